What follows belongs to an exercise in optimizing a design on an open flow for small area and a short achievable clock period; a production flow would make more cautious choices. Where RTL was checked, it was by simulation tests only, not by an equivalence proof against the original. Order is by start time. A run may have started before the one above it ended, and the first run may already hold edits. Not every run is shown, and edits may drop behaviour that the tests do not exercise. Function not checked in runs 2 to 16, 22, 23, 34 and 35: the RTL went through the layout flow alone. The flow treats the clock pin as an ideal source, which a real chip does not have. No activity file was given, so power comes from the tool's default toggle rates.

[design.v]
`timescale 1ns / 1ps
module adder(
    input [31:0] a,
    input [31:0] b,
    output [31:0] result
);
    assign result = a + b;
endmodule
`timescale 1ns / 1ps
module mux_32(
    input [31:0] a,
    input [31:0] b,
    input sel,
    output [31:0] y
);
    assign y = sel ? a : b;
endmodule
`timescale 1ns / 1ps
module mux_5(
    input [4:0] a,
    input [4:0] b,
    input sel,
    output [4:0] y
);
    assign y = sel ? a : b;
endmodule
`timescale 1ns / 1ps
module alu_control(
    input [1:0] alu_op,
    input [5:0] funct,
    output reg [2:0] select
);
    always @(*) begin
        case(alu_op)
            2'b00: select = 3'b010;  
            2'b01: select = 3'b110;  
            2'b10: begin
                case(funct)
                    6'b100000: select = 3'b010;  
                    6'b100010: select = 3'b110;  
                    6'b100100: select = 3'b000;  
                    6'b100101: select = 3'b001;  
                    6'b101010: select = 3'b111;  
                    default:   select = 3'b011;
                endcase
            end
            default: select = 3'b011;
        endcase
    end
endmodule
`timescale 1ns / 1ps
module alu(
    input [31:0] a,
    input [31:0] b,
    input [2:0] control,
    output reg [31:0] result,
    output zero
);
    always @(*) begin
        case(control)
            3'b000: result = a & b;         
            3'b001: result = a | b;         
            3'b010: result = a + b;         
            3'b110: result = a - b;         
            3'b111: result = (a < b) ? 1 : 0;  
            default: result = 32'b0;        
        endcase
    end
    assign zero = (result == 0);
endmodule
`timescale 1ns / 1ps
module ex_mem_latch(
    input clk,
    input [1:0] ctlwb_in,
    input [1:0] ctlm_in,
    input [31:0] adder_in,
    input [31:0] alu_result_in,
    input [31:0] rdata2_in,
    input [4:0] muxout_in,
    input alu_zero_in,
    output reg [1:0] ctlwb_out,
    output reg [1:0] ctlm_out,
    output reg [31:0] adder_out,
    output reg [31:0] alu_result_out,
    output reg [31:0] rdata2_out,
    output reg [4:0] muxout_out,
    output reg alu_zero_out
);
    always @(posedge clk) begin
        ctlwb_out <= ctlwb_in;
        ctlm_out <= ctlm_in;
        adder_out <= adder_in;
        alu_result_out <= alu_result_in;
        rdata2_out <= rdata2_in;
        muxout_out <= muxout_in;
        alu_zero_out <= alu_zero_in;
    end
endmodule
`timescale 1ns / 1ps
module execute(
    input clk,
    input [1:0] ctlwb_in, ctlm_in,
    input [31:0] npc, rdata1, rdata2, s_extend,
    input [4:0] instr_2016, instr_1511,
    input [1:0] alu_op,
    input [5:0] funct,
    input alusrc, regdst,
    output [1:0] ctlwb_out, ctlm_out,
    output [31:0] adder_out, alu_result_out, rdata2_out,
    output [4:0] muxout_out
);
    wire [31:0] adder_result;
    wire [31:0] alu_in2;
    wire [2:0] alu_control_out;
    wire [31:0] alu_result;
    wire alu_zero;
    wire [4:0] regdst_muxout;
    adder adder_inst(
        .a(npc), 
        .b(s_extend), 
        .result(adder_result)
    );
    mux_32 alusrc_mux(
        .a(s_extend), 
        .b(rdata2), 
        .sel(alusrc), 
        .y(alu_in2)
    );
    alu_control alu_ctrl_inst(
        .alu_op(alu_op), 
        .funct(funct), 
        .select(alu_control_out)
    );
    alu alu_inst(
        .a(rdata1), 
        .b(alu_in2), 
        .control(alu_control_out), 
        .result(alu_result), 
        .zero(alu_zero)
    );
    mux_5 regdst_mux(
        .a(instr_1511), 
        .b(instr_2016), 
        .sel(regdst), 
        .y(regdst_muxout)
    );
    ex_mem_latch ex_mem_reg(
        .clk(clk),
        .ctlwb_in(ctlwb_in),
        .ctlm_in(ctlm_in),
        .adder_in(adder_result),
        .alu_result_in(alu_result),
        .rdata2_in(rdata2),
        .muxout_in(regdst_muxout),
        .alu_zero_in(alu_zero),
        .ctlwb_out(ctlwb_out),
        .ctlm_out(ctlm_out),
        .adder_out(adder_out),
        .alu_result_out(alu_result_out),
        .rdata2_out(rdata2_out),
        .muxout_out(muxout_out),
        .alu_zero_out()  
    );
endmodule
[config.mk]
export PLATFORM = sky130hd
export DESIGN_NAME = execute
export DESIGN_NICKNAME = execute
export VERILOG_FILES = /design/flow/design.v
export SDC_FILE = /design/flow/constraint.sdc
export NUM_CORES = 4
export LEC_CHECK = 0
export CAP_MARGIN = 20
export CORE_MARGIN = 2
export CORE_UTILIZATION = 40
export SLEW_MARGIN = 20
[constraint.sdc]
create_clock -name core_clock -period 3.6 [get_ports {clk}]
set_input_delay 0.7200 -clock core_clock [delete_from_list [all_inputs] [get_ports {clk}]]
set_output_delay 0.7200 -clock core_clock [all_outputs]
set_load 0.01 [all_outputs]
[run.sh]
#!/bin/bash
# synth_recipe.tcl (not shown) runs the flow's synth.tcl, then flattens the netlist and writes it again
# the make line also repeats each setting of config.mk as NAME=value (left out here)
make -C /OpenROAD-flow-scripts/flow DESIGN_CONFIG=/design/flow/config.mk WORK_HOME=/design/flow/orfs CLKGATE_MAP_FILE= SYNTH_SCRIPT=/design/flow/synth_recipe.tcl finish
==> key figures, run 1 <==
Synthesis
  – Mapped Cells: around 1100
  – Cell taking the most area after synthesis: dfxtp_1
  – Most used DFF post-synth: dfxtp_1
  – Async set-or-reset flop fraction in the synthesized netlist: 0
  – Simple-Gate Fraction of Synth Area: 0.153
  – Synth Area in Compound Gates: 0.261
  – Mux cell area share after synthesis: 0.0486
  – Ys Warns: 3
  – Syn Area/Cell: around 8 um^2
  – Mapped cell area: ~9000 um^2
  – Top cells by count, synth: ha_1, a21oi_1, inv_1
  – Adder-Cell Fraction of Synth Area: 0.185
  – EDFF count, synth: 0
  – Cell variety after synth: 84
  – Xor/xnor share of the synthesized area: 0.0488
  – Post-synth top area share: 0.234
  – Top post-synthesis cells by area: dfxtp_1, ha_1, a21oi_1, inv_1, mux2i_1
  – Count leader, synth: ha_1
  – Post-Syn Nets: 1405
  – Largest family of logic cells by synthesized area: compound AO/OA/AOI/OAI gates
  – Post-synthesis sequential area ratio: 0.234
  – Flops & latches, synth: 105

CTS
  – Root buffer cell: clkbuf_16
  – CTS tree: built
  – Clock sink total: roughly 110
  – H-tree levels: 3
  – Hold_buf cts: 0
  – Clk buf depth: 2
  – Clock Pin Slew Worst Setup and Hold Paths: ~0.080 ns
  – CTS buffer count: 9

STA
  – Setup WS post-layout: about 0.10 ns
  – Period utilization: 0.971
  – Slew headroom: 0.477
  – Least-Margin Pin Slew: between 0.7 and 0.8 ns
  – Fin. max-slew vios: 0
  – Final Critical Period: roughly 3.5 ns
  – RSZ-0062 raised after global routing: true
  – Final Setup Violations: 0
  – Final hold vios: 0
  – Fmax: 286 MHz

Floorplanning
  – Core Rows: 54
  – # IOs: roughly 260
  – Die X: between 150 and 200 um
  – Die height: 154 um
  – Initial Util: 0.409
  – Die area: 23700 um^2
  – Core Area: 22000 um^2

Placed design
  – Post-DP HPWL: between 20000 and 30000 um
  – Port Buf Inserts: 257
  – Placer Congestion: between 0.9 and 1
  – Pre-CTS WS: -0.446 ns
  – Post-DP Area: approximately 14000 um^2

GRT
  – Antenna violations before repair: 0
  – Vias in the first global route: about 9500
  – First-pass GRT wire length: 49200 um
  – GRT Total Usage: 0.257
  – GR Overflow Total: 0
  – Pin count of the biggest net entering global routing: between 50 and 60

Critical path
  – Crit start category: input port
  – Critical Path Sink Type: flip-flop
  – Worst endpoint data arrival time: 3.77 ns
  – Required time of the critical path: a little under 4 ns
  – Worst setup path class: input port to flip-flop
  – Maximum fanout along the worst path: 9

Power and ir drop
  – Cell Pwr Density: between 300 and 400 nW/um^2
  – VDD IR max: about 0.00023 V
  – P_leak: between 0.006 and 0.007 uW

Routing
  – DR pass1 iterations: 6
  – Antenna-violating nets left: 0
  – WL/cell: 16.7 um
  – DR vias: 9827
  – Final WL: about 31000 um
  – # DRC: 0
  – Vias per inst: ~5.3
  – Drt first-iter violations: 627

Cells and area
  – Final-layout fill cell count: 1970
  – P&R area growth vs syn: 56.7%
  – Layout Cell Area excl Fill: 14100 um^2
  – Area occupied by registers: 2100 um^2
  – Share of cells above drive strength 1: 0.205
  – Final net count: between 1500 and 2000
  – Multi-input combinational cell area: 6490 um^2
  – # diodes: 0

Outcome
  – Outcome: no timing/DRC/antenna violations

Flow run
  – Max-cap violation count: 0

Min path
  – HP Class: input port to flip-flop
[repair_timing]
action | 4_1_cts | 5_1_grt
setup buffers | 0 | 1
gates resized for setup | 4 | 45
endpoints found under the setup margin | 8 | 23
endpoints found under the hold margin | 0 | 0
cloned | 0 | 0
pin swaps | 0 | 11
[report_power, final]
group | switching [uW] | total [uW] | internal (uW)
combinational | 1080 | 2290 | 1210
clock | 534 | 1100 | 563
sequential | 49.1 | 1380 | 1330
[registers in the layout (all words and copies together), names as in the netlist]
signal                     flops
ex_mem_reg.adder_out          32
ex_mem_reg.alu_result_out     32
ex_mem_reg.rdata2_out         32
ex_mem_reg.muxout_out          5
ex_mem_reg.ctlm_out            2
ex_mem_reg.ctlwb_out           2
[critical path, stage by stage]
cell	delay, ns
buf_2	0.11
buf_4	0.22
buf_4	0.18
mux2i_2	0.29
ha_1	0.33
a21o_1	0.20
a21o_1	0.18
a21oi_1	0.19
o211ai_1	0.15
a2111o_1	0.49
a31oi_4	0.21
a21oi_1	0.09
o211a_1	0.23
o221ai_1	0.16
[per-stage QoR]
stage	power [uW]	instances	util	hold slack, ns	TNS, ns
finish	4770	1860	0.641	0.795	0
global route	5060	1860	0.641	0.783	-0.00665
floorplan	2490	1121	-	0.748	-0.0654
global placement	3620	1843	0.615	1.17	-6.43
detailed placement	3630	1843	0.615	1.17	-7.46
CTS	4770	1859	0.631	0.779	0
[metal layers]
layer / global-route usage / vias up / wire length [um]
li1: - / 4909 / -
met5: 0 / - / 0
met1: 0.350 / 4575 / 14500
met4: 0.0565 / 0 / 521
met2: 0.430 / 303 / 14400
met3: 0.0397 / 40 / 1580
[path summary, 6_finish.rpt]
kind / start / end / slack (ns) / cells past startpoint
max: alusrc / ex_mem_reg.alu_result_out[27]$_DFF_P_ / 0.10 / 14
min: ctlwb_in[1] / ex_mem_reg.ctlwb_out[1]$_DFF_P_ / 0.80 / 1
[logic make-up after synthesis]
logic type,after synthesis
fa+ha+maj,131
simple gates,279
xor+xnor,50
compound gates,353
flops,105
buf+inv,160
mux,43
[cells in the final DEF, fill, tap and decap left out, types with 4 or more instances in the layout]
cell type / count
a21oi_2: 4
o21ai_0: 47
inv_1: 107
nor2_1: 94
a21o_1: 28
a31oi_1: 8
nand2b_1: 12
clkbuf_16: 9
o21ai_2: 4
mux2i_1: 32
nor4_1: 7
dfxtp_1: 105
nand4_1: 11
nand3_1: 25
o211ai_1: 14
xnor2_1: 38
o21a_1: 6
clkdlybuf4s50_1: 256
o21bai_1: 17
mux2i_2: 6
nor2b_1: 14
and3_1: 9
a211oi_1: 6
o32ai_1: 4
mux2_2: 5
xor2_1: 12
a211o_1: 4
o31ai_1: 15
buf_4: 235
a21oi_1: 110
nand2_1: 47
ha_2: 4
ha_1: 122
a211oi_2: 4
nor3_1: 29
o22ai_1: 23
[area by class of cell]
| cell class | instances | area share |
|---|---|---|
| tap | 280 | 0.0249 |
| timing repair buffer | 495 | 0.312 |
| inverter | 108 | 0.0288 |
| sequential | 105 | 0.149 |
| clock buffer | 9 | 0.0160 |
| multi-input combinational | 856 | 0.462 |
| clock inverter | 7 | 0.00712 |
==> run 2, diff against run 1 <==
==> design.v (replaced) <==
`timescale 1ns / 1ps
module execute(
    input clk,
    input [1:0] ctlwb_in, ctlm_in,
    input [31:0] npc, rdata1, rdata2, s_extend,
    input [4:0] instr_2016, instr_1511,
    input [1:0] alu_op,
    input [5:0] funct,
    input alusrc, regdst,
    output reg [1:0] ctlwb_out, ctlm_out,
    output reg [31:0] adder_out, alu_result_out, rdata2_out,
    output reg [4:0] muxout_out
);
    wire rtype   = (alu_op == 2'b10);
    wire f_add   = rtype & (funct == 6'b100000);
    wire f_sub   = rtype & (funct == 6'b100010);
    wire op_and  = rtype & (funct == 6'b100100);
    wire op_or   = rtype & (funct == 6'b100101);
    wire op_slt  = rtype & (funct == 6'b101010);
    wire op_arith = (alu_op == 2'b00) | (alu_op == 2'b01) | f_add | f_sub;
    wire sub     = (alu_op == 2'b01) | f_sub | op_slt;
    wire [31:0] a = rdata1;
    wire [31:0] b = alusrc ? s_extend : rdata2;
    wire [31:0] bx = b ^ {32{sub}};
    wire [33:0] s = {1'b0, a, 1'b1} + {1'b0, bx, sub};
    wire [31:0] sum = s[32:1];
    wire lt = ~s[33];
    wire [31:0] alu_result = ({32{op_arith}} & sum)
                           | ({32{op_and}} & (a & b))
                           | ({32{op_or}} & (a | b))
                           | {31'b0, op_slt & lt};
    always @(posedge clk) begin
        ctlwb_out      <= ctlwb_in;
        ctlm_out       <= ctlm_in;
        adder_out      <= npc + s_extend;
        alu_result_out <= alu_result;
        rdata2_out     <= rdata2;
        muxout_out     <= regdst ? instr_1511 : instr_2016;
    end
endmodule
==> key figures, run 2 <==
Outcome
  – Outcome: no timing/DRC/antenna violations (unchanged)

Floorplanning
  – Core Rows: 49 (was 54)
  – Die X: 139 um (was 154 um)
  – Core Area: 17900 um^2 (was 22000 um^2)
  – Die area: 19300 um^2 (was 23700 um^2)
  – Initial Util: 0.407 (was 0.409)
  – Die height: 139 um (was 154 um)
  – # IOs: 258 (unchanged)

Routing
  – Vias per inst: 5.14 (was 5.28)
  – Drt first-iter violations: 333 (was 627)
  – # DRC: 0 (unchanged)
  – WL/cell: 16.1 um (was 16.7 um)
  – DR pass1 iterations: 5 (was 6)
  – Antenna-violating nets left: 0 (unchanged)
  – Final WL: 24300 um (was 31000 um)
  – DR vias: 7735 (was 9827)

CTS
  – Clk buf depth: 2 (unchanged)
  – Clock sink total: 105 (unchanged)
  – Root buffer cell: clkbuf_16 (unchanged)
  – CTS tree: built (unchanged)
  – H-tree levels: 3 (unchanged)
  – Clock Pin Slew Worst Setup and Hold Paths: 0.08 ns (about the same)
  – CTS buffer count: 9 (unchanged)
  – Hold_buf cts: 0 (unchanged)

Cells and area
  – Top flop regs: adder_out x32, alu_result_out x32, rdata2_out x32 (was ex_mem_reg.adder_out x32, ex_mem_reg.alu_result_out x32, ex_mem_reg.rdata2_out x32)
  – # diodes: 0 (unchanged)
  – Final Instance Count excl. Fillers: 1505 (was 1860)
  – Commonest cells after routing, fill and taps aside: clkdlybuf4s50_1, buf_4, dfxtp_1, a21oi_1, o21ai_0 (was clkdlybuf4s50_1, buf_4, ha_1, a21oi_1, inv_1)
  – Layout Cell Area excl Fill: 12000 um^2 (was 14100 um^2)
  – Most common cell after layout, fill and taps aside: clkdlybuf4s50_1 (unchanged)
  – Share of cells above drive strength 1: 0.194 (was 0.205)
  – Final net count: 1497 (was 1859)
  – P&R area growth vs syn: 64.2% (was 56.7%)

STA
  – Final Critical Period: 3.47 ns (was 3.50 ns)
  – Least-Margin Pin Slew: 0.626 ns (was 0.785 ns)
  – Period utilization: 0.963 (was 0.971)
  – Fmax: 288 MHz (was 286 MHz)
  – Worst Hold Slack: 0.796 ns (was 0.795 ns)
  – Slew headroom: 0.582 (was 0.477)
  – Final Setup Violations: 0 (unchanged)
  – Final setup TNS: 0 ns (unchanged)
  – Final hold vios: 0 (unchanged)
  – Fin. max-slew vios: 0 (unchanged)

Power and ir drop
  – Switch Pwr: 1570 uW (was 1660 uW)
  – Clock Power Share: 0.223 (was 0.230)
  – P_leak: 0.00534 uW (was 0.00649 uW)
  – VDD IR max: 0.000253 V (was 0.000230 V)
  – Cell Pwr Density: 395 nW/um^2 (was 339 nW/um^2)
  – Comb power frac: 0.480 (about the same)
  – Sequential share of power: 0.297 (was 0.290)
  – P_int: 3150 uW (was 3110 uW)
  – Sw frac: 0.333 (was 0.348)

Critical path
  – Critical Path Sink Type: flip-flop (unchanged)
  – Maximum fanout along the worst path: 6 (was 9)
  – Crit start category: input port (unchanged)
  – Required time of the critical path: 3.84 ns (was 3.88 ns)
  – Worst endpoint data arrival time: 3.71 ns (was 3.77 ns)
  – Worst setup path class: input port to flip-flop (unchanged)

GRT
  – GR Overflow Total: 0 (unchanged)
  – First-pass GRT wire length: 38400 um (was 49200 um)
  – Vias in the first global route: 7566 (was 9523)
  – GRT Total Usage: 0.243 (was 0.257)
  – Pin count of the biggest net entering global routing: 33 (was 54)
  – Antenna violations before repair: 0 (unchanged)

Placed design
  – Post-DP HPWL: 19200 um (was 25300 um)
  – Placed Cells incl. Taps: 1468 (was 1843)
  – Port Buf Inserts: 257 (unchanged)
  – Post-DP Area: 11100 um^2 (was 13500 um^2)
  – Placer Congestion: 0.916 (was 0.919)

Synthesis
  – Syn Area/Cell: 8.39 um^2 (was 8.01 um^2)
  – Cell variety after synth: 76 (was 84)
  – EDFF count, synth: 0 (unchanged)
  – Mapped cell area: 7280 um^2 (was 8980 um^2)
  – Adder-Cell Fraction of Synth Area: 0.129 (was 0.185)
  – Ys Warns: 1 (was 3)
  – Xor/xnor share of the synthesized area: 0.102 (was 0.0488)
  – Largest family of logic cells by synthesized area: compound AO/OA/AOI/OAI gates (unchanged)
  – Post-synthesis sequential area ratio: 0.289 (was 0.234)
  – Count leader, synth: dfxtp_1 (was ha_1)
  – Post-synth top area share: 0.289 (was 0.234)
  – Simple-Gate Fraction of Synth Area: 0.125 (was 0.153)
  – Top cells by count, synth: dfxtp_1, a21oi_1, o21ai_0 (was ha_1, a21oi_1, inv_1)
  – Mapped Cells: 867 (was 1121)
  – Mux cell area share after synthesis: 0.0555 (was 0.0486)
  – Synth Area in Compound Gates: 0.259 (was 0.261)
  – Most used DFF post-synth: dfxtp_1 (unchanged)
  – Top post-synthesis cells by area: dfxtp_1, ha_1, xor2_1, a21oi_1, o21ai_0 (was dfxtp_1, ha_1, a21oi_1, inv_1, mux2i_1)
  – Cell taking the most area after synthesis: dfxtp_1 (unchanged)
  – Post-Syn Nets: 1093 (was 1405)
  – Async set-or-reset flop fraction in the synthesized netlist: 0 (unchanged)
  – Flops & latches, synth: 105 (unchanged)

Min path
  – HP Class: input port to flip-flop (unchanged)

Flow run
  – Max-cap violation count: 0 (unchanged)
[run 2: changes by cell type in the layout (fill, tap and decap cells not counted), moves of 23 or more]
cell / change
xor2_1: +35
o21ai_0: +29
buf_4: -83
a21oi_1: -27
nor2_1: -40
inv_1: -56
ha_1: -52
nor3_1: -23
[run 2: layer usage]
| metal | vias to the layer above | share of wire | track usage | routed length, um |
|---|---|---|---|---|
| li1 | 3930 | - | - | - |
| met1 | 3586 | 0.47 | 0.334 | 11500 |
| met2 | 196 | 0.47 | 0.407 | 11500 |
| met3 | 23 | 0.037 | 0.0345 | 902 |
| met4 | 0 | 0.015 | 0.0505 | 367 |
| met5 | - | 0 | 0 | 0 |
[run 2: power by group through the flow]
stage / logic [uW] / registers (uW) / clock network (uW)
after CTS: 2180 / 1400 / 1070
after global routing: 2450 / 1420 / 1130
final: 2270 / 1400 / 1050
after global placement: 2100 / 1420 / 0
after detailed placement: 2110 / 1430 / 0
after floorplan: 913 / 1530 / 0
[run 2: final cells by class]
| type | count | area [um^2] |
|---|---|---|
| fill | 1538 | 5950 |
| inverter | 51 | 191 |
| tap | 229 | 287 |
| clock buffer | 10 | 239 |
| sequential | 105 | 2100 |
| clock inverter | 6 | 72.6 |
| multi-input combinational | 685 | 5180 |
| timing repair buffer | 419 | 3880 |
[run 2: stage by stage]
step | power, uW | util | setup WS [ns]
3_3_place_gp | 3530 | 0.622 | -0.411
3_5_place_dp | 3530 | 0.622 | -0.493
4_1_cts | 4650 | 0.652 | 0.00000844
6_report | 4720 | 0.668 | 0.132
2_1_floorplan | 2440 | - | 0.0239
5_1_grt | 5000 | 0.668 | -0.0200
[run 2: kinds of logic after synthesis]
group,Yosys count
compound gates,301
simple gates,185
flops,105
xor+xnor,85
buf+inv,77
fa+ha+maj,75
mux,39
[run 2: repair_timing]
action | 4_1_cts | 5_1_grt
pin swaps | 14 | 42
gates resized for setup | 29 | 55
cloned | 2 | 0
hold endpoints to repair | 0 | 0
setup buffers | 5 | 17
setup endpoints to repair | 7 | 26
[run 2: path summary, 6_finish.rpt]
path	startpoint	to	slack (ns)	cells after the start
setup / recovery	funct[0]	alu_result_out[0]$_DFF_P_	0.13	17
hold / removal	ctlwb_in[0]	ctlwb_out[0]$_DFF_P_	0.80	1
[run 2: worst max-delay path: stages]
cell and delay (ns):
dlygate4sd2_1 0.24, and4bb_2 0.34, a21oi_4 0.08, buf_6 0.14, buf_12 0.14, buf_8 0.14
buf_4 0.14, xor2_2 0.17, ha_1 0.33, nor2_1 0.07, o21a_1 0.20, o32a_1 0.42
nand2_2 0.12, a211oi_4 0.07, buf_4 0.14, nor3_1 0.14, o21ai_0 0.09
==> run 3, diff against run 2 <==
--- a/config.mk
+++ b/config.mk
@@ -5,7 +5,10 @@
 export SDC_FILE = /design/flow/constraint.sdc
 export NUM_CORES = 4
 export LEC_CHECK = 0
+export ABC_CLOCK_PERIOD_IN_PS = 1500
 export CAP_MARGIN = 20
 export CORE_MARGIN = 2
 export CORE_UTILIZATION = 40
+export GPL_TIMING_DRIVEN = 0
+export SETUP_SLACK_MARGIN = 1.5
 export SLEW_MARGIN = 20
==> key figures, run 3 <==
Power and ir drop
  – Final Power: 5010 uW (was 4720 uW)
  – VDD IR max: 0.000278 V (was 0.000253 V)
  – P_leak: 0.00534 uW (about the same)
  – Cell Pwr Density: 389 nW/um^2 (was 395 nW/um^2)

Placed design
  – Pre-CTS WS: -0.934 ns (was -0.493 ns)
  – Post-DP HPWL: 18900 um (was 19200 um)
  – Placed Cells incl. Taps: 1352 (was 1468)
  – Port Buf Inserts: 256 (was 257)
  – Placer Congestion: 0.895 (was 0.916)

Min path
  – Worst hold stages: 2 (was 1)
  – Hold path startpoint: npc[0] (was ctlwb_in[0])
  – HP Class: input port to flip-flop (unchanged)
  – Hold Path Sink: adder_out[0]$_DFF_P_ (was ctlwb_out[0]$_DFF_P_)

GRT
  – Pin count of the biggest net entering global routing: 17 (was 33)
  – Vias in the first global route: 7802 (was 7566)
  – Antenna violations before repair: 0 (unchanged)
  – First-pass GRT wire length: 40800 um (was 38400 um)
  – GRT Total Usage: 0.262 (was 0.243)
  – GR Overflow Total: 0 (unchanged)

Synthesis
  – Ys Warns: 1 (unchanged)
  – Mux cell area share after synthesis: 0.0555 (unchanged)
  – Largest family of logic cells by synthesized area: compound AO/OA/AOI/OAI gates (unchanged)
  – Syn Area/Cell: 8.39 um^2 (unchanged)
  – Async set-or-reset flop fraction in the synthesized netlist: 0 (unchanged)
  – Post-synth top area share: 0.289 (unchanged)
  – Post-synthesis sequential area ratio: 0.289 (unchanged)
  – Cell taking the most area after synthesis: dfxtp_1 (unchanged)
  – Post-Syn Nets: 1093 (unchanged)
  – Mapped cell area: 7280 um^2 (unchanged)
  – Simple-Gate Fraction of Synth Area: 0.125 (unchanged)
  – Flops & latches, synth: 105 (unchanged)
  – Most used DFF post-synth: dfxtp_1 (unchanged)
  – Count leader, synth: dfxtp_1 (unchanged)
  – Mapped Cells: 867 (unchanged)
  – Synth Area in Compound Gates: 0.259 (unchanged)
  – Top post-synthesis cells by area: dfxtp_1, ha_1, xor2_1, a21oi_1, o21ai_0 (unchanged)
  – Adder-Cell Fraction of Synth Area: 0.129 (unchanged)
  – Cell variety after synth: 76 (unchanged)
  – Xor/xnor share of the synthesized area: 0.102 (unchanged)
  – Top cells by count, synth: dfxtp_1, a21oi_1, o21ai_0 (unchanged)
  – EDFF count, synth: 0 (unchanged)

Critical path
  – Maximum fanout along the worst path: 7 (was 6)
  – Critical Path Sink Type: flip-flop (unchanged)
  – Worst Setup SP: funct[2] (was funct[0])
  – Worst setup path class: input port to flip-flop (unchanged)
  – Worst endpoint data arrival time: 3.53 ns (was 3.71 ns)
  – Required time of the critical path: 3.83 ns (was 3.84 ns)
  – Crit start category: input port (unchanged)

Floorplanning
  – Die X: 139 um (unchanged)
  – Initial Util: 0.407 (unchanged)
  – Core Rows: 49 (unchanged)
  – Die area: 19300 um^2 (unchanged)
  – Core Area: 17900 um^2 (unchanged)
  – Die height: 139 um (unchanged)
  – # IOs: 258 (unchanged)

Cells and area
  – Final net count: 1468 (was 1497)
  – Final Instance Count excl. Fillers: 1475 (was 1505)
  – P&R area growth vs syn: 76.9% (was 64.2%)
  – Most common cell after layout, fill and taps aside: clkdlybuf4s50_1 (unchanged)
  – Share of cells above drive strength 1: 0.274 (was 0.194)
  – Commonest cells after routing, fill and taps aside: clkdlybuf4s50_1, dfxtp_1, buf_4, a21oi_1, o21ai_0 (was clkdlybuf4s50_1, buf_4, dfxtp_1, a21oi_1, o21ai_0)
  – # diodes: 0 (unchanged)
  – Top flop regs: adder_out x32, alu_result_out x32, rdata2_out x32 (unchanged)

Outcome
  – Outcome: no timing/DRC/antenna violations (unchanged)

STA
  – Final Setup Violations: 0 (unchanged)
  – Final hold vios: 0 (unchanged)
  – Slew headroom: 0.502 (was 0.582)
  – Setup WS post-layout: 0.299 ns (was 0.132 ns)
  – Worst Hold Slack: 0.566 ns (was 0.796 ns)
  – Period utilization: 0.917 (was 0.963)
  – Final Critical Period: 3.30 ns (was 3.47 ns)
  – RSZ-0062 raised after global routing: true
  – Fin. max-slew vios: 0 (unchanged)
  – Least-Margin Pin Slew: 0.739 ns (was 0.626 ns)
  – Fmax: 303 MHz (was 288 MHz)

CTS
  – Clock Pin Slew Worst Setup and Hold Paths: 0.07 ns (was 0.08 ns)
  – Clk buf depth: 2 (unchanged)
  – Hold_buf cts: 0 (unchanged)
  – Clock sink total: 105 (unchanged)
  – H-tree levels: 3 (unchanged)
  – Root buffer cell: clkbuf_16 (unchanged)
  – CTS buffer count: 9 (unchanged)
  – CTS tree: built (unchanged)

Routing
  – Antenna-violating nets left: 0 (unchanged)
  – DR vias: 8032 (was 7735)
  – DR pass1 iterations: 6 (was 5)
  – Vias per inst: 5.45 (was 5.14)
  – Drt first-iter violations: 381 (was 333)
  – Final WL: 26800 um (was 24300 um)
  – WL/cell: 18.2 um (was 16.1 um)
  – # DRC: 0 (unchanged)

Flow run
  – Max-cap violation count: 0 (unchanged)
-- run 3: final cells by class --
class | instances | area [um^2]
Inverter | 51 | 191
Sequential cell | 105 | 2100
Tap cell | 229 | 287
Fill cell | 1329 | 5030
Multi-Input combinational cell | 685 | 6240
Clock inverter | 5 | 56.3
Clock buffer | 10 | 229
Buffer | 26 | 228
Timing Repair Buffer | 364 | 3540
-- run 3: worst max-delay path: stages --
cell       delay (ns)
buf_8            0.09
and4bb_2         0.33
a21oi_4          0.07
buf_12           0.15
buf_12           0.15
xor2_1           0.16
ha_1             0.36
nand3_1          0.09
a21o_1           0.19
o21ai_4          0.27
o2111ai_4        0.18
o21ba_4          0.26
nor3b_4          0.23
mux2i_1          0.22
o21ai_1          0.07
-- run 3: report_power, final --
group          internal [uW]  switching, uW  leakage (uW)  total (uW)
sequential              1350           47.2      0.000883        1400
clock                    537            469      0.000139        1010
combinational           1380           1230       0.00432        2600
-- run 3: worst max path at each step --
stage / end / slack (ns)
detailed placement: alu_result_out[27]$_DFF_P_ / -0.93
global route: alu_result_out[29]$_DFF_P_ / 0.18
floorplan: alu_result_out[31]$_DFF_P_ / 0.36
CTS: alu_result_out[31]$_DFF_P_ / 0.29
global placement: alu_result_out[27]$_DFF_P_ / -0.92
finish: alu_result_out[31]$_DFF_P_ / 0.30
-- run 3: kinds of logic after synthesis --
logic type	after synthesis
xor gates and xnor gates	85
DFF	105
AOI/OAI and AO/OA	301
adders and majority gates	75
muxes	39
and+or+nand+nor	185
buffers and inverters	77
-- run 3: timing repair --
action / in CTS / in global routing
setup buffers: 78 / 28
cloned: 2 / 0
gates resized for setup: 277 / 98
endpoints found under the setup margin: 58 / 57
pin swaps: 111 / 80
-- run 3: through the flow --
| step | instance area (um^2) | TNS (ns) | util |
|---|---|---|---|
| 6_report | 12900 | 0 | 0.719 |
| 5_1_grt | 12900 | 0 | 0.719 |
| 4_1_cts | 12200 | 0 | 0.680 |
| 3_5_place_dp | 10400 | -18.65 | 0.581 |
| 3_3_place_gp | 10400 | -17.99 | 0.581 |
| 2_1_floorplan | 7540 | 0 | - |
-- run 3: per-layer routing --
layer | global-route usage | wire (um) | vias up
li1 | - | - | 3867
met1 | 0.341 | 11600 | 3796
met2 | 0.445 | 12800 | 311
met3 | 0.0466 | 1650 | 58
met4 | 0.0776 | 802 | 0
met5 | 0 | 0 | -
==> run 4, diff against run 3 <==
--- a/config.mk
+++ b/config.mk
@@ -10,5 +10,4 @@
 export CORE_MARGIN = 2
 export CORE_UTILIZATION = 40
 export GPL_TIMING_DRIVEN = 0
-export SETUP_SLACK_MARGIN = 1.5
 export SLEW_MARGIN = 20
==> key figures, run 4 <==
Outcome
  – Outcome: no timing/DRC/antenna violations (unchanged)

Synthesis
  – EDFF count, synth: 0 (unchanged)
  – Async set-or-reset flop fraction in the synthesized netlist: 0 (unchanged)
  – Count leader, synth: dfxtp_1 (unchanged)
  – Post-Syn Nets: 1093 (unchanged)
  – Most used DFF post-synth: dfxtp_1 (unchanged)
  – Flops & latches, synth: 105 (unchanged)
  – Top cells by count, synth: dfxtp_1, a21oi_1, o21ai_0 (unchanged)
  – Syn Area/Cell: 8.39 um^2 (unchanged)
  – Mapped Cells: 867 (unchanged)
  – Mapped cell area: 7280 um^2 (unchanged)
  – Post-synth top area share: 0.289 (unchanged)
  – Ys Warns: 1 (unchanged)
  – Post-synthesis sequential area ratio: 0.289 (unchanged)
  – Cell variety after synth: 76 (unchanged)
  – Cell taking the most area after synthesis: dfxtp_1 (unchanged)
  – Top post-synthesis cells by area: dfxtp_1, ha_1, xor2_1, a21oi_1, o21ai_0 (unchanged)

STA
  – Slew headroom: 0.464 (was 0.502)
  – Final hold vios: 0 (unchanged)
  – Final Setup Violations: 0 (unchanged)
  – Least-Margin Pin Slew: 0.795 ns (was 0.739 ns)
  – Fin. max-slew vios: 0 (unchanged)
  – Period utilization: 0.969 (was 0.917)
  – Worst Hold Slack: 0.797 ns (was 0.566 ns)
  – Setup WS post-layout: 0.112 ns (was 0.299 ns)
  – RSZ-0062 raised after global routing: true (unchanged)
  – Final Critical Period: 3.49 ns (was 3.30 ns)
  – Fmax: 287 MHz (was 303 MHz)

Critical path
  – Worst setup path class: input port to flip-flop (unchanged)
  – Worst path cell trace: dlygate4sd2_1 -> nor3b_4 -> a21oi_4 -> buf_12 -> buf_8 -> xor2_2 -> ha_1 -> a21oi_2 -> o21ai_2 -> a221oi_2 -> o32a_1 -> nand2_2 -> a211oi_4 -> xor2_1 -> o21ai_0 (was buf_8 -> and4bb_2 -> a21oi_4 -> buf_12 -> buf_12 -> xor2_1 -> ha_1 -> nand3_1 -> a21o_1 -> o21ai_4 -> o2111ai_4 -> o21ba_4 -> nor3b_4 -> mux2i_1 -> o21ai_1)
  – Maximum fanout along the worst path: 10 (was 7)
  – Worst endpoint data arrival time: 3.71 ns (was 3.53 ns)
  – CP max stage cell: ha_1 (unchanged)
  – Required time of the critical path: 3.82 ns (was 3.83 ns)
  – Crit start category: input port (unchanged)
  – Critical Path Sink Type: flip-flop (unchanged)
  – Worst path max stage delay: 0.36 ns (about the same)

Power and ir drop
  – VDD IR max: 0.000242 V (was 0.000278 V)
  – Cell Pwr Density: 402 nW/um^2 (was 389 nW/um^2)
  – P_leak: 0.00465 uW (was 0.00534 uW)

Placed design
  – Post-DP HPWL: 18600 um (was 18900 um)
  – Port Buf Inserts: 256 (unchanged)
  – Placed Cells incl. Taps: 1352 (unchanged)
  – Placer Congestion: 0.876 (was 0.895)
  – Pre-CTS WS: -1.56 ns (was -0.934 ns)

Routing
  – # DRC: 0 (unchanged)
  – Final WL: 23700 um (was 26800 um)
  – Drt first-iter violations: 396 (was 381)
  – Antenna-violating nets left: 0 (unchanged)
  – DR vias: 7404 (was 8032)
  – WL/cell: 17.0 um (was 18.2 um)
  – DR pass1 iterations: 5 (was 6)
  – Vias per inst: 5.31 (was 5.45)

Cells and area
  – Final net count: 1386 (was 1468)
  – P&R area growth vs syn: 50.2% (was 76.9%)
  – Final Instance Count excl. Fillers: 1394 (was 1475)
  – Share of cells above drive strength 1: 0.0936 (was 0.274)
  – Top flop regs: adder_out x32, alu_result_out x32, rdata2_out x32 (unchanged)
  – # diodes: 0 (unchanged)
  – Layout Utilization: 0.610 (was 0.719)
  – Commonest cells after routing, fill and taps aside: clkdlybuf4s50_1, dfxtp_1, a21oi_1, o21ai_0, ha_1 (was clkdlybuf4s50_1, dfxtp_1, buf_4, a21oi_1, o21ai_0)
  – Most common cell after layout, fill and taps aside: clkdlybuf4s50_1 (unchanged)

Floorplanning
  – # IOs: 258 (unchanged)
  – Die X: 139 um (unchanged)
  – Die area: 19300 um^2 (unchanged)
  – Core Rows: 49 (unchanged)
  – Core Area: 17900 um^2 (unchanged)
  – Die height: 139 um (unchanged)
  – Initial Util: 0.407 (unchanged)

Min path
  – HP Class: input port to flip-flop (unchanged)

GRT
  – Vias in the first global route: 7126 (was 7802)
  – GR Overflow Total: 0 (unchanged)
  – Pin count of the biggest net entering global routing: 19 (was 17)
  – First-pass GRT wire length: 37400 um (was 40800 um)
  – Antenna violations before repair: 0 (unchanged)
  – GRT Total Usage: 0.239 (was 0.262)

CTS
  – CTS tree: built (unchanged)
  – CTS buffer count: 9 (unchanged)
  – Root buffer cell: clkbuf_16 (unchanged)
  – Hold_buf cts: 0 (unchanged)
  – Clock Pin Slew Worst Setup and Hold Paths: 0.08 ns (was 0.07 ns)
  – H-tree levels: 3 (unchanged)
  – Clock sink total: 105 (unchanged)
  – Clk buf depth: 2 (unchanged)

Flow run
  – Max-cap violation count: 0 (unchanged)
[run 4: what timing repair did]
item / CTS / global route
gates resized for setup: 54 / 30
pin swaps: 27 / 23
setup endpoints to repair: 34 / 27
buffers inserted: 22 / 5
[run 4: final timing paths]
kind,slack [ns],end,from,cells after the start
min,0.80,ctlwb_out[0]$_DFF_P_,ctlwb_in[0],1
max,0.11,alu_result_out[28]$_DFF_P_,alu_op[0],15
[run 4: power by group]
part,internal [uW],switching [uW]
registers,1350,46.9
clock network,504,498
logic,1020,980
[run 4: final cells by class]
cell class	instances	area (um^2)
buffer	25	149
clock buffer	11	243
clock inverter	5	47.5
fill	1608	6970
inverter	51	191
multi-input combinational	685	5130
sequential	105	2100
tap	229	287
timing repair buffer	283	2780
[run 4: metrics by stage]
step	setup TNS [ns]	instance area (um^2)	total power [uW]
2_1_floorplan	0	7280	2440
3_3_place_gp	-39.95	10100	3250
3_5_place_dp	-38.10	10100	3250
4_1_cts	0	10800	4370
5_1_grt	-0.0680	10900	4660
6_report	0	10900	4400
[run 4: critical path, delay by kind of cell]
family	cells	cell delay, ns
simple gates	2	0.37
xor+xnor	2	0.39
compound gates	7	1.25
fa+ha+maj	1	0.36
buf+inv	3	0.58
[run 4: routing by layer]
layer,track usage,part of all wire
met5,0,0
met4,0.0532,0.012
met3,0.0363,0.048
met2,0.408,0.48
met1,0.320,0.46
[run 4: logic make-up after synthesis]
family                     after synthesis  synth area share
AOI/OAI and AO/OA                      301             0.259
and+or+nand+nor                        185             0.125
DFF                                    105             0.289
xor gates and xnor gates                85             0.102
buffers and inverters                   77            0.0399
adders and majority gates               75             0.129
muxes                                   39            0.0555
==> run 5, diff against run 4 <==
==> flow/run.sh (new file) <==
#!/bin/bash
set -euo pipefail
cd "$(dirname "$0")/.."
bash standard.sh BUFFER_PORTS_ARGS="-buffer_cell sky130_fd_sc_hd__buf_1" finish > standard.log 2>&1
==> standard.sh (new file) <==
#!/bin/bash
# synth_recipe.tcl (not shown) runs the flow's synth.tcl, then flattens the netlist and writes it again
# the make line also repeats each setting of config.mk as NAME=value (left out here)
make -C /OpenROAD-flow-scripts/flow DESIGN_CONFIG=/design/flow/config.mk WORK_HOME=/design/flow/orfs CLKGATE_MAP_FILE= SYNTH_SCRIPT=/design/flow/synth_recipe.tcl "${@:-finish}"
--- a/config.mk
+++ b/config.mk
@@ -5,7 +5,6 @@
 export SDC_FILE = /design/flow/constraint.sdc
 export NUM_CORES = 4
 export LEC_CHECK = 0
-export ABC_CLOCK_PERIOD_IN_PS = 1500
 export CAP_MARGIN = 20
 export CORE_MARGIN = 2
 export CORE_UTILIZATION = 40
removed: run.sh
==> key figures, run 5 <==
Cells and area
  – Most common cell after layout, fill and taps aside: buf_1 (was clkdlybuf4s50_1)
  – Final net count: 1371 (was 1386)
  – Commonest cells after routing, fill and taps aside: buf_1, dfxtp_1, a21oi_1, o21ai_0, ha_1 (was clkdlybuf4s50_1, dfxtp_1, a21oi_1, o21ai_0, ha_1)
  – Final Instance Count excl. Fillers: 1380 (was 1394)
  – Share of cells above drive strength 1: 0.0722 (was 0.0936)
  – P&R area growth vs syn: 25.5% (was 50.2%)
  – Layout Utilization: 0.510 (was 0.610)
  – Top flop regs: adder_out x32, alu_result_out x32, rdata2_out x32 (unchanged)

GRT
  – Pin count of the biggest net entering global routing: 19 (unchanged)
  – Antenna violations before repair: 0 (unchanged)
  – GRT Total Usage: 0.218 (was 0.239)
  – First-pass GRT wire length: 34100 um (was 37400 um)
  – Vias in the first global route: 6697 (was 7126)
  – GR Overflow Total: 0 (unchanged)

STA
  – Final setup TNS: 0 ns (unchanged)
  – Fmax: 287 MHz (about the same)
  – Setup WS post-layout: 0.118 ns (was 0.112 ns)
  – Slew headroom: 0.446 (was 0.464)
  – Fin. max-slew vios: 0 (unchanged)
  – Least-Margin Pin Slew: 0.822 ns (was 0.795 ns)
  – Final hold vios: 0 (unchanged)
  – Final Critical Period: 3.48 ns (was 3.49 ns)
  – Period utilization: 0.967 (was 0.969)
  – Final Setup Violations: 0 (unchanged)

Synthesis
  – EDFF count, synth: 0 (unchanged)
  – Top cells by count, synth: dfxtp_1, a21oi_1, o21ai_0 (unchanged)
  – Count leader, synth: dfxtp_1 (unchanged)
  – Post-synthesis sequential area ratio: 0.289 (unchanged)
  – Mapped cell area: 7280 um^2 (unchanged)
  – Post-Syn Nets: 1093 (unchanged)
  – Top post-synthesis cells by area: dfxtp_1, ha_1, xor2_1, a21oi_1, o21ai_0 (unchanged)
  – Syn Area/Cell: 8.39 um^2 (unchanged)
  – Most used DFF post-synth: dfxtp_1 (unchanged)
  – Cell variety after synth: 76 (unchanged)
  – Post-synth top area share: 0.289 (unchanged)
  – Flops & latches, synth: 105 (unchanged)
  – Cell taking the most area after synthesis: dfxtp_1 (unchanged)
  – Ys Warns: 1 (unchanged)
  – Async set-or-reset flop fraction in the synthesized netlist: 0 (unchanged)
  – Mapped Cells: 867 (unchanged)

Critical path
  – Crit start category: input port (unchanged)
  – Critical Path Sink Type: flip-flop (unchanged)
  – Required time of the critical path: 3.82 ns (about the same)
  – Maximum fanout along the worst path: 10 (unchanged)
  – Worst endpoint data arrival time: 3.70 ns (was 3.71 ns)
  – Worst Setup SP: funct[0] (was alu_op[0])
  – Worst setup path class: input port to flip-flop (unchanged)

Floorplanning
  – Core Area: 17900 um^2 (unchanged)
  – Die height: 139 um (unchanged)
  – Die area: 19300 um^2 (unchanged)
  – Die X: 139 um (unchanged)
  – # IOs: 258 (unchanged)
  – Core Rows: 49 (unchanged)
  – Initial Util: 0.407 (unchanged)

Min path
  – HP Class: input port to flip-flop (unchanged)
  – Hold path startpoint: ctlm_in[0] (was ctlwb_in[0])

CTS
  – Clock sink total: 105 (unchanged)
  – Clk buf depth: 2 (unchanged)
  – Hold_buf cts: 0 (unchanged)
  – CTS buffer count: 9 (unchanged)
  – Clock Pin Slew Worst Setup and Hold Paths: 0.08 ns (about the same)
  – H-tree levels: 3 (unchanged)
  – CTS tree: built (unchanged)
  – Root buffer cell: clkbuf_16 (unchanged)

Outcome
  – Outcome: no timing/DRC/antenna violations (unchanged)

Power and ir drop
  – P_leak: 0.00386 uW (was 0.00465 uW)
  – Final Power: 3950 uW (was 4400 uW)
  – VDD IR max: 0.000238 V (was 0.000242 V)
  – Cell Pwr Density: 432 nW/um^2 (was 402 nW/um^2)

Routing
  – Drt first-iter violations: 386 (was 396)
  – Final WL: 21800 um (was 23700 um)
  – # DRC: 0 (unchanged)
  – DR pass1 iterations: 5 (unchanged)
  – Antenna-violating nets left: 0 (unchanged)
  – DR vias: 7107 (was 7404)
  – WL/cell: 15.8 um (was 17.0 um)
  – Vias per inst: 5.15 (was 5.31)

Placed design
  – Placed Cells incl. Taps: 1352 (unchanged)
  – Placer Congestion: 0.897 (was 0.876)
  – Post-DP HPWL: 17400 um (was 18600 um)
  – Port Buf Inserts: 256 (unchanged)
  – Pre-CTS WS: -1.23 ns (was -1.56 ns)

Flow run
  – Max-cap violation count: 0 (unchanged)
## run 5: cell count changes in the layout (fill, tap and decap cells not counted), moves of 3 or more
| cell | delta |
|---|---|
| a21oi_1 | +6 |
| mux2i_1 | -3 |
| clkdlybuf4s50_1 | -249 |
| mux2i_2 | +4 |
| buf_1 | +253 |
| a21oi_2 | -7 |
| dlygate4sd2_1 | -3 |
| buf_4 | -15 |
## run 5: layer usage
| metal | global-route usage | wire [um] |
|---|---|---|
| met5 | 0 | 0 |
| met1 | 0.295 | 10200 |
| met3 | 0.0325 | 1070 |
| met2 | 0.357 | 10100 |
| met4 | 0.0718 | 399 |
## run 5: timing repair
| item | in CTS | in global routing |
|---|---|---|
| resized for setup | 20 | 39 |
| buffers inserted | 4 | 7 |
| pin swaps | 2 | 14 |
| setup endpoints to repair | 29 | 19 |
## run 5: path summary, 6_finish.rpt
path,endpoint,depth (start not counted)
worst max-delay path,alu_result_out[31]$_DFF_P_,16
worst min-delay path,ctlm_out[0]$_DFF_P_,1
## run 5: where the power goes
group	internal, uW	leakage [uW]	switching, uW
Sequential	1350	0.000883	45.4
Clock	499	0.000145	488
Combinational	632	0.00284	931
## run 5: cell type report
cell class                      instances  area [um^2]
Fill cell                            1835         8760
Multi-Input combinational cell        685         5030
Sequential cell                       105         2100
Timing Repair Buffer                  267         1070
Tap cell                              229          287
Clock buffer                           10          239
Inverter                               51          191
Buffer                                 26          173
Clock inverter                          6         51.3
Antenna cell                            1         2.50
## run 5: kinds of logic (layout without fill, tap and decap cells)
family                     Yosys count  after routing  share of synthesized area
AOI/OAI and AO/OA                  301            301                      0.259
xor gates and xnor gates            85             85                      0.102
adders and majority gates           75             75                      0.129
buffers and inverters               77            360                     0.0399
DFF                                105            105                      0.289
muxes                               39             39                     0.0555
other                                0              1                          0
and+or+nand+nor                    185            185                      0.125
## run 5: critical path, cell delays in order
cell	delay, ns
buf_4	0.15
and4bb_2	0.35
a21oi_4	0.08
buf_12	0.15
buf_6	0.12
buf_12	0.14
xnor2_2	0.14
ha_1	0.33
nand3_1	0.09
a21o_1	0.18
o21ai_4	0.27
o2111ai_4	0.17
o21ba_4	0.25
nor3b_4	0.22
mux2i_1	0.21
o21ai_0	0.11
## run 5: through the flow
step | hold WS, ns | instance area (um^2)
6_report | 0.439 | 9140
5_1_grt | 0.435 | 9140
4_1_cts | 0.430 | 8910
3_5_place_dp | 0.813 | 8540
3_3_place_gp | 0.812 | 8530
2_1_floorplan | 0.748 | 7280
==> run 6, diff against run 5 <==
==> flow/run.sh (replaced) <==
#!/bin/bash
set -euo pipefail
cd "$(dirname "$0")/.."
bash standard.sh BUFFER_PORTS_ARGS="-buffer_cell sky130_fd_sc_hd__buf_1"  finish > standard.log 2>&1
--- a/config.mk
+++ b/config.mk
@@ -9,4 +9,5 @@
 export CORE_MARGIN = 2
 export CORE_UTILIZATION = 40
 export GPL_TIMING_DRIVEN = 0
+export SETUP_SLACK_MARGIN = 1.2
 export SLEW_MARGIN = 20
==> key figures, run 6 <==
Synthesis
  – Count leader, synth: dfxtp_1 (unchanged)
  – Mapped cell area: 7280 um^2 (unchanged)
  – Ys Warns: 1 (unchanged)
  – Top post-synthesis cells by area: dfxtp_1, ha_1, xor2_1, a21oi_1, o21ai_0 (unchanged)
  – Flops & latches, synth: 105 (unchanged)
  – Post-synthesis sequential area ratio: 0.289 (unchanged)
  – Post-Syn Nets: 1093 (unchanged)
  – Cell variety after synth: 76 (unchanged)
  – Most used DFF post-synth: dfxtp_1 (unchanged)
  – Mapped Cells: 867 (unchanged)
  – Async set-or-reset flop fraction in the synthesized netlist: 0 (unchanged)
  – Cell taking the most area after synthesis: dfxtp_1 (unchanged)
  – EDFF count, synth: 0 (unchanged)
  – Post-synth top area share: 0.289 (unchanged)
  – Top cells by count, synth: dfxtp_1, a21oi_1, o21ai_0 (unchanged)
  – Syn Area/Cell: 8.39 um^2 (unchanged)

STA
  – Slew headroom: 0.461 (was 0.446)
  – Fmax: 304 MHz (was 287 MHz)
  – RSZ-0062 raised after global routing: true
  – Final hold vios: 0 (unchanged)
  – Fin. max-slew vios: 0 (unchanged)
  – Final Setup Violations: 0 (unchanged)
  – Period utilization: 0.914 (was 0.967)
  – Least-Margin Pin Slew: 0.800 ns (was 0.822 ns)
  – Final Critical Period: 3.29 ns (was 3.48 ns)

Cells and area
  – # diodes: 0 (was 1)
  – Commonest cells after routing, fill and taps aside: buf_1, dfxtp_1, a21oi_1, buf_4, o21ai_0 (was buf_1, dfxtp_1, a21oi_1, o21ai_0, ha_1)
  – Share of cells above drive strength 1: 0.261 (was 0.0722)
  – Multi-input combinational cell area: 6220 um^2 (was 5030 um^2)
  – Most common cell after layout, fill and taps aside: buf_1 (unchanged)
  – Final-layout fill cell count: 1545 (was 1835)
  – Area occupied by registers: 2100 um^2 (unchanged)
  – Final net count: 1448 (was 1371)
  – Layout Utilization: 0.622 (was 0.510)
  – Top flop regs: adder_out x32, alu_result_out x32, rdata2_out x32 (unchanged)
  – P&R area growth vs syn: 53.0% (was 25.5%)

GRT
  – Global Route met1 Usage: 0.307 (was 0.295)
  – Met2 Use GR: 0.410 (was 0.357)
  – Met3 Track Usage GR: 0.0466 (was 0.0325)
  – Antenna violations before repair: 0 (unchanged)
  – GRT Total Usage: 0.240 (was 0.218)
  – GRT busiest layer: met2 (unchanged)
  – First-pass GRT wire length: 37600 um (was 34100 um)
  – Vias in the first global route: 7348 (was 6697)
  – Pin count of the biggest net entering global routing: 19 (unchanged)
  – GR Overflow Total: 0 (unchanged)

Placed design
  – Placer Congestion: 0.862 (was 0.897)
  – Post-DP HPWL: 17800 um (was 17400 um)
  – Port Buf Inserts: 256 (unchanged)

Routing
  – WL/cell: 17.4 um (was 15.8 um)
  – # DRC: 0 (unchanged)
  – Antenna-violating nets left: 0 (unchanged)
  – Drt first-iter violations: 486 (was 386)
  – Vias per inst: 5.35 (was 5.15)
  – Final WL: 25300 um (was 21800 um)
  – DR vias: 7784 (was 7107)
  – DR pass1 iterations: 5 (unchanged)

Critical path
  – Worst endpoint data arrival time: 3.52 ns (was 3.70 ns)
  – Worst path max stage delay: 0.33 ns (was 0.35 ns)
  – Critical Path Sink Type: flip-flop (unchanged)
  – Crit-path most repeated cell: buf_12 (unchanged)
  – Maximum fanout along the worst path: 5 (was 10)
  – Crit start category: input port (unchanged)
  – CP max stage cell: and4bb_2 (unchanged)
  – Required time of the critical path: 3.83 ns (was 3.82 ns)
  – Worst path cell trace: buf_12 -> and4bb_2 -> a21oi_4 -> buf_6 -> buf_12 -> xor2_4 -> ha_4 -> nand3_2 -> a21o_1 -> o21ai_4 -> o2111ai_4 -> o21ba_4 -> nor3b_4 -> mux2i_1 -> o21ai_1 (was buf_4 -> and4bb_2 -> a21oi_4 -> buf_12 -> buf_6 -> buf_12 -> xnor2_2 -> ha_1 -> nand3_1 -> a21o_1 -> o21ai_4 -> o2111ai_4 -> o21ba_4 -> nor3b_4 -> mux2i_1 -> o21ai_0)
  – Worst setup path class: input port to flip-flop (unchanged)

CTS
  – CTS tree: built (unchanged)
  – Root buffer cell: clkbuf_16 (unchanged)
  – H-tree levels: 3 (unchanged)
  – CTS buffer count: 9 (unchanged)
  – Clock sink total: 105 (unchanged)
  – Clk buf depth: 2 (unchanged)
  – Clock Pin Slew Worst Setup and Hold Paths: 0.08 ns (about the same)

Outcome
  – Outcome: no timing/DRC/antenna violations (unchanged)

Power and ir drop
  – Final Power: 4560 uW (was 3950 uW)
  – P_leak: 0.00453 uW (was 0.00386 uW)
  – Cell Pwr Density: 409 nW/um^2 (was 432 nW/um^2)
  – VDD IR max: 0.000256 V (was 0.000238 V)

Min path
  – HP Class: input port to flip-flop (unchanged)

Floorplanning
  – Die height: 139 um (unchanged)
  – Core Area: 17900 um^2 (unchanged)
  – Die area: 19300 um^2 (unchanged)
  – Core Rows: 49 (unchanged)
  – Initial Util: 0.407 (unchanged)
  – # IOs: 258 (unchanged)
  – Die X: 139 um (unchanged)

Flow run
  – Max-cap violation count: 0 (unchanged)
-- run 6: cell type report --
type	instances	area share
inverter	51	0.0172
tap	229	0.0257
clock inverter	6	0.00449
buffer	26	0.0177
timing repair buffer	344	0.167
sequential	105	0.189
multi-input combinational	685	0.558
clock buffer	10	0.0206
-- run 6: critical path: cells and delay by family --
family / cells / cell delay [ns]
XOR/XNOR: 1 / 0.19
multiplexers: 1 / 0.22
AND/OR/NAND/NOR: 3 / 0.62
buffers and inverters: 3 / 0.39
AO/OA/AOI/OAI: 6 / 1.03
adder cells (fa/ha/maj): 1 / 0.33
-- run 6: final timing paths --
path                                     end        from  cells past startpoint  slack (ns)
setup / recovery  alu_result_out[31]$_DFF_P_    funct[0]                     15        0.31
hold / removal           ctlm_out[1]$_DFF_P_  ctlm_in[1]                      1        0.45
-- run 6: kinds of logic after synthesis --
logic type,synth area share
compound gates,0.259
simple gates,0.125
flops,0.289
xor+xnor,0.102
buf+inv,0.0399
fa+ha+maj,0.129
mux,0.0555
-- run 6: layer usage --
layer | vias to the layer above | routed length, um
met4 | 0 | 536
met2 | 254 | 12600
met5 | - | 0
met3 | 42 | 1490
li1 | 3824 | -
met1 | 3664 | 10700
-- run 6: through the flow --
step	instances	hold WS, ns	setup TNS [ns]	cell area (um^2)	setup slack (ns)
4_1_cts	1432	0.434	0	10300	0.390
3_5_place_dp	1352	0.813	-9.38	8790	-0.594
6_report	1456	0.446	0	11100	0.311
3_3_place_gp	1352	0.812	-8.62	8780	-0.574
5_1_grt	1456	0.438	0	11100	0.203
2_1_floorplan	867	0.748	0	7530	0.362
-- run 6: where the power goes --
part | internal [uW] | total [uW] | switching (uW)
clock network | 481 | 970 | 489
registers | 1350 | 1400 | 44.4
logic | 1000 | 2190 | 1190
total | 2830 | 4560 | 1720
-- run 6: timing repair --
action                     CTS  global route
buffers inserted            62            24
setup endpoints to repair   49            50
gates cloned                 2             0
pin swaps                   85            82
hold buffers                 0             0
resized for setup          158           130
==> run 7, diff against run 6 <==
--- a/design.v
+++ b/design.v
@@ -21,14 +21,29 @@
     wire sub     = (alu_op == 2'b01) | f_sub | op_slt;
     wire [31:0] a = rdata1;
     wire [31:0] b = alusrc ? s_extend : rdata2;
-    wire [31:0] bx = b ^ {32{sub}};
-    wire [33:0] s = {1'b0, a, 1'b1} + {1'b0, bx, sub};
-    wire [31:0] sum = s[32:1];
-    wire lt = ~s[33];
-    wire [31:0] alu_result = ({32{op_arith}} & sum)
-                           | ({32{op_and}} & (a & b))
-                           | ({32{op_or}} & (a | b))
-                           | {31'b0, op_slt & lt};
+    wire [31:0] bx = alusrc ? (s_extend ^ {32{sub}}) : (rdata2 ^ {32{sub}});
+    wire [31:0] g0 = a & bx;
+    wire [31:0] t0 = a | bx;
+    wire [31:0] h  = t0 & ~g0;           
+    reg  [31:0] g, t;
+    integer i, j;
+    always @(*) begin
+        g = g0;
+        t = t0;
+        g[0] = g0[0] | (t0[0] & sub);
+        for (i = 0; i < 5; i = i + 1)
+            for (j = 0; j < 32; j = j + 1)
+                if (j[i]) begin
+                    g[j] = g[j] | (t[j] & g[((j >> i) << i) - 1]);
+                    t[j] = t[j] & t[((j >> i) << i) - 1];
+                end
+    end
+    wire [31:0] c = {g[30:0], sub};
+    wire lt = ~g[31];
+    wire [31:0] logic_r = ({32{op_and}} & (a & b)) | ({32{op_or}} & (a | b));
+    wire [31:0] r0 = ({32{op_arith}} & h) | logic_r;
+    wire [31:0] r1 = ({32{op_arith}} & ~h) | logic_r;
+    wire [31:0] alu_result = ((c & r1) | (~c & r0)) | {31'b0, op_slt & lt};
     always @(posedge clk) begin
         ctlwb_out      <= ctlwb_in;
         ctlm_out       <= ctlm_in;
==> flow/run.sh (replaced) <==
#!/bin/bash
set -euo pipefail
cd "$(dirname "$0")/.."
bash standard.sh BUFFER_PORTS_ARGS="-buffer_cell sky130_fd_sc_hd__buf_1" ADDER_MAP_FILE= finish > standard.log 2>&1
==> key figures, run 7 <==
Outcome
  – Outcome: failed layout checks (was no timing/DRC/antenna violations)
  – Violated Checks: setup timing

CTS
  – Clk buf depth: 2 (unchanged)
  – Clock sink total: 105 (unchanged)
  – H-tree levels: 3 (unchanged)
  – Root buffer cell: clkbuf_16 (unchanged)
  – Clock Pin Slew Worst Setup and Hold Paths: 0.08 ns (about the same)
  – CTS tree: built (unchanged)
  – CTS buffer count: 9 (unchanged)
  – Hold_buf cts: 0 (unchanged)

Cells and area
  – Final net count: 1329 (was 1448)
  – Commonest cells after routing, fill and taps aside: buf_1, dfxtp_1, xnor2_1, buf_4, nor2_1 (was buf_1, dfxtp_1, a21oi_1, buf_4, o21ai_0)
  – # diodes: 0 (unchanged)
  – Share of cells above drive strength 1: 0.279 (was 0.261)
  – Top flop regs: adder_out x32, alu_result_out x32, rdata2_out x32 (unchanged)
  – Final-layout fill cell count: 1492 (was 1545)
  – Most common cell after layout, fill and taps aside: buf_1 (unchanged)
  – P&R area growth vs syn: 53.9% (was 53.0%)
  – Layout Utilization: 0.633 (was 0.622)
  – Layout Cell Area excl Fill: 11000 um^2 (was 11100 um^2)

Synthesis
  – Largest family of logic cells by synthesized area: compound AO/OA/AOI/OAI gates (unchanged)
  – Post-Syn Nets: 975 (was 1093)
  – Post-synthesis sequential area ratio: 0.295 (was 0.289)
  – Ys Warns: 1 (unchanged)
  – Most used DFF post-synth: dfxtp_1 (unchanged)
  – Post-synth top area share: 0.295 (was 0.289)
  – Mux cell area share after synthesis: 0.0889 (was 0.0555)
  – Count leader, synth: xnor2_1 (was dfxtp_1)
  – Xor/xnor share of the synthesized area: 0.179 (was 0.102)
  – Simple-Gate Fraction of Synth Area: 0.136 (was 0.125)
  – Flops & latches, synth: 105 (unchanged)
  – Mapped Cells: 822 (was 867)
  – Async set-or-reset flop fraction in the synthesized netlist: 0 (unchanged)
  – Adder-Cell Fraction of Synth Area: 0.0686 (was 0.129)
  – Cell variety after synth: 85 (was 76)
  – Mapped cell area: 7140 um^2 (was 7280 um^2)
  – Syn Area/Cell: 8.68 um^2 (was 8.39 um^2)
  – Cell taking the most area after synthesis: dfxtp_1 (unchanged)
  – Synth Area in Compound Gates: 0.195 (was 0.259)
  – EDFF count, synth: 0 (unchanged)
  – Top post-synthesis cells by area: dfxtp_1, xnor2_1, maj3_1, mux2i_1, a21oi_1 (was dfxtp_1, ha_1, xor2_1, a21oi_1, o21ai_0)
  – Top cells by count, synth: xnor2_1, dfxtp_1, nor2_1 (was dfxtp_1, a21oi_1, o21ai_0)

Floorplanning
  – Die height: 138 um (was 139 um)
  – Die X: 138 um (was 139 um)
  – Initial Util: 0.411 (was 0.407)
  – Core Area: 17400 um^2 (was 17900 um^2)
  – Die area: 18900 um^2 (was 19300 um^2)
  – Core Rows: 48 (was 49)
  – # IOs: 258 (unchanged)

Placed design
  – Post-DP HPWL: 16200 um (was 17800 um)
  – Pre-CTS WS: -1.09 ns (was -0.594 ns)
  – Placer Congestion: 0.870 (was 0.862)
  – Post-DP Area: 8590 um^2 (was 8790 um^2)
  – Port Buf Inserts: 244 (was 256)

STA
  – Final Setup Violations: 11 (was 0)
  – Final Critical Period: 3.75 ns (was 3.29 ns)
  – Fmax: 266 MHz (was 304 MHz)
  – Period utilization: 1.04 (was 0.914)
  – RSZ-0062 raised after global routing: true (unchanged)
  – Least-Margin Pin Slew: 0.801 ns (was 0.800 ns)
  – Final hold vios: 0 (unchanged)
  – Fin. max-slew vios: 0 (unchanged)
  – Slew headroom: 0.466 (was 0.461)
  – Setup WS post-layout: -0.155 ns (was 0.311 ns)

Routing
  – # DRC: 0 (unchanged)
  – Antenna-violating nets left: 0 (unchanged)
  – Final WL: 24300 um (was 25300 um)
  – WL/cell: 17.3 um (was 17.4 um)
  – DR pass1 iterations: 5 (unchanged)
  – Vias per inst: 5.32 (was 5.35)
  – Drt first-iter violations: 373 (was 486)
  – DR vias: 7478 (was 7784)

Power and ir drop
  – Sw frac: 0.342 (was 0.378)
  – Comb power frac: 0.435 (was 0.481)
  – Cell Pwr Density: 401 nW/um^2 (was 409 nW/um^2)
  – Sequential share of power: 0.315 (was 0.306)
  – Clock Power Share: 0.250 (was 0.213)
  – P_leak: 0.00411 uW (was 0.00453 uW)
  – Switch Pwr: 1510 uW (was 1720 uW)
  – P_int: 2890 uW (was 2830 uW)
  – VDD IR max: 0.000264 V (was 0.000256 V)
  – Final Power: 4400 uW (was 4560 uW)

Critical path
  – Critical Path Sink Type: flip-flop (unchanged)
  – Worst path cell trace: buf_8 -> and4bb_4 -> a32o_1 -> buf_6 -> mux2_4 -> a211oi_4 -> o221ai_2 -> a21o_1 -> a21o_1 -> nand2_2 -> o211ai_4 -> maj3_4 -> a21oi_4 -> mux2i_1 -> or4_1 -> o2111ai_1 (was buf_12 -> and4bb_2 -> a21oi_4 -> buf_6 -> buf_12 -> xor2_4 -> ha_4 -> nand3_2 -> a21o_1 -> o21ai_4 -> o2111ai_4 -> o21ba_4 -> nor3b_4 -> mux2i_1 -> o21ai_1)
  – CP top delay family: compound AO/OA/AOI/OAI gates (unchanged)
  – Crit start category: input port (unchanged)
  – Worst setup path class: input port to flip-flop (unchanged)
  – Required time of the critical path: 3.88 ns (was 3.83 ns)
  – CP max stage cell: or4_1 (was and4bb_2)
  – Worst path max stage delay: 0.43 ns (was 0.33 ns)
  – CP bufs+invs: 2 (was 3)
  – Crit path depth: 16 (was 15)
  – Worst endpoint data arrival time: 4.03 ns (was 3.52 ns)
  – Maximum fanout along the worst path: 6 (was 5)
  – Crit-path most repeated cell: a21o_1 (was buf_12)

GRT
  – Antenna violations before repair: 0 (unchanged)
  – Vias in the first global route: 6779 (was 7348)
  – GRT Total Usage: 0.237 (was 0.240)
  – First-pass GRT wire length: 34700 um (was 37600 um)
  – GR Overflow Total: 0 (unchanged)
  – Pin count of the biggest net entering global routing: 18 (was 19)

Min path
  – HP Class: input port to flip-flop (unchanged)
  – Worst hold stages: 1 (unchanged)

Flow run
  – Max-cap violation count: 0 (unchanged)
## run 7: path summary, 6_finish.rpt
check	slack (ns)	endpoint	from
setup / recovery	-0.15	alu_result_out[27]$_DFF_P_	alu_op[0]
hold / removal	0.45	ctlwb_out[0]$_DFF_P_	ctlwb_in[0]
## run 7: cell families after synthesis
| family | after synthesis |
|---|---|
| flops | 105 |
| fa+ha+maj | 48 |
| mux | 60 |
| simple gates | 197 |
| xor+xnor | 146 |
| compound gates | 202 |
| buf+inv | 64 |
## run 7: stage by stage
step,setup TNS [ns],std cells,hold slack [ns]
6_report,-0.954,1406,0.447
5_1_grt,-2.07,1406,0.442
4_1_cts,-1.49,1368,0.441
3_5_place_dp,-19.82,1291,0.816
3_3_place_gp,-19.23,1291,0.813
2_1_floorplan,-2.45,822,0.748
## run 7: cell type report
| cell class | count | area (um^2) | area share |
|---|---|---|---|
| clock inverter | 6 | 91.3 | 0.00832 |
| clock buffer | 10 | 229 | 0.0209 |
| sequential | 105 | 2100 | 0.191 |
| inverter | 24 | 90.1 | 0.00821 |
| timing repair buffer | 343 | 2020 | 0.184 |
| buffer | 40 | 369 | 0.0336 |
| multi-input combinational | 653 | 5800 | 0.528 |
| tap | 225 | 282 | 0.0256 |
## run 7: power by group through the flow
stage,logic (uW),clock network [uW],registers [uW]
global placement,1370,0,1410
floorplan,877,0,1510
global route,2060,1180,1410
detailed placement,1380,0,1410
finish,1910,1100,1390
CTS,1650,1120,1390
## run 7: repair_timing
item	CTS	global route
setup endpoints to repair	49	54
resized for setup	170	112
setup buffers	60	35
pin swaps	65	57
gates cloned	1	3
## run 7: layer usage
| metal | up-vias | wire, um | GRT usage |
|---|---|---|---|
| met4 | 0 | 450 | 0.0584 |
| met2 | 250 | 12200 | 0.410 |
| met3 | 30 | 1500 | 0.0522 |
| li1 | 3688 | - | - |
| met1 | 3510 | 10100 | 0.297 |
| met5 | - | 0 | 0 |
==> run 8, diff against run 7 <==
==> flow/run.sh (replaced) <==
#!/bin/bash
# The standard layout (standard.sh) with: synthesis through flow/synth.tcl
# (ABC mapping script flow/abc.script, no full/half-adder cell extraction),
# and plain buf_1 cells as the port buffers.
set -euo pipefail
cd "$(dirname "$0")/.."
export MY_ABC_SCRIPT=$PWD/flow/abc.script
bash standard.sh SYNTH_SCRIPT=$PWD/flow/synth.tcl ADDER_MAP_FILE= BUFFER_PORTS_ARGS="-buffer_cell sky130_fd_sc_hd__buf_1"  finish > standard.log 2>&1
==> flow/abc.script (new file) <==
strash
dch -f
map -D 1200
topo
buffer -c
upsize -c
dnsize -c
==> flow/synth.tcl (new file) <==
# The standard synthesis (synth_recipe.tcl), with ABC's mapping script
# replaced by flow/abc.script (delay-driven mapping).
proc synth {args} { yosys synth -nofsm -noshare {*}$args }
proc abc {args} {
  set i [lsearch $args -script]
  if {$i >= 0} { lset args [expr {$i+1}] $::env(MY_ABC_SCRIPT) }
  yosys abc {*}$args
}
source $::env(SCRIPTS_DIR)/synth.tcl
# left out here: clear keep_hierarchy, flatten, clean up, hide names made inside functions, write 1_2_yosys.v
--- a/config.mk
+++ b/config.mk
@@ -9,5 +9,4 @@
 export CORE_MARGIN = 2
 export CORE_UTILIZATION = 40
 export GPL_TIMING_DRIVEN = 0
-export SETUP_SLACK_MARGIN = 1.2
 export SLEW_MARGIN = 20
==> key figures, run 8 <==
GRT
  – First-pass GRT wire length: 47600 um (was 34700 um)
  – GR Overflow Total: 0 (unchanged)
  – GRT Total Usage: 0.277 (was 0.237)
  – Antenna violations before repair: 3 (was 0)
  – Vias in the first global route: 9109 (was 6779)
  – Pin count of the biggest net entering global routing: 21 (was 18)

CTS
  – Clk buf depth: 2 (unchanged)
  – H-tree levels: 3 (unchanged)
  – CTS buffer count: 9 (unchanged)
  – CTS tree: built (unchanged)
  – Post-CTS Setup Repair Bufs: 0 (was 60)
  – Hold_buf cts: 0 (unchanged)
  – Post-cts resize count: 0 (was 170)
  – Root buffer cell: clkbuf_16 (unchanged)
  – Clock Pin Slew Worst Setup and Hold Paths: 0.08 ns (about the same)
  – Clock sink total: 105 (unchanged)

Power and ir drop
  – Comb power frac: 0.365 (was 0.435)
  – P_int: 2250 uW (was 2890 uW)
  – P_leak: 0.00464 uW (was 0.00411 uW)
  – Clock Power Share: 0.273 (was 0.250)
  – Sequential share of power: 0.361 (was 0.315)
  – Cell Pwr Density: 380 nW/um^2 (was 401 nW/um^2)
  – VDD IR max: 0.000210 V (was 0.000264 V)
  – Final Power: 3750 uW (was 4400 uW)
  – Switch Pwr: 1500 uW (was 1510 uW)
  – Sw frac: 0.399 (was 0.342)

STA
  – RSZ-0062 raised after global routing: false (was true)
  – Final hold vios: 0 (unchanged)
  – Final Setup Violations: 0 (was 11)
  – Final Critical Period: 3.09 ns (was 3.75 ns)
  – Setup WS post-layout: 0.515 ns (was -0.155 ns)
  – Least-Margin Pin Slew: 0.824 ns (was 0.801 ns)
  – Fmax: 324 MHz (was 266 MHz)
  – Slew headroom: 0.446 (was 0.466)
  – Period utilization: 0.857 (was 1.04)
  – Final setup TNS: 0 ns (was -0.954 ns)
  – Fin. max-slew vios: 0 (unchanged)

Synthesis
  – Cell taking the most area after synthesis: dfxtp_1 (unchanged)
  – Post-synth top area share: 0.254 (was 0.295)
  – Top cells by count, synth: nand2_1, inv_1, nor2_1 (was xnor2_1, dfxtp_1, nor2_1)
  – Ys Warns: 1 (unchanged)
  – Syn Area/Cell: 6.23 um^2 (was 8.68 um^2)
  – Async set-or-reset flop fraction in the synthesized netlist: 0 (unchanged)
  – Flops & latches, synth: 105 (unchanged)
  – Count leader, synth: nand2_1 (was xnor2_1)
  – EDFF count, synth: 0 (unchanged)
  – Post-Syn Nets: 1481 (was 975)
  – Mapped Cells: 1328 (was 822)
  – Top post-synthesis cells by area: dfxtp_1, nand2_1, inv_1, nor2_1, nand3_1 (was dfxtp_1, xnor2_1, maj3_1, mux2i_1, a21oi_1)
  – Most used DFF post-synth: dfxtp_1 (unchanged)
  – Post-synthesis sequential area ratio: 0.254 (was 0.295)
  – Cell variety after synth: 61 (was 85)
  – Mapped cell area: 8270 um^2 (was 7140 um^2)

Floorplanning
  – Die height: 148 um (was 138 um)
  – Die X: 148 um (was 138 um)
  – Die area: 21900 um^2 (was 18900 um^2)
  – Core Area: 20300 um^2 (was 17400 um^2)
  – Core Rows: 52 (was 48)
  – Initial Util: 0.408 (was 0.411)
  – # IOs: 258 (unchanged)

Critical path
  – CP top delay family: buffers and inverters (was compound AO/OA/AOI/OAI gates)
  – Worst path cell trace: buf_1 -> inv_2 -> nand3_1 -> o22ai_2 -> nor2_2 -> buf_2 -> nand2_1 -> a32oi_2 -> nand4_2 -> a21oi_2 -> buf_4 -> o21bai_1 -> nand3_1 -> nand2_1 (was buf_8 -> and4bb_4 -> a32o_1 -> buf_6 -> mux2_4 -> a211oi_4 -> o221ai_2 -> a21o_1 -> a21o_1 -> nand2_2 -> o211ai_4 -> maj3_4 -> a21oi_4 -> mux2i_1 -> or4_1 -> o2111ai_1)
  – CP bufs+invs: 4 (was 2)
  – Worst endpoint data arrival time: 3.33 ns (was 4.03 ns)
  – Worst setup path class: input port to flip-flop (unchanged)
  – Required time of the critical path: 3.84 ns (was 3.88 ns)
  – Critical Path Sink Type: flip-flop (unchanged)
  – CP max stage cell: a21oi_2 (was or4_1)
  – Worst path max stage delay: 0.35 ns (was 0.43 ns)
  – Crit start category: input port (unchanged)
  – Maximum fanout along the worst path: 10 (was 6)

Routing
  – WL/cell: 16.6 um (was 17.3 um)
  – Antenna-violating nets left: 0 (unchanged)
  – Final WL: 31100 um (was 24300 um)
  – DR vias: 9974 (was 7478)
  – DR pass1 iterations: 5 (unchanged)
  – Drt first-iter violations: 568 (was 373)
  – Vias per inst: 5.33 (was 5.32)
  – # DRC: 0 (unchanged)

Cells and area
  – P&R area growth vs syn: 19.4% (was 53.9%)
  – Commonest cells after routing, fill and taps aside: nand2_1, buf_1, inv_1, nor2_1, dfxtp_1 (was buf_1, dfxtp_1, xnor2_1, buf_4, nor2_1)
  – Most common cell after layout, fill and taps aside: nand2_1 (was buf_1)
  – Final Instance Count excl. Fillers: 1871 (was 1406)
  – Top flop regs: adder_out x32, alu_result_out x32, rdata2_out x32 (unchanged)
  – Share of cells above drive strength 1: 0.0688 (was 0.279)
  – Layout Cell Area excl Fill: 9880 um^2 (was 11000 um^2)
  – Final-layout fill cell count: 2244 (was 1492)
  – Final net count: 1748 (was 1329)

Flow run
  – Max-cap violation count: 0 (unchanged)

Placed design
  – Placed Cells incl. Taps: 1854 (was 1291)
  – Post-DP Area: 9580 um^2 (was 8590 um^2)
  – Post-DP HPWL: 24800 um (was 16200 um)
  – Pre-CTS WS: 0.182 ns (was -1.09 ns)
  – Port Buf Inserts: 256 (was 244)
  – Placer Congestion: 0.908 (was 0.870)

Min path
  – Hold path startpoint: ctlm_in[0] (was ctlwb_in[0])
  – HP Class: input port to flip-flop (unchanged)
  – Hold Path Sink: ctlm_out[0]$_DFF_P_ (was ctlwb_out[0]$_DFF_P_)
  – Worst hold stages: 1 (unchanged)

Outcome
  – Outcome: no timing/DRC/antenna violations (was failed layout checks)
## run 8: cell types whose count changed after synthesis, sizes merged, moves of 14 or more
cell    delta
mux2i     -38
nand4     +48
nand3     +94
clkbuf    -14
a21oi     +63
o21bai    +25
maj3      -48
nand2    +282
mux2      -16
o21ai     +46
nor2      +93
inv      +129
xnor2    -109
## run 8: per-stage QoR
step | util | hold WS (ns)
after floorplan | - | 0.748
after global placement | 0.472 | 0.812
after detailed placement | 0.472 | 0.816
after CTS | 0.486 | 0.430
after global routing | 0.487 | 0.431
final | 0.487 | 0.440
## run 8: logic make-up after synthesis
logic type	count (synthesis)	share of synthesized area
buffers and inverters	189	0.0959
AOI/OAI and AO/OA	319	0.243
and+or+nand+nor	682	0.370
DFF	105	0.254
muxes	6	0.00801
xor gates and xnor gates	27	0.0286
## run 8: worst max path at each step
stage	cells after the start	slack, ns	end	startpoint
2_1_floorplan	14	1.00	alu_result_out[24]$_DFF_P_	alusrc
3_3_place_gp	14	0.19	alu_result_out[29]$_DFF_P_	alu_op[0]
3_5_place_dp	14	0.18	alu_result_out[30]$_DFF_P_	alu_op[0]
4_1_cts	14	0.56	alu_result_out[30]$_DFF_P_	alu_op[0]
5_1_grt	14	0.37	alu_result_out[25]$_DFF_P_	funct[3]
6_report	14	0.51	alu_result_out[30]$_DFF_P_	alu_op[0]
## run 8: layout make-up
| cell class | count | area (um^2) | share of cell area |
|---|---|---|---|
| Inverter | 154 | 578 | 0.0585 |
| Clock inverter | 7 | 70.1 | 0.00709 |
| Tap cell | 270 | 338 | 0.0342 |
| Multi-Input combinational cell | 1034 | 5390 | 0.545 |
| Antenna cell | 1 | 2.50 | 0.000253 |
| Buffer | 35 | 215 | 0.0218 |
| Timing Repair Buffer | 256 | 961 | 0.0973 |
| Clock buffer | 9 | 225 | 0.0228 |
| Sequential cell | 105 | 2100 | 0.213 |
## run 8: metal layers
| metal | part of all wire | global-route usage | vias up |
|---|---|---|---|
| met5 | 0.00097 | 0 | - |
| met4 | 0.019 | 0.0695 | 4 |
| met3 | 0.070 | 0.0463 | 41 |
| met2 | 0.46 | 0.464 | 353 |
| met1 | 0.45 | 0.371 | 4538 |
| li1 | - | - | 5038 |
## run 8: power by group through the flow
stage	sequential, uW	clock, uW	combinational [uW]
after detailed placement	1380	0	1350
after global routing	1370	1090	1520
final	1360	1030	1370
after CTS	1360	1060	1360
after global placement	1380	0	1350
after floorplan	1460	0	813
==> run 9, diff against run 8 <==
==> flow/abc.script (replaced) <==
strash
dch -f
map -D 1600
topo
buffer -c
upsize -c
dnsize -c
==> key figures, run 9 <==
Routing
  – DR pass1 iterations: 5 (unchanged)
  – DR vias: 8076 (was 9974)
  – Final WL: 24300 um (was 31100 um)
  – WL/cell: 14.9 um (was 16.6 um)
  – # DRC: 0 (unchanged)
  – Antenna-violating nets left: 0 (unchanged)
  – Vias per inst: 4.94 (was 5.33)
  – Drt first-iter violations: 499 (was 568)

Cells and area
  – Share of cells above drive strength 1: 0.0676 (was 0.0688)
  – Multi-input combinational cell area: 4480 um^2 (was 5390 um^2)
  – Area occupied by registers: 2100 um^2 (unchanged)
  – Final Instance Count excl. Fillers: 1634 (was 1871)
  – Top flop regs: adder_out x32, alu_result_out x32, rdata2_out x32 (unchanged)
  – Most common cell after layout, fill and taps aside: buf_1 (was nand2_1)
  – P&R area growth vs syn: 20.9% (was 19.4%)
  – Final net count: 1553 (was 1748)
  – Final-layout fill cell count: 1981 (was 2244)
  – Commonest cells after routing, fill and taps aside: buf_1, nand2_1, nor2_1, inv_1, dfxtp_1 (was nand2_1, buf_1, inv_1, nor2_1, dfxtp_1)
  – Layout Utilization: 0.494 (was 0.487)
  – # diodes: 0 (was 1)

Critical path
  – Worst endpoint data arrival time: 3.52 ns (was 3.33 ns)
  – Crit-path most repeated cell: nand2_1
  – Critical Path Sink Type: flip-flop (unchanged)
  – Crit start category: input port (unchanged)
  – Required time of the critical path: 3.83 ns (was 3.84 ns)
  – CP max stage cell: buf_2 (was a21oi_2)
  – Worst path cell trace: buf_1 -> inv_2 -> nor2_4 -> nand2_1 -> or2_4 -> nand3_4 -> buf_6 -> xnor2_1 -> nand2_1 -> a21oi_1 -> a21oi_2 -> o211ai_4 -> buf_2 -> a21oi_1 -> o22ai_1 -> nand2_1 (was buf_1 -> inv_2 -> nand3_1 -> o22ai_2 -> nor2_2 -> buf_2 -> nand2_1 -> a32oi_2 -> nand4_2 -> a21oi_2 -> buf_4 -> o21bai_1 -> nand3_1 -> nand2_1)
  – CP top delay family: compound AO/OA/AOI/OAI gates (was buffers and inverters)
  – Worst path max stage delay: 0.33 ns (was 0.35 ns)
  – Worst setup path class: input port to flip-flop (unchanged)
  – Maximum fanout along the worst path: 10 (unchanged)
  – CP bufs+invs: 4 (unchanged)

Synthesis
  – Ys Warns: 1 (unchanged)
  – Cell variety after synth: 57 (was 61)
  – Flops & latches, synth: 105 (unchanged)
  – Async set-or-reset flop fraction in the synthesized netlist: 0 (unchanged)
  – Post-synthesis sequential area ratio: 0.285 (was 0.254)
  – Most used DFF post-synth: dfxtp_1 (unchanged)
  – Cell taking the most area after synthesis: dfxtp_1 (unchanged)
  – Syn Area/Cell: 6.51 um^2 (was 6.23 um^2)
  – Mapped Cells: 1133 (was 1328)
  – Count leader, synth: nand2_1 (unchanged)
  – EDFF count, synth: 0 (unchanged)
  – Top post-synthesis cells by area: dfxtp_1, nand2_1, nor2_1, inv_1, a21oi_1 (was dfxtp_1, nand2_1, inv_1, nor2_1, nand3_1)
  – Mapped cell area: 7370 um^2 (was 8270 um^2)
  – Post-synth top area share: 0.285 (was 0.254)
  – Top cells by count, synth: nand2_1, nor2_1, inv_1 (was nand2_1, inv_1, nor2_1)
  – Post-Syn Nets: 1286 (was 1481)

STA
  – RSZ-0062 raised after global routing: false (unchanged)
  – Final setup TNS: 0 ns (unchanged)
  – Least-Margin Pin Slew: 0.935 ns (was 0.824 ns)
  – Slew headroom: 0.371 (was 0.446)
  – Final hold vios: 0 (unchanged)
  – Fin. max-slew vios: 0 (unchanged)
  – Worst Hold Slack: 0.447 ns (was 0.440 ns)
  – Period utilization: 0.913 (was 0.857)
  – Setup WS post-layout: 0.312 ns (was 0.515 ns)
  – Fmax: 304 MHz (was 324 MHz)
  – Final Critical Period: 3.29 ns (was 3.09 ns)
  – Final Setup Violations: 0 (unchanged)

CTS
  – Post-CTS Setup Repair Bufs: 0 (unchanged)
  – Root buffer cell: clkbuf_16 (unchanged)
  – Hold_buf cts: 0 (unchanged)
  – Clock Pin Slew Worst Setup and Hold Paths: 0.07 ns (was 0.08 ns)
  – H-tree levels: 3 (unchanged)
  – Post-cts resize count: 0 (unchanged)
  – Clock sink total: 105 (unchanged)
  – Clk buf depth: 2 (unchanged)
  – CTS buffer count: 9 (unchanged)
  – CTS tree: built (unchanged)

GRT
  – GRT Total Usage: 0.241 (was 0.277)
  – Pin count of the biggest net entering global routing: 19 (was 21)
  – First-pass GRT wire length: 37500 um (was 47600 um)
  – GR Overflow Total: 0 (unchanged)
  – Vias in the first global route: 7259 (was 9109)
  – Antenna violations before repair: 0 (was 3)

Floorplanning
  – # IOs: 258 (unchanged)
  – Die height: 140 um (was 148 um)
  – Die area: 19500 um^2 (was 21900 um^2)
  – Core Rows: 49 (was 52)
  – Die X: 140 um (was 148 um)
  – Core Area: 18000 um^2 (was 20300 um^2)
  – Initial Util: 0.409 (was 0.408)

Power and ir drop
  – P_leak: 0.00415 uW (was 0.00464 uW)
  – Cell Pwr Density: 411 nW/um^2 (was 380 nW/um^2)
  – VDD IR max: 0.000227 V (was 0.000210 V)

Placed design
  – Port Buf Inserts: 256 (unchanged)
  – Post-DP HPWL: 19600 um (was 24800 um)
  – Pre-CTS WS: 0.00221 ns (was 0.182 ns)
  – Placer Congestion: 0.880 (was 0.908)
  – Placed Cells incl. Taps: 1618 (was 1854)

Min path
  – HP Class: input port to flip-flop (unchanged)

Outcome
  – Outcome: no timing/DRC/antenna violations (unchanged)

Flow run
  – Max-cap violation count: 0 (unchanged)
## run 9: cell count changes after synthesis, sizes merged, moves of 10 or more
cell    change
o21ai      +14
o21bai     -23
xor2       +41
nand4      -48
nand3      -61
nand2     -139
buf        -12
inv        +19
nor2       +30
mux2       +10
## run 9: final timing paths
kind | from | end | slack [ns] | depth (start not counted)
max | alu_op[1] | alu_result_out[20]$_DFF_P_ | 0.31 | 16
min | ctlwb_in[0] | ctlwb_out[0]$_DFF_P_ | 0.45 | 1
## run 9: area by class of cell
class	instances	share of cell area
Buffer	22	0.0161
Clock buffer	10	0.0268
Clock inverter	6	0.00562
Inverter	174	0.0733
Multi-Input combinational cell	832	0.502
Sequential cell	105	0.236
Tap cell	229	0.0321
Timing Repair Buffer	256	0.108
## run 9: cells by family after synthesis
family          count (synthesis)  share of synthesized area
mux                            15                     0.0229
xor+xnor                       67                     0.0852
simple gates                  455                      0.260
buf+inv                       196                      0.108
flops                         105                      0.285
compound gates                295                      0.239
## run 9: layer usage
layer,vias to the layer above,part of all wire,global-route usage
met1,3523,0.44,0.307
met5,-,0,0
met4,0,0.020,0.0726
li1,4235,-,-
met3,24,0.070,0.0399
met2,294,0.47,0.420
## run 9: power by group
| part | total [uW] | internal, uW | switching, uW |
|---|---|---|---|
| sequential | 1370 | 1330 | 43.3 |
| combinational | 1310 | 451 | 855 |
| clock | 984 | 498 | 487 |
## run 9: metrics by stage
| step | instance area [um^2] | total power, uW |
|---|---|---|
| 2_1_floorplan | 7370 | 2280 |
| 3_3_place_gp | 8620 | 2690 |
| 3_5_place_dp | 8620 | 2700 |
| 4_1_cts | 8910 | 3680 |
| 5_1_grt | 8910 | 3890 |
| 6_report | 8910 | 3660 |
==> run 10, diff against run 9 <==
==> flow/abc.script (replaced) <==
strash
dch -f
map -D 1200
topo
buffer -c
upsize -c
dnsize -c
--- a/config.mk
+++ b/config.mk
@@ -9,4 +9,5 @@
 export CORE_MARGIN = 2
 export CORE_UTILIZATION = 40
 export GPL_TIMING_DRIVEN = 0
+export SETUP_SLACK_MARGIN = 1.2
 export SLEW_MARGIN = 20
==> key figures, run 10 <==
Synthesis
  – Mapped Cells: 1328 (was 1133)
  – Post-synthesis sequential area ratio: 0.254 (was 0.285)
  – Flops & latches, synth: 105 (unchanged)
  – Syn Area/Cell: 6.23 um^2 (was 6.51 um^2)
  – Count leader, synth: nand2_1 (unchanged)
  – Post-Syn Nets: 1481 (was 1286)
  – Async set-or-reset flop fraction in the synthesized netlist: 0 (unchanged)
  – Cell taking the most area after synthesis: dfxtp_1 (unchanged)
  – EDFF count, synth: 0 (unchanged)
  – Cell variety after synth: 61 (was 57)
  – Post-synth top area share: 0.254 (was 0.285)
  – Top post-synthesis cells by area: dfxtp_1, nand2_1, inv_1, nor2_1, nand3_1 (was dfxtp_1, nand2_1, nor2_1, inv_1, a21oi_1)
  – Top cells by count, synth: nand2_1, inv_1, nor2_1 (was nand2_1, nor2_1, inv_1)
  – Ys Warns: 1 (unchanged)
  – Most used DFF post-synth: dfxtp_1 (unchanged)
  – Mapped cell area: 8270 um^2 (was 7370 um^2)

Routing
  – WL/cell: 16.9 um (was 14.9 um)
  – Antenna-violating nets left: 0 (unchanged)
  – DR pass1 iterations: 5 (unchanged)
  – Drt first-iter violations: 579 (was 499)
  – DR vias: 10400 (was 8076)
  – # DRC: 0 (unchanged)
  – Vias per inst: 5.41 (was 4.94)
  – Final WL: 32500 um (was 24300 um)

GRT
  – Antenna violations before repair: 2 (was 0)
  – GRT Total Usage: 0.282 (was 0.241)
  – Vias in the first global route: 9409 (was 7259)
  – Pin count of the biggest net entering global routing: 21 (was 19)
  – GR Overflow Total: 0 (unchanged)
  – First-pass GRT wire length: 48700 um (was 37500 um)

Critical path
  – Required time of the critical path: 3.84 ns (was 3.83 ns)
  – Crit start category: input port (unchanged)
  – Worst setup path class: input port to flip-flop (unchanged)
  – Critical Path Sink Type: flip-flop (unchanged)
  – Maximum fanout along the worst path: 4 (was 10)
  – Worst endpoint data arrival time: 2.79 ns (was 3.52 ns)

Cells and area
  – Final net count: 1802 (was 1553)
  – P&R area growth vs syn: 36.6% (was 20.9%)
  – Top flop regs: adder_out x32, alu_result_out x32, rdata2_out x32 (unchanged)
  – Most common cell after layout, fill and taps aside: nand2_1 (was buf_1)
  – Share of cells above drive strength 1: 0.176 (was 0.0676)
  – Commonest cells after routing, fill and taps aside: nand2_1, buf_1, inv_1, nor2_1, dfxtp_1 (was buf_1, nand2_1, nor2_1, inv_1, dfxtp_1)
  – Final Instance Count excl. Fillers: 1927 (was 1634)

CTS
  – CTS buffer count: 9 (unchanged)
  – H-tree levels: 3 (unchanged)
  – CTS tree: built (unchanged)
  – Hold_buf cts: 0 (unchanged)
  – Clk buf depth: 2 (unchanged)
  – Clock sink total: 105 (unchanged)
  – Clock Pin Slew Worst Setup and Hold Paths: 0.08 ns (was 0.07 ns)
  – Root buffer cell: clkbuf_16 (unchanged)

STA
  – Final Critical Period: 2.55 ns (was 3.29 ns)
  – Final Setup Violations: 0 (unchanged)
  – Fmax: 392 MHz (was 304 MHz)
  – RSZ-0062 raised after global routing: true (was false)
  – Final hold vios: 0 (unchanged)
  – Period utilization: 0.709 (was 0.913)
  – Fin. max-slew vios: 0 (unchanged)
  – Final setup TNS: 0 ns (unchanged)
  – Least-Margin Pin Slew: 0.627 ns (was 0.935 ns)
  – Slew headroom: 0.582 (was 0.371)
  – Worst Hold Slack: 0.440 ns (was 0.447 ns)

Floorplanning
  – Core Area: 20300 um^2 (was 18000 um^2)
  – Core Rows: 52 (was 49)
  – Die height: 148 um (was 140 um)
  – Initial Util: 0.408 (was 0.409)
  – Die X: 148 um (was 140 um)
  – Die area: 21900 um^2 (was 19500 um^2)
  – # IOs: 258 (unchanged)

Placed design
  – Post-DP HPWL: 24800 um (was 19600 um)
  – Placed Cells incl. Taps: 1855 (was 1618)
  – Placer Congestion: 0.923 (was 0.880)
  – Port Buf Inserts: 256 (unchanged)

Power and ir drop
  – P_leak: 0.00520 uW (was 0.00415 uW)
  – Final Power: 4170 uW (was 3660 uW)
  – Cell Pwr Density: 369 nW/um^2 (was 411 nW/um^2)
  – VDD IR max: 0.000204 V (was 0.000227 V)

Flow run
  – Max-cap violation count: 0 (unchanged)

Min path
  – HP Class: input port to flip-flop (unchanged)

Outcome
  – Outcome: no timing/DRC/antenna violations (unchanged)
## run 10: cell types whose count changed in the layout (fill, tap and decap cells not counted), moves of 16 or more
cell and delta:
xor2_1 -38, nor2_1 -38, nand3_2 +25, nand2_2 +28
nand2_1 +109, buf_4 +46, o21bai_1 +18, a21oi_2 +20
nand4_1 +41, nand3_1 +33, o21ai_0 -16, inv_1 -27
a21oi_1 -17
## run 10: final cells by class
| cell class | instances | area (um^2) |
|---|---|---|
| fill | 2110 | 9000 |
| tap | 270 | 338 |
| sequential | 105 | 2100 |
| multi-input combinational | 1035 | 6010 |
| antenna | 3 | 7.51 |
| clock inverter | 7 | 124 |
| clock buffer | 9 | 225 |
| buffer | 35 | 325 |
| inverter | 154 | 594 |
| timing repair buffer | 309 | 1570 |
## run 10: layer usage
metal,track usage,up-vias,share of wire
met5,0,-,0.00040
met4,0.0862,2,0.026
met3,0.0531,52,0.078
met2,0.476,435,0.47
met1,0.367,4773,0.43
li1,-,5158,-
## run 10: through the flow
step           cell area [um^2]  worst slack, ns  utilization
6_report                  11300             1.05        0.557
5_1_grt                   11300            0.952        0.556
4_1_cts                   10800             1.10        0.534
3_5_place_dp               9740            0.190        0.480
3_3_place_gp               9730            0.206        0.479
2_1_floorplan              8430             1.12            -
## run 10: worst paths after layout
check | from | to | slack [ns] | depth (start not counted)
hold / removal | ctlwb_in[0] | ctlwb_out[0]$_DFF_P_ | 0.44 | 1
setup / recovery | funct[0] | alu_result_out[31]$_DFF_P_ | 1.05 | 15
## run 10: report_power, final
part	leakage, uW	switching (uW)	internal (uW)
Combinational	0.00415	1040	610
Clock	0.000169	534	634
Sequential	0.000883	38.9	1320
## run 10: timing repair
item,4_1_cts,5_1_grt
endpoints found under the hold margin,0,0
gates resized for setup,114,76
buffers inserted,28,20
pin swaps,32,56
gates cloned,4,1
setup endpoints to repair,45,41
## run 10: worst max-delay path, stage by stage
cell      delay, ns
buf_8          0.10
inv_2          0.05
nand4_1        0.21
o22ai_4        0.29
buf_6          0.17
o22ai_4        0.07
nand3_2        0.10
nand4_1        0.18
nand2_1        0.16
nand2_2        0.09
a21oi_4        0.26
buf_6          0.17
o21bai_1       0.06
nand3_1        0.08
nand2_2        0.07
## run 10: logic make-up (layout without fill, tap and decap cells)
group | count (synthesis) | count (layout) | synth area share
other cells | 0 | 3 | 0
mux | 6 | 6 | 0.00801
compound gates | 319 | 319 | 0.243
flops | 105 | 105 | 0.254
buf+inv | 189 | 514 | 0.0959
xor+xnor | 27 | 27 | 0.0286
simple gates | 682 | 683 | 0.370
==> run 11, diff against run 10 <==
==> flow/abc.script (replaced) <==
strash
dch -f
map -D 1600
topo
buffer -c
upsize -c
dnsize -c
--- a/config.mk
+++ b/config.mk
@@ -9,5 +9,5 @@
 export CORE_MARGIN = 2
 export CORE_UTILIZATION = 40
 export GPL_TIMING_DRIVEN = 0
-export SETUP_SLACK_MARGIN = 1.2
+export SETUP_SLACK_MARGIN = 0.9
 export SLEW_MARGIN = 20
==> key figures, run 11 <==
GRT
  – Global Route met1 Usage: 0.313 (was 0.367)
  – Met3 Track Usage GR: 0.0451 (was 0.0531)
  – GRT busiest layer: met2 (unchanged)
  – Met2 Use GR: 0.449 (was 0.476)
  – Antenna violations before repair: 1 (was 2)
  – GR Overflow Total: 0 (unchanged)
  – First-pass GRT wire length: 39400 um (was 48700 um)
  – Vias in the first global route: 7875 (was 9409)
  – GRT Total Usage: 0.252 (was 0.282)
  – Pin count of the biggest net entering global routing: 20 (was 21)

Power and ir drop
  – Cell Pwr Density: 403 nW/um^2 (was 369 nW/um^2)
  – P_leak: 0.00459 uW (was 0.00520 uW)
  – VDD IR max: 0.000287 V (was 0.000204 V)

Placed design
  – Placer Congestion: 0.916 (was 0.923)
  – Port Buf Inserts: 256 (unchanged)
  – Post-DP Area: 8700 um^2 (was 9740 um^2)
  – Placed Cells incl. Taps: 1618 (was 1855)
  – Post-DP HPWL: 19800 um (was 24800 um)
  – Pre-CTS WS: 0.107 ns (was 0.190 ns)

CTS
  – Clock sink total: 105 (unchanged)
  – Clk buf depth: 2 (unchanged)
  – Root buffer cell: clkbuf_16 (unchanged)
  – H-tree levels: 3 (unchanged)
  – CTS tree: built (unchanged)
  – CTS buffer count: 9 (unchanged)
  – Hold_buf cts: 0 (unchanged)
  – Clock Pin Slew Worst Setup and Hold Paths: 0.08 ns (about the same)

Synthesis
  – Cell variety after synth: 57 (was 61)
  – Top post-synthesis cells by area: dfxtp_1, nand2_1, nor2_1, inv_1, a21oi_1 (was dfxtp_1, nand2_1, inv_1, nor2_1, nand3_1)
  – Syn Area/Cell: 6.51 um^2 (was 6.23 um^2)
  – Post-Syn Nets: 1286 (was 1481)
  – Top cells by count, synth: nand2_1, nor2_1, inv_1 (was nand2_1, inv_1, nor2_1)
  – Async set-or-reset flop fraction in the synthesized netlist: 0 (unchanged)
  – Cell taking the most area after synthesis: dfxtp_1 (unchanged)
  – Flops & latches, synth: 105 (unchanged)
  – Post-synth top area share: 0.285 (was 0.254)
  – Ys Warns: 1 (unchanged)
  – Mapped cell area: 7370 um^2 (was 8270 um^2)
  – Most used DFF post-synth: dfxtp_1 (unchanged)
  – Count leader, synth: nand2_1 (unchanged)
  – EDFF count, synth: 0 (unchanged)
  – Mapped Cells: 1133 (was 1328)
  – Post-synthesis sequential area ratio: 0.285 (was 0.254)

Routing
  – Drt first-iter violations: 572 (was 579)
  – Vias per inst: 5.05 (was 5.41)
  – DR pass1 iterations: 5 (unchanged)
  – WL/cell: 15.3 um (was 16.9 um)
  – Final WL: 25800 um (was 32500 um)
  – DR vias: 8488 (was 10400)
  – # DRC: 0 (unchanged)
  – Antenna-violating nets left: 0 (unchanged)

Floorplanning
  – Die height: 140 um (was 148 um)
  – Core Rows: 49 (was 52)
  – Die X: 140 um (was 148 um)
  – # IOs: 258 (unchanged)
  – Die area: 19500 um^2 (was 21900 um^2)
  – Initial Util: 0.409 (was 0.408)
  – Core Area: 18000 um^2 (was 20300 um^2)

STA
  – Period utilization: 0.802 (was 0.709)
  – Final hold vios: 0 (unchanged)
  – RSZ-0062 raised after global routing: true (unchanged)
  – Fmax: 346 MHz (was 392 MHz)
  – Setup WS post-layout: 0.712 ns (was 1.05 ns)
  – Slew headroom: 0.320 (was 0.582)
  – Final setup TNS: 0 ns (unchanged)
  – Least-Margin Pin Slew: 1.01 ns (was 0.627 ns)
  – Fin. max-slew vios: 0 (unchanged)
  – Final Setup Violations: 0 (unchanged)
  – Final Critical Period: 2.89 ns (was 2.55 ns)

Critical path
  – Worst path max stage delay: 0.25 ns (was 0.29 ns)
  – CP top delay family: simple AND/OR/NAND/NOR gates (unchanged)
  – Worst path cell trace: buf_1 -> nor2_4 -> nand3_2 -> nand3b_1 -> nand3_4 -> buf_12 -> buf_16 -> xor2_4 -> nor2_4 -> nor2_2 -> nor2_1 -> nand2_2 -> o211ai_4 -> buf_12 -> buf_6 -> a21boi_1 -> o22ai_1 -> nand2_1 (was buf_8 -> inv_2 -> nand4_1 -> o22ai_4 -> buf_6 -> o22ai_4 -> nand3_2 -> nand4_1 -> nand2_1 -> nand2_2 -> a21oi_4 -> buf_6 -> o21bai_1 -> nand3_1 -> nand2_2)
  – Critical Path Sink Type: flip-flop (unchanged)
  – Crit start category: input port (unchanged)
  – CP bufs+invs: 5 (was 4)
  – Maximum fanout along the worst path: 6 (was 4)
  – CP max stage cell: nand3b_1 (was o22ai_4)
  – Worst setup path class: input port to flip-flop (unchanged)
  – Worst endpoint data arrival time: 3.13 ns (was 2.79 ns)
  – Required time of the critical path: 3.84 ns (about the same)

Flow run
  – Max-cap violation count: 0 (unchanged)

Cells and area
  – Final-layout fill cell count: 1819 (was 2110)
  – Most common cell after layout, fill and taps aside: buf_1 (was nand2_1)
  – Commonest cells after routing, fill and taps aside: buf_1, inv_1, nand2_1, nor2_1, dfxtp_1 (was nand2_1, buf_1, inv_1, nor2_1, dfxtp_1)
  – Final net count: 1599 (was 1802)
  – Final Instance Count excl. Fillers: 1682 (was 1927)
  – Multi-input combinational cell area: 5070 um^2 (was 6010 um^2)
  – Layout Utilization: 0.558 (was 0.557)
  – Area occupied by registers: 2100 um^2 (unchanged)
  – Layout Cell Area excl Fill: 10100 um^2 (was 11300 um^2)
  – Top flop regs: adder_out x32, alu_result_out x32, rdata2_out x32 (unchanged)
  – P&R area growth vs syn: 36.4% (was 36.6%)
  – Share of cells above drive strength 1: 0.167 (was 0.176)

Min path
  – HP Class: input port to flip-flop (unchanged)

Outcome
  – Outcome: no timing/DRC/antenna violations (unchanged)
## run 11: kinds of logic (layout without fill, tap and decap cells)
family                 Yosys count  after routing  synth area share
AND/OR/NAND/NOR                455            455             0.260
AO/OA/AOI/OAI                  295            295             0.239
buffers and inverters          196            514             0.108
flip-flops                     105            105             0.285
XOR/XNOR                        67             67            0.0852
multiplexers                    15             15            0.0229
other                            0              2                 0
## run 11: path summary, 6_finish.rpt
| check | endpoint | from | slack, ns | cells past startpoint |
|---|---|---|---|---|
| worst max-delay path | alu_result_out[21]$_DFF_P_ | funct[4] | 0.71 | 18 |
| worst min-delay path | ctlm_out[1]$_DFF_P_ | ctlm_in[1] | 0.45 | 1 |
## run 11: layout make-up
class                           instances  share of cell area
Multi-Input combinational cell        832               0.504
Sequential cell                       105               0.209
Timing Repair Buffer                  302               0.142
Inverter                              174              0.0661
Tap cell                              229              0.0285
Clock buffer                            9              0.0224
Buffer                                 22              0.0194
Clock inverter                          7             0.00858
Antenna cell                            2            0.000498
## run 11: timing repair
action | in CTS | in global routing
gates cloned | 3 | 2
setup buffers | 19 | 22
pin swaps | 16 | 45
setup endpoints to repair | 39 | 39
gates resized for setup | 52 | 111
## run 11: metal layers
layer / vias to the layer above / wire length [um]
met4: 0 / 648
met2: 320 / 12500
li1: 4333 / -
met3: 36 / 1730
met5: - / 0
met1: 3799 / 10900
## run 11: where the power goes
group | switching [uW] | total (uW) | internal [uW] | leakage, uW
Combinational | 997 | 1630 | 634 | 0.00355
Sequential | 42.2 | 1370 | 1330 | 0.000883
Clock | 496 | 1050 | 555 | 0.000154
Total | 1530 | 4050 | 2520 | 0.00459
## run 11: per-stage QoR
step | power [uW] | hold WS (ns)
after floorplan | 2300 | 0.748
after global placement | 2710 | 0.810
after detailed placement | 2720 | 0.813
after CTS | 3890 | 0.427
after global routing | 4300 | 0.432
final | 4050 | 0.447
==> run 12, diff against run 11 <==
==> design.v (replaced) <==
`timescale 1ns / 1ps
module execute(
    input clk,
    input [1:0] ctlwb_in, ctlm_in,
    input [31:0] npc, rdata1, rdata2, s_extend,
    input [4:0] instr_2016, instr_1511,
    input [1:0] alu_op,
    input [5:0] funct,
    input alusrc, regdst,
    output reg [1:0] ctlwb_out, ctlm_out,
    output reg [31:0] adder_out, alu_result_out, rdata2_out,
    output reg [4:0] muxout_out
);
    wire rtype    = (alu_op == 2'b10);
    wire f_add    = rtype & (funct == 6'b100000);
    wire f_sub    = rtype & (funct == 6'b100010);
    wire op_and   = rtype & (funct == 6'b100100);
    wire op_or    = rtype & (funct == 6'b100101);
    wire op_slt   = rtype & (funct == 6'b101010);
    wire op_arith = (alu_op == 2'b00) | (alu_op == 2'b01) | f_add | f_sub;
    wire sub      = (alu_op == 2'b01) | f_sub | op_slt;
    wire [31:0] ax = rdata1 ^ {32{sub}};
    wire [31:0] b  = alusrc ? s_extend : rdata2;
    wire [31:0] ag = ax & b;
    wire [31:0] at = ax | b;
    wire [31:0] ah = ax ^ b;
    reg [31:0] g, t;
    integer i, j;
    always @(*) begin
        g = ag;
        t = at;
        for (i = 0; i < 5; i = i + 1)
            for (j = 31; j >= (1 << i); j = j - 1) begin
                g[j] = g[j] | (t[j] & g[j - (1 << i)]);
                t[j] = t[j] & t[j - (1 << i)];
            end
    end
    wire [31:0] c  = {g[30:0], 1'b0};
    wire        lt = g[31];
    wire [31:0] hs  = ah ^ {32{sub}};
    wire [31:0] lg  = ({32{op_and}} & ag) | ({32{op_or}} & at);
    wire [31:0] r0  = ({32{op_arith}} & hs) | lg;
    wire [31:0] r1  = ({32{op_arith}} & ~hs) | lg;
    wire [31:0] alu_result = (c & r1) | (~c & r0) | {31'b0, op_slt & lt};
    wire [31:0] bg0 = npc & s_extend;
    wire [31:0] bp0 = npc ^ s_extend;
    reg  [31:0] bg, bp;
    integer l, k;
    always @(*) begin
        bg = bg0;
        bp = bp0;
        for (l = 0; l < 5; l = l + 1)
            for (k = (2 << l) - 1; k < 32; k = k + (2 << l)) begin
                bg[k] = bg[k] | (bp[k] & bg[k - (1 << l)]);
                bp[k] = bp[k] & bp[k - (1 << l)];
            end
        for (l = 3; l >= 0; l = l - 1)
            for (k = (3 << l) - 1; k < 32; k = k + (2 << l)) begin
                bg[k] = bg[k] | (bp[k] & bg[k - (1 << l)]);
                bp[k] = bp[k] & bp[k - (1 << l)];
            end
    end
    wire [31:0] branch = bp0 ^ {bg[30:0], 1'b0};
    always @(posedge clk) begin
        ctlwb_out      <= ctlwb_in;
        ctlm_out       <= ctlm_in;
        adder_out      <= branch;
        alu_result_out <= alu_result;
        rdata2_out     <= rdata2;
        muxout_out     <= regdst ? instr_1511 : instr_2016;
    end
endmodule
==> flow/abc.script (replaced) <==
strash
map -D 2000
topo
buffer -c
upsize -c
dnsize -c
--- a/config.mk
+++ b/config.mk
@@ -9,5 +9,5 @@
 export CORE_MARGIN = 2
 export CORE_UTILIZATION = 40
 export GPL_TIMING_DRIVEN = 0
-export SETUP_SLACK_MARGIN = 0.9
+export SETUP_SLACK_MARGIN = 1.2
 export SLEW_MARGIN = 20
==> key figures, run 12 <==
Outcome
  – Outcome: no timing/DRC/antenna violations (unchanged)

Synthesis
  – Count leader, synth: nand2_1 (unchanged)
  – EDFF count, synth: 0 (unchanged)
  – Mapped Cells: 1092 (was 1133)
  – Most used DFF post-synth: dfxtp_1 (unchanged)
  – Post-synthesis sequential area ratio: 0.280 (was 0.285)
  – Top post-synthesis cells by area: dfxtp_1, nand2_1, nor2_1, xor2_1, inv_1 (was dfxtp_1, nand2_1, nor2_1, inv_1, a21oi_1)
  – Ys Warns: 1 (unchanged)
  – Post-Syn Nets: 1245 (was 1286)
  – Post-synth top area share: 0.280 (was 0.285)
  – Top cells by count, synth: nand2_1, nor2_1, inv_1 (unchanged)
  – Syn Area/Cell: 6.87 um^2 (was 6.51 um^2)
  – Cell taking the most area after synthesis: dfxtp_1 (unchanged)
  – Flops & latches, synth: 105 (unchanged)
  – Cell variety after synth: 58 (was 57)
  – Async set-or-reset flop fraction in the synthesized netlist: 0 (unchanged)
  – Mapped cell area: 7500 um^2 (was 7370 um^2)

Cells and area
  – Share of cells above drive strength 1: 0.311 (was 0.167)
  – Final net count: 1618 (was 1599)
  – Layout Utilization: 0.618 (was 0.558)
  – P&R area growth vs syn: 52.6% (was 36.4%)
  – Top flop regs: adder_out x32, alu_result_out x32, rdata2_out x32 (unchanged)
  – Most common cell after layout, fill and taps aside: buf_1 (unchanged)
  – Layout Cell Area excl Fill: 11400 um^2 (was 10100 um^2)
  – Commonest cells after routing, fill and taps aside: buf_1, nand2_1, inv_1, dfxtp_1, nor2_1 (was buf_1, inv_1, nand2_1, nor2_1, dfxtp_1)
  – # diodes: 0 (was 2)

Routing
  – Vias per inst: 5.09 (was 5.05)
  – DR vias: 8681 (was 8488)
  – WL/cell: 16.2 um (was 15.3 um)
  – Drt first-iter violations: 434 (was 572)
  – # DRC: 0 (unchanged)
  – Final WL: 27600 um (was 25800 um)
  – DR pass1 iterations: 7 (was 5)
  – Antenna-violating nets left: 0 (unchanged)

Critical path
  – Crit-path most repeated cell: buf_4
  – Worst endpoint data arrival time: 3.15 ns (was 3.13 ns)
  – Worst path cell trace: clkbuf_2 -> nor2_4 -> nand4_1 -> buf_4 -> buf_4 -> buf_4 -> buf_4 -> buf_4 -> buf_4 -> buf_4 -> buf_4 -> buf_4 -> buf_4 -> buf_4 -> buf_4 -> buf_4 -> buf_4 -> buf_4 -> o221ai_2 (was buf_1 -> nor2_4 -> nand3_2 -> nand3b_1 -> nand3_4 -> buf_12 -> buf_16 -> xor2_4 -> nor2_4 -> nor2_2 -> nor2_1 -> nand2_2 -> o211ai_4 -> buf_12 -> buf_6 -> a21boi_1 -> o22ai_1 -> nand2_1)
  – Worst setup path class: input port to flip-flop (unchanged)
  – Required time of the critical path: 3.89 ns (was 3.84 ns)
  – Critical Path Sink Type: flip-flop (unchanged)
  – CP max stage cell: nand4_1 (was nand3b_1)
  – Worst path max stage delay: 0.20 ns (was 0.25 ns)
  – Crit start category: input port (unchanged)
  – Maximum fanout along the worst path: 3 (was 6)

Power and ir drop
  – Comb power frac: 0.467 (was 0.402)
  – Sequential share of power: 0.307 (was 0.338)
  – P_int: 2660 uW (was 2520 uW)
  – Final Power: 4490 uW (was 4050 uW)
  – Cell Pwr Density: 392 nW/um^2 (was 403 nW/um^2)
  – VDD IR max: 0.000265 V (was 0.000287 V)
  – Sw frac: 0.407 (was 0.379)
  – P_leak: 0.00499 uW (was 0.00459 uW)
  – Clock Power Share: 0.226 (was 0.259)
  – Switch Pwr: 1830 uW (was 1530 uW)

Floorplanning
  – Die height: 141 um (was 140 um)
  – Die X: 141 um (was 140 um)
  – Die area: 19900 um^2 (was 19500 um^2)
  – # IOs: 258 (unchanged)
  – Initial Util: 0.405 (was 0.409)
  – Core Rows: 50 (was 49)
  – Core Area: 18500 um^2 (was 18000 um^2)

Flow run
  – Max-cap violation count: 0 (unchanged)

STA
  – RSZ-0062 raised after global routing: true (unchanged)
  – Period utilization: 0.792 (was 0.802)
  – Fin. max-slew vios: 0 (unchanged)
  – Final Setup Violations: 0 (unchanged)
  – Final hold vios: 0 (unchanged)
  – Fmax: 351 MHz (was 346 MHz)
  – Slew headroom: 0.446 (was 0.320)
  – Final Critical Period: 2.85 ns (was 2.89 ns)
  – Least-Margin Pin Slew: 0.807 ns (was 1.01 ns)

Placed design
  – Post-DP Area: 8970 um^2 (was 8700 um^2)
  – Port Buf Inserts: 256 (unchanged)
  – Placer Congestion: 0.936 (was 0.916)
  – Post-DP HPWL: 20300 um (was 19800 um)

CTS
  – Hold_buf cts: 0 (unchanged)
  – Clock sink total: 105 (unchanged)
  – CTS buffer count: 9 (unchanged)
  – Clk buf depth: 2 (unchanged)
  – H-tree levels: 3 (unchanged)
  – Clock Pin Slew Worst Setup and Hold Paths: 0.08 ns (about the same)
  – CTS tree: built (unchanged)
  – Root buffer cell: clkbuf_16 (unchanged)

GRT
  – GRT Total Usage: 0.263 (was 0.252)
  – Vias in the first global route: 7984 (was 7875)
  – Pin count of the biggest net entering global routing: 21 (was 20)
  – First-pass GRT wire length: 40800 um (was 39400 um)
  – Antenna violations before repair: 0 (was 1)
  – GR Overflow Total: 0 (unchanged)

Min path
  – HP Class: input port to flip-flop (unchanged)
[run 12: changes by cell type in the layout (fill, tap and decap cells not counted), moves of 20 or more]
cell and delta:
nor2_2 +29, nor2_1 -58, buf_4 +54, a22oi_1 +20, inv_1 -55, nand2_1 -26, inv_2 +34, nand3_1 -30
mux2i_1 +25, a21oi_1 -57, o21ai_0 -26
[run 12: path summary, 6_finish.rpt]
kind              cells past startpoint  slack [ns]  startpoint                   endpoint
hold / removal                        1        0.44  ctlm_in[1]        ctlm_out[1]$_DFF_P_
setup / recovery                     19        0.75    funct[4]  alu_result_out[0]$_DFF_P_
[run 12: cell families after synthesis]
family	share of synthesized area
muxes	0.0436
adders and majority gates	0.00134
xor gates and xnor gates	0.125
DFF	0.280
and+or+nand+nor	0.226
AOI/OAI and AO/OA	0.227
buffers and inverters	0.0958
[run 12: metal layers]
layer  up-vias  track usage  wire (um)
met5         -            0          0
met4         0        0.118        936
met3        58       0.0506       1740
met2       349        0.442      13200
met1      3974        0.327      11700
li1       4300            -          -
[run 12: worst max-delay path: cells and delay by family]
kind	cells	cell delay, ns
AOI/OAI and AO/OA	1	0.12
and+or+nand+nor	2	0.33
buffers and inverters	16	1.99
[run 12: layout make-up]
class | count | area [um^2]
sequential | 105 | 2100
inverter | 155 | 611
fill | 1736 | 7080
clock buffer | 9 | 225
tap | 234 | 293
timing repair buffer | 362 | 1960
multi-input combinational | 810 | 5990
buffer | 22 | 184
clock inverter | 7 | 73.8
[run 12: power by group through the flow]
stage                     sequential (uW)  clock (uW)  combinational (uW)
final                                1380        1020                2090
after global routing                 1390        1080                2250
after CTS                            1380        1040                1860
after detailed placement             1410           0                1490
after global placement               1400           0                1480
after floorplan                      1500           0                 910
[run 12: repair_timing]
action,CTS,global route
pin swaps,86,91
resized for setup,228,152
gates cloned,2,0
buffers inserted,82,22
endpoints found under the setup margin,42,44
[run 12: through the flow]
stage	setup slack, ns	cells	hold slack, ns	TNS (ns)
after floorplan	0.960	1092	0.748	0
after global placement	-0.260	1582	0.811	-0.633
after global routing	0.669	1704	0.436	0
after detailed placement	-0.261	1582	0.813	-0.636
after CTS	0.809	1682	0.429	0
final	0.747	1704	0.438	0
==> run 13, diff against run 12 <==
==> flow/abc.script (replaced) <==
strash
dch -f
map -D 1600
topo
buffer -c
upsize -c
dnsize -c
==> key figures, run 13 <==
STA
  – Least-Margin Pin Slew: 0.790 ns (was 0.807 ns)
  – Final Setup Violations: 0 (unchanged)
  – Final hold vios: 0 (unchanged)
  – Setup WS post-layout: 0.696 ns (was 0.747 ns)
  – Fmax: 344 MHz (was 351 MHz)
  – Fin. max-slew vios: 0 (unchanged)
  – Slew headroom: 0.474 (was 0.446)
  – Period utilization: 0.807 (was 0.792)
  – Final Critical Period: 2.90 ns (was 2.85 ns)
  – Final setup TNS: 0 ns (unchanged)
  – RSZ-0062 raised after global routing: true (unchanged)

CTS
  – Root buffer cell: clkbuf_16 (unchanged)
  – Clk buf depth: 2 (unchanged)
  – H-tree levels: 3 (unchanged)
  – CTS tree: built (unchanged)
  – Clock sink total: 105 (unchanged)
  – CTS buffer count: 9 (unchanged)
  – Clock Pin Slew Worst Setup and Hold Paths: 0.08 ns (about the same)

Synthesis
  – Cell variety after synth: 62 (was 58)
  – Post-synthesis sequential area ratio: 0.271 (was 0.280)
  – Flops & latches, synth: 105 (unchanged)
  – Ys Warns: 1 (unchanged)
  – EDFF count, synth: 0 (unchanged)
  – Count leader, synth: nand2_1 (unchanged)
  – Syn Area/Cell: 6.51 um^2 (was 6.87 um^2)
  – Most used DFF post-synth: dfxtp_1 (unchanged)
  – Async set-or-reset flop fraction in the synthesized netlist: 0 (unchanged)
  – Mapped Cells: 1190 (was 1092)
  – Top cells by count, synth: nand2_1, inv_1, nor2_1 (was nand2_1, nor2_1, inv_1)
  – Top post-synthesis cells by area: dfxtp_1, nand2_1, xor2_1, inv_1, nor2_1 (was dfxtp_1, nand2_1, nor2_1, xor2_1, inv_1)
  – Post-synth top area share: 0.271 (was 0.280)
  – Cell taking the most area after synthesis: dfxtp_1 (unchanged)
  – Post-Syn Nets: 1343 (was 1245)
  – Mapped cell area: 7750 um^2 (was 7500 um^2)

Placed design
  – Placer Congestion: 0.974 (was 0.936)
  – Post-DP HPWL: 22900 um (was 20300 um)
  – Port Buf Inserts: 256 (unchanged)
  – Post-DP Area: 9320 um^2 (was 8970 um^2)
  – Pre-CTS WS: -0.0804 ns (was -0.261 ns)

Critical path
  – Maximum fanout along the worst path: 8 (was 3)
  – Crit start category: input port (unchanged)
  – CP endpoint: alu_result_out[12]$_DFF_P_ (was alu_result_out[0]$_DFF_P_)
  – Required time of the critical path: 3.85 ns (was 3.89 ns)
  – Worst Setup SP: funct[5] (was funct[4])
  – Critical Path Sink Type: flip-flop (unchanged)
  – Worst setup path class: input port to flip-flop (unchanged)
  – Worst endpoint data arrival time: 3.16 ns (was 3.15 ns)

Power and ir drop
  – Clock Power Share: 0.233 (was 0.226)
  – Switch Pwr: 1940 uW (was 1830 uW)
  – P_leak: 0.00548 uW (was 0.00499 uW)
  – Sequential share of power: 0.292 (was 0.307)
  – P_int: 2760 uW (was 2660 uW)
  – Comb power frac: 0.475 (was 0.467)
  – Cell Pwr Density: 373 nW/um^2 (was 392 nW/um^2)
  – Final Power: 4700 uW (was 4490 uW)
  – Sw frac: 0.412 (was 0.407)
  – VDD IR max: 0.000247 V (was 0.000265 V)

Floorplanning
  – Die height: 143 um (was 141 um)
  – Core Rows: 50 (unchanged)
  – Die area: 20500 um^2 (was 19900 um^2)
  – Core Area: 18800 um^2 (was 18500 um^2)
  – Initial Util: 0.411 (was 0.405)
  – Die X: 143 um (was 141 um)
  – # IOs: 258 (unchanged)

GRT
  – GRT Total Usage: 0.293 (was 0.263)
  – Pin count of the biggest net entering global routing: 21 (unchanged)
  – First-pass GRT wire length: 46100 um (was 40800 um)
  – GR Overflow Total: 0 (unchanged)
  – Vias in the first global route: 9058 (was 7984)
  – Antenna violations before repair: 0 (unchanged)

Cells and area
  – # diodes: 0 (unchanged)
  – Layout Cell Area excl Fill: 12600 um^2 (was 11400 um^2)
  – Top flop regs: adder_out x32, alu_result_out x32, rdata2_out x32 (unchanged)
  – P&R area growth vs syn: 62.5% (was 52.6%)
  – Final-layout fill cell count: 1658 (was 1736)
  – Share of cells above drive strength 1: 0.347 (was 0.311)
  – Most common cell after layout, fill and taps aside: buf_1 (unchanged)
  – Final net count: 1711 (was 1618)
  – Commonest cells after routing, fill and taps aside: buf_1, nand2_1, inv_1, dfxtp_1, nor2_1 (unchanged)

Routing
  – WL/cell: 17.8 um (was 16.2 um)
  – Final WL: 32400 um (was 27600 um)
  – DR vias: 9656 (was 8681)
  – Antenna-violating nets left: 0 (unchanged)
  – Drt first-iter violations: 685 (was 434)
  – Vias per inst: 5.30 (was 5.09)
  – # DRC: 0 (unchanged)
  – DR pass1 iterations: 5 (was 7)

Min path
  – HP Class: input port to flip-flop (unchanged)

Outcome
  – Outcome: no timing/DRC/antenna violations (unchanged)

Flow run
  – Max-cap violation count: 0 (unchanged)
-- run 13: changes by cell type after synthesis, sizes merged, moves of 15 or more --
| cell | delta |
|---|---|
| nand3 | +39 |
| nand2 | +118 |
| xnor2 | -15 |
| nor2 | -41 |
| mux2i | -27 |
| o21ai | +16 |
-- run 13: kinds of logic (layout without fill, tap and decap cells) --
family	after synthesis	in the layout	share of synthesized area
AND/OR/NAND/NOR	553	554	0.315
flip-flops	105	105	0.271
AO/OA/AOI/OAI	281	281	0.226
multiplexers	7	7	0.0102
XOR/XNOR	78	78	0.0901
buffers and inverters	166	538	0.0880
-- run 13: cell type report --
class / count / area, um^2 / share of cell area
clock inverter: 7 / 97.6 / 0.00775
clock buffer: 9 / 225 / 0.0179
sequential: 105 / 2100 / 0.167
inverter: 142 / 556 / 0.0441
multi-input combinational: 920 / 7030 / 0.558
timing repair buffer: 356 / 2030 / 0.161
tap: 260 / 325 / 0.0258
buffer: 24 / 229 / 0.0182
-- run 13: routing by layer --
metal / vias to the layer above / track usage / share of wire
met5: - / 0 / 0
met4: 0 / 0.121 / 0.036
met1: 4446 / 0.363 / 0.41
met2: 466 / 0.493 / 0.47
li1: 4657 / - / -
met3: 87 / 0.0614 / 0.083
-- run 13: metrics by stage --
stage               hold WS, ns  instances  utilization
finish                    0.438       1823        0.669
global route              0.427       1823        0.669
CTS                       0.428       1795        0.618
detailed placement        0.813       1706        0.495
global placement          0.811       1706        0.495
floorplan                 0.748       1190            -
-- run 13: timing repair --
item                                    4_1_cts  5_1_grt
hold buffers                                  0        0
endpoints found under the setup margin       37       44
gates resized for setup                     326      180
pin swaps                                   104      128
gates cloned                                  5        0
buffers inserted                             68       28
-- run 13: power groups by stage --
stage / clock network (uW) / logic [uW] / registers [uW]
final: 1090 / 2230 / 1370
after global routing: 1140 / 2380 / 1390
after CTS: 1110 / 1940 / 1380
after detailed placement: 0 / 1480 / 1400
after global placement: 0 / 1480 / 1400
after floorplan: 0 / 925 / 1490
-- run 13: worst min path at each step --
stage,cells past startpoint,slack (ns),endpoint,start
after floorplan,0,0.75,ctlm_out[0]$_DFF_P_,ctlm_in[0]
after detailed placement,1,0.81,ctlwb_out[0]$_DFF_P_,ctlwb_in[0]
after global placement,1,0.81,ctlm_out[1]$_DFF_P_,ctlm_in[1]
final,1,0.44,ctlm_out[1]$_DFF_P_,ctlm_in[1]
after global routing,1,0.43,ctlwb_out[0]$_DFF_P_,ctlwb_in[0]
after CTS,1,0.43,ctlwb_out[0]$_DFF_P_,ctlwb_in[0]
-- run 13: critical path: stages --
cell	delay, ns
buf_8	0.08
inv_6	0.03
nor2_4	0.10
nand3_2	0.07
or3b_4	0.41
nand3_4	0.09
buf_12	0.18
buf_16	0.14
buf_6	0.10
nand2_4	0.06
nand3_4	0.15
nand2_4	0.10
nor4_4	0.32
nand2_2	0.13
a31o_1	0.24
a31o_1	0.24
==> run 14, diff against run 13 <==
--- a/design.v
+++ b/design.v
@@ -30,10 +30,11 @@
         g = ag;
         t = at;
         for (i = 0; i < 5; i = i + 1)
-            for (j = 31; j >= (1 << i); j = j - 1) begin
-                g[j] = g[j] | (t[j] & g[j - (1 << i)]);
-                t[j] = t[j] & t[j - (1 << i)];
-            end
+            for (j = 0; j < 32; j = j + 1)
+                if (j[i]) begin
+                    g[j] = g[j] | (t[j] & g[((j >> i) << i) - 1]);
+                    t[j] = t[j] & t[((j >> i) << i) - 1];
+                end
     end
     wire [31:0] c  = {g[30:0], 1'b0};
     wire        lt = g[31];
--- a/config.mk
+++ b/config.mk
@@ -11,3 +11,4 @@
 export GPL_TIMING_DRIVEN = 0
 export SETUP_SLACK_MARGIN = 1.2
 export SLEW_MARGIN = 20
+export TNS_END_PERCENT = 0
==> key figures, run 14 <==
Synthesis
  – Post-Syn Nets: 1137 (was 1343)
  – Syn Area/Cell: 6.89 um^2 (was 6.51 um^2)
  – Mux cell area share after synthesis: 0.0183 (was 0.0102)
  – Top post-synthesis cells by area: dfxtp_1, nand2_1, xor2_1, inv_1, nor2_1 (unchanged)
  – Cell variety after synth: 54 (was 62)
  – Top cells by count, synth: nand2_1, inv_1, nor2_1 (unchanged)
  – Post-synth top area share: 0.310 (was 0.271)
  – Mapped cell area: 6780 um^2 (was 7750 um^2)
  – EDFF count, synth: 0 (unchanged)
  – Simple-Gate Fraction of Synth Area: 0.249 (was 0.315)
  – Largest family of logic cells by synthesized area: simple AND/OR/NAND/NOR gates (unchanged)
  – Adder-Cell Fraction of Synth Area: 0 (unchanged)
  – Most used DFF post-synth: dfxtp_1 (unchanged)
  – Cell taking the most area after synthesis: dfxtp_1 (unchanged)
  – Xor/xnor share of the synthesized area: 0.121 (was 0.0901)
  – Synth Area in Compound Gates: 0.215 (was 0.226)
  – Flops & latches, synth: 105 (unchanged)
  – Ys Warns: 1 (unchanged)
  – Count leader, synth: nand2_1 (unchanged)
  – Post-synthesis sequential area ratio: 0.310 (was 0.271)
  – Mapped Cells: 984 (was 1190)
  – Async set-or-reset flop fraction in the synthesized netlist: 0 (unchanged)

CTS
  – Clock sink total: 105 (unchanged)
  – Clock Pin Slew Worst Setup and Hold Paths: 0.08 ns (about the same)
  – Clk buf depth: 2 (unchanged)
  – CTS tree: built (unchanged)
  – CTS buffer count: 9 (unchanged)
  – H-tree levels: 3 (unchanged)
  – Root buffer cell: clkbuf_16 (unchanged)

Critical path
  – Worst Setup SP: funct[4] (was funct[5])
  – Worst path max stage delay: 0.24 ns (was 0.41 ns)
  – CP bufs+invs: 7 (was 5)
  – Required time of the critical path: 3.88 ns (was 3.85 ns)
  – Worst endpoint data arrival time: 3.20 ns (was 3.16 ns)
  – Crit start category: input port (unchanged)
  – CP top delay family: simple AND/OR/NAND/NOR gates (unchanged)
  – Worst path cell trace: buf_1 -> inv_1 -> nand2_2 -> nor3_4 -> nand4_1 -> nand3_4 -> buf_12 -> inv_2 -> buf_8 -> nand2_2 -> nand2_1 -> nand2_1 -> inv_1 -> nand2_1 -> nand3_4 -> o21ai_4 -> buf_6 -> nand2_8 -> a21boi_4 -> o21ai_2 -> o21ai_2 (was buf_8 -> inv_6 -> nor2_4 -> nand3_2 -> or3b_4 -> nand3_4 -> buf_12 -> buf_16 -> buf_6 -> nand2_4 -> nand3_4 -> nand2_4 -> nor4_4 -> nand2_2 -> a31o_1 -> a31o_1)
  – Crit-path most repeated cell: nand2_1
  – CP max stage cell: o21ai_4 (was or3b_4)
  – Critical Path Sink Type: flip-flop (unchanged)
  – Maximum fanout along the worst path: 10 (was 8)
  – Worst setup path class: input port to flip-flop (unchanged)

Routing
  – DR pass1 iterations: 5 (unchanged)
  – WL/cell: 14.4 um (was 17.8 um)
  – Top layer in use: met4 (unchanged)
  – Length of routed met2 wiring: 10200 um (was 15200 um)
  – Final WL: 21600 um (was 32400 um)
  – Antenna-violating nets left: 0 (unchanged)
  – Drt first-iter violations: 358 (was 685)
  – Metal1 wirelength: 9900 um (was 13300 um)
  – Vias per inst: 4.87 (was 5.30)
  – Met3 routed WL: 1040 um (was 2670 um)
  – # DRC: 0 (unchanged)
  – DR vias: 7326 (was 9656)

GRT
  – GR Overflow Total: 0 (unchanged)
  – Antenna violations before repair: 0 (unchanged)
  – GRT Total Usage: 0.228 (was 0.293)
  – First-pass GRT wire length: 32500 um (was 46100 um)
  – Vias in the first global route: 6569 (was 9058)
  – Pin count of the biggest net entering global routing: 20 (was 21)

Floorplanning
  – Die area: 18000 um^2 (was 20500 um^2)
  – Core Rows: 47 (was 50)
  – # IOs: 258 (unchanged)
  – Die height: 134 um (was 143 um)
  – Core Area: 16600 um^2 (was 18800 um^2)
  – Initial Util: 0.409 (was 0.411)
  – Die X: 134 um (was 143 um)

STA
  – Final setup TNS: 0 ns (unchanged)
  – Slew headroom: 0.450 (was 0.474)
  – Final Critical Period: 2.92 ns (was 2.90 ns)
  – Final Setup Violations: 0 (unchanged)
  – RSZ-0062 raised after global routing: true (unchanged)
  – Least-Margin Pin Slew: 0.822 ns (was 0.790 ns)
  – Final hold vios: 0 (unchanged)
  – Fin. max-slew vios: 0 (unchanged)
  – Period utilization: 0.812 (was 0.807)
  – Fmax: 342 MHz (was 344 MHz)

Cells and area
  – P&R area growth vs syn: 32.1% (was 62.5%)
  – # diodes: 0 (unchanged)
  – Layout Utilization: 0.540 (was 0.669)
  – Final net count: 1432 (was 1711)
  – Top flop regs: adder_out x32, alu_result_out x32, rdata2_out x32 (unchanged)
  – Area occupied by registers: 2100 um^2 (unchanged)
  – Multi-input combinational cell area: 4480 um^2 (was 7030 um^2)
  – Final-layout fill cell count: 1665 (was 1658)
  – Most common cell after layout, fill and taps aside: buf_1 (unchanged)
  – Commonest cells after routing, fill and taps aside: buf_1, nand2_1, inv_1, nor2_1, dfxtp_1 (was buf_1, nand2_1, inv_1, dfxtp_1, nor2_1)
  – Share of cells above drive strength 1: 0.143 (was 0.347)

Placed design
  – Post-DP HPWL: 16200 um (was 22900 um)
  – Port Buf Inserts: 257 (was 256)
  – Placer Congestion: 0.897 (was 0.974)

Outcome
  – Outcome: no timing/DRC/antenna violations (unchanged)

Power and ir drop
  – P_int: 2330 uW (was 2760 uW)
  – Comb power frac: 0.363 (was 0.475)
  – P_leak: 0.00395 uW (was 0.00548 uW)
  – Sw frac: 0.372 (was 0.412)
  – Switch Pwr: 1380 uW (was 1940 uW)
  – Clock Power Share: 0.267 (was 0.233)
  – VDD IR max: 0.000254 V (was 0.000247 V)
  – Sequential share of power: 0.370 (was 0.292)
  – Cell Pwr Density: 414 nW/um^2 (was 373 nW/um^2)

Min path
  – Worst hold stages: 1 (unchanged)
  – HP Class: input port to flip-flop (unchanged)
  – Hold path startpoint: ctlwb_in[0] (was ctlm_in[1])
  – Hold Path Sink: ctlwb_out[0]$_DFF_P_ (was ctlm_out[1]$_DFF_P_)

Flow run
  – Max-cap violation count: 0 (unchanged)
## run 14: kinds of logic after synthesis
| logic type | count (synthesis) |
|---|---|
| flops | 105 |
| mux | 11 |
| xor+xnor | 93 |
| simple gates | 388 |
| compound gates | 244 |
| buf+inv | 143 |
## run 14: final cells by class
| type | instances | share of cell area |
|---|---|---|
| Multi-Input combinational cell | 737 | 0.500 |
| Buffer | 24 | 0.0207 |
| Timing Repair Buffer | 283 | 0.132 |
| Sequential cell | 105 | 0.235 |
| Clock inverter | 6 | 0.00629 |
| Inverter | 119 | 0.0499 |
| Tap cell | 220 | 0.0307 |
| Clock buffer | 10 | 0.0256 |
## run 14: routing by layer
metal / vias up / track usage
met1: 3290 / 0.310
li1: 3794 / -
met3: 28 / 0.0302
met4: 0 / 0.0731
met5: - / 0
met2: 214 / 0.376
## run 14: repair_timing
action / 4_1_cts / 5_1_grt
pin swaps: 6 / 30
setup buffers: 6 / 19
resized for setup: 24 / 89
gates cloned: 0 / 2
hold buffers: 0 / 0
endpoints found under the setup margin: 46 / 46
## run 14: how the worst max path moves through the flow
stage / end / slack [ns] / cells past startpoint
6_report: alu_result_out[22]$_DFF_P_ / 0.68 / 21
5_1_grt: alu_result_out[0]$_DFF_P_ / 0.54 / 18
4_1_cts: alu_result_out[13]$_DFF_P_ / 0.74 / 18
3_5_place_dp: adder_out[31]$_DFF_P_ / 0.14 / 15
3_3_place_gp: adder_out[31]$_DFF_P_ / 0.17 / 15
2_1_floorplan: alu_result_out[27]$_DFF_P_ / 0.88 / 16
## run 14: metrics by stage
step	power [uW]	hold slack [ns]	cell area (um^2)	worst slack, ns	instances
floorplan	2190	0.748	6780	0.884	984
global placement	2550	0.812	8020	0.169	1461
detailed placement	2560	0.813	8020	0.140	1461
CTS	3600	0.430	8450	0.741	1483
global route	3940	0.442	8950	0.539	1504
finish	3710	0.446	8950	0.678	1504
## run 14: power groups by stage
stage | Clock (uW) | Sequential [uW] | Combinational [uW]
6_report | 989 | 1370 | 1350
5_1_grt | 1060 | 1390 | 1490
4_1_cts | 1030 | 1370 | 1200
3_5_place_dp | 0 | 1400 | 1160
3_3_place_gp | 0 | 1400 | 1160
2_1_floorplan | 0 | 1490 | 694
==> run 15, diff against run 14 <==
==> design.v (replaced) <==
`timescale 1ns / 1ps
module execute(
    input clk,
    input [1:0] ctlwb_in, ctlm_in,
    input [31:0] npc, rdata1, rdata2, s_extend,
    input [4:0] instr_2016, instr_1511,
    input [1:0] alu_op,
    input [5:0] funct,
    input alusrc, regdst,
    output reg [1:0] ctlwb_out, ctlm_out,
    output reg [31:0] adder_out, alu_result_out, rdata2_out,
    output reg [4:0] muxout_out
);
    wire rtype   = (alu_op == 2'b10);
    wire f_add   = rtype & (funct == 6'b100000);
    wire f_sub   = rtype & (funct == 6'b100010);
    wire op_and  = rtype & (funct == 6'b100100);
    wire op_or   = rtype & (funct == 6'b100101);
    wire op_slt  = rtype & (funct == 6'b101010);
    wire op_arith = (alu_op == 2'b00) | (alu_op == 2'b01) | f_add | f_sub;
    wire sub     = (alu_op == 2'b01) | f_sub | op_slt;
    wire [31:0] a = rdata1;
    wire [31:0] b = alusrc ? s_extend : rdata2;
    wire [31:0] bx = alusrc ? (s_extend ^ {32{sub}}) : (rdata2 ^ {32{sub}});
    wire [31:0] g0 = a & bx;
    wire [31:0] t0 = a | bx;
    wire [31:0] h  = t0 & ~g0;           
    reg  [31:0] g, t;
    integer i, j;
    always @(*) begin
        g = g0;
        t = t0;
        g[0] = g0[0] | (t0[0] & sub);
        for (i = 0; i < 5; i = i + 1)
            for (j = 0; j < 32; j = j + 1)
                if (j[i]) begin
                    g[j] = g[j] | (t[j] & g[((j >> i) << i) - 1]);
                    t[j] = t[j] & t[((j >> i) << i) - 1];
                end
    end
    wire [31:0] c = {g[30:0], sub};
    wire lt = ~g[31];
    wire [31:0] logic_r = ({32{op_and}} & (a & b)) | ({32{op_or}} & (a | b));
    wire [31:0] r0 = ({32{op_arith}} & h) | logic_r;
    wire [31:0] r1 = ({32{op_arith}} & ~h) | logic_r;
    wire [31:0] alu_result = ((c & r1) | (~c & r0)) | {31'b0, op_slt & lt};
    always @(posedge clk) begin
        ctlwb_out      <= ctlwb_in;
        ctlm_out       <= ctlm_in;
        adder_out      <= npc + s_extend;
        alu_result_out <= alu_result;
        rdata2_out     <= rdata2;
        muxout_out     <= regdst ? instr_1511 : instr_2016;
    end
endmodule
--- a/config.mk
+++ b/config.mk
@@ -9,6 +9,6 @@
 export CORE_MARGIN = 2
 export CORE_UTILIZATION = 40
 export GPL_TIMING_DRIVEN = 0
-export SETUP_SLACK_MARGIN = 1.2
+export SETUP_SLACK_MARGIN = 0.9
 export SLEW_MARGIN = 20
 export TNS_END_PERCENT = 0
==> key figures, run 15 <==
Critical path
  – Critical Path Sink Type: flip-flop (unchanged)
  – Required time of the critical path: 3.90 ns (was 3.88 ns)
  – CP top delay family: simple AND/OR/NAND/NOR gates (unchanged)
  – Crit start category: input port (unchanged)
  – CP max stage cell: nand3b_1 (was o21ai_4)
  – Worst path cell trace: buf_1 -> inv_2 -> nor2_4 -> nand3_2 -> nand3b_1 -> nand3_4 -> buf_12 -> buf_16 -> xor2_4 -> a22oi_2 -> inv_1 -> nor2_4 -> nand2_4 -> nor3_2 -> a21boi_1 -> o22ai_1 -> nand2_1 (was buf_1 -> inv_1 -> nand2_2 -> nor3_4 -> nand4_1 -> nand3_4 -> buf_12 -> inv_2 -> buf_8 -> nand2_2 -> nand2_1 -> nand2_1 -> inv_1 -> nand2_1 -> nand3_4 -> o21ai_4 -> buf_6 -> nand2_8 -> a21boi_4 -> o21ai_2 -> o21ai_2)
  – Worst path max stage delay: 0.26 ns (was 0.24 ns)
  – Worst endpoint data arrival time: 3.20 ns (about the same)
  – Worst setup path class: input port to flip-flop (unchanged)
  – CP bufs+invs: 5 (was 7)
  – Crit-path most repeated cell: nor2_4 (was nand2_1)
  – Maximum fanout along the worst path: 9 (was 10)

Placed design
  – Post-DP HPWL: 19800 um (was 16200 um)
  – Post-DP Area: 8660 um^2 (was 8020 um^2)
  – Placer Congestion: 0.895 (was 0.897)
  – Port Buf Inserts: 256 (was 257)

STA
  – Final hold vios: 0 (unchanged)
  – Least-Margin Pin Slew: 0.791 ns (was 0.822 ns)
  – Slew headroom: 0.470 (was 0.450)
  – Final Setup Violations: 0 (unchanged)
  – RSZ-0062 raised after global routing: true (unchanged)
  – Final Critical Period: 2.90 ns (was 2.92 ns)
  – Period utilization: 0.806 (was 0.812)
  – Fmax: 345 MHz (was 342 MHz)
  – Fin. max-slew vios: 0 (unchanged)
  – Worst Hold Slack: 0.449 ns (was 0.446 ns)

Synthesis
  – Async set-or-reset flop fraction in the synthesized netlist: 0 (unchanged)
  – EDFF count, synth: 0 (unchanged)
  – Flops & latches, synth: 105 (unchanged)
  – Syn Area/Cell: 6.51 um^2 (was 6.89 um^2)
  – Cell variety after synth: 57 (was 54)
  – Mapped Cells: 1133 (was 984)
  – Top cells by count, synth: nand2_1, nor2_1, inv_1 (was nand2_1, inv_1, nor2_1)
  – Post-synth top area share: 0.285 (was 0.310)
  – Post-synthesis sequential area ratio: 0.285 (was 0.310)
  – Mapped cell area: 7370 um^2 (was 6780 um^2)
  – Top post-synthesis cells by area: dfxtp_1, nand2_1, nor2_1, inv_1, a21oi_1 (was dfxtp_1, nand2_1, xor2_1, inv_1, nor2_1)
  – Ys Warns: 1 (unchanged)
  – Count leader, synth: nand2_1 (unchanged)
  – Post-Syn Nets: 1286 (was 1137)
  – Most used DFF post-synth: dfxtp_1 (unchanged)
  – Cell taking the most area after synthesis: dfxtp_1 (unchanged)

CTS
  – Clock Pin Slew Worst Setup and Hold Paths: 0.07 ns (was 0.08 ns)
  – Root buffer cell: clkbuf_16 (unchanged)
  – Clock sink total: 105 (unchanged)
  – CTS tree: built (unchanged)
  – H-tree levels: 3 (unchanged)
  – Clk buf depth: 2 (unchanged)
  – CTS buffer count: 9 (unchanged)

Cells and area
  – Top flop regs: adder_out x32, alu_result_out x32, rdata2_out x32 (unchanged)
  – Final net count: 1574 (was 1432)
  – Layout Cell Area excl Fill: 9650 um^2 (was 8950 um^2)
  – Most common cell after layout, fill and taps aside: buf_1 (unchanged)
  – P&R area growth vs syn: 30.9% (was 32.1%)
  – Final-layout fill cell count: 1884 (was 1665)
  – Multi-input combinational cell area: 4920 um^2 (was 4480 um^2)
  – Commonest cells after routing, fill and taps aside: buf_1, nand2_1, inv_1, nor2_1, dfxtp_1 (unchanged)
  – Share of cells above drive strength 1: 0.128 (was 0.143)
  – Area occupied by registers: 2100 um^2 (unchanged)

Routing
  – WL/cell: 15.2 um (was 14.4 um)
  – DR pass1 iterations: 5 (unchanged)
  – DR vias: 8321 (was 7326)
  – Vias per inst: 5.03 (was 4.87)
  – Drt first-iter violations: 548 (was 358)
  – Antenna-violating nets left: 0 (unchanged)
  – # DRC: 0 (unchanged)
  – Final WL: 25200 um (was 21600 um)

GRT
  – Pin count of the biggest net entering global routing: 17 (was 20)
  – GR Overflow Total: 0 (unchanged)
  – Antenna violations before repair: 2 (was 0)
  – First-pass GRT wire length: 37900 um (was 32500 um)
  – GRT Total Usage: 0.244 (was 0.228)
  – Vias in the first global route: 7447 (was 6569)

Power and ir drop
  – VDD IR max: 0.000242 V (was 0.000254 V)
  – Cell Pwr Density: 412 nW/um^2 (was 414 nW/um^2)
  – P_leak: 0.00440 uW (was 0.00395 uW)

Floorplanning
  – Core Rows: 49 (was 47)
  – Die area: 19500 um^2 (was 18000 um^2)
  – Die X: 140 um (was 134 um)
  – Initial Util: 0.409 (about the same)
  – # IOs: 258 (unchanged)
  – Die height: 140 um (was 134 um)
  – Core Area: 18000 um^2 (was 16600 um^2)

Min path
  – HP Class: input port to flip-flop (unchanged)

Flow run
  – Max-cap violation count: 0 (unchanged)

Outcome
  – Outcome: no timing/DRC/antenna violations (unchanged)
## run 15: path summary, 6_finish.rpt
check	end	start	cells after the start	slack, ns
worst max-delay path	alu_result_out[31]$_DFF_P_	funct[5]	17	0.70
worst min-delay path	ctlm_out[0]$_DFF_P_	ctlm_in[0]	1	0.45
## run 15: area by class of cell
class | instances | share of cell area
Multi-Input combinational cell | 832 | 0.510
Tap cell | 229 | 0.0297
Clock inverter | 5 | 0.0108
Sequential cell | 105 | 0.218
Buffer | 22 | 0.0189
Clock buffer | 9 | 0.0233
Inverter | 174 | 0.0677
Timing Repair Buffer | 277 | 0.122
Antenna cell | 1 | 0.000259
## run 15: repair_timing
item | in CTS | in global routing
gates cloned | 0 | 4
buffers inserted | 6 | 11
resized for setup | 33 | 78
pin swaps | 7 | 31
hold endpoints to repair | 0 | 0
setup endpoints to repair | 40 | 41
hold buffers | 0 | 0
## run 15: metrics by stage
step / cells / setup slack (ns) / TNS [ns] / util / power, uW
after CTS: 1638 / 0.741 / 0 / 0.508 / 3900
after detailed placement: 1618 / 0.139 / 0 / 0.480 / 2700
after global placement: 1618 / -0.177 / -1.27 / 0.480 / 2690
after global routing: 1653 / 0.552 / 0 / 0.535 / 4220
after floorplan: 1133 / 0.844 / 0 / - / 2290
final: 1654 / 0.698 / 0 / 0.535 / 3980
## run 15: cell families (layout without fill, tap and decap cells)
family / count (synthesis) / after routing / share of synthesized area
simple gates: 455 / 455 / 0.260
compound gates: 295 / 295 / 0.239
buf+inv: 196 / 487 / 0.108
flops: 105 / 105 / 0.285
xor+xnor: 67 / 67 / 0.0852
mux: 15 / 15 / 0.0229
other cells: 0 / 1 / 0
## run 15: routing by layer
metal,routed length (um),share of wire,global-route usage,vias up
met3,2130,0.084,0.0557,29
li1,-,-,-,4269
met2,12100,0.48,0.427,295
met5,0,0,0,-
met4,427,0.017,0.0674,0
met1,10600,0.42,0.300,3728
## run 15: report_power, final
group / switching, uW / internal [uW] / total [uW]
clock network: 456 / 674 / 1130
logic: 933 / 546 / 1480
registers: 43.0 / 1330 / 1370
total: 1430 / 2550 / 3980
==> run 16, diff against run 15 <==
==> design.v (replaced) <==
`timescale 1ns / 1ps
module execute(
    input clk,
    input [1:0] ctlwb_in, ctlm_in,
    input [31:0] npc, rdata1, rdata2, s_extend,
    input [4:0] instr_2016, instr_1511,
    input [1:0] alu_op,
    input [5:0] funct,
    input alusrc, regdst,
    output reg [1:0] ctlwb_out, ctlm_out,
    output reg [31:0] adder_out, alu_result_out, rdata2_out,
    output reg [4:0] muxout_out
);
    wire rtype    = (alu_op == 2'b10);
    wire f_add    = rtype & (funct == 6'b100000);
    wire f_sub    = rtype & (funct == 6'b100010);
    wire op_and   = rtype & (funct == 6'b100100);
    wire op_or    = rtype & (funct == 6'b100101);
    wire op_slt   = rtype & (funct == 6'b101010);
    wire op_arith = (alu_op == 2'b00) | (alu_op == 2'b01) | f_add | f_sub;
    wire sub      = alu_op[0] | (alu_op[1] & funct[1]);
    wire [31:0] ax = rdata1 ^ {32{sub}};
    wire [31:0] b  = alusrc ? s_extend : rdata2;
    wire [31:0] ag = ax & b;
    wire [31:0] at = ax | b;
    wire [31:0] ah = ax ^ b;
    reg [31:0] g, t;
    integer i, j;
    always @(*) begin
        g = ag;
        t = at;
        for (i = 0; i < 5; i = i + 1)
            for (j = 0; j < 32; j = j + 1)
                if (j[i]) begin
                    g[j] = g[j] | (t[j] & g[((j >> i) << i) - 1]);
                    t[j] = t[j] & t[((j >> i) << i) - 1];
                end
    end
    wire [31:0] c  = {g[30:0], 1'b0};
    wire        lt = g[31];
    wire [31:0] hs  = ah ^ {32{sub}};
    wire [31:0] lg  = ({32{op_and}} & ag) | ({32{op_or}} & at);
    wire [31:0] r0  = ({32{op_arith}} & hs) | lg;
    wire [31:0] r1  = ({32{op_arith}} & ~hs) | lg;
    wire [31:0] alu_result = (c & r1) | (~c & r0) | {31'b0, op_slt & lt};
    wire [31:0] bg0 = npc & s_extend;
    wire [31:0] bp0 = npc ^ s_extend;
    reg  [31:0] bg, bp;
    integer l, k;
    always @(*) begin
        bg = bg0;
        bp = bp0;
        for (l = 0; l < 5; l = l + 1)
            for (k = (2 << l) - 1; k < 32; k = k + (2 << l)) begin
                bg[k] = bg[k] | (bp[k] & bg[k - (1 << l)]);
                bp[k] = bp[k] & bp[k - (1 << l)];
            end
        for (l = 3; l >= 0; l = l - 1)
            for (k = (3 << l) - 1; k < 32; k = k + (2 << l)) begin
                bg[k] = bg[k] | (bp[k] & bg[k - (1 << l)]);
                bp[k] = bp[k] & bp[k - (1 << l)];
            end
    end
    wire [31:0] branch = bp0 ^ {bg[30:0], 1'b0};
    always @(posedge clk) begin
        ctlwb_out      <= ctlwb_in;
        ctlm_out       <= ctlm_in;
        adder_out      <= branch;
        alu_result_out <= alu_result;
        rdata2_out     <= rdata2;
        muxout_out     <= regdst ? instr_1511 : instr_2016;
    end
endmodule
--- a/config.mk
+++ b/config.mk
@@ -9,6 +9,6 @@
 export CORE_MARGIN = 2
 export CORE_UTILIZATION = 40
 export GPL_TIMING_DRIVEN = 0
-export SETUP_SLACK_MARGIN = 0.9
+export SETUP_SLACK_MARGIN = 1.2
 export SLEW_MARGIN = 20
 export TNS_END_PERCENT = 0
==> key figures, run 16 <==
STA
  – Final setup TNS: 0 ns (unchanged)
  – Least-Margin Pin Slew: 0.622 ns (was 0.791 ns)
  – Fin. max-slew vios: 0 (unchanged)
  – Slew headroom: 0.585 (was 0.470)
  – Setup WS post-layout: 1.02 ns (was 0.698 ns)
  – Final hold vios: 0 (unchanged)
  – Final Setup Violations: 0 (unchanged)
  – Final Critical Period: 2.58 ns (was 2.90 ns)
  – Fmax: 388 MHz (was 345 MHz)
  – RSZ-0062 raised after global routing: true (unchanged)
  – Period utilization: 0.716 (was 0.806)

Routing
  – WL/cell: 14.2 um (was 15.2 um)
  – Drt first-iter violations: 365 (was 548)
  – # DRC: 0 (unchanged)
  – Vias per inst: 4.78 (was 5.03)
  – Final WL: 20600 um (was 25200 um)
  – Antenna-violating nets left: 0 (unchanged)
  – DR vias: 6911 (was 8321)
  – DR pass1 iterations: 5 (unchanged)

Placed design
  – Pre-CTS WS: 0.0315 ns (was 0.139 ns)
  – Placed Cells incl. Taps: 1410 (was 1618)
  – Placer Congestion: 0.882 (was 0.895)
  – Port Buf Inserts: 256 (unchanged)
  – Post-DP HPWL: 16100 um (was 19800 um)
  – Post-DP Area: 7930 um^2 (was 8660 um^2)

Cells and area
  – Final net count: 1378 (was 1574)
  – Share of cells above drive strength 1: 0.113 (was 0.128)
  – Final-layout fill cell count: 1679 (was 1884)
  – P&R area growth vs syn: 30.3% (was 30.9%)
  – Layout Cell Area excl Fill: 8610 um^2 (was 9650 um^2)
  – Commonest cells after routing, fill and taps aside: buf_1, nand2_1, nor2_1, dfxtp_1, inv_1 (was buf_1, nand2_1, inv_1, nor2_1, dfxtp_1)
  – Top flop regs: adder_out x32, alu_result_out x32, rdata2_out x32 (unchanged)
  – Final Instance Count excl. Fillers: 1446 (was 1654)
  – # diodes: 0 (was 1)
  – Most common cell after layout, fill and taps aside: buf_1 (unchanged)

CTS
  – Root buffer cell: clkbuf_16 (unchanged)
  – H-tree levels: 3 (unchanged)
  – CTS tree: built (unchanged)
  – CTS buffer count: 9 (unchanged)
  – Clock sink total: 105 (unchanged)
  – Clk buf depth: 2 (unchanged)
  – Clock Pin Slew Worst Setup and Hold Paths: 0.08 ns (was 0.07 ns)
  – Hold_buf cts: 0 (unchanged)

Critical path
  – Worst setup path class: input port to flip-flop (unchanged)
  – Required time of the critical path: 3.89 ns (was 3.90 ns)
  – Maximum fanout along the worst path: 7 (was 9)
  – Worst endpoint data arrival time: 2.86 ns (was 3.20 ns)
  – Critical Path Sink Type: flip-flop (unchanged)
  – Crit start category: input port (unchanged)

Min path
  – Hold Path Sink: ctlwb_out[1]$_DFF_P_ (was ctlm_out[0]$_DFF_P_)
  – Worst hold stages: 1 (unchanged)
  – Hold path startpoint: ctlwb_in[1] (was ctlm_in[0])
  – HP Class: input port to flip-flop (unchanged)

Flow run
  – Max-cap violation count: 0 (unchanged)

GRT
  – GRT Total Usage: 0.228 (was 0.244)
  – First-pass GRT wire length: 31700 um (was 37900 um)
  – GR Overflow Total: 0 (unchanged)
  – Pin count of the biggest net entering global routing: 21 (was 17)
  – Antenna violations before repair: 0 (was 2)
  – Vias in the first global route: 6314 (was 7447)

Floorplanning
  – Core Rows: 46 (was 49)
  – Die area: 17600 um^2 (was 19500 um^2)
  – Die height: 133 um (was 140 um)
  – Core Area: 16000 um^2 (was 18000 um^2)
  – Die X: 133 um (was 140 um)
  – # IOs: 258 (unchanged)
  – Initial Util: 0.413 (was 0.409)

Synthesis
  – Flops & latches, synth: 105 (unchanged)
  – Mapped cell area: 6610 um^2 (was 7370 um^2)
  – Ys Warns: 1 (unchanged)
  – Cell taking the most area after synthesis: dfxtp_1 (unchanged)
  – Post-synth top area share: 0.318 (was 0.285)
  – Most used DFF post-synth: dfxtp_1 (unchanged)
  – Top cells by count, synth: nand2_1, nor2_1, dfxtp_1 (was nand2_1, nor2_1, inv_1)
  – Cell variety after synth: 65 (was 57)
  – Top post-synthesis cells by area: dfxtp_1, nand2_1, xor2_1, nor2_1, inv_1 (was dfxtp_1, nand2_1, nor2_1, inv_1, a21oi_1)
  – Async set-or-reset flop fraction in the synthesized netlist: 0 (unchanged)
  – Syn Area/Cell: 7.05 um^2 (was 6.51 um^2)
  – Count leader, synth: nand2_1 (unchanged)
  – Post-synthesis sequential area ratio: 0.318 (was 0.285)
  – Mapped Cells: 938 (was 1133)
  – EDFF count, synth: 0 (unchanged)
  – Post-Syn Nets: 1091 (was 1286)

Power and ir drop
  – VDD IR max: 0.000268 V (was 0.000242 V)
  – Final Power: 3770 uW (was 3980 uW)
  – P_leak: 0.00390 uW (was 0.00440 uW)
  – Cell Pwr Density: 438 nW/um^2 (was 412 nW/um^2)

Outcome
  – Outcome: no timing/DRC/antenna violations (unchanged)
run 16: cell count changes in the layout (fill, tap and decap cells not counted), sizes merged, moves of 15 or more:
cell / delta
nand3: -36
nor2: -32
o21ai: -23
a21oi: -65
inv: -63
xor2: +15
run 16: worst max-delay path: stages:
cell and delay (ns):
buf_8 0.11, nand2_8 0.07, nand2_8 0.08, bufbuf_16 0.28
xor2_2 0.14, nor2_1 0.18, inv_1 0.11, nand3_1 0.12
nor2_2 0.06, or2_4 0.24, nand4_2 0.10, nand2_4 0.08
buf_4 0.16, a31oi_1 0.21, nand2_1 0.09, o21ai_1 0.09
run 16: cell families after synthesis:
logic type,share of synthesized area
flops,0.318
compound gates,0.200
mux,0.0235
buf+inv,0.0822
xor+xnor,0.127
simple gates,0.250
run 16: area by class of cell:
cell class | count | area, um^2 | share of cell area
clock buffers | 9 | 225 | 0.0262
plain buffers | 21 | 189 | 0.0219
multi-input cells | 703 | 4130 | 0.480
well taps | 216 | 270 | 0.0314
inverters | 109 | 415 | 0.0483
clock inverters | 7 | 97.6 | 0.0113
flip-flops and latches | 105 | 2100 | 0.244
repair buffers | 276 | 1180 | 0.137
run 16: worst max path at each step:
stage | cells after the start | to | from | slack, ns
after detailed placement | 8 | alu_result_out[11]$_DFF_P_ | alu_op[1] | 0.03
after CTS | 16 | alu_result_out[0]$_DFF_P_ | funct[1] | 1.06
after global routing | 19 | alu_result_out[21]$_DFF_P_ | funct[1] | 0.88
after global placement | 8 | alu_result_out[19]$_DFF_P_ | alu_op[1] | 0.04
final | 16 | alu_result_out[25]$_DFF_P_ | funct[1] | 1.02
after floorplan | 15 | alu_result_out[0]$_DFF_P_ | alu_op[1] | 1.03
run 16: power breakdown:
part | internal (uW) | leakage, uW | switching (uW)
Sequential | 1340 | 0.000883 | 45.1
Combinational | 517 | 0.00286 | 806
Clock | 561 | 0.000157 | 504
Total | 2410 | 0.00390 | 1360
run 16: per-layer routing:
metal  global-route usage  vias up  part of all wire
met1                0.289     3030              0.45
met3               0.0517       25             0.073
li1                     -     3622                 -
met2                0.384      234              0.46
met5                    0        -                 0
met4               0.0723        0             0.020
run 16: timing repair:
action / in CTS / in global routing
setup endpoints to repair: 45 / 40
setup buffers: 15 / 4
cloned: 1 / 0
pin swaps: 12 / 7
gates resized for setup: 44 / 18
run 16: through the flow:
stage	util	hold slack [ns]
final	0.538	0.445
after global routing	0.538	0.427
after CTS	0.532	0.432
after detailed placement	0.495	0.813
after global placement	0.495	0.813
after floorplan	-	0.748
==> run 17, diff against run 16 <==
--- a/design.v
+++ b/design.v
@@ -30,11 +30,15 @@
         g = ag;
         t = at;
         for (i = 0; i < 5; i = i + 1)
-            for (j = 0; j < 32; j = j + 1)
-                if (j[i]) begin
-                    g[j] = g[j] | (t[j] & g[((j >> i) << i) - 1]);
-                    t[j] = t[j] & t[((j >> i) << i) - 1];
-                end
+            for (j = (2 << i) - 1; j < 32; j = j + (2 << i)) begin
+                g[j] = g[j] | (t[j] & g[j - (1 << i)]);
+                t[j] = t[j] & t[j - (1 << i)];
+            end
+        for (i = 3; i >= 0; i = i - 1)
+            for (j = (3 << i) - 1; j < 32; j = j + (2 << i)) begin
+                g[j] = g[j] | (t[j] & g[j - (1 << i)]);
+                t[j] = t[j] & t[j - (1 << i)];
+            end
     end
     wire [31:0] c  = {g[30:0], 1'b0};
     wire        lt = g[31];
==> key figures, run 17 <==
Cells and area
  – Most common cell after layout, fill and taps aside: buf_1 (unchanged)
  – P&R area growth vs syn: 30.5% (was 30.3%)
  – Final net count: 1304 (was 1378)
  – Final Instance Count excl. Fillers: 1373 (was 1446)
  – Layout Utilization: 0.529 (was 0.538)
  – Share of cells above drive strength 1: 0.117 (was 0.113)
  – Top flop regs: adder_out x32, alu_result_out x32, rdata2_out x32 (unchanged)
  – Final-layout fill cell count: 1622 (was 1679)
  – Commonest cells after routing, fill and taps aside: buf_1, nand2_1, dfxtp_1, inv_1, nor2_1 (was buf_1, nand2_1, nor2_1, dfxtp_1, inv_1)

Routing
  – DR vias: 6489 (was 6911)
  – Final WL: 18800 um (was 20600 um)
  – WL/cell: 13.7 um (was 14.2 um)
  – Vias per inst: 4.73 (was 4.78)
  – DR pass1 iterations: 5 (unchanged)
  – Drt first-iter violations: 270 (was 365)
  – # DRC: 0 (unchanged)
  – Antenna-violating nets left: 0 (unchanged)

Synthesis
  – Top cells by count, synth: nand2_1, nor2_1, dfxtp_1 (unchanged)
  – Async set-or-reset flop fraction in the synthesized netlist: 0 (unchanged)
  – Syn Area/Cell: 7.34 um^2 (was 7.05 um^2)
  – Flops & latches, synth: 105 (unchanged)
  – Post-synthesis sequential area ratio: 0.329 (was 0.318)
  – Top post-synthesis cells by area: dfxtp_1, xor2_1, nand2_1, nor2_1, inv_1 (was dfxtp_1, nand2_1, xor2_1, nor2_1, inv_1)
  – Mapped cell area: 6390 um^2 (was 6610 um^2)
  – Mapped Cells: 870 (was 938)
  – Count leader, synth: nand2_1 (unchanged)
  – EDFF count, synth: 0 (unchanged)
  – Most used DFF post-synth: dfxtp_1 (unchanged)
  – Cell variety after synth: 59 (was 65)
  – Post-synth top area share: 0.329 (was 0.318)
  – Cell taking the most area after synthesis: dfxtp_1 (unchanged)
  – Post-Syn Nets: 1023 (was 1091)
  – Ys Warns: 1 (unchanged)

Floorplanning
  – Core Rows: 46 (unchanged)
  – Core Area: 15800 um^2 (was 16000 um^2)
  – Die height: 130 um (was 133 um)
  – Die area: 17000 um^2 (was 17600 um^2)
  – Die X: 130 um (was 133 um)
  – Initial Util: 0.405 (was 0.413)
  – # IOs: 258 (unchanged)

Critical path
  – Crit start category: input port (unchanged)
  – Worst path cell trace: buf_8 -> a21oi_4 -> buf_12 -> buf_12 -> xor2_2 -> or2_1 -> o21ai_2 -> nand3_1 -> nand3_2 -> o21bai_4 -> a21boi_4 -> o21bai_4 -> nand2_2 -> a21oi_2 -> o21ai_1 -> o221ai_1 (was buf_8 -> nand2_8 -> nand2_8 -> bufbuf_16 -> xor2_2 -> nor2_1 -> inv_1 -> nand3_1 -> nor2_2 -> or2_4 -> nand4_2 -> nand2_4 -> buf_4 -> a31oi_1 -> nand2_1 -> o21ai_1)
  – Worst setup path class: input port to flip-flop (unchanged)
  – Critical Path Sink Type: flip-flop (unchanged)
  – CP max stage cell: or2_1 (was bufbuf_16)
  – Maximum fanout along the worst path: 6 (was 7)
  – CP bufs+invs: 3 (was 4)
  – Required time of the critical path: 3.79 ns (was 3.89 ns)
  – CP top delay family: compound AO/OA/AOI/OAI gates (was simple AND/OR/NAND/NOR gates)
  – Worst endpoint data arrival time: 2.82 ns (was 2.86 ns)
  – Worst path max stage delay: 0.27 ns (was 0.28 ns)

STA
  – Fin. max-slew vios: 0 (unchanged)
  – RSZ-0062 raised after global routing: true (unchanged)
  – Least-Margin Pin Slew: 0.741 ns (was 0.622 ns)
  – Worst Hold Slack: 0.450 ns (was 0.445 ns)
  – Final setup TNS: 0 ns (unchanged)
  – Period utilization: 0.731 (was 0.716)
  – Final Critical Period: 2.63 ns (was 2.58 ns)
  – Fmax: 380 MHz (was 388 MHz)
  – Final Setup Violations: 0 (unchanged)
  – Final hold vios: 0 (unchanged)
  – Slew headroom: 0.506 (was 0.585)

Power and ir drop
  – Sw frac: 0.357 (was 0.360)
  – Clock Power Share: 0.270 (was 0.283)
  – P_leak: 0.00371 uW (was 0.00390 uW)
  – Final Power: 3620 uW (was 3770 uW)
  – Comb power frac: 0.348 (was 0.351)
  – Sequential share of power: 0.382 (was 0.366)
  – Switch Pwr: 1290 uW (was 1360 uW)
  – P_int: 2330 uW (was 2410 uW)
  – Cell Pwr Density: 434 nW/um^2 (was 438 nW/um^2)
  – VDD IR max: 0.000237 V (was 0.000268 V)

Placed design
  – Placed Cells incl. Taps: 1342 (was 1410)
  – Placer Congestion: 0.845 (was 0.882)
  – Post-DP HPWL: 14500 um (was 16100 um)
  – Port Buf Inserts: 256 (unchanged)

CTS
  – Clk buf depth: 2 (unchanged)
  – CTS tree: built (unchanged)
  – CTS buffer count: 9 (unchanged)
  – Clock Pin Slew Worst Setup and Hold Paths: 0.07 ns (was 0.08 ns)
  – Root buffer cell: clkbuf_16 (unchanged)
  – Hold_buf cts: 0 (unchanged)
  – H-tree levels: 3 (unchanged)
  – Clock sink total: 105 (unchanged)

Flow run
  – Max-cap violation count: 0 (unchanged)

GRT
  – Antenna violations before repair: 0 (unchanged)
  – Pin count of the biggest net entering global routing: 19 (was 21)
  – First-pass GRT wire length: 28800 um (was 31700 um)
  – Vias in the first global route: 5994 (was 6314)
  – GRT Total Usage: 0.218 (was 0.228)
  – GR Overflow Total: 0 (unchanged)

Min path
  – HP Class: input port to flip-flop (unchanged)

Outcome
  – Outcome: no timing/DRC/antenna violations (unchanged)
[run 17: cells by family after synthesis]
kind of cell	share of synthesized area
buffers and inverters	0.0797
DFF	0.329
muxes	0.0370
AOI/OAI and AO/OA	0.182
xor gates and xnor gates	0.158
and+or+nand+nor	0.214
[run 17: repair_timing]
action | 4_1_cts | 5_1_grt
endpoints found under the setup margin | 40 | 42
gates resized for setup | 35 | 35
setup buffers | 9 | 4
gates cloned | 1 | 0
pin swaps | 16 | 18
[run 17: final cells by class]
type,instances,area [um^2],area share
Antenna cell,1,2.50,0.000300
Buffer,17,136,0.0164
Clock buffer,11,243,0.0291
Clock inverter,5,43.8,0.00525
Inverter,104,390,0.0468
Multi-Input combinational cell,644,4020,0.482
Sequential cell,105,2100,0.252
Tap cell,216,270,0.0324
Timing Repair Buffer,270,1130,0.135
[run 17: final timing paths]
kind / from / end / slack [ns] / cells after the start
worst min-delay path: ctlm_in[1] / ctlm_out[1]$_DFF_P_ / 0.45 / 1
worst max-delay path: funct[1] / alu_result_out[28]$_DFF_P_ / 0.97 / 16
[run 17: power groups by stage]
stage,registers (uW),clock network (uW),logic [uW]
2_1_floorplan,1500,0,696
3_5_place_dp,1410,0,1150
3_3_place_gp,1410,0,1140
6_report,1380,978,1260
4_1_cts,1380,1010,1220
5_1_grt,1400,1060,1410
[run 17: routing by layer]
layer	global-route usage	up-vias	part of all wire
met5	0	-	0
met4	0.0701	0	0.012
met3	0.0443	15	0.074
met2	0.391	221	0.49
met1	0.260	2864	0.43
li1	-	3389	-
[run 17: per-stage QoR]
stage	area (um^2)	setup WS, ns
global route	8330	0.816
CTS	8170	0.986
detailed placement	7620	0.349
global placement	7620	0.368
finish	8340	0.969
floorplan	6390	1.02
==> run 18, diff against run 17 <==
--- a/config.mk
+++ b/config.mk
@@ -9,6 +9,6 @@
 export CORE_MARGIN = 2
 export CORE_UTILIZATION = 40
 export GPL_TIMING_DRIVEN = 0
-export SETUP_SLACK_MARGIN = 1.2
+export SETUP_SLACK_MARGIN = 1.6
 export SLEW_MARGIN = 20
 export TNS_END_PERCENT = 0
==> key figures, run 18 <==
Outcome
  – Outcome: no timing/DRC/antenna violations (unchanged)

Routing
  – WL/cell: 13.7 um (unchanged)
  – # DRC: 0 (unchanged)
  – DR pass1 iterations: 5 (unchanged)
  – Drt first-iter violations: 270 (unchanged)
  – DR vias: 6489 (unchanged)
  – Vias per inst: 4.73 (unchanged)
  – Antenna-violating nets left: 0 (unchanged)
  – Final WL: 18800 um (unchanged)

Floorplanning
  – Die X: 130 um (unchanged)
  – Core Area: 15800 um^2 (unchanged)
  – Initial Util: 0.405 (unchanged)
  – Die area: 17000 um^2 (unchanged)
  – Core Rows: 46 (unchanged)
  – # IOs: 258 (unchanged)
  – Die height: 130 um (unchanged)

Synthesis
  – EDFF count, synth: 0 (unchanged)
  – Syn Area/Cell: 7.34 um^2 (unchanged)
  – Ys Warns: 1 (unchanged)
  – Cell variety after synth: 59 (unchanged)
  – Post-synth top area share: 0.329 (unchanged)
  – Post-synthesis sequential area ratio: 0.329 (unchanged)
  – Most used DFF post-synth: dfxtp_1 (unchanged)
  – Count leader, synth: nand2_1 (unchanged)
  – Top cells by count, synth: nand2_1, nor2_1, dfxtp_1 (unchanged)
  – Cell taking the most area after synthesis: dfxtp_1 (unchanged)
  – Mapped cell area: 6390 um^2 (unchanged)
  – Post-Syn Nets: 1023 (unchanged)
  – Mapped Cells: 870 (unchanged)
  – Flops & latches, synth: 105 (unchanged)
  – Top post-synthesis cells by area: dfxtp_1, xor2_1, nand2_1, nor2_1, inv_1 (unchanged)
  – Async set-or-reset flop fraction in the synthesized netlist: 0 (unchanged)

Cells and area
  – Top flop regs: adder_out x32, alu_result_out x32, rdata2_out x32 (unchanged)
  – Share of cells above drive strength 1: 0.117 (unchanged)
  – Final net count: 1304 (unchanged)
  – P&R area growth vs syn: 30.5% (unchanged)
  – Most common cell after layout, fill and taps aside: buf_1 (unchanged)
  – Final Instance Count excl. Fillers: 1373 (unchanged)
  – Commonest cells after routing, fill and taps aside: buf_1, nand2_1, dfxtp_1, inv_1, nor2_1 (unchanged)

STA
  – Final Setup Violations: 0 (unchanged)
  – Final hold vios: 0 (unchanged)
  – Fin. max-slew vios: 0 (unchanged)
  – Setup WS post-layout: 0.969 ns (unchanged)
  – Final Critical Period: 2.63 ns (unchanged)
  – RSZ-0062 raised after global routing: true (unchanged)
  – Least-Margin Pin Slew: 0.741 ns (unchanged)
  – Final setup TNS: 0 ns (unchanged)
  – Slew headroom: 0.506 (unchanged)
  – Period utilization: 0.731 (unchanged)
  – Fmax: 380 MHz (unchanged)

Placed design
  – Port Buf Inserts: 256 (unchanged)
  – Post-DP HPWL: 14500 um (unchanged)
  – Placer Congestion: 0.845 (unchanged)
  – Placed Cells incl. Taps: 1342 (unchanged)
  – Pre-CTS WS: 0.349 ns (unchanged)

GRT
  – First-pass GRT wire length: 28800 um (unchanged)
  – Met3 Track Usage GR: 0.0443 (unchanged)
  – Vias in the first global route: 5994 (unchanged)
  – Met2 Use GR: 0.391 (unchanged)
  – GRT Total Usage: 0.218 (unchanged)
  – Global Route met1 Usage: 0.260 (unchanged)
  – GR Overflow Total: 0 (unchanged)
  – Pin count of the biggest net entering global routing: 19 (unchanged)
  – Antenna violations before repair: 0 (unchanged)
  – GRT busiest layer: met2 (unchanged)

Power and ir drop
  – VDD IR max: 0.000237 V (unchanged)
  – Cell Pwr Density: 434 nW/um^2 (unchanged)
  – P_leak: 0.00371 uW (unchanged)

CTS
  – Clock Pin Slew Worst Setup and Hold Paths: 0.07 ns (about the same)
  – Root buffer cell: clkbuf_16 (unchanged)
  – CTS tree: built (unchanged)
  – Clk buf depth: 2 (unchanged)
  – Clock sink total: 105 (unchanged)
  – H-tree levels: 3 (unchanged)
  – CTS buffer count: 9 (unchanged)

Critical path
  – CP max stage cell: or2_1 (unchanged)
  – Worst endpoint data arrival time: 2.82 ns (about the same)
  – Worst path max stage delay: 0.27 ns (about the same)
  – Crit start category: input port (unchanged)
  – Required time of the critical path: 3.79 ns (about the same)
  – Worst path cell trace: buf_8 -> a21oi_4 -> buf_12 -> buf_12 -> xor2_2 -> or2_1 -> o21ai_2 -> nand3_1 -> nand3_2 -> o21bai_4 -> a21boi_4 -> o21bai_4 -> nand2_2 -> a21oi_2 -> o21ai_1 -> o221ai_1 (unchanged)
  – Critical Path Sink Type: flip-flop (unchanged)
  – Worst setup path class: input port to flip-flop (unchanged)
  – Maximum fanout along the worst path: 6 (unchanged)

Min path
  – Hold Path Sink: ctlm_out[1]$_DFF_P_ (unchanged)
  – HP Class: input port to flip-flop (unchanged)
  – Hold path startpoint: ctlm_in[1] (unchanged)
  – Worst hold stages: 1 (unchanged)

Flow run
  – Max-cap violation count: 0 (unchanged)
run 18: cell counts after synthesis:
Identical to the previous run, type by type.
run 18: area by class of cell:
type	count	area, um^2
clock buffer	11	243
buffer	17	136
sequential	105	2100
multi-input combinational	644	4020
tap	216	270
clock inverter	5	43.8
inverter	104	390
fill	1622	7430
timing repair buffer	270	1130
antenna	1	2.50
run 18: cells by family (layout without fill, tap and decap cells):
kind of cell              after synthesis  after routing  share of synthesized area
DFF                                   105            105                      0.329
xor gates and xnor gates              113            113                      0.158
muxes                                  22             22                     0.0370
buffers and inverters                 121            407                     0.0797
other                                   0              1                          0
AOI/OAI and AO/OA                     183            183                      0.182
and+or+nand+nor                       326            326                      0.214
run 18: timing repair:
action                                  in CTS  in global routing
pin swaps                                   16                 18
endpoints found under the setup margin      51                 54
gates cloned                                 1                  0
hold buffers                                 0                  0
resized for setup                           35                 35
setup buffers                                9                  4
run 18: how the worst max path moves through the flow:
| stage | start | endpoint | cells after the start |
|---|---|---|---|
| 6_report | funct[1] | alu_result_out[28]$_DFF_P_ | 16 |
| 5_1_grt | funct[1] | alu_result_out[28]$_DFF_P_ | 14 |
| 3_5_place_dp | s_extend[0] | adder_out[31]$_DFF_P_ | 16 |
| 2_1_floorplan | funct[1] | alu_result_out[20]$_DFF_P_ | 13 |
| 3_3_place_gp | s_extend[0] | adder_out[31]$_DFF_P_ | 16 |
| 4_1_cts | alu_op[1] | alu_result_out[28]$_DFF_P_ | 17 |
run 18: per-stage QoR:
stage                      util  instance area, um^2  total power (uW)  hold slack, ns
final                     0.529                 8340              3620           0.450
after global routing      0.528                 8330              3870           0.437
after CTS                 0.518                 8170              3620           0.438
after detailed placement  0.483                 7620              2560           0.816
after global placement    0.483                 7620              2550           0.811
after floorplan               -                 6390              2200           0.748
run 18: per-layer routing:
| layer | vias up | routed length [um] |
|---|---|---|
| li1 | 3389 | - |
| met1 | 2864 | 8020 |
| met2 | 221 | 9210 |
| met3 | 15 | 1390 |
| met4 | 0 | 218 |
| met5 | - | 0 |
run 18: power by group:
part / internal, uW / total (uW) / leakage, uW / switching [uW]
clock network: 500 / 978 / 0.000141 / 479
logic: 492 / 1260 / 0.00268 / 769
registers: 1340 / 1380 / 0.000883 / 46.1
total: 2330 / 3620 / 0.00371 / 1290
run 18: critical path: cells and delay by family:
kind / cells / cell delay (ns)
compound gates: 8 / 1.02
buf+inv: 3 / 0.39
simple gates: 4 / 0.62
xor+xnor: 1 / 0.06
==> run 19, diff against run 18 <==
--- a/config.mk
+++ b/config.mk
@@ -7,8 +7,9 @@
 export LEC_CHECK = 0
 export CAP_MARGIN = 20
 export CORE_MARGIN = 2
-export CORE_UTILIZATION = 40
+export CORE_UTILIZATION = 60
 export GPL_TIMING_DRIVEN = 0
-export SETUP_SLACK_MARGIN = 1.6
+export PLACE_DENSITY = 0.8
+export SETUP_SLACK_MARGIN = 1.2
 export SLEW_MARGIN = 20
 export TNS_END_PERCENT = 0
==> key figures, run 19 <==
Outcome
  – Outcome: no timing/DRC/antenna violations (unchanged)

Routing
  – Length of routed met2 wiring: 9280 um (was 9210 um)
  – DR pass1 iterations: 5 (unchanged)
  – Antenna-violating nets left: 0 (unchanged)
  – Drt first-iter violations: 397 (was 270)
  – Met3 routed WL: 1720 um (was 1390 um)
  – Vias per inst: 5.28 (was 4.73)
  – DR vias: 6870 (was 6489)
  – Metal1 wirelength: 7310 um (was 8020 um)
  – WL/cell: 14.8 um (was 13.7 um)
  – Top layer in use: met4 (unchanged)
  – Final WL: 19200 um (was 18800 um)
  – # DRC: 0 (unchanged)

Power and ir drop
  – Cell Pwr Density: 434 nW/um^2 (about the same)
  – VDD IR max: 0.000236 V (was 0.000237 V)
  – P_leak: 0.00371 uW (about the same)

GRT
  – GRT Total Usage: 0.325 (was 0.218)
  – Antenna violations before repair: 2 (was 0)
  – Vias in the first global route: 6510 (was 5994)
  – GR Overflow Total: 0 (unchanged)
  – First-pass GRT wire length: 29400 um (was 28800 um)
  – Pin count of the biggest net entering global routing: 16 (was 19)

Critical path
  – Critical Path Sink Type: flip-flop (unchanged)
  – Worst path cell trace: buf_2 -> a21oi_4 -> buf_12 -> buf_12 -> xor2_1 -> nand2_1 -> nand2_1 -> nor2_2 -> buf_4 -> a21oi_2 -> o21a_1 -> nor2_2 -> nor2_2 -> a21oi_1 -> o21ai_1 -> o221ai_1 (was buf_8 -> a21oi_4 -> buf_12 -> buf_12 -> xor2_2 -> or2_1 -> o21ai_2 -> nand3_1 -> nand3_2 -> o21bai_4 -> a21boi_4 -> o21bai_4 -> nand2_2 -> a21oi_2 -> o21ai_1 -> o221ai_1)
  – Worst endpoint data arrival time: 2.94 ns (was 2.82 ns)
  – CP max stage cell: o21a_1 (was or2_1)
  – Maximum fanout along the worst path: 10 (was 6)
  – Worst path max stage delay: 0.21 ns (was 0.27 ns)
  – Crit start category: input port (unchanged)
  – CP top delay family: compound AO/OA/AOI/OAI gates (unchanged)
  – CP bufs+invs: 4 (was 3)
  – Required time of the critical path: 3.82 ns (was 3.79 ns)
  – Crit-path most repeated cell: nor2_2
  – Worst setup path class: input port to flip-flop (unchanged)

Floorplanning
  – Die X: 107 um (was 130 um)
  – Core Area: 10300 um^2 (was 15800 um^2)
  – Core Rows: 37 (was 46)
  – Initial Util: 0.619 (was 0.405)
  – Die area: 11500 um^2 (was 17000 um^2)
  – # IOs: 258 (unchanged)
  – Die height: 107 um (was 130 um)

Synthesis
  – Flops & latches, synth: 105 (unchanged)
  – Ys Warns: 1 (unchanged)
  – Syn Area/Cell: 7.34 um^2 (unchanged)
  – Most used DFF post-synth: dfxtp_1 (unchanged)
  – Async set-or-reset flop fraction in the synthesized netlist: 0 (unchanged)
  – Count leader, synth: nand2_1 (unchanged)
  – Post-Syn Nets: 1023 (unchanged)
  – Mapped cell area: 6390 um^2 (unchanged)
  – Cell taking the most area after synthesis: dfxtp_1 (unchanged)
  – Top post-synthesis cells by area: dfxtp_1, xor2_1, nand2_1, nor2_1, inv_1 (unchanged)
  – Mapped Cells: 870 (unchanged)
  – Post-synth top area share: 0.329 (unchanged)
  – EDFF count, synth: 0 (unchanged)
  – Top cells by count, synth: nand2_1, nor2_1, dfxtp_1 (unchanged)
  – Cell variety after synth: 59 (unchanged)
  – Post-synthesis sequential area ratio: 0.329 (unchanged)

STA
  – Fmax: 368 MHz (was 380 MHz)
  – RSZ-0062 raised after global routing: true (unchanged)
  – Final setup TNS: 0 ns (unchanged)
  – Slew headroom: 0.554 (was 0.506)
  – Least-Margin Pin Slew: 0.669 ns (was 0.741 ns)
  – Final Setup Violations: 0 (unchanged)
  – Final Critical Period: 2.72 ns (was 2.63 ns)
  – Final hold vios: 0 (unchanged)
  – Fin. max-slew vios: 0 (unchanged)
  – Period utilization: 0.756 (was 0.731)

CTS
  – CTS buffer count: 9 (unchanged)
  – Clock Pin Slew Worst Setup and Hold Paths: 0.10 ns (was 0.07 ns)
  – Clock sink total: 105 (unchanged)
  – CTS tree: built (unchanged)
  – H-tree levels: 3 (unchanged)
  – Clk buf depth: 2 (unchanged)
  – Hold_buf cts: 0 (unchanged)
  – Root buffer cell: clkbuf_8 (was clkbuf_16)

Placed design
  – Placer Congestion: 0.921 (was 0.845)
  – Placed Cells incl. Taps: 1262 (was 1342)
  – Post-DP HPWL: 13800 um (was 14500 um)
  – Port Buf Inserts: 256 (unchanged)

Min path
  – Hold Path Sink: ctlwb_out[1]$_DFF_P_ (was ctlm_out[1]$_DFF_P_)
  – Hold path startpoint: ctlwb_in[1] (was ctlm_in[1])
  – Worst hold stages: 1 (unchanged)
  – HP Class: input port to flip-flop (unchanged)

Cells and area
  – P&R area growth vs syn: 28.6% (was 30.5%)
  – Final Instance Count excl. Fillers: 1300 (was 1373)
  – Most common cell after layout, fill and taps aside: buf_1 (unchanged)
  – Final net count: 1312 (was 1304)
  – Commonest cells after routing, fill and taps aside: buf_1, nand2_1, dfxtp_1, inv_1, nor2_1 (unchanged)
  – Share of cells above drive strength 1: 0.120 (was 0.117)
  – Top flop regs: adder_out x32, alu_result_out x32, rdata2_out x32 (unchanged)

Flow run
  – Max-cap violation count: 0 (unchanged)
-- run 19: cell counts after synthesis --
Identical to the previous run, type by type.
-- run 19: final cells by class --
class,count,area (um^2)
antenna,2,5.00
buffer,17,136
clock buffer,11,141
clock inverter,3,90.1
fill,798,2110
inverter,104,390
multi-input combinational,644,4020
sequential,105,2100
tap,136,170
timing repair buffer,278,1160
-- run 19: stage by stage --
step	total power (uW)	hold slack [ns]	setup slack [ns]	utilization	cell area (um^2)
6_report	3560	0.433	0.879	0.796	8220
5_1_grt	3750	0.429	0.816	0.796	8210
4_1_cts	3510	0.427	1.02	0.788	8140
3_5_place_dp	2550	0.815	0.431	0.729	7520
3_3_place_gp	2530	0.810	0.477	0.729	7520
2_1_floorplan	2200	0.748	1.02	-	6390
-- run 19: worst max-delay path by stage --
stage | startpoint | to | slack, ns | depth (start not counted)
after global routing | alu_op[1] | alu_result_out[25]$_DFF_P_ | 0.82 | 17
after detailed placement | s_extend[0] | adder_out[31]$_DFF_P_ | 0.43 | 16
after global placement | s_extend[18] | adder_out[31]$_DFF_P_ | 0.48 | 12
after floorplan | funct[1] | alu_result_out[20]$_DFF_P_ | 1.02 | 13
after CTS | alu_op[1] | alu_result_out[20]$_DFF_P_ | 1.02 | 16
final | alu_op[1] | alu_result_out[20]$_DFF_P_ | 0.88 | 16
-- run 19: cells by family after synthesis --
group | synth area share
simple gates | 0.214
compound gates | 0.182
flops | 0.329
xor+xnor | 0.158
buf+inv | 0.0797
mux | 0.0370
-- run 19: what timing repair did --
item                                    in CTS  in global routing
endpoints found under the setup margin      39                 43
cloned                                       1                  0
buffers inserted                            15                  6
pin swaps                                   20                  5
gates resized for setup                     53                  8
-- run 19: per-layer routing --
metal	GRT usage	vias to the layer above
met5	0	-
met4	0.170	0
met3	0.0742	87
met2	0.578	346
met1	0.360	3035
li1	-	3402
-- run 19: where the power goes --
group / internal [uW] / switching, uW
combinational: 506 / 794
clock: 474 / 410
sequential: 1340 / 45.3
total: 2320 / 1250
==> run 20, diff against run 19 <==
--- a/config.mk
+++ b/config.mk
@@ -7,9 +7,9 @@
 export LEC_CHECK = 0
 export CAP_MARGIN = 20
 export CORE_MARGIN = 2
-export CORE_UTILIZATION = 60
+export CORE_UTILIZATION = 40
+export CTS_BUF_LIST = sky130_fd_sc_hd__clkbuf_4 sky130_fd_sc_hd__clkbuf_8
 export GPL_TIMING_DRIVEN = 0
-export PLACE_DENSITY = 0.8
 export SETUP_SLACK_MARGIN = 1.2
 export SLEW_MARGIN = 20
 export TNS_END_PERCENT = 0
==> key figures, run 20 <==
Outcome
  – Outcome: no timing/DRC/antenna violations (unchanged)

CTS
  – Clock Pin Slew Worst Setup and Hold Paths: 0.10 ns (about the same)
  – Root buffer cell: clkbuf_8 (unchanged)
  – H-tree levels: 3 (unchanged)
  – CTS tree: built (unchanged)
  – Clock sink total: 105 (unchanged)
  – Clk buf depth: 2 (unchanged)
  – CTS buffer count: 9 (unchanged)

Cells and area
  – Share of cells above drive strength 1: 0.122 (was 0.120)
  – P&R area growth vs syn: 29.5% (was 28.6%)
  – Top flop regs: adder_out x32, alu_result_out x32, rdata2_out x32 (unchanged)
  – # diodes: 0 (was 2)
  – Final net count: 1308 (was 1312)
  – Most common cell after layout, fill and taps aside: buf_1 (unchanged)
  – Final Instance Count excl. Fillers: 1376 (was 1300)
  – Commonest cells after routing, fill and taps aside: buf_1, nand2_1, dfxtp_1, inv_1, nor2_1 (unchanged)

Routing
  – Antenna-violating nets left: 0 (unchanged)
  – Vias per inst: 4.73 (was 5.28)
  – DR pass1 iterations: 5 (unchanged)
  – Drt first-iter violations: 286 (was 397)
  – # DRC: 0 (unchanged)
  – Final WL: 18800 um (was 19200 um)
  – DR vias: 6506 (was 6870)
  – WL/cell: 13.6 um (was 14.8 um)

Critical path
  – Maximum fanout along the worst path: 6 (was 10)
  – Worst path max stage delay: 0.28 ns (was 0.21 ns)
  – CP max stage cell: or2_1 (was o21a_1)
  – CP top delay family: buffers and inverters (was compound AO/OA/AOI/OAI gates)
  – Worst setup path class: input port to flip-flop (unchanged)
  – Worst path cell trace: buf_2 -> a21oi_4 -> buf_12 -> buf_16 -> xnor2_2 -> or2_1 -> nand4_1 -> a21oi_4 -> buf_4 -> nor2_4 -> buf_4 -> inv_2 -> a21o_1 -> a21oi_2 -> xor2_1 -> o21ai_1 (was buf_2 -> a21oi_4 -> buf_12 -> buf_12 -> xor2_1 -> nand2_1 -> nand2_1 -> nor2_2 -> buf_4 -> a21oi_2 -> o21a_1 -> nor2_2 -> nor2_2 -> a21oi_1 -> o21ai_1 -> o221ai_1)
  – Crit start category: input port (unchanged)
  – CP bufs+invs: 6 (was 4)
  – Worst endpoint data arrival time: 2.88 ns (was 2.94 ns)
  – Required time of the critical path: 3.85 ns (was 3.82 ns)
  – Critical Path Sink Type: flip-flop (unchanged)

Synthesis
  – Most used DFF post-synth: dfxtp_1 (unchanged)
  – Ys Warns: 1 (unchanged)
  – Cell variety after synth: 59 (unchanged)
  – Top cells by count, synth: nand2_1, nor2_1, dfxtp_1 (unchanged)
  – Count leader, synth: nand2_1 (unchanged)
  – Cell taking the most area after synthesis: dfxtp_1 (unchanged)
  – EDFF count, synth: 0 (unchanged)
  – Top post-synthesis cells by area: dfxtp_1, xor2_1, nand2_1, nor2_1, inv_1 (unchanged)
  – Async set-or-reset flop fraction in the synthesized netlist: 0 (unchanged)
  – Post-synth top area share: 0.329 (unchanged)
  – Post-synthesis sequential area ratio: 0.329 (unchanged)
  – Post-Syn Nets: 1023 (unchanged)
  – Flops & latches, synth: 105 (unchanged)
  – Mapped cell area: 6390 um^2 (unchanged)
  – Mapped Cells: 870 (unchanged)
  – Syn Area/Cell: 7.34 um^2 (unchanged)

Floorplanning
  – Die area: 17000 um^2 (was 11500 um^2)
  – Initial Util: 0.405 (was 0.619)
  – Core Area: 15800 um^2 (was 10300 um^2)
  – Die X: 130 um (was 107 um)
  – # IOs: 258 (unchanged)
  – Core Rows: 46 (was 37)
  – Die height: 130 um (was 107 um)

GRT
  – Antenna violations before repair: 0 (was 2)
  – First-pass GRT wire length: 29000 um (was 29400 um)
  – Pin count of the biggest net entering global routing: 19 (was 16)
  – GRT Total Usage: 0.219 (was 0.325)
  – Vias in the first global route: 6047 (was 6510)
  – GR Overflow Total: 0 (unchanged)

STA
  – Final Critical Period: 2.62 ns (was 2.72 ns)
  – RSZ-0062 raised after global routing: true (unchanged)
  – Fmax: 381 MHz (was 368 MHz)
  – Setup WS post-layout: 0.976 ns (was 0.879 ns)
  – Period utilization: 0.729 (was 0.756)
  – Final setup TNS: 0 ns (unchanged)
  – Final hold vios: 0 (unchanged)
  – Least-Margin Pin Slew: 0.700 ns (was 0.669 ns)
  – Final Setup Violations: 0 (unchanged)
  – Worst Hold Slack: 0.413 ns (was 0.433 ns)
  – Slew headroom: 0.534 (was 0.554)
  – Fin. max-slew vios: 0 (unchanged)

Placed design
  – Pre-CTS WS: 0.349 ns (was 0.431 ns)
  – Placer Congestion: 0.845 (was 0.921)
  – Port Buf Inserts: 256 (unchanged)
  – Post-DP HPWL: 14500 um (was 13800 um)
  – Placed Cells incl. Taps: 1342 (was 1262)

Flow run
  – Max-cap violation count: 0 (unchanged)

Power and ir drop
  – Cell Pwr Density: 410 nW/um^2 (was 434 nW/um^2)
  – P_leak: 0.00368 uW (was 0.00371 uW)
  – VDD IR max: 0.000226 V (was 0.000236 V)

Min path
  – HP Class: input port to flip-flop (unchanged)
## run 20: changes by cell type in the layout (fill, tap and decap cells not counted), moves of 2 or more
cell	change
inv_6	+3
a21oi_2	-2
xor2_2	+2
mux2i_2	+2
diode_2	-2
bufinv_16	-3
clkinv_4	+2
xor2_1	-3
buf_4	-5
## run 20: cell families after synthesis
| family | count (synthesis) | share of synthesized area |
|---|---|---|
| XOR/XNOR | 113 | 0.158 |
| AND/OR/NAND/NOR | 326 | 0.214 |
| buffers and inverters | 121 | 0.0797 |
| AO/OA/AOI/OAI | 183 | 0.182 |
| flip-flops | 105 | 0.329 |
| multiplexers | 22 | 0.0370 |
## run 20: worst paths after layout
check             startpoint  slack [ns]                          to  cells after the start
hold / removal    ctlm_in[1]        0.41         ctlm_out[1]$_DFF_P_                      1
setup / recovery   alu_op[1]        0.98  alu_result_out[14]$_DFF_P_                     16
## run 20: cell type report
class                   count  area (um^2)
plain buffers              17          136
flip-flops and latches    105         2100
multi-input cells         644         4050
repair buffers            274         1140
clock buffers              11          145
clock inverters             5         43.8
inverters                 104          390
fillers                  1634         7500
well taps                 216          270
## run 20: layer usage
metal / part of all wire / routed length (um) / up-vias / global-route usage
met5: 0 / 0 / - / 0
met4: 0.017 / 324 / 0 / 0.0682
met3: 0.068 / 1270 / 21 / 0.0443
met2: 0.48 / 9030 / 212 / 0.394
met1: 0.43 / 8150 / 2888 / 0.263
li1: - / - / 3385 / -
## run 20: per-stage QoR
| stage | utilization | instance area [um^2] | total power, uW |
|---|---|---|---|
| 2_1_floorplan | - | 6390 | 2200 |
| 3_3_place_gp | 0.483 | 7620 | 2550 |
| 3_5_place_dp | 0.483 | 7620 | 2560 |
| 4_1_cts | 0.520 | 8200 | 3400 |
| 5_1_grt | 0.525 | 8270 | 3630 |
| 6_report | 0.525 | 8270 | 3390 |
## run 20: where the power goes
part	switching, uW	leakage (uW)	total [uW]	internal, uW
Sequential	45.8	0.000883	1380	1340
Clock	451	0.0000983	740	289
Combinational	772	0.00269	1270	498
## run 20: repair_timing
action                                  4_1_cts  5_1_grt
gates resized for setup                      52       14
endpoints found under the setup margin       40       42
gates cloned                                  1        0
setup buffers                                15        2
hold buffers                                  0        0
pin swaps                                    21        9
endpoints found under the hold margin         0        0
==> run 21, diff against run 20 <==
--- a/flow/run.sh
+++ b/flow/run.sh
@@ -5,4 +5,4 @@
 set -euo pipefail
 cd "$(dirname "$0")/.."
 export MY_ABC_SCRIPT=$PWD/flow/abc.script
-bash standard.sh SYNTH_SCRIPT=$PWD/flow/synth.tcl ADDER_MAP_FILE= BUFFER_PORTS_ARGS="-buffer_cell sky130_fd_sc_hd__buf_1"  finish > standard.log 2>&1
+bash standard.sh SYNTH_SCRIPT=$PWD/flow/synth.tcl ADDER_MAP_FILE= BUFFER_PORTS_ARGS="-buffer_cell sky130_fd_sc_hd__buf_1" POST_CTS_TCL=$PWD/flow/post_cts.tcl finish > standard.log 2>&1
==> flow/post_cts.tcl (new file) <==
# Extra setup repair after CTS, without the footprint restriction, aimed at
# the worst path only.
estimate_parasitics -placement
repair_timing -setup -setup_margin 1.6 -repair_tns 0 -max_passes 200 -verbose
detailed_placement
check_placement -verbose
--- a/config.mk
+++ b/config.mk
@@ -8,7 +8,6 @@
 export CAP_MARGIN = 20
 export CORE_MARGIN = 2
 export CORE_UTILIZATION = 40
-export CTS_BUF_LIST = sky130_fd_sc_hd__clkbuf_4 sky130_fd_sc_hd__clkbuf_8
 export GPL_TIMING_DRIVEN = 0
 export SETUP_SLACK_MARGIN = 1.2
 export SLEW_MARGIN = 20
==> key figures, run 21 <==
GRT
  – Met2 Use GR: 0.395 (was 0.394)
  – GRT Total Usage: 0.220 (was 0.219)
  – Global Route met1 Usage: 0.263 (about the same)
  – First-pass GRT wire length: 29100 um (was 29000 um)
  – Met3 Track Usage GR: 0.0463 (was 0.0443)
  – GRT busiest layer: met2 (unchanged)
  – Pin count of the biggest net entering global routing: 19 (unchanged)
  – GR Overflow Total: 0 (unchanged)
  – Antenna violations before repair: 0 (unchanged)
  – Vias in the first global route: 6038 (was 6047)

Synthesis
  – Count leader, synth: nand2_1 (unchanged)
  – Async set-or-reset flop fraction in the synthesized netlist: 0 (unchanged)
  – Flops & latches, synth: 105 (unchanged)
  – Mapped cell area: 6390 um^2 (unchanged)
  – Ys Warns: 1 (unchanged)
  – Top cells by count, synth: nand2_1, nor2_1, dfxtp_1 (unchanged)
  – Post-synthesis sequential area ratio: 0.329 (unchanged)
  – Post-synth top area share: 0.329 (unchanged)
  – Most used DFF post-synth: dfxtp_1 (unchanged)
  – Syn Area/Cell: 7.34 um^2 (unchanged)
  – Top post-synthesis cells by area: dfxtp_1, xor2_1, nand2_1, nor2_1, inv_1 (unchanged)
  – EDFF count, synth: 0 (unchanged)
  – Cell variety after synth: 59 (unchanged)
  – Cell taking the most area after synthesis: dfxtp_1 (unchanged)
  – Post-Syn Nets: 1023 (unchanged)
  – Mapped Cells: 870 (unchanged)

Cells and area
  – Most common cell after layout, fill and taps aside: buf_1 (unchanged)
  – Multi-input combinational cell area: 4060 um^2 (was 4050 um^2)
  – Top flop regs: adder_out x32, alu_result_out x32, rdata2_out x32 (unchanged)
  – P&R area growth vs syn: 31.4% (was 29.5%)
  – Share of cells above drive strength 1: 0.121 (was 0.122)
  – Final net count: 1306 (was 1308)
  – Area occupied by registers: 2100 um^2 (unchanged)
  – Final-layout fill cell count: 1615 (was 1634)
  – Layout Utilization: 0.532 (was 0.525)
  – Commonest cells after routing, fill and taps aside: buf_1, nand2_1, dfxtp_1, inv_1, nor2_1 (unchanged)

Routing
  – DR vias: 6497 (was 6506)
  – WL/cell: 13.7 um (was 13.6 um)
  – # DRC: 0 (unchanged)
  – DR pass1 iterations: 5 (unchanged)
  – Drt first-iter violations: 292 (was 286)
  – Vias per inst: 4.73 (about the same)
  – Final WL: 18800 um (about the same)
  – Antenna-violating nets left: 0 (unchanged)

STA
  – Slew headroom: 0.524 (was 0.534)
  – Final Setup Violations: 0 (unchanged)
  – Fin. max-slew vios: 0 (unchanged)
  – Fmax: 383 MHz (was 381 MHz)
  – Period utilization: 0.725 (was 0.729)
  – Final Critical Period: 2.61 ns (was 2.62 ns)
  – Least-Margin Pin Slew: 0.714 ns (was 0.700 ns)
  – Final hold vios: 0 (unchanged)
  – RSZ-0062 raised after global routing: true (unchanged)
  – Final setup TNS: 0 ns (unchanged)

Flow run
  – Max-cap violation count: 0 (unchanged)

Critical path
  – CP max stage cell: a2111oi_4 (was or2_1)
  – Required time of the critical path: 3.85 ns (about the same)
  – Maximum fanout along the worst path: 3 (was 6)
  – Crit start category: input port (unchanged)
  – CP top delay family: compound AO/OA/AOI/OAI gates (was buffers and inverters)
  – Critical Path Sink Type: flip-flop (unchanged)
  – Crit path depth: 15 (was 16)
  – Worst path max stage delay: 0.27 ns (was 0.28 ns)
  – Worst endpoint data arrival time: 2.86 ns (was 2.88 ns)
  – Crit-path most repeated cell: nor2_1
  – Worst path cell trace: buf_1 -> and2_1 -> a21oi_1 -> nor2_1 -> a31oi_2 -> nor2_1 -> a2111oi_4 -> o31ai_4 -> nand2_2 -> a21oi_2 -> nor2_2 -> nor2_1 -> o21a_1 -> o21ai_0 -> nand2_1 (was buf_2 -> a21oi_4 -> buf_12 -> buf_16 -> xnor2_2 -> or2_1 -> nand4_1 -> a21oi_4 -> buf_4 -> nor2_4 -> buf_4 -> inv_2 -> a21o_1 -> a21oi_2 -> xor2_1 -> o21ai_1)
  – CP bufs+invs: 1 (was 6)
  – Worst setup path class: input port to flip-flop (unchanged)

Min path
  – HP Class: input port to flip-flop (unchanged)
  – Worst hold stages: 1 (unchanged)

Power and ir drop
  – Final Power: 3630 uW (was 3390 uW)
  – VDD IR max: 0.000234 V (was 0.000226 V)
  – P_leak: 0.00373 uW (was 0.00368 uW)
  – Cell Pwr Density: 432 nW/um^2 (was 410 nW/um^2)

Placed design
  – Placer Congestion: 0.845 (unchanged)
  – Post-DP HPWL: 14500 um (unchanged)
  – Port Buf Inserts: 256 (unchanged)

Floorplanning
  – Die X: 130 um (unchanged)
  – Core Area: 15800 um^2 (unchanged)
  – Die area: 17000 um^2 (unchanged)
  – Core Rows: 46 (unchanged)
  – Initial Util: 0.405 (unchanged)
  – Die height: 130 um (unchanged)
  – # IOs: 258 (unchanged)

CTS
  – Clock sink total: 105 (unchanged)
  – Clock Pin Slew Worst Setup and Hold Paths: 0.07 ns (was 0.10 ns)
  – CTS tree: built (unchanged)

Outcome
  – Outcome: no timing/DRC/antenna violations (unchanged)
-- run 21: changes by cell type in the layout (fill, tap and decap cells not counted), moves of 2 or more --
cell | before | now
clkbuf_16 | 0 | 9
clkbuf_8 | 10 | 1
buf_2 | 6 | 3
nor2_2 | 9 | 12
buf_4 | 18 | 16
buf_8 | 0 | 2
mux2i_2 | 5 | 3
nor2_4 | 4 | 2
xor2_1 | 74 | 76
-- run 21: per-stage QoR --
step	cell area, um^2	hold WS [ns]	std cells	worst slack [ns]
after floorplan	6390	0.748	870	1.02
after global placement	7620	0.811	1342	0.368
after detailed placement	7620	0.816	1342	0.349
after global routing	8390	0.437	1374	0.838
final	8390	0.452	1375	0.991
-- run 21: path summary, 6_finish.rpt --
check / from / slack, ns / endpoint
worst max-delay path: s_extend[9] / 0.99 / adder_out[31]$_DFF_P_
worst min-delay path: ctlm_in[1] / 0.45 / ctlm_out[1]$_DFF_P_
-- run 21: kinds of logic after synthesis --
logic type / after synthesis / share of synthesized area
simple gates: 326 / 0.214
compound gates: 183 / 0.182
buf+inv: 121 / 0.0797
xor+xnor: 113 / 0.158
flops: 105 / 0.329
mux: 22 / 0.0370
-- run 21: metal layers --
metal / part of all wire / up-vias
li1: - / 3393
met1: 0.43 / 2865
met2: 0.48 / 220
met3: 0.074 / 19
met4: 0.016 / 0
met5: 0 / -
-- run 21: cell type report --
type,instances,area share
Inverter,104,0.0465
Buffer,17,0.0167
Timing Repair Buffer,272,0.136
Clock inverter,5,0.00522
Multi-Input combinational cell,644,0.483
Tap cell,216,0.0322
Clock buffer,11,0.0289
Sequential cell,105,0.250
Antenna cell,1,0.000298
-- run 21: power breakdown --
part,total [uW],internal (uW),switching (uW)
sequential,1380,1340,46.3
combinational,1270,496,769
clock,979,500,479
==> run 22, diff against run 21 <==
--- a/design.v
+++ b/design.v
@@ -18,12 +18,15 @@
     wire op_or    = rtype & (funct == 6'b100101);
     wire op_slt   = rtype & (funct == 6'b101010);
     wire op_arith = (alu_op == 2'b00) | (alu_op == 2'b01) | f_add | f_sub;
-    wire sub      = alu_op[0] | (alu_op[1] & funct[1]);
-    wire [31:0] ax = rdata1 ^ {32{sub}};
+    wire sub0     = alu_op[0] | (alu_op[1] & funct[1]);
+    wire sub1     = (alu_op[0] & ~alu_op[1]) | (alu_op[1] & funct[1]);
+    wire sub2     = alu_op[0] ^ (alu_op[1] & funct[1]);
+    wire sub3     = alu_op[0] ? ~alu_op[1] : (alu_op[1] & funct[1]);
+    wire [31:0] subv = {{8{sub3}}, {8{sub2}}, {8{sub1}}, {8{sub0}}};
+    wire [31:0] ax = rdata1 ^ subv;
     wire [31:0] b  = alusrc ? s_extend : rdata2;
     wire [31:0] ag = ax & b;
     wire [31:0] at = ax | b;
-    wire [31:0] ah = ax ^ b;
     reg [31:0] g, t;
     integer i, j;
     always @(*) begin
@@ -42,7 +45,7 @@
     end
     wire [31:0] c  = {g[30:0], 1'b0};
     wire        lt = g[31];
-    wire [31:0] hs  = ah ^ {32{sub}};
+    wire [31:0] hs  = rdata1 ^ b;
     wire [31:0] lg  = ({32{op_and}} & ag) | ({32{op_or}} & at);
     wire [31:0] r0  = ({32{op_arith}} & hs) | lg;
     wire [31:0] r1  = ({32{op_arith}} & ~hs) | lg;
==> flow/run.sh (replaced) <==
#!/bin/bash
# The standard layout (standard.sh) with: synthesis through flow/synth.tcl
# (ABC mapping script flow/abc.script, no full/half-adder cell extraction),
# and plain buf_1 cells as the port buffers.
set -euo pipefail
cd "$(dirname "$0")/.."
export MY_ABC_SCRIPT=$PWD/flow/abc.script
bash standard.sh SYNTH_SCRIPT=$PWD/flow/synth.tcl ADDER_MAP_FILE= BUFFER_PORTS_ARGS="-buffer_cell sky130_fd_sc_hd__buf_1" MATCH_CELL_FOOTPRINT=0 finish > standard.log 2>&1
removed: flow/post_cts.tcl
==> key figures, run 22 <==
Outcome
  – Outcome: no timing/DRC/antenna violations (unchanged)

STA
  – RSZ-0062 raised after global routing: true (unchanged)
  – Fmax: 373 MHz (was 383 MHz)
  – Final Critical Period: 2.68 ns (was 2.61 ns)
  – Period utilization: 0.745 (was 0.725)
  – Final setup TNS: 0 ns (unchanged)
  – Fin. max-slew vios: 0 (unchanged)
  – Final Setup Violations: 0 (unchanged)
  – Slew headroom: 0.421 (was 0.524)
  – Final hold vios: 0 (unchanged)
  – Least-Margin Pin Slew: 0.864 ns (was 0.714 ns)
  – Setup WS post-layout: 0.918 ns (was 0.991 ns)

Routing
  – DR vias: 6548 (was 6497)
  – Top layer in use: met4 (unchanged)
  – # DRC: 0 (unchanged)
  – Antenna-violating nets left: 0 (unchanged)
  – Final WL: 18900 um (was 18800 um)
  – Drt first-iter violations: 256 (was 292)
  – Metal1 wirelength: 8230 um (was 8040 um)
  – DR pass1 iterations: 5 (unchanged)
  – Length of routed met2 wiring: 9280 um (was 9080 um)
  – WL/cell: 13.8 um (was 13.7 um)
  – Vias per inst: 4.79 (was 4.73)
  – Met3 routed WL: 1100 um (was 1400 um)

Critical path
  – Crit-path most repeated cell: buf_6 (was nor2_1)
  – Worst path cell trace: buf_6 -> a21oi_4 -> buf_6 -> buf_6 -> xor2_4 -> nand2_2 -> buf_4 -> nand3_1 -> o211ai_1 -> a21o_4 -> nand3_4 -> a21oi_4 -> o21ai_2 -> a21boi_2 -> buf_4 -> o31ai_2 (was buf_1 -> and2_1 -> a21oi_1 -> nor2_1 -> a31oi_2 -> nor2_1 -> a2111oi_4 -> o31ai_4 -> nand2_2 -> a21oi_2 -> nor2_2 -> nor2_1 -> o21a_1 -> o21ai_0 -> nand2_1)
  – Required time of the critical path: 3.87 ns (was 3.85 ns)
  – Critical Path Sink Type: flip-flop (unchanged)
  – CP max stage cell: a21o_4 (was a2111oi_4)
  – Worst path max stage delay: 0.23 ns (was 0.27 ns)
  – Worst setup path class: input port to flip-flop (unchanged)
  – Worst endpoint data arrival time: 2.95 ns (was 2.86 ns)
  – CP bufs+invs: 5 (was 1)
  – CP top delay family: compound AO/OA/AOI/OAI gates (unchanged)
  – Crit start category: input port (unchanged)
  – Maximum fanout along the worst path: 5 (was 3)

Synthesis
  – Top post-synthesis cells by area: dfxtp_1, xor2_1, nand2_1, inv_1, nor2_1 (was dfxtp_1, xor2_1, nand2_1, nor2_1, inv_1)
  – Post-synth top area share: 0.334 (was 0.329)
  – Mapped Cells: 862 (was 870)
  – Mapped cell area: 6300 um^2 (was 6390 um^2)
  – Async set-or-reset flop fraction in the synthesized netlist: 0 (unchanged)
  – Cell variety after synth: 57 (was 59)
  – EDFF count, synth: 0 (unchanged)
  – Flops & latches, synth: 105 (unchanged)
  – Top cells by count, synth: nand2_1, inv_1, nor2_1 (was nand2_1, nor2_1, dfxtp_1)
  – Post-synthesis sequential area ratio: 0.334 (was 0.329)
  – Post-Syn Nets: 1015 (was 1023)
  – Most used DFF post-synth: dfxtp_1 (unchanged)
  – Count leader, synth: nand2_1 (unchanged)
  – Syn Area/Cell: 7.31 um^2 (was 7.34 um^2)
  – Ys Warns: 1 (unchanged)
  – Cell taking the most area after synthesis: dfxtp_1 (unchanged)

Min path
  – Worst hold stages: 1 (unchanged)
  – HP Class: input port to flip-flop (unchanged)
  – Hold path startpoint: ctlwb_in[0] (was ctlm_in[1])
  – Hold Path Sink: ctlwb_out[0]$_DFF_P_ (was ctlm_out[1]$_DFF_P_)

Cells and area
  – Commonest cells after routing, fill and taps aside: buf_1, nand2_1, inv_1, nor2_1, dfxtp_1 (was buf_1, nand2_1, dfxtp_1, inv_1, nor2_1)
  – Top flop regs: adder_out x32, alu_result_out x32, rdata2_out x32 (unchanged)
  – # diodes: 0 (was 1)
  – Layout Cell Area excl Fill: 8420 um^2 (was 8390 um^2)
  – Final net count: 1304 (was 1306)
  – Most common cell after layout, fill and taps aside: buf_1 (unchanged)
  – P&R area growth vs syn: 33.6% (was 31.4%)
  – Share of cells above drive strength 1: 0.122 (was 0.121)

Floorplanning
  – Die height: 129 um (was 130 um)
  – Die area: 16800 um^2 (was 17000 um^2)
  – Core Area: 15300 um^2 (was 15800 um^2)
  – Core Rows: 45 (was 46)
  – Initial Util: 0.411 (was 0.405)
  – # IOs: 258 (unchanged)
  – Die X: 129 um (was 130 um)

GRT
  – First-pass GRT wire length: 28600 um (was 29100 um)
  – Vias in the first global route: 6031 (was 6038)
  – GRT Total Usage: 0.217 (was 0.220)
  – Pin count of the biggest net entering global routing: 20 (was 19)
  – GR Overflow Total: 0 (unchanged)
  – Antenna violations before repair: 0 (unchanged)

Placed design
  – Post-DP HPWL: 14600 um (was 14500 um)
  – Pre-CTS WS: 0.0499 ns (was 0.349 ns)
  – Port Buf Inserts: 256 (unchanged)
  – Post-DP Area: 7600 um^2 (was 7620 um^2)
  – Placer Congestion: 0.844 (was 0.845)

CTS
  – Clk buf depth: 2
  – Clock Pin Slew Worst Setup and Hold Paths: 0.07 ns (about the same)
  – CTS tree: built (unchanged)
  – H-tree levels: 3
  – Root buffer cell: clkbuf_16
  – Hold_buf cts: 0
  – CTS buffer count: 9
  – Clock sink total: 105 (unchanged)

Power and ir drop
  – P_int: 2380 uW (was 2330 uW)
  – Sequential share of power: 0.375 (was 0.381)
  – Comb power frac: 0.343 (was 0.349)
  – VDD IR max: 0.000326 V (was 0.000234 V)
  – Clock Power Share: 0.283 (was 0.270)
  – Cell Pwr Density: 436 nW/um^2 (was 432 nW/um^2)
  – Switch Pwr: 1290 uW (about the same)
  – P_leak: 0.00364 uW (was 0.00373 uW)
  – Sw frac: 0.352 (was 0.357)

Flow run
  – Max-cap violation count: 0 (unchanged)
run 22: repair_timing:
action,4_1_cts,5_1_grt
pin swaps,24,8
cloned,1,0
endpoints found under the setup margin,45,42
buffers inserted,19,2
resized for setup,70,23
run 22: kinds of logic after synthesis:
group | synth area share
flip-flops | 0.334
XOR/XNOR | 0.160
buffers and inverters | 0.0818
multiplexers | 0.0246
AO/OA/AOI/OAI | 0.195
AND/OR/NAND/NOR | 0.205
run 22: how the worst max path moves through the flow:
stage / cells past startpoint / start / slack [ns] / to
floorplan: 15 / alu_op[1] / 0.95 / alu_result_out[25]$_DFF_P_
global placement: 16 / s_extend[0] / 0.06 / adder_out[31]$_DFF_P_
detailed placement: 16 / s_extend[0] / 0.05 / adder_out[31]$_DFF_P_
CTS: 16 / funct[1] / 1.03 / alu_result_out[25]$_DFF_P_
global route: 18 / alu_op[1] / 0.77 / alu_result_out[29]$_DFF_P_
finish: 16 / alu_op[1] / 0.92 / alu_result_out[30]$_DFF_P_
run 22: stage by stage:
step	total power, uW	cells	utilization	hold slack (ns)
finish	3670	1367	0.550	0.447
global route	3910	1367	0.550	0.445
CTS	3670	1365	0.542	0.437
detailed placement	2530	1329	0.496	0.816
global placement	2510	1329	0.496	0.813
floorplan	2160	862	-	0.748
run 22: final cells by class:
class                   count  area [um^2]
fillers                  1580         6900
multi-input cells         624         4010
flip-flops and latches    105         2100
repair buffers            278         1180
inverters                 121          460
well taps                 211          264
clock buffers               9          225
plain buffers              12         91.3
clock inverters             7         85.1
run 22: power groups by stage:
stage | combinational [uW] | sequential [uW] | clock (uW)
final | 1260 | 1370 | 1040
after global routing | 1400 | 1390 | 1120
after CTS | 1230 | 1380 | 1070
after detailed placement | 1120 | 1400 | 0
after global placement | 1110 | 1400 | 0
after floorplan | 673 | 1490 | 0
run 22: per-layer routing:
| metal | track usage | vias to the layer above |
|---|---|---|
| met2 | 0.389 | 197 |
| met5 | 0 | - |
| met4 | 0.0651 | 0 |
| met3 | 0.0359 | 16 |
| met1 | 0.268 | 2945 |
| li1 | - | 3390 |
==> run 23, diff against run 22 <==
--- a/design.v
+++ b/design.v
@@ -33,12 +33,7 @@
         g = ag;
         t = at;
         for (i = 0; i < 5; i = i + 1)
-            for (j = (2 << i) - 1; j < 32; j = j + (2 << i)) begin
-                g[j] = g[j] | (t[j] & g[j - (1 << i)]);
-                t[j] = t[j] & t[j - (1 << i)];
-            end
-        for (i = 3; i >= 0; i = i - 1)
-            for (j = (3 << i) - 1; j < 32; j = j + (2 << i)) begin
+            for (j = 31; j >= (1 << i); j = j - 1) begin
                 g[j] = g[j] | (t[j] & g[j - (1 << i)]);
                 t[j] = t[j] & t[j - (1 << i)];
             end
==> key figures, run 23 <==
CTS
  – Root buffer cell: clkbuf_16 (unchanged)
  – CTS tree: built (unchanged)
  – Clock Pin Slew Worst Setup and Hold Paths: 0.08 ns (was 0.07 ns)
  – Clk buf depth: 2 (unchanged)
  – CTS buffer count: 9 (unchanged)
  – H-tree levels: 3 (unchanged)
  – Hold_buf cts: 0 (unchanged)
  – Clock sink total: 105 (unchanged)

Routing
  – WL/cell: 14.7 um (was 13.8 um)
  – DR pass1 iterations: 5 (unchanged)
  – # DRC: 0 (unchanged)
  – Vias per inst: 4.89 (was 4.79)
  – Final WL: 22800 um (was 18900 um)
  – Antenna-violating nets left: 0 (unchanged)
  – Drt first-iter violations: 373 (was 256)
  – DR vias: 7588 (was 6548)

GRT
  – GRT Total Usage: 0.232 (was 0.217)
  – First-pass GRT wire length: 33900 um (was 28600 um)
  – GR Overflow Total: 0 (unchanged)
  – Antenna violations before repair: 0 (unchanged)
  – Vias in the first global route: 6992 (was 6031)
  – Pin count of the biggest net entering global routing: 19 (was 20)

Cells and area
  – Final net count: 1474 (was 1304)
  – Final-layout fill cell count: 1737 (was 1580)
  – Top flop regs: adder_out x32, alu_result_out x32, rdata2_out x32 (unchanged)
  – Area occupied by registers: 2100 um^2 (unchanged)
  – Final Instance Count excl. Fillers: 1551 (was 1367)
  – # diodes: 0 (unchanged)
  – Commonest cells after routing, fill and taps aside: buf_1, nand2_1, inv_1, dfxtp_1, nor2_1 (was buf_1, nand2_1, inv_1, nor2_1, dfxtp_1)
  – Share of cells above drive strength 1: 0.220 (was 0.122)
  – Most common cell after layout, fill and taps aside: buf_1 (unchanged)
  – P&R area growth vs syn: 38.3% (was 33.6%)
  – Multi-input combinational cell area: 5130 um^2 (was 4010 um^2)

Power and ir drop
  – P_int: 2560 uW (was 2380 uW)
  – Clock Power Share: 0.247 (was 0.283)
  – VDD IR max: 0.000236 V (was 0.000326 V)
  – Switch Pwr: 1590 uW (was 1290 uW)
  – Sw frac: 0.383 (was 0.352)
  – Final Power: 4150 uW (was 3670 uW)
  – Cell Pwr Density: 422 nW/um^2 (was 436 nW/um^2)
  – P_leak: 0.00428 uW (was 0.00364 uW)
  – Sequential share of power: 0.330 (was 0.375)
  – Comb power frac: 0.422 (was 0.343)

Floorplanning
  – Die X: 137 um (was 129 um)
  – Core Rows: 48 (was 45)
  – Die height: 137 um (was 129 um)
  – Core Area: 17400 um^2 (was 15300 um^2)
  – # IOs: 258 (unchanged)
  – Die area: 18900 um^2 (was 16800 um^2)
  – Initial Util: 0.410 (was 0.411)

Synthesis
  – EDFF count, synth: 0 (unchanged)
  – Post-Syn Nets: 1167 (was 1015)
  – Mapped Cells: 1014 (was 862)
  – Flops & latches, synth: 105 (unchanged)
  – Syn Area/Cell: 7.01 um^2 (was 7.31 um^2)
  – Top post-synthesis cells by area: dfxtp_1, nand2_1, xor2_1, inv_1, nor2_1 (was dfxtp_1, xor2_1, nand2_1, inv_1, nor2_1)
  – Mapped cell area: 7110 um^2 (was 6300 um^2)
  – Cell variety after synth: 69 (was 57)
  – Async set-or-reset flop fraction in the synthesized netlist: 0 (unchanged)
  – Cell taking the most area after synthesis: dfxtp_1 (unchanged)
  – Post-synthesis sequential area ratio: 0.296 (was 0.334)
  – Ys Warns: 1 (unchanged)
  – Post-synth top area share: 0.296 (was 0.334)
  – Count leader, synth: nand2_1 (unchanged)
  – Top cells by count, synth: nand2_1, inv_1, nor2_1 (unchanged)
  – Most used DFF post-synth: dfxtp_1 (unchanged)

STA
  – Final Critical Period: 2.62 ns (was 2.68 ns)
  – Fmax: 381 MHz (was 373 MHz)
  – Final hold vios: 0 (unchanged)
  – Final setup TNS: 0 ns (unchanged)
  – Slew headroom: 0.440 (was 0.421)
  – Worst Hold Slack: 0.445 ns (was 0.447 ns)
  – Fin. max-slew vios: 0 (unchanged)
  – Period utilization: 0.729 (was 0.745)
  – RSZ-0062 raised after global routing: true (unchanged)
  – Final Setup Violations: 0 (unchanged)
  – Setup WS post-layout: 0.976 ns (was 0.918 ns)
  – Least-Margin Pin Slew: 0.840 ns (was 0.864 ns)

Critical path
  – Crit start category: input port (unchanged)
  – Worst endpoint data arrival time: 2.92 ns (was 2.95 ns)
  – Worst setup path class: input port to flip-flop (unchanged)
  – Maximum fanout along the worst path: 5 (unchanged)
  – Critical Path Sink Type: flip-flop (unchanged)
  – Required time of the critical path: 3.89 ns (was 3.87 ns)

Min path
  – HP Class: input port to flip-flop (unchanged)
  – Worst hold stages: 1 (unchanged)
  – Hold Path Sink: ctlm_out[0]$_DFF_P_ (was ctlwb_out[0]$_DFF_P_)
  – Hold path startpoint: ctlm_in[0] (was ctlwb_in[0])

Outcome
  – Outcome: no timing/DRC/antenna violations (unchanged)

Flow run
  – Max-cap violation count: 0 (unchanged)

Placed design
  – Post-DP HPWL: 17700 um (was 14600 um)
  – Placed Cells incl. Taps: 1494 (was 1329)
  – Pre-CTS WS: 0.337 ns (was 0.0499 ns)
  – Port Buf Inserts: 255 (was 256)
  – Placer Congestion: 0.929 (was 0.844)
-- run 23: cell count changes in the layout (fill, tap and decap cells not counted), moves of 12 or more --
cell / change
a21oi_2: +16
buf_4: +23
nand2_1: +34
nand2_2: +28
nor2_2: +15
nor2_4: +15
o21ai_0: -26
o21ai_1: +14
o21ai_2: +12
-- run 23: through the flow --
stage                     area, um^2   util
after floorplan                 7110      -
after global placement          8350  0.481
after detailed placement        8350  0.481
after CTS                       9150  0.527
after global routing            9840  0.567
final                           9840  0.567
-- run 23: per-layer routing --
metal	track usage	vias up	routed length, um
li1	-	3909	-
met1	0.289	3403	9790
met2	0.398	243	10800
met3	0.0456	33	1730
met4	0.0813	0	523
met5	0	-	0
-- run 23: timing repair --
action | CTS | global route
gates cloned | 1 | 0
pin swaps | 31 | 45
setup endpoints to repair | 41 | 45
resized for setup | 97 | 158
buffers inserted | 23 | 17
-- run 23: logic make-up after synthesis --
logic type	after synthesis	synth area share
multiplexers	8	0.0127
flip-flops	105	0.296
buffers and inverters	157	0.0892
AO/OA/AOI/OAI	214	0.199
XOR/XNOR	105	0.140
AND/OR/NAND/NOR	425	0.264
-- run 23: cell type report --
class                      instances  area share
clock buffer                       9      0.0229
buffer                            17      0.0153
inverter                         140      0.0534
timing repair buffer             296       0.136
sequential                       105       0.214
clock inverter                     7     0.00763
tap                              225      0.0286
multi-input combinational        752       0.522
-- run 23: worst max path at each step --
stage / endpoint / startpoint / slack, ns / cells past startpoint
final: alu_result_out[30]$_DFF_P_ / alu_op[1] / 0.98 / 16
after global routing: alu_result_out[18]$_DFF_P_ / alu_op[1] / 0.89 / 17
after CTS: adder_out[31]$_DFF_P_ / s_extend[2] / 0.98 / 16
after detailed placement: alu_result_out[23]$_DFF_P_ / alusrc / 0.34 / 12
after global placement: alu_result_out[23]$_DFF_P_ / alusrc / 0.32 / 12
after floorplan: alu_result_out[27]$_DFF_P_ / alu_op[0] / 1.0 / 18
-- run 23: critical path, stage by stage --
cell and delay [ns]:
clkbuf_4 0.15, nand2_8 0.12, nand2_8 0.08, buf_12 0.15, xor2_4 0.16, nor2_4 0.13, inv_2 0.08, nand2_2 0.06
o211ai_1 0.10, o21ai_2 0.26, o21bai_4 0.10, nand4_4 0.11, o211ai_4 0.13, a311oi_2 0.36, o21ai_1 0.11, o21ai_1 0.09
-- run 23: power by group through the flow --
stage	sequential (uW)	combinational, uW	clock, uW
floorplan	1490	865	0
global route	1390	1920	1090
detailed placement	1400	1390	0
global placement	1400	1380	0
finish	1370	1750	1030
CTS	1380	1560	1050
==> run 24, diff against run 23 <==
--- a/design.v
+++ b/design.v
@@ -18,29 +18,31 @@
     wire op_or    = rtype & (funct == 6'b100101);
     wire op_slt   = rtype & (funct == 6'b101010);
     wire op_arith = (alu_op == 2'b00) | (alu_op == 2'b01) | f_add | f_sub;
-    wire sub0     = alu_op[0] | (alu_op[1] & funct[1]);
-    wire sub1     = (alu_op[0] & ~alu_op[1]) | (alu_op[1] & funct[1]);
-    wire sub2     = alu_op[0] ^ (alu_op[1] & funct[1]);
-    wire sub3     = alu_op[0] ? ~alu_op[1] : (alu_op[1] & funct[1]);
-    wire [31:0] subv = {{8{sub3}}, {8{sub2}}, {8{sub1}}, {8{sub0}}};
-    wire [31:0] ax = rdata1 ^ subv;
+    wire sub      = alu_op[0] | (alu_op[1] & funct[1]);
+    wire [31:0] ax = rdata1 ^ {32{sub}};
     wire [31:0] b  = alusrc ? s_extend : rdata2;
     wire [31:0] ag = ax & b;
     wire [31:0] at = ax | b;
+    wire [31:0] ah = ax ^ b;
     reg [31:0] g, t;
     integer i, j;
     always @(*) begin
         g = ag;
         t = at;
         for (i = 0; i < 5; i = i + 1)
-            for (j = 31; j >= (1 << i); j = j - 1) begin
+            for (j = (2 << i) - 1; j < 32; j = j + (2 << i)) begin
+                g[j] = g[j] | (t[j] & g[j - (1 << i)]);
+                t[j] = t[j] & t[j - (1 << i)];
+            end
+        for (i = 3; i >= 0; i = i - 1)
+            for (j = (3 << i) - 1; j < 32; j = j + (2 << i)) begin
                 g[j] = g[j] | (t[j] & g[j - (1 << i)]);
                 t[j] = t[j] & t[j - (1 << i)];
             end
     end
     wire [31:0] c  = {g[30:0], 1'b0};
     wire        lt = g[31];
-    wire [31:0] hs  = rdata1 ^ b;
+    wire [31:0] hs  = ah ^ {32{sub}};
     wire [31:0] lg  = ({32{op_and}} & ag) | ({32{op_or}} & at);
     wire [31:0] r0  = ({32{op_arith}} & hs) | lg;
     wire [31:0] r1  = ({32{op_arith}} & ~hs) | lg;
==> flow/abc.script (replaced) <==
strash
dch -f
map -D 1600
==> key figures, run 24 <==
Outcome
  – Outcome: no timing/DRC/antenna violations (unchanged)

Cells and area
  – Share of cells above drive strength 1: 0.169 (was 0.220)
  – Final net count: 1329 (was 1474)
  – Top flop regs: adder_out x32, alu_result_out x32, rdata2_out x32 (unchanged)
  – Most common cell after layout, fill and taps aside: buf_1 (unchanged)
  – P&R area growth vs syn: 42.4% (was 38.3%)
  – Layout Utilization: 0.580 (was 0.567)
  – # diodes: 0 (unchanged)
  – Commonest cells after routing, fill and taps aside: buf_1, nand2_1, dfxtp_1, clkinv_1, nor2_1 (was buf_1, nand2_1, inv_1, dfxtp_1, nor2_1)
  – Final Instance Count excl. Fillers: 1369 (was 1551)

Routing
  – WL/cell: 12.8 um (was 14.7 um)
  – DR vias: 6503 (was 7588)
  – # DRC: 0 (unchanged)
  – Vias per inst: 4.75 (was 4.89)
  – DR pass1 iterations: 4 (was 5)
  – Drt first-iter violations: 204 (was 373)
  – Antenna-violating nets left: 0 (unchanged)
  – Final WL: 17500 um (was 22800 um)

Synthesis
  – Post-Syn Nets: 1006 (was 1167)
  – Post-synthesis sequential area ratio: 0.342 (was 0.296)
  – Top cells by count, synth: nand2_1, nor2_1, dfxtp_1 (was nand2_1, inv_1, nor2_1)
  – Top post-synthesis cells by area: dfxtp_1, xor2_1, nand2_1, nor2_1, o21ai_0 (was dfxtp_1, nand2_1, xor2_1, inv_1, nor2_1)
  – Mapped Cells: 853 (was 1014)
  – Syn Area/Cell: 7.20 um^2 (was 7.01 um^2)
  – Mapped cell area: 6140 um^2 (was 7110 um^2)
  – Async set-or-reset flop fraction in the synthesized netlist: 0 (unchanged)
  – Count leader, synth: nand2_1 (unchanged)
  – Most used DFF post-synth: dfxtp_1 (unchanged)
  – Cell taking the most area after synthesis: dfxtp_1 (unchanged)
  – Ys Warns: 1 (unchanged)
  – EDFF count, synth: 0 (unchanged)
  – Post-synth top area share: 0.342 (was 0.296)
  – Cell variety after synth: 33 (was 69)
  – Flops & latches, synth: 105 (unchanged)

STA
  – Final hold vios: 0 (unchanged)
  – Final Setup Violations: 0 (unchanged)
  – RSZ-0062 raised after global routing: true (unchanged)
  – Fin. max-slew vios: 0 (unchanged)
  – Fmax: 374 MHz (was 381 MHz)
  – Least-Margin Pin Slew: 0.556 ns (was 0.840 ns)
  – Final Critical Period: 2.67 ns (was 2.62 ns)
  – Slew headroom: 0.630 (was 0.440)
  – Period utilization: 0.742 (was 0.729)

CTS
  – Hold_buf cts: 0 (unchanged)
  – Clk buf depth: 2 (unchanged)
  – CTS tree: built (unchanged)
  – CTS buffer count: 9 (unchanged)
  – H-tree levels: 3 (unchanged)
  – Clock sink total: 105 (unchanged)
  – Clock Pin Slew Worst Setup and Hold Paths: 0.07 ns (was 0.08 ns)
  – Root buffer cell: clkbuf_16 (unchanged)

Placed design
  – Post-DP HPWL: 13400 um (was 17700 um)
  – Placed Cells incl. Taps: 1306 (was 1494)
  – Placer Congestion: 0.786 (was 0.929)
  – Port Buf Inserts: 257 (was 255)

Floorplanning
  – # IOs: 258 (unchanged)
  – Core Rows: 45 (was 48)
  – Initial Util: 0.407 (was 0.410)
  – Core Area: 15100 um^2 (was 17400 um^2)
  – Die height: 128 um (was 137 um)
  – Die X: 128 um (was 137 um)
  – Die area: 16400 um^2 (was 18900 um^2)

GRT
  – Pin count of the biggest net entering global routing: 25 (was 19)
  – Vias in the first global route: 6054 (was 6992)
  – Antenna violations before repair: 0 (unchanged)
  – GR Overflow Total: 0 (unchanged)
  – First-pass GRT wire length: 27600 um (was 33900 um)
  – GRT Total Usage: 0.211 (was 0.232)

Critical path
  – Worst setup path class: input port to flip-flop (unchanged)
  – Required time of the critical path: 3.83 ns (was 3.89 ns)
  – Maximum fanout along the worst path: 8 (was 5)
  – Worst endpoint data arrival time: 2.90 ns (was 2.92 ns)
  – Crit start category: input port (unchanged)
  – Critical Path Sink Type: flip-flop (unchanged)

Power and ir drop
  – Cell Pwr Density: 418 nW/um^2 (was 422 nW/um^2)
  – P_leak: 0.00352 uW (was 0.00428 uW)
  – VDD IR max: 0.000340 V (was 0.000236 V)

Flow run
  – Max-cap violation count: 0 (unchanged)

Min path
  – HP Class: input port to flip-flop (unchanged)
==> run 24: cell families (layout without fill, tap and decap cells) <==
family | Yosys count | after routing | share of synthesized area
muxes | 22 | 22 | 0.0385
xor gates and xnor gates | 113 | 113 | 0.161
AOI/OAI and AO/OA | 183 | 183 | 0.176
buffers and inverters | 104 | 432 | 0.0635
and+or+nand+nor | 326 | 326 | 0.219
DFF | 105 | 105 | 0.342
==> run 24: through the flow <==
stage          worst slack [ns]  setup TNS, ns  power, uW  instance area, um^2  hold WS [ns]
2_1_floorplan           -0.0305        -0.0459       2140                 6170         0.748
3_3_place_gp              -1.93         -47.34       2490                 7370         0.813
3_5_place_dp             -0.632          -5.52       2520                 7550         0.817
4_1_cts                   0.943              0       3620                 8420         0.438
5_1_grt                   0.800              0       3920                 8750         0.441
6_report                  0.928              0       3660                 8750         0.455
==> run 24: what timing repair did <==
action / 4_1_cts / 5_1_grt
gates cloned: 3 / 0
pin swaps: 28 / 30
setup endpoints to repair: 51 / 42
hold endpoints to repair: 0 / 0
setup buffers: 36 / 8
gates resized for setup: 83 / 61
==> run 24: final timing paths <==
| path | start | endpoint | cells past startpoint |
|---|---|---|---|
| max | funct[1] | alu_result_out[0]$_DFF_P_ | 17 |
| min | ctlwb_in[1] | ctlwb_out[1]$_DFF_P_ | 1 |
==> run 24: per-layer routing <==
metal  track usage  share of wire  vias up
met5             0              0        -
met1         0.243           0.42     2865
met2         0.385           0.50      189
met4        0.0582          0.011        0
met3        0.0576          0.076       13
li1              -              -     3436
==> run 24: layout make-up <==
type,count,area [um^2]
fillers,1509,6340
well taps,188,235
repair buffers,312,1570
multi-input cells,644,4160
clock inverters,7,55.1
clock buffers,9,225
inverters,104,394
flip-flops and latches,105,2100
==> run 24: worst max-delay path: stages <==
cell       delay, ns
buf_6           0.10
a21oi_4         0.17
clkbuf_16       0.20
buf_16          0.14
clkbuf_16       0.14
buf_4           0.11
xor2_2          0.16
nand2_2         0.10
nand2_2         0.11
nor3_4          0.05
buf_4           0.12
buf_4           0.12
buf_4           0.12
buf_4           0.12
buf_4           0.13
a31oi_2         0.19
o21ai_0         0.09
==> run 24: power breakdown <==
group	switching [uW]	total [uW]	leakage [uW]	internal (uW)
clock	469	945	0.000132	476
sequential	42.9	1380	0.000883	1340
combinational	777	1340	0.00251	560
==> run 25, diff against run 24 <==
==> flow/abc.script (replaced) <==
strash
dch -f
map -D 1600
topo
upsize -c
dnsize -c
==> key figures, run 25 <==
Synthesis
  – Most used DFF post-synth: dfxtp_1 (unchanged)
  – Syn Area/Cell: 7.26 um^2 (was 7.20 um^2)
  – Flops & latches, synth: 105 (unchanged)
  – Post-synthesis sequential area ratio: 0.339 (was 0.342)
  – Ys Warns: 1 (unchanged)
  – Mapped Cells: 853 (unchanged)
  – Post-synth top area share: 0.339 (was 0.342)
  – Post-Syn Nets: 1006 (unchanged)
  – Mapped cell area: 6190 um^2 (was 6140 um^2)
  – EDFF count, synth: 0 (unchanged)
  – Cell variety after synth: 46 (was 33)
  – Top cells by count, synth: nand2_1, nor2_1, dfxtp_1 (unchanged)
  – Cell taking the most area after synthesis: dfxtp_1 (unchanged)
  – Async set-or-reset flop fraction in the synthesized netlist: 0 (unchanged)
  – Top post-synthesis cells by area: dfxtp_1, xor2_1, nand2_1, nor2_1, clkinv_1 (was dfxtp_1, xor2_1, nand2_1, nor2_1, o21ai_0)
  – Count leader, synth: nand2_1 (unchanged)

CTS
  – H-tree levels: 3 (unchanged)
  – Root buffer cell: clkbuf_16 (unchanged)
  – CTS tree: built (unchanged)
  – Clk buf depth: 2 (unchanged)
  – Clock Pin Slew Worst Setup and Hold Paths: 0.07 ns (about the same)
  – CTS buffer count: 9 (unchanged)
  – Clock sink total: 105 (unchanged)

Cells and area
  – Top flop regs: adder_out x32, alu_result_out x32, rdata2_out x32 (unchanged)
  – Most common cell after layout, fill and taps aside: buf_1 (unchanged)
  – Share of cells above drive strength 1: 0.152 (was 0.169)
  – Final net count: 1316 (was 1329)
  – # diodes: 0 (unchanged)
  – Final Instance Count excl. Fillers: 1356 (was 1369)
  – Commonest cells after routing, fill and taps aside: buf_1, nand2_1, dfxtp_1, clkinv_1, nor2_1 (unchanged)
  – Final-layout fill cell count: 1509 (unchanged)
  – Layout Utilization: 0.570 (was 0.580)
  – Layout Cell Area excl Fill: 8630 um^2 (was 8750 um^2)
  – P&R area growth vs syn: 39.3% (was 42.4%)

Placed design
  – Post-DP HPWL: 13400 um (about the same)
  – Placer Congestion: 0.812 (was 0.786)
  – Placed Cells incl. Taps: 1306 (unchanged)
  – Port Buf Inserts: 257 (unchanged)
  – Post-DP Area: 7550 um^2 (unchanged)

STA
  – RSZ-0062 raised after global routing: true (unchanged)
  – Fin. max-slew vios: 0 (unchanged)
  – Final Setup Violations: 0 (unchanged)
  – Final hold vios: 0 (unchanged)
  – Slew headroom: 0.581 (was 0.630)
  – Final setup TNS: 0 ns (unchanged)
  – Final Critical Period: 2.68 ns (was 2.67 ns)
  – Fmax: 373 MHz (was 374 MHz)
  – Least-Margin Pin Slew: 0.625 ns (was 0.556 ns)
  – Period utilization: 0.745 (was 0.742)

Min path
  – HP Class: input port to flip-flop (unchanged)
  – Hold path startpoint: ctlm_in[1] (was ctlwb_in[1])

Critical path
  – Worst endpoint data arrival time: 2.93 ns (was 2.90 ns)
  – Required time of the critical path: 3.85 ns (was 3.83 ns)
  – Critical Path Sink Type: flip-flop (unchanged)
  – Crit start category: input port (unchanged)
  – Worst Setup SP: alu_op[1] (was funct[1])
  – Worst setup path class: input port to flip-flop (unchanged)
  – Maximum fanout along the worst path: 8 (unchanged)

GRT
  – Vias in the first global route: 5800 (was 6054)
  – Pin count of the biggest net entering global routing: 25 (unchanged)
  – Antenna violations before repair: 0 (unchanged)
  – First-pass GRT wire length: 27200 um (was 27600 um)
  – GRT Total Usage: 0.205 (was 0.211)
  – GR Overflow Total: 0 (unchanged)

Power and ir drop
  – VDD IR max: 0.000312 V (was 0.000340 V)
  – P_leak: 0.00346 uW (was 0.00352 uW)
  – Cell Pwr Density: 424 nW/um^2 (was 418 nW/um^2)

Outcome
  – Outcome: no timing/DRC/antenna violations (unchanged)

Routing
  – # DRC: 0 (unchanged)
  – Antenna-violating nets left: 0 (unchanged)
  – WL/cell: 13.3 um (was 12.8 um)
  – DR vias: 6473 (was 6503)
  – DR pass1 iterations: 4 (unchanged)
  – Drt first-iter violations: 280 (was 204)
  – Final WL: 18000 um (was 17500 um)
  – Vias per inst: 4.77 (was 4.75)

Floorplanning
  – Die height: 128 um (about the same)
  – # IOs: 258 (unchanged)
  – Initial Util: 0.409 (was 0.407)
  – Die area: 16500 um^2 (was 16400 um^2)
  – Core Rows: 45 (unchanged)
  – Core Area: 15100 um^2 (about the same)
  – Die X: 128 um (about the same)

Flow run
  – Max-cap violation count: 0 (unchanged)
run 25: cell count changes after synthesis, sizes merged:
cell    change
clkinv      -2
inv         +2
nand2b      +1
or2b        -1
run 25: repair_timing:
item                                    4_1_cts  5_1_grt
gates cloned                                  1        1
setup buffers                                21       11
endpoints found under the setup margin       49       44
pin swaps                                    20       24
resized for setup                            54       76
hold buffers                                  0        0
run 25: per-stage QoR:
step           total power [uW]  hold WS [ns]  setup slack, ns
2_1_floorplan              2160         0.748         -0.00645
3_3_place_gp               2510         0.815            -2.04
3_5_place_dp               2540         0.819           -0.495
4_1_cts                    3590         0.452            0.902
5_1_grt                    3880         0.463            0.790
6_report                   3660         0.458            0.918
run 25: final cells by class:
| type | instances | area, um^2 | share of cell area |
|---|---|---|---|
| multi-input combinational | 644 | 4170 | 0.484 |
| sequential | 105 | 2100 | 0.244 |
| timing repair buffer | 299 | 1450 | 0.168 |
| inverter | 104 | 390 | 0.0452 |
| clock buffer | 12 | 246 | 0.0286 |
| tap | 188 | 235 | 0.0273 |
| clock inverter | 4 | 28.8 | 0.00333 |
run 25: final timing paths:
kind / end / slack, ns / cells after the start
min: ctlm_out[1]$_DFF_P_ / 0.46 / 1
max: alu_result_out[30]$_DFF_P_ / 0.92 / 17
run 25: worst max-delay path, stage by stage:
cell and delay (ns):
buf_8 0.10, a21oi_4 0.19, buf_8 0.18, buf_16 0.17
buf_6 0.11, xor2_2 0.18, nor2_2 0.09, o21ai_2 0.14
o21ai_2 0.09, a21oi_4 0.22, a21boi_4 0.11, o21bai_1 0.21
nand2_2 0.12, nand2_2 0.09, nand2_2 0.07, o21ai_2 0.07
o21ai_2 0.07
run 25: logic make-up (layout without fill, tap and decap cells):
logic type / after synthesis / in the layout / synth area share
compound gates: 183 / 183 / 0.181
flops: 105 / 105 / 0.339
mux: 22 / 22 / 0.0382
buf+inv: 104 / 419 / 0.0630
simple gates: 326 / 326 / 0.218
xor+xnor: 113 / 113 / 0.161
run 25: routing by layer:
layer / up-vias / wire [um] / GRT usage
met4: 0 / 318 / 0.0679
met5: - / 0 / 0
met3: 20 / 884 / 0.0295
met1: 2881 / 8250 / 0.274
met2: 174 / 8520 / 0.342
li1: 3398 / - / -
run 25: power by group:
| part | total, uW | internal [uW] | switching (uW) |
|---|---|---|---|
| Sequential | 1380 | 1340 | 43.4 |
| Combinational | 1320 | 531 | 793 |
| Clock | 953 | 490 | 463 |
==> run 26, diff against run 25 <==
==> flow/abc.script (replaced) <==
strash
dch -f
map -D 1600
topo
buffer -c
upsize -c
dnsize -c
--- a/config.mk
+++ b/config.mk
@@ -5,10 +5,11 @@
 export SDC_FILE = /design/flow/constraint.sdc
 export NUM_CORES = 4
 export LEC_CHECK = 0
-export CAP_MARGIN = 20
+export CAP_MARGIN = 0
 export CORE_MARGIN = 2
 export CORE_UTILIZATION = 40
+export CTS_BUF_LIST = sky130_fd_sc_hd__clkbuf_8
 export GPL_TIMING_DRIVEN = 0
 export SETUP_SLACK_MARGIN = 1.2
-export SLEW_MARGIN = 20
+export SLEW_MARGIN = 0
 export TNS_END_PERCENT = 0
==> key figures, run 26 <==
GRT
  – Antenna violations before repair: 0 (unchanged)
  – GR Overflow Total: 0 (unchanged)
  – GRT Total Usage: 0.219 (was 0.205)
  – First-pass GRT wire length: 29000 um (was 27200 um)
  – Pin count of the biggest net entering global routing: 19 (was 25)
  – Vias in the first global route: 6023 (was 5800)

Routing
  – # DRC: 0 (unchanged)
  – DR pass1 iterations: 6 (was 4)
  – DR vias: 6511 (was 6473)
  – WL/cell: 13.7 um (was 13.3 um)
  – Vias per inst: 4.72 (was 4.77)
  – Drt first-iter violations: 267 (was 280)
  – Final WL: 18800 um (was 18000 um)
  – Antenna-violating nets left: 0 (unchanged)

Synthesis
  – Syn Area/Cell: 7.34 um^2 (was 7.26 um^2)
  – Cell taking the most area after synthesis: dfxtp_1 (unchanged)
  – Top post-synthesis cells by area: dfxtp_1, xor2_1, nand2_1, nor2_1, inv_1 (was dfxtp_1, xor2_1, nand2_1, nor2_1, clkinv_1)
  – Count leader, synth: nand2_1 (unchanged)
  – Mapped cell area: 6390 um^2 (was 6190 um^2)
  – Cell variety after synth: 59 (was 46)
  – Flops & latches, synth: 105 (unchanged)
  – Top cells by count, synth: nand2_1, nor2_1, dfxtp_1 (unchanged)
  – Most used DFF post-synth: dfxtp_1 (unchanged)
  – Async set-or-reset flop fraction in the synthesized netlist: 0 (unchanged)
  – Post-Syn Nets: 1023 (was 1006)
  – Post-synthesis sequential area ratio: 0.329 (was 0.339)
  – EDFF count, synth: 0 (unchanged)
  – Ys Warns: 1 (unchanged)
  – Mapped Cells: 870 (was 853)
  – Post-synth top area share: 0.329 (was 0.339)

Floorplanning
  – Die area: 17000 um^2 (was 16500 um^2)
  – Initial Util: 0.405 (was 0.409)
  – Die X: 130 um (was 128 um)
  – Core Area: 15800 um^2 (was 15100 um^2)
  – Core Rows: 46 (was 45)
  – Die height: 130 um (was 128 um)
  – # IOs: 258 (unchanged)

Min path
  – Hold Path Sink: ctlm_out[1]$_DFF_P_ (unchanged)
  – HP Class: input port to flip-flop (unchanged)
  – Worst hold stages: 1 (unchanged)
  – Hold path startpoint: ctlm_in[1] (unchanged)

Power and ir drop
  – Final Power: 3400 uW (was 3660 uW)
  – P_leak: 0.00370 uW (was 0.00346 uW)
  – VDD IR max: 0.000227 V (was 0.000312 V)
  – Cell Pwr Density: 407 nW/um^2 (was 424 nW/um^2)

STA
  – Worst Hold Slack: 0.415 ns (was 0.458 ns)
  – Fin. max-slew vios: 0 (unchanged)
  – Final Critical Period: 2.62 ns (was 2.68 ns)
  – Fmax: 382 MHz (was 373 MHz)
  – RSZ-0062 raised after global routing: true (unchanged)
  – Period utilization: 0.727 (was 0.745)
  – Final setup TNS: 0 ns (unchanged)
  – Final Setup Violations: 0 (unchanged)
  – Slew headroom: 0.511 (was 0.581)
  – Least-Margin Pin Slew: 0.733 ns (was 0.625 ns)
  – Final hold vios: 0 (unchanged)

Critical path
  – Maximum fanout along the worst path: 6 (was 8)
  – Worst setup path class: input port to flip-flop (unchanged)
  – Worst endpoint data arrival time: 2.86 ns (was 2.93 ns)
  – Required time of the critical path: 3.85 ns (about the same)
  – Critical Path Sink Type: flip-flop (unchanged)
  – Crit start category: input port (unchanged)

Cells and area
  – Most common cell after layout, fill and taps aside: buf_1 (unchanged)
  – Multi-input combinational cell area: 4090 um^2 (was 4170 um^2)
  – P&R area growth vs syn: 30.9% (was 39.3%)
  – Area occupied by registers: 2100 um^2 (unchanged)
  – Final-layout fill cell count: 1625 (was 1509)
  – Final net count: 1310 (was 1316)
  – Final Instance Count excl. Fillers: 1379 (was 1356)
  – Share of cells above drive strength 1: 0.132 (was 0.152)
  – Commonest cells after routing, fill and taps aside: buf_1, nand2_1, dfxtp_1, inv_1, nor2_1 (was buf_1, nand2_1, dfxtp_1, clkinv_1, nor2_1)
  – Top flop regs: adder_out x32, alu_result_out x32, rdata2_out x32 (unchanged)

Flow run
  – Max-cap violation count: 0 (unchanged)

Placed design
  – Post-DP HPWL: 14500 um (was 13400 um)
  – Placer Congestion: 0.845 (was 0.812)
  – Placed Cells incl. Taps: 1342 (was 1306)
  – Port Buf Inserts: 256 (was 257)

CTS
  – H-tree levels: 3 (unchanged)
  – CTS buffer count: 9 (unchanged)
  – Clk buf depth: 2 (unchanged)
  – Clock Pin Slew Worst Setup and Hold Paths: 0.12 ns (was 0.07 ns)
  – CTS tree: built (unchanged)
  – Hold_buf cts: 0 (unchanged)
  – Clock sink total: 105 (unchanged)
  – Root buffer cell: clkbuf_8 (was clkbuf_16)

Outcome
  – Outcome: no timing/DRC/antenna violations (unchanged)
==> run 26: cell types whose count changed in the layout (fill, tap and decap cells not counted), moves of 5 or more <==
cell | before | now
buf_4 | 32 | 19
clkbuf_16 | 11 | 1
clkbuf_8 | 1 | 10
clkinv_1 | 100 | 0
inv_1 | 0 | 102
mux2i_1 | 9 | 3
mux2i_2 | 0 | 5
nand2_1 | 136 | 148
nand2_2 | 22 | 11
==> run 26: what timing repair did <==
| item | in CTS | in global routing |
|---|---|---|
| setup buffers | 14 | 5 |
| gates cloned | 1 | 0 |
| setup endpoints to repair | 40 | 42 |
| resized for setup | 44 | 47 |
| pin swaps | 18 | 21 |
==> run 26: area by class of cell <==
class / count / share of cell area
antenna: 1 / 0.000299
buffer: 17 / 0.0168
clock buffer: 10 / 0.0165
clock inverter: 6 / 0.00569
inverter: 104 / 0.0467
multi-input combinational: 644 / 0.490
sequential: 105 / 0.251
tap: 216 / 0.0323
timing repair buffer: 276 / 0.141
==> run 26: kinds of logic (layout without fill, tap and decap cells) <==
kind of cell / count (synthesis) / count (layout) / synth area share
other: 0 / 1 / 0
DFF: 105 / 105 / 0.329
and+or+nand+nor: 326 / 326 / 0.214
buffers and inverters: 121 / 413 / 0.0797
AOI/OAI and AO/OA: 183 / 183 / 0.182
xor gates and xnor gates: 113 / 113 / 0.158
muxes: 22 / 22 / 0.0370
==> run 26: per-stage QoR <==
| step | cell area, um^2 | util | worst slack [ns] |
|---|---|---|---|
| after global routing | 8360 | 0.530 | 0.861 |
| after detailed placement | 7620 | 0.483 | 0.349 |
| after global placement | 7620 | 0.483 | 0.368 |
| after floorplan | 6390 | - | 1.02 |
| final | 8360 | 0.530 | 0.982 |
| after CTS | 8150 | 0.517 | 1.05 |
==> run 26: metal layers <==
layer / share of wire / vias up / wire [um] / track usage
met1: 0.43 / 2879 / 8180 / 0.264
met3: 0.068 / 17 / 1280 / 0.0431
met5: 0 / - / 0 / 0
met2: 0.48 / 218 / 9110 / 0.393
met4: 0.014 / 0 / 263 / 0.0670
li1: - / 3397 / - / -
==> run 26: power breakdown <==
part,switching [uW],internal [uW]
registers,46.3,1340
logic,780,510
clock network,449,279
==> run 26: worst max path at each step <==
stage	end	from	depth (start not counted)	slack (ns)
after global routing	alu_result_out[28]$_DFF_P_	funct[1]	16	0.86
after global placement	adder_out[31]$_DFF_P_	s_extend[0]	16	0.37
final	alu_result_out[17]$_DFF_P_	funct[1]	16	0.98
after CTS	alu_result_out[28]$_DFF_P_	alu_op[1]	17	1.05
after floorplan	alu_result_out[20]$_DFF_P_	funct[1]	13	1.02
after detailed placement	adder_out[31]$_DFF_P_	s_extend[0]	16	0.35
==> run 26: worst max-delay path: stages <==
cell and delay [ns]:
buf_8 0.10, a21oi_4 0.15, buf_12 0.15, buf_12 0.14, xor2_2 0.07, or2_1 0.27, o21ai_2 0.17, nand3_1 0.11
nand3_2 0.13, nor2_4 0.06, o21a_1 0.23, buf_4 0.15, o21ai_2 0.12, a21oi_1 0.08, o21ai_1 0.11, o221ai_1 0.12
==> run 27, diff against run 26 <==
==> flow/abc.script (replaced) <==
strash
dch -f
map -D 1300
topo
buffer -c
upsize -c
dnsize -c
==> config.mk (replaced) <==
export PLATFORM = sky130hd
export DESIGN_NAME = execute
export DESIGN_NICKNAME = execute
export VERILOG_FILES = /design/flow/design.v
export SDC_FILE = /design/flow/constraint.sdc
export NUM_CORES = 4
export LEC_CHECK = 0
export CAP_MARGIN = 20
export CORE_MARGIN = 2
export CORE_UTILIZATION = 40
export GPL_TIMING_DRIVEN = 0
export SETUP_SLACK_MARGIN = 1.2
export SLEW_MARGIN = 20
export TNS_END_PERCENT = 0
==> key figures, run 27 <==
Critical path
  – CP max stage cell: o21ai_1 (was or2_1)
  – Crit start category: input port (unchanged)
  – Crit-path most repeated cell: nand3_2
  – CP top delay family: compound AO/OA/AOI/OAI gates (unchanged)
  – Worst setup path class: input port to flip-flop (unchanged)
  – Maximum fanout along the worst path: 9 (was 6)
  – CP bufs+invs: 1 (was 4)
  – Critical Path Sink Type: flip-flop (unchanged)
  – Worst endpoint data arrival time: 2.77 ns (was 2.86 ns)
  – Required time of the critical path: 3.83 ns (was 3.85 ns)
  – Worst path cell trace: buf_6 -> o21ai_1 -> nand3_2 -> nand2_1 -> nand4_2 -> a21oi_4 -> or2_1 -> nand3_2 -> a21oi_1 -> nor2_1 -> o21ai_0 -> o221ai_1 (was buf_8 -> a21oi_4 -> buf_12 -> buf_12 -> xor2_2 -> or2_1 -> o21ai_2 -> nand3_1 -> nand3_2 -> nor2_4 -> o21a_1 -> buf_4 -> o21ai_2 -> a21oi_1 -> o21ai_1 -> o221ai_1)
  – Worst path max stage delay: 0.42 ns (was 0.27 ns)

Synthesis
  – Post-synthesis sequential area ratio: 0.312 (was 0.329)
  – Post-Syn Nets: 1125 (was 1023)
  – Post-synth top area share: 0.312 (was 0.329)
  – Cell variety after synth: 58 (was 59)
  – Mapped Cells: 972 (was 870)
  – Top post-synthesis cells by area: dfxtp_1, nand2_1, xor2_1, inv_1, nor2_1 (was dfxtp_1, xor2_1, nand2_1, nor2_1, inv_1)
  – Mapped cell area: 6730 um^2 (was 6390 um^2)
  – Flops & latches, synth: 105 (unchanged)
  – Syn Area/Cell: 6.92 um^2 (was 7.34 um^2)
  – Async set-or-reset flop fraction in the synthesized netlist: 0 (unchanged)
  – Count leader, synth: nand2_1 (unchanged)
  – Most used DFF post-synth: dfxtp_1 (unchanged)
  – EDFF count, synth: 0 (unchanged)
  – Cell taking the most area after synthesis: dfxtp_1 (unchanged)
  – Ys Warns: 1 (unchanged)
  – Top cells by count, synth: nand2_1, inv_1, dfxtp_1, nor2_1, xor2_1 (was nand2_1, nor2_1, dfxtp_1)

Placed design
  – Placer Congestion: 0.831 (was 0.845)
  – Pre-CTS WS: 0.307 ns (was 0.349 ns)
  – Post-DP HPWL: 16300 um (was 14500 um)
  – Port Buf Inserts: 256 (unchanged)

STA
  – Fin. max-slew vios: 0 (unchanged)
  – Final setup TNS: 0 ns (unchanged)
  – Slew headroom: 0.511 (about the same)
  – RSZ-0062 raised after global routing: true (unchanged)
  – Final hold vios: 0 (unchanged)
  – Final Critical Period: 2.53 ns (was 2.62 ns)
  – Final Setup Violations: 0 (unchanged)
  – Least-Margin Pin Slew: 0.730 ns (was 0.733 ns)
  – Fmax: 395 MHz (was 382 MHz)
  – Setup WS post-layout: 1.07 ns (was 0.982 ns)
  – Period utilization: 0.704 (was 0.727)

Routing
  – Drt first-iter violations: 375 (was 267)
  – DR pass1 iterations: 5 (was 6)
  – Antenna-violating nets left: 0 (unchanged)
  – Final WL: 20300 um (was 18800 um)
  – # DRC: 0 (unchanged)
  – DR vias: 6994 (was 6511)
  – WL/cell: 13.8 um (was 13.7 um)
  – Vias per inst: 4.75 (was 4.72)

GRT
  – First-pass GRT wire length: 31800 um (was 29000 um)
  – Antenna violations before repair: 0 (unchanged)
  – Pin count of the biggest net entering global routing: 19 (unchanged)
  – GR Overflow Total: 0 (unchanged)
  – Vias in the first global route: 6481 (was 6023)
  – GRT Total Usage: 0.225 (was 0.219)

Floorplanning
  – Core Rows: 47 (was 46)
  – Die area: 17900 um^2 (was 17000 um^2)
  – Die height: 134 um (was 130 um)
  – Initial Util: 0.407 (was 0.405)
  – Die X: 134 um (was 130 um)
  – Core Area: 16500 um^2 (was 15800 um^2)
  – # IOs: 258 (unchanged)

Flow run
  – Max-cap violation count: 0 (unchanged)

Outcome
  – Outcome: no timing/DRC/antenna violations (unchanged)

CTS
  – Clock Pin Slew Worst Setup and Hold Paths: 0.09 ns (was 0.12 ns)
  – H-tree levels: 3 (unchanged)
  – CTS buffer count: 9 (unchanged)
  – CTS tree: built (unchanged)
  – Clock sink total: 105 (unchanged)
  – Clk buf depth: 2 (unchanged)
  – Root buffer cell: clkbuf_16 (was clkbuf_8)

Cells and area
  – # diodes: 0 (was 1)
  – P&R area growth vs syn: 26.7% (was 30.9%)
  – Commonest cells after routing, fill and taps aside: buf_1, nand2_1, inv_1, dfxtp_1, nor2_1 (was buf_1, nand2_1, dfxtp_1, inv_1, nor2_1)
  – Final net count: 1399 (was 1310)
  – Most common cell after layout, fill and taps aside: buf_1 (unchanged)
  – Share of cells above drive strength 1: 0.104 (was 0.132)
  – Top flop regs: adder_out x32, alu_result_out x32, rdata2_out x32 (unchanged)

Power and ir drop
  – P_leak: 0.00390 uW (was 0.00370 uW)
  – Cell Pwr Density: 416 nW/um^2 (was 407 nW/um^2)
  – VDD IR max: 0.000287 V (was 0.000227 V)

Min path
  – Worst hold stages: 1 (unchanged)
  – HP Class: input port to flip-flop (unchanged)
  – Hold path startpoint: ctlm_in[0] (was ctlm_in[1])
  – Hold Path Sink: ctlm_out[0]$_DFF_P_ (was ctlm_out[1]$_DFF_P_)
run 27: cell types whose count changed after synthesis, moves of 13 or more:
cell,change
xor2_1,-21
nand3_1,+15
nand2_1,+92
inv_1,+13
run 27: worst max path at each step:
stage	start	end	cells after the start
2_1_floorplan	alusrc	alu_result_out[13]$_DFF_P_	12
3_3_place_gp	s_extend[14]	adder_out[31]$_DFF_P_	12
3_5_place_dp	s_extend[14]	adder_out[31]$_DFF_P_	12
4_1_cts	funct[1]	alu_result_out[28]$_DFF_P_	14
5_1_grt	funct[1]	alu_result_out[30]$_DFF_P_	15
6_report	alusrc	alu_result_out[14]$_DFF_P_	12
run 27: layout make-up:
cell class / instances / area (um^2)
plain buffers: 21 / 185
flip-flops and latches: 105 / 2100
repair buffers: 263 / 1020
multi-input cells: 731 / 4240
clock inverters: 6 / 48.8
fillers: 1727 / 8000
inverters: 115 / 432
well taps: 220 / 275
clock buffers: 10 / 229
run 27: layer usage:
metal	up-vias	part of all wire	GRT usage	routed length [um]
met4	0	0.011	0.0621	229
met5	-	0	0	0
met1	3075	0.45	0.287	9220
met2	192	0.47	0.381	9480
met3	16	0.069	0.0506	1400
li1	3711	-	-	-
run 27: timing repair:
item	in CTS	in global routing
cloned	0	0
setup buffers	2	5
hold buffers	0	0
pin swaps	1	9
gates resized for setup	7	46
setup endpoints to repair	43	46
run 27: logic make-up after synthesis:
| logic type | after synthesis | synth area share |
|---|---|---|
| DFF | 105 | 0.312 |
| and+or+nand+nor | 438 | 0.274 |
| buffers and inverters | 136 | 0.0876 |
| xor gates and xnor gates | 82 | 0.108 |
| AOI/OAI and AO/OA | 200 | 0.200 |
| muxes | 11 | 0.0173 |
run 27: power breakdown:
part	switching [uW]	internal (uW)	total [uW]
Sequential	38.0	1330	1360
Clock	483	479	962
Combinational	760	460	1220
run 27: stage by stage:
step,util,hold slack (ns),total power (uW),instances,cell area [um^2]
floorplan,-,0.748,2190,972,6770
global placement,0.484,0.811,2550,1448,8000
detailed placement,0.484,0.815,2560,1448,8000
CTS,0.503,0.439,3520,1466,8310
global route,0.516,0.433,3770,1471,8530
finish,0.516,0.446,3550,1471,8530
==> run 28, diff against run 27 <==
==> flow/abc.script (replaced) <==
strash
dch -f
map -D 1600
topo
buffer -c
upsize -c
dnsize -c
==> key figures, run 28 <==
CTS
  – H-tree levels: 3 (unchanged)
  – CTS tree: built (unchanged)
  – Hold_buf cts: 0 (unchanged)
  – CTS buffer count: 9 (unchanged)
  – Clock Pin Slew Worst Setup and Hold Paths: 0.07 ns (was 0.09 ns)
  – Clock sink total: 105 (unchanged)
  – Clk buf depth: 2 (unchanged)
  – Root buffer cell: clkbuf_16 (unchanged)

Synthesis
  – Async set-or-reset flop fraction in the synthesized netlist: 0 (unchanged)
  – Cell taking the most area after synthesis: dfxtp_1 (unchanged)
  – Count leader, synth: nand2_1 (unchanged)
  – Post-Syn Nets: 1023 (was 1125)
  – Top cells by count, synth: nand2_1, nor2_1, dfxtp_1 (was nand2_1, inv_1, dfxtp_1, nor2_1, xor2_1)
  – Ys Warns: 1 (unchanged)
  – Cell variety after synth: 59 (was 58)
  – Mapped Cells: 870 (was 972)
  – Flops & latches, synth: 105 (unchanged)
  – Most used DFF post-synth: dfxtp_1 (unchanged)
  – Post-synthesis sequential area ratio: 0.329 (was 0.312)
  – Post-synth top area share: 0.329 (was 0.312)
  – Top post-synthesis cells by area: dfxtp_1, xor2_1, nand2_1, nor2_1, inv_1 (was dfxtp_1, nand2_1, xor2_1, inv_1, nor2_1)
  – EDFF count, synth: 0 (unchanged)
  – Syn Area/Cell: 7.34 um^2 (was 6.92 um^2)
  – Mapped cell area: 6390 um^2 (was 6730 um^2)

Floorplanning
  – Core Rows: 46 (was 47)
  – Die height: 130 um (was 134 um)
  – Initial Util: 0.405 (was 0.407)
  – Core Area: 15800 um^2 (was 16500 um^2)
  – Die area: 17000 um^2 (was 17900 um^2)
  – # IOs: 258 (unchanged)
  – Die X: 130 um (was 134 um)

Placed design
  – Post-DP HPWL: 14500 um (was 16300 um)
  – Placed Cells incl. Taps: 1342 (was 1448)
  – Placer Congestion: 0.845 (was 0.831)
  – Pre-CTS WS: 0.349 ns (was 0.307 ns)
  – Post-DP Area: 7620 um^2 (was 8000 um^2)
  – Port Buf Inserts: 256 (unchanged)

Critical path
  – Required time of the critical path: 3.90 ns (was 3.83 ns)
  – CP endpoint: alu_result_out[19]$_DFF_P_ (was alu_result_out[14]$_DFF_P_)
  – Crit start category: input port (unchanged)
  – Worst setup path class: input port to flip-flop (unchanged)
  – Critical Path Sink Type: flip-flop (unchanged)
  – Worst endpoint data arrival time: 2.94 ns (was 2.77 ns)
  – Worst Setup SP: alu_op[1] (was alusrc)
  – Maximum fanout along the worst path: 10 (was 9)

STA
  – Final Critical Period: 2.65 ns (was 2.53 ns)
  – Fmax: 378 MHz (was 395 MHz)
  – Period utilization: 0.735 (was 0.704)
  – RSZ-0062 raised after global routing: true (unchanged)
  – Setup WS post-layout: 0.955 ns (was 1.07 ns)
  – Fin. max-slew vios: 0 (unchanged)
  – Slew headroom: 0.515 (was 0.511)
  – Least-Margin Pin Slew: 0.728 ns (was 0.730 ns)
  – Final Setup Violations: 0 (unchanged)
  – Final hold vios: 0 (unchanged)
  – Final setup TNS: 0 ns (unchanged)

Cells and area
  – Final Instance Count excl. Fillers: 1367 (was 1471)
  – Final net count: 1298 (was 1399)
  – Commonest cells after routing, fill and taps aside: buf_1, nand2_1, dfxtp_1, nor2_1, inv_1 (was buf_1, nand2_1, inv_1, dfxtp_1, nor2_1)
  – Most common cell after layout, fill and taps aside: buf_1 (unchanged)
  – Layout Cell Area excl Fill: 8140 um^2 (was 8530 um^2)
  – Final-layout fill cell count: 1640 (was 1727)
  – Share of cells above drive strength 1: 0.0948 (was 0.104)
  – Top flop regs: adder_out x32, alu_result_out x32, rdata2_out x32 (unchanged)
  – P&R area growth vs syn: 27.4% (was 26.7%)

Routing
  – DR pass1 iterations: 5 (unchanged)
  – Drt first-iter violations: 311 (was 375)
  – DR vias: 6428 (was 6994)
  – Antenna-violating nets left: 0 (unchanged)
  – Vias per inst: 4.70 (was 4.75)
  – Final WL: 18400 um (was 20300 um)
  – WL/cell: 13.5 um (was 13.8 um)
  – # DRC: 0 (unchanged)

Min path
  – HP Class: input port to flip-flop (unchanged)

GRT
  – Global Route met1 Usage: 0.260 (was 0.287)
  – First-pass GRT wire length: 28700 um (was 31800 um)
  – GR Overflow Total: 0 (unchanged)
  – Antenna violations before repair: 0 (unchanged)
  – Vias in the first global route: 5972 (was 6481)
  – GRT Total Usage: 0.217 (was 0.225)
  – Met2 Use GR: 0.390 (was 0.381)
  – Pin count of the biggest net entering global routing: 19 (unchanged)
  – Met3 Track Usage GR: 0.0443 (was 0.0506)
  – GRT busiest layer: met2 (unchanged)

Outcome
  – Outcome: no timing/DRC/antenna violations (unchanged)

Flow run
  – Max-cap violation count: 0 (unchanged)

Power and ir drop
  – Cell Pwr Density: 439 nW/um^2 (was 416 nW/um^2)
  – P_leak: 0.00364 uW (was 0.00390 uW)
  – VDD IR max: 0.000234 V (was 0.000287 V)
run 28: metrics by stage:
stage / utilization / hold slack (ns) / power [uW]
2_1_floorplan: - / 0.748 / 2200
3_3_place_gp: 0.483 / 0.811 / 2550
3_5_place_dp: 0.483 / 0.816 / 2560
4_1_cts: 0.516 / 0.438 / 3610
5_1_grt: 0.516 / 0.437 / 3820
6_report: 0.516 / 0.450 / 3570
run 28: worst min-delay path by stage:
stage / slack, ns / cells past startpoint / to / start
after floorplan: 0.75 / 0 / ctlm_out[0]$_DFF_P_ / ctlm_in[0]
after global placement: 0.81 / 1 / ctlm_out[0]$_DFF_P_ / ctlm_in[0]
after detailed placement: 0.82 / 1 / ctlm_out[0]$_DFF_P_ / ctlm_in[0]
after CTS: 0.44 / 1 / ctlm_out[1]$_DFF_P_ / ctlm_in[1]
after global routing: 0.44 / 1 / ctlm_out[1]$_DFF_P_ / ctlm_in[1]
final: 0.45 / 1 / ctlm_out[1]$_DFF_P_ / ctlm_in[1]
run 28: worst max-delay path, stage by stage:
cell	delay, ns
clkbuf_2	0.12
inv_1	0.07
nor2_1	0.15
nand2_1	0.07
nor2_1	0.08
inv_1	0.08
nor3_1	0.22
clkbuf_1	0.51
buf_1	0.61
a22oi_1	0.21
nand2_1	0.10
run 28: cells by family (layout without fill, tap and decap cells):
group	Yosys count	count (layout)	synth area share
xor+xnor	113	113	0.158
flops	105	105	0.329
mux	22	22	0.0370
compound gates	183	183	0.182
other cells	0	1	0
simple gates	326	326	0.214
buf+inv	121	401	0.0797
run 28: what timing repair did:
| action | CTS | global route |
|---|---|---|
| pin swaps | 12 | 3 |
| gates cloned | 1 | 0 |
| buffers inserted | 7 | 0 |
| gates resized for setup | 35 | 1 |
| endpoints found under the setup margin | 40 | 42 |
run 28: area by class of cell:
cell class	instances	area, um^2	area share
Buffer	17	130	0.0160
Clock inverter	5	43.8	0.00538
Timing Repair Buffer	264	1050	0.130
Inverter	104	390	0.0480
Antenna cell	1	2.50	0.000308
Clock buffer	11	243	0.0298
Tap cell	216	270	0.0332
Multi-Input combinational cell	644	3900	0.479
Sequential cell	105	2100	0.258
run 28: per-layer routing:
metal | share of wire | vias up
li1 | - | 3381
met1 | 0.43 | 2810
met2 | 0.48 | 223
met3 | 0.072 | 14
met4 | 0.014 | 0
met5 | 0 | -
run 28: power breakdown:
part | internal [uW] | total, uW | switching [uW]
Sequential | 1340 | 1380 | 46.1
Combinational | 466 | 1210 | 746
Clock | 500 | 978 | 478
==> run 29, diff against run 28 <==
==> flow/abc.script (replaced) <==
strash
dch -f
map -D 1300
topo
buffer -c
upsize -c
dnsize -c
--- a/config.mk
+++ b/config.mk
@@ -11,4 +11,4 @@
 export GPL_TIMING_DRIVEN = 0
 export SETUP_SLACK_MARGIN = 1.2
 export SLEW_MARGIN = 20
-export TNS_END_PERCENT = 0
+export TNS_END_PERCENT = 20
==> key figures, run 29 <==
STA
  – Worst Hold Slack: 0.435 ns (was 0.450 ns)
  – Final Setup Violations: 0 (unchanged)
  – Slew headroom: 0.498 (was 0.515)
  – Fin. max-slew vios: 0 (unchanged)
  – Fmax: 396 MHz (was 378 MHz)
  – Least-Margin Pin Slew: 0.750 ns (was 0.728 ns)
  – Period utilization: 0.702 (was 0.735)
  – RSZ-0062 raised after global routing: true (unchanged)
  – Final hold vios: 0 (unchanged)
  – Final Critical Period: 2.53 ns (was 2.65 ns)
  – Final setup TNS: 0 ns (unchanged)
  – Setup WS post-layout: 1.07 ns (was 0.955 ns)

Cells and area
  – Area occupied by registers: 2100 um^2 (unchanged)
  – Layout Utilization: 0.558 (was 0.516)
  – Top flop regs: adder_out x32, alu_result_out x32, rdata2_out x32 (unchanged)
  – Most common cell after layout, fill and taps aside: buf_1 (unchanged)
  – Share of cells above drive strength 1: 0.179 (was 0.0948)
  – Final net count: 1425 (was 1298)
  – Commonest cells after routing, fill and taps aside: buf_1, nand2_1, inv_1, dfxtp_1, nor2_1 (was buf_1, nand2_1, dfxtp_1, nor2_1, inv_1)
  – # diodes: 0 (was 1)
  – P&R area growth vs syn: 37.1% (was 27.4%)
  – Multi-input combinational cell area: 4580 um^2 (was 3900 um^2)
  – Final-layout fill cell count: 1672 (was 1640)

Routing
  – # DRC: 0 (unchanged)
  – Drt first-iter violations: 377 (was 311)
  – Antenna-violating nets left: 0 (unchanged)
  – Final WL: 21600 um (was 18400 um)
  – DR vias: 7297 (was 6428)
  – WL/cell: 14.4 um (was 13.5 um)
  – DR pass1 iterations: 5 (unchanged)
  – Vias per inst: 4.87 (was 4.70)

Min path
  – Worst hold stages: 1 (unchanged)
  – Hold path startpoint: ctlm_in[1] (unchanged)
  – HP Class: input port to flip-flop (unchanged)
  – Hold Path Sink: ctlm_out[1]$_DFF_P_ (unchanged)

Placed design
  – Post-DP HPWL: 16400 um (was 14500 um)
  – Port Buf Inserts: 256 (unchanged)
  – Placer Congestion: 0.868 (was 0.845)
  – Pre-CTS WS: 0.289 ns (was 0.349 ns)

Synthesis
  – Cell variety after synth: 58 (was 59)
  – Top cells by count, synth: nand2_1, inv_1, dfxtp_1, nor2_1, xor2_1 (was nand2_1, nor2_1, dfxtp_1)
  – Flops & latches, synth: 105 (unchanged)
  – Ys Warns: 1 (unchanged)
  – Post-synth top area share: 0.312 (was 0.329)
  – Post-synthesis sequential area ratio: 0.312 (was 0.329)
  – Synth Area in Compound Gates: 0.200 (was 0.182)
  – Syn Area/Cell: 6.92 um^2 (was 7.34 um^2)
  – Async set-or-reset flop fraction in the synthesized netlist: 0 (unchanged)
  – Count leader, synth: nand2_1 (unchanged)
  – Simple-Gate Fraction of Synth Area: 0.274 (was 0.214)
  – Most used DFF post-synth: dfxtp_1 (unchanged)
  – Mapped cell area: 6730 um^2 (was 6390 um^2)
  – Largest family of logic cells by synthesized area: simple AND/OR/NAND/NOR gates (unchanged)
  – Mapped Cells: 972 (was 870)
  – Adder-Cell Fraction of Synth Area: 0 (unchanged)
  – Post-Syn Nets: 1125 (was 1023)
  – Top post-synthesis cells by area: dfxtp_1, nand2_1, xor2_1, inv_1, nor2_1 (was dfxtp_1, xor2_1, nand2_1, nor2_1, inv_1)
  – Mux cell area share after synthesis: 0.0173 (was 0.0370)
  – EDFF count, synth: 0 (unchanged)
  – Xor/xnor share of the synthesized area: 0.108 (was 0.158)
  – Cell taking the most area after synthesis: dfxtp_1 (unchanged)

CTS
  – H-tree levels: 3 (unchanged)
  – Clock sink total: 105 (unchanged)
  – CTS buffer count: 9 (unchanged)
  – Clock Pin Slew Worst Setup and Hold Paths: 0.08 ns (was 0.07 ns)
  – Root buffer cell: clkbuf_16 (unchanged)
  – Clk buf depth: 2 (unchanged)
  – Hold_buf cts: 0 (unchanged)
  – CTS tree: built (unchanged)

Critical path
  – Critical Path Sink Type: flip-flop (unchanged)
  – Required time of the critical path: 3.78 ns (was 3.90 ns)
  – Worst endpoint data arrival time: 2.71 ns (was 2.94 ns)
  – Worst setup path class: input port to flip-flop (unchanged)
  – Crit start category: input port (unchanged)
  – Maximum fanout along the worst path: 5 (was 10)

Floorplanning
  – Die X: 134 um (was 130 um)
  – Core Rows: 47 (was 46)
  – # IOs: 258 (unchanged)
  – Die area: 17900 um^2 (was 17000 um^2)
  – Die height: 134 um (was 130 um)
  – Core Area: 16500 um^2 (was 15800 um^2)
  – Initial Util: 0.407 (was 0.405)

GRT
  – GR Overflow Total: 0 (unchanged)
  – Antenna violations before repair: 0 (unchanged)
  – Vias in the first global route: 6577 (was 5972)
  – GRT Total Usage: 0.233 (was 0.217)
  – First-pass GRT wire length: 32700 um (was 28700 um)
  – Pin count of the biggest net entering global routing: 20 (was 19)

Power and ir drop
  – P_leak: 0.00418 uW (was 0.00364 uW)
  – Cell Pwr Density: 410 nW/um^2 (was 439 nW/um^2)
  – VDD IR max: 0.000300 V (was 0.000234 V)

Outcome
  – Outcome: no timing/DRC/antenna violations (unchanged)

Flow run
  – Max-cap violation count: 0 (unchanged)
## run 29: cell count changes in the layout (fill, tap and decap cells not counted), sizes merged, moves of 8 or more
cell and delta:
nand2 +96, buf +25, xor2 -23, nand3 +20, inv +12, o21ai -9
mux2 -8, o221ai +8, xnor2 -8
## run 29: metrics by stage
stage	std cells	power (uW)	area [um^2]
floorplan	972	2190	6780
global placement	1448	2550	8020
detailed placement	1448	2560	8020
CTS	1487	3720	8800
global route	1497	4000	9230
finish	1497	3780	9230
## run 29: power by group
group / total, uW / switching [uW] / internal (uW)
logic: 1360 / 824 / 536
registers: 1370 / 39.2 / 1330
clock network: 1060 / 498 / 559
## run 29: repair_timing
item                                    in CTS  in global routing
setup buffers                               19                  9
resized for setup                           78                 85
cloned                                       4                  1
pin swaps                                   29                 35
endpoints found under the setup margin      43                 43
## run 29: metal layers
metal,GRT usage,wire (um),vias up
met5,0,0,-
met4,0.0751,372,0
met3,0.0479,1540,22
met2,0.395,10200,234
met1,0.296,9400,3274
li1,-,-,3767
## run 29: area by class of cell
| cell class | count | share of cell area |
|---|---|---|
| Multi-Input combinational cell | 731 | 0.497 |
| Buffer | 21 | 0.0217 |
| Tap cell | 220 | 0.0298 |
| Clock buffer | 10 | 0.0248 |
| Sequential cell | 105 | 0.228 |
| Inverter | 115 | 0.0468 |
| Timing Repair Buffer | 289 | 0.143 |
| Clock inverter | 6 | 0.00908 |
## run 29: worst max-delay path by stage
stage | from | end | slack [ns] | cells past startpoint
after detailed placement | s_extend[14] | adder_out[31]$_DFF_P_ | 0.29 | 12
final | alu_op[1] | alu_result_out[16]$_DFF_P_ | 1.07 | 13
after floorplan | alu_op[1] | alu_result_out[28]$_DFF_P_ | 1.13 | 13
after global placement | s_extend[14] | adder_out[31]$_DFF_P_ | 0.32 | 12
after global routing | alu_op[1] | alu_result_out[22]$_DFF_P_ | 0.99 | 14
after CTS | funct[1] | alu_result_out[0]$_DFF_P_ | 1.06 | 12
## run 29: critical path: stages
cell      delay [ns]
buf_6           0.11
a21oi_4         0.27
buf_6           0.19
nand2_2         0.06
nand3_2         0.08
a21boi_2        0.15
nand4_1         0.19
o21bai_4        0.25
buf_4           0.15
nand2_4         0.08
buf_4           0.13
xor2_1          0.15
o221ai_1        0.17
## run 29: cell families (layout without fill, tap and decap cells)
family / count (synthesis) / after routing
muxes: 11 / 11
DFF: 105 / 105
buffers and inverters: 136 / 441
AOI/OAI and AO/OA: 200 / 200
xor gates and xnor gates: 82 / 82
and+or+nand+nor: 438 / 438
==> run 30, diff against run 29 <==
==> flow/abc.script (replaced) <==
strash
&get -n
&st
&dch -f
&nf -p
&put
topo
buffer -c
upsize -c
dnsize -c
--- a/config.mk
+++ b/config.mk
@@ -11,4 +11,4 @@
 export GPL_TIMING_DRIVEN = 0
 export SETUP_SLACK_MARGIN = 1.2
 export SLEW_MARGIN = 20
-export TNS_END_PERCENT = 20
+export TNS_END_PERCENT = 0
==> key figures, run 30 <==
Power and ir drop
  – Final Power: 3830 uW (was 3780 uW)
  – Cell Pwr Density: 476 nW/um^2 (was 410 nW/um^2)
  – VDD IR max: 0.000262 V (was 0.000300 V)
  – P_leak: 0.00285 uW (was 0.00418 uW)

Routing
  – DR pass1 iterations: 5 (unchanged)
  – # DRC: 0 (unchanged)
  – WL/cell: 14.4 um (about the same)
  – Drt first-iter violations: 260 (was 377)
  – Final WL: 16800 um (was 21600 um)
  – Vias per inst: 4.92 (was 4.87)
  – DR vias: 5708 (was 7297)
  – Antenna-violating nets left: 0 (unchanged)

Critical path
  – Worst setup path class: input port to flip-flop (unchanged)
  – Required time of the critical path: 3.83 ns (was 3.78 ns)
  – Maximum fanout along the worst path: 10 (was 5)
  – Critical Path Sink Type: flip-flop (unchanged)
  – Crit start category: input port (unchanged)
  – CP max stage cell: a2111oi_4 (was a21oi_4)
  – Worst path cell trace: buf_8 -> a21oi_4 -> buf_12 -> buf_12 -> buf_12 -> xnor2_1 -> nor2_2 -> nor4_4 -> a2111oi_4 -> o21ai_4 -> a21oi_2 -> o31ai_4 -> maj3_2 -> xnor2_1 -> o21ai_1 (was buf_6 -> a21oi_4 -> buf_6 -> nand2_2 -> nand3_2 -> a21boi_2 -> nand4_1 -> o21bai_4 -> buf_4 -> nand2_4 -> buf_4 -> xor2_1 -> o221ai_1)
  – Worst endpoint data arrival time: 3.34 ns (was 2.71 ns)
  – Crit-path most repeated cell: buf_12
  – Worst path max stage delay: 0.40 ns (was 0.27 ns)

Floorplanning
  – Die area: 15900 um^2 (was 17900 um^2)
  – Initial Util: 0.410 (was 0.407)
  – Core Area: 14500 um^2 (was 16500 um^2)
  – Die X: 126 um (was 134 um)
  – Die height: 126 um (was 134 um)
  – # IOs: 258 (unchanged)
  – Core Rows: 44 (was 47)

CTS
  – CTS tree: built (unchanged)
  – Clock sink total: 105 (unchanged)
  – Hold_buf cts: 0 (unchanged)
  – Root buffer cell: clkbuf_16 (unchanged)
  – Clock Pin Slew Worst Setup and Hold Paths: 0.07 ns (was 0.08 ns)
  – CTS buffer count: 9 (unchanged)
  – Clk buf depth: 2 (unchanged)
  – H-tree levels: 3 (unchanged)

Synthesis
  – Count leader, synth: xnor2_1 (was nand2_1)
  – Mapped cell area: 5960 um^2 (was 6730 um^2)
  – Post-Syn Nets: 836 (was 1125)
  – Cell taking the most area after synthesis: dfxtp_1 (unchanged)
  – Cell variety after synth: 58 (unchanged)
  – Flops & latches, synth: 105 (unchanged)
  – Mapped Cells: 683 (was 972)
  – Post-synthesis sequential area ratio: 0.352 (was 0.312)
  – Most used DFF post-synth: dfxtp_1 (unchanged)
  – Post-synth top area share: 0.352 (was 0.312)
  – Syn Area/Cell: 8.73 um^2 (was 6.92 um^2)
  – EDFF count, synth: 0 (unchanged)
  – Top cells by count, synth: xnor2_1, dfxtp_1, nand2_1 (was nand2_1, inv_1, dfxtp_1, nor2_1, xor2_1)
  – Async set-or-reset flop fraction in the synthesized netlist: 0 (unchanged)
  – Top post-synthesis cells by area: dfxtp_1, xnor2_1, mux2_2, nand2_1, o21ai_0 (was dfxtp_1, nand2_1, xor2_1, inv_1, nor2_1)
  – Ys Warns: 1 (unchanged)

GRT
  – First-pass GRT wire length: 25900 um (was 32700 um)
  – GR Overflow Total: 0 (unchanged)
  – GRT Total Usage: 0.202 (was 0.233)
  – Antenna violations before repair: 0 (unchanged)
  – Pin count of the biggest net entering global routing: 18 (was 20)
  – Vias in the first global route: 5420 (was 6577)

STA
  – Fmax: 322 MHz (was 396 MHz)
  – Period utilization: 0.864 (was 0.702)
  – Slew headroom: 0.351 (was 0.498)
  – Least-Margin Pin Slew: 0.967 ns (was 0.750 ns)
  – Fin. max-slew vios: 0 (unchanged)
  – Final Critical Period: 3.11 ns (was 2.53 ns)
  – Final Setup Violations: 0 (unchanged)
  – RSZ-0062 raised after global routing: true (unchanged)
  – Final hold vios: 0 (unchanged)
  – Worst Hold Slack: 0.448 ns (was 0.435 ns)

Cells and area
  – Top flop regs: adder_out x32, alu_result_out x32, rdata2_out x32 (unchanged)
  – Share of cells above drive strength 1: 0.129 (was 0.179)
  – Final net count: 1124 (was 1425)
  – P&R area growth vs syn: 35.0% (was 37.1%)
  – Final-layout fill cell count: 1386 (was 1672)
  – Commonest cells after routing, fill and taps aside: buf_1, xnor2_1, dfxtp_1, nand2_1, nor2_1 (was buf_1, nand2_1, inv_1, dfxtp_1, nor2_1)
  – # diodes: 0 (unchanged)
  – Most common cell after layout, fill and taps aside: buf_1 (unchanged)

Placed design
  – Port Buf Inserts: 256 (unchanged)
  – Post-DP HPWL: 12600 um (was 16400 um)
  – Placer Congestion: 0.811 (was 0.868)

Min path
  – HP Class: input port to flip-flop (unchanged)

Flow run
  – Max-cap violation count: 0 (unchanged)

Outcome
  – Outcome: no timing/DRC/antenna violations (unchanged)
-- run 30: cell count changes in the layout (fill, tap and decap cells not counted), sizes merged, moves of 12 or more --
| cell | change |
|---|---|
| nand2 | -185 |
| inv | -112 |
| xnor2 | +99 |
| xor2 | -42 |
| nor2 | -39 |
| nand3 | -32 |
| nor2b | +30 |
| mux2 | +23 |
| buf | -14 |
| a21boi | -12 |
-- run 30: final timing paths --
check                      start                         end  cells past startpoint
worst max-delay path    funct[1]  alu_result_out[23]$_DFF_P_                     15
worst min-delay path  ctlm_in[1]         ctlm_out[1]$_DFF_P_                      1
-- run 30: critical path: cells and delay by family --
family | cells | cell delay (ns)
XOR/XNOR | 2 | 0.22
AND/OR/NAND/NOR | 2 | 0.39
AO/OA/AOI/OAI | 6 | 1.16
adder cells (fa/ha/maj) | 1 | 0.32
buffers and inverters | 4 | 0.49
-- run 30: layer usage --
metal / part of all wire / up-vias / track usage
met1: 0.44 / 2565 / 0.252
met5: 0 / - / 0
met2: 0.48 / 179 / 0.345
li1: - / 2950 / -
met3: 0.066 / 14 / 0.0493
met4: 0.010 / 0 / 0.0588
-- run 30: report_power, final --
part	internal, uW	switching (uW)
Combinational	582	744
Sequential	1340	46.0
Clock	653	466
-- run 30: cells by family after synthesis --
| group | synth area share |
|---|---|
| compound gates | 0.188 |
| xor+xnor | 0.205 |
| fa+ha+maj | 0.00860 |
| buf+inv | 0.0206 |
| flops | 0.352 |
| mux | 0.0613 |
| simple gates | 0.164 |
-- run 30: final cells by class --
| type | count | area, um^2 | share of cell area |
|---|---|---|---|
| multi-input cells | 554 | 4040 | 0.502 |
| plain buffers | 18 | 138 | 0.0171 |
| inverters | 6 | 22.5 | 0.00280 |
| repair buffers | 277 | 1180 | 0.147 |
| well taps | 184 | 230 | 0.0286 |
| clock buffers | 11 | 253 | 0.0314 |
| clock inverters | 5 | 86.3 | 0.0107 |
| flip-flops and latches | 105 | 2100 | 0.261 |
-- run 30: metrics by stage --
| stage | setup TNS, ns | setup WS [ns] | util | area (um^2) | cells |
|---|---|---|---|---|---|
| 6_report | 0 | 0.490 | 0.554 | 8050 | 1160 |
| 5_1_grt | 0 | 0.351 | 0.554 | 8050 | 1160 |
| 4_1_cts | 0 | 0.459 | 0.540 | 7850 | 1152 |
| 3_5_place_dp | -2.84 | -0.461 | 0.498 | 7240 | 1124 |
| 3_3_place_gp | -2.73 | -0.439 | 0.497 | 7220 | 1123 |
| 2_1_floorplan | 0 | 0.461 | - | 6030 | 683 |
-- run 30: repair_timing --
| item | 4_1_cts | 5_1_grt |
|---|---|---|
| pin swaps | 19 | 13 |
| resized for setup | 38 | 22 |
| gates cloned | 1 | 0 |
| setup buffers | 11 | 8 |
| endpoints found under the setup margin | 49 | 49 |
==> run 31, diff against run 30 <==
==> flow/abc.script (replaced) <==
strash
dch -f
amap
topo
buffer -c
upsize -c
dnsize -c
--- a/config.mk
+++ b/config.mk
@@ -9,6 +9,4 @@
 export CORE_MARGIN = 2
 export CORE_UTILIZATION = 40
 export GPL_TIMING_DRIVEN = 0
-export SETUP_SLACK_MARGIN = 1.2
 export SLEW_MARGIN = 20
-export TNS_END_PERCENT = 0
==> key figures, run 31 <==
Synthesis
  – Post-synth top area share: 0.367 (was 0.352)
  – Post-synthesis sequential area ratio: 0.367 (was 0.352)
  – Post-Syn Nets: 947 (was 836)
  – Async set-or-reset flop fraction in the synthesized netlist: 0 (unchanged)
  – Count leader, synth: nor2_1 (was xnor2_1)
  – Cell taking the most area after synthesis: dfxtp_1 (unchanged)
  – EDFF count, synth: 0 (unchanged)
  – Top cells by count, synth: nor2_1, dfxtp_1, o21ai_0 (was xnor2_1, dfxtp_1, nand2_1)
  – Cell variety after synth: 50 (was 58)
  – Syn Area/Cell: 7.22 um^2 (was 8.73 um^2)
  – Top post-synthesis cells by area: dfxtp_1, o21ai_0, nor2_1, a21oi_1, o22ai_1 (was dfxtp_1, xnor2_1, mux2_2, nand2_1, o21ai_0)
  – Ys Warns: 1 (unchanged)
  – Most used DFF post-synth: dfxtp_1 (unchanged)
  – Mapped Cells: 794 (was 683)
  – Flops & latches, synth: 105 (unchanged)
  – Mapped cell area: 5730 um^2 (was 5960 um^2)

CTS
  – Root buffer cell: clkbuf_16 (unchanged)
  – Clock sink total: 105 (unchanged)
  – Hold_buf cts: 0 (unchanged)
  – CTS buffer count: 9 (unchanged)
  – CTS tree: built (unchanged)
  – Clk buf depth: 2 (unchanged)
  – H-tree levels: 3 (unchanged)
  – Clock Pin Slew Worst Setup and Hold Paths: 0.08 ns (was 0.07 ns)

Routing
  – WL/cell: 14.2 um (was 14.4 um)
  – DR pass1 iterations: 5 (unchanged)
  – Antenna-violating nets left: 0 (unchanged)
  – Final WL: 18100 um (was 16800 um)
  – Drt first-iter violations: 315 (was 260)
  – # DRC: 0 (unchanged)
  – Vias per inst: 5.16 (was 4.92)
  – DR vias: 6554 (was 5708)

Placed design
  – Port Buf Inserts: 257 (was 256)
  – Post-DP Area: 6920 um^2 (was 7240 um^2)
  – Placer Congestion: 0.842 (was 0.811)
  – Placed Cells incl. Taps: 1231 (was 1124)
  – Post-DP HPWL: 13700 um (was 12600 um)

Outcome
  – Outcome: no timing/DRC/antenna violations (unchanged)

Power and ir drop
  – Cell Pwr Density: 438 nW/um^2 (was 476 nW/um^2)
  – VDD IR max: 0.000270 V (was 0.000262 V)
  – P_leak: 0.00299 uW (was 0.00285 uW)

Floorplanning
  – # IOs: 258 (unchanged)
  – Core Area: 13900 um^2 (was 14500 um^2)
  – Die area: 15300 um^2 (was 15900 um^2)
  – Die height: 124 um (was 126 um)
  – Die X: 124 um (was 126 um)
  – Initial Util: 0.411 (was 0.410)
  – Core Rows: 43 (was 44)

STA
  – Least-Margin Pin Slew: 1.00 ns (was 0.967 ns)
  – Final Critical Period: 3.51 ns (was 3.11 ns)
  – RSZ-0062 raised after global routing: true (unchanged)
  – Final hold vios: 0 (unchanged)
  – Worst Hold Slack: 0.450 ns (was 0.448 ns)
  – Fmax: 285 MHz (was 322 MHz)
  – Final Setup Violations: 0 (unchanged)
  – Period utilization: 0.976 (was 0.864)
  – Final setup TNS: 0 ns (unchanged)
  – Fin. max-slew vios: 0 (unchanged)
  – Slew headroom: 0.333 (was 0.351)

Flow run
  – Max-cap violation count: 0 (unchanged)

GRT
  – Pin count of the biggest net entering global routing: 19 (was 18)
  – First-pass GRT wire length: 27000 um (was 25900 um)
  – GRT Total Usage: 0.225 (was 0.202)
  – Vias in the first global route: 5754 (was 5420)
  – Antenna violations before repair: 0 (unchanged)
  – GR Overflow Total: 0 (unchanged)

Critical path
  – Maximum fanout along the worst path: 5 (was 10)
  – Critical Path Sink Type: flip-flop (unchanged)
  – Worst endpoint data arrival time: 3.73 ns (was 3.34 ns)
  – Required time of the critical path: 3.82 ns (was 3.83 ns)
  – Worst setup path class: input port to flip-flop (unchanged)
  – Crit start category: input port (unchanged)

Cells and area
  – Commonest cells after routing, fill and taps aside: buf_1, nor2_1, dfxtp_1, o21ai_0, a21oi_1 (was buf_1, xnor2_1, dfxtp_1, nand2_1, nor2_1)
  – # diodes: 0 (unchanged)
  – Share of cells above drive strength 1: 0.126 (was 0.129)
  – Final net count: 1239 (was 1124)
  – Final Instance Count excl. Fillers: 1271 (was 1160)
  – Layout Utilization: 0.554 (about the same)
  – Layout Cell Area excl Fill: 7720 um^2 (was 8050 um^2)
  – Top flop regs: adder_out x32, alu_result_out x32, rdata2_out x32 (unchanged)
  – Most common cell after layout, fill and taps aside: buf_1 (unchanged)
  – P&R area growth vs syn: 34.7% (was 35.0%)

Min path
  – HP Class: input port to flip-flop (unchanged)
## run 31: cell types whose count changed after synthesis, moves of 5 or more
cell and change:
a21oi_1 +44, inv_2 +7, nand2b_1 -8, o221ai_1 +11
xor2_1 -14, o21ai_0 +53, nor2b_1 -14, xnor2_1 -119
or2_2 +8, mux2i_1 -5, mux2_2 -28, o22ai_1 +50
nor2_1 +62, inv_1 +54
## run 31: timing repair
| action | CTS | global route |
|---|---|---|
| gates resized for setup | 21 | 61 |
| pin swaps | 4 | 11 |
| buffers inserted | 13 | 10 |
| gates cloned | 1 | 0 |
| setup endpoints to repair | 8 | 15 |
## run 31: kinds of logic after synthesis
family,share of synthesized area
compound gates,0.351
xor+xnor,0.00764
buf+inv,0.0646
flops,0.367
simple gates,0.210
## run 31: path summary, 6_finish.rpt
path,from,end,slack (ns),cells after the start
worst min-delay path,ctlwb_in[1],ctlwb_out[1]$_DFF_P_,0.45,1
worst max-delay path,alu_op[1],alu_result_out[30]$_DFF_P_,0.09,22
## run 31: where the power goes
part,total [uW],internal [uW],switching (uW)
combinational,1060,411,647
clock,990,498,492
sequential,1340,1300,39.0
total,3380,2210,1180
## run 31: critical path, stage by stage
cell      delay, ns
clkbuf_2       0.11
a21oi_4        0.24
inv_4          0.08
buf_8          0.15
o21ai_4        0.14
nor2_2         0.06
inv_1          0.09
o21ai_2        0.08
a31oi_4        0.16
inv_2          0.07
a31oi_4        0.22
inv_2          0.08
a31oi_4        0.29
nor4_4         0.07
nor4_4         0.26
nor4_4         0.07
nor4_4         0.20
nor3_2         0.07
nor3_2         0.22
inv_1          0.09
o21ai_1        0.13
o221ai_1       0.12
## run 31: layout make-up
class | count | area, um^2
timing repair buffer | 281 | 1200
multi-input combinational | 595 | 3500
sequential | 105 | 2100
tap | 180 | 225
clock buffer | 10 | 239
clock inverter | 6 | 51.3
inverter | 68 | 258
buffer | 26 | 141
fill | 1354 | 6220
## run 31: per-stage QoR
stage                     power (uW)  setup slack (ns)
final                           3380            0.0881
after global routing            3600           -0.0745
after CTS                       3350           -0.0355
after detailed placement        2310            -0.603
after global placement          2300            -0.567
after floorplan                 1990             0.179
## run 31: per-layer routing
layer	GRT usage	wire length, um
met1	0.294	8040
met2	0.359	8130
met3	0.0554	1550
met4	0.0845	384
met5	0	0
==> run 32, diff against run 31 <==
==> flow/abc.script (replaced) <==
strash
dch -f
map -D 1600
topo
buffer -c
upsize -c
dnsize -c
--- a/config.mk
+++ b/config.mk
@@ -8,5 +8,8 @@
 export CAP_MARGIN = 20
 export CORE_MARGIN = 2
 export CORE_UTILIZATION = 40
+export CTS_BUF_LIST = sky130_fd_sc_hd__clkbuf_8
 export GPL_TIMING_DRIVEN = 0
+export SETUP_SLACK_MARGIN = 1.2
 export SLEW_MARGIN = 20
+export TNS_END_PERCENT = 0
==> key figures, run 32 <==
Synthesis
  – EDFF count, synth: 0 (unchanged)
  – Post-Syn Nets: 1023 (was 947)
  – Ys Warns: 1 (unchanged)
  – Cell taking the most area after synthesis: dfxtp_1 (unchanged)
  – Flops & latches, synth: 105 (unchanged)
  – Top post-synthesis cells by area: dfxtp_1, xor2_1, nand2_1, nor2_1, inv_1 (was dfxtp_1, o21ai_0, nor2_1, a21oi_1, o22ai_1)
  – Count leader, synth: nand2_1 (was nor2_1)
  – Post-synth top area share: 0.329 (was 0.367)
  – Mapped Cells: 870 (was 794)
  – Async set-or-reset flop fraction in the synthesized netlist: 0 (unchanged)
  – Top cells by count, synth: nand2_1, nor2_1, dfxtp_1 (was nor2_1, dfxtp_1, o21ai_0)
  – Cell variety after synth: 59 (was 50)
  – Most used DFF post-synth: dfxtp_1 (unchanged)
  – Post-synthesis sequential area ratio: 0.329 (was 0.367)
  – Mapped cell area: 6390 um^2 (was 5730 um^2)
  – Syn Area/Cell: 7.34 um^2 (was 7.22 um^2)

Critical path
  – Required time of the critical path: 3.85 ns (was 3.82 ns)
  – Worst setup path class: input port to flip-flop (unchanged)
  – Worst Setup SP: funct[1] (was alu_op[1])
  – Worst endpoint data arrival time: 2.86 ns (was 3.73 ns)
  – Maximum fanout along the worst path: 6 (was 5)
  – Critical Path Sink Type: flip-flop (unchanged)
  – Crit start category: input port (unchanged)

GRT
  – GRT Total Usage: 0.219 (was 0.225)
  – GR Overflow Total: 0 (unchanged)
  – Pin count of the biggest net entering global routing: 19 (unchanged)
  – Vias in the first global route: 6023 (was 5754)
  – First-pass GRT wire length: 29000 um (was 27000 um)
  – Antenna violations before repair: 0 (unchanged)

Floorplanning
  – Die area: 17000 um^2 (was 15300 um^2)
  – Die X: 130 um (was 124 um)
  – # IOs: 258 (unchanged)
  – Core Area: 15800 um^2 (was 13900 um^2)
  – Die height: 130 um (was 124 um)
  – Core Rows: 46 (was 43)
  – Initial Util: 0.405 (was 0.411)

STA
  – Final hold vios: 0 (unchanged)
  – Final Critical Period: 2.62 ns (was 3.51 ns)
  – Fin. max-slew vios: 0 (unchanged)
  – Least-Margin Pin Slew: 0.733 ns (was 1.00 ns)
  – Slew headroom: 0.511 (was 0.333)
  – Period utilization: 0.727 (was 0.976)
  – RSZ-0062 raised after global routing: true (unchanged)
  – Fmax: 382 MHz (was 285 MHz)
  – Final Setup Violations: 0 (unchanged)
  – Final setup TNS: 0 ns (unchanged)

CTS
  – Clock sink total: 105 (unchanged)
  – H-tree levels: 3 (unchanged)
  – CTS buffer count: 9 (unchanged)
  – Root buffer cell: clkbuf_8 (was clkbuf_16)
  – Clk buf depth: 2 (unchanged)
  – CTS tree: built (unchanged)
  – Clock Pin Slew Worst Setup and Hold Paths: 0.12 ns (was 0.08 ns)

Placed design
  – Placer Congestion: 0.845 (was 0.842)
  – Port Buf Inserts: 256 (was 257)
  – Post-DP HPWL: 14500 um (was 13700 um)
  – Post-DP Area: 7620 um^2 (was 6920 um^2)

Routing
  – WL/cell: 13.7 um (was 14.2 um)
  – Antenna-violating nets left: 0 (unchanged)
  – DR vias: 6511 (was 6554)
  – Drt first-iter violations: 267 (was 315)
  – DR pass1 iterations: 6 (was 5)
  – Vias per inst: 4.72 (was 5.16)
  – # DRC: 0 (unchanged)
  – Final WL: 18800 um (was 18100 um)

Power and ir drop
  – Switch Pwr: 1280 uW (was 1180 uW)
  – Clock Power Share: 0.214 (was 0.293)
  – P_leak: 0.00370 uW (was 0.00299 uW)
  – Comb power frac: 0.379 (was 0.313)
  – P_int: 2120 uW (was 2210 uW)
  – Sequential share of power: 0.406 (was 0.395)
  – Sw frac: 0.375 (was 0.348)
  – Cell Pwr Density: 407 nW/um^2 (was 438 nW/um^2)
  – VDD IR max: 0.000227 V (was 0.000270 V)

Cells and area
  – Top flop regs: adder_out x32, alu_result_out x32, rdata2_out x32 (unchanged)
  – Final net count: 1310 (was 1239)
  – Most common cell after layout, fill and taps aside: buf_1 (unchanged)
  – Share of cells above drive strength 1: 0.132 (was 0.126)
  – Final-layout fill cell count: 1625 (was 1354)
  – P&R area growth vs syn: 30.9% (was 34.7%)
  – Layout Cell Area excl Fill: 8360 um^2 (was 7720 um^2)
  – Commonest cells after routing, fill and taps aside: buf_1, nand2_1, dfxtp_1, inv_1, nor2_1 (was buf_1, nor2_1, dfxtp_1, o21ai_0, a21oi_1)

Flow run
  – Max-cap violation count: 0 (unchanged)

Min path
  – HP Class: input port to flip-flop (unchanged)
  – Hold path startpoint: ctlm_in[1] (was ctlwb_in[1])

Outcome
  – Outcome: no timing/DRC/antenna violations (unchanged)
-- run 32: cell count changes after synthesis, moves of 16 or more --
cell	previous run	this run
nand2_1	72	157
o21ai_1	10	26
nor2_1	125	108
xnor2_1	1	30
a21oi_1	91	35
xor2_1	4	80
o221ai_1	32	7
o21ai_0	103	49
inv_1	60	101
o22ai_1	54	3
-- run 32: routing by layer --
metal / track usage / share of wire / vias up
met4: 0.0670 / 0.014 / 0
li1: - / - / 3397
met3: 0.0431 / 0.068 / 17
met2: 0.393 / 0.48 / 218
met1: 0.264 / 0.43 / 2879
met5: 0 / 0 / -
-- run 32: power groups by stage --
stage | logic [uW] | clock network [uW] | registers, uW
after floorplan | 696 | 0 | 1500
after global placement | 1140 | 0 | 1410
after detailed placement | 1150 | 0 | 1410
after CTS | 1240 | 755 | 1380
after global routing | 1440 | 800 | 1400
final | 1290 | 728 | 1380
-- run 32: through the flow --
step | utilization | setup WS (ns) | hold slack (ns) | total power (uW) | instances
after floorplan | - | 1.02 | 0.748 | 2200 | 870
after global placement | 0.483 | 0.368 | 0.811 | 2550 | 1342
after detailed placement | 0.483 | 0.349 | 0.816 | 2560 | 1342
after CTS | 0.517 | 1.05 | 0.397 | 3380 | 1373
after global routing | 0.530 | 0.861 | 0.393 | 3640 | 1378
final | 0.530 | 0.982 | 0.415 | 3400 | 1379
-- run 32: critical path, stage by stage --
cell and delay, ns:
buf_8 0.10, a21oi_4 0.15, buf_12 0.15, buf_12 0.14, xor2_2 0.07, or2_1 0.27
o21ai_2 0.17, nand3_1 0.11, nand3_2 0.13, nor2_4 0.06, o21a_1 0.23, buf_4 0.15
o21ai_2 0.12, a21oi_1 0.08, o21ai_1 0.11, o221ai_1 0.12
-- run 32: what timing repair did --
item / CTS / global route
endpoints found under the setup margin: 40 / 42
setup buffers: 14 / 5
hold buffers: 0 / 0
pin swaps: 18 / 21
gates resized for setup: 44 / 47
gates cloned: 1 / 0
-- run 32: final timing paths --
check / endpoint / depth (start not counted)
hold / removal: ctlm_out[1]$_DFF_P_ / 1
setup / recovery: alu_result_out[17]$_DFF_P_ / 16
-- run 32: cells by family (layout without fill, tap and decap cells) --
family | Yosys count | count (layout) | synth area share
AND/OR/NAND/NOR | 326 | 326 | 0.214
AO/OA/AOI/OAI | 183 | 183 | 0.182
buffers and inverters | 121 | 413 | 0.0797
XOR/XNOR | 113 | 113 | 0.158
flip-flops | 105 | 105 | 0.329
multiplexers | 22 | 22 | 0.0370
other | 0 | 1 | 0
-- run 32: area by class of cell --
type                       instances  area, um^2  share of cell area
tap                              216         270              0.0323
inverter                         104         390              0.0467
clock buffer                      10         138              0.0165
multi-input combinational        644        4090               0.490
buffer                            17         140              0.0168
sequential                       105        2100               0.251
clock inverter                     6        47.5             0.00569
timing repair buffer             276        1170               0.141
antenna                            1        2.50            0.000299
==> run 33, diff against run 32 <==
--- a/config.mk
+++ b/config.mk
@@ -9,6 +9,7 @@
 export CORE_MARGIN = 2
 export CORE_UTILIZATION = 40
 export CTS_BUF_LIST = sky130_fd_sc_hd__clkbuf_8
+export CTS_CLUSTER_SIZE = 12
 export GPL_TIMING_DRIVEN = 0
 export SETUP_SLACK_MARGIN = 1.2
 export SLEW_MARGIN = 20
==> key figures, run 33 <==
Outcome
  – Outcome: no timing/DRC/antenna violations (unchanged)

Critical path
  – Critical Path Sink Type: flip-flop (unchanged)
  – Crit start category: input port (unchanged)
  – Required time of the critical path: 3.85 ns (about the same)
  – Maximum fanout along the worst path: 6 (unchanged)
  – Worst setup path class: input port to flip-flop (unchanged)
  – Worst endpoint data arrival time: 2.86 ns (about the same)

Cells and area
  – Final Instance Count excl. Fillers: 1379 (unchanged)
  – Final-layout fill cell count: 1625 (unchanged)
  – P&R area growth vs syn: 30.9% (unchanged)
  – Commonest cells after routing, fill and taps aside: buf_1, nand2_1, dfxtp_1, inv_1, nor2_1 (unchanged)
  – Most common cell after layout, fill and taps aside: buf_1 (unchanged)
  – Final net count: 1310 (unchanged)
  – Top flop regs: adder_out x32, alu_result_out x32, rdata2_out x32 (unchanged)
  – Share of cells above drive strength 1: 0.132 (unchanged)

Synthesis
  – Cell variety after synth: 59 (unchanged)
  – Ys Warns: 1 (unchanged)
  – Flops & latches, synth: 105 (unchanged)
  – Cell taking the most area after synthesis: dfxtp_1 (unchanged)
  – Syn Area/Cell: 7.34 um^2 (unchanged)
  – Count leader, synth: nand2_1 (unchanged)
  – EDFF count, synth: 0 (unchanged)
  – Post-synth top area share: 0.329 (unchanged)
  – Post-Syn Nets: 1023 (unchanged)
  – Top post-synthesis cells by area: dfxtp_1, xor2_1, nand2_1, nor2_1, inv_1 (unchanged)
  – Async set-or-reset flop fraction in the synthesized netlist: 0 (unchanged)
  – Top cells by count, synth: nand2_1, nor2_1, dfxtp_1 (unchanged)
  – Mapped cell area: 6390 um^2 (unchanged)
  – Post-synthesis sequential area ratio: 0.329 (unchanged)
  – Mapped Cells: 870 (unchanged)
  – Most used DFF post-synth: dfxtp_1 (unchanged)

Flow run
  – Max-cap violation count: 0 (unchanged)

Min path
  – Worst hold stages: 1 (unchanged)
  – Hold path startpoint: ctlm_in[1] (unchanged)
  – HP Class: input port to flip-flop (unchanged)
  – Hold Path Sink: ctlm_out[1]$_DFF_P_ (unchanged)

STA
  – Final hold vios: 0 (unchanged)
  – Worst Hold Slack: 0.415 ns (unchanged)
  – Final setup TNS: 0 ns (unchanged)
  – Final Critical Period: 2.62 ns (unchanged)
  – RSZ-0062 raised after global routing: true (unchanged)
  – Least-Margin Pin Slew: 0.733 ns (unchanged)
  – Fmax: 382 MHz (unchanged)
  – Fin. max-slew vios: 0 (unchanged)
  – Slew headroom: 0.511 (unchanged)
  – Period utilization: 0.727 (unchanged)
  – Final Setup Violations: 0 (unchanged)

CTS
  – Hold_buf cts: 0 (unchanged)
  – Root buffer cell: clkbuf_8 (unchanged)
  – Clock Pin Slew Worst Setup and Hold Paths: 0.12 ns (about the same)
  – H-tree levels: 3 (unchanged)
  – CTS buffer count: 9 (unchanged)
  – Clk buf depth: 2 (unchanged)
  – Clock sink total: 105 (unchanged)
  – CTS tree: built (unchanged)

Routing
  – DR pass1 iterations: 6 (unchanged)
  – Antenna-violating nets left: 0 (unchanged)
  – # DRC: 0 (unchanged)
  – Final WL: 18800 um (unchanged)
  – DR vias: 6511 (unchanged)
  – Vias per inst: 4.72 (unchanged)
  – Drt first-iter violations: 267 (unchanged)
  – WL/cell: 13.7 um (unchanged)

Placed design
  – Port Buf Inserts: 256 (unchanged)
  – Placer Congestion: 0.845 (unchanged)
  – Placed Cells incl. Taps: 1342 (unchanged)
  – Post-DP HPWL: 14500 um (unchanged)

Floorplanning
  – Die height: 130 um (unchanged)
  – Core Rows: 46 (unchanged)
  – Die X: 130 um (unchanged)
  – # IOs: 258 (unchanged)
  – Die area: 17000 um^2 (unchanged)
  – Initial Util: 0.405 (unchanged)
  – Core Area: 15800 um^2 (unchanged)

GRT
  – Vias in the first global route: 6023 (unchanged)
  – Pin count of the biggest net entering global routing: 19 (unchanged)
  – First-pass GRT wire length: 29000 um (unchanged)
  – GRT Total Usage: 0.219 (unchanged)
  – Antenna violations before repair: 0 (unchanged)
  – GR Overflow Total: 0 (unchanged)

Power and ir drop
  – Final Power: 3400 uW (unchanged)
  – VDD IR max: 0.000227 V (unchanged)
  – P_leak: 0.00370 uW (unchanged)
  – Cell Pwr Density: 407 nW/um^2 (unchanged)
run 33: repair_timing:
item | CTS | global route
gates cloned | 1 | 0
pin swaps | 18 | 21
resized for setup | 44 | 47
endpoints found under the setup margin | 40 | 42
setup buffers | 14 | 5
run 33: cell type report:
type                            count  area, um^2  share of cell area
Inverter                          104         390              0.0467
Multi-Input combinational cell    644        4090               0.490
Buffer                             17         140              0.0168
Antenna cell                        1        2.50            0.000299
Tap cell                          216         270              0.0323
Clock inverter                      6        47.5             0.00569
Sequential cell                   105        2100               0.251
Clock buffer                       10         138              0.0165
Timing Repair Buffer              276        1170               0.141
run 33: cell families (layout without fill, tap and decap cells):
kind of cell	after synthesis	in the layout	share of synthesized area
buffers and inverters	121	413	0.0797
AOI/OAI and AO/OA	183	183	0.182
muxes	22	22	0.0370
and+or+nand+nor	326	326	0.214
other	0	1	0
DFF	105	105	0.329
xor gates and xnor gates	113	113	0.158
run 33: metal layers:
| metal | part of all wire | up-vias | wire length (um) | GRT usage |
|---|---|---|---|---|
| li1 | - | 3397 | - | - |
| met1 | 0.43 | 2879 | 8180 | 0.264 |
| met2 | 0.48 | 218 | 9110 | 0.393 |
| met3 | 0.068 | 17 | 1280 | 0.0431 |
| met4 | 0.014 | 0 | 263 | 0.0670 |
| met5 | 0 | - | 0 | 0 |
run 33: worst max path at each step:
stage	start	end	slack [ns]	cells past startpoint
floorplan	funct[1]	alu_result_out[20]$_DFF_P_	1.02	13
global placement	s_extend[0]	adder_out[31]$_DFF_P_	0.37	16
detailed placement	s_extend[0]	adder_out[31]$_DFF_P_	0.35	16
CTS	alu_op[1]	alu_result_out[28]$_DFF_P_	1.05	17
global route	funct[1]	alu_result_out[28]$_DFF_P_	0.86	16
finish	funct[1]	alu_result_out[17]$_DFF_P_	0.98	16
run 33: power by group:
group / internal, uW / switching [uW]
registers: 1340 / 46.3
clock network: 279 / 449
logic: 510 / 780
total: 2120 / 1280
run 33: critical path, cell delays in order:
cell      delay [ns]
buf_8           0.10
a21oi_4         0.15
buf_12          0.15
buf_12          0.14
xor2_2          0.07
or2_1           0.27
o21ai_2         0.17
nand3_1         0.11
nand3_2         0.13
nor2_4          0.06
o21a_1          0.23
buf_4           0.15
o21ai_2         0.12
a21oi_1         0.08
o21ai_1         0.11
o221ai_1        0.12
run 33: metrics by stage:
stage	util	setup slack, ns	cell area [um^2]
finish	0.530	0.982	8360
floorplan	-	1.02	6390
detailed placement	0.483	0.349	7620
global placement	0.483	0.368	7620
CTS	0.517	1.05	8150
global route	0.530	0.861	8360
==> run 34, diff against run 33 <==
--- a/design.v
+++ b/design.v
@@ -55,15 +55,11 @@
         bg = bg0;
         bp = bp0;
         for (l = 0; l < 5; l = l + 1)
-            for (k = (2 << l) - 1; k < 32; k = k + (2 << l)) begin
-                bg[k] = bg[k] | (bp[k] & bg[k - (1 << l)]);
-                bp[k] = bp[k] & bp[k - (1 << l)];
-            end
-        for (l = 3; l >= 0; l = l - 1)
-            for (k = (3 << l) - 1; k < 32; k = k + (2 << l)) begin
-                bg[k] = bg[k] | (bp[k] & bg[k - (1 << l)]);
-                bp[k] = bp[k] & bp[k - (1 << l)];
-            end
+            for (k = 0; k < 32; k = k + 1)
+                if (k[l]) begin
+                    bg[k] = bg[k] | (bp[k] & bg[((k >> l) << l) - 1]);
+                    bp[k] = bp[k] & bp[((k >> l) << l) - 1];
+                end
     end
     wire [31:0] branch = bp0 ^ {bg[30:0], 1'b0};
     always @(posedge clk) begin
==> flow/abc.script (replaced) <==
strash
dch -f
map -D 1400
topo
buffer -c
upsize -c
dnsize -c
--- a/config.mk
+++ b/config.mk
@@ -8,8 +8,6 @@
 export CAP_MARGIN = 20
 export CORE_MARGIN = 2
 export CORE_UTILIZATION = 40
-export CTS_BUF_LIST = sky130_fd_sc_hd__clkbuf_8
-export CTS_CLUSTER_SIZE = 12
 export GPL_TIMING_DRIVEN = 0
 export SETUP_SLACK_MARGIN = 1.2
 export SLEW_MARGIN = 20
==> key figures, run 34 <==
Cells and area
  – Commonest cells after routing, fill and taps aside: buf_1, nand2_1, inv_1, dfxtp_1, nor2_1 (was buf_1, nand2_1, dfxtp_1, inv_1, nor2_1)
  – Final net count: 1390 (was 1310)
  – Final-layout fill cell count: 1610 (was 1625)
  – # diodes: 0 (was 1)
  – Most common cell after layout, fill and taps aside: buf_1 (unchanged)
  – P&R area growth vs syn: 35.9% (was 30.9%)
  – Share of cells above drive strength 1: 0.148 (was 0.132)
  – Top flop regs: adder_out x32, alu_result_out x32, rdata2_out x32 (unchanged)

STA
  – Worst Hold Slack: 0.445 ns (was 0.415 ns)
  – Slew headroom: 0.520 (was 0.511)
  – Final Critical Period: 2.57 ns (was 2.62 ns)
  – Final hold vios: 0 (unchanged)
  – RSZ-0062 raised after global routing: true (unchanged)
  – Final setup TNS: 0 ns (unchanged)
  – Final Setup Violations: 0 (unchanged)
  – Fmax: 390 MHz (was 382 MHz)
  – Period utilization: 0.713 (was 0.727)
  – Least-Margin Pin Slew: 0.720 ns (was 0.733 ns)
  – Fin. max-slew vios: 0 (unchanged)

Synthesis
  – Ys Warns: 1 (unchanged)
  – Cell variety after synth: 57 (was 59)
  – Mapped Cells: 940 (was 870)
  – Flops & latches, synth: 105 (unchanged)
  – Post-synthesis sequential area ratio: 0.320 (was 0.329)
  – EDFF count, synth: 0 (unchanged)
  – Syn Area/Cell: 6.99 um^2 (was 7.34 um^2)
  – Top cells by count, synth: nand2_1, inv_1, dfxtp_1 (was nand2_1, nor2_1, dfxtp_1)
  – Cell taking the most area after synthesis: dfxtp_1 (unchanged)
  – Async set-or-reset flop fraction in the synthesized netlist: 0 (unchanged)
  – Top post-synthesis cells by area: dfxtp_1, nand2_1, xor2_1, inv_1, nor2_1 (was dfxtp_1, xor2_1, nand2_1, nor2_1, inv_1)
  – Most used DFF post-synth: dfxtp_1 (unchanged)
  – Post-synth top area share: 0.320 (was 0.329)
  – Post-Syn Nets: 1093 (was 1023)
  – Count leader, synth: nand2_1 (unchanged)
  – Mapped cell area: 6570 um^2 (was 6390 um^2)

GRT
  – GRT Total Usage: 0.220 (was 0.219)
  – Antenna violations before repair: 0 (unchanged)
  – Met3 Track Usage GR: 0.0469 (was 0.0431)
  – Global Route met1 Usage: 0.266 (was 0.264)
  – Met2 Use GR: 0.385 (was 0.393)
  – GR Overflow Total: 0 (unchanged)
  – First-pass GRT wire length: 30700 um (was 29000 um)
  – Pin count of the biggest net entering global routing: 19 (unchanged)
  – Vias in the first global route: 6343 (was 6023)
  – GRT busiest layer: met2 (unchanged)

Outcome
  – Outcome: no timing/DRC/antenna violations (unchanged)

Power and ir drop
  – Cell Pwr Density: 415 nW/um^2 (was 407 nW/um^2)
  – Final Power: 3710 uW (was 3400 uW)
  – VDD IR max: 0.000234 V (was 0.000227 V)
  – P_leak: 0.00406 uW (was 0.00370 uW)

Critical path
  – Worst path max stage delay: 0.26 ns (was 0.27 ns)
  – Maximum fanout along the worst path: 7 (was 6)
  – Critical Path Sink Type: flip-flop (unchanged)
  – Worst endpoint data arrival time: 2.79 ns (was 2.86 ns)
  – Worst path cell trace: buf_12 -> a21oi_4 -> buf_12 -> buf_4 -> nand2_1 -> a21o_1 -> o221ai_4 -> a21oi_4 -> a21oi_4 -> buf_6 -> nor2_2 -> o21ai_2 -> nand2_1 -> nand2_1 -> o221ai_2 (was buf_8 -> a21oi_4 -> buf_12 -> buf_12 -> xor2_2 -> or2_1 -> o21ai_2 -> nand3_1 -> nand3_2 -> nor2_4 -> o21a_1 -> buf_4 -> o21ai_2 -> a21oi_1 -> o21ai_1 -> o221ai_1)
  – Worst setup path class: input port to flip-flop (unchanged)
  – CP max stage cell: a21o_1 (was or2_1)
  – Required time of the critical path: 3.82 ns (was 3.85 ns)
  – Crit start category: input port (unchanged)

CTS
  – Hold_buf cts: 0 (unchanged)
  – Root buffer cell: clkbuf_16 (was clkbuf_8)
  – Clock Pin Slew Worst Setup and Hold Paths: 0.08 ns (was 0.12 ns)
  – Clk buf depth: 2 (unchanged)
  – CTS tree: built (unchanged)
  – H-tree levels: 3 (unchanged)
  – CTS buffer count: 9 (unchanged)
  – Clock sink total: 105 (unchanged)

Routing
  – WL/cell: 14.0 um (was 13.7 um)
  – DR pass1 iterations: 5 (was 6)
  – DR vias: 6987 (was 6511)
  – Final WL: 20400 um (was 18800 um)
  – # DRC: 0 (unchanged)
  – Antenna-violating nets left: 0 (unchanged)
  – Drt first-iter violations: 327 (was 267)
  – Vias per inst: 4.79 (was 4.72)

Placed design
  – Post-DP HPWL: 15200 um (was 14500 um)
  – Port Buf Inserts: 257 (was 256)
  – Placer Congestion: 0.867 (was 0.845)

Flow run
  – Max-cap violation count: 0 (unchanged)

Floorplanning
  – # IOs: 258 (unchanged)
  – Die height: 132 um (was 130 um)
  – Core Rows: 46 (unchanged)
  – Initial Util: 0.412 (was 0.405)
  – Die X: 132 um (was 130 um)
  – Core Area: 15900 um^2 (was 15800 um^2)
  – Die area: 17500 um^2 (was 17000 um^2)

Min path
  – Worst hold stages: 1 (unchanged)
  – Hold Path Sink: ctlm_out[1]$_DFF_P_ (unchanged)
  – HP Class: input port to flip-flop (unchanged)
  – Hold path startpoint: ctlm_in[1] (unchanged)
run 34: cell types whose count changed after synthesis, moves of 8 or more:
cell / change
o21ai_1: -8
a21oi_1: +10
o221ai_1: +8
o21ai_0: +11
nand2_1: +57
inv_1: +17
nor2_1: -13
xor2_1: -13
nand3_1: +20
xnor2_1: -11
run 34: per-stage QoR:
step	utilization	worst slack, ns	instance area, um^2	cells
3_5_place_dp	0.490	0.387	7810	1413
2_1_floorplan	-	1.15	6580	940
4_1_cts	0.527	1.04	8410	1442
3_3_place_gp	0.490	0.380	7810	1413
6_report	0.560	1.03	8930	1458
5_1_grt	0.560	0.888	8930	1458
run 34: logic make-up after synthesis:
family / Yosys count / share of synthesized area
DFF: 105 / 0.320
xor gates and xnor gates: 88 / 0.120
and+or+nand+nor: 401 / 0.259
muxes: 11 / 0.0181
AOI/OAI and AO/OA: 193 / 0.191
buffers and inverters: 141 / 0.0899
adders and majority gates: 1 / 0.00171
run 34: power by group:
part | internal [uW] | switching (uW)
combinational | 517 | 801
clock | 521 | 499
sequential | 1330 | 39.8
run 34: what timing repair did:
action,4_1_cts,5_1_grt
endpoints found under the setup margin,41,45
resized for setup,64,94
gates cloned,3,2
pin swaps,16,30
setup buffers,10,14
run 34: how the worst max path moves through the flow:
stage	from	endpoint	slack, ns
6_report	funct[1]	alu_result_out[25]$_DFF_P_	1.03
5_1_grt	s_extend[0]	adder_out[30]$_DFF_P_	0.89
4_1_cts	funct[1]	alu_result_out[28]$_DFF_P_	1.04
3_5_place_dp	funct[1]	alu_result_out[31]$_DFF_P_	0.39
3_3_place_gp	funct[1]	alu_result_out[31]$_DFF_P_	0.38
2_1_floorplan	alusrc	alu_result_out[31]$_DFF_P_	1.15
run 34: area by class of cell:
class,instances,area (um^2),share of cell area
Buffer,21,200,0.0224
Multi-Input combinational cell,694,4290,0.481
Sequential cell,105,2100,0.235
Clock inverter,5,46.3,0.00518
Inverter,120,450,0.0504
Tap cell,216,270,0.0303
Clock buffer,11,253,0.0283
Timing Repair Buffer,286,1310,0.147
run 34: per-layer routing:
layer,share of wire,wire (um)
met1,0.43,8810
met4,0.016,325
met3,0.062,1250
met2,0.49,9980
met5,0,0
run 34: critical path: cells and delay by family:
kind,cells,cell delay [ns]
buffers and inverters,4,0.52
AOI/OAI and AO/OA,7,1.27
and+or+nand+nor,4,0.27
==> run 35, diff against run 34 <==
==> flow/abc.script (replaced) <==
strash
dch -f
map -D 1300
topo
buffer -c
upsize -c
dnsize -c
==> key figures, run 35 <==
Outcome
  – Outcome: no timing/DRC/antenna violations (unchanged)

STA
  – Least-Margin Pin Slew: 0.730 ns (was 0.720 ns)
  – Final hold vios: 0 (unchanged)
  – Final Setup Violations: 0 (unchanged)
  – Final setup TNS: 0 ns (unchanged)
  – Setup WS post-layout: 1.04 ns (was 1.03 ns)
  – Final Critical Period: 2.56 ns (was 2.57 ns)
  – Slew headroom: 0.513 (was 0.520)
  – Fmax: 390 MHz (about the same)
  – Period utilization: 0.712 (was 0.713)
  – Fin. max-slew vios: 0 (unchanged)
  – RSZ-0062 raised after global routing: true (unchanged)

Placed design
  – Pre-CTS WS: 0.489 ns (was 0.387 ns)
  – Post-DP HPWL: 15300 um (was 15200 um)
  – Post-DP Area: 7870 um^2 (was 7810 um^2)
  – Placer Congestion: 0.829 (was 0.867)
  – Port Buf Inserts: 256 (was 257)

Synthesis
  – Ys Warns: 1 (unchanged)
  – Cell variety after synth: 54 (was 57)
  – Flops & latches, synth: 105 (unchanged)
  – Most used DFF post-synth: dfxtp_1 (unchanged)
  – Post-synthesis sequential area ratio: 0.319 (was 0.320)
  – Top post-synthesis cells by area: dfxtp_1, nand2_1, xor2_1, inv_1, nor2_1 (unchanged)
  – Mapped Cells: 955 (was 940)
  – Count leader, synth: nand2_1 (unchanged)
  – EDFF count, synth: 0 (unchanged)
  – Post-synth top area share: 0.319 (was 0.320)
  – Async set-or-reset flop fraction in the synthesized netlist: 0 (unchanged)
  – Cell taking the most area after synthesis: dfxtp_1 (unchanged)
  – Post-Syn Nets: 1108 (was 1093)
  – Mapped cell area: 6590 um^2 (was 6570 um^2)
  – Top cells by count, synth: nand2_1, inv_1, dfxtp_1 (unchanged)
  – Syn Area/Cell: 6.90 um^2 (was 6.99 um^2)

GRT
  – GR Overflow Total: 0 (unchanged)
  – First-pass GRT wire length: 31900 um (was 30700 um)
  – GRT Total Usage: 0.227 (was 0.220)
  – Pin count of the biggest net entering global routing: 17 (was 19)
  – Antenna violations before repair: 0 (unchanged)
  – Vias in the first global route: 6475 (was 6343)

CTS
  – Clk buf depth: 2 (unchanged)
  – H-tree levels: 3 (unchanged)
  – Root buffer cell: clkbuf_16 (unchanged)
  – CTS tree: built (unchanged)
  – Clock sink total: 105 (unchanged)
  – Clock Pin Slew Worst Setup and Hold Paths: 0.07 ns (was 0.08 ns)
  – CTS buffer count: 9 (unchanged)

Routing
  – # DRC: 0 (unchanged)
  – WL/cell: 13.8 um (was 14.0 um)
  – DR pass1 iterations: 6 (was 5)
  – Final WL: 20200 um (was 20400 um)
  – Vias per inst: 4.78 (was 4.79)
  – Drt first-iter violations: 435 (was 327)
  – DR vias: 7010 (was 6987)
  – Antenna-violating nets left: 0 (unchanged)

Critical path
  – CP top delay family: compound AO/OA/AOI/OAI gates (unchanged)
  – Crit start category: input port (unchanged)
  – Worst Setup SP: funct[1] (unchanged)
  – Critical Path Sink Type: flip-flop (unchanged)
  – CP bufs+invs: 3 (was 4)
  – Worst setup path class: input port to flip-flop (unchanged)
  – Worst path cell trace: buf_6 -> a21oi_4 -> buf_12 -> buf_8 -> nand2_4 -> nand3_4 -> nand4_1 -> a21oi_4 -> o21bai_4 -> a21oi_4 -> o21bai_4 -> nand2_2 -> a21oi_1 -> o21ai_1 -> o221ai_2 (was buf_12 -> a21oi_4 -> buf_12 -> buf_4 -> nand2_1 -> a21o_1 -> o221ai_4 -> a21oi_4 -> a21oi_4 -> buf_6 -> nor2_2 -> o21ai_2 -> nand2_1 -> nand2_1 -> o221ai_2)
  – Maximum fanout along the worst path: 6 (was 7)
  – Worst endpoint data arrival time: 2.77 ns (was 2.79 ns)
  – Worst path max stage delay: 0.30 ns (was 0.26 ns)
  – Crit-path most repeated cell: a21oi_4
  – CP max stage cell: a21oi_4 (was a21o_1)
  – Required time of the critical path: 3.81 ns (was 3.82 ns)

Cells and area
  – Top flop regs: adder_out x32, alu_result_out x32, rdata2_out x32 (unchanged)
  – Share of cells above drive strength 1: 0.115 (was 0.148)
  – Final-layout fill cell count: 1663 (was 1610)
  – Layout Cell Area excl Fill: 8690 um^2 (was 8930 um^2)
  – Commonest cells after routing, fill and taps aside: buf_1, nand2_1, inv_1, dfxtp_1, nor2_1 (unchanged)
  – Most common cell after layout, fill and taps aside: buf_1 (unchanged)
  – # diodes: 0 (unchanged)
  – Final net count: 1397 (was 1390)
  – P&R area growth vs syn: 31.9% (was 35.9%)
  – Multi-input combinational cell area: 4200 um^2 (was 4290 um^2)
  – Layout Utilization: 0.543 (was 0.560)
  – Area occupied by registers: 2100 um^2 (unchanged)

Floorplanning
  – # IOs: 258 (unchanged)
  – Die height: 132 um (about the same)
  – Die area: 17500 um^2 (about the same)
  – Die X: 132 um (about the same)
  – Core Area: 16000 um^2 (was 15900 um^2)
  – Core Rows: 46 (unchanged)
  – Initial Util: 0.412 (about the same)

Power and ir drop
  – Cell Pwr Density: 420 nW/um^2 (was 415 nW/um^2)
  – P_leak: 0.00400 uW (was 0.00406 uW)
  – Final Power: 3650 uW (was 3710 uW)
  – VDD IR max: 0.000220 V (was 0.000234 V)

Min path
  – HP Class: input port to flip-flop (unchanged)
  – Hold path startpoint: ctlwb_in[0] (was ctlm_in[1])

Flow run
  – Max-cap violation count: 0 (unchanged)
-- run 35: cell types whose count changed in the layout (fill, tap and decap cells not counted), moves of 5 or more --
cell and delta:
o21a_1 +5, nor2_1 +11, nand2_1 +21, clkbuf_1 +6, xnor2_1 +5, inv_2 -5, nor2_2 -5
-- run 35: logic make-up (layout without fill, tap and decap cells) --
kind of cell | after synthesis | after routing | share of synthesized area
buf+inv | 139 | 433 | 0.0882
compound gates | 197 | 197 | 0.192
simple gates | 412 | 412 | 0.259
xor+xnor | 87 | 87 | 0.117
flops | 105 | 105 | 0.319
mux | 15 | 15 | 0.0241
-- run 35: where the power goes --
group | switching (uW) | internal [uW]
Sequential | 40.4 | 1330
Combinational | 779 | 494
Clock | 461 | 543
Total | 1280 | 2370
-- run 35: what timing repair did --
| action | CTS | global route |
|---|---|---|
| hold buffers | 0 | 0 |
| setup buffers | 18 | 2 |
| setup endpoints to repair | 38 | 43 |
| pin swaps | 27 | 16 |
| gates resized for setup | 69 | 20 |
| endpoints found under the hold margin | 0 | 0 |
| gates cloned | 2 | 0 |
-- run 35: area by class of cell --
cell class	instances	share of cell area
well taps	216	0.0311
plain buffers	22	0.0199
clock inverters	4	0.00619
repair buffers	278	0.139
inverters	117	0.0510
multi-input cells	711	0.484
clock buffers	12	0.0272
flip-flops and latches	105	0.242
-- run 35: stage by stage --
stage / instances / hold slack (ns)
final: 1465 / 0.451
after CTS: 1463 / 0.444
after global placement: 1427 / 0.815
after detailed placement: 1427 / 0.819
after global routing: 1465 / 0.458
after floorplan: 955 / 0.748
-- run 35: final timing paths --
check	slack [ns]	cells after the start	end
min	0.45	1	ctlwb_out[0]$_DFF_P_
max	1.04	15	alu_result_out[28]$_DFF_P_
-- run 35: per-layer routing --
metal	global-route usage	share of wire
met2	0.384	0.47
met5	0	0
met3	0.0315	0.056
met4	0.0705	0.015
met1	0.300	0.46
==> run 36, diff against run 35 <==
--- a/design.v
+++ b/design.v
@@ -55,11 +55,15 @@
         bg = bg0;
         bp = bp0;
         for (l = 0; l < 5; l = l + 1)
-            for (k = 0; k < 32; k = k + 1)
-                if (k[l]) begin
-                    bg[k] = bg[k] | (bp[k] & bg[((k >> l) << l) - 1]);
-                    bp[k] = bp[k] & bp[((k >> l) << l) - 1];
-                end
+            for (k = (2 << l) - 1; k < 32; k = k + (2 << l)) begin
+                bg[k] = bg[k] | (bp[k] & bg[k - (1 << l)]);
+                bp[k] = bp[k] & bp[k - (1 << l)];
+            end
+        for (l = 3; l >= 0; l = l - 1)
+            for (k = (3 << l) - 1; k < 32; k = k + (2 << l)) begin
+                bg[k] = bg[k] | (bp[k] & bg[k - (1 << l)]);
+                bp[k] = bp[k] & bp[k - (1 << l)];
+            end
     end
     wire [31:0] branch = bp0 ^ {bg[30:0], 1'b0};
     always @(posedge clk) begin
==> flow/abc.script (replaced) <==
strash
dch -f
map -D 1600
topo
buffer -c
upsize -c
dnsize -c
--- a/config.mk
+++ b/config.mk
@@ -9,6 +9,6 @@
 export CORE_MARGIN = 2
 export CORE_UTILIZATION = 40
 export GPL_TIMING_DRIVEN = 0
-export SETUP_SLACK_MARGIN = 1.2
+export SETUP_SLACK_MARGIN = 0.9
 export SLEW_MARGIN = 20
 export TNS_END_PERCENT = 0
==> key figures, run 36 <==
Outcome
  – Outcome: no timing/DRC/antenna violations (unchanged)

Synthesis
  – Mapped Cells: 870 (was 955)
  – Adder-Cell Fraction of Synth Area: 0 (unchanged)
  – Syn Area/Cell: 7.34 um^2 (was 6.90 um^2)
  – Mapped cell area: 6390 um^2 (was 6590 um^2)
  – Cell variety after synth: 59 (was 54)
  – Post-Syn Nets: 1023 (was 1108)
  – Async set-or-reset flop fraction in the synthesized netlist: 0 (unchanged)
  – Post-synthesis sequential area ratio: 0.329 (was 0.319)
  – EDFF count, synth: 0 (unchanged)
  – Simple-Gate Fraction of Synth Area: 0.214 (was 0.259)
  – Cell taking the most area after synthesis: dfxtp_1 (unchanged)
  – Mux cell area share after synthesis: 0.0370 (was 0.0241)
  – Xor/xnor share of the synthesized area: 0.158 (was 0.117)
  – Flops & latches, synth: 105 (unchanged)
  – Synth Area in Compound Gates: 0.182 (was 0.192)
  – Largest family of logic cells by synthesized area: simple AND/OR/NAND/NOR gates (unchanged)
  – Ys Warns: 1 (unchanged)
  – Count leader, synth: nand2_1 (unchanged)
  – Top post-synthesis cells by area: dfxtp_1, xor2_1, nand2_1, nor2_1, inv_1 (was dfxtp_1, nand2_1, xor2_1, inv_1, nor2_1)
  – Top cells by count, synth: nand2_1, nor2_1, dfxtp_1 (was nand2_1, inv_1, dfxtp_1)
  – Most used DFF post-synth: dfxtp_1 (unchanged)
  – Post-synth top area share: 0.329 (was 0.319)

CTS
  – Root buffer cell: clkbuf_16 (unchanged)
  – Clock Pin Slew Worst Setup and Hold Paths: 0.08 ns (was 0.07 ns)
  – H-tree levels: 3 (unchanged)
  – CTS tree: built (unchanged)
  – Clock sink total: 105 (unchanged)
  – CTS buffer count: 9 (unchanged)
  – Clk buf depth: 2 (unchanged)

Routing
  – Drt first-iter violations: 248 (was 435)
  – Final WL: 18700 um (was 20200 um)
  – Antenna-violating nets left: 0 (unchanged)
  – WL/cell: 13.6 um (was 13.8 um)
  – # DRC: 0 (unchanged)
  – DR pass1 iterations: 4 (was 6)
  – Vias per inst: 4.67 (was 4.78)
  – DR vias: 6438 (was 7010)

Power and ir drop
  – VDD IR max: 0.000226 V (was 0.000220 V)
  – P_leak: 0.00376 uW (was 0.00400 uW)
  – Cell Pwr Density: 432 nW/um^2 (was 420 nW/um^2)

GRT
  – First-pass GRT wire length: 28400 um (was 31900 um)
  – GRT Total Usage: 0.213 (was 0.227)
  – Vias in the first global route: 5951 (was 6475)
  – GR Overflow Total: 0 (unchanged)
  – Pin count of the biggest net entering global routing: 19 (was 17)
  – Antenna violations before repair: 0 (unchanged)

STA
  – Final Critical Period: 2.61 ns (was 2.56 ns)
  – Slew headroom: 0.522 (was 0.513)
  – Final hold vios: 0 (unchanged)
  – Period utilization: 0.724 (was 0.712)
  – Final setup TNS: 0 ns (unchanged)
  – RSZ-0062 raised after global routing: true (unchanged)
  – Least-Margin Pin Slew: 0.716 ns (was 0.730 ns)
  – Final Setup Violations: 0 (unchanged)
  – Fmax: 384 MHz (was 390 MHz)
  – Fin. max-slew vios: 0 (unchanged)
  – Setup WS post-layout: 0.992 ns (was 1.04 ns)

Min path
  – Hold Path Sink: ctlm_out[0]$_DFF_P_ (was ctlwb_out[0]$_DFF_P_)
  – HP Class: input port to flip-flop (unchanged)
  – Hold path startpoint: ctlm_in[0] (was ctlwb_in[0])
  – Worst hold stages: 1 (unchanged)

Cells and area
  – Final Instance Count excl. Fillers: 1380 (was 1465)
  – P&R area growth vs syn: 32.0% (was 31.9%)
  – Share of cells above drive strength 1: 0.127 (was 0.115)
  – Layout Cell Area excl Fill: 8430 um^2 (was 8690 um^2)
  – Commonest cells after routing, fill and taps aside: buf_1, nand2_1, dfxtp_1, inv_1, nor2_1 (was buf_1, nand2_1, inv_1, dfxtp_1, nor2_1)
  – Layout Utilization: 0.535 (was 0.543)
  – Final-layout fill cell count: 1551 (was 1663)
  – Most common cell after layout, fill and taps aside: buf_1 (unchanged)
  – # diodes: 0 (unchanged)
  – Final net count: 1312 (was 1397)
  – Top flop regs: adder_out x32, alu_result_out x32, rdata2_out x32 (unchanged)

Placed design
  – Placer Congestion: 0.834 (was 0.829)
  – Post-DP HPWL: 14400 um (was 15300 um)
  – Placed Cells incl. Taps: 1342 (was 1427)
  – Port Buf Inserts: 256 (unchanged)
  – Pre-CTS WS: 0.403 ns (was 0.489 ns)
  – Post-DP Area: 7620 um^2 (was 7870 um^2)

Critical path
  – Crit start category: input port (unchanged)
  – Worst setup path class: input port to flip-flop (unchanged)
  – Critical Path Sink Type: flip-flop (unchanged)
  – Required time of the critical path: 3.79 ns (was 3.81 ns)
  – Worst endpoint data arrival time: 2.80 ns (was 2.77 ns)
  – Maximum fanout along the worst path: 6 (unchanged)

Floorplanning
  – Die area: 17000 um^2 (was 17500 um^2)
  – Die height: 130 um (was 132 um)
  – # IOs: 258 (unchanged)
  – Core Rows: 46 (unchanged)
  – Die X: 130 um (was 132 um)
  – Initial Util: 0.405 (was 0.412)
  – Core Area: 15800 um^2 (was 16000 um^2)

Flow run
  – Max-cap violation count: 0 (unchanged)
==> run 36: worst max-delay path: stages <==
cell,delay [ns]
buf_8,0.10
a21oi_4,0.15
buf_12,0.14
buf_12,0.13
xor2_2,0.06
or2_1,0.27
o21ai_2,0.16
nand3_1,0.09
nand3_2,0.13
o21bai_4,0.10
a21boi_4,0.22
o21bai_2,0.11
nand2_2,0.11
a21oi_2,0.06
o21ai_1,0.10
o221ai_1,0.12
==> run 36: what timing repair did <==
| action | 4_1_cts | 5_1_grt |
|---|---|---|
| gates resized for setup | 3 | 78 |
| hold buffers | 0 | 0 |
| buffers inserted | 1 | 20 |
| gates cloned | 0 | 1 |
| pin swaps | 1 | 24 |
| setup endpoints to repair | 15 | 34 |
==> run 36: layout make-up <==
class / count / area, um^2 / area share
Inverter: 104 / 390 / 0.0463
Tap cell: 216 / 270 / 0.0321
Sequential cell: 105 / 2100 / 0.249
Buffer: 17 / 144 / 0.0171
Clock inverter: 5 / 43.8 / 0.00520
Clock buffer: 11 / 243 / 0.0288
Multi-Input combinational cell: 644 / 4050 / 0.481
Timing Repair Buffer: 278 / 1180 / 0.140
==> run 36: how the worst max path moves through the flow <==
stage,cells past startpoint,end,startpoint,slack (ns)
3_3_place_gp,14,alu_result_out[25]$_DFF_P_,funct[1],0.42
2_1_floorplan,15,alu_result_out[25]$_DFF_P_,alu_op[1],1.01
5_1_grt,15,alu_result_out[28]$_DFF_P_,alu_op[1],0.83
6_report,16,alu_result_out[28]$_DFF_P_,alu_op[1],0.99
4_1_cts,17,alu_result_out[29]$_DFF_P_,funct[1],0.82
3_5_place_dp,16,adder_out[31]$_DFF_P_,s_extend[0],0.40
==> run 36: layer usage <==
layer / GRT usage / routed length, um / vias up
met4: 0.0620 / 405 / 0
met1: 0.267 / 8290 / 2809
li1: - / - / 3390
met2: 0.374 / 8810 / 215
met5: 0 / 0 / -
met3: 0.0406 / 1210 / 24
==> run 36: per-stage QoR <==
step | hold WS (ns) | total power (uW)
4_1_cts | 0.439 | 3560
2_1_floorplan | 0.748 | 2190
3_5_place_dp | 0.813 | 2560
3_3_place_gp | 0.812 | 2550
5_1_grt | 0.436 | 3890
6_report | 0.449 | 3640
==> run 36: kinds of logic after synthesis <==
| family | after synthesis |
|---|---|
| simple gates | 326 |
| buf+inv | 121 |
| compound gates | 183 |
| xor+xnor | 113 |
| flops | 105 |
| mux | 22 |
==> run 36: power by group <==
part | switching (uW) | internal [uW]
Sequential | 44.2 | 1340
Clock | 481 | 500
Combinational | 773 | 505
Total | 1300 | 2340
==> run 37, diff against run 36 <==
--- a/config.mk
+++ b/config.mk
@@ -9,6 +9,6 @@
 export CORE_MARGIN = 2
 export CORE_UTILIZATION = 40
 export GPL_TIMING_DRIVEN = 0
-export SETUP_SLACK_MARGIN = 0.9
+export SETUP_SLACK_MARGIN = 0.6
 export SLEW_MARGIN = 20
 export TNS_END_PERCENT = 0
==> key figures, run 37 <==
Critical path
  – Required time of the critical path: 3.86 ns (was 3.79 ns)
  – Critical Path Sink Type: flip-flop (unchanged)
  – Crit-path most repeated cell: inv_1 (was buf_12)
  – Worst path cell trace: buf_1 -> inv_1 -> nor2_1 -> nand2_1 -> nor2_1 -> inv_1 -> nor3_2 -> inv_1 -> clkbuf_1 -> o211ai_1 (was buf_8 -> a21oi_4 -> buf_12 -> buf_12 -> xor2_2 -> or2_1 -> o21ai_2 -> nand3_1 -> nand3_2 -> o21bai_4 -> a21boi_4 -> o21bai_2 -> nand2_2 -> a21oi_2 -> o21ai_1 -> o221ai_1)
  – Worst path max stage delay: 0.69 ns (was 0.27 ns)
  – CP max stage cell: nor3_2 (was or2_1)
  – Crit start category: input port (unchanged)
  – Worst endpoint data arrival time: 3.05 ns (was 2.80 ns)
  – Worst setup path class: input port to flip-flop (unchanged)
  – Maximum fanout along the worst path: 10 (was 6)

Synthesis
  – Cell taking the most area after synthesis: dfxtp_1 (unchanged)
  – Mux cell area share after synthesis: 0.0370 (unchanged)
  – Cell variety after synth: 59 (unchanged)
  – Synth Area in Compound Gates: 0.182 (unchanged)
  – Count leader, synth: nand2_1 (unchanged)
  – Post-synth top area share: 0.329 (unchanged)
  – Syn Area/Cell: 7.34 um^2 (unchanged)
  – Simple-Gate Fraction of Synth Area: 0.214 (unchanged)
  – Flops & latches, synth: 105 (unchanged)
  – Xor/xnor share of the synthesized area: 0.158 (unchanged)
  – Post-synthesis sequential area ratio: 0.329 (unchanged)
  – Mapped Cells: 870 (unchanged)
  – Adder-Cell Fraction of Synth Area: 0 (unchanged)
  – Ys Warns: 1 (unchanged)
  – Post-Syn Nets: 1023 (unchanged)
  – Top cells by count, synth: nand2_1, nor2_1, dfxtp_1 (unchanged)
  – Largest family of logic cells by synthesized area: simple AND/OR/NAND/NOR gates (unchanged)
  – Async set-or-reset flop fraction in the synthesized netlist: 0 (unchanged)
  – Top post-synthesis cells by area: dfxtp_1, xor2_1, nand2_1, nor2_1, inv_1 (unchanged)
  – Most used DFF post-synth: dfxtp_1 (unchanged)
  – Mapped cell area: 6390 um^2 (unchanged)
  – EDFF count, synth: 0 (unchanged)

Floorplanning
  – Core Area: 15800 um^2 (unchanged)
  – Initial Util: 0.405 (unchanged)
  – Core Rows: 46 (unchanged)
  – Die area: 17000 um^2 (unchanged)
  – # IOs: 258 (unchanged)
  – Die X: 130 um (unchanged)
  – Die height: 130 um (unchanged)

Routing
  – DR vias: 6308 (was 6438)
  – Drt first-iter violations: 326 (was 248)
  – WL/cell: 13.4 um (was 13.6 um)
  – Antenna-violating nets left: 0 (unchanged)
  – Vias per inst: 4.65 (was 4.67)
  – # DRC: 0 (unchanged)
  – Final WL: 18100 um (was 18700 um)
  – DR pass1 iterations: 5 (was 4)

CTS
  – Clock sink total: 105 (unchanged)
  – Root buffer cell: clkbuf_16 (unchanged)
  – Post-CTS Setup Repair Bufs: 0 (was 1)
  – CTS tree: built (unchanged)
  – H-tree levels: 3 (unchanged)
  – CTS buffer count: 9 (unchanged)
  – Clock Pin Slew Worst Setup and Hold Paths: 0.08 ns (about the same)
  – Clk buf depth: 2 (unchanged)

Power and ir drop
  – P_leak: 0.00354 uW (was 0.00376 uW)
  – Sw frac: 0.355 (was 0.357)
  – Cell Pwr Density: 445 nW/um^2 (was 432 nW/um^2)
  – Sequential share of power: 0.392 (was 0.379)
  – Comb power frac: 0.329 (was 0.351)
  – VDD IR max: 0.000222 V (was 0.000226 V)
  – P_int: 2270 uW (was 2340 uW)
  – Clock Power Share: 0.279 (was 0.270)
  – Switch Pwr: 1250 uW (was 1300 uW)

GRT
  – First-pass GRT wire length: 28300 um (was 28400 um)
  – Pin count of the biggest net entering global routing: 19 (unchanged)
  – GRT busiest layer: met2 (unchanged)
  – Met3 Track Usage GR: 0.0406 (unchanged)
  – GR Overflow Total: 0 (unchanged)
  – GRT Total Usage: 0.213 (about the same)
  – Global Route met1 Usage: 0.267 (unchanged)
  – Vias in the first global route: 5934 (was 5951)
  – Antenna violations before repair: 0 (unchanged)
  – Met2 Use GR: 0.373 (was 0.374)

Min path
  – HP Class: input port to flip-flop (unchanged)

STA
  – Least-Margin Pin Slew: 0.921 ns (was 0.716 ns)
  – Period utilization: 0.776 (was 0.724)
  – Fin. max-slew vios: 0 (unchanged)
  – Final hold vios: 0 (unchanged)
  – Final Critical Period: 2.79 ns (was 2.61 ns)
  – Slew headroom: 0.383 (was 0.522)
  – Fmax: 358 MHz (was 384 MHz)
  – Final Setup Violations: 0 (unchanged)
  – Final setup TNS: 0 ns (unchanged)
  – RSZ-0062 raised after global routing: true (unchanged)

Cells and area
  – Share of cells above drive strength 1: 0.0692 (was 0.127)
  – Commonest cells after routing, fill and taps aside: buf_1, nand2_1, nor2_1, dfxtp_1, inv_1 (was buf_1, nand2_1, dfxtp_1, inv_1, nor2_1)
  – Final-layout fill cell count: 1602 (was 1551)
  – Layout Utilization: 0.502 (was 0.535)
  – Top flop regs: adder_out x32, alu_result_out x32, rdata2_out x32 (unchanged)
  – P&R area growth vs syn: 23.9% (was 32.0%)
  – # diodes: 0 (unchanged)
  – Final net count: 1290 (was 1312)
  – Most common cell after layout, fill and taps aside: buf_1 (unchanged)

Flow run
  – Max-cap violation count: 0 (unchanged)

Placed design
  – Post-DP HPWL: 14400 um (unchanged)
  – Port Buf Inserts: 256 (unchanged)
  – Placer Congestion: 0.834 (unchanged)

Outcome
  – Outcome: no timing/DRC/antenna violations (unchanged)
[run 37: cell counts after synthesis]
Identical to the previous run, type by type.
[run 37: path summary, 6_finish.rpt]
| check | from | end | slack [ns] | depth (start not counted) |
|---|---|---|---|---|
| setup / recovery | alu_op[1] | alu_result_out[7]$_DFF_P_ | 0.81 | 10 |
| hold / removal | ctlm_in[0] | ctlm_out[0]$_DFF_P_ | 0.45 | 1 |
[run 37: per-layer routing]
metal  up-vias  wire length, um  share of wire
met4         0              211          0.012
met2       214             8500           0.47
met5         -                0              0
li1       3351                -              -
met1      2731             8220           0.45
met3        12             1200          0.066
[run 37: logic make-up after synthesis]
family                 count (synthesis)
flip-flops                           105
buffers and inverters                121
XOR/XNOR                             113
AND/OR/NAND/NOR                      326
AO/OA/AOI/OAI                        183
multiplexers                          22
[run 37: metrics by stage]
step                      setup WS (ns)  std cells  hold slack [ns]  cell area, um^2  power, uW
final                             0.808       1358            0.450             7910       3520
after global routing              0.530       1358            0.436             7910       3760
after floorplan                    1.01        870            0.748             6390       2190
after detailed placement          0.403       1342            0.813             7620       2560
after global placement            0.424       1342            0.812             7620       2550
after CTS                         0.774       1358            0.439             7910       3560
[run 37: layout make-up]
cell class                      instances  area, um^2  area share
Tap cell                              216         270      0.0342
Buffer                                 17         119      0.0150
Sequential cell                       105        2100       0.266
Inverter                              104         390      0.0493
Clock buffer                           11         243      0.0307
Multi-Input combinational cell        644        3780       0.478
Clock inverter                          5        43.8     0.00553
Timing Repair Buffer                  256         961       0.121
[run 37: critical path, delay by kind of cell]
kind	cells	cell delay (ns)
AOI/OAI and AO/OA	1	0.32
buffers and inverters	5	0.99
and+or+nand+nor	4	1.02
[run 37: power by group through the flow]
stage	Combinational (uW)	Sequential (uW)	Clock, uW
detailed placement	1150	1410	0
global route	1310	1400	1050
floorplan	694	1500	0
global placement	1150	1400	0
CTS	1160	1380	1010
finish	1160	1380	982
[run 37: what timing repair did]
action	4_1_cts	5_1_grt
hold buffers	0	0
resized for setup	0	1
setup endpoints to repair	0	5
endpoints found under the hold margin	0	0
==> run 38, diff against run 37 <==
--- a/config.mk
+++ b/config.mk
@@ -8,7 +8,9 @@
 export CAP_MARGIN = 20
 export CORE_MARGIN = 2
 export CORE_UTILIZATION = 40
+export CTS_CLUSTER_DIAMETER = 100
+export CTS_CLUSTER_SIZE = 30
 export GPL_TIMING_DRIVEN = 0
-export SETUP_SLACK_MARGIN = 0.6
+export SETUP_SLACK_MARGIN = 1.2
 export SLEW_MARGIN = 20
 export TNS_END_PERCENT = 0
==> key figures, run 38 <==
Cells and area
  – Final-layout fill cell count: 1640 (was 1602)
  – Layout Cell Area excl Fill: 8140 um^2 (was 7910 um^2)
  – P&R area growth vs syn: 27.4% (was 23.9%)
  – Top flop regs: adder_out x32, alu_result_out x32, rdata2_out x32 (unchanged)
  – Share of cells above drive strength 1: 0.0948 (was 0.0692)
  – Commonest cells after routing, fill and taps aside: buf_1, nand2_1, dfxtp_1, nor2_1, inv_1 (was buf_1, nand2_1, nor2_1, dfxtp_1, inv_1)
  – Final net count: 1298 (was 1290)
  – Most common cell after layout, fill and taps aside: buf_1 (unchanged)

Power and ir drop
  – Cell Pwr Density: 439 nW/um^2 (was 445 nW/um^2)
  – P_leak: 0.00364 uW (was 0.00354 uW)
  – VDD IR max: 0.000234 V (was 0.000222 V)
  – Final Power: 3570 uW (was 3520 uW)

Placed design
  – Post-DP Area: 7620 um^2 (about the same)
  – Post-DP HPWL: 14500 um (was 14400 um)
  – Port Buf Inserts: 256 (unchanged)
  – Placer Congestion: 0.845 (was 0.834)

CTS
  – Clock sink total: 105 (unchanged)
  – Root buffer cell: clkbuf_16 (unchanged)
  – Hold_buf cts: 0 (unchanged)
  – CTS tree: built (unchanged)
  – Clock Pin Slew Worst Setup and Hold Paths: 0.07 ns (was 0.08 ns)
  – H-tree levels: 3 (unchanged)
  – CTS buffer count: 9 (unchanged)
  – Clk buf depth: 2 (unchanged)

STA
  – RSZ-0062 raised after global routing: true (unchanged)
  – Least-Margin Pin Slew: 0.728 ns (was 0.921 ns)
  – Fmax: 378 MHz (was 358 MHz)
  – Worst Hold Slack: 0.450 ns (about the same)
  – Period utilization: 0.735 (was 0.776)
  – Slew headroom: 0.515 (was 0.383)
  – Final hold vios: 0 (unchanged)
  – Final Critical Period: 2.65 ns (was 2.79 ns)
  – Final setup TNS: 0 ns (unchanged)
  – Fin. max-slew vios: 0 (unchanged)
  – Final Setup Violations: 0 (unchanged)

Floorplanning
  – Die X: 130 um (unchanged)
  – Core Rows: 46 (unchanged)
  – Die height: 130 um (unchanged)
  – Core Area: 15800 um^2 (unchanged)
  – # IOs: 258 (unchanged)
  – Die area: 17000 um^2 (unchanged)
  – Initial Util: 0.405 (unchanged)

Critical path
  – Required time of the critical path: 3.90 ns (was 3.86 ns)
  – CP max stage cell: buf_1 (was nor3_2)
  – Worst Setup SP: alu_op[1] (unchanged)
  – Worst path max stage delay: 0.61 ns (was 0.69 ns)
  – Worst setup path class: input port to flip-flop (unchanged)
  – Maximum fanout along the worst path: 10 (unchanged)
  – Critical Path Sink Type: flip-flop (unchanged)
  – Crit start category: input port (unchanged)
  – Worst path cell trace: clkbuf_2 -> inv_1 -> nor2_1 -> nand2_1 -> nor2_1 -> inv_1 -> nor3_1 -> clkbuf_1 -> buf_1 -> a22oi_1 -> nand2_1 (was buf_1 -> inv_1 -> nor2_1 -> nand2_1 -> nor2_1 -> inv_1 -> nor3_2 -> inv_1 -> clkbuf_1 -> o211ai_1)
  – Worst endpoint data arrival time: 2.94 ns (was 3.05 ns)

Synthesis
  – EDFF count, synth: 0 (unchanged)
  – Most used DFF post-synth: dfxtp_1 (unchanged)
  – Post-synth top area share: 0.329 (unchanged)
  – Count leader, synth: nand2_1 (unchanged)
  – Top cells by count, synth: nand2_1, nor2_1, dfxtp_1 (unchanged)
  – Mapped Cells: 870 (unchanged)
  – Syn Area/Cell: 7.34 um^2 (unchanged)
  – Post-Syn Nets: 1023 (unchanged)
  – Mapped cell area: 6390 um^2 (unchanged)
  – Flops & latches, synth: 105 (unchanged)
  – Cell taking the most area after synthesis: dfxtp_1 (unchanged)
  – Ys Warns: 1 (unchanged)
  – Cell variety after synth: 59 (unchanged)
  – Async set-or-reset flop fraction in the synthesized netlist: 0 (unchanged)
  – Top post-synthesis cells by area: dfxtp_1, xor2_1, nand2_1, nor2_1, inv_1 (unchanged)
  – Post-synthesis sequential area ratio: 0.329 (unchanged)

Min path
  – Hold path startpoint: ctlm_in[1] (was ctlm_in[0])
  – HP Class: input port to flip-flop (unchanged)

GRT
  – Vias in the first global route: 5972 (was 5934)
  – GRT Total Usage: 0.217 (was 0.213)
  – Antenna violations before repair: 0 (unchanged)
  – GR Overflow Total: 0 (unchanged)
  – Pin count of the biggest net entering global routing: 19 (unchanged)
  – First-pass GRT wire length: 28700 um (was 28300 um)

Routing
  – Antenna-violating nets left: 0 (unchanged)
  – WL/cell: 13.5 um (was 13.4 um)
  – # DRC: 0 (unchanged)
  – Final WL: 18400 um (was 18100 um)
  – DR pass1 iterations: 5 (unchanged)
  – Vias per inst: 4.70 (was 4.65)
  – Drt first-iter violations: 311 (was 326)
  – DR vias: 6428 (was 6308)

Outcome
  – Outcome: no timing/DRC/antenna violations (unchanged)

Flow run
  – Max-cap violation count: 0 (unchanged)
-- run 38: cell count changes in the layout (fill, tap and decap cells not counted), sizes merged --
cell / previous run / this run
buf: 267 / 273
clkbuf: 17 / 19
diode: 0 / 1
-- run 38: stage by stage --
stage	util	worst slack, ns	cells
global route	0.516	0.769	1366
finish	0.516	0.955	1367
detailed placement	0.483	0.349	1342
floorplan	-	1.02	870
global placement	0.483	0.368	1342
CTS	0.516	0.975	1366
-- run 38: final cells by class --
cell class | instances | area (um^2) | share of cell area
clock inverter | 5 | 43.8 | 0.00538
clock buffer | 11 | 243 | 0.0298
multi-input combinational | 644 | 3900 | 0.479
inverter | 104 | 390 | 0.0480
tap | 216 | 270 | 0.0332
timing repair buffer | 264 | 1050 | 0.130
antenna | 1 | 2.50 | 0.000308
sequential | 105 | 2100 | 0.258
buffer | 17 | 130 | 0.0160
-- run 38: final timing paths --
path / to / slack, ns / depth (start not counted)
hold / removal: ctlm_out[1]$_DFF_P_ / 0.45 / 1
setup / recovery: alu_result_out[19]$_DFF_P_ / 0.95 / 11
-- run 38: critical path: cells and delay by family --
family                 cells  cell delay (ns)
and+or+nand+nor            5             0.62
AOI/OAI and AO/OA          1             0.21
buffers and inverters      5             1.39
-- run 38: cells by family after synthesis --
kind of cell           Yosys count  synth area share
buffers and inverters          121            0.0797
flip-flops                     105             0.329
multiplexers                    22            0.0370
XOR/XNOR                       113             0.158
AO/OA/AOI/OAI                  183             0.182
AND/OR/NAND/NOR                326             0.214
-- run 38: repair_timing --
item / in CTS / in global routing
pin swaps: 12 / 3
gates resized for setup: 35 / 1
endpoints found under the setup margin: 40 / 42
cloned: 1 / 0
setup buffers: 7 / 0
-- run 38: layer usage --
layer  GRT usage  routed length [um]  vias up
met1       0.260                8000     2810
met3      0.0443                1330       14
met5           0                   0        -
met4      0.0695                 251        0
met2       0.390                8870      223
li1            -                   -     3381
-- run 38: report_power, final --
part           internal [uW]  switching (uW)  total, uW
clock network            500             478        978
logic                    466             746       1210
registers               1340            46.1       1380
total                   2300            1270       3570
==> run 39, diff against run 38 <==
--- a/config.mk
+++ b/config.mk
@@ -8,8 +8,8 @@
 export CAP_MARGIN = 20
 export CORE_MARGIN = 2
 export CORE_UTILIZATION = 40
-export CTS_CLUSTER_DIAMETER = 100
-export CTS_CLUSTER_SIZE = 30
+export CTS_CLUSTER_DIAMETER = 200
+export CTS_CLUSTER_SIZE = 50
 export GPL_TIMING_DRIVEN = 0
 export SETUP_SLACK_MARGIN = 1.2
 export SLEW_MARGIN = 20
==> key figures, run 39 <==
Outcome
  – Outcome: no timing/DRC/antenna violations (unchanged)

Critical path
  – Worst path cell trace: clkbuf_2 -> inv_1 -> nor2_1 -> nand2_1 -> nor2_1 -> inv_1 -> nor3_1 -> clkbuf_1 -> buf_1 -> a22oi_1 -> nand2_1 (unchanged)
  – Worst path max stage delay: 0.61 ns (about the same)
  – Worst setup path class: input port to flip-flop (unchanged)
  – Crit start category: input port (unchanged)
  – Worst endpoint data arrival time: 2.94 ns (about the same)
  – Critical Path Sink Type: flip-flop (unchanged)
  – Required time of the critical path: 3.90 ns (about the same)
  – CP max stage cell: buf_1 (unchanged)
  – Maximum fanout along the worst path: 10 (unchanged)
  – CP bufs+invs: 5 (unchanged)
  – CP top delay family: buffers and inverters (unchanged)

GRT
  – GRT Total Usage: 0.217 (unchanged)
  – First-pass GRT wire length: 28700 um (unchanged)
  – Vias in the first global route: 5972 (unchanged)
  – Antenna violations before repair: 0 (unchanged)
  – Pin count of the biggest net entering global routing: 19 (unchanged)
  – GR Overflow Total: 0 (unchanged)

Routing
  – Antenna-violating nets left: 0 (unchanged)
  – Vias per inst: 4.70 (unchanged)
  – WL/cell: 13.5 um (unchanged)
  – Final WL: 18400 um (unchanged)
  – Drt first-iter violations: 311 (unchanged)
  – # DRC: 0 (unchanged)
  – DR vias: 6428 (unchanged)
  – DR pass1 iterations: 5 (unchanged)

STA
  – Fin. max-slew vios: 0 (unchanged)
  – Final Setup Violations: 0 (unchanged)
  – Fmax: 378 MHz (unchanged)
  – Final Critical Period: 2.65 ns (unchanged)
  – Final hold vios: 0 (unchanged)
  – Least-Margin Pin Slew: 0.728 ns (unchanged)
  – Setup WS post-layout: 0.955 ns (unchanged)
  – RSZ-0062 raised after global routing: true (unchanged)
  – Period utilization: 0.735 (unchanged)
  – Final setup TNS: 0 ns (unchanged)
  – Slew headroom: 0.515 (unchanged)

Placed design
  – Placed Cells incl. Taps: 1342 (unchanged)
  – Placer Congestion: 0.845 (unchanged)
  – Post-DP HPWL: 14500 um (unchanged)
  – Port Buf Inserts: 256 (unchanged)
  – Pre-CTS WS: 0.349 ns (unchanged)

Synthesis
  – Flops & latches, synth: 105 (unchanged)
  – Mapped Cells: 870 (unchanged)
  – Ys Warns: 1 (unchanged)
  – Top cells by count, synth: nand2_1, nor2_1, dfxtp_1 (unchanged)
  – Async set-or-reset flop fraction in the synthesized netlist: 0 (unchanged)
  – Cell taking the most area after synthesis: dfxtp_1 (unchanged)
  – Syn Area/Cell: 7.34 um^2 (unchanged)
  – Cell variety after synth: 59 (unchanged)
  – Mapped cell area: 6390 um^2 (unchanged)
  – Count leader, synth: nand2_1 (unchanged)
  – Post-synthesis sequential area ratio: 0.329 (unchanged)
  – Post-Syn Nets: 1023 (unchanged)
  – EDFF count, synth: 0 (unchanged)
  – Post-synth top area share: 0.329 (unchanged)
  – Top post-synthesis cells by area: dfxtp_1, xor2_1, nand2_1, nor2_1, inv_1 (unchanged)
  – Most used DFF post-synth: dfxtp_1 (unchanged)

Cells and area
  – Most common cell after layout, fill and taps aside: buf_1 (unchanged)
  – Final Instance Count excl. Fillers: 1367 (unchanged)
  – Top flop regs: adder_out x32, alu_result_out x32, rdata2_out x32 (unchanged)
  – P&R area growth vs syn: 27.4% (unchanged)
  – Commonest cells after routing, fill and taps aside: buf_1, nand2_1, dfxtp_1, nor2_1, inv_1 (unchanged)
  – Layout Utilization: 0.516 (unchanged)
  – Multi-input combinational cell area: 3900 um^2 (unchanged)
  – Area occupied by registers: 2100 um^2 (unchanged)
  – Final-layout fill cell count: 1640 (unchanged)
  – Final net count: 1298 (unchanged)
  – Share of cells above drive strength 1: 0.0948 (unchanged)

Floorplanning
  – Core Rows: 46 (unchanged)
  – Die X: 130 um (unchanged)
  – Die area: 17000 um^2 (unchanged)
  – Initial Util: 0.405 (unchanged)
  – Core Area: 15800 um^2 (unchanged)
  – Die height: 130 um (unchanged)
  – # IOs: 258 (unchanged)

Min path
  – HP Class: input port to flip-flop (unchanged)

CTS
  – Hold_buf cts: 0 (unchanged)
  – H-tree levels: 3 (unchanged)
  – CTS buffer count: 9 (unchanged)
  – Root buffer cell: clkbuf_16 (unchanged)
  – Clk buf depth: 2 (unchanged)
  – CTS tree: built (unchanged)
  – Clock Pin Slew Worst Setup and Hold Paths: 0.07 ns (about the same)
  – Clock sink total: 105 (unchanged)

Power and ir drop
  – VDD IR max: 0.000234 V (unchanged)
  – P_leak: 0.00364 uW (unchanged)
  – Cell Pwr Density: 439 nW/um^2 (unchanged)

Flow run
  – Max-cap violation count: 0 (unchanged)
run 39: stage by stage:
stage	hold WS, ns	area [um^2]	power, uW
2_1_floorplan	0.748	6390	2200
3_3_place_gp	0.811	7620	2550
3_5_place_dp	0.816	7620	2560
4_1_cts	0.438	8130	3610
5_1_grt	0.437	8140	3820
6_report	0.450	8140	3570
run 39: final cells by class:
type,count,area share
inverter,104,0.0480
clock buffer,11,0.0298
antenna,1,0.000308
sequential,105,0.258
multi-input combinational,644,0.479
timing repair buffer,264,0.130
clock inverter,5,0.00538
buffer,17,0.0160
tap,216,0.0332
run 39: logic make-up (layout without fill, tap and decap cells):
group,Yosys count,count (layout),synth area share
flip-flops,105,105,0.329
AND/OR/NAND/NOR,326,326,0.214
buffers and inverters,121,401,0.0797
multiplexers,22,22,0.0370
AO/OA/AOI/OAI,183,183,0.182
XOR/XNOR,113,113,0.158
other,0,1,0
run 39: routing by layer:
layer	GRT usage	up-vias	share of wire
li1	-	3381	-
met1	0.260	2810	0.43
met2	0.390	223	0.48
met3	0.0443	14	0.072
met4	0.0695	0	0.014
met5	0	-	0
run 39: worst paths after layout:
check | startpoint | endpoint | depth (start not counted)
worst max-delay path | alu_op[1] | alu_result_out[19]$_DFF_P_ | 11
worst min-delay path | ctlm_in[1] | ctlm_out[1]$_DFF_P_ | 1
run 39: what timing repair did:
| action | in CTS | in global routing |
|---|---|---|
| setup buffers | 7 | 0 |
| gates cloned | 1 | 0 |
| pin swaps | 12 | 3 |
| gates resized for setup | 35 | 1 |
| endpoints found under the setup margin | 40 | 42 |
run 39: power breakdown:
| part | switching (uW) | total (uW) | internal [uW] | leakage (uW) |
|---|---|---|---|---|
| Sequential | 46.1 | 1380 | 1340 | 0.000883 |
| Combinational | 746 | 1210 | 466 | 0.00262 |
| Clock | 478 | 978 | 500 | 0.000141 |

re-timing with driven ports:
In the flow no input, the clock included, has a driving cell. The finished layouts below were timed again as built, in two steps. Step 1 assumes that a clkbuf_16 drives the clock port and a buf_2 every other input. Step 2, shift: input delay + t, output delay - t, t = (earliest + latest rising clock arrival at the registers) / 2. This alone moves slack from input paths to output paths. Three values: ideal ports, drivers, drivers and shift; two values: the first two.
| run | t, ns | slack for setup (ns) | worst setup path at the end | pins driven straight from the clock port |
|---|---|---|---|---|
| run 1 | 0.399 | 0.105 / 0.125 / -0.274 | input to register | 1 |
| run 2 | 0.400 | 0.132 / 0.157 / -0.244 | input to register | 1 |
| run 3 | 0.404 | 0.299 / 0.301 / -0.103 | input to register | 1 |
| run 4 | 0.393 | 0.112 / 0.136 / -0.256 | input to register | 1 |
| run 5 | 0.400 | 0.118 / 0.136 / -0.263 | input to register | 1 |
| run 6 | 0.399 | 0.311 / 0.308 / -0.091 | input to register | 1 |
| run 7 | 0.402 | -0.155 / -0.150 / -0.551 | input to register | 1 |
| run 8 | 0.411 | 0.515 / 0.540 / 0.129 | input to register | 1 |
| run 9 | 0.404 | 0.312 / 0.335 / -0.069 | input to register | 1 |
| run 10 | 0.408 | 1.047 / 1.042 / 0.634 | input to register | 1 |
| run 11 | 0.401 | 0.712 / 0.704 / 0.303 | input to register | 1 |
| run 12 | 0.415 | 0.747 / 0.717 / 0.302 | input to register | 1 |
| run 13 | 0.412 | 0.696 / 0.687 / 0.274 | input to register | 1 |
| run 14 | 0.398 | 0.678 / 0.701 / 0.304 | input to register | 1 |
| run 15 | 0.401 | 0.698 / 0.719 / 0.318 | input to register | 1 |
| run 16 | 0.395 | 1.022 / 1.024 / 0.629 | input to register | 1 |
| run 17 | 0.394 | 0.969 / 0.965 / 0.572 | input to register | 1 |
| run 18 | 0.394 | 0.969 / 0.965 / 0.572 | input to register | 1 |
| run 19 | 0.411 | 0.879 / 0.886 / 0.475 | input to register | 1 |
| run 20 | 0.426 | 0.976 / 0.975 / 0.549 | input to register | 1 |
| run 21 | 0.393 | 0.991 / 1.007 / 0.614 | input to register | 1 |
| run 22 | 0.396 | 0.918 / 0.927 / 0.531 | input to register | 1 |
| run 23 | 0.403 | 0.976 / 0.980 / 0.577 | input to register | 1 |
| run 24 | 0.395 | 0.928 / 0.923 / 0.529 | input to register | 1 |
| run 25 | 0.395 | 0.918 / 0.917 / 0.523 | input to register | 1 |
| run 26 | 0.422 | 0.982 / 0.975 / 0.552 | input to register | 1 |
| run 27 | 0.404 | 1.067 / 1.080 / 0.675 | input to register | 1 |
| run 28 | 0.393 | 0.955 / 0.964 / 0.571 | input to register | 1 |
| run 29 | 0.402 | 1.072 / 1.070 / 0.668 | input to register | 1 |
| run 30 | 0.401 | 0.490 / 0.496 / 0.095 | input to register | 1 |
| run 31 | 0.398 | 0.088 / 0.102 / -0.296 | input to register | 1 |
| run 32 | 0.422 | 0.982 / 0.975 / 0.552 | input to register | 1 |
| run 33 | 0.422 | 0.982 / 0.975 / 0.552 | input to register | 1 |
| run 34 | 0.402 | 1.033 / 1.000 / 0.598 | input to register | 1 |
| run 35 | 0.392 | 1.038 / 1.049 / 0.657 | input to register | 1 |
| run 36 | 0.388 | 0.992 / 0.991 / 0.603 | input to register | 1 |
| run 37 | 0.390 | 0.808 / 0.804 / 0.414 | input to register | 1 |
| run 38 | 0.393 | 0.955 / 0.964 / 0.571 | input to register | 1 |
| run 39 | 0.393 | 0.955 / 0.964 / 0.571 | input to register | 1 |
Met with ideal ports but missed after step 2: setup timing in 8 of these runs. For run 12, which loses most, drivers alone change the setup slack by -0.030 ns; drivers and shift together by -0.445 ns.
